Source: an optimization exercise on an open RTL-to-GDS flow (aim: small area, a short achievable clock period and few clock cycles). Production flows keep margins and buffers that such runs may drop. Where RTL was checked, it was by simulation tests only, not by an equivalence proof against the original. The runs stand in the order in which they began. Some may have run side by side, so a run need not build on the results above it, and the first need not be the original design. The series may have gaps, and a smaller design here may also do less where the tests do not look. Function not checked in runs 13, 16 to 18, 25, 26, 28, 29, 36, 38 and 43: the RTL went through the layout flow alone. Power is estimated from default activity; no workload was simulated.

### config.mk
export PLATFORM = sky130hd
export DESIGN_NAME = PE
export DESIGN_NICKNAME = PE
export VERILOG_FILES = /design/flow/design.v
export SDC_FILE = /design/flow/constraint.sdc
export NUM_CORES = 8
export LEC_CHECK = 0
export CAP_MARGIN = 20
export CORE_MARGIN = 2
export CORE_UTILIZATION = 40
export SLEW_MARGIN = 20
### constraint.sdc
create_clock -name core_clock -period 12.0 [get_ports {clk}]
set_input_delay 2.4000 -clock core_clock [delete_from_list [all_inputs] [get_ports {clk}]]
set_output_delay 2.4000 -clock core_clock [all_outputs]
set_load 0.01 [all_outputs]
### design.v
module PE (
	input clk,
	input rst,
	input PE_en,
	input [13-1:0] i_config,
	input [32-1:0] ifmap,
	input [32-1:0] filter,
	input [32-1:0] ipsum,
	input ifmap_valid,
	input filter_valid,
	input ipsum_valid,
	input opsum_ready,
	output reg [32-1:0] opsum,
	output reg ifmap_ready,
	output reg filter_ready,
	output reg ipsum_ready,
	output reg opsum_valid
);
integer i;
reg [13-1:0] i_config_reg;
reg  U_minus1;
reg  [2:0] p;  
reg  [4:0] F;  
reg  [2:0] q;  
reg  [1:0] filter_rs;
reg depthwise;
always@(*) begin
	depthwise = i_config_reg[12];
	filter_rs = i_config_reg[11:10] + 2'b1;
	U_minus1 = i_config_reg[9];
	p = {1'b0, i_config_reg[8:7]} + 3'b1;
	F = i_config_reg[6:2];
	q = {1'b0, i_config_reg[1:0]} + 3'b1;
end
always @(posedge clk or posedge rst) begin
	if(rst)begin
		i_config_reg <= 13'b0;
	end
	else if (PE_en)begin
		i_config_reg <= i_config;
	end
	else begin
		i_config_reg <= i_config_reg;
	end
end
reg signed [8 - 1:0] ifmap_spad  [0:12 - 1];
reg signed [8 - 1:0]filter_spad [0:48 - 1];
reg signed [32 - 1:0]	 psum_spad [0:4 - 1];
reg [2:0] state;
reg [2:0] next_state;
parameter IDLE          	= 3'd0;
parameter READ_FILTER   	= 3'd1;
parameter READ_IFMAP		= 3'd2;
parameter READ_IPSUM    	= 3'd3;
parameter CONV				= 3'd4;
parameter WRITE_OPSUM   	= 3'd5;
reg [4 - 1:0]  ifmap_spad_cnt;
reg [6 - 1:0] filter_spad_cnt;
reg [2 - 1:0]  psum_spad_cnt;
reg [4 - 1:0]  conv_ifmap_cnt;
reg [6 - 1:0] conv_filter_cnt;
reg [2 - 1:0]  conv_result_cnt;
wire filter_full = ({26'b0, filter_spad_cnt} == (p * q * filter_rs));
wire ifmap_full = ({28'b0, ifmap_spad_cnt} == ({29'b0, q} * filter_rs));
wire filter_fire = filter_valid && !filter_full;
wire ifmap_fire = ifmap_valid && !ifmap_full;
wire [3:0] shift;
assign shift = ({1'b0, q} << U_minus1);
reg [8 - 1:0] split_filter[0:3];
reg [8 - 1:0] split_ifmap[0:3];
always@(*) begin
	{split_filter[3], split_filter[2], split_filter[1], split_filter[0]} = filter;
	{split_ifmap[3], split_ifmap[2], split_ifmap[1], split_ifmap[0]} = ifmap;
end
always @(posedge clk or posedge rst) begin
	if(rst)begin
		ifmap_spad_cnt <= 4'b0;
		filter_spad_cnt <= 6'b0;
		psum_spad_cnt <= 2'b0;
		conv_ifmap_cnt <= 4'b0;
		conv_filter_cnt <= 6'b0;
		conv_result_cnt <= 2'b0;
	end
	else begin
		case (state)
			READ_FILTER:begin
				filter_spad_cnt <= (filter_fire)? 
					filter_spad_cnt + {3'b0, q}:
					filter_spad_cnt;
			end
			READ_IFMAP:begin
				ifmap_spad_cnt <= (ifmap_fire)?
					ifmap_spad_cnt + {1'b0, q}:
					ifmap_spad_cnt;
			end
			READ_IPSUM:begin
				psum_spad_cnt <= (ipsum_valid)?
					psum_spad_cnt + 2'b1:
					psum_spad_cnt;
			end
			CONV:begin
				conv_filter_cnt <= conv_filter_cnt + 6'b1;
				if(depthwise)begin
					conv_ifmap_cnt <= conv_ifmap_cnt + 4'b1;
					if(conv_result_cnt == q[1:0]-2'b1)begin
						conv_result_cnt <= 2'b0;
					end
					else begin
						conv_result_cnt <= conv_result_cnt + 2'b1;
					end
				end
				else begin
					if(conv_ifmap_cnt == ifmap_spad_cnt - 4'b1)begin
						conv_ifmap_cnt <= 4'b0;
						conv_result_cnt <= conv_result_cnt + 2'b1;
					end
					else begin
						conv_ifmap_cnt <= conv_ifmap_cnt + 4'b1;
					end
				end
				if(next_state == WRITE_OPSUM)
					conv_result_cnt <= 2'b0;
			end
			WRITE_OPSUM:begin
				conv_result_cnt <= (opsum_ready)?
					conv_result_cnt + 2'b1:
					conv_result_cnt;
				if(next_state == READ_IFMAP)begin
					conv_result_cnt <= 2'b0;
					conv_ifmap_cnt <= 4'b0;
					conv_filter_cnt <= 6'b0;
					psum_spad_cnt <= 2'b0;
					ifmap_spad_cnt <= ifmap_spad_cnt - ({1'b0, q} << U_minus1);
				end
			end
			default: begin
				ifmap_spad_cnt <= 4'b0;
				filter_spad_cnt <= 6'b0;
				psum_spad_cnt <= 2'b0;
				conv_ifmap_cnt <= 4'b0;
				conv_filter_cnt <= 6'b0;
				conv_result_cnt <= 2'b0;
			end
		endcase
	end
end
always @(posedge clk or posedge rst) begin
	if(rst)begin
		for (i = 0;i <12 ; i = i + 1) begin
			ifmap_spad[i] <= 8'b0;
		end
		for (i = 0;i <48 ; i = i + 1) begin
			filter_spad[i] <= 8'b0;
		end
		for (i = 0;i <4 ; i = i + 1) begin
			psum_spad[i] <= 32'b0;
		end
	end
	else begin
		case (state)
			READ_FILTER:begin
				if(filter_fire)begin
					filter_spad[
						filter_spad_cnt + 6'd0
					] <=  split_filter[0];
					filter_spad[
						filter_spad_cnt + 6'd1
					] <=  split_filter[1];
					filter_spad[
						filter_spad_cnt + 6'd2
					] <=  split_filter[2];
					filter_spad[
						filter_spad_cnt + 6'd3
					] <=  split_filter[3];
				end
			end
			READ_IFMAP:begin
				if(ifmap_fire)begin
					ifmap_spad[
						ifmap_spad_cnt + 4'd0
					] <= split_ifmap[0]  ^ 8'd128;
					ifmap_spad[
						ifmap_spad_cnt + 4'd1
					] <= split_ifmap[1]  ^ 8'd128;
					ifmap_spad[
						ifmap_spad_cnt + 4'd2
					] <= split_ifmap[2]  ^ 8'd128;
					ifmap_spad[
						ifmap_spad_cnt + 4'd3
					] <= split_ifmap[3]  ^ 8'd128;
				end
			end
			READ_IPSUM:begin
				if(ipsum_valid)begin
					psum_spad[psum_spad_cnt] <= ipsum;
				end
			end
			CONV:begin
				psum_spad[conv_result_cnt] <= psum_spad[conv_result_cnt] + (
					filter_spad[conv_filter_cnt] * ifmap_spad[conv_ifmap_cnt]
				);
			end
			WRITE_OPSUM:begin
			if(next_state == READ_IFMAP)begin
				for (i = 0; i < 12; i = i + 1) begin
					ifmap_spad[i] <= (shift + i[3:0] >= 12)?
						8'b0:
						ifmap_spad[shift + i[3:0]];
				end
			end
			end
			default: begin
				for (i = 0;i <12 ; i = i + 1) begin
					ifmap_spad[i] <= 8'b0;
				end
				for (i = 0;i <48 ; i = i + 1) begin
					filter_spad[i] <= 8'b0;
				end
				for (i = 0;i <4 ; i = i + 1) begin
					psum_spad[i] <= 32'b0;
				end
			end
		endcase
	end
end
reg [4:0] output_col_cnt;
always @(posedge clk or posedge rst) begin
	if(rst)begin
		output_col_cnt <= 5'b0;
	end
	else if(state == IDLE)begin
		output_col_cnt <= 5'b0;
	end
	else if(state == WRITE_OPSUM && next_state == READ_IFMAP)begin
		output_col_cnt <= output_col_cnt + 5'b1;
	end
end
always @(posedge clk or posedge rst) begin
	if(rst)begin
		state <= IDLE;
	end
	else begin
		state <= next_state;
	end
end
always @(*) begin
	case (state)
		IDLE: begin
			if(PE_en)begin
				next_state = READ_FILTER;
			end
			else begin
				next_state = IDLE;
			end
		end
		READ_FILTER: begin
			if(filter_full)begin
				next_state = READ_IFMAP;
			end
			else begin
				next_state = READ_FILTER;
			end
		end
		READ_IFMAP: begin
			if(ifmap_full)begin
				next_state = READ_IPSUM;
			end
			else begin
				next_state = READ_IFMAP;
			end
		end
		READ_IPSUM: begin
			if(depthwise)begin
				if(({1'b0, psum_spad_cnt} == (q - 3'b1)) && ipsum_valid)begin
					next_state = CONV;
				end
				else begin
					next_state = READ_IPSUM;
				end
			end
			else begin
				if(({1'b0, psum_spad_cnt} == (p - 3'b1)) && ipsum_valid)begin
					next_state = CONV;
				end
				else begin
					next_state = READ_IPSUM;
				end
			end
		end
		CONV:begin
			if(depthwise)begin
				if(
					{1'b0,conv_result_cnt} == (q-1) && 
					conv_ifmap_cnt == ((filter_rs * q) -1)
				)begin
					next_state = WRITE_OPSUM;
				end
				else begin
					next_state = CONV;
				end
			end
			else begin
				if(conv_filter_cnt == filter_spad_cnt - 6'b1)begin
					next_state = WRITE_OPSUM;
				end
				else begin
					next_state = CONV;
				end
			end
		end
		WRITE_OPSUM:begin
			if(depthwise)begin
				if(({1'b0, conv_result_cnt} == (q - 3'b1)) && opsum_ready)begin
					if (output_col_cnt == F) begin
						next_state = IDLE;
					end
					else begin
						next_state = READ_IFMAP;
					end
				end
				else begin
					next_state = WRITE_OPSUM;
				end
			end
			else begin
				if(({1'b0, conv_result_cnt} == (p - 3'b1)) && opsum_ready)begin
					if (output_col_cnt == F) begin
						next_state = IDLE;
					end
					else begin
						next_state = READ_IFMAP;
					end
				end
				else begin
					next_state = WRITE_OPSUM;
				end
			end
		end
		default: next_state = IDLE;
	endcase
end
always@(*) begin
	opsum = psum_spad[conv_result_cnt];
	filter_ready = (state == READ_FILTER && !filter_full) ? 1'b1 : 1'b0;
	ifmap_ready = (state == READ_IFMAP && !ifmap_full) ? 1'b1 : 1'b0;
	ipsum_ready = (state == READ_IPSUM) ? 1'b1 : 1'b0;
	opsum_valid = (state == WRITE_OPSUM)? 1'b1: 1'b0;
end
endmodule
### run.sh
#!/bin/bash
# synth_recipe.tcl (not shown) runs the flow's synth.tcl, then flattens the netlist and writes it again
# the make line also repeats each setting of config.mk as NAME=value (left out here)
make -C /OpenROAD-flow-scripts/flow DESIGN_CONFIG=/design/flow/config.mk WORK_HOME=/design/flow/orfs CLKGATE_MAP_FILE= SYNTH_SCRIPT=/design/flow/synth_recipe.tcl finish
==> impl_metrics.json, run 1 <==
{
  "status": "timing/DRC/antenna clean",
  "synth_top_cells_by_count": "nand2_1 (911), nor2_1 (881), a21oi_1 (724), dfrtp_1 (653), clkbuf_1 (642)",
  "total_power_w": 0.0167,
  "syn_nets": 8151,
  "post_cts_buffers": 0,
  "yosysMostFrequentCell": "nand2_1",
  "synthDistinctLibCells": 104,
  "clkLatencyLatePin_ns": 0.74,
  "numCtsBuffers": 86,
  "antenna_found_initial": 15,
  "drc": 0,
  "port_buffers": 151,
  "cts_sinks": 653,
  "cts_resized": 0,
  "cp.required_ns": 12.60,
  "cp-start-kind": "register",
  "crit_arrival_ns": 11.04,
  "slowest_delay_ns": 1.08,
  "report.final.hold_viol_count": 0,
  "synthesis.area_um2": 61800,
  "cts_hold_buf": 0,
  "drt_pass1_iterations": 11,
  "core_area_um2": 154000,
  "path_buf_inv": 3,
  "viasPerCell": 6.88,
  "rsz0062_at_grt": "no",
  "htreeDepth": 3,
  "routed_wl_mm": 331,
  "yosysTopAreaCell": "dfrtp_1",
  "gr-total-overflow": 0,
  "detailed_place_hpwl_mm": 219,
  "path_delay_family": "adder cells",
  "die_y_um": 397,
  "grt_pass1_vias": 60558,
  "routabilityCongestion": 1.03,
  "wl_per_cell_um": 34.7,
  "layout-drive-gt1-share_pct": 10.3,
  "rows": 144,
  "synth_top_area_share_pct": 26.5,
  "regMostFlops": "filter_spad",
  "start_util_pct": 40.2,
  "vias": 65590,
  "nNetsFinal": 7821,
  "synthTopCellsByArea": "dfrtp_1 (26%), mux2i_1 (9.8%), a21oi_1 (5.9%)",
  "grtUsageTotal_pct": 40.7,
  "max-vdd-ir-drop_mv": 0.188,
  "synth-main-ff-cell": "dfrtp_1",
  "largest_reg_flops": 384,
  "synth_seq_area_share_pct": 26.5,
  "cpMaxStageDelayCell": "fa_1",
  "path_clk_slew_ns": 0.06,
  "io_pins": 152,
  "hold_path.class": "reg2reg",
  "synth_enable_flop_cells": 0,
  "cts_tree": "done",
  "fp.dieW_um": 397,
  "p_leak_nw": 27.3,
  "synthCells": 7746,
  "syn_avg_cell_area_um2": 7.98,
  "finalMaxSlewViolations": 0,
  "dieArea_um2": 158000,
  "fin_crit_sh_pct": 86.9,
  "ant_nets": 0,
  "power.density_nw_per_um2": 246,
  "tns_ns": 0,
  "crit_fanout": 21,
  "relSlewSlack_pct": 12.7,
  "cts.path.max_buffers": 3,
  "async_reset_ff_share_pct": 100,
  "yosys_warnings": 6,
  "synth_seq_cells": 653,
  "root_buffer": "clkbuf_16",
  "skew_ns": 0.0418,
  "fmax_mhz": 95.8,
  "maxCapViolCount": 0,
  "tightest_slew_ns": 1.31,
  "drt_iter0_drc": 10509,
  "area.growth.synth_to_final_pct": 9.59,
  "grt_max_degree": 158,
  "setup_viol": 0,
  "crit_path_end_kind": "register",
  "fin_crit_ns": 10.43,
  "setup.worst_path.class": "reg2reg",
  "path_common_cell": "fa_1",
  "grt_pass1_wl_mm": 468,
  "top_regs": "filter_spad (384), psum_spad (128), ifmap_spad (96)",
  "reg2reg_slack_ns": 1.57
}
[cells in the final DEF (no fill, tap or decap), types with 87 or more instances in the layout]
cell / instances
a211oi_1: 174
a21oi_1: 715
a221oi_1: 142
a222oi_1: 153
a22o_1: 143
a22oi_1: 140
buf_4: 238
clkbuf_16: 87
clkdlybuf4s50_1: 119
dfrtp_1: 651
fa_1: 144
ha_1: 140
inv_1: 198
mux2_2: 111
mux2i_1: 605
nand2_1: 909
nand3_1: 132
nor2_1: 845
o21ai_0: 477
o31ai_1: 259
[metal layers]
| metal | up-vias | track usage (%) | share of wire [%] |
|---|---|---|---|
| li1 | 27735 | - | - |
| met1 | 31638 | 51.9 | 38 |
| met2 | 4821 | 59.9 | 42 |
| met3 | 1376 | 11.8 | 12 |
| met4 | 20 | 26.8 | 8.3 |
| met5 | - | 0 | 0.038 |
[cell families after synthesis]
group                    after synthesis  synth area share (%)
AO/OA/AOI/OAI                       2643                  29.4
flip-flops                           653                  26.5
buffers and inverters               1004                  6.57
adder cells (fa/ha/maj)              289                  7.60
AND/OR/NAND/NOR                     2320                  16.2
multiplexers                         740                  12.4
XOR/XNOR                              97                  1.38
[metrics by stage]
stage                     setup WS, ns  util, %  instances  area, µm²  hold slack (ns)
after global routing              1.13     44.0       9528      67700            0.505
after global placement            1.79     42.0       9365      64600            0.460
final                             1.57     44.1       9533      67700            0.479
after detailed placement          1.69     42.0       9367      64600            0.468
after CTS                         1.69     43.9       9523      67500            0.482
after floorplan                  0.675        -       7746      61800            0.447
[area by class of cell]
type	instances	area, µm²
fillers	15224	86000
clock buffers	119	2480
diodes	5	12.5
clock inverters	37	468
well taps	2044	2560
inverters	203	766
multi-input cells	6089	41900
flip-flops and latches	653	16300
repair buffers	383	3170
[tightest hold or removal path: cells and delay by family, from the launching register on]
| family | cells | cell delay, ns |
|---|---|---|
| AND/OR/NAND/NOR | 1 | 0.05 |
| flip-flops | 1 | 0.34 |
| AO/OA/AOI/OAI | 1 | 0.06 |
[worst paths after layout]
check / from / to / cells after the start
worst max-delay path: conv_filter_cnt[5] / psum_spad[0][26] / 27
worst max register to register: conv_filter_cnt[5] / psum_spad[0][26] / 27
max in group asynchronous: rst / i_config_reg[9] / 4
min in group asynchronous: rst / ifmap_spad[10][5] / 2
worst min register to register: filter_spad[0][7] / filter_spad[0][7] / 2
worst min-delay path: filter_spad[0][7] / filter_spad[0][7] / 2
[power by group]
group          switching (W)  internal, W
sequential           0.00109      0.00293
clock                0.00115      0.00162
combinational        0.00655      0.00331
total                0.00879      0.00786
Testbench counts, summed over its fixed seeds: cycles 76,993.
==> run 2: too many edits to list; what changed since run 1 <==
design.v: 349 -> 2802 lines; modules unchanged: 0
  PE: edited, 349 -> 2802 lines, shown in part
==> module PE, changes in run 2, first 59 of 3096 lines <==
@@ -17,333 +17,2786 @@
 	output reg opsum_valid
 );
 integer i;
-reg [13-1:0] i_config_reg;
-reg  U_minus1;
-reg  [2:0] p;  
-reg  [4:0] F;  
-reg  [2:0] q;  
-reg  [1:0] filter_rs;
-reg depthwise;
-always@(*) begin
-	depthwise = i_config_reg[12];
-	filter_rs = i_config_reg[11:10] + 2'b1;
-	U_minus1 = i_config_reg[9];
-	p = {1'b0, i_config_reg[8:7]} + 3'b1;
-	F = i_config_reg[6:2];
-	q = {1'b0, i_config_reg[1:0]} + 3'b1;
+reg busy;
+reg cdw;           
+reg [1:0] crs;     
+reg cst;           
+reg [1:0] cp;      
+reg [4:0] ccol;    
+reg [1:0] cq;      
+wire f_fire = filter_valid & filter_ready;
+wire i_fire = ifmap_valid & ifmap_ready;
+wire p_fire = ipsum_valid & ipsum_ready;
+reg vA, lA, vB, lB, olast;
+reg [1:0] np;                       
+wire o_free = !opsum_valid | opsum_ready;
+wire c_go = vB & (np != 2'd0) & o_free;    
+wire adv = !vB | c_go;                     
+wire job_end = opsum_valid & opsum_ready & olast;
+reg [383:0] fmem;
+reg [2:0] kw;      
+reg [1:0] fr;      
+reg fdone;         
+wire [1:0] e_rs = busy ? crs : i_config[11:10];
+wire [1:0] e_p = busy ? cp : i_config[8:7];
+wire f_rowlast = (fr == e_rs);
+wire f_last = f_rowlast & (kw[1:0] == e_p);
+always @(posedge clk) begin
+	for (i = 0; i < 12; i = i + 1)
+		if (f_fire && kw[1:0] == i / 3 && fr == i % 3)
+			fmem[i*32 +: 32] <= filter;
 end
 always @(posedge clk or posedge rst) begin
-	if(rst)begin
-		i_config_reg <= 13'b0;
-	end
-	else if (PE_en)begin
-		i_config_reg <= i_config;
-	end
-	else begin
-		i_config_reg <= i_config_reg;
+	if (rst) begin
+		kw <= 3'd0; fr <= 2'd0; fdone <= 1'b0; filter_ready <= 1'b1;
+	end else if (job_end) begin
==> impl_metrics.json, run 2 <==
{
  "fin_crit_sh_pct": 58.3,
  "io_pins": 152,
  "crit_fanout": 21,
  "synthCells": 4198,
  "met3_usage_pct": 5.61,
  "crit_arrival_ns": 7.42,
  "cp-start-kind": "register",
  "total_power_w": 0.0167,
  "setup_viol": 0,
  "tns_ns": 0,
  "numCtsBuffers": 94,
  "port_buffers": 151,
  "setup.worst_path.class": "reg2reg",
  "grt_pass1_vias": 35107,
  "viasPerCell": 5.41,
  "maxCapViolCount": 0,
  "status": "timing/DRC/antenna clean",
  "max-vdd-ir-drop_mv": 0.201,
  "final_common_cell": "edfxtp_1",
  "layout-drive-gt1-share_pct": 10.4,
  "gr-usage-met1_pct": 34.6,
  "grt_pass1_wl_mm": 249,
  "drt_pass1_iterations": 8,
  "path_delay_family": "adder cells",
  "post_cts_buffers": 0,
  "synth_seq_area_share_pct": 45.1,
  "cts_hold_buf": 0,
  "yosysTopAreaCell": "edfxtp_1",
  "fin_crit_ns": 7.00,
  "yosys_warnings": 1,
  "grtUsageTotal_pct": 24.6,
  "relSlewSlack_pct": 18.6,
  "synthDistinctLibCells": 73,
  "cts_tree": "done",
  "power.density_nw_per_um2": 270,
  "rows": 136,
  "rsz0062_at_grt": "no",
  "async_reset_ff_share_pct": 5.02,
  "gr-total-overflow": 0,
  "syn_avg_cell_area_um2": 13.2,
  "cts_sinks": 836,
  "grt_max_degree": 84,
  "largest_reg_flops": 384,
  "fin_cells": 6235,
  "routed_wl_mm": 172,
  "final_cell_mix": "edfxtp_1 (794), fa_1 (750), inv_1 (689)",
  "tightest_slew_ns": 1.21,
  "clkLatencyLatePin_ns": 0.75,
  "drt_iter0_drc": 3651,
  "dieArea_um2": 141000,
  "antenna_found_initial": 8,
  "dp_cells": 6060,
  "wl_per_cell_um": 27.5,
  "start_util_pct": 40.2,
  "ant_nets": 0,
  "die_y_um": 376,
  "root_buffer": "clkbuf_16",
  "path_common_cell": "fa_1",
  "final_util_pct": 45.2,
  "core_area_um2": 137000,
  "synth_seq_cells": 836,
  "p_leak_nw": 24.4,
  "cp.required_ns": 12.42,
  "skew_ns": 0.0734,
  "yosysMostFrequentCell": "edfxtp_1",
  "synthTopCellsByArea": "edfxtp_1 (43%), fa_1 (27%), inv_1 (4.7%)",
  "slowest_delay_ns": 0.78,
  "syn_nets": 5129,
  "cts.path.max_buffers": 3,
  "place_area_um2": 58900,
  "synth_top_cells_by_count": "edfxtp_1 (794), fa_1 (750), inv_1 (690), nand2_1 (594), and2_1 (298)",
  "regMostFlops": "fmem",
  "crit_path_end_kind": "register",
  "routabilityCongestion": 1.03,
  "hold_path.class": "reg2reg",
  "htreeDepth": 3,
  "synthesis.area_um2": 55300,
  "synth_top_area_share_pct": 43.1,
  "drc": 0,
  "area.growth.synth_to_final_pct": 12.3,
  "cts_resized": 0,
  "vias": 33707,
  "synth_enable_flop_cells": 794,
  "fp.dieW_um": 376,
  "fmax_mhz": 143,
  "synth-main-ff-cell": "edfxtp_1",
  "path_buf_inv": 4,
  "diodes": 0,
  "use_met2_pct": 37.4,
  "finalMaxSlewViolations": 0,
  "cpMaxStageDelayCell": "nor2b_1",
  "fin_area_um2": 62100,
  "grt_busiest_layer": "met2",
  "path_clk_slew_ns": 0.06,
  "report.final.hold_viol_count": 0,
  "detailed_place_hpwl_mm": 136,
  "path_cells": "inv_1 -> ha_1 -> buf_4 -> nor2b_1 -> nor2b_1 -> buf_4 -> nor2b_1 -> a22o_1 -> a221o_1 -> nand2_1 -> fa_1 -> fa_1 -> fa_1 -> fa_1 -> inv_1 -> fa_1",
  "nNetsFinal": 5294
}
## run 2: cell type report
type | count | area (µm²)
fillers | 12366 | 75300
multi-input cells | 2526 | 27200
flip-flops and latches | 836 | 24900
inverters | 694 | 2610
clock buffers | 113 | 2420
well taps | 1794 | 2240
repair buffers | 211 | 1970
clock inverters | 61 | 724
## run 2: per-layer routing
metal	wire length, µm	vias up	share of wire [%]
met3	15300	337	8.9
met4	6460	2	3.8
met2	76100	1703	44
li1	-	14129	-
met1	73700	17536	43
met5	13	-	0.0076
## run 2: worst register-to-register path, delay by kind of cell (launching register included)
| kind | cells | cell delay [ns] |
|---|---|---|
| fa+ha+maj | 6 | 2.80 |
| simple gates | 4 | 1.91 |
| buf+inv | 4 | 0.74 |
| compound gates | 2 | 0.82 |
| flops | 1 | 0.41 |
## run 2: logic make-up (layout without fill, tap and decap cells)
logic type                 after synthesis  count (layout)  share of synthesized area [%]
and+or+nand+nor                       1081            1081                           9.36
DFF                                    836             836                           45.1
AOI/OAI and AO/OA                      308             308                           4.33
muxes                                  278             278                           6.02
xor gates and xnor gates                44              44                          0.725
adders and majority gates              815             815                           28.6
buffers and inverters                  836            1079                           5.87
## run 2: through the flow
| stage | worst slack [ns] | hold WS [ns] |
|---|---|---|
| after floorplan | 1.07 | 0.400 |
| after global placement | 5.24 | 0.402 |
| after detailed placement | 5.18 | 0.415 |
| after CTS | 5.08 | 0.422 |
| after global routing | 4.72 | 0.445 |
| final | 5.00 | 0.428 |
## run 2: final timing paths
| path | from | to | slack, ns | depth (start not counted) |
|---|---|---|---|---|
| max | ki[1] | ca_7_9 | 5.00 | 16 |
| min | ca_0_1 | cb_0_1 | 0.43 | 0 |
| max reg2reg | ki[1] | ca_7_9 | 5.00 | 16 |
| min reg2reg | ca_0_1 | cb_0_1 | 0.43 | 0 |
| max in group asynchronous | rst | cst | 9.40 | 3 |
| min in group asynchronous | rst | cp[1] | 2.14 | 3 |
## run 2: power by group
part / switching, W / total (W) / internal (W) / leakage [nW]
Clock: 0.00126 / 0.00294 / 0.00168 / 1.51
Sequential: 0.000387 / 0.00477 / 0.00439 / 7.98
Combinational: 0.00537 / 0.00902 / 0.00365 / 14.9
Total: 0.00702 / 0.0167 / 0.00971 / 24.4
Testbench counts for the RTL of run 2, summed over its fixed seeds: cycles 9,744.
==> run 3: changes to the inputs <==
--- a/config.mk
+++ b/config.mk
@@ -5,7 +5,10 @@
 export SDC_FILE = /design/flow/constraint.sdc
 export NUM_CORES = 8
 export LEC_CHECK = 0
-export CAP_MARGIN = 20
+export ABC_CLOCK_PERIOD_IN_PS = 3000
+export CAP_MARGIN = 50
 export CORE_MARGIN = 2
 export CORE_UTILIZATION = 40
-export SLEW_MARGIN = 20
+export SETUP_SLACK_MARGIN = 5
+export SLEW_MARGIN = 50
+export TNS_END_PERCENT = 100
==> impl_metrics.json, run 3 <==
{
  "status": "timing/DRC/antenna clean",
  "post_cts_buffers": 0,
  "cp.required_ns": 12.46,
  "viasPerCell": 5.39,
  "path_clk_slew_ns": 0.06,
  "path_delay_family": "adder cells",
  "io_pins": 152,
  "yosysMostFrequentCell": "edfxtp_1",
  "drt_pass1_iterations": 7,
  "synth_top_cells_by_count": "edfxtp_1 (794), fa_1 (750), inv_1 (690), nand2_1 (594), and2_1 (298)",
  "synth_mux_area_share_pct": 6.02,
  "final_common_cell": "edfxtp_1",
  "cp-start-kind": "register",
  "yosys_warnings": 1,
  "synth-main-ff-cell": "edfxtp_1",
  "gr-total-overflow": 0,
  "slowest_delay_ns": 0.63,
  "hold_path.class": "reg2reg",
  "rsz0062_at_grt": "no",
  "layout-drive-gt1-share_pct": 11.9,
  "fin_crit_ns": 6.37,
  "routabilityCongestion": 1.05,
  "holdWs_ns": 0.420,
  "root_buffer": "clkbuf_16",
  "synthAdderAreaFrac_pct": 28.6,
  "largest_reg_flops": 384,
  "yosysTopAreaCell": "edfxtp_1",
  "fin_area_um2": 62300,
  "path_buf_inv": 6,
  "maxCapViolCount": 0,
  "wl_per_cell_um": 27.6,
  "synth_enable_flop_cells": 794,
  "synthDistinctLibCells": 73,
  "synth_seq_area_share_pct": 45.1,
  "numCtsBuffers": 93,
  "cpMaxStageDelayCell": "a221o_1",
  "relSlewSlack_pct": 43.8,
  "tightest_slew_ns": 0.843,
  "cts_hold_buf": 0,
  "finalMaxSlewViolations": 0,
  "report.final.hold_viol_count": 0,
  "fin_cells": 6246,
  "cts_resized": 0,
  "fp.dieW_um": 376,
  "die_y_um": 376,
  "synthTopCellsByArea": "edfxtp_1 (43%), fa_1 (27%), inv_1 (4.7%)",
  "cts_tree": "done",
  "power.density_nw_per_um2": 265,
  "fmax_mhz": 157,
  "routed_wl_mm": 173,
  "place_area_um2": 59300,
  "area.growth.synth_to_final_pct": 12.8,
  "nNetsFinal": 5303,
  "clkLatencyLatePin_ns": 0.74,
  "start_util_pct": 40.2,
  "crit_arrival_ns": 6.82,
  "p_leak_nw": 24.5,
  "syn_nets": 5129,
  "path_cells": "inv_1 -> ha_1 -> buf_4 -> nor2b_2 -> nor2b_1 -> buf_4 -> nor2b_2 -> a22o_1 -> a221o_1 -> nand2_1 -> fa_1 -> fa_1 -> inv_1 -> fa_1 -> inv_1 -> fa_1 -> inv_1 -> fa_1",
  "synthesis.area_um2": 55300,
  "path_common_cell": "fa_1",
  "fin_crit_sh_pct": 53.0,
  "port_buffers": 151,
  "final_cell_mix": "edfxtp_1 (794), fa_1 (750), inv_1 (689)",
  "finalWorstSetupSlack_ns": 5.63,
  "synth_top_area_share_pct": 43.1,
  "antenna_found_initial": 4,
  "dp_slack_ns": 5.53,
  "synth_xor_area_share_pct": 0.725,
  "drc": 0,
  "cts.path.max_buffers": 3,
  "cts_sinks": 836,
  "setup_viol": 0,
  "skew_ns": 0.0731,
  "synth_top_family_by_area": "adder cells",
  "syn_avg_cell_area_um2": 13.2,
  "crit_path_end_kind": "register",
  "async_reset_ff_share_pct": 5.02,
  "setup.worst_path.class": "reg2reg",
  "rows": 136,
  "drt_iter0_drc": 3690,
  "synth_seq_cells": 836,
  "synthCells": 4198,
  "regMostFlops": "fmem",
  "ant_nets": 0,
  "synth_compound_area_share_pct": 4.33,
  "grtUsageTotal_pct": 24.7,
  "core_area_um2": 137000,
  "dp_cells": 6070,
  "max-vdd-ir-drop_mv": 0.156,
  "tns_ns": 0,
  "grt_max_degree": 80,
  "synthSimpleGateAreaFrac_pct": 9.36,
  "grt_pass1_wl_mm": 249,
  "crit_fanout": 21,
  "detailed_place_hpwl_mm": 136,
  "grt_pass1_vias": 35214,
  "vias": 33646,
  "final.fill_count": 12342,
  "dieArea_um2": 141000,
  "htreeDepth": 3
}
-- run 3: cell type report --
cell class / count / area, µm² / share of cell area [%]
Sequential cell: 836 / 24900 / 39.9
Tap cell: 1794 / 2240 / 3.60
Timing Repair Buffer: 221 / 2080 / 3.34
Multi-Input combinational cell: 2526 / 27500 / 44.1
Clock buffer: 110 / 2410 / 3.87
Inverter: 694 / 2610 / 4.18
Antenna cell: 3 / 7.51 / 0.0120
Clock inverter: 62 / 607 / 0.973
-- run 3: final timing paths --
kind | startpoint | to | slack (ns) | cells past startpoint
worst min register to register | ca_2_0 | cb_2_0 | 0.42 | 0
max in group asynchronous | rst | cst | 9.52 | 3
min in group asynchronous | rst | cq[1] | 2.09 | 3
worst min-delay path | ca_2_0 | cb_2_0 | 0.42 | 0
worst max register to register | ki[1] | ca_6_6 | 5.63 | 18
worst max-delay path | ki[1] | ca_6_6 | 5.63 | 18
-- run 3: logic make-up (layout without fill, tap and decap cells) --
| family | Yosys count | in the layout |
|---|---|---|
| AOI/OAI and AO/OA | 308 | 308 |
| xor gates and xnor gates | 44 | 44 |
| adders and majority gates | 815 | 815 |
| buffers and inverters | 836 | 1087 |
| DFF | 836 | 836 |
| muxes | 278 | 278 |
| other | 0 | 3 |
| and+or+nand+nor | 1081 | 1081 |
-- run 3: power breakdown --
group	internal [W]	switching [W]	leakage, nW
Clock	0.00158	0.00122	1.45
Combinational	0.00364	0.00531	15.1
Sequential	0.00439	0.000393	7.98
-- run 3: stage by stage --
stage	utilization (%)	power, W
after floorplan	-	0.0104
after global placement	43.0	0.0136
after detailed placement	43.2	0.0138
after CTS	45.4	0.0167
after global routing	45.4	0.0180
final	45.4	0.0165
-- run 3: routing by layer --
layer | track usage (%) | vias to the layer above | share of wire [%] | wire length, µm
met5 | 0 | - | 0 | 0
met4 | 9.24 | 0 | 4.0 | 6910
met3 | 5.68 | 350 | 8.8 | 15200
met2 | 37.8 | 1623 | 45 | 76900
met1 | 34.4 | 17531 | 43 | 73600
li1 | - | 14142 | - | -
==> run 4: changes to the inputs <==
==> config.mk (replaced) <==
export PLATFORM = sky130hd
export DESIGN_NAME = PE
export DESIGN_NICKNAME = PE
export VERILOG_FILES = /design/flow/design.v
export SDC_FILE = /design/flow/constraint.sdc
export NUM_CORES = 8
export LEC_CHECK = 0
export CAP_MARGIN = 20
export CORE_MARGIN = 2
export CORE_UTILIZATION = 40
export SETUP_SLACK_MARGIN = 5
export SLEW_MARGIN = 20
export TNS_END_PERCENT = 100
==> impl_metrics.json, run 4 <==
{
  "rows": 136,
  "dieArea_um2": 141000,
  "yosys_warnings": 1,
  "finalMaxSlewViolations": 0,
  "place_area_um2": 59100,
  "fin_area_um2": 62300,
  "root_buffer": "clkbuf_16",
  "cts.path.max_buffers": 3,
  "ant_nets": 0,
  "p_seq_share_pct": 28.9,
  "status": "timing/DRC/antenna clean",
  "maxCapViolCount": 0,
  "yosysTopAreaCell": "edfxtp_1",
  "cts_tree": "done",
  "drt_iter0_drc": 3594,
  "power_frac_comb_pct": 53.6,
  "dp_slack_ns": 5.28,
  "crit_fanout": 21,
  "cp.required_ns": 12.45,
  "cpMaxStageDelayCell": "nor2b_1",
  "yosysMostFrequentCell": "edfxtp_1",
  "r2r-start": "ki[1]",
  "drc": 0,
  "cts_hold_buf": 0,
  "pwr-share-clk_pct": 17.6,
  "area.growth.synth_to_final_pct": 12.7,
  "synthDistinctLibCells": 73,
  "power.net_switching_w": 0.00689,
  "tns_ns": 0,
  "setup.worst_path.class": "reg2reg",
  "finalWorstSetupSlack_ns": 5.42,
  "regMostFlops": "fmem",
  "synthesis.area_um2": 55300,
  "layout-drive-gt1-share_pct": 11.0,
  "path_cells": "inv_1 -> ha_1 -> buf_4 -> nor2b_2 -> nor2b_1 -> buf_4 -> nor2b_1 -> a22o_1 -> a221o_1 -> nand2_1 -> fa_1 -> fa_1 -> inv_1 -> fa_1 -> inv_1 -> fa_1 -> inv_1 -> fa_1",
  "fin_crit_ns": 6.58,
  "crit_arrival_ns": 7.03,
  "path_delay_family": "adder cells",
  "largest_reg_flops": 384,
  "numCtsBuffers": 92,
  "fp.dieW_um": 376,
  "switching_share_pct": 41.6,
  "detailed_place_hpwl_mm": 136,
  "synth_seq_cells": 836,
  "p_leak_nw": 24.5,
  "final_common_cell": "edfxtp_1",
  "timing.critical_path.from": "ki[1]",
  "setup_viol": 0,
  "synth_seq_area_share_pct": 45.1,
  "holdCritStartpoint": "ca_2_1",
  "syn_nets": 5129,
  "nNetsFinal": 5299,
  "start_util_pct": 40.2,
  "relSlewSlack_pct": 16.8,
  "core_area_um2": 137000,
  "vias": 33692,
  "hold_path.class": "reg2reg",
  "grt_max_degree": 80,
  "power.density_nw_per_um2": 266,
  "viasPerCell": 5.40,
  "internal-power_w": 0.00969,
  "grt_pass1_vias": 35117,
  "slowest_delay_ns": 0.65,
  "syn_avg_cell_area_um2": 13.2,
  "async_reset_ff_share_pct": 5.02,
  "synthCells": 4198,
  "routabilityCongestion": 1.05,
  "post_cts_buffers": 0,
  "wl_per_cell_um": 27.7,
  "synth_enable_flop_cells": 794,
  "die_y_um": 376,
  "final_cell_mix": "edfxtp_1 (794), fa_1 (750), inv_1 (689)",
  "grtUsageTotal_pct": 24.7,
  "total_power_w": 0.0166,
  "crit_path_end_kind": "register",
  "holdWs_ns": 0.434,
  "synthTopCellsByArea": "edfxtp_1 (43%), fa_1 (27%), inv_1 (4.7%)",
  "fin_crit_sh_pct": 54.8,
  "path_buf_inv": 6,
  "report.final.hold_viol_count": 0,
  "antenna_found_initial": 4,
  "clkLatencyLatePin_ns": 0.74,
  "skew_ns": 0.0809,
  "synth-main-ff-cell": "edfxtp_1",
  "fmax_mhz": 152,
  "rsz0062_at_grt": "no",
  "routed_wl_mm": 173,
  "grt_pass1_wl_mm": 249,
  "path_common_cell": "fa_1",
  "cp-start-kind": "register",
  "port_buffers": 151,
  "cts_sinks": 836,
  "drt_pass1_iterations": 7,
  "max-vdd-ir-drop_mv": 0.160,
  "io_pins": 152,
  "tightest_slew_ns": 1.24,
  "gr-total-overflow": 0,
  "htreeDepth": 3,
  "path_clk_slew_ns": 0.06,
  "synth_top_area_share_pct": 43.1,
  "synth_top_cells_by_count": "edfxtp_1 (794), fa_1 (750), inv_1 (690), nand2_1 (594), and2_1 (298)"
}
[run 4: cell types whose count changed in the layout (fill, tap and decap cells not counted), sizes merged]
cell / change
buf: -2
clkinv: -12
diode: -1
bufinv: +6
clkbuf: -2
clkinvlp: +2
[run 4: routing by layer]
layer	up-vias	wire (µm)	GRT usage [%]
met2	1614	76900	37.9
met4	4	6850	8.80
li1	14121	-	-
met1	17609	73500	34.5
met5	-	33	0
met3	344	15200	5.51
[run 4: final timing paths]
path,to,slack [ns],cells after the start
hold reg to reg,cb_2_1,0.43,0
setup reg to reg,ca_4_3,5.42,18
hold / removal,cb_2_1,0.43,0
min in group asynchronous,cdw,2.17,3
max in group asynchronous,cst,9.34,3
setup / recovery,ca_4_3,5.42,18
[run 4: power groups by stage]
| stage | Clock (W) | Sequential (W) | Combinational, W |
|---|---|---|---|
| 2_1_floorplan | 0 | 0.00459 | 0.00582 |
| 3_3_place_gp | 0 | 0.00483 | 0.00874 |
| 3_5_place_dp | 0 | 0.00484 | 0.00897 |
| 4_1_cts | 0.00299 | 0.00478 | 0.00897 |
| 5_1_grt | 0.00309 | 0.00481 | 0.0101 |
| 6_report | 0.00291 | 0.00478 | 0.00888 |
[run 4: cell type report]
class                   count  area (µm²)
diodes                      2        5.00
clock buffers             109        2370
clock inverters            58         763
fillers                 12306       75100
inverters                 694        2610
multi-input cells        2526       27400
flip-flops and latches    836       24900
well taps                1794        2240
repair buffers            218        2030
[run 4: kinds of logic after synthesis]
logic type / after synthesis / synth area share (%)
XOR/XNOR: 44 / 0.725
multiplexers: 278 / 6.02
buffers and inverters: 836 / 5.87
adder cells (fa/ha/maj): 815 / 28.6
flip-flops: 836 / 45.1
AO/OA/AOI/OAI: 308 / 4.33
AND/OR/NAND/NOR: 1081 / 9.36
[run 4: worst register-to-register path: cells and delay by family, from the launching register on]
family	cells	cell delay, ns
simple gates	4	1.51
fa+ha+maj	6	2.72
buf+inv	6	0.85
compound gates	2	0.82
flops	1	0.41
[run 4: what timing repair did]
item,in CTS,in global routing
resized for setup,0,1
setup endpoints to repair,0,3
endpoints found under the hold margin,0,0
[run 4: through the flow]
stage / util (%) / instances
2_1_floorplan: - / 4198
3_3_place_gp: 43.0 / 6066
3_5_place_dp: 43.0 / 6066
4_1_cts: 45.3 / 6233
5_1_grt: 45.3 / 6235
6_report: 45.3 / 6237
==> run 5: changes to the inputs <==
==> flow/run.sh (new file) <==
#!/bin/bash
# Standard ORFS layout, with repair_timing asked for more setup margin than the clock needs.
set -euo pipefail
bash standard.sh SETUP_SLACK_MARGIN=8 TNS_END_PERCENT=100 finish > standard.log 2>&1
==> standard.sh (new file) <==
#!/bin/bash
# synth_recipe.tcl (not shown) runs the flow's synth.tcl, then flattens the netlist and writes it again
# the make line also repeats each setting of config.mk as NAME=value (left out here)
make -C /OpenROAD-flow-scripts/flow DESIGN_CONFIG=/design/flow/config.mk WORK_HOME=/design/flow/orfs CLKGATE_MAP_FILE= SYNTH_SCRIPT=/design/flow/synth_recipe.tcl "${@:-finish}"
--- a/config.mk
+++ b/config.mk
@@ -8,6 +8,4 @@
 export CAP_MARGIN = 20
 export CORE_MARGIN = 2
 export CORE_UTILIZATION = 40
-export SETUP_SLACK_MARGIN = 5
 export SLEW_MARGIN = 20
-export TNS_END_PERCENT = 100
removed: run.sh
==> impl_metrics.json, run 5 <==
{
  "fp.dieW_um": 376,
  "antenna_found_initial": 7,
  "rsz0062_at_grt": "yes",
  "slowest_delay_ns": 0.57,
  "r2r_cells": 16,
  "clkLatencyLatePin_ns": 0.75,
  "path_common_cell": "fa_2",
  "syn_avg_cell_area_um2": 13.2,
  "cts.path.max_buffers": 3,
  "r2r-start": "ki[1]",
  "power_frac_comb_pct": 57.4,
  "numCtsBuffers": 89,
  "regArea_um2": 24900,
  "yosys_warnings": 1,
  "pwr-share-clk_pct": 16.2,
  "multiInputGateArea_um2": 29700,
  "routed_wl_mm": 180,
  "crit_path_end_kind": "register",
  "crit_arrival_ns": 5.48,
  "grtUsageTotal_pct": 25.5,
  "path_clk_slew_ns": 0.06,
  "largest_reg_flops": 384,
  "die_y_um": 376,
  "holdPathEnd": "cb_0_1",
  "ant_nets": 0,
  "viasPerCell": 5.42,
  "max-vdd-ir-drop_mv": 0.216,
  "syn_nets": 5129,
  "final_cell_mix": "edfxtp_1 (794), nand2_1 (523), inv_1 (514)",
  "cts_sinks": 836,
  "drc": 0,
  "cts_tree": "done",
  "vias": 35317,
  "path_cells": "inv_4 -> ha_4 -> nor2b_4 -> buf_4 -> and2_4 -> a222oi_1 -> o21ai_4 -> buf_4 -> buf_6 -> nand2_2 -> fa_2 -> fa_2 -> fa_2 -> fa_2 -> inv_2 -> fa_2",
  "yosysMostFrequentCell": "edfxtp_1",
  "tightest_slew_ns": 1.04,
  "port_buffers": 151,
  "synth_top_cells_by_count": "edfxtp_1 (794), fa_1 (750), inv_1 (690), nand2_1 (594), and2_1 (298)",
  "synthDistinctLibCells": 73,
  "cp.required_ns": 12.41,
  "synthCells": 4198,
  "nNetsFinal": 5580,
  "setup.worst_path.class": "reg2reg",
  "setup_viol": 0,
  "root_buffer": "clkbuf_16",
  "synth_enable_flop_cells": 794,
  "final_common_cell": "edfxtp_1",
  "synth-main-ff-cell": "edfxtp_1",
  "status": "timing/DRC/antenna clean",
  "skew_ns": 0.0821,
  "power.net_switching_w": 0.00744,
  "io_pins": 152,
  "layout-drive-gt1-share_pct": 33.3,
  "internal-power_w": 0.0106,
  "synthTopCellsByArea": "edfxtp_1 (43%), fa_1 (27%), inv_1 (4.7%)",
  "detailed_place_hpwl_mm": 133,
  "synth_seq_area_share_pct": 45.1,
  "wl_per_cell_um": 27.5,
  "report.final.hold_viol_count": 0,
  "dieArea_um2": 141000,
  "power.density_nw_per_um2": 264,
  "synthesis.area_um2": 55300,
  "fin_crit_ns": 5.07,
  "final_util_pct": 49.8,
  "synth_seq_cells": 836,
  "drt_iter0_drc": 3385,
  "hold_depth": 0,
  "finalMaxSlewViolations": 0,
  "fin_crit_sh_pct": 42.2,
  "path_delay_family": "adder cells",
  "synth_top_area_share_pct": 43.1,
  "grt_max_degree": 158,
  "start_util_pct": 40.2,
  "reg2reg_slack_ns": 6.93,
  "htreeDepth": 3,
  "cp-start-kind": "register",
  "switching_share_pct": 41.2,
  "routabilityCongestion": 1.01,
  "grt_pass1_wl_mm": 258,
  "async_reset_ff_share_pct": 5.02,
  "relSlewSlack_pct": 30.6,
  "gr-total-overflow": 0,
  "drt_pass1_iterations": 7,
  "rows": 136,
  "p_seq_share_pct": 26.5,
  "path_buf_inv": 5,
  "regMostFlops": "fmem",
  "hold_path.class": "reg2reg",
  "p_leak_nw": 26.6,
  "fmax_mhz": 197,
  "area.growth.synth_to_final_pct": 23.8,
  "r2r_end": "ca_5_6",
  "crit_fanout": 8,
  "grt_pass1_vias": 37009,
  "cpMaxStageDelayCell": "fa_2",
  "yosysTopAreaCell": "edfxtp_1",
  "holdCritStartpoint": "ca_0_1",
  "maxCapViolCount": 0,
  "tns_ns": 0,
  "final.fill_count": 11698,
  "core_area_um2": 137000
}
run 5: timing repair:
| item | 4_1_cts | 5_1_grt |
|---|---|---|
| setup buffers | 235 | 49 |
| endpoints found under the setup margin | 527 | 418 |
| gates cloned | 27 | 4 |
| resized for setup | 666 | 138 |
| pin swaps | 306 | 171 |
| hold buffers | 0 | 0 |
run 5: cell families (layout without fill, tap and decap cells):
family | after synthesis | in the layout | share of synthesized area, %
simple gates | 1081 | 1089 | 9.36
flops | 836 | 836 | 45.1
buf+inv | 836 | 1353 | 5.87
fa+ha+maj | 815 | 815 | 28.6
compound gates | 308 | 309 | 4.33
mux | 278 | 278 | 6.02
xor+xnor | 44 | 44 | 0.725
other cells | 0 | 1 | 0
run 5: worst max path at each step:
| stage | from | endpoint | slack (ns) | cells after the start |
|---|---|---|---|---|
| finish | ki[1] | ca_5_6 | 6.93 | 16 |
| global route | ki[0] | ca_6_6 | 6.84 | 17 |
| CTS | ki[0] | ca_6_6 | 6.96 | 17 |
| detailed placement | opsum_ready | p0[13] | 5.62 | 8 |
| global placement | opsum_ready | p0[16] | 5.69 | 8 |
| floorplan | opsum_ready | q3[0] | 4.38 | 7 |
run 5: layout make-up:
cell class / count / area share (%)
inverters: 694 / 3.84
clock inverters: 66 / 1.26
clock buffers: 100 / 3.32
well taps: 1794 / 3.28
diodes: 1 / 0.00366
multi-input cells: 2535 / 43.5
flip-flops and latches: 836 / 36.4
repair buffers: 493 / 8.41
run 5: power by group through the flow:
stage,Combinational (W),Clock (W),Sequential (W)
after CTS,0.0103,0.00298,0.00478
final,0.0104,0.00292,0.00479
after global placement,0.00921,0,0.00483
after detailed placement,0.00948,0,0.00483
after global routing,0.0117,0.00309,0.00481
after floorplan,0.00614,0,0.00459
run 5: stage by stage:
stage | power (W) | cell area, µm² | std cells | setup slack, ns | hold WS, ns
2_1_floorplan | 0.0107 | 56300 | 4198 | 4.38 | 0.400
3_3_place_gp | 0.0140 | 59600 | 6036 | 5.69 | 0.405
3_5_place_dp | 0.0143 | 59600 | 6036 | 5.62 | 0.408
4_1_cts | 0.0181 | 67500 | 6464 | 6.96 | 0.421
5_1_grt | 0.0196 | 68400 | 6519 | 6.84 | 0.441
6_report | 0.0181 | 68400 | 6519 | 6.93 | 0.427
run 5: worst register-to-register path, cell delays in order, from the launching register on:
cell and delay (ns):
dfrtp_2 0.45, inv_4 0.10, ha_4 0.17, nor2b_4 0.18, buf_4 0.12, and2_4 0.21, a222oi_1 0.15, o21ai_4 0.46
buf_4 0.21, buf_6 0.08, nand2_2 0.05, fa_2 0.58, fa_2 0.53, fa_2 0.42, fa_2 0.54, inv_2 0.04
fa_2 0.44
run 5: layer usage:
metal | global-route usage, % | up-vias | wire, µm
met5 | 0 | - | 27
met4 | 10.7 | 4 | 9070
met3 | 6.10 | 460 | 17100
met2 | 40.4 | 1850 | 81800
met1 | 33.8 | 18251 | 71700
li1 | - | 14752 | -
==> run 6: too many edits to list; what changed since run 5 <==
design.v: 2802 -> 2948 lines; modules unchanged: 0
  PE: edited, 2802 -> 2948 lines, shown in part
==> module PE, changes in run 6, first 35 of 1387 lines <==
@@ -30,8 +30,9 @@
 reg vA, lA, vB, lB, olast;
 reg [1:0] np;                       
 wire o_free = !opsum_valid | opsum_ready;
-wire c_go = vB & (np != 2'd0) & o_free;    
-wire adv = !vB | c_go;                     
+wire hasp = (np != 2'd0);
+wire c_go = vB & hasp & o_free;            
+wire adv = !vB | (hasp & !opsum_valid) | (vB & hasp & opsum_ready);    
 wire job_end = opsum_valid & opsum_ready & olast;
 reg [383:0] fmem;
 reg [2:0] kw;      
@@ -48,13 +49,16 @@
 end
 always @(posedge clk or posedge rst) begin
 	if (rst) begin
-		kw <= 3'd0; fr <= 2'd0; fdone <= 1'b0; filter_ready <= 1'b1;
+		kw <= 3'd0; fr <= 2'd0; fdone <= 1'b0; filter_ready <= 1'b0;
 	end else if (job_end) begin
 		kw <= 3'd0; fr <= 2'd0; fdone <= 1'b0; filter_ready <= 1'b1;
 	end else if (f_fire) begin
 		fr <= f_rowlast ? 2'd0 : fr + 2'd1;
 		if (f_rowlast) kw <= kw + 3'd1;
-		if (f_last) begin fdone <= 1'b1; filter_ready <= 1'b0; end
+		if (f_last) fdone <= 1'b1;
+		filter_ready <= !f_last;
+	end else begin
+		filter_ready <= !fdone;
 	end
 end
 reg [31:0] q0, q1, q2, q3, q4;
@@ -62,6 +66,9 @@
 reg [4:0] ci;      
 reg [1:0] ki;      
 reg idone;         
removed: flow/run.sh
removed: standard.sh
==> run.sh (new file) <==
#!/bin/bash
# synth_recipe.tcl (not shown) runs the flow's synth.tcl, then flattens the netlist and writes it again
# the make line also repeats each setting of config.mk as NAME=value (left out here)
make -C /OpenROAD-flow-scripts/flow DESIGN_CONFIG=/design/flow/config.mk WORK_HOME=/design/flow/orfs CLKGATE_MAP_FILE= SYNTH_SCRIPT=/design/flow/synth_recipe.tcl finish
--- a/config.mk
+++ b/config.mk
@@ -8,4 +8,6 @@
 export CAP_MARGIN = 20
 export CORE_MARGIN = 2
 export CORE_UTILIZATION = 40
+export SETUP_SLACK_MARGIN = 5
 export SLEW_MARGIN = 20
+export TNS_END_PERCENT = 100
==> impl_metrics.json, run 6 <==
{
  "status": "timing/DRC/antenna clean",
  "synth_top_area_share_pct": 44.7,
  "nNetsFinal": 5532,
  "synthDistinctLibCells": 65,
  "detailed_place_hpwl_mm": 167,
  "async_reset_ff_share_pct": 6.65,
  "path_cells": "clkdlybuf4s50_1 -> nor2b_4 -> o21ai_4 -> buf_4 -> and3b_1 -> o221a_4 -> and2_4 -> mux2i_4 -> and4_2 -> buf_4 -> or2_4",
  "wl_met3_mm": 15.8,
  "ant_nets": 0,
  "antenna_found_initial": 13,
  "yosysTopAreaCell": "edfxtp_1",
  "viasPerCell": 5.44,
  "path_clk_slew_ns": 0.06,
  "hold_depth": 0,
  "tightest_slew_ns": 1.18,
  "highest_layer": "met5",
  "vias": 35849,
  "htreeDepth": 3,
  "dp_cells": 6404,
  "synth_xor_area_share_pct": 0.746,
  "report.final.hold_viol_count": 0,
  "io_pins": 152,
  "cts_sinks": 917,
  "synth-main-ff-cell": "edfxtp_1",
  "fmax_mhz": 162,
  "crit_fanout": 68,
  "maxCapViolCount": 0,
  "tns_ns": 0,
  "wl_per_cell_um": 30.7,
  "cp.required_ns": 12.34,
  "synth_compound_area_share_pct": 4.59,
  "synth_top_cells_by_count": "edfxtp_1 (856), fa_1 (750), inv_1 (712), nand2_1 (374), nor2_1 (336)",
  "cts_hold_buf": 0,
  "skew_ns": 0.0613,
  "synthAdderAreaFrac_pct": 27.5,
  "clkLatencyLatePin_ns": 0.74,
  "cts_resized": 0,
  "layout-drive-gt1-share_pct": 11.9,
  "fp.dieW_um": 383,
  "rows": 139,
  "drt_pass1_iterations": 6,
  "synth_seq_area_share_pct": 47.3,
  "dieArea_um2": 147000,
  "relSlewSlack_pct": 21.3,
  "synth_seq_cells": 917,
  "syn_nets": 5329,
  "path_common_cell": "buf_4",
  "die_y_um": 383,
  "largest_reg_flops": 384,
  "synthSimpleGateAreaFrac_pct": 8.77,
  "drt_iter0_drc": 3623,
  "r2r_cells": 9,
  "drc": 0,
  "fin_crit_sh_pct": 51.6,
  "grt_pass1_wl_mm": 281,
  "area.growth.synth_to_final_pct": 13.1,
  "grtUsageTotal_pct": 27.7,
  "yosys_warnings": 1,
  "synthCells": 4398,
  "gr-total-overflow": 0,
  "cts.path.max_buffers": 3,
  "finalMaxSlewViolations": 0,
  "synthTopCellsByArea": "edfxtp_1 (45%), fa_1 (26%), inv_1 (4.6%)",
  "rsz0062_at_grt": "no",
  "fin_crit_ns": 6.19,
  "fin_cells": 6588,
  "grt_max_degree": 81,
  "cts_tree": "done",
  "route.met2.wl_mm": 91.5,
  "regMostFlops": "fmem",
  "synth_enable_flop_cells": 856,
  "synth_mux_area_share_pct": 5.48,
  "start_util_pct": 40.2,
  "crit_path_end_kind": "register",
  "yosysMostFrequentCell": "edfxtp_1",
  "final.fill_count": 13008,
  "core_area_um2": 143000,
  "cpMaxStageDelayCell": "buf_4",
  "cp-start-kind": "input pin",
  "crit_arrival_ns": 6.53,
  "final_cell_mix": "edfxtp_1 (856), fa_1 (750), inv_1 (711)",
  "synthesis.area_um2": 57500,
  "port_buffers": 151,
  "post_cts_buffers": 0,
  "setup.worst_path.class": "in2reg",
  "final_util_pct": 45.5,
  "routed_wl_mm": 202,
  "grt_pass1_vias": 36883,
  "routabilityCongestion": 1.08,
  "final_common_cell": "edfxtp_1",
  "syn_avg_cell_area_um2": 13.1,
  "numCtsBuffers": 98,
  "synth_top_family_by_area": "adder cells",
  "wl_met1_mm": 84.2,
  "root_buffer": "clkbuf_16",
  "setup_viol": 0,
  "hold_path.class": "reg2reg",
  "slowest_delay_ns": 0.72
}
-- run 6: cell count changes in the layout (fill, tap and decap cells not counted), moves of 98 or more --
cell	previous run	this run
inv_1	514	711
nor2_1	36	334
inv_2	172	2
fa_2	351	0
fa_1	399	750
nand3_1	19	176
and2_1	200	80
a22oi_1	17	130
and2_4	99	1
nand2_1	523	374
-- run 6: worst paths after layout --
path,slack [ns],startpoint,endpoint
min in group asynchronous,2.27,rst,cp[0]
max in group asynchronous,9.00,rst,sk1
max reg2reg,6.61,sk2,ca_9_16
min,0.42,ca_0_0,cb_0_0
min reg2reg,0.42,ca_0_0,cb_0_0
max,5.81,opsum_ready,q2[18]
-- run 6: metrics by stage --
stage | cell area, µm² | worst slack (ns) | hold WS [ns]
after global placement | 61800 | 5.10 | 0.404
after CTS | 65100 | 5.83 | 0.427
final | 65100 | 5.81 | 0.422
after detailed placement | 61900 | 5.07 | 0.408
after floorplan | 57800 | 3.71 | 0.400
after global routing | 65100 | 5.57 | 0.442
-- run 6: area by class of cell --
type,count,area [µm²],share of cell area [%]
antenna,1,2.50,0.00385
clock buffer,127,2580,3.97
clock inverter,56,628,0.965
inverter,713,2680,4.11
multi-input combinational,2644,27400,42.2
sequential,917,27200,41.9
tap,1903,2380,3.66
timing repair buffer,227,2110,3.25
-- run 6: cells by family after synthesis --
| family | Yosys count |
|---|---|
| multiplexers | 275 |
| buffers and inverters | 837 |
| AO/OA/AOI/OAI | 384 |
| flip-flops | 917 |
| AND/OR/NAND/NOR | 1121 |
| adder cells (fa/ha/maj) | 815 |
| XOR/XNOR | 49 |
-- run 6: layer usage --
metal | vias to the layer above | global-route usage [%]
met1 | 18863 | 37.9
met4 | 4 | 12.7
met5 | - | 0
li1 | 15003 | -
met2 | 1616 | 43.2
met3 | 363 | 4.98
-- run 6: critical path: cells and delay by family --
| kind | cells | cell delay (ns) |
|---|---|---|
| AO/OA/AOI/OAI | 2 | 0.36 |
| buffers and inverters | 3 | 1.78 |
| AND/OR/NAND/NOR | 5 | 1.51 |
| multiplexers | 1 | 0.39 |
Testbench counts for the RTL of run 6, summed over its fixed seeds: cycles 9,744.
Power of run 6 is not shown: default switching activity piles up to over one toggle a cycle in this logic, so the estimate is an artifact.
==> run 7: changes to the inputs <==
==> flow/run.sh (new file) <==
#!/bin/bash
# Standard ORFS layout, with repair_timing asked for more setup margin than the clock needs.
set -euo pipefail
bash standard.sh SETUP_SLACK_MARGIN=8 TNS_END_PERCENT=100 finish > standard.log 2>&1
==> standard.sh (new file) <==
#!/bin/bash
# synth_recipe.tcl (not shown) runs the flow's synth.tcl, then flattens the netlist and writes it again
# the make line also repeats each setting of config.mk as NAME=value (left out here)
make -C /OpenROAD-flow-scripts/flow DESIGN_CONFIG=/design/flow/config.mk WORK_HOME=/design/flow/orfs CLKGATE_MAP_FILE= SYNTH_SCRIPT=/design/flow/synth_recipe.tcl "${@:-finish}"
--- a/config.mk
+++ b/config.mk
@@ -8,6 +8,4 @@
 export CAP_MARGIN = 20
 export CORE_MARGIN = 2
 export CORE_UTILIZATION = 40
-export SETUP_SLACK_MARGIN = 5
 export SLEW_MARGIN = 20
-export TNS_END_PERCENT = 100
removed: run.sh
==> impl_metrics.json, run 7 <==
{
  "status": "timing/DRC/antenna clean",
  "synth_seq_area_share_pct": 47.3,
  "finalMaxSlewViolations": 0,
  "synthTopCellsByArea": "edfxtp_1 (45%), fa_1 (26%), inv_1 (4.6%)",
  "cp.required_ns": 12.49,
  "path_clk_slew_ns": 0.07,
  "yosysMostFrequentCell": "edfxtp_1",
  "slowest_delay_ns": 0.46,
  "r2r-start": "sk1",
  "port_buffers": 151,
  "rsz0062_at_grt": "yes",
  "cts.path.max_buffers": 3,
  "reg2reg_slack_ns": 7.75,
  "crit_path_end_kind": "register",
  "drc": 0,
  "grt_max_degree": 79,
  "tns_ns": 0,
  "core_area_um2": 143000,
  "synth_top_cells_by_count": "edfxtp_1 (856), fa_1 (750), inv_1 (712), nand2_1 (374), nor2_1 (336)",
  "cts_hold_buf": 0,
  "hold_path.class": "reg2reg",
  "ant_nets": 0,
  "r2r_end": "ca_4_5",
  "layout-drive-gt1-share_pct": 32.0,
  "clkLatencyLatePin_ns": 0.76,
  "synth_seq_cells": 917,
  "nNetsFinal": 5850,
  "gr-total-overflow": 0,
  "fmax_mhz": 231,
  "dieArea_um2": 147000,
  "drt_iter0_drc": 4000,
  "path_common_cell": "buf_12",
  "synthCells": 4398,
  "grtUsageTotal_pct": 29.9,
  "synth-main-ff-cell": "edfxtp_1",
  "syn_avg_cell_area_um2": 13.1,
  "final_common_cell": "edfxtp_1",
  "synth_top_area_share_pct": 44.7,
  "synthDistinctLibCells": 65,
  "holdCritStartpoint": "ca_2_3",
  "report.final.hold_viol_count": 0,
  "cp-start-kind": "input pin",
  "detailed_place_hpwl_mm": 169,
  "vias": 38044,
  "hold_depth": 0,
  "holdPathEnd": "cb_2_1",
  "yosysTopAreaCell": "edfxtp_1",
  "rows": 139,
  "synthesis.area_um2": 57500,
  "viasPerCell": 5.51,
  "maxCapViolCount": 0,
  "cts_sinks": 917,
  "regMostFlops": "fmem",
  "area.growth.synth_to_final_pct": 24.4,
  "fin_crit_sh_pct": 36.0,
  "skew_ns": 0.0576,
  "fp.dieW_um": 383,
  "start_util_pct": 40.2,
  "root_buffer": "clkbuf_16",
  "tightest_slew_ns": 1.11,
  "numCtsBuffers": 98,
  "largest_reg_flops": 384,
  "htreeDepth": 3,
  "io_pins": 152,
  "crit_arrival_ns": 4.81,
  "setup.worst_path.class": "in2reg",
  "syn_nets": 5329,
  "relSlewSlack_pct": 25.7,
  "synth_enable_flop_cells": 856,
  "cpMaxStageDelayCell": "or3b_4",
  "fin_crit_ns": 4.33,
  "wl_per_cell_um": 32.0,
  "antenna_found_initial": 13,
  "r2r_cells": 14,
  "die_y_um": 383,
  "grt_pass1_wl_mm": 301,
  "path_cells": "buf_8 -> nor2b_4 -> o21ai_4 -> buf_12 -> and3b_1 -> o221a_4 -> and2_4 -> mux2i_4 -> buf_6 -> or3b_4 -> buf_12 -> clkbuf_16 -> mux2_4",
  "cts_tree": "done",
  "setup_viol": 0,
  "async_reset_ff_share_pct": 6.65,
  "crit_fanout": 5,
  "routed_wl_mm": 221,
  "drt_pass1_iterations": 6,
  "final_cell_mix": "edfxtp_1 (856), inv_1 (558), fa_1 (478)",
  "yosys_warnings": 1,
  "grt_pass1_vias": 38937,
  "routabilityCongestion": 1.03
}
==> run 7: final cells by class <==
cell class,instances,area (µm²)
multi-input cells,2656,29800
clock inverters,59,704
clock buffers,120,2590
repair buffers,533,6170
flip-flops and latches,917,27300
fillers,12437,71600
diodes,3,7.51
well taps,1903,2380
inverters,713,2690
==> run 7: worst max-delay path by stage <==
stage               slack [ns]  cells past startpoint   startpoint     end
floorplan                 3.71                      8  opsum_ready   q4[0]
global placement          5.19                     10  opsum_ready  q2[21]
detailed placement        5.11                     10  opsum_ready  q2[12]
CTS                       7.75                     13  opsum_ready   q1[4]
global route              7.63                     14  opsum_ready  q3[11]
finish                    7.67                     13  opsum_ready  q1[20]
==> run 7: layer usage <==
layer | part of all wire [%] | track usage (%) | vias to the layer above
met3 | 8.8 | 6.83 | 432
met4 | 5.3 | 13.2 | 10
met2 | 45 | 46.5 | 1867
met5 | 0.031 | 0 | -
met1 | 41 | 40.3 | 20040
li1 | - | - | 15695
==> run 7: worst max-delay path: cells and delay by family <==
family	cells	cell delay, ns
buffers and inverters	5	0.70
and+or+nand+nor	4	0.97
muxes	2	0.51
AOI/OAI and AO/OA	2	0.21
==> run 7: logic make-up (layout without fill, tap and decap cells) <==
logic type | Yosys count | in the layout | share of synthesized area (%)
other cells | 0 | 3 | 0
simple gates | 1121 | 1133 | 8.77
mux | 275 | 275 | 5.48
fa+ha+maj | 815 | 815 | 27.5
flops | 917 | 917 | 47.3
buf+inv | 837 | 1425 | 5.56
xor+xnor | 49 | 49 | 0.746
compound gates | 384 | 384 | 4.59
==> run 7: repair_timing <==
| action | in CTS | in global routing |
|---|---|---|
| gates cloned | 33 | 9 |
| pin swaps | 150 | 285 |
| buffers inserted | 182 | 87 |
| gates resized for setup | 582 | 494 |
| endpoints found under the setup margin | 746 | 566 |
==> run 7: per-stage QoR <==
step                hold WS [ns]  worst slack (ns)  util (%)  std cells  area, µm²
CTS                        0.429              7.75      48.4       6805      69300
global placement           0.406              5.19      43.2       6410      61900
global route               0.432              7.63      50.0       6901      71600
detailed placement         0.415              5.11      43.2       6411      61900
finish                     0.425              7.67      50.0       6904      71600
floorplan                  0.400              3.71         -       4398      57800
Power of run 7 is left out for the same reason.
==> run 8: changes to the inputs <==
--- a/config.mk
+++ b/config.mk
@@ -7,5 +7,5 @@
 export LEC_CHECK = 0
 export CAP_MARGIN = 20
 export CORE_MARGIN = 2
-export CORE_UTILIZATION = 40
+export CORE_UTILIZATION = 60
 export SLEW_MARGIN = 20
==> impl_metrics.json, run 8 <==
{
  "routabilityCongestion": 1.12,
  "start_util_pct": 60.5,
  "hold_path.class": "reg2reg",
  "yosys_warnings": 1,
  "yosysTopAreaCell": "edfxtp_1",
  "fin_crit_ns": 4.40,
  "synth_enable_flop_cells": 856,
  "syn_nets": 5329,
  "regArea_um2": 27300,
  "setup.worst_path.class": "reg2reg",
  "path_buf_inv": 4,
  "r2r_cells": 11,
  "relSlewSlack_pct": 21.0,
  "synthCells": 4398,
  "cp.required_ns": 12.41,
  "synth_seq_area_share_pct": 47.3,
  "yosysMostFrequentCell": "edfxtp_1",
  "synthTopCellsByArea": "edfxtp_1 (45%), fa_1 (26%), inv_1 (4.6%)",
  "nNetsFinal": 5797,
  "fmax_mhz": 227,
  "syn_avg_cell_area_um2": 13.1,
  "ant_nets": 0,
  "crit_path_end_kind": "register",
  "r2r-start": "sk1",
  "multiInputGateArea_um2": 29600,
  "grtUsageTotal_pct": 44.9,
  "path_clk_slew_ns": 0.06,
  "drc": 0,
  "synth-main-ff-cell": "edfxtp_1",
  "tightest_slew_ns": 1.19,
  "maxCapViolCount": 0,
  "core_area_um2": 95000,
  "tns_ns": 0,
  "path_delay_family": "adder cells",
  "status": "timing/DRC/antenna clean",
  "cpMaxStageDelayCell": "fa_1",
  "cts_tree": "done",
  "slowest_delay_ns": 0.67,
  "rsz0062_at_grt": "yes",
  "synthesis.area_um2": 57500,
  "synthDistinctLibCells": 65,
  "grt_max_degree": 154,
  "htreeDepth": 3,
  "report.final.hold_viol_count": 0,
  "dieArea_um2": 98400,
  "port_buffers": 151,
  "hold_depth": 0,
  "grt_pass1_wl_mm": 300,
  "r2r_end": "ca_4_6",
  "layout-drive-gt1-share_pct": 29.8,
  "die_y_um": 314,
  "clkLatencyLatePin_ns": 0.74,
  "gr-total-overflow": 0,
  "fin_crit_sh_pct": 36.7,
  "async_reset_ff_share_pct": 6.65,
  "finalMaxSlewViolations": 0,
  "routed_wl_mm": 224,
  "cp-start-kind": "register",
  "path_cells": "buf_12 -> buf_12 -> buf_16 -> a22oi_1 -> nand2_1 -> nand3_1 -> fa_1 -> fa_1 -> inv_1 -> fa_2 -> fa_2",
  "wl_per_cell_um": 36.1,
  "largest_reg_flops": 384,
  "finalWorstSetupSlack_ns": 7.60,
  "rows": 113,
  "root_buffer": "clkbuf_16",
  "drt_pass1_iterations": 8,
  "fp.dieW_um": 314,
  "final_common_cell": "edfxtp_1",
  "holdCritStartpoint": "ca_0_0",
  "cts.path.max_buffers": 3,
  "final_cell_mix": "edfxtp_1 (856), inv_1 (581), fa_1 (471)",
  "crit_arrival_ns": 4.81,
  "grt_pass1_vias": 40716,
  "final.fill_count": 5874,
  "cts_sinks": 917,
  "holdPathEnd": "cb_0_0",
  "synth_top_area_share_pct": 44.7,
  "crit_fanout": 6,
  "regMostFlops": "fmem",
  "viasPerCell": 6.45,
  "synth_seq_cells": 917,
  "vias": 40055,
  "synth_top_cells_by_count": "edfxtp_1 (856), fa_1 (750), inv_1 (712), nand2_1 (374), nor2_1 (336)",
  "skew_ns": 0.0679,
  "reg2reg_slack_ns": 7.60,
  "drt_iter0_drc": 5651,
  "detailed_place_hpwl_mm": 160,
  "numCtsBuffers": 94,
  "area.growth.synth_to_final_pct": 21.7,
  "setup_viol": 0,
  "dp_slack_ns": 5.30,
  "io_pins": 152,
  "antenna_found_initial": 16
}
-- run 8: worst max-delay path by stage --
stage	from	end	slack [ns]	cells after the start
3_3_place_gp	opsum_ready	q2[14]	5.46	9
3_5_place_dp	opsum_ready	q2[12]	5.30	9
4_1_cts	opsum_ready	q1[0]	7.69	13
5_1_grt	opsum_ready	q2[28]	7.58	14
2_1_floorplan	opsum_ready	q4[0]	3.71	8
6_report	sk1	ca_4_6	7.60	11
-- run 8: layer usage --
layer,wire length [µm],vias up,track usage [%]
met3,28900,879,13.3
met2,101000,3199,69.3
met5,143,-,0
li1,-,15580,-
met1,75800,20377,56.6
met4,17900,20,26.8
-- run 8: per-stage QoR --
step	std cells	utilization (%)	instance area (µm²)	hold WS, ns
after floorplan	4398	-	57800	0.400
after global placement	5755	64.2	61000	0.405
after detailed placement	5755	64.2	61000	0.405
after CTS	6133	71.7	68100	0.424
after global routing	6209	73.7	70000	0.445
final	6212	73.7	70000	0.425
-- run 8: cell families after synthesis --
group / Yosys count / synth area share [%]
XOR/XNOR: 49 / 0.746
adder cells (fa/ha/maj): 815 / 27.5
AND/OR/NAND/NOR: 1121 / 8.77
multiplexers: 275 / 5.48
flip-flops: 917 / 47.3
buffers and inverters: 837 / 5.56
AO/OA/AOI/OAI: 384 / 4.59
-- run 8: final cells by class --
type	instances	area share, %
inverters	713	3.83
flip-flops and latches	917	38.9
well taps	1265	2.26
multi-input cells	2657	42.4
clock inverters	56	0.846
diodes	3	0.0107
repair buffers	483	8.17
clock buffers	118	3.58
-- run 8: timing repair --
action,4_1_cts,5_1_grt
setup buffers,167,68
pin swaps,168,206
endpoints found under the setup margin,659,597
resized for setup,567,372
cloned,37,8
hold buffers,0,0
endpoints found under the hold margin,0,0
Power of run 8 is left out for the same reason.
==> run 9: changes to the inputs <==
==> flow/run.sh (replaced) <==
#!/bin/bash
# Standard ORFS layout, with repair_timing asked for more setup margin than the clock needs.
set -euo pipefail
bash standard.sh SETUP_SLACK_MARGIN=7.5 TNS_END_PERCENT=100 finish > standard.log 2>&1
--- a/config.mk
+++ b/config.mk
@@ -7,5 +7,5 @@
 export LEC_CHECK = 0
 export CAP_MARGIN = 20
 export CORE_MARGIN = 2
-export CORE_UTILIZATION = 60
+export CORE_UTILIZATION = 40
 export SLEW_MARGIN = 20
==> impl_metrics.json, run 9 <==
{
  "yosys_warnings": 1,
  "synth-main-ff-cell": "edfxtp_1",
  "tns_ns": 0,
  "synth_seq_cells": 917,
  "cp.required_ns": 12.47,
  "final_common_cell": "edfxtp_1",
  "crit_arrival_ns": 4.98,
  "syn_avg_cell_area_um2": 13.1,
  "synth_seq_area_share_pct": 47.3,
  "syn_nets": 5329,
  "grt_max_degree": 152,
  "routed_wl_mm": 207,
  "largest_reg_flops": 384,
  "start_util_pct": 40.2,
  "tightest_slew_ns": 1.10,
  "viasPerCell": 5.45,
  "skew_ns": 0.0545,
  "crit_fanout": 14,
  "nNetsFinal": 5572,
  "layout-drive-gt1-share_pct": 13.5,
  "synthTopCellsByArea": "edfxtp_1 (45%), fa_1 (26%), inv_1 (4.6%)",
  "fin_crit_ns": 4.51,
  "rows": 139,
  "async_reset_ff_share_pct": 6.65,
  "path_delay_family": "adder cells",
  "cp-start-kind": "register",
  "path_cells": "a22oi_1 -> nand2_1 -> nand3_1 -> fa_1 -> fa_1 -> inv_1 -> fa_1 -> inv_1 -> fa_1",
  "path_buf_inv": 2,
  "crit_path_end_kind": "register",
  "io_pins": 152,
  "ant_nets": 0,
  "regMostFlops": "fmem",
  "timing.critical_path.from": "sk2",
  "grt_pass1_wl_mm": 285,
  "cts.path.max_buffers": 3,
  "synthesis.area_um2": 57500,
  "slowest_delay_ns": 0.82,
  "grtUsageTotal_pct": 28.3,
  "final.fill_count": 12958,
  "fp.dieW_um": 383,
  "synth_top_area_share_pct": 44.7,
  "final_cell_mix": "edfxtp_1 (856), fa_1 (750), inv_1 (711)",
  "path_depth": 9,
  "dieArea_um2": 147000,
  "relSlewSlack_pct": 26.4,
  "vias": 36121,
  "synthDistinctLibCells": 65,
  "die_y_um": 383,
  "status": "timing/DRC/antenna clean",
  "path_clk_slew_ns": 0.06,
  "reg2reg_slack_ns": 7.49,
  "endpoint": "ca_8_16",
  "port_buffers": 151,
  "cts_tree": "done",
  "final_util_pct": 46.1,
  "gr-total-overflow": 0,
  "area.growth.synth_to_final_pct": 14.7,
  "yosysMostFrequentCell": "edfxtp_1",
  "cts_sinks": 917,
  "wl_per_cell_um": 31.2,
  "cpMaxStageDelayCell": "a22oi_1",
  "routabilityCongestion": 1.08,
  "antenna_found_initial": 11,
  "htreeDepth": 3,
  "numCtsBuffers": 98,
  "report.final.hold_viol_count": 0,
  "path_common_cell": "fa_1",
  "synthCells": 4398,
  "drt_iter0_drc": 3694,
  "synth_top_cells_by_count": "edfxtp_1 (856), fa_1 (750), inv_1 (712), nand2_1 (374), nor2_1 (336)",
  "fmax_mhz": 222,
  "maxCapViolCount": 0,
  "yosysTopAreaCell": "edfxtp_1",
  "hold_path.class": "reg2reg",
  "detailed_place_hpwl_mm": 167,
  "finalMaxSlewViolations": 0,
  "r2r_cells": 9,
  "drc": 0,
  "fin_crit_sh_pct": 37.6,
  "clkLatencyLatePin_ns": 0.76,
  "setup_viol": 0,
  "r2r_end": "ca_8_16",
  "r2r-start": "sk2",
  "drt_pass1_iterations": 6,
  "synth_enable_flop_cells": 856,
  "rsz0062_at_grt": "yes",
  "grt_pass1_vias": 37321,
  "setup.worst_path.class": "reg2reg",
  "root_buffer": "clkbuf_16",
  "core_area_um2": 143000
}
==> run 9: cell types whose count changed in the layout (fill, tap and decap cells not counted), moves of 27 or more <==
cell and change:
inv_2 -127, a22oi_2 -53, mux2_4 -27, fa_2 -279
buf_4 -71, nand2_1 +36, buf_12 -37, fa_1 +279
buf_6 -84, inv_1 +130, nor2_1 +37, a22oi_1 +53
==> run 9: kinds of logic (layout without fill, tap and decap cells) <==
logic type / Yosys count / after routing / synth area share, %
other cells: 0 / 3 / 0
buf+inv: 837 / 1151 / 5.56
fa+ha+maj: 815 / 815 / 27.5
mux: 275 / 275 / 5.48
xor+xnor: 49 / 49 / 0.746
flops: 917 / 917 / 47.3
compound gates: 384 / 384 / 4.59
simple gates: 1121 / 1130 / 8.77
==> run 9: worst min path at each step <==
stage / start / to / slack, ns / cells after the start
2_1_floorplan: ca_0_0 / cb_0_0 / 0.40 / 0
3_3_place_gp: ca_2_2 / cb_2_0 / 0.41 / 0
3_5_place_dp: ca_2_2 / cb_2_0 / 0.41 / 0
4_1_cts: ca_2_2 / cb_2_0 / 0.43 / 0
5_1_grt: ca_2_2 / cb_2_0 / 0.43 / 0
6_report: ca_0_1 / cb_0_1 / 0.42 / 0
==> run 9: area by class of cell <==
| class | instances | area [µm²] | area share, % |
|---|---|---|---|
| antenna | 3 | 7.51 | 0.0114 |
| multi-input combinational | 2653 | 27700 | 42.0 |
| inverter | 713 | 2680 | 4.06 |
| clock buffer | 121 | 2580 | 3.91 |
| clock inverter | 59 | 707 | 1.07 |
| tap | 1903 | 2380 | 3.61 |
| timing repair buffer | 258 | 2630 | 3.98 |
| sequential | 917 | 27300 | 41.3 |
==> run 9: routing by layer <==
layer  vias up  wire length (µm)  track usage [%]  share of wire [%]
met2      1631             95600             44.9                 46
li1      15104                 -                -                  -
met5         -                85                0              0.041
met4        12              8920             10.9                4.3
met1     18970             84700             37.8                 41
met3       404             17600             6.50                8.5
==> run 9: repair_timing <==
item                                    CTS  global route
endpoints found under the setup margin  518           117
pin swaps                                 9             2
cloned                                   11             0
hold endpoints to repair                  0             0
resized for setup                        59            22
setup buffers                            21             4
hold buffers                              0             0
==> run 9: stage by stage <==
stage                     hold slack [ns]  cell area [µm²]  instances  worst slack [ns]
after detailed placement            0.412            61900       6408              5.68
final                               0.421            66000       6627              7.49
after global routing                0.432            66000       6624              7.48
after CTS                           0.430            65800       6620              7.49
after floorplan                     0.400            57800       4398              3.71
after global placement              0.408            61800       6407              5.70
==> run 9: worst reg2reg max path, stage by stage (launching register included) <==
cell and delay [ns]:
dfrtp_4 0.62, a22oi_1 0.82, nand2_1 0.39, nand3_1 0.21
fa_1 0.44, fa_1 0.52, inv_1 0.05, fa_1 0.62
inv_1 0.09, fa_1 0.48
Power of run 9 is left out for the same reason.
==> run 10: changes to the inputs <==
==> flow/run.sh (replaced) <==
#!/bin/bash
# Layout flow: the standard synthesis, then a netlist pass (fapol.py) that
# re-polarises full adders to drop the inverters synthesis leaves between them,
# then the standard ORFS layout with repair_timing asked for extra setup margin.
set -euo pipefail
RES=$PWD/orfs/results/sky130hd/PE/base
LIB=$FLOW_HOME/platforms/sky130hd/lib/sky130_fd_sc_hd__tt_025C_1v80.lib
bash standard.sh synth > synth.log 2>&1
cp $RES/1_2_yosys.v $RES/1_2_yosys.orig.v
python3 flow/fapol.py $LIB $RES/1_2_yosys.orig.v $RES/1_2_yosys.v > fapol.log 2>&1
rm -f $RES/1_synth.odb
bash standard.sh SETUP_SLACK_MARGIN=8 TNS_END_PERCENT=100 finish > standard.log 2>&1
==> flow/fapol.py (new file) <==
#!/usr/bin/env python3
"""Re-polarise full adders (and simple gates) in a mapped sky130hd netlist.

A full adder is self-dual: FA(~a, ~b, ~c) = (~cout, ~sum).  Yosys' extract_fa
leaves inverters between chained fa cells.  This pass chooses, for every fa
cell, whether it computes the true or the complemented function, and for some
simple gates whether to use the cell or its complement (nand2 <-> and2, ...),
so that as few inverters as possible are needed.  It then removes every
inverter and adds back one inverter per signal whose complement is still
read.  Flip-flops, ports and all other cells keep their function and names.

usage: fapol.py LIBERTY IN.v OUT.v [report]
"""
import re, sys, random, math
from collections import defaultdict, Counter

lib, fin, fout = sys.argv[1:4]
rng = random.Random(1)

# ---- liberty: pin directions and areas
txt = open(lib).read()
pindir, AREA = {}, {}
for chunk in re.split(r'\n\s*cell\s*\(', txt)[1:]:
    nm = re.match(r'\s*"?(\w+)"?', chunk).group(1)
    am = re.search(r'area\s*:\s*([\d.]+)', chunk)
    if am:
        AREA[nm] = float(am.group(1))
    d = {}
    for pm in re.finditer(r'\bpin\s*\(\s*"?(\w+)"?\s*\)\s*\{[^{}]*?direction\s*:\s*"?(\w+)"?', chunk, re.S):
        d[pm.group(1)] = pm.group(2)
    pindir[nm] = d
INV = AREA["sky130_fd_sc_hd__inv_1"]

# ---- netlist
src = open(fin).read()
inst_re = re.compile(r'^  (sky130_fd_sc_hd__\w+)\s+(\\\S+ |\S+)\s*\((.*?)\);\n', re.M | re.S)
pin_re = re.compile(r'\.(\w+)\(\s*(\\\S+ |[^()]*?)\s*\)')
insts = []
for m in inst_re.finditer(src):
    pins = [(p, n.strip()) for p, n in pin_re.findall(m.group(3))]
    insts.append(dict(typ=m.group(1), name=m.group(2), pins=pins, span=m.span()))
if re.search(r'^\s*assign\s', src, re.M):
    sys.exit("fapol: netlist has assign statements; not handled")
outports = set()
for m in re.finditer(r'^\s*output\s+(\[(\d+):(\d+)\]\s+)?(\w+);', src, re.M):
    if m.group(1):
        hi, lo = int(m.group(2)), int(m.group(3))
        for b in range(min(hi, lo), max(hi, lo) + 1):
            outports.add(f"{m.group(4)}[{b}]")
    else:
        outports.add(m.group(4))

def is_inv(t): return re.fullmatch(r'sky130_fd_sc_hd__(inv|clkinv)_\d+', t) is not None
def is_fa(t): return re.fullmatch(r'sky130_fd_sc_hd__fa_\d+', t) is not None

driver = {}
for i, ins in enumerate(insts):
    for p, n in ins['pins']:
        if pindir[ins['typ']].get(p) == 'output' and n:
            driver[n] = (i, p)

def root(n):
    par = 0
    for _ in range(1000):
        if n in driver and is_inv(insts[driver[n][0]]['typ']):
            n = dict(insts[driver[n][0]]['pins'])['A']
            par ^= 1
        else:
            return n, par
    sys.exit("fapol: inverter loop")

cons = defaultdict(list)          # root -> [(inst or None, pin/port, parity)]
for i, ins in enumerate(insts):
    if is_inv(ins['typ']):
        continue
    for p, n in ins['pins']:
        if pindir[ins['typ']].get(p) == 'input' and n and not n.startswith("1'"):
            r, par = root(n)
            cons[r].append((i, p, par))
for n in outports:
    r, par = root(n)
    cons[r].append((None, n, par))

fas = [i for i, ins in enumerate(insts) if is_fa(ins['typ'])]
s = {i: 0 for i in fas}
fa_of_root = {}
for i in fas:
    for p, n in insts[i]['pins']:
        if p in ('SUM', 'COUT'):
            fa_of_root[n] = i
fa_inroots = defaultdict(set)
for r, lst in cons.items():
    for ci, p, par in lst:
        if ci is not None and ci in s:
            fa_inroots[ci].add(r)

COMP = {}
for a, b in [("nand2_1", "and2_1"), ("nor2_1", "or2_1"), ("xor2_1", "xnor2_1"),
             ("nand3_1", "and3_1"), ("nor3_1", "or3_1"), ("a21oi_1", "a21o_1"),
             ("o21ai_0", "o21a_1"), ("a22oi_1", "a22o_1"), ("o22ai_1", "o22a_1"),
             ("mux2i_1", "mux2_1"), ("a211oi_1", "a211o_1"), ("o211ai_1", "o211a_1"),
             ("nand4_1", "and4_1"), ("nor4_1", "or4_1"), ("a31oi_1", "a31o_1"),
             ("o31ai_1", "o31a_1")]:
    COMP["sky130_fd_sc_hd__" + a] = "sky130_fd_sc_hd__" + b
    COMP["sky130_fd_sc_hd__" + b] = "sky130_fd_sc_hd__" + a
gates = {}
for i, ins in enumerate(insts):
    if ins['typ'] in COMP:
        outs = [n for p, n in ins['pins'] if pindir[ins['typ']].get(p) == 'output']
        if len(outs) == 1 and outs[0] in cons:
            gates[i] = outs[0]
g_of_root = {n: i for i, n in gates.items()}
gs = {i: 0 for i in gates}

def pol(r):
    if r in fa_of_root: return s[fa_of_root[r]]
    if r in g_of_root: return gs[g_of_root[r]]
    return 0
def need_inv(r):
    pi = pol(r)
    for ci, p, par in cons[r]:
        if par ^ (s[ci] if (ci is not None and ci in s) else 0) != pi:
            return 1
    return 0
def affected(i):
    rs = set(fa_inroots[i])
    for p, n in insts[i]['pins']:
        if p in ('SUM', 'COUT') and n in cons:
            rs.add(n)
    return rs
def gdelta(i):
    t0 = insts[i]['typ']
    return AREA[COMP[t0]] - AREA[t0]

ninv_old = sum(1 for ins in insts if is_inv(ins['typ']))
before = sum(need_inv(r) for r in cons)

# ---- simulated annealing over fa polarities and gate types
moves = [("f", i) for i in fas] + [("g", i) for i in gates]
cur = before * INV
best_cost, best = cur, (dict(s), dict(gs))
T0, T1, N = 4.0, 0.02, 400000
for step in range(N):
    T = T0 * (T1 / T0) ** (step / N)
    kind, i = moves[rng.randrange(len(moves))]
    if kind == "f":
        rs = affected(i)
        c0 = sum(need_inv(r) for r in rs) * INV
        s[i] ^= 1
        d = sum(need_inv(r) for r in rs) * INV - c0
        if d <= 0 or rng.random() < math.exp(-d / T):
            cur += d
        else:
            s[i] ^= 1
    else:
        r = gates[i]
        c0 = need_inv(r) * INV
        gs[i] ^= 1
        d = need_inv(r) * INV + (gdelta(i) if gs[i] else -gdelta(i)) - c0
        if d <= 0 or rng.random() < math.exp(-d / T):
            cur += d
        else:
            gs[i] ^= 1
    if cur < best_cost - 1e-9:
        best_cost, best = cur, (dict(s), dict(gs))
s, gs = best
for i in gates:
    if gs[i]:
        old_t = insts[i]['typ']; new_t = COMP[old_t]
        oo = [p for p, dd in pindir[old_t].items() if dd == 'output']
        no = [p for p, dd in pindir[new_t].items() if dd == 'output']
        assert len(oo) == 1 and len(no) == 1
        insts[i]['pins'] = [((no[0] if p == oo[0] else p), n) for p, n in insts[i]['pins']]
        assert set(p for p, n in insts[i]['pins']) <= set(pindir[new_t]), (old_t, new_t)
        insts[i]['typ'] = new_t
after = sum(need_inv(r) for r in cons)

# ---- rebuild
def fmt(n):
    return n.rstrip() + ' ' if n.startswith('\\') else n
newinv, newwires = {}, []
def phys(r, want):
    if want == pol(r):
        return r
    if r not in newinv:
        k = len(newinv)
        newinv[r] = f"fapol_n{k}"
        newwires.append((f"fapol_inv{k}", r, f"fapol_n{k}"))
    return newinv[r]
newpins = {}
for r, lst in cons.items():
    for ci, p, par in lst:
        req = par ^ (s[ci] if (ci is not None and ci in s) else 0)
        newpins[(ci, p)] = phys(r, req)

out, pos = [], 0
for i, ins in enumerate(insts):
    a, b = ins['span']
    out.append(src[pos:a]); pos = b
    if is_inv(ins['typ']):
        continue
    pins = [(p, newpins.get((i, p), n)) for p, n in ins['pins']]
    body = ",\n".join(f"    .{p}({fmt(n)})" for p, n in pins)
    out.append(f"  {ins['typ']} {ins['name']} (\n{body}\n  );\n")
tail = src[pos:]
extra = []
for n in sorted(outports):
    pn = newpins[(None, n)]
    if pn != n:
        extra.append(f"  sky130_fd_sc_hd__buf_1 fapol_obuf{len(extra)} (\n    .A({fmt(pn)}),\n    .X({n})\n  );\n")
decl = "".join(f"  wire {w};\n" for _, _, w in newwires)
invs = "".join(f"  sky130_fd_sc_hd__inv_1 {nm} (\n    .A({fmt(r)}),\n    .Y({w})\n  );\n" for nm, r, w in newwires)
res = "".join(out)
hdr_end = res.index(');\n') + 3
res = res[:hdr_end] + decl + res[hdr_end:]
tail = tail.replace("endmodule", invs + "".join(extra) + "endmodule", 1)
open(fout, "w").write(res + tail)
print(f"fapol: {len(fas)} fa cells, {sum(s.values())} flipped; {sum(gs.values())} gates swapped; "
      f"inverters {ninv_old} -> {len(newwires)}, port buffers {len(extra)}; area change "
      f"{(len(newwires) - ninv_old) * INV + sum(gdelta(i) * 0 for i in gates):.0f} um2 (inverters only)")
if len(sys.argv) > 4:
    c = Counter()
    for nm, r, w in newwires:
        t = (insts[driver[r][0]]['typ'][18:] + "." + driver[r][1]) if r in driver else "port"
        kinds = Counter(insts[ci]['typ'][18:] if ci is not None else 'port' for ci, p, par in cons[r])
        c[(t, tuple(sorted(kinds)))] += 1
    for k, v in c.most_common(15): print(v, k)
==> impl_metrics.json, run 10 <==
{
  "cts_sinks": 917,
  "core_area_um2": 139000,
  "met3_usage_pct": 6.00,
  "regArea_um2": 27300,
  "hold_path.class": "reg2reg",
  "routed_wl_mm": 213,
  "setup_viol": 0,
  "vias": 35419,
  "nNetsFinal": 5223,
  "finalMaxSlewViolations": 0,
  "root_buffer": "clkbuf_16",
  "grt_pass1_vias": 36609,
  "fin_crit_ns": 4.17,
  "final.fill_count": 12083,
  "layout-drive-gt1-share_pct": 27.2,
  "cp.required_ns": 12.51,
  "holdCritStartpoint": "ca_2_2",
  "syn_avg_cell_area_um2": 14.4,
  "use_met2_pct": 46.9,
  "gr-total-overflow": 0,
  "htreeDepth": 3,
  "grt_max_degree": 82,
  "routabilityCongestion": 1.08,
  "report.final.hold_viol_count": 0,
  "cts.path.max_buffers": 3,
  "port_buffers": 151,
  "rows": 137,
  "skew_ns": 0.0578,
  "antenna_found_initial": 13,
  "clkLatencyLatePin_ns": 0.76,
  "drt_iter0_drc": 3891,
  "fmax_mhz": 240,
  "rsz0062_at_grt": "yes",
  "drc": 0,
  "cts_tree": "done",
  "drt_pass1_iterations": 6,
  "cp-start-kind": "input pin",
  "synthCells": 3875,
  "wl_per_cell_um": 34.0,
  "regMostFlops": "fmem",
  "crit_path_end_kind": "register",
  "start_util_pct": 40.2,
  "numCtsBuffers": 100,
  "crit_arrival_ns": 4.68,
  "crit_fanout": 5,
  "tns_ns": 0,
  "dieArea_um2": 143000,
  "multiInputGateArea_um2": 29400,
  "cts_hold_buf": 0,
  "fp.dieW_um": 378,
  "grtUsageTotal_pct": 29.7,
  "final_common_cell": "edfxtp_1",
  "area.growth.synth_to_final_pct": 21.3,
  "ant_nets": 0,
  "gr-usage-met1_pct": 39.9,
  "final_cell_mix": "edfxtp_1 (856), fa_1 (565), nor2_1 (284)",
  "tightest_slew_ns": 1.16,
  "path_clk_slew_ns": 0.06,
  "io_pins": 152,
  "grt_pass1_wl_mm": 288,
  "detailed_place_hpwl_mm": 165,
  "setup.worst_path.class": "in2reg",
  "status": "timing/DRC/antenna clean",
  "die_y_um": 378,
  "relSlewSlack_pct": 22.6,
  "fin_crit_sh_pct": 34.7,
  "yosys_warnings": 1,
  "largest_reg_flops": 384,
  "timing.critical_path.from": "opsum_ready",
  "viasPerCell": 5.67,
  "syn_nets": 4806,
  "synthesis.area_um2": 55900,
  "r2r-start": "sk1",
  "grt_busiest_layer": "met2",
  "maxCapViolCount": 0
}
-- run 10: final cells by class --
class,instances,area share [%]
timing repair buffer,426,7.14
multi-input combinational,2657,43.4
clock inverter,50,0.822
inverter,190,1.05
clock buffer,132,3.96
sequential,917,40.2
tap,1876,3.46
antenna,4,0.0148
-- run 10: metrics by stage --
| stage | hold WS, ns | setup slack [ns] | instance area (µm²) | utilization [%] | std cells |
|---|---|---|---|---|---|
| detailed placement | 0.410 | 5.61 | 60200 | 43.2 | 5854 |
| global placement | 0.407 | 5.64 | 60200 | 43.2 | 5852 |
| global route | 0.438 | 7.83 | 67800 | 48.7 | 6248 |
| CTS | 0.419 | 7.87 | 66400 | 47.7 | 6186 |
| finish | 0.422 | 7.83 | 67900 | 48.7 | 6252 |
| floorplan | 0.400 | 3.71 | 56200 | - | 3875 |
-- run 10: what timing repair did --
item / in CTS / in global routing
cloned: 29 / 16
endpoints found under the setup margin: 749 / 490
setup buffers: 121 / 46
resized for setup: 400 / 216
pin swaps: 143 / 161
-- run 10: per-layer routing --
metal  wire length, µm  share of wire (%)  vias up
li1                  -                  -    14456
met1             86900                 41    18905
met2             98600                 46     1644
met3             16600                7.8      406
met4             10700                5.0        8
met5                95              0.045        -
-- run 10: path summary, 6_finish.rpt --
path	to	slack, ns	cells after the start
setup / recovery	q1[11]	7.83	13
hold / removal	cb_2_0	0.42	0
setup reg to reg	ca_6_11	7.83	12
hold reg to reg	cb_2_0	0.42	0
max in group asynchronous	cst	8.98	3
min in group asynchronous	fr[1]	2.28	3
-- run 10: critical path: stages --
cell	delay (ns)
buf_8	0.08
nor2b_4	0.04
o21ai_4	0.13
buf_12	0.16
and3b_1	0.18
o221a_4	0.19
buf_6	0.11
nand4_1	0.15
o31ai_4	0.10
or3b_4	0.48
buf_8	0.17
clkbuf_16	0.16
mux2_4	0.29
Power of run 10 is left out for the same reason.
--- run 11: outline of the changes from run 10 ---
design.v: 2948 -> 2872 lines; modules unchanged: 0
  PE: edited, 2948 -> 2872 lines, shown in part
==> module PE, changes in run 11, first 37 of 1360 lines <==
@@ -29,10 +29,12 @@
 wire p_fire = ipsum_valid & ipsum_ready;
 reg vA, lA, vB, lB, olast;
 reg [1:0] np;                       
-wire o_free = !opsum_valid | opsum_ready;
+reg sfull, slast;                   
+reg [31:0] sk_o;
+wire o_take = !opsum_valid | opsum_ready;
 wire hasp = (np != 2'd0);
-wire c_go = vB & hasp & o_free;            
-wire adv = !vB | (hasp & !opsum_valid) | (vB & hasp & opsum_ready);    
+wire c_go = vB & hasp & !sfull;            
+wire adv = !vB | c_go;                     
 wire job_end = opsum_valid & opsum_ready & olast;
 reg [383:0] fmem;
 reg [2:0] kw;      
@@ -49,16 +51,18 @@
 end
 always @(posedge clk or posedge rst) begin
 	if (rst) begin
-		kw <= 3'd0; fr <= 2'd0; fdone <= 1'b0; filter_ready <= 1'b0;
+		kw <= 3'd0; fr <= 2'd0; fdone <= 1'b0; filter_ready <= 1'b0; kwd <= 3'd0;
 	end else if (job_end) begin
-		kw <= 3'd0; fr <= 2'd0; fdone <= 1'b0; filter_ready <= 1'b1;
+		kw <= 3'd0; fr <= 2'd0; fdone <= 1'b0; filter_ready <= 1'b1; kwd <= 3'd0;
 	end else if (f_fire) begin
+		kwd <= kw;
 		fr <= f_rowlast ? 2'd0 : fr + 2'd1;
 		if (f_rowlast) kw <= kw + 3'd1;
 		if (f_last) fdone <= 1'b1;
 		filter_ready <= !f_last;
 	end else begin
 		filter_ready <= !fdone;
+		kwd <= kw;
 	end
 end
 reg [31:0] q0, q1, q2, q3, q4;
--- a/flow/run.sh
+++ b/flow/run.sh
@@ -9,4 +9,4 @@
 cp $RES/1_2_yosys.v $RES/1_2_yosys.orig.v
 python3 flow/fapol.py $LIB $RES/1_2_yosys.orig.v $RES/1_2_yosys.v > fapol.log 2>&1
 rm -f $RES/1_synth.odb
-bash standard.sh SETUP_SLACK_MARGIN=8 TNS_END_PERCENT=100 finish > standard.log 2>&1
+bash standard.sh SETUP_SLACK_MARGIN=7.5 TNS_END_PERCENT=100 finish > standard.log 2>&1
==> impl_metrics.json, run 11 <==
{
  "dieArea_um2": 148000,
  "fin_crit_ns": 4.40,
  "largest_reg_flops": 384,
  "hold_depth": 0,
  "core_area_um2": 144000,
  "crit_arrival_ns": 4.80,
  "numCtsBuffers": 105,
  "multiInputGateArea_um2": 28000,
  "clkLatencyLatePin_ns": 0.76,
  "holdCritStartpoint": "ca_0_0",
  "r2r_end": "ca_6_6",
  "synthCells": 4016,
  "gr-total-overflow": 0,
  "drt_pass1_iterations": 5,
  "status": "timing/DRC/antenna clean",
  "fin_cells": 6134,
  "holdPathEnd": "cb_0_0",
  "regArea_um2": 28800,
  "port_buffers": 151,
  "fmax_mhz": 227,
  "finalMaxSlewViolations": 0,
  "tns_ns": 0,
  "fp.dieW_um": 385,
  "die_y_um": 385,
  "tightest_slew_ns": 0.959,
  "r2r-start": "xen[8]",
  "root_buffer": "clkbuf_16",
  "io_pins": 152,
  "drc": 0,
  "cts_tree": "done",
  "grt_max_degree": 80,
  "start_util_pct": 40.3,
  "top_regs": "fmem (384), fsr (96)",
  "cts.path.max_buffers": 3,
  "final.fill_count": 12737,
  "crit_path_end_kind": "register",
  "r2r_cells": 9,
  "rows": 139,
  "viasPerCell": 5.70,
  "routabilityCongestion": 1.09,
  "fin_area_um2": 65400,
  "routed_wl_mm": 175,
  "wl_per_cell_um": 28.6,
  "synthesis.area_um2": 58000,
  "drt_iter0_drc": 3335,
  "setup_viol": 0,
  "ant_nets": 0,
  "regMostFlops": "fmem",
  "fin_crit_sh_pct": 36.7,
  "syn_nets": 4945,
  "crit_fanout": 34,
  "grtUsageTotal_pct": 23.9,
  "final_common_cell": "edfxtp_1",
  "maxCapViolCount": 0,
  "report.final.hold_viol_count": 0,
  "layout-drive-gt1-share_pct": 12.6,
  "nNetsFinal": 5065,
  "path_clk_slew_ns": 0.06,
  "relSlewSlack_pct": 36.1,
  "syn_avg_cell_area_um2": 14.4,
  "yosys_warnings": 1,
  "antenna_found_initial": 11,
  "area.growth.synth_to_final_pct": 12.8,
  "hold_path.class": "reg2reg",
  "rsz0062_at_grt": "no",
  "detailed_place_hpwl_mm": 135,
  "setup.worst_path.class": "in2reg",
  "cp.required_ns": 12.40,
  "cp-start-kind": "input pin",
  "cts_sinks": 1002,
  "reg2reg_slack_ns": 7.62,
  "final_cell_mix": "edfxtp_1 (840), fa_1 (750), nand3_1 (429)",
  "dp_cells": 5925,
  "place_area_um2": 61800,
  "skew_ns": 0.0650,
  "grt_pass1_wl_mm": 252,
  "grt_pass1_vias": 36188,
  "htreeDepth": 3,
  "vias": 34934
}
[run 11: final cells by class]
cell class | count | share of cell area [%]
Antenna cell | 4 | 0.0153
Clock buffer | 144 | 4.48
Clock inverter | 54 | 0.884
Inverter | 191 | 1.10
Multi-Input combinational cell | 2628 | 42.8
Sequential cell | 1002 | 44.0
Tap cell | 1903 | 3.64
Timing Repair Buffer | 208 | 3.02
[run 11: per-layer routing]
layer	share of wire (%)	GRT usage, %
met5	0.050	0
met3	11	7.71
met4	4.5	9.88
met2	44	36.0
met1	41	31.8
[run 11: stage by stage]
stage / util [%] / hold slack, ns / setup WS, ns
after floorplan: - / 0.400 / 6.10
after global placement: 42.9 / 0.404 / 6.13
after detailed placement: 42.9 / 0.409 / 6.65
after CTS: 45.4 / 0.418 / 7.55
after global routing: 45.5 / 0.432 / 7.50
final: 45.5 / 0.421 / 7.60
[run 11: worst max-delay path by stage]
| stage | from | to | slack, ns | cells past startpoint |
|---|---|---|---|---|
| floorplan | sfull | q1[0] | 6.10 | 9 |
| global placement | ifmap_valid | q3[24] | 6.13 | 5 |
| detailed placement | sfull | q1[2] | 6.65 | 8 |
| CTS | sfull | q2[30] | 7.55 | 9 |
| global route | sfull | q3[4] | 7.50 | 9 |
| finish | ifmap_valid | q3[4] | 7.60 | 5 |
[run 11: worst max-delay path, cell delays in order]
cell and delay [ns]:
clkdlybuf4s50_1 0.46, nand2_1 0.40, inv_1 0.31, nand3_4 0.61, nand2b_4 0.58
[run 11: what timing repair did]
action	CTS	global route
pin swaps	2	1
resized for setup	4	8
cloned	3	1
setup endpoints to repair	350	128
hold buffers	0	0
buffers inserted	3	0
Testbench counts for the RTL of run 11, summed over its fixed seeds: cycles 9,840.
Power of run 11 is left out for the same reason.
==> run 12: changes to the inputs <==
--- a/flow/run.sh
+++ b/flow/run.sh
@@ -9,4 +9,4 @@
 cp $RES/1_2_yosys.v $RES/1_2_yosys.orig.v
 python3 flow/fapol.py $LIB $RES/1_2_yosys.orig.v $RES/1_2_yosys.v > fapol.log 2>&1
 rm -f $RES/1_synth.odb
-bash standard.sh SETUP_SLACK_MARGIN=7.5 TNS_END_PERCENT=100 finish > standard.log 2>&1
+bash standard.sh SETUP_SLACK_MARGIN=8 TNS_END_PERCENT=100 finish > standard.log 2>&1
==> impl_metrics.json, run 12 <==
{
  "fp.dieW_um": 385,
  "gr-total-overflow": 0,
  "hold_path.class": "reg2reg",
  "route.met2.wl_mm": 83.0,
  "core_area_um2": 144000,
  "clkLatencyLatePin_ns": 0.77,
  "syn_avg_cell_area_um2": 14.4,
  "root_buffer": "clkbuf_16",
  "yosys_warnings": 1,
  "vias": 36046,
  "dp_cells": 5921,
  "die_y_um": 385,
  "detailed_place_hpwl_mm": 136,
  "fin_cells": 6236,
  "area.growth.synth_to_final_pct": 15.9,
  "viasPerCell": 5.78,
  "regMostFlops": "fmem",
  "relSlewSlack_pct": 30.6,
  "crit_arrival_ns": 4.45,
  "cts.path.max_buffers": 3,
  "rsz0062_at_grt": "yes",
  "grt_max_degree": 169,
  "cp-start-kind": "register",
  "fin_crit_ns": 3.98,
  "crit_fanout": 8,
  "antenna_found_initial": 12,
  "wl_per_cell_um": 29.7,
  "report.final.hold_viol_count": 0,
  "io_pins": 152,
  "fmax_mhz": 251,
  "crit_path_end_kind": "register",
  "ant_nets": 0,
  "routabilityCongestion": 1.04,
  "finalMaxSlewViolations": 0,
  "synthCells": 4016,
  "syn_nets": 4945,
  "drt_pass1_iterations": 6,
  "finalWorstSetupSlack_ns": 8.02,
  "dp_slack_ns": 6.70,
  "path_common_cell": "fa_1",
  "htreeDepth": 3,
  "cpMaxStageDelayCell": "edfxtp_1",
  "highest_layer": "met5",
  "path_cells": "nand3_1 -> fa_1 -> inv_1 -> fa_1 -> fa_1 -> fa_1 -> fa_1",
  "start_util_pct": 40.3,
  "setup_viol": 0,
  "setup.worst_path.class": "reg2reg",
  "final.fill_count": 12613,
  "cts_tree": "done",
  "routed_wl_mm": 185,
  "wl_met1_mm": 73.2,
  "skew_ns": 0.0650,
  "maxCapViolCount": 0,
  "regArea_um2": 28900,
  "grt_pass1_vias": 36529,
  "largest_reg_flops": 384,
  "path_clk_slew_ns": 0.06,
  "synthesis.area_um2": 58000,
  "multiInputGateArea_um2": 28400,
  "rows": 139,
  "fin_crit_sh_pct": 33.2,
  "final_cell_mix": "edfxtp_1 (840), fa_1 (706), nand3_1 (429)",
  "port_buffers": 151,
  "cts_sinks": 1002,
  "layout-drive-gt1-share_pct": 18.0,
  "slowest_delay_ns": 0.84,
  "final_common_cell": "edfxtp_1",
  "tns_ns": 0,
  "cp.required_ns": 12.47,
  "numCtsBuffers": 103,
  "grtUsageTotal_pct": 24.6,
  "grt_pass1_wl_mm": 259,
  "dieArea_um2": 148000,
  "wl_met3_mm": 19.2,
  "tightest_slew_ns": 1.04,
  "drt_iter0_drc": 3693,
  "drc": 0,
  "nNetsFinal": 5174,
  "status": "timing/DRC/antenna clean",
  "top_regs": "fmem (384), fsr (96)"
}
==> run 12: path summary, 6_finish.rpt <==
kind	from	to	slack [ns]	cells after the start
setup / recovery	q0[23]	ca_15_3	8.02	7
hold / removal	ca_4_3	cb_4_0	0.42	0
setup reg to reg	q0[23]	ca_15_3	8.02	7
hold reg to reg	ca_4_3	cb_4_0	0.42	0
max in group asynchronous	rst	cst	9.02	3
min in group asynchronous	rst	olast	2.28	3
==> run 12: cell type report <==
| type | instances | share of cell area [%] |
|---|---|---|
| diodes | 2 | 0.00745 |
| clock buffers | 140 | 4.16 |
| clock inverters | 51 | 0.791 |
| inverters | 191 | 1.07 |
| multi-input cells | 2629 | 42.2 |
| flip-flops and latches | 1002 | 43.0 |
| well taps | 1903 | 3.54 |
| repair buffers | 318 | 5.24 |
==> run 12: routing by layer <==
metal,vias to the layer above,GRT usage [%]
met2,1996,37.4
li1,14767,-
met3,500,6.18
met1,18773,33.5
met4,10,10.8
met5,-,0
==> run 12: critical path, delay by kind of cell, from the launching register on <==
family                   cells  cell delay, ns
adder cells (fa/ha/maj)      5            2.53
buffers and inverters        1            0.06
flip-flops                   1            0.84
AND/OR/NAND/NOR              1            0.22
==> run 12: stage by stage <==
step           util [%]  hold slack (ns)  area, µm²
6_report           46.7            0.419      67200
5_1_grt            46.7            0.429      67200
4_1_cts            46.1            0.423      66300
3_5_place_dp       42.9            0.405      61800
3_3_place_gp       42.9            0.403      61800
2_1_floorplan         -            0.400      58300
==> run 12: timing repair <==
action,in CTS,in global routing
endpoints found under the setup margin,584,335
gates cloned,8,10
pin swaps,13,29
buffers inserted,69,35
resized for setup,172,113
hold buffers,0,0
Power of run 12 is left out for the same reason.
--- run 13: outline of the changes from run 12 ---
design.v: 2872 -> 2028 lines; modules unchanged: 0
  PE: edited, 2872 -> 2028 lines, not shown
==> impl_metrics.json, run 13 <==
{
  "status": "timing/DRC/antenna clean",
  "core_area_um2": 154000,
  "grt_pass1_vias": 43432,
  "io_pins": 152,
  "rsz0062_at_grt": "yes",
  "tightest_slew_ns": 1.07,
  "regArea_um2": 28500,
  "grtUsageTotal_pct": 26.3,
  "cts_hold_buf": 0,
  "grt_busiest_layer": "met2",
  "drc": 0,
  "clkLatencyLatePin_ns": 0.78,
  "setup.worst_path.class": "reg2reg",
  "fin_crit_ns": 4.07,
  "use_met2_pct": 40.2,
  "wl_per_cell_um": 27.1,
  "crit_fanout": 6,
  "nNetsFinal": 6346,
  "multiInputGateArea_um2": 32200,
  "cts_tree": "done",
  "tns_ns": 0,
  "vias": 46215,
  "cp-start-kind": "register",
  "top_regs": "fmem (384), fsr (96)",
  "final_util_pct": 46.9,
  "cts_sinks": 989,
  "dp_slack_ns": 6.85,
  "rows": 144,
  "setup_viol": 0,
  "cpMaxStageDelayCell": "fa_2",
  "fp.dieW_um": 397,
  "htreeDepth": 3,
  "fin_crit_sh_pct": 33.9,
  "crit_arrival_ns": 4.55,
  "hold_path.class": "reg2reg",
  "fmax_mhz": 246,
  "gr-total-overflow": 0,
  "regMostFlops": "fmem",
  "slowest_delay_ns": 0.64,
  "syn_avg_cell_area_um2": 11.0,
  "grt_pass1_wl_mm": 304,
  "routed_wl_mm": 213,
  "dieArea_um2": 158000,
  "place_area_um2": 65200,
  "routabilityCongestion": 0.996,
  "die_y_um": 397,
  "numCtsBuffers": 102,
  "finalWorstSetupSlack_ns": 7.93,
  "path_common_cell": "fa_1",
  "drt_pass1_iterations": 9,
  "largest_reg_flops": 384,
  "skew_ns": 0.107,
  "synthCells": 5630,
  "met3_usage_pct": 4.21,
  "path_clk_slew_ns": 0.06,
  "final_cell_mix": "edfxtp_1 (827), nand2_1 (573), o21ai_0 (467)",
  "grt_max_degree": 88,
  "maxCapViolCount": 0,
  "cp.required_ns": 12.48,
  "finalMaxSlewViolations": 0,
  "detailed_place_hpwl_mm": 153,
  "report.final.hold_viol_count": 0,
  "viasPerCell": 5.87,
  "layout-drive-gt1-share_pct": 17.7,
  "syn_nets": 6234,
  "synthesis.area_um2": 61900,
  "ant_nets": 0,
  "final.fill_count": 13995,
  "reg2reg_slack_ns": 7.93,
  "final_common_cell": "edfxtp_1",
  "area.growth.synth_to_final_pct": 16.5,
  "drt_iter0_drc": 5894,
  "relSlewSlack_pct": 28.6,
  "port_buffers": 151,
  "fin_area_um2": 72100,
  "root_buffer": "clkbuf_16",
  "cts.path.max_buffers": 3,
  "start_util_pct": 40.2,
  "yosys_warnings": 1,
  "crit_path_end_kind": "register",
  "antenna_found_initial": 6,
  "path_cells": "buf_12 -> xor2_4 -> and2_4 -> a222oi_1 -> nor2b_1 -> fa_1 -> fa_1 -> fa_2 -> fa_1",
  "gr-usage-met1_pct": 35.7
}
## run 13: layer usage
layer / share of wire, % / wire [µm] / vias up
met2: 44 / 94500 / 2358
met1: 41 / 86600 / 22919
met4: 6.7 / 14400 / 6
met3: 8.2 / 17500 / 428
met5: 0.019 / 41 / -
li1: - / - / 20504
## run 13: final timing paths
| check | from | to | cells after the start |
|---|---|---|---|
| setup reg to reg | q2[1] | ca_7_7 | 9 |
| hold reg to reg | ca_2_0 | cb_2_0 | 0 |
| setup / recovery | q2[1] | ca_7_7 | 9 |
| hold / removal | ca_2_0 | cb_2_0 | 0 |
| min in group asynchronous | rst | ccol[4] | 3 |
| max in group asynchronous | rst | sfull | 3 |
## run 13: final cells by class
cell class / count / share of cell area (%)
multi-input cells: 3947 / 44.7
flip-flops and latches: 989 / 39.5
repair buffers: 456 / 6.12
clock buffers: 149 / 4.02
well taps: 2044 / 3.55
inverters: 246 / 1.39
clock inverters: 42 / 0.697
diodes: 2 / 0.00694
## run 13: stage by stage
step / hold WS, ns / std cells
floorplan: 0.400 / 5630
global placement: 0.403 / 7453
detailed placement: 0.407 / 7453
CTS: 0.424 / 7787
global route: 0.440 / 7873
finish: 0.421 / 7875
## run 13: worst max-delay path: cells and delay by family, from the launching register on
family | cells | cell delay, ns
xor gates and xnor gates | 1 | 0.19
DFF | 1 | 0.46
adders and majority gates | 4 | 2.09
buffers and inverters | 1 | 0.19
and+or+nand+nor | 2 | 0.33
AOI/OAI and AO/OA | 1 | 0.50
## run 13: repair_timing
item	in CTS	in global routing
pin swaps	29	68
setup endpoints to repair	414	308
buffers inserted	137	81
gates cloned	6	5
resized for setup	259	247
hold endpoints to repair	0	0
Power of run 13 is left out for the same reason.
==> run 14: changes to the inputs <==
==> design.v: back to that of run 11 <==
--- a/flow/run.sh
+++ b/flow/run.sh
@@ -9,4 +9,4 @@
 cp $RES/1_2_yosys.v $RES/1_2_yosys.orig.v
 python3 flow/fapol.py $LIB $RES/1_2_yosys.orig.v $RES/1_2_yosys.v > fapol.log 2>&1
 rm -f $RES/1_synth.odb
-bash standard.sh SETUP_SLACK_MARGIN=8 TNS_END_PERCENT=100 finish > standard.log 2>&1
+bash standard.sh SETUP_SLACK_MARGIN=8.5 TNS_END_PERCENT=100 finish > standard.log 2>&1
==> impl_metrics.json, run 14 <==
{
  "crit_path_end_kind": "register",
  "start_util_pct": 40.3,
  "yosys_warnings": 1,
  "r2r_cells": 8,
  "viasPerCell": 5.88,
  "syn_avg_cell_area_um2": 14.4,
  "report.final.hold_viol_count": 0,
  "cts_hold_buf": 0,
  "status": "timing/DRC/antenna clean",
  "hold_path.class": "reg2reg",
  "rows": 139,
  "slowest_delay_ns": 0.64,
  "cpMaxStageDelayCell": "fa_2",
  "regArea_um2": 28900,
  "fin_crit_ns": 3.96,
  "path_common_cell": "fa_2",
  "holdPathEnd": "cb_4_0",
  "reg2reg_slack_ns": 8.04,
  "hold_depth": 0,
  "htreeDepth": 3,
  "wl_met1_mm": 76.8,
  "place_area_um2": 61900,
  "crit_fanout": 6,
  "path_cells": "buf_12 -> and2_4 -> and2_4 -> fa_2 -> fa_2 -> fa_2 -> fa_2 -> fa_2",
  "fmax_mhz": 252,
  "path_delay_family": "adder cells",
  "largest_reg_flops": 384,
  "skew_ns": 0.0623,
  "top_regs": "fmem (384), fsr (96)",
  "cts_sinks": 1002,
  "cts_tree": "done",
  "maxCapViolCount": 0,
  "setup_viol": 0,
  "path_buf_inv": 1,
  "multiInputGateArea_um2": 31100,
  "port_buffers": 151,
  "io_pins": 152,
  "r2r_end": "ca_6_6",
  "highest_layer": "met5",
  "dieArea_um2": 148000,
  "synthesis.area_um2": 58000,
  "fp.dieW_um": 385,
  "path_clk_slew_ns": 0.06,
  "grtUsageTotal_pct": 27.2,
  "nNetsFinal": 5373,
  "grt_pass1_wl_mm": 283,
  "vias": 37852,
  "route.met2.wl_mm": 92.3,
  "wl_met3_mm": 20.5,
  "cts.path.max_buffers": 3,
  "routed_wl_mm": 205,
  "numCtsBuffers": 102,
  "cp-start-kind": "register",
  "tightest_slew_ns": 1.01,
  "ant_nets": 0,
  "synthCells": 4016,
  "finalMaxSlewViolations": 0,
  "die_y_um": 385,
  "layout-drive-gt1-share_pct": 39.4,
  "final_cell_mix": "edfxtp_1 (840), fa_2 (504), nand3_1 (350)",
  "grt_pass1_vias": 39165,
  "final_common_cell": "edfxtp_1",
  "syn_nets": 4945,
  "r2r-start": "xen[1]",
  "final.fill_count": 11971,
  "drt_iter0_drc": 3879,
  "wl_per_cell_um": 31.9,
  "regMostFlops": "fmem",
  "root_buffer": "clkbuf_16",
  "area.growth.synth_to_final_pct": 26.2,
  "rsz0062_at_grt": "yes",
  "antenna_found_initial": 14,
  "tns_ns": 0,
  "drc": 0,
  "grt_max_degree": 89,
  "gr-total-overflow": 0,
  "relSlewSlack_pct": 32.6,
  "core_area_um2": 144000,
  "setup.worst_path.class": "reg2reg",
  "crit_arrival_ns": 4.44,
  "drt_pass1_iterations": 6,
  "clkLatencyLatePin_ns": 0.76,
  "fin_area_um2": 73200,
  "cp.required_ns": 12.48,
  "holdCritStartpoint": "ca_4_3",
  "fin_crit_sh_pct": 33.0,
  "routabilityCongestion": 0.998,
  "detailed_place_hpwl_mm": 135
}
run 14: cell count changes in the layout (fill, tap and decap cells not counted), sizes merged, moves of 156 or more:
cell	before	now
a22oi	348	192
a21oi	260	52
o21ai	502	34
and3	23	200
nor2	373	45
nand2	584	314
fa	426	750
nand3	52	432
run 14: repair_timing:
item                                    4_1_cts  5_1_grt
gates resized for setup                     959      325
pin swaps                                   370      299
cloned                                       58       18
endpoints found under the setup margin     1106      902
setup buffers                               203       57
run 14: how the worst max path moves through the flow:
stage	startpoint	end	slack (ns)	depth (start not counted)
global placement	PE_en	fsr[89]	6.78	7
finish	xen[1]	ca_6_6	8.04	8
detailed placement	PE_en	fsr[79]	6.69	7
CTS	cb_14_2	opsum[25]	8.04	11
global route	cb_14_0	opsum[25]	7.96	11
floorplan	sfull	q1[0]	6.10	9
run 14: area by class of cell:
class | instances | share of cell area [%]
Multi-Input combinational cell | 2647 | 42.5
Sequential cell | 1002 | 39.5
Timing Repair Buffer | 500 | 9.01
Clock buffer | 130 | 3.79
Tap cell | 1903 | 3.25
Inverter | 191 | 0.985
Clock inverter | 58 | 0.930
Antenna cell | 3 | 0.0103
run 14: per-layer routing:
metal	GRT usage, %	up-vias
met3	7.97	782
met1	34.0	19591
met4	15.8	8
met2	42.1	2261
li1	-	15210
met5	0	-
run 14: through the flow:
| step | worst slack (ns) | hold WS, ns | cells | utilization [%] |
|---|---|---|---|---|
| floorplan | 6.10 | 0.400 | 4016 | - |
| global placement | 6.78 | 0.403 | 5907 | 43.0 |
| detailed placement | 6.69 | 0.405 | 5907 | 43.0 |
| CTS | 8.04 | 0.421 | 6356 | 49.4 |
| global route | 7.96 | 0.428 | 6433 | 50.9 |
| finish | 8.04 | 0.420 | 6434 | 50.9 |
run 14: worst register-to-register path, cell delays in order, from the launching register on:
cell,delay [ns]
dfrtp_2,0.55
buf_12,0.16
and2_4,0.23
and2_4,0.17
fa_2,0.44
fa_2,0.65
fa_2,0.49
fa_2,0.56
fa_2,0.44
Testbench counts for the RTL of run 14, summed over its fixed seeds: cycles 9,840.
Power of run 14 is left out for the same reason.
==> run 15: changes to the inputs <==
--- a/flow/run.sh
+++ b/flow/run.sh
@@ -9,4 +9,4 @@
 cp $RES/1_2_yosys.v $RES/1_2_yosys.orig.v
 python3 flow/fapol.py $LIB $RES/1_2_yosys.orig.v $RES/1_2_yosys.v > fapol.log 2>&1
 rm -f $RES/1_synth.odb
-bash standard.sh SETUP_SLACK_MARGIN=8.5 TNS_END_PERCENT=100 finish > standard.log 2>&1
+bash standard.sh SETUP_SLACK_MARGIN=8 TNS_END_PERCENT=100 finish > standard.log 2>&1
--- a/config.mk
+++ b/config.mk
@@ -5,7 +5,7 @@
 export SDC_FILE = /design/flow/constraint.sdc
 export NUM_CORES = 8
 export LEC_CHECK = 0
-export CAP_MARGIN = 20
+export CAP_MARGIN = 5
 export CORE_MARGIN = 2
 export CORE_UTILIZATION = 40
-export SLEW_MARGIN = 20
+export SLEW_MARGIN = 5
==> impl_metrics.json, run 15 <==
{
  "cts.path.max_buffers": 3,
  "area.growth.synth_to_final_pct": 16.1,
  "final_common_cell": "edfxtp_1",
  "vias": 36104,
  "final_cell_mix": "edfxtp_1 (840), fa_1 (694), nand3_1 (429)",
  "finalMaxSlewViolations": 0,
  "routabilityCongestion": 1.04,
  "drc": 0,
  "r2r_cells": 7,
  "cts_sinks": 1002,
  "antenna_found_initial": 15,
  "timing.critical_path.from": "fsr[9]",
  "reg2reg_slack_ns": 7.98,
  "detailed_place_hpwl_mm": 136,
  "cp.required_ns": 12.46,
  "layout-drive-gt1-share_pct": 18.0,
  "synthesis.area_um2": 58000,
  "hold_depth": 0,
  "tns_ns": 0,
  "die_y_um": 385,
  "maxCapViolCount": 0,
  "syn_avg_cell_area_um2": 14.4,
  "rows": 139,
  "dieArea_um2": 148000,
  "setup.worst_path.class": "reg2reg",
  "relSlewSlack_pct": 34.8,
  "fp.dieW_um": 385,
  "clkLatencyLatePin_ns": 0.76,
  "grt_max_degree": 169,
  "multiInputGateArea_um2": 28400,
  "fin_cells": 6235,
  "routed_wl_mm": 187,
  "tightest_slew_ns": 0.978,
  "largest_reg_flops": 384,
  "htreeDepth": 3,
  "ant_nets": 0,
  "skew_ns": 0.0553,
  "syn_nets": 4945,
  "nNetsFinal": 5168,
  "hold_path.class": "reg2reg",
  "fin_crit_sh_pct": 33.5,
  "drt_pass1_iterations": 6,
  "viasPerCell": 5.79,
  "start_util_pct": 40.3,
  "grt_pass1_wl_mm": 261,
  "status": "timing/DRC/antenna clean",
  "crit_path_end_kind": "register",
  "yosys_warnings": 1,
  "core_area_um2": 144000,
  "drt_iter0_drc": 3887,
  "cp-start-kind": "register",
  "wl_per_cell_um": 30.0,
  "numCtsBuffers": 104,
  "io_pins": 152,
  "gr-total-overflow": 0,
  "port_buffers": 151,
  "holdCritStartpoint": "ca_4_3",
  "regMostFlops": "fmem",
  "dp_cells": 5921,
  "setup_viol": 0,
  "fin_crit_ns": 4.02,
  "grt_pass1_vias": 36577,
  "r2r-start": "fsr[9]",
  "regArea_um2": 28900,
  "crit_arrival_ns": 4.48,
  "rsz0062_at_grt": "yes",
  "root_buffer": "clkbuf_16",
  "top_regs": "fmem (384), fsr (96)",
  "final.fill_count": 12607,
  "synthCells": 4016,
  "cts_tree": "done",
  "fmax_mhz": 249,
  "report.final.hold_viol_count": 0,
  "grtUsageTotal_pct": 24.8,
  "crit_fanout": 8,
  "path_clk_slew_ns": 0.06
}
==> run 15: critical path, cell delays in order (launching register included) <==
cell	delay, ns
dfxtp_1	0.80
nand3_1	0.24
fa_1	0.52
fa_1	0.56
fa_1	0.46
fa_1	0.58
inv_1	0.07
fa_1	0.48
==> run 15: worst paths after layout <==
| path | to |
|---|---|
| worst max-delay path | ca_4_3 |
| worst min-delay path | cb_4_0 |
| worst max register to register | ca_4_3 |
| worst min register to register | cb_4_0 |
| max in group asynchronous | cst |
| min in group asynchronous | olast |
==> run 15: layout make-up <==
cell class	instances	area share [%]
sequential	1002	42.9
multi-input combinational	2629	42.1
timing repair buffer	311	5.38
clock buffer	138	4.13
tap	1903	3.54
inverter	191	1.07
clock inverter	55	0.866
antenna	6	0.0223
==> run 15: repair_timing <==
| item | CTS | global route |
|---|---|---|
| endpoints found under the setup margin | 585 | 321 |
| pin swaps | 19 | 25 |
| buffers inserted | 59 | 35 |
| cloned | 9 | 12 |
| hold buffers | 0 | 0 |
| gates resized for setup | 176 | 109 |
==> run 15: per-stage QoR <==
step | cell area, µm² | utilization (%) | hold WS (ns) | worst slack, ns
floorplan | 58300 | - | 0.400 | 6.10
global placement | 61800 | 42.9 | 0.403 | 6.22
detailed placement | 61800 | 42.9 | 0.405 | 6.18
CTS | 66300 | 46.1 | 0.419 | 7.96
global route | 67300 | 46.8 | 0.426 | 7.89
finish | 67300 | 46.8 | 0.418 | 7.98
==> run 15: routing by layer <==
layer	wire length [µm]	GRT usage, %	vias up
met1	74200	33.7	18850
li1	-	-	14742
met2	82900	38.0	1961
met5	72	0	-
met3	19100	6.20	542
met4	10700	10.7	9
Power of run 15 is left out for the same reason.
==> run 16: changes to the inputs <==
--- a/design.v
+++ b/design.v
@@ -28,11 +28,11 @@
 wire i_fire = ifmap_valid & ifmap_ready;
 wire p_fire = ipsum_valid & ipsum_ready;
 reg vA, lA, vB, lB, olast;
-reg [1:0] np;                       
+reg np;                             
 reg sfull, slast;                   
 reg [31:0] sk_o;
 wire o_take = !opsum_valid | opsum_ready;
-wire hasp = (np != 2'd0);
+wire hasp = np;
 wire c_go = vB & hasp & !sfull;            
 wire adv = !vB | c_go;                     
 wire job_end = opsum_valid & opsum_ready & olast;
@@ -65,7 +65,7 @@
 		kwd <= kw;
 	end
 end
-reg [31:0] q0, q1, q2, q3, q4;
+reg [31:0] q0, q1, q2, q3;
 reg [2:0] nq;
 reg [4:0] ci;      
 reg [1:0] ki;      
@@ -88,11 +88,26 @@
 always @(posedge clk) begin
 	if (i_fire && nq_pop == 3'd0) q0 <= iword; else if (pop) q0 <= cst ? q2 : q1;
 	if (i_fire && nq_pop == 3'd1) q1 <= iword; else if (pop) q1 <= cst ? q3 : q2;
-	if (i_fire && nq_pop == 3'd2) q2 <= iword; else if (pop) q2 <= cst ? q4 : q3;
-	if (i_fire && nq_pop == 3'd3) q3 <= iword; else if (pop) q3 <= q4;
-	if (i_fire && nq_pop == 3'd4) q4 <= iword;
+	if (i_fire && nq_pop == 3'd2) q2 <= iword; else if (pop && !cst) q2 <= q3;
+	if (i_fire && nq_pop == 3'd3) q3 <= iword;
 end
 wire [2:0] nq_next = nq_pop + {2'b0, i_fire};
+reg [31:0] p0;
+wire np_next = (np & !c_go) | p_fire;
+wire vB_next = adv ? vA : vB;
+wire sfull_next = !o_take & (sfull | c_go);
+wire c_go_next = vB_next & np_next & !sfull_next;
+wire adv_n = !vB_next | c_go_next;
+wire [1:0] ki_n = issue ? (last_in_col ? 2'd0 : ki + 2'd1) : ki;
+wire [4:0] ci_n = (issue & last_in_col & !last_col) ? ci + 5'd1 : ci;
+wire idone_n = idone | (issue & last_in_col & last_col);
+wire fdone_n = fdone | (f_fire & f_last);
+wire lic_n = (ki_n == nout_m1);
+wire lc_n = (ci_n == ccol);
+wire win_ok_n = (nq_next > {1'b0, crs}) & (!lic_n | lc_n | !cst | (nq_next >= 3'd2));
+wire filt_ok_n = cdw ? (kw != 3'd0) : (kw > {1'b0, ki_n});
+wire fin_ok_n = !(lic_n & lc_n) | fdone_n;
+wire pop_n = busy & !job_end & !idone_n & win_ok_n & filt_ok_n & fin_ok_n & adv_n & lic_n & !lc_n;
 always @(posedge clk or posedge rst) begin
 	if (rst) begin
 		nq <= 3'd0; ifmap_ready <= 1'b0;
@@ -100,22 +115,18 @@
 		nq <= 3'd0; ifmap_ready <= 1'b1;
 	end else begin
 		nq <= nq_next;
-		ifmap_ready <= (nq_next != 3'd5);
+		ifmap_ready <= (nq_next != 3'd4) | pop_n;
 	end
 end
-reg [31:0] p0, p1;
-wire [1:0] np_go = np - {1'b0, c_go};
-wire [1:0] np_next = np_go + {1'b0, p_fire};
 always @(posedge clk) begin
-	if (p_fire && np_go == 2'd0) p0 <= ipsum; else if (c_go) p0 <= p1;
-	if (p_fire && np_go == 2'd1) p1 <= ipsum;
+	if (p_fire) p0 <= ipsum;
 end
 always @(posedge clk or posedge rst) begin
 	if (rst) begin
-		np <= 2'd0; ipsum_ready <= 1'b0;
+		np <= 1'b0; ipsum_ready <= 1'b0;
 	end else begin
 		np <= np_next;
-		ipsum_ready <= (np_next != 2'd2);
+		ipsum_ready <= !np_next | c_go_next;
 	end
 end
 always @(posedge clk or posedge rst) begin
--- a/config.mk
+++ b/config.mk
@@ -5,7 +5,7 @@
 export SDC_FILE = /design/flow/constraint.sdc
 export NUM_CORES = 8
 export LEC_CHECK = 0
-export CAP_MARGIN = 5
+export CAP_MARGIN = 20
 export CORE_MARGIN = 2
 export CORE_UTILIZATION = 40
-export SLEW_MARGIN = 5
+export SLEW_MARGIN = 20
==> impl_metrics.json, run 16 <==
{
  "wl_per_cell_um": 30.4,
  "syn_avg_cell_area_um2": 14.4,
  "drt_iter0_drc": 4402,
  "relSlewSlack_pct": 23.0,
  "final_util_pct": 46.6,
  "path_cells": "and3_1 -> fa_1 -> fa_1 -> fa_1 -> fa_1 -> fa_1",
  "drt_pass1_iterations": 7,
  "path_delay_family": "adder cells",
  "status": "timing/DRC/antenna clean",
  "reg2reg_slack_ns": 7.98,
  "r2r_end": "ca_6_5",
  "rsz0062_at_grt": "yes",
  "area.growth.synth_to_final_pct": 16.0,
  "dieArea_um2": 141000,
  "cp-start-kind": "register",
  "detailed_place_hpwl_mm": 134,
  "layout-drive-gt1-share_pct": 13.3,
  "path_clk_slew_ns": 0.06,
  "cts_hold_buf": 0,
  "top_regs": "fmem (384), fsr (96)",
  "finalWorstSetupSlack_ns": 7.98,
  "fin_crit_sh_pct": 33.5,
  "slowest_delay_ns": 0.84,
  "core_area_um2": 137000,
  "crit_fanout": 8,
  "crit_path_end_kind": "register",
  "final_common_cell": "edfxtp_1",
  "crit_arrival_ns": 4.44,
  "hold_path.class": "reg2reg",
  "port_buffers": 151,
  "cp.required_ns": 12.43,
  "nNetsFinal": 4978,
  "numCtsBuffers": 97,
  "clkLatencyLatePin_ns": 0.74,
  "die_y_um": 375,
  "path_buf_inv": 0,
  "root_buffer": "clkbuf_16",
  "dp_slack_ns": 6.68,
  "syn_nets": 4769,
  "drc": 0,
  "final_cell_mix": "edfxtp_1 (776), fa_1 (729), and3_1 (431)",
  "grt_max_degree": 77,
  "setup.worst_path.class": "reg2reg",
  "fin_crit_ns": 4.02,
  "gr-total-overflow": 0,
  "fmax_mhz": 249,
  "r2r-start": "fsr[28]",
  "yosys_warnings": 1,
  "skew_ns": 0.0559,
  "report.final.hold_viol_count": 0,
  "cpMaxStageDelayCell": "dfxtp_1",
  "io_pins": 152,
  "viasPerCell": 5.91,
  "htreeDepth": 3,
  "vias": 35014,
  "maxCapViolCount": 0,
  "r2r_cells": 6,
  "synthCells": 3839,
  "fp.dieW_um": 375,
  "cts_sinks": 937,
  "largest_reg_flops": 384,
  "grt_pass1_vias": 35378,
  "antenna_found_initial": 11,
  "tightest_slew_ns": 1.15,
  "synthesis.area_um2": 55100,
  "cts_tree": "done",
  "grtUsageTotal_pct": 25.0,
  "ant_nets": 0,
  "start_util_pct": 40.2,
  "grt_pass1_wl_mm": 251,
  "regMostFlops": "fmem",
  "rows": 136,
  "tns_ns": 0,
  "final.fill_count": 12020,
  "holdCritStartpoint": "ca_2_1",
  "finalMaxSlewViolations": 0,
  "holdWs_ns": 0.419,
  "cts.path.max_buffers": 3,
  "holdPathEnd": "cb_2_1",
  "routed_wl_mm": 180,
  "routabilityCongestion": 1.03,
  "hold_depth": 0,
  "setup_viol": 0,
  "path_common_cell": "fa_1"
}
[run 16: cell type report]
type | count | area [µm²] | share of cell area (%)
clock inverters | 44 | 584 | 0.914
flip-flops and latches | 937 | 26900 | 42.1
repair inverters | 2 | 10.0 | 0.0157
multi-input cells | 2567 | 27400 | 42.9
well taps | 1794 | 2240 | 3.51
repair buffers | 293 | 3480 | 5.44
inverters | 150 | 573 | 0.896
diodes | 3 | 7.51 | 0.0117
clock buffers | 137 | 2700 | 4.22
[run 16: worst register-to-register path: stages (launching register included)]
cell and delay [ns]:
dfxtp_1 0.84, and3_1 0.32, fa_1 0.49, fa_1 0.59, fa_1 0.49, fa_1 0.56, fa_1 0.44
[run 16: what timing repair did]
| item | CTS | global route |
|---|---|---|
| hold endpoints to repair | 0 | 0 |
| cloned | 4 | 13 |
| resized for setup | 89 | 91 |
| buffers inserted | 38 | 48 |
| pin swaps | 6 | 22 |
| endpoints found under the setup margin | 509 | 314 |
[run 16: worst max-delay path by stage]
stage / startpoint / to / cells past startpoint
floorplan: sfull / ifmap_ready / 14
global placement: ifmap_valid / q0[18] / 7
detailed placement: ifmap_valid / q2[26] / 7
CTS: sfull / ifmap_ready / 15
global route: cb_4_2 / opsum[26] / 12
finish: fsr[28] / ca_6_5 / 6
[run 16: layer usage]
metal	wire (µm)	vias up	track usage (%)	share of wire [%]
li1	-	14211	-	-
met1	69700	18266	33.4	39
met2	81300	2034	39.1	45
met3	19900	497	6.67	11
met4	9270	6	9.90	5.1
met5	45	-	0	0.025
[run 16: through the flow]
stage | area, µm² | std cells
after floorplan | 55400 | 3839
after global placement | 58700 | 5638
after detailed placement | 58700 | 5640
after CTS | 62700 | 5863
after global routing | 63900 | 5924
final | 63900 | 5927
Power of run 16 is left out for the same reason.
==> run 17: changes to the inputs <==
--- a/flow/run.sh
+++ b/flow/run.sh
@@ -9,4 +9,4 @@
 cp $RES/1_2_yosys.v $RES/1_2_yosys.orig.v
 python3 flow/fapol.py $LIB $RES/1_2_yosys.orig.v $RES/1_2_yosys.v > fapol.log 2>&1
 rm -f $RES/1_synth.odb
-bash standard.sh SETUP_SLACK_MARGIN=8 TNS_END_PERCENT=100 finish > standard.log 2>&1
+bash standard.sh SETUP_SLACK_MARGIN=7.8 TNS_END_PERCENT=100 finish > standard.log 2>&1
==> impl_metrics.json, run 17 <==
{
  "status": "timing/DRC/antenna clean",
  "synthesis.area_um2": 55100,
  "vias": 34181,
  "io_pins": 152,
  "clkLatencyLatePin_ns": 0.75,
  "crit_arrival_ns": 4.74,
  "drt_pass1_iterations": 9,
  "fin_cells": 5837,
  "skew_ns": 0.0672,
  "die_y_um": 375,
  "drc": 0,
  "relSlewSlack_pct": 27.9,
  "path_clk_slew_ns": 0.06,
  "fin_crit_sh_pct": 35.6,
  "r2r_cells": 7,
  "tns_ns": 0,
  "start_util_pct": 40.2,
  "syn_avg_cell_area_um2": 14.4,
  "port_buffers": 151,
  "hold_depth": 0,
  "cts_sinks": 937,
  "root_buffer": "clkbuf_16",
  "nNetsFinal": 4885,
  "fmax_mhz": 234,
  "tightest_slew_ns": 1.08,
  "fin_area_um2": 62300,
  "grt_max_degree": 79,
  "antenna_found_initial": 16,
  "cp.required_ns": 12.46,
  "dp_cells": 5635,
  "routed_wl_mm": 176,
  "setup_viol": 0,
  "routabilityCongestion": 1.03,
  "htreeDepth": 3,
  "final_cell_mix": "edfxtp_1 (776), fa_1 (749), and3_1 (431)",
  "regMostFlops": "fmem",
  "syn_nets": 4769,
  "grt_pass1_vias": 35321,
  "grtUsageTotal_pct": 25.1,
  "gr-total-overflow": 0,
  "rsz0062_at_grt": "yes",
  "report.final.hold_viol_count": 0,
  "dp_slack_ns": 6.62,
  "crit_fanout": 8,
  "fp.dieW_um": 375,
  "drt_iter0_drc": 4074,
  "grt_pass1_wl_mm": 253,
  "wl_per_cell_um": 30.1,
  "regArea_um2": 26900,
  "numCtsBuffers": 97,
  "cts.path.max_buffers": 3,
  "top_regs": "fmem (384), fsr (96)",
  "core_area_um2": 137000,
  "ant_nets": 0,
  "multiInputGateArea_um2": 27300,
  "cp-start-kind": "register",
  "dieArea_um2": 141000,
  "detailed_place_hpwl_mm": 133,
  "final_common_cell": "edfxtp_1",
  "place_area_um2": 58600,
  "layout-drive-gt1-share_pct": 9.71,
  "final.fill_count": 12212,
  "maxCapViolCount": 0,
  "finalWorstSetupSlack_ns": 7.72,
  "finalMaxSlewViolations": 0,
  "viasPerCell": 5.86,
  "hold_path.class": "reg2reg",
  "area.growth.synth_to_final_pct": 12.9,
  "crit_path_end_kind": "register",
  "rows": 136,
  "fin_crit_ns": 4.28,
  "yosys_warnings": 1,
  "synthCells": 3839,
  "setup.worst_path.class": "reg2reg",
  "cts_tree": "done",
  "largest_reg_flops": 384
}
[run 17: per-layer routing]
metal	vias to the layer above	part of all wire (%)	track usage [%]
met5	-	0.035	0
met4	8	4.7	10.4
met3	484	10	6.43
met2	1868	45	38.5
met1	17789	41	34.0
li1	14032	-	-
[run 17: stage by stage]
stage	hold WS [ns]	util [%]
floorplan	0.400	-
global placement	0.403	42.8
detailed placement	0.410	42.8
CTS	0.414	45.3
global route	0.426	45.4
finish	0.422	45.4
[run 17: layout make-up]
| cell class | count | share of cell area [%] |
|---|---|---|
| Tap cell | 1794 | 3.61 |
| Clock inverter | 48 | 0.920 |
| Timing Repair inverter | 1 | 0.00804 |
| Multi-Input combinational cell | 2569 | 43.9 |
| Sequential cell | 937 | 43.1 |
| Antenna cell | 5 | 0.0201 |
| Inverter | 150 | 0.914 |
| Timing Repair Buffer | 199 | 3.22 |
| Clock buffer | 134 | 4.27 |
[run 17: critical path, stage by stage (launching register included)]
cell     delay [ns]
dfxtp_1        0.98
nand3_1        0.20
fa_1           0.52
fa_1           0.51
inv_1          0.07
fa_1           0.68
fa_1           0.49
fa_1           0.50
[run 17: path summary, 6_finish.rpt]
check	from	end	slack, ns
max	fsr[44]	ca_6_6	7.72
max in group asynchronous	rst	xen[4]	9.01
min	ca_2_1	cb_2_1	0.42
min in group asynchronous	rst	vA	2.24
max reg2reg	fsr[44]	ca_6_6	7.72
min reg2reg	ca_2_1	cb_2_1	0.42
[run 17: what timing repair did]
action | 4_1_cts | 5_1_grt
gates resized for setup | 39 | 40
pin swaps | 3 | 3
gates cloned | 4 | 1
endpoints found under the setup margin | 405 | 227
hold buffers | 0 | 0
buffers inserted | 2 | 7
Power of run 17 is left out for the same reason.
==> run 18: too many edits to list; what changed since run 17 <==
design.v: 2883 -> 2787 lines; modules unchanged: 0
  PE: edited, 2883 -> 2787 lines, not shown
--- a/flow/run.sh
+++ b/flow/run.sh
@@ -9,4 +9,4 @@
 cp $RES/1_2_yosys.v $RES/1_2_yosys.orig.v
 python3 flow/fapol.py $LIB $RES/1_2_yosys.orig.v $RES/1_2_yosys.v > fapol.log 2>&1
 rm -f $RES/1_synth.odb
-bash standard.sh SETUP_SLACK_MARGIN=7.8 TNS_END_PERCENT=100 finish > standard.log 2>&1
+bash standard.sh SETUP_SLACK_MARGIN=8 TNS_END_PERCENT=100 finish > standard.log 2>&1
==> impl_metrics.json, run 18 <==
{
  "cts_tree": "done",
  "cp-start-kind": "register",
  "report.final.hold_viol_count": 0,
  "place_area_um2": 57700,
  "fmax_mhz": 230,
  "cts_sinks": 889,
  "final_common_cell": "edfxtp_1",
  "synthesis.area_um2": 54400,
  "syn_avg_cell_area_um2": 13.9,
  "syn_nets": 4853,
  "detailed_place_hpwl_mm": 133,
  "area.growth.synth_to_final_pct": 21.0,
  "cts_hold_buf": 0,
  "fp.dieW_um": 373,
  "numCtsBuffers": 94,
  "drt_iter0_drc": 4544,
  "path_common_cell": "fa_2",
  "grt_pass1_vias": 36776,
  "die_y_um": 373,
  "htreeDepth": 3,
  "cp.required_ns": 12.42,
  "final_cell_mix": "edfxtp_1 (728), fa_2 (418), nand3_1 (380)",
  "clkLatencyLatePin_ns": 0.74,
  "io_pins": 152,
  "root_buffer": "clkbuf_16",
  "rows": 135,
  "grt_max_degree": 82,
  "final_util_pct": 48.7,
  "largest_reg_flops": 384,
  "path_buf_inv": 1,
  "core_area_um2": 135000,
  "viasPerCell": 5.99,
  "vias": 36432,
  "gr-total-overflow": 0,
  "layout-drive-gt1-share_pct": 28.5,
  "cpMaxStageDelayCell": "edfxtp_1",
  "regMostFlops": "fmem",
  "fin_crit_ns": 4.35,
  "tns_ns": 0,
  "drt_pass1_iterations": 8,
  "synthCells": 3923,
  "grt_pass1_wl_mm": 265,
  "yosys_warnings": 1,
  "tightest_slew_ns": 1.11,
  "wl_per_cell_um": 32.1,
  "skew_ns": 0.0554,
  "relSlewSlack_pct": 26.1,
  "maxCapViolCount": 0,
  "slowest_delay_ns": 0.75,
  "path_cells": "and3_1 -> fa_2 -> fa_2 -> fa_1 -> inv_2 -> fa_2 -> fa_2 -> fa_2",
  "crit_arrival_ns": 4.77,
  "drc": 0,
  "rsz0062_at_grt": "yes",
  "path_clk_slew_ns": 0.06,
  "dieArea_um2": 139000,
  "setup_viol": 0,
  "hold_path.class": "reg2reg",
  "grtUsageTotal_pct": 26.8,
  "routed_wl_mm": 195,
  "top_regs": "fmem (384), fsr (96)",
  "cts.path.max_buffers": 3,
  "start_util_pct": 40.2,
  "crit_fanout": 8,
  "ant_nets": 0,
  "final.fill_count": 11632,
  "port_buffers": 151,
  "fin_crit_sh_pct": 36.2,
  "finalMaxSlewViolations": 0,
  "antenna_found_initial": 14,
  "routabilityCongestion": 1.02,
  "path_delay_family": "adder cells",
  "fin_area_um2": 65800,
  "crit_path_end_kind": "register",
  "status": "timing/DRC/antenna clean",
  "nNetsFinal": 5150,
  "setup.worst_path.class": "reg2reg"
}
[run 18: worst register-to-register path: stages, from the launching register on]
cell,delay [ns]
edfxtp_1,0.75
and3_1,0.30
fa_2,0.48
fa_2,0.38
fa_1,0.60
inv_2,0.06
fa_2,0.47
fa_2,0.59
fa_2,0.43
[run 18: timing repair]
item                                    in CTS  in global routing
pin swaps                                  151                276
cloned                                      22                 32
gates resized for setup                    428                307
endpoints found under the setup margin     409                303
buffers inserted                           117                 43
[run 18: worst paths after layout]
kind,startpoint,slack (ns),depth (start not counted),to
setup / recovery,q0[24],7.65,8,ca_8_6
hold / removal,ca_2_0,0.42,0,cb_2_0
setup reg to reg,q0[24],7.65,8,ca_8_6
hold reg to reg,ca_2_0,0.42,0,cb_2_0
max in group asynchronous,rst,8.93,3,xen[0]
min in group asynchronous,rst,2.29,3,ipsum_ready
[run 18: per-stage QoR]
stage / hold slack [ns] / worst slack (ns) / std cells
global route: 0.427 / 7.63 / 6084
CTS: 0.418 / 7.68 / 6006
global placement: 0.403 / 6.91 / 5691
floorplan: 0.400 / 7.97 / 3923
finish: 0.417 / 7.65 / 6086
detailed placement: 0.405 / 6.86 / 5691
[run 18: layer usage]
metal  track usage (%)  wire length, µm  vias up
li1                  -                -    14567
met1              33.6            70700    18687
met2              41.4            86100     2391
met3              8.63            23600      777
met4              14.2            14600       10
met5                 0               62        -
[run 18: area by class of cell]
cell class | instances | area, µm² | area share, %
multi-input combinational | 2659 | 29200 | 44.4
sequential | 889 | 25500 | 38.8
timing repair buffer | 390 | 5180 | 7.86
clock buffer | 132 | 2620 | 3.98
tap | 1781 | 2230 | 3.38
inverter | 186 | 704 | 1.07
clock inverter | 44 | 382 | 0.580
antenna | 5 | 12.5 | 0.0190
Power of run 18 is left out for the same reason.
--- run 19: outline of the changes from run 18 ---
design.v: 2787 -> 2855 lines; modules unchanged: 0
  PE: edited, 2787 -> 2855 lines, not shown
==> impl_metrics.json, run 19 <==
{
  "hold_depth": 0,
  "r2r_end": "ca_9_10",
  "viasPerCell": 5.88,
  "fin_crit_sh_pct": 33.6,
  "cp.required_ns": 12.46,
  "synthCells": 3682,
  "grt_pass1_wl_mm": 258,
  "setup_viol": 0,
  "cp-start-kind": "register",
  "syn_avg_cell_area_um2": 14.9,
  "antenna_found_initial": 10,
  "endpoint": "ca_9_10",
  "finalMaxSlewViolations": 0,
  "fp.dieW_um": 374,
  "area.growth.synth_to_final_pct": 15.0,
  "ant_nets": 0,
  "routabilityCongestion": 1.01,
  "final_cell_mix": "edfxtp_1 (762), fa_1 (730), and3_1 (465)",
  "cts_hold_buf": 0,
  "dp_cells": 5468,
  "tightest_slew_ns": 1.12,
  "gr-total-overflow": 0,
  "htreeDepth": 3,
  "syn_nets": 4612,
  "dp_slack_ns": 6.70,
  "crit_fanout": 8,
  "fmax_mhz": 248,
  "fin_crit_ns": 4.03,
  "clkLatencyLatePin_ns": 0.76,
  "vias": 33829,
  "yosys_warnings": 1,
  "final_common_cell": "edfxtp_1",
  "io_pins": 152,
  "r2r_cells": 6,
  "drt_pass1_iterations": 7,
  "numCtsBuffers": 96,
  "cts_tree": "done",
  "status": "timing/DRC/antenna clean",
  "dieArea_um2": 140000,
  "die_y_um": 374,
  "final_util_pct": 46.4,
  "root_buffer": "clkbuf_16",
  "crit_path_end_kind": "register",
  "reg2reg_slack_ns": 7.97,
  "top_regs": "fmem (384), fsr (96)",
  "largest_reg_flops": 384,
  "path_clk_slew_ns": 0.06,
  "start_util_pct": 40.3,
  "layout-drive-gt1-share_pct": 13.5,
  "finalWorstSetupSlack_ns": 7.97,
  "setup.worst_path.class": "reg2reg",
  "synthesis.area_um2": 54700,
  "rsz0062_at_grt": "yes",
  "rows": 135,
  "grt_max_degree": 71,
  "drt_iter0_drc": 3781,
  "regMostFlops": "fmem",
  "cts_sinks": 923,
  "cts.path.max_buffers": 3,
  "grtUsageTotal_pct": 26.0,
  "routed_wl_mm": 182,
  "skew_ns": 0.0978,
  "core_area_um2": 136000,
  "hold_path.class": "reg2reg",
  "crit_arrival_ns": 4.49,
  "fin_cells": 5749,
  "timing.critical_path.from": "fsr[13]",
  "r2r-start": "fsr[13]",
  "tns_ns": 0,
  "grt_pass1_vias": 35238,
  "port_buffers": 151,
  "detailed_place_hpwl_mm": 132,
  "wl_per_cell_um": 31.6,
  "relSlewSlack_pct": 25.1,
  "maxCapViolCount": 0,
  "final.fill_count": 11913,
  "nNetsFinal": 4812,
  "drc": 0,
  "report.final.hold_viol_count": 0
}
==> run 19: cell count changes in the layout (fill, tap and decap cells not counted), sizes merged, moves of 73 or more <==
cell / previous run / this run
a221o: 0 / 74
a22o: 1 / 74
a22oi: 121 / 2
and3: 396 / 476
buf: 217 / 119
nand2: 272 / 162
nand3: 401 / 253
o21ai: 113 / 36
==> run 19: area by class of cell <==
type	instances	area, µm²	area share (%)
multi-input cells	2466	27400	43.6
flip-flops and latches	923	26500	42.1
repair buffers	278	3170	5.04
clock buffers	130	2630	4.18
well taps	1781	2230	3.54
clock inverters	48	500	0.796
inverters	117	449	0.714
diodes	6	15.0	0.0239
==> run 19: routing by layer <==
| layer | GRT usage [%] | up-vias | part of all wire, % |
|---|---|---|---|
| met4 | 13.5 | 6 | 6.7 |
| met1 | 33.3 | 17644 | 38 |
| met5 | 0 | - | 0.038 |
| li1 | - | 13825 | - |
| met2 | 40.8 | 1837 | 45 |
| met3 | 6.79 | 517 | 9.7 |
==> run 19: worst max-delay path, stage by stage (launching register included) <==
cell	delay [ns]
dfxtp_1	0.97
and3_1	0.32
fa_1	0.44
fa_1	0.53
fa_1	0.42
fa_1	0.49
fa_1	0.56
==> run 19: through the flow <==
| stage | area [µm²] | hold WS [ns] |
|---|---|---|
| after floorplan | 54800 | 0.400 |
| after global placement | 58100 | 0.409 |
| after detailed placement | 58100 | 0.407 |
| after CTS | 62000 | 0.421 |
| after global routing | 62900 | 0.426 |
| final | 62900 | 0.419 |
==> run 19: how the worst min path moves through the flow <==
stage          slack, ns  endpoint  startpoint
6_report            0.42    cb_0_1      ca_0_1
5_1_grt             0.43    cb_0_0      ca_0_0
4_1_cts             0.42    cb_0_1      ca_0_1
3_5_place_dp        0.41    cb_0_1      ca_0_1
3_3_place_gp        0.41    cb_2_1      ca_2_1
2_1_floorplan       0.40    cb_0_0      ca_0_0
==> run 19: repair_timing <==
item / in CTS / in global routing
gates resized for setup: 127 / 66
pin swaps: 12 / 15
gates cloned: 7 / 7
endpoints found under the setup margin: 442 / 184
setup buffers: 37 / 46
Testbench counts for the RTL of run 19, summed over its fixed seeds: cycles 9,840.
Power of run 19 is left out for the same reason.
==> run 20: changes to the inputs <==
--- a/flow/run.sh
+++ b/flow/run.sh
@@ -9,4 +9,4 @@
 cp $RES/1_2_yosys.v $RES/1_2_yosys.orig.v
 python3 flow/fapol.py $LIB $RES/1_2_yosys.orig.v $RES/1_2_yosys.v > fapol.log 2>&1
 rm -f $RES/1_synth.odb
-bash standard.sh SETUP_SLACK_MARGIN=8 TNS_END_PERCENT=100 finish > standard.log 2>&1
+bash standard.sh SETUP_SLACK_MARGIN=8 TNS_END_PERCENT=100 'BUFFER_PORTS_ARGS=-buffer_cell sky130_fd_sc_hd__buf_2' finish > standard.log 2>&1
==> impl_metrics.json, run 20 <==
{
  "syn_nets": 4612,
  "numCtsBuffers": 96,
  "crit_fanout": 9,
  "hold_path.class": "reg2reg",
  "grt_max_degree": 66,
  "maxCapViolCount": 0,
  "tns_ns": 0,
  "drc": 0,
  "detailed_place_hpwl_mm": 130,
  "crit_path_end_kind": "register",
  "largest_reg_flops": 384,
  "crit_arrival_ns": 4.45,
  "slowest_delay_ns": 0.76,
  "yosys_warnings": 1,
  "cts_tree": "done",
  "dieArea_um2": 140000,
  "fin_area_um2": 61700,
  "fin_crit_sh_pct": 33.5,
  "fin_crit_ns": 4.02,
  "fp.dieW_um": 374,
  "path_common_cell": "fa_1",
  "antenna_found_initial": 20,
  "synthCells": 3682,
  "rows": 135,
  "synthesis.area_um2": 54700,
  "wl_per_cell_um": 30.9,
  "grt_pass1_vias": 34810,
  "htreeDepth": 3,
  "fin_cells": 5717,
  "drt_pass1_iterations": 6,
  "finalMaxSlewViolations": 0,
  "report.final.hold_viol_count": 0,
  "status": "timing/DRC/antenna clean",
  "viasPerCell": 5.94,
  "nNetsFinal": 4777,
  "syn_avg_cell_area_um2": 14.9,
  "top_regs": "fmem (384), fsr (96)",
  "path_clk_slew_ns": 0.06,
  "cts.path.max_buffers": 3,
  "area.growth.synth_to_final_pct": 12.8,
  "relSlewSlack_pct": 25.3,
  "cts_hold_buf": 0,
  "io_pins": 152,
  "grtUsageTotal_pct": 25.1,
  "final.fill_count": 11933,
  "final_util_pct": 45.5,
  "tightest_slew_ns": 1.11,
  "path_cells": "nand3_1 -> fa_1 -> fa_1 -> inv_1 -> fa_1 -> fa_1 -> fa_1",
  "setup_viol": 0,
  "path_delay_family": "adder cells",
  "drt_iter0_drc": 4197,
  "clkLatencyLatePin_ns": 0.76,
  "port_buffers": 151,
  "die_y_um": 374,
  "grt_pass1_wl_mm": 251,
  "cts_sinks": 923,
  "vias": 33979,
  "fmax_mhz": 249,
  "cp.required_ns": 12.43,
  "gr-total-overflow": 0,
  "final_common_cell": "edfxtp_1",
  "routabilityCongestion": 1.02,
  "dp_cells": 5476,
  "setup.worst_path.class": "reg2reg",
  "path_buf_inv": 1,
  "routed_wl_mm": 177,
  "start_util_pct": 40.3,
  "cpMaxStageDelayCell": "edfxtp_1",
  "final_cell_mix": "edfxtp_1 (762), fa_1 (739), and3_1 (464)",
  "core_area_um2": 136000,
  "regMostFlops": "fmem",
  "layout-drive-gt1-share_pct": 16.3,
  "skew_ns": 0.0774,
  "place_area_um2": 57400,
  "cp-start-kind": "register",
  "ant_nets": 0,
  "rsz0062_at_grt": "yes",
  "root_buffer": "clkbuf_16"
}
==> run 20: changes by cell type in the layout (fill, tap and decap cells not counted), sizes merged, moves of 2 or more <==
| cell | delta |
|---|---|
| buf | +119 |
| clkdlybuf4s50 | -119 |
| dlygate4sd2 | -31 |
| clkbuf | -15 |
| clkinv | +10 |
| bufinv | +4 |
| clkinvlp | +2 |
| diode | +2 |
==> run 20: repair_timing <==
item | in CTS | in global routing
resized for setup | 61 | 55
cloned | 5 | 6
endpoints found under the setup margin | 254 | 277
pin swaps | 3 | 11
setup buffers | 20 | 23
==> run 20: per-layer routing <==
| metal | vias up | wire length (µm) | track usage (%) |
|---|---|---|---|
| li1 | 13762 | - | - |
| met1 | 17744 | 69400 | 33.3 |
| met2 | 1999 | 79100 | 38.7 |
| met3 | 460 | 20000 | 7.14 |
| met4 | 14 | 8380 | 10.7 |
| met5 | - | 90 | 0 |
==> run 20: per-stage QoR <==
stage               hold slack [ns]  setup slack, ns
floorplan                     0.400             7.86
global placement              0.408             6.79
detailed placement            0.406             6.72
CTS                           0.416             7.95
global route                  0.435             7.96
finish                        0.420             7.98
==> run 20: layout make-up <==
type / instances / area [µm²] / area share [%]
Inverter: 117 / 449 / 0.728
Timing Repair Buffer: 245 / 1940 / 3.14
Antenna cell: 8 / 20.0 / 0.0324
Clock inverter: 63 / 722 / 1.17
Tap cell: 1781 / 2230 / 3.61
Clock buffer: 116 / 2530 / 4.10
Sequential cell: 923 / 26500 / 42.9
Multi-Input combinational cell: 2464 / 27400 / 44.3
==> run 20: path summary, 6_finish.rpt <==
path | slack (ns) | cells after the start | endpoint | startpoint
setup / recovery | 7.98 | 7 | ca_6_6 | q1[3]
hold / removal | 0.42 | 0 | cb_2_1 | ca_2_1
setup reg to reg | 7.98 | 7 | ca_6_6 | q1[3]
hold reg to reg | 0.42 | 0 | cb_2_1 | ca_2_1
max in group asynchronous | 9.32 | 3 | xen[1] | rst
min in group asynchronous | 1.96 | 3 | opsum_valid | rst
Power of run 20 is left out for the same reason.
==> run 21: changes to the inputs <==
--- a/flow/run.sh
+++ b/flow/run.sh
@@ -9,4 +9,4 @@
 cp $RES/1_2_yosys.v $RES/1_2_yosys.orig.v
 python3 flow/fapol.py $LIB $RES/1_2_yosys.orig.v $RES/1_2_yosys.v > fapol.log 2>&1
 rm -f $RES/1_synth.odb
-bash standard.sh SETUP_SLACK_MARGIN=8 TNS_END_PERCENT=100 'BUFFER_PORTS_ARGS=-buffer_cell sky130_fd_sc_hd__buf_2' finish > standard.log 2>&1
+bash standard.sh SETUP_SLACK_MARGIN=8 TNS_END_PERCENT=100 'BUFFER_PORTS_ARGS=-buffer_cell sky130_fd_sc_hd__buf_1' finish > standard.log 2>&1
==> impl_metrics.json, run 21 <==
{
  "routed_wl_mm": 176,
  "hold_depth": 0,
  "cts.path.max_buffers": 3,
  "finalMaxSlewViolations": 0,
  "final_common_cell": "edfxtp_1",
  "reg2reg_slack_ns": 7.96,
  "cts_sinks": 923,
  "fmax_mhz": 248,
  "grt_pass1_vias": 34796,
  "yosys_warnings": 1,
  "multiInputGateArea_um2": 27300,
  "vias": 34335,
  "drc": 0,
  "io_pins": 152,
  "clkLatencyLatePin_ns": 0.75,
  "tns_ns": 0,
  "synthesis.area_um2": 54700,
  "largest_reg_flops": 384,
  "skew_ns": 0.0657,
  "final.fill_count": 12002,
  "drt_pass1_iterations": 6,
  "fin_crit_sh_pct": 33.6,
  "place_area_um2": 57200,
  "dieArea_um2": 140000,
  "regMostFlops": "fmem",
  "gr-total-overflow": 0,
  "die_y_um": 374,
  "r2r_cells": 7,
  "fp.dieW_um": 374,
  "syn_nets": 4612,
  "nNetsFinal": 4795,
  "grt_max_degree": 73,
  "rsz0062_at_grt": "yes",
  "port_buffers": 151,
  "viasPerCell": 5.99,
  "grt_pass1_wl_mm": 251,
  "r2r_end": "ca_10_10",
  "wl_per_cell_um": 30.7,
  "crit_arrival_ns": 4.50,
  "synthCells": 3682,
  "setup.worst_path.class": "reg2reg",
  "tightest_slew_ns": 1.08,
  "antenna_found_initial": 22,
  "start_util_pct": 40.3,
  "routabilityCongestion": 1.03,
  "setup_viol": 0,
  "grtUsageTotal_pct": 25.0,
  "root_buffer": "clkbuf_16",
  "ant_nets": 0,
  "top_regs": "fmem (384), fsr (96)",
  "status": "timing/DRC/antenna clean",
  "htreeDepth": 3,
  "crit_path_end_kind": "register",
  "detailed_place_hpwl_mm": 129,
  "core_area_um2": 136000,
  "path_clk_slew_ns": 0.06,
  "cp.required_ns": 12.46,
  "crit_fanout": 8,
  "report.final.hold_viol_count": 0,
  "fin_area_um2": 61700,
  "cp-start-kind": "register",
  "fin_crit_ns": 4.04,
  "holdCritStartpoint": "ca_0_1",
  "hold_path.class": "reg2reg",
  "numCtsBuffers": 94,
  "rows": 135,
  "syn_avg_cell_area_um2": 14.9,
  "final_cell_mix": "edfxtp_1 (762), fa_1 (737), and3_1 (464)",
  "area.growth.synth_to_final_pct": 12.8,
  "holdPathEnd": "cb_0_1",
  "layout-drive-gt1-share_pct": 12.8,
  "maxCapViolCount": 0,
  "cts_tree": "done",
  "regArea_um2": 26500,
  "r2r-start": "fsr[90]",
  "relSlewSlack_pct": 28.2,
  "drt_iter0_drc": 4459
}
run 21: worst max-delay path by stage:
stage / startpoint / to / slack, ns / cells past startpoint
floorplan: opsum_ready / slast / 7.86 / 4
global placement: ifmap_valid / q0[24] / 6.88 / 7
detailed placement: ifmap_valid / q2[25] / 7.04 / 7
CTS: xen[4] / ca_6_6 / 8.00 / 9
global route: cst / ifmap_ready / 7.78 / 15
finish: fsr[90] / ca_10_10 / 7.96 / 7
run 21: timing repair:
action | 4_1_cts | 5_1_grt
endpoints found under the setup margin | 370 | 337
setup buffers | 21 | 48
pin swaps | 2 | 6
resized for setup | 54 | 77
hold buffers | 0 | 0
cloned | 4 | 7
run 21: layer usage:
metal,global-route usage (%),share of wire [%],up-vias
met1,32.3,38,17877
met5,0,0.049,-
met3,7.88,11,584
li1,-,-,13782
met4,12.6,5.9,12
met2,38.0,44,2080
run 21: cell type report:
cell class	instances	share of cell area, %
repair buffers	267	3.40
flip-flops and latches	923	42.9
clock buffers	122	4.13
multi-input cells	2462	44.3
diodes	12	0.0487
inverters	117	0.728
well taps	1781	3.61
clock inverters	51	0.868
run 21: stage by stage:
| step | hold WS (ns) | instances | util [%] | setup slack [ns] |
|---|---|---|---|---|
| 2_1_floorplan | 0.400 | 3682 | - | 7.86 |
| 3_3_place_gp | 0.406 | 5468 | 42.1 | 6.88 |
| 3_5_place_dp | 0.405 | 5470 | 42.2 | 7.04 |
| 4_1_cts | 0.420 | 5668 | 44.8 | 8.00 |
| 5_1_grt | 0.440 | 5726 | 45.5 | 7.78 |
| 6_report | 0.416 | 5735 | 45.5 | 7.96 |
run 21: worst max-delay path: stages, from the launching register on:
cell and delay [ns]:
dfxtp_1 0.85, and3_1 0.34, fa_1 0.47, fa_1 0.44, inv_1 0.08, fa_1 0.50
fa_1 0.59, fa_1 0.47
Power of run 21 is left out for the same reason.
==> run 22: changes to the inputs <==
--- a/design.v
+++ b/design.v
@@ -142,10 +142,7 @@
 			cp <= i_config[8:7]; ccol <= i_config[6:2]; cq <= i_config[1:0];
 		end
 		sk0 <= sk0_n; sk1 <= sk1_n; sk2 <= sk2_n; sk3 <= sk3_n;
-		if (PE_en && !busy) begin
-			for (i = 0; i < 12; i = i + 1)
-				xen[i] <= (i / 4 <= i_config[11:10]) & (i_config[12] | (i % 4 <= i_config[1:0]));
-		end
+		xen <= xen_n;
 		if (job_end) begin
 			busy <= 1'b0; ci <= 5'd0; ki <= 2'd0; idone <= 1'b0;
 		end else if (issue) begin
@@ -177,11 +174,15 @@
 		end
 	end
 end
+reg [11:0] xen_n;
 reg [3:0] sk0_n;
 reg sk1_n, sk2_n, sk3_n;
 always @(*) begin
 	sk0_n = sk0; sk1_n = sk1; sk2_n = sk2; sk3_n = sk3;
+	xen_n = xen;
 	if (PE_en && !busy) begin
+		for (i = 0; i < 12; i = i + 1)
+			xen_n[i] = (i / 4 <= i_config[11:10]) & (i_config[12] | (i % 4 <= i_config[1:0]));
 		sk0_n = i_config[12] ? 4'b0001 : 4'b1111; sk1_n = 1'b0; sk2_n = 1'b0; sk3_n = 1'b0;
 	end else if (issue) begin
 		if (cdw) begin
@@ -201,21 +202,18 @@
 always @(posedge clk) begin
 	for (fr_i = 0; fr_i < 3; fr_i = fr_i + 1)
 		for (fc_i = 0; fc_i < 4; fc_i = fc_i + 1)
-			fsr[fr_i*32 + fc_i*8 +: 8] <=
+			fsr[fr_i*32 + fc_i*8 +: 8] <= {8{xen_n[fr_i*4 + fc_i]}} & (
 				  ({8{sk0_n[fc_i]}} & fmem[(0*3 + fr_i)*32 + fc_i*8 +: 8])
 				| ({8{sk1_n}} & fmem[(1*3 + fr_i)*32 + fc_i*8 +: 8])
 				| ({8{sk2_n}} & fmem[(2*3 + fr_i)*32 + fc_i*8 +: 8])
-				| ({8{sk3_n}} & fmem[(3*3 + fr_i)*32 + fc_i*8 +: 8]);
+				| ({8{sk3_n}} & fmem[(3*3 + fr_i)*32 + fc_i*8 +: 8]));
 end
 assign {fs03, fs02, fs01, fs00} = fsr[31:0];
 assign {fs13, fs12, fs11, fs10} = fsr[63:32];
 assign {fs23, fs22, fs21, fs20} = fsr[95:64];
-wire [31:0] xm0 = q0 & {{8{xen[3]}}, {8{xen[2]}}, {8{xen[1]}}, {8{xen[0]}}};
-wire [31:0] xm1 = q1 & {{8{xen[7]}}, {8{xen[6]}}, {8{xen[5]}}, {8{xen[4]}}};
-wire [31:0] xm2 = q2 & {{8{xen[11]}}, {8{xen[10]}}, {8{xen[9]}}, {8{xen[8]}}};
-assign {xs03, xs02, xs01, xs00} = xm0;
-assign {xs13, xs12, xs11, xs10} = xm1;
-assign {xs23, xs22, xs21, xs20} = xm2;
+assign {xs03, xs02, xs01, xs00} = q0;
+assign {xs13, xs12, xs11, xs10} = q1;
+assign {xs23, xs22, xs21, xs20} = q2;
 reg ca_0_0;
 reg ca_0_1;
 reg ca_1_0;
--- a/flow/run.sh
+++ b/flow/run.sh
@@ -9,4 +9,4 @@
 cp $RES/1_2_yosys.v $RES/1_2_yosys.orig.v
 python3 flow/fapol.py $LIB $RES/1_2_yosys.orig.v $RES/1_2_yosys.v > fapol.log 2>&1
 rm -f $RES/1_synth.odb
-bash standard.sh SETUP_SLACK_MARGIN=8 TNS_END_PERCENT=100 'BUFFER_PORTS_ARGS=-buffer_cell sky130_fd_sc_hd__buf_1' finish > standard.log 2>&1
+bash standard.sh SETUP_SLACK_MARGIN=8 TNS_END_PERCENT=100 'BUFFER_PORTS_ARGS=-buffer_cell sky130_fd_sc_hd__buf_2' finish > standard.log 2>&1
==> impl_metrics.json, run 22 <==
{
  "holdPathEnd": "cb_0_0",
  "ant_nets": 0,
  "finalMaxSlewViolations": 0,
  "path_common_cell": "fa_1",
  "cts_sinks": 923,
  "holdWs_ns": 0.415,
  "dieArea_um2": 139000,
  "port_buffers": 151,
  "core_area_um2": 135000,
  "synthesis.area_um2": 54300,
  "io_pins": 152,
  "start_util_pct": 40.2,
  "rsz0062_at_grt": "yes",
  "viasPerCell": 5.59,
  "drt_iter0_drc": 3581,
  "drt_pass1_iterations": 6,
  "vias": 33464,
  "r2r-start": "fsr[28]",
  "layout-drive-gt1-share_pct": 15.0,
  "report.final.hold_viol_count": 0,
  "fin_cells": 5987,
  "routabilityCongestion": 1.02,
  "holdCritStartpoint": "ca_0_0",
  "dp_cells": 5755,
  "grt_max_degree": 83,
  "detailed_place_hpwl_mm": 127,
  "antenna_found_initial": 22,
  "final_common_cell": "edfxtp_1",
  "status": "timing/DRC/antenna clean",
  "routed_wl_mm": 172,
  "r2r_end": "ca_6_6",
  "setup_viol": 0,
  "cts_tree": "done",
  "top_regs": "fmem (384), fsr (96)",
  "gr-total-overflow": 0,
  "syn_avg_cell_area_um2": 13.9,
  "die_y_um": 373,
  "final.fill_count": 12089,
  "path_cells": "nand2_1 -> fa_1 -> fa_1 -> inv_1 -> fa_1 -> fa_1 -> fa_1",
  "path_clk_slew_ns": 0.07,
  "grtUsageTotal_pct": 25.0,
  "multiInputGateArea_um2": 26800,
  "crit_path_end_kind": "register",
  "maxCapViolCount": 0,
  "fin_crit_ns": 3.98,
  "reg2reg_slack_ns": 8.02,
  "r2r_cells": 7,
  "grt_pass1_vias": 34765,
  "htreeDepth": 3,
  "drc": 0,
  "root_buffer": "clkbuf_16",
  "regArea_um2": 26500,
  "cp.required_ns": 12.47,
  "finalWorstSetupSlack_ns": 8.02,
  "area.growth.synth_to_final_pct": 12.7,
  "fin_crit_sh_pct": 33.2,
  "yosys_warnings": 1,
  "wl_per_cell_um": 28.7,
  "clkLatencyLatePin_ns": 0.74,
  "hold_depth": 0,
  "grt_pass1_wl_mm": 245,
  "relSlewSlack_pct": 24.7,
  "crit_fanout": 8,
  "syn_nets": 4825,
  "cp-start-kind": "register",
  "path_buf_inv": 1,
  "path_delay_family": "adder cells",
  "largest_reg_flops": 384,
  "nNetsFinal": 5046,
  "fmax_mhz": 251,
  "setup.worst_path.class": "reg2reg",
  "synthCells": 3895,
  "hold_path.class": "reg2reg",
  "skew_ns": 0.0270,
  "tightest_slew_ns": 1.13,
  "tns_ns": 0,
  "rows": 135,
  "cts.path.max_buffers": 3,
  "fp.dieW_um": 373,
  "cpMaxStageDelayCell": "dfxtp_1",
  "dp_slack_ns": 6.95,
  "final_cell_mix": "edfxtp_1 (762), fa_1 (749), nand2_1 (719)",
  "crit_arrival_ns": 4.45,
  "regMostFlops": "fmem",
  "slowest_delay_ns": 0.91,
  "numCtsBuffers": 97
}
## run 22: metal layers
| layer | routed length (µm) | vias up | track usage [%] |
|---|---|---|---|
| met3 | 18800 | 466 | 7.37 |
| met2 | 76900 | 1814 | 38.3 |
| met1 | 69700 | 17394 | 34.0 |
| li1 | - | 13770 | - |
| met4 | 6620 | 20 | 8.52 |
| met5 | 128 | - | 0 |
## run 22: worst max-delay path by stage
stage	endpoint	cells after the start	from
2_1_floorplan	q2[0]	5	ifmap_valid
5_1_grt	ifmap_ready	15	crs[1]
3_3_place_gp	fsr[50]	7	PE_en
3_5_place_dp	fsr[51]	7	PE_en
4_1_cts	ifmap_ready	14	nq[1]
6_report	ca_6_6	7	fsr[28]
## run 22: final cells by class
type,instances,area share (%)
repair buffers,224,2.36
diodes,6,0.0245
clock inverters,63,1.17
well taps,1781,3.64
clock buffers,120,4.21
flip-flops and latches,923,43.3
inverters,243,1.51
multi-input cells,2627,43.8
## run 22: worst register-to-register path: stages, from the launching register on
cell and delay, ns:
dfxtp_1 0.91, nand2_1 0.20, fa_1 0.54, fa_1 0.55
inv_1 0.05, fa_1 0.53, fa_1 0.46, fa_1 0.48
## run 22: stage by stage
step	cell area [µm²]	utilization (%)
floorplan	54400	-
global route	61200	45.3
CTS	60800	45.0
detailed placement	57300	42.4
global placement	57200	42.4
finish	61200	45.3
## run 22: repair_timing
action                                  4_1_cts  5_1_grt
pin swaps                                     1        2
resized for setup                            34       40
setup buffers                                12       26
hold buffers                                  0        0
endpoints found under the setup margin      278      208
cloned                                        2        2
Testbench counts for the RTL of run 22, summed over its fixed seeds: cycles 9,840.
Power of run 22 is not shown: the default activity estimate is doubtful for this run.
==> run 23: changes to the inputs <==
--- a/config.mk
+++ b/config.mk
@@ -8,4 +8,6 @@
 export CAP_MARGIN = 20
 export CORE_MARGIN = 2
 export CORE_UTILIZATION = 40
+export CTS_CLUSTER_DIAMETER = 80
+export CTS_CLUSTER_SIZE = 30
 export SLEW_MARGIN = 20
==> impl_metrics.json, run 23 <==
{
  "grt_pass1_wl_mm": 242,
  "detailed_place_hpwl_mm": 127,
  "top_regs": "fmem (384), fsr (96)",
  "skew_ns": 0.0768,
  "synthCells": 3895,
  "multiInputGateArea_um2": 26800,
  "dieArea_um2": 139000,
  "status": "timing/DRC/antenna clean",
  "die_y_um": 373,
  "io_pins": 152,
  "holdCritStartpoint": "ca_0_0",
  "grtUsageTotal_pct": 24.6,
  "drc": 0,
  "cts_tree": "done",
  "final_cell_mix": "edfxtp_1 (762), fa_1 (749), nand2_1 (719)",
  "crit_fanout": 10,
  "final_common_cell": "edfxtp_1",
  "drt_iter0_drc": 3602,
  "fin_crit_sh_pct": 33.3,
  "grt_pass1_vias": 34091,
  "holdPathEnd": "cb_0_0",
  "finalMaxSlewViolations": 0,
  "slowest_delay_ns": 0.81,
  "crit_path_end_kind": "register",
  "port_buffers": 151,
  "regMostFlops": "fmem",
  "regArea_um2": 26500,
  "start_util_pct": 40.2,
  "yosys_warnings": 1,
  "maxCapViolCount": 0,
  "grt_max_degree": 83,
  "gr-total-overflow": 0,
  "reg2reg_slack_ns": 8.01,
  "syn_nets": 4825,
  "r2r_cells": 7,
  "tightest_slew_ns": 1.14,
  "setup_viol": 0,
  "root_buffer": "clkbuf_16",
  "numCtsBuffers": 51,
  "relSlewSlack_pct": 24.2,
  "cts_hold_buf": 0,
  "cp.required_ns": 12.42,
  "r2r_end": "ca_10_8",
  "path_cells": "nand2_1 -> fa_1 -> fa_1 -> fa_1 -> fa_1 -> fa_1 -> inv_1",
  "nNetsFinal": 5011,
  "report.final.hold_viol_count": 0,
  "core_area_um2": 135000,
  "fin_crit_ns": 3.99,
  "ant_nets": 0,
  "routabilityCongestion": 1.02,
  "hold_depth": 0,
  "wl_per_cell_um": 28.8,
  "fp.dieW_um": 373,
  "clkLatencyLatePin_ns": 0.72,
  "path_clk_slew_ns": 0.11,
  "hold_path.class": "reg2reg",
  "cts_sinks": 923,
  "syn_avg_cell_area_um2": 13.9,
  "cpMaxStageDelayCell": "edfxtp_1",
  "path_common_cell": "fa_1",
  "cts.path.max_buffers": 3,
  "r2r-start": "q2[11]",
  "antenna_found_initial": 20,
  "routed_wl_mm": 170,
  "layout-drive-gt1-share_pct": 13.9,
  "cp-start-kind": "register",
  "synthesis.area_um2": 54300,
  "drt_pass1_iterations": 5,
  "htreeDepth": 2,
  "viasPerCell": 5.59,
  "setup.worst_path.class": "reg2reg",
  "final.fill_count": 12168,
  "rows": 135,
  "fmax_mhz": 250,
  "tns_ns": 0,
  "crit_arrival_ns": 4.42,
  "largest_reg_flops": 384,
  "area.growth.synth_to_final_pct": 10.3,
  "vias": 33055,
  "rsz0062_at_grt": "yes"
}
[run 23: how the worst max path moves through the flow]
stage	startpoint	to	slack [ns]	cells past startpoint
finish	q2[11]	ca_10_8	8.01	7
global route	cdw	ifmap_ready	7.89	13
CTS	cdw	ifmap_ready	7.89	13
detailed placement	PE_en	fsr[51]	6.95	7
global placement	PE_en	fsr[50]	7.00	7
floorplan	ifmap_valid	q2[0]	8.00	5
[run 23: final cells by class]
class                   instances  share of cell area [%]
diodes                          4                  0.0167
clock inverters                31                   0.792
repair buffers                235                    2.68
flip-flops and latches        923                    44.2
inverters                     243                    1.54
clock buffers                  65                    2.25
multi-input cells            2627                    44.8
well taps                    1781                    3.72
[run 23: worst max-delay path, delay by kind of cell, from the launching register on]
kind                       cells  cell delay [ns]
adders and majority gates      5             2.69
buffers and inverters          1             0.05
DFF                            1             0.81
and+or+nand+nor                1             0.16
[run 23: stage by stage]
stage               hold WS (ns)  worst slack (ns)  instance area [µm²]  std cells  util [%]
floorplan                  0.400              8.00                54400       3895         -
global placement           0.408              7.00                57200       5754      42.4
detailed placement         0.405              6.95                57300       5755      42.4
CTS                        0.433              7.89                59400       5871      44.0
global route               0.447              7.89                59900       5907      44.3
finish                     0.429              8.01                59900       5909      44.3
[run 23: routing by layer]
layer | track usage (%) | vias to the layer above | part of all wire [%]
li1 | - | 13638 | -
met1 | 33.9 | 17282 | 41
met2 | 38.2 | 1693 | 45
met3 | 6.42 | 420 | 10
met4 | 7.73 | 22 | 3.7
met5 | 0 | - | 0.089
[run 23: what timing repair did]
action,in CTS,in global routing
pin swaps,0,4
buffers inserted,18,31
endpoints found under the setup margin,294,214
gates cloned,2,2
gates resized for setup,37,39
Power of run 23 is not shown: the default activity estimate is doubtful for this run.
==> run 24: changes to the inputs <==
--- a/config.mk
+++ b/config.mk
@@ -8,6 +8,6 @@
 export CAP_MARGIN = 20
 export CORE_MARGIN = 2
 export CORE_UTILIZATION = 40
-export CTS_CLUSTER_DIAMETER = 80
-export CTS_CLUSTER_SIZE = 30
+export CTS_CLUSTER_DIAMETER = 70
+export CTS_CLUSTER_SIZE = 25
 export SLEW_MARGIN = 20
==> impl_metrics.json, run 24 <==
{
  "cts.path.max_buffers": 3,
  "drt_iter0_drc": 3546,
  "yosys_warnings": 1,
  "relSlewSlack_pct": 24.0,
  "maxCapViolCount": 0,
  "crit_fanout": 8,
  "final.fill_count": 12125,
  "met3_usage_pct": 6.70,
  "regMostFlops": "fmem",
  "syn_avg_cell_area_um2": 13.9,
  "syn_nets": 4825,
  "fp.dieW_um": 373,
  "final_common_cell": "edfxtp_1",
  "skew_ns": 0.0429,
  "hold_path.class": "reg2reg",
  "grtUsageTotal_pct": 24.8,
  "routabilityCongestion": 1.02,
  "top_regs": "fmem (384), fsr (96)",
  "layout-drive-gt1-share_pct": 14.5,
  "fin_crit_ns": 4.01,
  "status": "timing/DRC/antenna clean",
  "crit_arrival_ns": 4.45,
  "synthesis.area_um2": 54300,
  "fin_crit_sh_pct": 33.4,
  "use_met2_pct": 38.2,
  "gr-usage-met1_pct": 34.1,
  "path_clk_slew_ns": 0.09,
  "detailed_place_hpwl_mm": 127,
  "crit_path_end_kind": "register",
  "core_area_um2": 135000,
  "setup_viol": 0,
  "antenna_found_initial": 22,
  "drc": 0,
  "cp.required_ns": 12.44,
  "dieArea_um2": 139000,
  "numCtsBuffers": 66,
  "rows": 135,
  "synthCells": 3895,
  "grt_pass1_wl_mm": 243,
  "htreeDepth": 3,
  "report.final.hold_viol_count": 0,
  "nNetsFinal": 5028,
  "hold_depth": 0,
  "final_cell_mix": "edfxtp_1 (762), fa_1 (749), nand2_1 (719)",
  "largest_reg_flops": 384,
  "cp-start-kind": "register",
  "port_buffers": 151,
  "ant_nets": 0,
  "grt_max_degree": 83,
  "root_buffer": "clkbuf_16",
  "vias": 33272,
  "tns_ns": 0,
  "cts_tree": "done",
  "clkLatencyLatePin_ns": 0.72,
  "rsz0062_at_grt": "yes",
  "finalMaxSlewViolations": 0,
  "drt_pass1_iterations": 7,
  "grt_pass1_vias": 34392,
  "cts_hold_buf": 0,
  "die_y_um": 373,
  "io_pins": 152,
  "fmax_mhz": 249,
  "cts_sinks": 923,
  "r2r_cells": 7,
  "routed_wl_mm": 171,
  "area.growth.synth_to_final_pct": 11.2,
  "gr-total-overflow": 0,
  "wl_per_cell_um": 28.8,
  "start_util_pct": 40.2,
  "tightest_slew_ns": 1.14,
  "grt_busiest_layer": "met2",
  "setup.worst_path.class": "reg2reg",
  "viasPerCell": 5.61
}
==> run 24: cell types whose count changed in the layout (fill, tap and decap cells not counted), moves of 3 or more <==
| cell | before | now |
|---|---|---|
| dfxtp_2 | 38 | 33 |
| clkbuf_16 | 52 | 67 |
| dfxtp_1 | 58 | 63 |
| clkbuf_1 | 13 | 8 |
| clkinv_8 | 5 | 8 |
| clkinv_16 | 5 | 2 |
| inv_8 | 1 | 7 |
| clkinv_2 | 1 | 4 |
==> run 24: final cells by class <==
class                   instances  area [µm²]  share of cell area, %
repair buffers                237        1630                   2.69
clock inverters                45         607                   1.00
diodes                          5        12.5                 0.0207
multi-input cells            2627       26800                   44.4
inverters                     243         923                   1.53
flip-flops and latches        923       26500                   43.8
well taps                    1781        2230                   3.69
clock buffers                  75        1710                   2.83
==> run 24: through the flow <==
| step | area [µm²] | cells | util (%) | setup WS, ns | hold slack (ns) |
|---|---|---|---|---|---|
| 4_1_cts | 59800 | 5891 | 44.3 | 7.89 | 0.425 |
| 3_3_place_gp | 57200 | 5754 | 42.4 | 7.00 | 0.408 |
| 3_5_place_dp | 57300 | 5755 | 42.4 | 6.95 | 0.405 |
| 6_report | 60400 | 5936 | 44.7 | 7.99 | 0.424 |
| 5_1_grt | 60400 | 5933 | 44.7 | 7.92 | 0.437 |
| 2_1_floorplan | 54400 | 3895 | - | 8.00 | 0.400 |
==> run 24: routing by layer <==
layer | up-vias | share of wire [%]
met5 | - | 0.089
met2 | 1746 | 45
met1 | 17378 | 41
met3 | 434 | 10
met4 | 22 | 3.8
li1 | 13692 | -
==> run 24: worst paths after layout <==
path,slack (ns),end,from
max in group asynchronous,9.36,cdw,rst
setup reg to reg,7.99,ca_6_6,fsr[42]
hold reg to reg,0.42,cb_0_0,ca_0_0
min in group asynchronous,1.97,ipsum_ready,rst
setup / recovery,7.99,ca_6_6,fsr[42]
hold / removal,0.42,cb_0_0,ca_0_0
==> run 24: repair_timing <==
action	in CTS	in global routing
endpoints found under the setup margin	264	203
gates cloned	2	2
pin swaps	0	2
resized for setup	35	42
setup buffers	14	37
==> run 24: critical path, cell delays in order (launching register included) <==
cell	delay (ns)
dfxtp_1	0.84
nand2_1	0.17
fa_1	0.53
fa_1	0.50
inv_1	0.05
fa_1	0.67
fa_1	0.49
fa_1	0.49
Power of run 24 is not shown: the default activity estimate is doubtful for this run.
==> run 25: changes to the inputs <==
--- a/design.v
+++ b/design.v
@@ -44,25 +44,28 @@
 wire [1:0] e_p = busy ? cp : i_config[8:7];
 wire f_rowlast = (fr == e_rs);
 wire f_last = f_rowlast & (kw[1:0] == e_p);
+reg [11:0] fwen;
+always @(*) begin
+	for (i = 0; i < 12; i = i + 1)
+		fwen[i] = f_fire && kw[1:0] == i / 3 && fr == i % 3;
+end
 always @(posedge clk) begin
 	for (i = 0; i < 12; i = i + 1)
-		if (f_fire && kw[1:0] == i / 3 && fr == i % 3)
+		if (fwen[i])
 			fmem[i*32 +: 32] <= filter;
 end
 always @(posedge clk or posedge rst) begin
 	if (rst) begin
-		kw <= 3'd0; fr <= 2'd0; fdone <= 1'b0; filter_ready <= 1'b0; kwd <= 3'd0;
+		kw <= 3'd0; fr <= 2'd0; fdone <= 1'b0; filter_ready <= 1'b0;
 	end else if (job_end) begin
-		kw <= 3'd0; fr <= 2'd0; fdone <= 1'b0; filter_ready <= 1'b1; kwd <= 3'd0;
+		kw <= 3'd0; fr <= 2'd0; fdone <= 1'b0; filter_ready <= 1'b1;
 	end else if (f_fire) begin
-		kwd <= kw;
 		fr <= f_rowlast ? 2'd0 : fr + 2'd1;
 		if (f_rowlast) kw <= kw + 3'd1;
 		if (f_last) fdone <= 1'b1;
 		filter_ready <= !f_last;
 	end else begin
 		filter_ready <= !fdone;
-		kwd <= kw;
 	end
 end
 reg [31:0] q0, q1, q2, q3;
@@ -77,8 +80,7 @@
 wire last_in_col = (ki == nout_m1);
 wire last_col = (ci == ccol);
 wire win_ok = (nq > {1'b0, crs}) & (!last_in_col | last_col | !cst | (nq >= 3'd2));
-reg [2:0] kwd;     
-wire filt_ok = cdw ? (kwd != 3'd0) : (kwd > {1'b0, ki});
+wire filt_ok = cdw ? (kw != 3'd0) : (kw > {1'b0, ki});
 wire fin_ok = !(last_in_col & last_col) | fdone;
 wire can_issue = busy & !idone & win_ok & filt_ok & fin_ok;
 wire issue = can_issue & adv;
@@ -105,7 +107,8 @@
 wire lic_n = (ki_n == nout_m1);
 wire lc_n = (ci_n == ccol);
 wire win_ok_n = (nq_next > {1'b0, crs}) & (!lic_n | lc_n | !cst | (nq_next >= 3'd2));
-wire filt_ok_n = cdw ? (kw != 3'd0) : (kw > {1'b0, ki_n});
+wire [2:0] kw_n = kw + {2'b0, f_fire & f_rowlast};
+wire filt_ok_n = cdw ? (kw_n != 3'd0) : (kw_n > {1'b0, ki_n});
 wire fin_ok_n = !(lic_n & lc_n) | fdone_n;
 wire pop_n = busy & !job_end & !idone_n & win_ok_n & filt_ok_n & fin_ok_n & adv_n & lic_n & !lc_n;
 always @(posedge clk or posedge rst) begin
@@ -203,10 +206,12 @@
 	for (fr_i = 0; fr_i < 3; fr_i = fr_i + 1)
 		for (fc_i = 0; fc_i < 4; fc_i = fc_i + 1)
 			fsr[fr_i*32 + fc_i*8 +: 8] <= {8{xen_n[fr_i*4 + fc_i]}} & (
-				  ({8{sk0_n[fc_i]}} & fmem[(0*3 + fr_i)*32 + fc_i*8 +: 8])
-				| ({8{sk1_n}} & fmem[(1*3 + fr_i)*32 + fc_i*8 +: 8])
-				| ({8{sk2_n}} & fmem[(2*3 + fr_i)*32 + fc_i*8 +: 8])
-				| ({8{sk3_n}} & fmem[(3*3 + fr_i)*32 + fc_i*8 +: 8]));
+				  ({8{sk0_n[fc_i] & !fwen[0*3 + fr_i]}} & fmem[(0*3 + fr_i)*32 + fc_i*8 +: 8])
+				| ({8{sk1_n & !fwen[1*3 + fr_i]}} & fmem[(1*3 + fr_i)*32 + fc_i*8 +: 8])
+				| ({8{sk2_n & !fwen[2*3 + fr_i]}} & fmem[(2*3 + fr_i)*32 + fc_i*8 +: 8])
+				| ({8{sk3_n & !fwen[3*3 + fr_i]}} & fmem[(3*3 + fr_i)*32 + fc_i*8 +: 8])
+				| ({8{(sk0_n[fc_i] & fwen[0*3 + fr_i]) | (sk1_n & fwen[1*3 + fr_i])
+				    | (sk2_n & fwen[2*3 + fr_i]) | (sk3_n & fwen[3*3 + fr_i])}} & filter[fc_i*8 +: 8]));
 end
 assign {fs03, fs02, fs01, fs00} = fsr[31:0];
 assign {fs13, fs12, fs11, fs10} = fsr[63:32];
--- a/flow/run.sh
+++ b/flow/run.sh
@@ -9,4 +9,4 @@
 cp $RES/1_2_yosys.v $RES/1_2_yosys.orig.v
 python3 flow/fapol.py $LIB $RES/1_2_yosys.orig.v $RES/1_2_yosys.v > fapol.log 2>&1
 rm -f $RES/1_synth.odb
-bash standard.sh SETUP_SLACK_MARGIN=8 TNS_END_PERCENT=100 'BUFFER_PORTS_ARGS=-buffer_cell sky130_fd_sc_hd__buf_2' finish > standard.log 2>&1
+bash standard.sh SETUP_SLACK_MARGIN=8.4 TNS_END_PERCENT=100 'BUFFER_PORTS_ARGS=-buffer_cell sky130_fd_sc_hd__buf_2' finish > standard.log 2>&1
--- a/config.mk
+++ b/config.mk
@@ -8,6 +8,6 @@
 export CAP_MARGIN = 20
 export CORE_MARGIN = 2
 export CORE_UTILIZATION = 40
-export CTS_CLUSTER_DIAMETER = 70
-export CTS_CLUSTER_SIZE = 25
+export CTS_CLUSTER_DIAMETER = 80
+export CTS_CLUSTER_SIZE = 30
 export SLEW_MARGIN = 20
==> impl_metrics.json, run 25 <==
{
  "setup_viol": 0,
  "die_y_um": 379,
  "largest_reg_flops": 384,
  "syn_avg_cell_area_um2": 13.8,
  "grt_max_degree": 155,
  "gr-total-overflow": 0,
  "fmax_mhz": 254,
  "hold_path.class": "reg2reg",
  "routabilityCongestion": 1.01,
  "tightest_slew_ns": 1.03,
  "fin_crit_sh_pct": 32.8,
  "vias": 36981,
  "finalMaxSlewViolations": 0,
  "viasPerCell": 5.79,
  "yosys_warnings": 1,
  "synthCells": 4096,
  "layout-drive-gt1-share_pct": 27.7,
  "grtUsageTotal_pct": 26.3,
  "syn_nets": 5028,
  "area.growth.synth_to_final_pct": 17.6,
  "crit_fanout": 2,
  "wl_per_cell_um": 29.6,
  "cts_hold_buf": 0,
  "crit_path_end_kind": "register",
  "cts.path.max_buffers": 3,
  "grt_pass1_wl_mm": 269,
  "path_clk_slew_ns": 0.11,
  "regMostFlops": "fmem",
  "top_regs": "fmem (384), fsr (96)",
  "core_area_um2": 140000,
  "grt_pass1_vias": 37579,
  "rows": 137,
  "fin_area_um2": 66300,
  "drc": 0,
  "start_util_pct": 40.3,
  "report.final.hold_viol_count": 0,
  "reg2reg_slack_ns": 8.30,
  "status": "timing/DRC/antenna clean",
  "final_cell_mix": "edfxtp_1 (762), nand2_1 (701), fa_1 (507)",
  "routed_wl_mm": 189,
  "cp.required_ns": 12.66,
  "cts_tree": "done",
  "dieArea_um2": 144000,
  "final_common_cell": "edfxtp_1",
  "crit_arrival_ns": 4.59,
  "place_area_um2": 59500,
  "tns_ns": 0,
  "synthesis.area_um2": 56400,
  "numCtsBuffers": 52,
  "port_buffers": 151,
  "setup.worst_path.class": "in2reg",
  "fp.dieW_um": 379,
  "fin_crit_ns": 3.94,
  "cp-start-kind": "input pin",
  "detailed_place_hpwl_mm": 140,
  "rsz0062_at_grt": "yes",
  "ant_nets": 0,
  "drt_pass1_iterations": 6,
  "relSlewSlack_pct": 31.1,
  "io_pins": 152,
  "cts_sinks": 920,
  "htreeDepth": 2,
  "clkLatencyLatePin_ns": 0.73,
  "holdWs_ns": 0.435,
  "drt_iter0_drc": 4054,
  "maxCapViolCount": 0,
  "root_buffer": "clkbuf_16",
  "skew_ns": 0.0908,
  "nNetsFinal": 5402,
  "antenna_found_initial": 10
}
## run 25: final timing paths
kind / end / from / cells past startpoint
max: ifmap_ready / i_config[10] / 15
min: cb_0_1 / ca_0_1 / 0
max reg2reg: ca_6_6 / q0[24] / 8
min reg2reg: cb_0_1 / ca_0_1 / 0
max in group asynchronous: cdw / rst / 3
min in group asynchronous: ipsum_ready / rst / 2
## run 25: layout make-up
class                      instances  area, µm²
fill                           12217      73400
multi-input combinational       2786      30100
sequential                       920      26600
timing repair buffer             436       4260
tap                             1876       2350
clock buffer                      59       1360
inverter                         267       1050
clock inverter                    39        584
timing repair inverter             7       50.0
antenna                            1       2.50
## run 25: repair_timing
action | in CTS | in global routing
setup endpoints to repair | 625 | 390
pin swaps | 167 | 204
setup buffers | 215 | 28
resized for setup | 416 | 212
gates cloned | 19 | 7
## run 25: per-layer routing
metal  up-vias  GRT usage, %  share of wire (%)
met4         6          8.73                3.9
met2      2139          40.7                 45
met5         -             0              0.022
met3       408          6.62                 11
met1     19301          36.1                 40
li1      15127             -                  -
## run 25: per-stage QoR
step / util (%) / setup slack (ns) / instances
2_1_floorplan: - / 6.42 / 4096
3_3_place_gp: 42.6 / 6.09 / 6023
6_report: 47.5 / 8.06 / 6391
4_1_cts: 46.8 / 8.03 / 6355
5_1_grt: 47.5 / 7.98 / 6391
3_5_place_dp: 42.6 / 5.98 / 6023
## run 25: critical path: stages
cell       delay (ns)
buf_8            0.10
mux2i_4          0.18
xnor2_2          0.10
nor3_2           0.21
ha_2             0.23
ha_4             0.21
ha_4             0.27
nor2b_4          0.13
o21ai_2          0.06
nand3_2          0.08
nand3b_1         0.07
a21oi_1          0.13
nand2_1          0.07
nand4bb_1        0.21
o21ai_1          0.15
Power of run 25 is left out: the tool's default activity adds up to more than one toggle a clock period on the data nets, which glitch-free logic cannot reach.
==> run 26: changes to the inputs <==
--- a/flow/run.sh
+++ b/flow/run.sh
@@ -9,4 +9,4 @@
 cp $RES/1_2_yosys.v $RES/1_2_yosys.orig.v
 python3 flow/fapol.py $LIB $RES/1_2_yosys.orig.v $RES/1_2_yosys.v > fapol.log 2>&1
 rm -f $RES/1_synth.odb
-bash standard.sh SETUP_SLACK_MARGIN=8.4 TNS_END_PERCENT=100 'BUFFER_PORTS_ARGS=-buffer_cell sky130_fd_sc_hd__buf_2' finish > standard.log 2>&1
+bash standard.sh SETUP_SLACK_MARGIN=8.2 TNS_END_PERCENT=100 'BUFFER_PORTS_ARGS=-buffer_cell sky130_fd_sc_hd__buf_2' finish > standard.log 2>&1
==> impl_metrics.json, run 26 <==
{
  "status": "timing/DRC/antenna clean",
  "viasPerCell": 5.74,
  "route.met2.wl_mm": 83.4,
  "top_regs": "fmem (384), fsr (96)",
  "r2r_end": "ca_6_6",
  "path_buf_inv": 1,
  "detailed_place_hpwl_mm": 141,
  "cp-start-kind": "input pin",
  "wl_met3_mm": 20.4,
  "path_cells": "buf_8 -> mux2i_4 -> xnor2_2 -> nor3_2 -> ha_2 -> ha_4 -> ha_4 -> nor2b_4 -> o21ai_1 -> nand3_1 -> nand3b_1 -> a21oi_2 -> nand2_1 -> nand4bb_1 -> o21ai_1",
  "r2r-start": "q1[1]",
  "io_pins": 152,
  "layout-drive-gt1-share_pct": 20.7,
  "largest_reg_flops": 384,
  "routed_wl_mm": 186,
  "grtUsageTotal_pct": 25.8,
  "hold_depth": 0,
  "fin_crit_ns": 3.99,
  "numCtsBuffers": 50,
  "report.final.hold_viol_count": 0,
  "dieArea_um2": 144000,
  "holdCritStartpoint": "ca_0_1",
  "syn_nets": 5028,
  "wl_per_cell_um": 29.3,
  "fin_crit_sh_pct": 33.2,
  "tightest_slew_ns": 1.26,
  "final_util_pct": 46.3,
  "yosys_warnings": 1,
  "wl_met1_mm": 74.3,
  "relSlewSlack_pct": 15.3,
  "setup.worst_path.class": "in2reg",
  "r2r_cells": 8,
  "start_util_pct": 40.3,
  "maxCapViolCount": 0,
  "gr-total-overflow": 0,
  "htreeDepth": 2,
  "core_area_um2": 140000,
  "hold_path.class": "reg2reg",
  "final_cell_mix": "edfxtp_1 (762), nand2_1 (714), fa_1 (695)",
  "synthesis.area_um2": 56400,
  "highest_layer": "met5",
  "grt_max_degree": 155,
  "cts.path.max_buffers": 3,
  "area.growth.synth_to_final_pct": 14.6,
  "rows": 137,
  "crit_arrival_ns": 4.64,
  "skew_ns": 0.106,
  "nNetsFinal": 5350,
  "cts_sinks": 920,
  "grt_pass1_vias": 37060,
  "finalMaxSlewViolations": 0,
  "setup_viol": 0,
  "cts_tree": "done",
  "rsz0062_at_grt": "yes",
  "vias": 36391,
  "ant_nets": 0,
  "holdWs_ns": 0.418,
  "drt_iter0_drc": 4231,
  "fmax_mhz": 251,
  "routabilityCongestion": 0.999,
  "drc": 0,
  "synthCells": 4096,
  "crit_path_end_kind": "register",
  "path_clk_slew_ns": 0.10,
  "holdPathEnd": "cb_0_1",
  "root_buffer": "clkbuf_16",
  "antenna_found_initial": 14,
  "grt_pass1_wl_mm": 264,
  "syn_avg_cell_area_um2": 13.8,
  "path_delay_family": "simple AND/OR/NAND/NOR gates",
  "cp.required_ns": 12.65,
  "drt_pass1_iterations": 7,
  "clkLatencyLatePin_ns": 0.74,
  "fp.dieW_um": 379,
  "tns_ns": 0,
  "crit_fanout": 2,
  "reg2reg_slack_ns": 8.14,
  "cpMaxStageDelayCell": "ha_4",
  "die_y_um": 379,
  "slowest_delay_ns": 0.27,
  "regMostFlops": "fmem",
  "final_common_cell": "edfxtp_1",
  "port_buffers": 151
}
==> run 26: cell count changes in the layout (fill, tap and decap cells not counted), sizes merged, moves of 2 or more <==
cell,delta
nand3,-2
inv,-9
clkinvlp,-4
clkinv,+8
nand2,-5
buf,-37
clkbuf,-2
bufinv,+2
bufbuf,-2
==> run 26: metal layers <==
layer | vias up | track usage [%]
met5 | - | 0
met4 | 14 | 8.54
met3 | 431 | 7.01
met2 | 2027 | 40.1
met1 | 18919 | 35.1
li1 | 15000 | -
==> run 26: worst reg2reg max path: stages (launching register included) <==
cell,delay [ns]
edfxtp_1,0.59
and2_4,0.23
fa_1,0.49
fa_2,0.67
fa_1,0.44
inv_1,0.08
fa_1,0.46
fa_1,0.56
inv_1,0.04
==> run 26: how the worst max path moves through the flow <==
stage	start	endpoint	slack, ns	depth (start not counted)
detailed placement	filter_valid	fsr[91]	5.98	9
global route	i_config[10]	ifmap_ready	7.97	15
finish	i_config[10]	ifmap_ready	8.01	15
global placement	filter_valid	fsr[94]	6.05	9
CTS	i_config[10]	ifmap_ready	7.99	15
floorplan	np	q3[0]	6.42	8
==> run 26: cell type report <==
cell class,instances,area [µm²]
Antenna cell,2,5.00
Clock buffer,57,1320
Clock inverter,37,621
Fill cell,12436,75100
Inverter,267,1040
Multi-Input combinational cell,2776,29100
Sequential cell,920,26500
Tap cell,1876,2350
Timing Repair Buffer,397,3590
Timing Repair inverter,6,45.0
==> run 26: metrics by stage <==
step,setup WS [ns],instance area (µm²),std cells
finish,8.01,64600,6338
global route,7.97,64600,6337
CTS,7.99,63900,6298
detailed placement,5.98,59400,6030
global placement,6.05,59400,6030
floorplan,6.42,56600,4096
==> run 26: timing repair <==
action,CTS,global route
cloned,10,1
pin swaps,26,39
resized for setup,181,108
hold buffers,0,0
endpoints found under the setup margin,539,270
buffers inserted,164,37
Power of run 26 is left out for the same reason.
==> run 27: changes to the inputs <==
==> design.v: back to that of run 22 <==
==> impl_metrics.json, run 27 <==
{
  "status": "timing/DRC/antenna clean",
  "setup_viol": 0,
  "htreeDepth": 2,
  "relSlewSlack_pct": 26.4,
  "start_util_pct": 40.2,
  "path_delay_family": "adder cells",
  "dp_cells": 5754,
  "synthesis.area_um2": 54300,
  "top_regs": "fmem (384), fsr (96)",
  "antenna_found_initial": 14,
  "path_buf_inv": 1,
  "nNetsFinal": 5112,
  "cp-start-kind": "register",
  "regMostFlops": "fmem",
  "fin_crit_sh_pct": 31.8,
  "cp.required_ns": 12.43,
  "fin_cells": 6010,
  "r2r_cells": 7,
  "area.growth.synth_to_final_pct": 13.2,
  "grt_pass1_wl_mm": 243,
  "final_common_cell": "edfxtp_1",
  "hold_path.class": "reg2reg",
  "path_common_cell": "fa_1",
  "skew_ns": 0.0731,
  "cts_hold_buf": 0,
  "fp.dieW_um": 373,
  "yosys_warnings": 1,
  "routed_wl_mm": 172,
  "finalWorstSetupSlack_ns": 8.18,
  "die_y_um": 373,
  "rsz0062_at_grt": "yes",
  "tns_ns": 0,
  "drt_iter0_drc": 3823,
  "finalMaxSlewViolations": 0,
  "r2r-start": "fsr[10]",
  "r2r_end": "ca_4_2",
  "ant_nets": 0,
  "largest_reg_flops": 384,
  "dieArea_um2": 139000,
  "drc": 0,
  "syn_avg_cell_area_um2": 13.9,
  "wl_per_cell_um": 28.6,
  "syn_nets": 4825,
  "rows": 135,
  "grt_max_degree": 80,
  "clkLatencyLatePin_ns": 0.71,
  "path_depth": 7,
  "root_buffer": "clkbuf_16",
  "detailed_place_hpwl_mm": 128,
  "layout-drive-gt1-share_pct": 17.9,
  "tightest_slew_ns": 1.10,
  "synthCells": 3895,
  "cts_sinks": 923,
  "fin_area_um2": 61500,
  "dp_slack_ns": 7.02,
  "holdPathEnd": "cb_2_0",
  "report.final.hold_viol_count": 0,
  "hold_depth": 0,
  "gr-total-overflow": 0,
  "crit_path_end_kind": "register",
  "drt_pass1_iterations": 5,
  "viasPerCell": 5.60,
  "crit_fanout": 8,
  "setup.worst_path.class": "reg2reg",
  "vias": 33667,
  "crit_arrival_ns": 4.25,
  "final_cell_mix": "edfxtp_1 (762), fa_1 (730), nand2_1 (717)",
  "core_area_um2": 135000,
  "cpMaxStageDelayCell": "dfxtp_1",
  "slowest_delay_ns": 0.78,
  "fin_crit_ns": 3.82,
  "path_clk_slew_ns": 0.09,
  "routabilityCongestion": 1.03,
  "grtUsageTotal_pct": 24.7,
  "grt_pass1_vias": 34423,
  "port_buffers": 151,
  "path_cells": "nand2_1 -> fa_1 -> fa_1 -> fa_1 -> fa_1 -> fa_1 -> inv_1",
  "fmax_mhz": 262,
  "reg2reg_slack_ns": 8.18,
  "numCtsBuffers": 53,
  "cts.path.max_buffers": 3,
  "io_pins": 152,
  "holdCritStartpoint": "ca_2_0",
  "maxCapViolCount": 0,
  "cts_tree": "done",
  "place_area_um2": 57300
}
-- run 27: timing repair --
action	in CTS	in global routing
pin swaps	4	24
resized for setup	117	71
setup buffers	112	36
setup endpoints to repair	399	202
gates cloned	3	2
endpoints found under the hold margin	0	0
-- run 27: cell type report --
cell class / count / area [µm²]
Clock buffer: 67 / 1380
Inverter: 243 / 923
Timing Repair Buffer: 333 / 2900
Sequential cell: 923 / 26600
Antenna cell: 4 / 10.0
Multi-Input combinational cell: 2628 / 26900
Fill cell: 12005 / 73600
Clock inverter: 31 / 541
Tap cell: 1781 / 2230
-- run 27: worst max path at each step --
stage	to	start
floorplan	q2[0]	ifmap_valid
global placement	fsr[88]	PE_en
detailed placement	fsr[17]	PE_en
CTS	ca_10_7	q2[7]
global route	ifmap_ready	nq[1]
finish	ca_4_2	fsr[10]
-- run 27: stage by stage --
| step | utilization [%] | hold WS, ns |
|---|---|---|
| 6_report | 45.5 | 0.430 |
| 5_1_grt | 45.5 | 0.447 |
| 4_1_cts | 45.0 | 0.433 |
| 3_5_place_dp | 42.4 | 0.406 |
| 3_3_place_gp | 42.4 | 0.405 |
| 2_1_floorplan | - | 0.400 |
-- run 27: worst register-to-register path, stage by stage (launching register included) --
cell     delay (ns)
dfxtp_1        0.78
nand2_1        0.16
fa_1           0.48
fa_1           0.53
fa_1           0.54
fa_1           0.48
fa_1           0.56
inv_1          0.04
-- run 27: metal layers --
layer  global-route usage, %  wire [µm]  vias up
met2                    38.6      77900     1794
met1                    34.8      71000    17566
met4                    8.17       6870        8
met5                       0         54        -
met3                    4.63      16200      441
li1                        -          -    13858
Testbench counts for the RTL of run 27, summed over its fixed seeds: cycles 9,840.
Power of run 27 is not shown: the default activity estimate is doubtful for this run.
==> run 28: changes to the inputs <==
--- a/design.v
+++ b/design.v
@@ -44,25 +44,28 @@
 wire [1:0] e_p = busy ? cp : i_config[8:7];
 wire f_rowlast = (fr == e_rs);
 wire f_last = f_rowlast & (kw[1:0] == e_p);
+reg [11:0] fwen;
+always @(*) begin
+	for (i = 0; i < 12; i = i + 1)
+		fwen[i] = f_fire && kw[1:0] == i / 3 && fr == i % 3;
+end
 always @(posedge clk) begin
 	for (i = 0; i < 12; i = i + 1)
-		if (f_fire && kw[1:0] == i / 3 && fr == i % 3)
+		if (fwen[i])
 			fmem[i*32 +: 32] <= filter;
 end
 always @(posedge clk or posedge rst) begin
 	if (rst) begin
-		kw <= 3'd0; fr <= 2'd0; fdone <= 1'b0; filter_ready <= 1'b0; kwd <= 3'd0;
+		kw <= 3'd0; fr <= 2'd0; fdone <= 1'b0; filter_ready <= 1'b0;
 	end else if (job_end) begin
-		kw <= 3'd0; fr <= 2'd0; fdone <= 1'b0; filter_ready <= 1'b1; kwd <= 3'd0;
+		kw <= 3'd0; fr <= 2'd0; fdone <= 1'b0; filter_ready <= 1'b1;
 	end else if (f_fire) begin
-		kwd <= kw;
 		fr <= f_rowlast ? 2'd0 : fr + 2'd1;
 		if (f_rowlast) kw <= kw + 3'd1;
 		if (f_last) fdone <= 1'b1;
 		filter_ready <= !f_last;
 	end else begin
 		filter_ready <= !fdone;
-		kwd <= kw;
 	end
 end
 reg [31:0] q0, q1, q2, q3;
@@ -77,8 +80,7 @@
 wire last_in_col = (ki == nout_m1);
 wire last_col = (ci == ccol);
 wire win_ok = (nq > {1'b0, crs}) & (!last_in_col | last_col | !cst | (nq >= 3'd2));
-reg [2:0] kwd;     
-wire filt_ok = cdw ? (kwd != 3'd0) : (kwd > {1'b0, ki});
+wire filt_ok = cdw ? (kw != 3'd0) : (kw > {1'b0, ki});
 wire fin_ok = !(last_in_col & last_col) | fdone;
 wire can_issue = busy & !idone & win_ok & filt_ok & fin_ok;
 wire issue = can_issue & adv;
@@ -101,13 +103,10 @@
 wire [1:0] ki_n = issue ? (last_in_col ? 2'd0 : ki + 2'd1) : ki;
 wire [4:0] ci_n = (issue & last_in_col & !last_col) ? ci + 5'd1 : ci;
 wire idone_n = idone | (issue & last_in_col & last_col);
-wire fdone_n = fdone | (f_fire & f_last);
 wire lic_n = (ki_n == nout_m1);
 wire lc_n = (ci_n == ccol);
-wire win_ok_n = (nq_next > {1'b0, crs}) & (!lic_n | lc_n | !cst | (nq_next >= 3'd2));
 wire filt_ok_n = cdw ? (kw != 3'd0) : (kw > {1'b0, ki_n});
-wire fin_ok_n = !(lic_n & lc_n) | fdone_n;
-wire pop_n = busy & !job_end & !idone_n & win_ok_n & filt_ok_n & fin_ok_n & adv_n & lic_n & !lc_n;
+wire pop_n = busy & !job_end & !idone_n & filt_ok_n & adv_n & lic_n & !lc_n;
 always @(posedge clk or posedge rst) begin
 	if (rst) begin
 		nq <= 3'd0; ifmap_ready <= 1'b0;
@@ -203,10 +202,12 @@
 	for (fr_i = 0; fr_i < 3; fr_i = fr_i + 1)
 		for (fc_i = 0; fc_i < 4; fc_i = fc_i + 1)
 			fsr[fr_i*32 + fc_i*8 +: 8] <= {8{xen_n[fr_i*4 + fc_i]}} & (
-				  ({8{sk0_n[fc_i]}} & fmem[(0*3 + fr_i)*32 + fc_i*8 +: 8])
-				| ({8{sk1_n}} & fmem[(1*3 + fr_i)*32 + fc_i*8 +: 8])
-				| ({8{sk2_n}} & fmem[(2*3 + fr_i)*32 + fc_i*8 +: 8])
-				| ({8{sk3_n}} & fmem[(3*3 + fr_i)*32 + fc_i*8 +: 8]));
+				  ({8{sk0_n[fc_i] & !fwen[0*3 + fr_i]}} & fmem[(0*3 + fr_i)*32 + fc_i*8 +: 8])
+				| ({8{sk1_n & !fwen[1*3 + fr_i]}} & fmem[(1*3 + fr_i)*32 + fc_i*8 +: 8])
+				| ({8{sk2_n & !fwen[2*3 + fr_i]}} & fmem[(2*3 + fr_i)*32 + fc_i*8 +: 8])
+				| ({8{sk3_n & !fwen[3*3 + fr_i]}} & fmem[(3*3 + fr_i)*32 + fc_i*8 +: 8])
+				| ({8{(sk0_n[fc_i] & fwen[0*3 + fr_i]) | (sk1_n & fwen[1*3 + fr_i])
+				    | (sk2_n & fwen[2*3 + fr_i]) | (sk3_n & fwen[3*3 + fr_i])}} & filter[fc_i*8 +: 8]));
 end
 assign {fs03, fs02, fs01, fs00} = fsr[31:0];
 assign {fs13, fs12, fs11, fs10} = fsr[63:32];
==> impl_metrics.json, run 28 <==
{
  "tightest_slew_ns": 1.04,
  "crit_path_end_kind": "register",
  "report.final.hold_viol_count": 0,
  "path_clk_slew_ns": 0.10,
  "drc": 0,
  "synthCells": 4056,
  "start_util_pct": 40.2,
  "wl_per_cell_um": 29.6,
  "hold_path.class": "reg2reg",
  "cp-start-kind": "input pin",
  "htreeDepth": 2,
  "synthesis.area_um2": 55000,
  "vias": 35950,
  "ant_nets": 0,
  "layout-drive-gt1-share_pct": 18.1,
  "reg2reg_slack_ns": 8.19,
  "fp.dieW_um": 375,
  "grtUsageTotal_pct": 25.9,
  "port_buffers": 151,
  "cp.required_ns": 12.55,
  "drt_iter0_drc": 4537,
  "routed_wl_mm": 184,
  "dieArea_um2": 140000,
  "routabilityCongestion": 1.04,
  "rows": 136,
  "final_common_cell": "edfxtp_1",
  "crit_arrival_ns": 4.38,
  "top_regs": "fmem (384), fsr (96)",
  "nNetsFinal": 5313,
  "fin_crit_ns": 3.83,
  "drt_pass1_iterations": 9,
  "area.growth.synth_to_final_pct": 15.5,
  "cts_tree": "done",
  "finalMaxSlewViolations": 0,
  "viasPerCell": 5.78,
  "grt_max_degree": 82,
  "setup_viol": 0,
  "cts.path.max_buffers": 3,
  "antenna_found_initial": 11,
  "numCtsBuffers": 52,
  "gr-total-overflow": 0,
  "fin_crit_sh_pct": 31.9,
  "clkLatencyLatePin_ns": 0.74,
  "final_cell_mix": "edfxtp_1 (762), fa_1 (719), nand2_1 (675)",
  "cts_sinks": 920,
  "relSlewSlack_pct": 30.0,
  "io_pins": 152,
  "status": "timing/DRC/antenna clean",
  "largest_reg_flops": 384,
  "detailed_place_hpwl_mm": 139,
  "crit_fanout": 8,
  "maxCapViolCount": 0,
  "grt_pass1_wl_mm": 261,
  "setup.worst_path.class": "in2reg",
  "syn_nets": 4986,
  "root_buffer": "clkbuf_16",
  "die_y_um": 375,
  "grt_pass1_vias": 36269,
  "yosys_warnings": 1,
  "tns_ns": 0,
  "cts_hold_buf": 0,
  "core_area_um2": 137000,
  "regMostFlops": "fmem",
  "skew_ns": 0.102,
  "rsz0062_at_grt": "yes",
  "fmax_mhz": 261,
  "syn_avg_cell_area_um2": 13.6
}
## run 28: worst paths after layout
check                                   from          end  depth (start not counted)
worst max-delay path            filter_valid      fsr[25]                         13
worst min-delay path                  ca_2_0       cb_2_0                          0
worst max register to register        q2[10]      ca_8_11                          8
worst min register to register        ca_2_0       cb_2_0                          0
max in group asynchronous                rst          cst                          3
min in group asynchronous                rst  ifmap_ready                          3
## run 28: area by class of cell
cell class / count / area (µm²)
sequential: 920 / 26500
timing repair buffer: 388 / 3450
clock inverter: 35 / 619
fill: 12078 / 73400
timing repair inverter: 9 / 45.0
multi-input combinational: 2750 / 28300
clock buffer: 61 / 1390
inverter: 262 / 1030
antenna: 1 / 2.50
tap: 1794 / 2240
## run 28: per-stage QoR
stage	area (µm²)	util [%]	std cells	worst slack [ns]	hold slack (ns)
global placement	58300	42.6	5907	6.61	0.408
CTS	62600	45.7	6167	8.19	0.446
detailed placement	58300	42.6	5907	6.57	0.421
floorplan	55500	-	4056	7.29	0.400
finish	63500	46.4	6220	8.17	0.437
global route	63500	46.4	6219	8.04	0.453
## run 28: what timing repair did
item,4_1_cts,5_1_grt
pin swaps,14,29
cloned,14,5
setup buffers,150,47
endpoints found under the setup margin,412,284
gates resized for setup,140,121
## run 28: routing by layer
layer	GRT usage [%]	part of all wire, %	up-vias
met5	0	0.018	-
met2	39.9	45	2086
met4	8.57	4.0	4
met1	36.1	40	18785
met3	6.39	11	356
li1	-	-	14719
## run 28: critical path, stage by stage
cell and delay, ns:
buf_8 0.10, and2_4 0.18, buf_12 0.13, nand3_4 0.10, clkinvlp_4 0.13, a22o_1 0.20
nand3_1 0.11, o221ai_2 0.12, a211oi_4 0.21, buf_6 0.17, a21oi_4 0.06, buf_12 0.15
a221o_1 0.28
Power of run 28 is not shown: default switching activity piles up to over one toggle a cycle in this logic, so the estimate is an artifact.
==> run 29: changes to the inputs <==
--- a/design.v
+++ b/design.v
@@ -44,28 +44,25 @@
 wire [1:0] e_p = busy ? cp : i_config[8:7];
 wire f_rowlast = (fr == e_rs);
 wire f_last = f_rowlast & (kw[1:0] == e_p);
-reg [11:0] fwen;
-always @(*) begin
-	for (i = 0; i < 12; i = i + 1)
-		fwen[i] = f_fire && kw[1:0] == i / 3 && fr == i % 3;
-end
 always @(posedge clk) begin
 	for (i = 0; i < 12; i = i + 1)
-		if (fwen[i])
+		if (f_fire && kw[1:0] == i / 3 && fr == i % 3)
 			fmem[i*32 +: 32] <= filter;
 end
 always @(posedge clk or posedge rst) begin
 	if (rst) begin
-		kw <= 3'd0; fr <= 2'd0; fdone <= 1'b0; filter_ready <= 1'b0;
+		kw <= 3'd0; fr <= 2'd0; fdone <= 1'b0; filter_ready <= 1'b0; kwd <= 3'd0;
 	end else if (job_end) begin
-		kw <= 3'd0; fr <= 2'd0; fdone <= 1'b0; filter_ready <= 1'b1;
+		kw <= 3'd0; fr <= 2'd0; fdone <= 1'b0; filter_ready <= 1'b1; kwd <= 3'd0;
 	end else if (f_fire) begin
+		kwd <= kw;
 		fr <= f_rowlast ? 2'd0 : fr + 2'd1;
 		if (f_rowlast) kw <= kw + 3'd1;
 		if (f_last) fdone <= 1'b1;
 		filter_ready <= !f_last;
 	end else begin
 		filter_ready <= !fdone;
+		kwd <= kw;
 	end
 end
 reg [31:0] q0, q1, q2, q3;
@@ -80,7 +77,8 @@
 wire last_in_col = (ki == nout_m1);
 wire last_col = (ci == ccol);
 wire win_ok = (nq > {1'b0, crs}) & (!last_in_col | last_col | !cst | (nq >= 3'd2));
-wire filt_ok = cdw ? (kw != 3'd0) : (kw > {1'b0, ki});
+reg [2:0] kwd;     
+wire filt_ok = cdw ? (kwd != 3'd0) : (kwd > {1'b0, ki});
 wire fin_ok = !(last_in_col & last_col) | fdone;
 wire can_issue = busy & !idone & win_ok & filt_ok & fin_ok;
 wire issue = can_issue & adv;
@@ -202,12 +200,10 @@
 	for (fr_i = 0; fr_i < 3; fr_i = fr_i + 1)
 		for (fc_i = 0; fc_i < 4; fc_i = fc_i + 1)
 			fsr[fr_i*32 + fc_i*8 +: 8] <= {8{xen_n[fr_i*4 + fc_i]}} & (
-				  ({8{sk0_n[fc_i] & !fwen[0*3 + fr_i]}} & fmem[(0*3 + fr_i)*32 + fc_i*8 +: 8])
-				| ({8{sk1_n & !fwen[1*3 + fr_i]}} & fmem[(1*3 + fr_i)*32 + fc_i*8 +: 8])
-				| ({8{sk2_n & !fwen[2*3 + fr_i]}} & fmem[(2*3 + fr_i)*32 + fc_i*8 +: 8])
-				| ({8{sk3_n & !fwen[3*3 + fr_i]}} & fmem[(3*3 + fr_i)*32 + fc_i*8 +: 8])
-				| ({8{(sk0_n[fc_i] & fwen[0*3 + fr_i]) | (sk1_n & fwen[1*3 + fr_i])
-				    | (sk2_n & fwen[2*3 + fr_i]) | (sk3_n & fwen[3*3 + fr_i])}} & filter[fc_i*8 +: 8]));
+				  ({8{sk0_n[fc_i]}} & fmem[(0*3 + fr_i)*32 + fc_i*8 +: 8])
+				| ({8{sk1_n}} & fmem[(1*3 + fr_i)*32 + fc_i*8 +: 8])
+				| ({8{sk2_n}} & fmem[(2*3 + fr_i)*32 + fc_i*8 +: 8])
+				| ({8{sk3_n}} & fmem[(3*3 + fr_i)*32 + fc_i*8 +: 8]));
 end
 assign {fs03, fs02, fs01, fs00} = fsr[31:0];
 assign {fs13, fs12, fs11, fs10} = fsr[63:32];
==> impl_metrics.json, run 29 <==
{
  "cts.path.max_buffers": 3,
  "root_buffer": "clkbuf_16",
  "numCtsBuffers": 50,
  "antenna_found_initial": 10,
  "report.final.hold_viol_count": 0,
  "io_pins": 152,
  "wl_per_cell_um": 28.7,
  "rsz0062_at_grt": "yes",
  "gr-total-overflow": 0,
  "crit_arrival_ns": 4.23,
  "nNetsFinal": 4913,
  "fp.dieW_um": 371,
  "drt_pass1_iterations": 6,
  "relSlewSlack_pct": 33.2,
  "fin_crit_sh_pct": 31.8,
  "finalMaxSlewViolations": 0,
  "final_common_cell": "edfxtp_1",
  "synthesis.area_um2": 53800,
  "crit_fanout": 4,
  "detailed_place_hpwl_mm": 127,
  "viasPerCell": 5.67,
  "cp.required_ns": 12.41,
  "drc": 0,
  "tns_ns": 0,
  "port_buffers": 151,
  "path_clk_slew_ns": 0.10,
  "status": "timing/DRC/antenna clean",
  "grtUsageTotal_pct": 24.4,
  "grt_max_degree": 74,
  "skew_ns": 0.0923,
  "maxCapViolCount": 0,
  "start_util_pct": 40.3,
  "die_y_um": 371,
  "cts_hold_buf": 0,
  "vias": 32845,
  "core_area_um2": 133000,
  "synthCells": 3681,
  "grt_pass1_wl_mm": 239,
  "drt_iter0_drc": 3520,
  "cp-start-kind": "register",
  "routabilityCongestion": 1.04,
  "syn_avg_cell_area_um2": 14.6,
  "setup_viol": 0,
  "routed_wl_mm": 167,
  "setup.worst_path.class": "reg2reg",
  "cts_sinks": 923,
  "area.growth.synth_to_final_pct": 13.5,
  "fmax_mhz": 262,
  "final.fill_count": 11880,
  "final_cell_mix": "edfxtp_1 (762), fa_1 (739), nand2_1 (678)",
  "cts_tree": "done",
  "crit_path_end_kind": "register",
  "clkLatencyLatePin_ns": 0.72,
  "largest_reg_flops": 384,
  "top_regs": "fmem (384), fsr (96)",
  "syn_nets": 4611,
  "layout-drive-gt1-share_pct": 19.2,
  "regMostFlops": "fmem",
  "yosys_warnings": 1,
  "tightest_slew_ns": 1.00,
  "htreeDepth": 2,
  "hold_path.class": "reg2reg",
  "dieArea_um2": 137000,
  "grt_pass1_vias": 34031,
  "fin_crit_ns": 3.82,
  "rows": 134,
  "ant_nets": 0
}
run 29: cell types whose count changed in the layout (fill, tap and decap cells not counted), moves of 24 or more:
| cell | change |
|---|---|
| nor2_1 | -113 |
| mux2_2 | +104 |
| and2_1 | -83 |
| o2bb2ai_1 | +72 |
| a221o_1 | -71 |
| mux2i_1 | -50 |
| buf_4 | -48 |
| inv_1 | -48 |
| nand3_1 | -34 |
| o21ai_0 | -34 |
| dfxtp_4 | +30 |
| a22o_1 | -26 |
| mux2_4 | +24 |
run 29: layout make-up:
| cell class | instances | area [µm²] | share of cell area, % |
|---|---|---|---|
| Multi-Input combinational cell | 2463 | 26500 | 43.3 |
| Clock buffer | 60 | 1290 | 2.11 |
| Timing Repair Buffer | 343 | 3220 | 5.27 |
| Inverter | 202 | 762 | 1.25 |
| Sequential cell | 923 | 26600 | 43.6 |
| Tap cell | 1768 | 2210 | 3.62 |
| Antenna cell | 4 | 10.0 | 0.0164 |
| Clock inverter | 33 | 495 | 0.811 |
run 29: worst max-delay path, stage by stage, from the launching register on:
cell      delay [ns]
edfxtp_1        0.51
buf_4           0.20
nand2_1         0.10
fa_1            0.53
fa_1            0.48
fa_1            0.62
fa_1            0.47
fa_1            0.56
inv_1           0.04
run 29: per-layer routing:
layer | up-vias | share of wire [%] | GRT usage [%]
li1 | 13399 | - | -
met1 | 17096 | 40 | 33.0
met2 | 1856 | 45 | 37.9
met3 | 492 | 9.8 | 6.10
met4 | 2 | 4.9 | 9.57
met5 | - | 0.0078 | 0
run 29: path summary, 6_finish.rpt:
kind	depth (start not counted)	slack, ns	from	end
hold / removal	0	0.42	ca_2_0	cb_2_0
hold reg to reg	0	0.42	ca_2_0	cb_2_0
setup reg to reg	8	8.18	q2[3]	ca_4_3
setup / recovery	8	8.18	q2[3]	ca_4_3
max in group asynchronous	3	9.37	rst	cst
min in group asynchronous	3	1.99	rst	ipsum_ready
run 29: repair_timing:
action | 4_1_cts | 5_1_grt
cloned | 1 | 1
resized for setup | 127 | 60
endpoints found under the setup margin | 406 | 248
buffers inserted | 133 | 25
pin swaps | 5 | 13
run 29: stage by stage:
step	setup slack, ns	instance area [µm²]	utilization, %	hold slack (ns)	std cells
after floorplan	6.46	54000	-	0.400	3681
after global placement	6.54	56700	42.5	0.407	5538
after detailed placement	6.56	56800	42.5	0.412	5539
after CTS	8.20	60600	45.4	0.425	5766
after global routing	8.11	61100	45.8	0.436	5794
final	8.18	61100	45.8	0.419	5796
Power of run 29 is left out for the same reason.
## Run 30: large edit since run 29, in outline
design.v: 2850 -> 2948 lines; modules unchanged: 0
  PE: edited, 2850 -> 2948 lines, not shown
==> impl_metrics.json, run 30 <==
{
  "tightest_slew_ns": 1.11,
  "grtUsageTotal_pct": 23.9,
  "top_regs": "fmem (384), fsr (96)",
  "synthesis.area_um2": 55300,
  "grt_max_degree": 85,
  "status": "timing/DRC/antenna clean",
  "dieArea_um2": 141000,
  "maxCapViolCount": 0,
  "holdPathEnd": "cb_1_0",
  "final.fill_count": 12232,
  "finalMaxSlewViolations": 0,
  "vias": 32909,
  "synthCells": 3848,
  "cts_sinks": 970,
  "crit_path_end_kind": "register",
  "wl_per_cell_um": 28.8,
  "routabilityCongestion": 1.04,
  "cts.path.max_buffers": 3,
  "cts_tree": "done",
  "dp_cells": 5704,
  "fin_crit_sh_pct": 31.1,
  "antenna_found_initial": 14,
  "setup_viol": 0,
  "holdCritStartpoint": "ca_1_0",
  "numCtsBuffers": 52,
  "root_buffer": "clkbuf_16",
  "clkLatencyLatePin_ns": 0.74,
  "relSlewSlack_pct": 26.2,
  "syn_avg_cell_area_um2": 14.4,
  "core_area_um2": 137000,
  "hold_depth": 0,
  "fmax_mhz": 268,
  "r2r_cells": 6,
  "fin_cells": 5833,
  "setup.worst_path.class": "reg2reg",
  "reg2reg_slack_ns": 8.26,
  "fin_crit_ns": 3.74,
  "hold_path.class": "reg2reg",
  "r2r_end": "ca_8_15",
  "holdWs_ns": 0.425,
  "gr-total-overflow": 0,
  "die_y_um": 376,
  "htreeDepth": 2,
  "syn_nets": 4780,
  "fp.dieW_um": 376,
  "path_clk_slew_ns": 0.11,
  "skew_ns": 0.114,
  "rows": 136,
  "start_util_pct": 40.3,
  "area.growth.synth_to_final_pct": 9.82,
  "report.final.hold_viol_count": 0,
  "r2r-start": "fsr[68]",
  "drt_pass1_iterations": 5,
  "grt_pass1_vias": 34373,
  "drt_iter0_drc": 3662,
  "final_common_cell": "edfxtp_1",
  "viasPerCell": 5.64,
  "ant_nets": 0,
  "final_util_pct": 44.2,
  "rsz0062_at_grt": "yes",
  "detailed_place_hpwl_mm": 127,
  "grt_pass1_wl_mm": 240,
  "cp.required_ns": 12.37,
  "crit_arrival_ns": 4.11,
  "drc": 0,
  "nNetsFinal": 4923,
  "port_buffers": 151,
  "crit_fanout": 8,
  "cp-start-kind": "register",
  "cts_hold_buf": 0,
  "layout-drive-gt1-share_pct": 12.2,
  "yosys_warnings": 1,
  "tns_ns": 0,
  "routed_wl_mm": 168,
  "io_pins": 152,
  "final_cell_mix": "edfxtp_1 (809), fa_1 (748), nand2_1 (592)",
  "largest_reg_flops": 384,
  "regMostFlops": "fmem"
}
[run 30: worst max-delay path by stage]
stage                 from           to  slack [ns]  cells after the start
3_3_place_gp   ifmap_valid       q0[16]        6.41                      6
4_1_cts            ca_12_0      cb_13_0        8.20                      6
3_5_place_dp   ifmap_valid       q0[16]        6.37                      6
6_report           fsr[68]      ca_8_15        8.26                      6
5_1_grt              ki[1]  ifmap_ready        8.13                     15
2_1_floorplan        sfull  ifmap_ready        5.49                     13
[run 30: critical path, stage by stage (launching register included)]
cell,delay (ns)
dfxtp_1,0.94
nand2_1,0.18
fa_1,0.57
inv_1,0.06
fa_1,0.51
fa_1,0.64
fa_1,0.46
[run 30: layer usage]
| metal | global-route usage, % | vias to the layer above | part of all wire, % |
|---|---|---|---|
| met5 | 0 | - | 0.067 |
| met4 | 9.47 | 16 | 4.9 |
| met3 | 6.30 | 534 | 10 |
| met2 | 37.2 | 1716 | 45 |
| met1 | 31.9 | 17105 | 40 |
| li1 | - | 13538 | - |
[run 30: timing repair]
action,4_1_cts,5_1_grt
resized for setup,27,19
endpoints found under the setup margin,322,304
cloned,5,0
pin swaps,12,24
setup buffers,12,10
[run 30: per-stage QoR]
| stage | cell area (µm²) | setup slack (ns) |
|---|---|---|
| 5_1_grt | 60700 | 8.13 |
| 4_1_cts | 60500 | 8.20 |
| 3_3_place_gp | 58400 | 6.41 |
| 2_1_floorplan | 55900 | 5.49 |
| 6_report | 60700 | 8.26 |
| 3_5_place_dp | 58400 | 6.37 |
[run 30: cell type report]
| class | instances | area [µm²] | area share (%) |
|---|---|---|---|
| diodes | 4 | 10.0 | 0.0165 |
| clock buffers | 64 | 1370 | 2.25 |
| clock inverters | 34 | 485 | 0.800 |
| inverters | 197 | 739 | 1.22 |
| multi-input cells | 2566 | 26800 | 44.1 |
| flip-flops and latches | 970 | 27900 | 45.9 |
| well taps | 1794 | 2240 | 3.70 |
| repair buffers | 204 | 1260 | 2.07 |
Testbench counts for the RTL of run 30, summed over its fixed seeds: cycles 9,840.
Power of run 30 is left out for the same reason.
==> run 31: changes to the inputs <==
--- a/config.mk
+++ b/config.mk
@@ -8,6 +8,6 @@
 export CAP_MARGIN = 20
 export CORE_MARGIN = 2
 export CORE_UTILIZATION = 40
-export CTS_CLUSTER_DIAMETER = 80
-export CTS_CLUSTER_SIZE = 30
+export CTS_CLUSTER_DIAMETER = 70
+export CTS_CLUSTER_SIZE = 25
 export SLEW_MARGIN = 20
==> impl_metrics.json, run 31 <==
{
  "grtUsageTotal_pct": 24.1,
  "clkLatencyLatePin_ns": 0.72,
  "root_buffer": "clkbuf_16",
  "hold_path.class": "reg2reg",
  "nNetsFinal": 4943,
  "final_common_cell": "edfxtp_1",
  "layout-drive-gt1-share_pct": 13.0,
  "dieArea_um2": 141000,
  "numCtsBuffers": 69,
  "place_area_um2": 58400,
  "maxCapViolCount": 0,
  "tightest_slew_ns": 1.13,
  "fin_crit_ns": 3.73,
  "cts.path.max_buffers": 3,
  "gr-total-overflow": 0,
  "io_pins": 152,
  "synthCells": 3848,
  "syn_avg_cell_area_um2": 14.4,
  "status": "timing/DRC/antenna clean",
  "crit_fanout": 36,
  "crit_path_end_kind": "register",
  "core_area_um2": 137000,
  "cp.required_ns": 12.48,
  "ant_nets": 0,
  "r2r_cells": 6,
  "viasPerCell": 5.64,
  "cts_hold_buf": 0,
  "area.growth.synth_to_final_pct": 10.9,
  "rows": 136,
  "regMostFlops": "fmem",
  "synthesis.area_um2": 55300,
  "finalMaxSlewViolations": 0,
  "syn_nets": 4780,
  "fin_crit_sh_pct": 31.1,
  "cp-start-kind": "input pin",
  "multiInputGateArea_um2": 26800,
  "drc": 0,
  "routed_wl_mm": 169,
  "drt_pass1_iterations": 5,
  "report.final.hold_viol_count": 0,
  "grt_pass1_vias": 34634,
  "htreeDepth": 3,
  "port_buffers": 151,
  "fin_area_um2": 61300,
  "tns_ns": 0,
  "largest_reg_flops": 384,
  "grt_pass1_wl_mm": 241,
  "final.fill_count": 12194,
  "fp.dieW_um": 376,
  "setup.worst_path.class": "in2reg",
  "setup_viol": 0,
  "regArea_um2": 27900,
  "routabilityCongestion": 1.04,
  "final_util_pct": 44.6,
  "finalWorstSetupSlack_ns": 8.27,
  "cts_sinks": 970,
  "vias": 33040,
  "relSlewSlack_pct": 24.9,
  "top_regs": "fmem (384), fsr (96)",
  "fmax_mhz": 268,
  "skew_ns": 0.0389,
  "hold_depth": 0,
  "die_y_um": 376,
  "final_cell_mix": "edfxtp_1 (809), fa_1 (748), nand2_1 (592)",
  "grt_max_degree": 85,
  "rsz0062_at_grt": "yes",
  "wl_per_cell_um": 28.8,
  "crit_arrival_ns": 4.21,
  "antenna_found_initial": 12,
  "yosys_warnings": 1,
  "start_util_pct": 40.3,
  "cts_tree": "done",
  "path_clk_slew_ns": 0.09,
  "detailed_place_hpwl_mm": 127,
  "drt_iter0_drc": 3490,
  "dp_slack_ns": 6.37
}
## run 31: critical path, stage by stage
cell and delay (ns):
buf_2 0.07, and2_1 0.33, a21boi_2 0.25, buf_6 0.30, and2_4 0.45, mux2_4 0.34
## run 31: timing repair
item	in CTS	in global routing
resized for setup	26	21
cloned	4	1
setup buffers	7	18
endpoints found under the setup margin	323	321
pin swaps	12	26
## run 31: worst paths after layout
kind	start	endpoint	slack (ns)
max in group asynchronous	rst	cst	9.34
max	ifmap_valid	q0[9]	8.27
min in group asynchronous	rst	ipsum_ready	1.92
min	ca_1_0	cb_1_0	0.42
max reg2reg	ca_12_0	cb_12_0	8.27
min reg2reg	ca_1_0	cb_1_0	0.42
## run 31: area by class of cell
class                           count  area share [%]
Multi-Input combinational cell   2566            43.7
Timing Repair Buffer              207            2.03
Inverter                          197            1.21
Tap cell                         1794            3.66
Clock inverter                     48           0.992
Clock buffer                       80            3.00
Antenna cell                        1         0.00408
Sequential cell                   970            45.4
## run 31: stage by stage
step | instances | hold WS [ns]
final | 5863 | 0.424
after floorplan | 3848 | 0.400
after CTS | 5843 | 0.424
after global placement | 5704 | 0.408
after global routing | 5863 | 0.436
after detailed placement | 5704 | 0.405
## run 31: per-layer routing
metal | global-route usage, % | up-vias | routed length [µm]
met5 | 0 | - | 99
met1 | 31.7 | 17185 | 66600
met2 | 37.1 | 1706 | 75400
met4 | 10.4 | 14 | 8510
li1 | - | 13594 | -
met3 | 7.15 | 541 | 17900
Power of run 31 is left out for the same reason.
==> run 32: changes to the inputs <==
--- a/flow/run.sh
+++ b/flow/run.sh
@@ -9,4 +9,4 @@
 cp $RES/1_2_yosys.v $RES/1_2_yosys.orig.v
 python3 flow/fapol.py $LIB $RES/1_2_yosys.orig.v $RES/1_2_yosys.v > fapol.log 2>&1
 rm -f $RES/1_synth.odb
-bash standard.sh SETUP_SLACK_MARGIN=8.2 TNS_END_PERCENT=100 'BUFFER_PORTS_ARGS=-buffer_cell sky130_fd_sc_hd__buf_2' finish > standard.log 2>&1
+bash standard.sh SETUP_SLACK_MARGIN=8.4 TNS_END_PERCENT=100 'BUFFER_PORTS_ARGS=-buffer_cell sky130_fd_sc_hd__buf_2' finish > standard.log 2>&1
--- a/config.mk
+++ b/config.mk
@@ -8,6 +8,6 @@
 export CAP_MARGIN = 20
 export CORE_MARGIN = 2
 export CORE_UTILIZATION = 40
-export CTS_CLUSTER_DIAMETER = 70
-export CTS_CLUSTER_SIZE = 25
+export CTS_CLUSTER_DIAMETER = 80
+export CTS_CLUSTER_SIZE = 30
 export SLEW_MARGIN = 20
==> impl_metrics.json, run 32 <==
{
  "dp_cells": 5704,
  "fin_cells": 5863,
  "cts_hold_buf": 0,
  "maxCapViolCount": 0,
  "dieArea_um2": 141000,
  "setup_viol": 0,
  "cp-start-kind": "register",
  "grt_max_degree": 85,
  "drt_iter0_drc": 3766,
  "viasPerCell": 5.67,
  "drt_pass1_iterations": 5,
  "finalMaxSlewViolations": 0,
  "clkLatencyLatePin_ns": 0.74,
  "regMostFlops": "fmem",
  "fin_crit_ns": 3.68,
  "holdWs_ns": 0.425,
  "final_cell_mix": "edfxtp_1 (809), fa_1 (731), nand2_1 (592)",
  "grt_pass1_wl_mm": 241,
  "numCtsBuffers": 52,
  "die_y_um": 376,
  "crit_path_end_kind": "register",
  "fin_crit_sh_pct": 30.7,
  "port_buffers": 151,
  "tightest_slew_ns": 1.12,
  "crit_arrival_ns": 4.08,
  "synthesis.area_um2": 55300,
  "root_buffer": "clkbuf_16",
  "rows": 136,
  "layout-drive-gt1-share_pct": 14.2,
  "nNetsFinal": 4956,
  "gr-total-overflow": 0,
  "grtUsageTotal_pct": 24.0,
  "routabilityCongestion": 1.04,
  "routed_wl_mm": 170,
  "yosys_warnings": 1,
  "status": "timing/DRC/antenna clean",
  "area.growth.synth_to_final_pct": 11.0,
  "report.final.hold_viol_count": 0,
  "synthCells": 3848,
  "rsz0062_at_grt": "yes",
  "skew_ns": 0.110,
  "detailed_place_hpwl_mm": 127,
  "htreeDepth": 2,
  "relSlewSlack_pct": 25.6,
  "top_regs": "fmem (384), fsr (96)",
  "drc": 0,
  "largest_reg_flops": 384,
  "fp.dieW_um": 376,
  "hold_path.class": "reg2reg",
  "vias": 33235,
  "setup.worst_path.class": "reg2reg",
  "ant_nets": 0,
  "path_clk_slew_ns": 0.09,
  "syn_avg_cell_area_um2": 14.4,
  "crit_fanout": 1,
  "start_util_pct": 40.3,
  "final_common_cell": "edfxtp_1",
  "antenna_found_initial": 11,
  "tns_ns": 0,
  "cts_sinks": 970,
  "syn_nets": 4780,
  "cts_tree": "done",
  "wl_per_cell_um": 28.9,
  "grt_pass1_vias": 34523,
  "cp.required_ns": 12.40,
  "cts.path.max_buffers": 3,
  "io_pins": 152,
  "fmax_mhz": 272,
  "core_area_um2": 137000
}
run 32: critical path, cell delays in order, from the launching register on:
cell and delay (ns):
edfxtp_1 0.40, fa_1 0.59, fa_2 0.47, fa_2 0.55, fa_2 0.45, fa_1 0.54, fa_2 0.43
run 32: final timing paths:
kind	start	end	slack (ns)	cells after the start
worst min register to register	ca_1_0	cb_1_0	0.43	0
worst min-delay path	ca_1_0	cb_1_0	0.43	0
worst max-delay path	ca_12_3	cb_12_0	8.32	6
min in group asynchronous	rst	ipsum_ready	1.97	3
worst max register to register	ca_12_3	cb_12_0	8.32	6
max in group asynchronous	rst	cst	9.34	3
run 32: final cells by class:
class                           instances  area (µm²)
Antenna cell                            1        2.50
Clock buffer                           64        1370
Clock inverter                         34         485
Fill cell                           12174       75900
Inverter                              197         739
Multi-Input combinational cell       2567       26900
Sequential cell                       970       27900
Tap cell                             1794        2240
Timing Repair Buffer                  236        1740
run 32: stage by stage:
stage                     instance area [µm²]  util [%]  setup slack, ns
final                                   61400      44.7             8.32
after global routing                    61400      44.7             8.22
after CTS                               60900      44.4             8.29
after detailed placement                58400      42.5             6.37
after global placement                  58400      42.5             6.41
after floorplan                         55900         -             5.49
run 32: repair_timing:
item	in CTS	in global routing
pin swaps	47	20
buffers inserted	30	21
gates resized for setup	65	64
cloned	7	2
setup endpoints to repair	424	375
run 32: routing by layer:
metal	up-vias	part of all wire [%]	GRT usage, %
met5	-	0.065	0
met4	16	5.0	9.78
met3	548	10	6.44
met2	1816	45	37.4
met1	17248	39	31.9
li1	13607	-	-
Power of run 32 is left out for the same reason.
==> run 33: changes to the inputs <==
--- a/design.v
+++ b/design.v
@@ -36,33 +36,57 @@
 wire c_go = vB & hasp & !sfull;            
 wire adv = !vB | c_go;                     
 wire job_end = opsum_valid & opsum_ready & olast;
-reg [383:0] fmem;
+reg [95:0] stg;                   
+reg stg_full;                     
+reg [1:0] stg_k;                  
+reg [95:0] R0, R1, R2, R3;
+reg [2:0] T0, T1, T2, T3;         
 reg [2:0] kw;      
 reg [1:0] fr;      
 reg fdone;         
+wire e_dw = busy ? cdw : i_config[12];
 wire [1:0] e_rs = busy ? crs : i_config[11:10];
 wire [1:0] e_p = busy ? cp : i_config[8:7];
 wire f_rowlast = (fr == e_rs);
 wire f_last = f_rowlast & (kw[1:0] == e_p);
+wire f_store = f_fire & (!e_dw | (kw == 3'd0));
+wire f_done_one = f_store & f_rowlast;
+wire ins_rule = cdw ? !T1[2] : ((stg_k == 2'd0) | (T0[2] & (T0[1:0] == stg_k - 2'd1)));
+wire ins = stg_full & ins_rule;
 always @(posedge clk) begin
-	for (i = 0; i < 12; i = i + 1)
-		if (f_fire && kw[1:0] == i / 3 && fr == i % 3)
-			fmem[i*32 +: 32] <= filter;
-end
+	if (f_store && fr == 2'd0) stg[31:0] <= filter;
+	if (f_store && fr == 2'd1) stg[63:32] <= filter;
+	if (f_store && fr == 2'd2) stg[95:64] <= filter;
+	R0 <= ins ? stg : R1;
+	R1 <= R2;
+	R2 <= R3;
+	R3 <= R0;
+end
+wire stg_full_next = f_done_one | (stg_full & !(ins & !cdw));
+wire [1:0] stg_k_next = f_done_one ? kw[1:0] : stg_k;
+wire [2:0] T0_next = ins ? {1'b1, stg_k} : T1;
+wire ins_next = stg_full_next & (cdw ? !T2[2] :
+	((stg_k_next == 2'd0) | (T0_next[2] & (T0_next[1:0] == stg_k_next - 2'd1))));
+wire fdone_next = fdone | (f_fire & f_last);
 always @(posedge clk or posedge rst) begin
 	if (rst) begin
-		kw <= 3'd0; fr <= 2'd0; fdone <= 1'b0; filter_ready <= 1'b0; kwd <= 3'd0;
+		kw <= 3'd0; fr <= 2'd0; fdone <= 1'b0; filter_ready <= 1'b0;
+		stg_full <= 1'b0; stg_k <= 2'd0;
+		T0 <= 3'd0; T1 <= 3'd0; T2 <= 3'd0; T3 <= 3'd0;
 	end else if (job_end) begin
-		kw <= 3'd0; fr <= 2'd0; fdone <= 1'b0; filter_ready <= 1'b1; kwd <= 3'd0;
-	end else if (f_fire) begin
-		kwd <= kw;
-		fr <= f_rowlast ? 2'd0 : fr + 2'd1;
-		if (f_rowlast) kw <= kw + 3'd1;
-		if (f_last) fdone <= 1'b1;
-		filter_ready <= !f_last;
+		kw <= 3'd0; fr <= 2'd0; fdone <= 1'b0; filter_ready <= 1'b1;
+		stg_full <= 1'b0; stg_k <= 2'd0;
+		T0 <= 3'd0; T1 <= 3'd0; T2 <= 3'd0; T3 <= 3'd0;
 	end else begin
-		filter_ready <= !fdone;
-		kwd <= kw;
+		if (f_fire) begin
+			fr <= f_rowlast ? 2'd0 : fr + 2'd1;
+			if (f_rowlast) kw <= kw + 3'd1;
+		end
+		fdone <= fdone_next;
+		stg_full <= stg_full_next;
+		stg_k <= stg_k_next;
+		T0 <= T0_next; T1 <= T2; T2 <= T3; T3 <= T0;
+		filter_ready <= !fdone_next & !(stg_full_next & !ins_next & !cdw);
 	end
 end
 reg [31:0] q0, q1, q2, q3;
@@ -70,15 +94,14 @@
 reg [4:0] ci;      
 reg [1:0] ki;      
 reg idone;         
-reg [3:0] sk0;     
-reg sk1, sk2, sk3;
 reg [11:0] xen;    
+reg [3:0] dwl;     
+reg [11:0] lm;     
 wire [1:0] nout_m1 = cdw ? cq : cp;
 wire last_in_col = (ki == nout_m1);
 wire last_col = (ci == ccol);
 wire win_ok = (nq > {1'b0, crs}) & (!last_in_col | last_col | !cst | (nq >= 3'd2));
-reg [2:0] kwd;     
-wire filt_ok = cdw ? (kwd != 3'd0) : (kwd > {1'b0, ki});
+wire filt_ok = T0[2] & (cdw | (T0[1:0] == ki));
 wire fin_ok = !(last_in_col & last_col) | fdone;
 wire can_issue = busy & !idone & win_ok & filt_ok & fin_ok;
 wire issue = can_issue & adv;
@@ -103,7 +126,7 @@
 wire idone_n = idone | (issue & last_in_col & last_col);
 wire lic_n = (ki_n == nout_m1);
 wire lc_n = (ci_n == ccol);
-wire filt_ok_n = cdw ? (kw != 3'd0) : (kw > {1'b0, ki_n});
+wire filt_ok_n = T0_next[2] & (cdw | (T0_next[1:0] == ki_n));
 wire pop_n = busy & !job_end & !idone_n & filt_ok_n & adv_n & lic_n & !lc_n;
 always @(posedge clk or posedge rst) begin
 	if (rst) begin
@@ -131,15 +154,14 @@
 		busy <= 1'b0;
 		cdw <= 1'b0; crs <= 2'd0; cst <= 1'b0; cp <= 2'd0; ccol <= 5'd0; cq <= 2'd0;
 		ci <= 5'd0; ki <= 2'd0; idone <= 1'b0;
-		sk0 <= 4'd0; sk1 <= 1'b0; sk2 <= 1'b0; sk3 <= 1'b0; xen <= 12'd0;
+		xen <= 12'd0; dwl <= 4'd0; lm <= 12'd0;
 	end else begin
 		if (PE_en && !busy) begin
 			busy <= 1'b1;
 			cdw <= i_config[12]; crs <= i_config[11:10]; cst <= i_config[9];
 			cp <= i_config[8:7]; ccol <= i_config[6:2]; cq <= i_config[1:0];
 		end
-		sk0 <= sk0_n; sk1 <= sk1_n; sk2 <= sk2_n; sk3 <= sk3_n;
-		xen <= xen_n;
+		xen <= xen_n; dwl <= dwl_n; lm <= xen_n & {3{dwl_n}};
 		if (job_end) begin
 			busy <= 1'b0; ci <= 5'd0; ki <= 2'd0; idone <= 1'b0;
 		end else if (issue) begin
@@ -172,45 +194,26 @@
 	end
 end
 reg [11:0] xen_n;
-reg [3:0] sk0_n;
-reg sk1_n, sk2_n, sk3_n;
+reg [3:0] dwl_n;
 always @(*) begin
-	sk0_n = sk0; sk1_n = sk1; sk2_n = sk2; sk3_n = sk3;
 	xen_n = xen;
+	dwl_n = dwl;
 	if (PE_en && !busy) begin
 		for (i = 0; i < 12; i = i + 1)
 			xen_n[i] = (i / 4 <= i_config[11:10]) & (i_config[12] | (i % 4 <= i_config[1:0]));
-		sk0_n = i_config[12] ? 4'b0001 : 4'b1111; sk1_n = 1'b0; sk2_n = 1'b0; sk3_n = 1'b0;
-	end else if (issue) begin
-		if (cdw) begin
-			sk0_n = last_in_col ? 4'b0001 : {sk0[2:0], 1'b0};
-		end else begin
-			sk0_n = {4{last_in_col}};
-			sk1_n = !last_in_col & (ki == 2'd0);
-			sk2_n = !last_in_col & (ki == 2'd1);
-			sk3_n = !last_in_col & (ki == 2'd2);
-		end
+		dwl_n = i_config[12] ? 4'b0001 : 4'b1111;
+	end else if (issue & cdw) begin
+		dwl_n = last_in_col ? 4'b0001 : {dwl[2:0], 1'b0};
 	end
 end
 wire [7:0] fs00, fs01, fs02, fs03, fs10, fs11, fs12, fs13, fs20, fs21, fs22, fs23;
 wire [7:0] xs00, xs01, xs02, xs03, xs10, xs11, xs12, xs13, xs20, xs21, xs22, xs23;
-reg [95:0] fsr;
-integer fr_i, fc_i;
-always @(posedge clk) begin
-	for (fr_i = 0; fr_i < 3; fr_i = fr_i + 1)
-		for (fc_i = 0; fc_i < 4; fc_i = fc_i + 1)
-			fsr[fr_i*32 + fc_i*8 +: 8] <= {8{xen_n[fr_i*4 + fc_i]}} & (
-				  ({8{sk0_n[fc_i]}} & fmem[(0*3 + fr_i)*32 + fc_i*8 +: 8])
-				| ({8{sk1_n}} & fmem[(1*3 + fr_i)*32 + fc_i*8 +: 8])
-				| ({8{sk2_n}} & fmem[(2*3 + fr_i)*32 + fc_i*8 +: 8])
-				| ({8{sk3_n}} & fmem[(3*3 + fr_i)*32 + fc_i*8 +: 8]));
-end
-assign {fs03, fs02, fs01, fs00} = fsr[31:0];
-assign {fs13, fs12, fs11, fs10} = fsr[63:32];
-assign {fs23, fs22, fs21, fs20} = fsr[95:64];
-assign {xs03, xs02, xs01, xs00} = q0;
-assign {xs13, xs12, xs11, xs10} = q1;
-assign {xs23, xs22, xs21, xs20} = q2;
+assign {fs03, fs02, fs01, fs00} = R0[31:0];
+assign {fs13, fs12, fs11, fs10} = R0[63:32];
+assign {fs23, fs22, fs21, fs20} = R0[95:64];
+assign {xs03, xs02, xs01, xs00} = q0 & {{8{lm[3]}}, {8{lm[2]}}, {8{lm[1]}}, {8{lm[0]}}};
+assign {xs13, xs12, xs11, xs10} = q1 & {{8{lm[7]}}, {8{lm[6]}}, {8{lm[5]}}, {8{lm[4]}}};
+assign {xs23, xs22, xs21, xs20} = q2 & {{8{lm[11]}}, {8{lm[10]}}, {8{lm[9]}}, {8{lm[8]}}};
 reg ca_0_0;
 reg ca_0_1;
 reg ca_1_0;
--- a/flow/run.sh
+++ b/flow/run.sh
@@ -9,4 +9,4 @@
 cp $RES/1_2_yosys.v $RES/1_2_yosys.orig.v
 python3 flow/fapol.py $LIB $RES/1_2_yosys.orig.v $RES/1_2_yosys.v > fapol.log 2>&1
 rm -f $RES/1_synth.odb
-bash standard.sh SETUP_SLACK_MARGIN=8.4 TNS_END_PERCENT=100 'BUFFER_PORTS_ARGS=-buffer_cell sky130_fd_sc_hd__buf_2' finish > standard.log 2>&1
+bash standard.sh SETUP_SLACK_MARGIN=8.2 TNS_END_PERCENT=100 'BUFFER_PORTS_ARGS=-buffer_cell sky130_fd_sc_hd__buf_2' finish > standard.log 2>&1
==> impl_metrics.json, run 33 <==
{
  "status": "timing/DRC/antenna clean",
  "skew_ns": 0.0425,
  "final_common_cell": "fa_1",
  "grt_pass1_vias": 32254,
  "rsz0062_at_grt": "no",
  "r2r-start": "lm[6]",
  "grt_pass1_wl_mm": 231,
  "crit_arrival_ns": 4.13,
  "drt_pass1_iterations": 7,
  "tns_ns": 0,
  "cts_tree": "done",
  "gr-usage-met1_pct": 32.8,
  "maxCapViolCount": 0,
  "numCtsBuffers": 48,
  "final.fill_count": 11957,
  "crit_fanout": 54,
  "syn_avg_cell_area_um2": 14.5,
  "met3_usage_pct": 7.17,
  "yosys_warnings": 1,
  "gr-total-overflow": 0,
  "core_area_um2": 131000,
  "multiInputGateArea_um2": 26800,
  "fp.dieW_um": 368,
  "crit_path_end_kind": "register",
  "hold_path.class": "reg2reg",
  "tightest_slew_ns": 1.00,
  "drt_iter0_drc": 3391,
  "grt_max_degree": 171,
  "cts_sinks": 991,
  "rows": 133,
  "htreeDepth": 2,
  "vias": 31194,
  "cts.path.max_buffers": 3,
  "routabilityCongestion": 1.02,
  "cp-start-kind": "register",
  "drc": 0,
  "relSlewSlack_pct": 33.2,
  "fin_crit_ns": 3.72,
  "finalMaxSlewViolations": 0,
  "antenna_found_initial": 20,
  "grt_busiest_layer": "met2",
  "layout-drive-gt1-share_pct": 15.3,
  "use_met2_pct": 35.8,
  "clkLatencyLatePin_ns": 0.68,
  "area.growth.synth_to_final_pct": 9.03,
  "io_pins": 152,
  "wl_per_cell_um": 29.2,
  "fin_crit_sh_pct": 31.0,
  "path_clk_slew_ns": 0.11,
  "cp.required_ns": 12.41,
  "detailed_place_hpwl_mm": 127,
  "dieArea_um2": 135000,
  "die_y_um": 368,
  "report.final.hold_viol_count": 0,
  "port_buffers": 151,
  "final_cell_mix": "fa_1 (750), edfxtp_1 (521), and3_1 (506)",
  "regArea_um2": 25500,
  "cts_hold_buf": 0,
  "root_buffer": "clkbuf_16",
  "holdCritStartpoint": "R3[29]",
  "fmax_mhz": 269,
  "routed_wl_mm": 162,
  "syn_nets": 4567,
  "timing.critical_path.from": "lm[6]",
  "setup.worst_path.class": "reg2reg",
  "setup_viol": 0,
  "reg2reg_slack_ns": 8.28,
  "synthesis.area_um2": 53000,
  "start_util_pct": 40.3,
  "ant_nets": 0,
  "viasPerCell": 5.64,
  "grtUsageTotal_pct": 23.8,
  "nNetsFinal": 4655,
  "synthCells": 3642
}
run 33: stage by stage:
| step | instance area, µm² | std cells | util (%) | setup slack, ns | hold WS (ns) |
|---|---|---|---|---|---|
| 2_1_floorplan | 53100 | 3642 | - | 7.80 | 0.310 |
| 3_3_place_gp | 55700 | 5419 | 42.4 | 7.15 | 0.310 |
| 3_5_place_dp | 55700 | 5419 | 42.4 | 7.03 | 0.312 |
| 4_1_cts | 57600 | 5519 | 43.8 | 8.17 | 0.322 |
| 5_1_grt | 57700 | 5525 | 43.9 | 8.20 | 0.319 |
| 6_report | 57800 | 5533 | 43.9 | 8.28 | 0.323 |
run 33: final timing paths:
| path | to | cells past startpoint |
|---|---|---|
| setup / recovery | ca_8_14 | 7 |
| hold / removal | R2[29] | 0 |
| setup reg to reg | ca_8_14 | 7 |
| hold reg to reg | R2[29] | 0 |
| max in group asynchronous | cst | 3 |
| min in group asynchronous | kw[0] | 2 |
run 33: layout make-up:
class / count / share of cell area [%]
clock inverters: 25 / 0.672
repair buffers: 195 / 2.05
well taps: 1755 / 3.80
multi-input cells: 2408 / 46.4
flip-flops and latches: 991 / 44.1
clock buffers: 63 / 2.29
inverters: 86 / 0.578
diodes: 10 / 0.0433
run 33: what timing repair did:
action | 4_1_cts | 5_1_grt
gates cloned | 2 | 0
buffers inserted | 10 | 4
endpoints found under the setup margin | 241 | 169
pin swaps | 4 | 16
resized for setup | 15 | 20
run 33: metal layers:
metal  vias to the layer above  share of wire, %  wire [µm]
met4                         4               3.8       6160
met5                         -             0.017         27
li1                      12862                 -          -
met2                      1530                44      70800
met1                     16457                42      67500
met3                       341                11      17000
run 33: worst max-delay path, stage by stage, from the launching register on:
cell	delay [ns]
dfrtp_1	0.35
buf_6	0.32
and2_1	0.42
and2_1	0.21
fa_1	0.45
fa_1	0.59
fa_1	0.54
fa_1	0.53
Testbench counts for the RTL of run 33, summed over its fixed seeds: cycles 10,032.
Power of run 33 is not shown: the default activity estimate is doubtful for this run.
==> run 34: changes to the inputs <==
--- a/flow/run.sh
+++ b/flow/run.sh
@@ -9,4 +9,4 @@
 cp $RES/1_2_yosys.v $RES/1_2_yosys.orig.v
 python3 flow/fapol.py $LIB $RES/1_2_yosys.orig.v $RES/1_2_yosys.v > fapol.log 2>&1
 rm -f $RES/1_synth.odb
-bash standard.sh SETUP_SLACK_MARGIN=8.2 TNS_END_PERCENT=100 'BUFFER_PORTS_ARGS=-buffer_cell sky130_fd_sc_hd__buf_2' finish > standard.log 2>&1
+bash standard.sh SETUP_SLACK_MARGIN=8.4 TNS_END_PERCENT=100 'BUFFER_PORTS_ARGS=-buffer_cell sky130_fd_sc_hd__buf_2' finish > standard.log 2>&1
==> impl_metrics.json, run 34 <==
{
  "status": "timing/DRC/antenna clean",
  "crit_fanout": 1,
  "setup.worst_path.class": "reg2reg",
  "multiInputGateArea_um2": 27200,
  "die_y_um": 368,
  "crit_path_end_kind": "register",
  "detailed_place_hpwl_mm": 126,
  "skew_ns": 0.0764,
  "hold_path.class": "reg2reg",
  "relSlewSlack_pct": 35.8,
  "start_util_pct": 40.3,
  "crit_arrival_ns": 4.13,
  "grtUsageTotal_pct": 23.2,
  "vias": 30833,
  "antenna_found_initial": 8,
  "setup_viol": 0,
  "drt_iter0_drc": 3073,
  "cts.path.max_buffers": 3,
  "io_pins": 152,
  "fin_crit_sh_pct": 30.9,
  "htreeDepth": 2,
  "rows": 133,
  "fin_crit_ns": 3.71,
  "report.final.hold_viol_count": 0,
  "synthCells": 3642,
  "core_area_um2": 131000,
  "yosys_warnings": 1,
  "viasPerCell": 5.55,
  "cp.required_ns": 12.42,
  "finalMaxSlewViolations": 0,
  "fp.dieW_um": 368,
  "grt_pass1_vias": 31926,
  "regArea_um2": 25500,
  "tns_ns": 0,
  "clkLatencyLatePin_ns": 0.70,
  "root_buffer": "clkbuf_16",
  "maxCapViolCount": 0,
  "rsz0062_at_grt": "yes",
  "final_common_cell": "fa_1",
  "gr-total-overflow": 0,
  "dieArea_um2": 135000,
  "port_buffers": 151,
  "syn_avg_cell_area_um2": 14.5,
  "syn_nets": 4567,
  "grt_pass1_wl_mm": 226,
  "numCtsBuffers": 52,
  "drc": 0,
  "drt_pass1_iterations": 5,
  "cp-start-kind": "register",
  "routed_wl_mm": 158,
  "wl_per_cell_um": 28.4,
  "cts_sinks": 991,
  "path_clk_slew_ns": 0.10,
  "cts_tree": "done",
  "final_cell_mix": "fa_1 (722), edfxtp_1 (521), and3_1 (506)",
  "fmax_mhz": 270,
  "synthesis.area_um2": 53000,
  "routabilityCongestion": 0.976,
  "final.fill_count": 11731,
  "nNetsFinal": 4680,
  "area.growth.synth_to_final_pct": 10.7,
  "grt_max_degree": 163,
  "tightest_slew_ns": 0.963,
  "layout-drive-gt1-share_pct": 17.7,
  "ant_nets": 0
}
run 34: repair_timing:
action | CTS | global route
setup buffers | 20 | 14
endpoints found under the setup margin | 538 | 347
hold buffers | 0 | 0
cloned | 5 | 1
pin swaps | 37 | 30
gates resized for setup | 68 | 79
run 34: layer usage:
| layer | share of wire, % | GRT usage, % | up-vias |
|---|---|---|---|
| met4 | 2.9 | 5.97 | 6 |
| li1 | - | - | 12910 |
| met5 | 0.023 | 0 | - |
| met1 | 43 | 33.3 | 16279 |
| met3 | 9.6 | 5.40 | 271 |
| met2 | 45 | 35.5 | 1367 |
run 34: final timing paths:
path	cells after the start	to	from	slack, ns
min in group asynchronous	2	lm[0]	rst	1.68
min reg2reg	0	R1[45]	R2[45]	0.32
max reg2reg	6	cb_12_0	ca_12_2	8.29
max	6	cb_12_0	ca_12_2	8.29
max in group asynchronous	3	lm[1]	rst	9.01
min	0	R1[45]	R2[45]	0.32
run 34: area by class of cell:
class | instances | area share [%]
well taps | 1755 | 3.75
inverters | 86 | 0.583
diodes | 1 | 0.00427
multi-input cells | 2411 | 46.3
clock buffers | 64 | 2.35
repair buffers | 213 | 2.56
clock inverters | 33 | 0.958
flip-flops and latches | 991 | 43.5
run 34: stage by stage:
| stage | hold WS (ns) | cell area (µm²) | instances | setup WS (ns) | util (%) |
|---|---|---|---|---|---|
| 2_1_floorplan | 0.310 | 53200 | 3642 | 7.80 | - |
| 3_3_place_gp | 0.309 | 55800 | 5416 | 6.74 | 42.4 |
| 3_5_place_dp | 0.312 | 55800 | 5416 | 6.64 | 42.4 |
| 4_1_cts | 0.318 | 58200 | 5538 | 8.24 | 44.3 |
| 5_1_grt | 0.310 | 58600 | 5553 | 8.21 | 44.6 |
| 6_report | 0.316 | 58600 | 5554 | 8.29 | 44.6 |
run 34: worst max-delay path: stages, from the launching register on:
cell and delay [ns]:
edfxtp_1 0.41, fa_2 0.59, fa_2 0.45, fa_2 0.55, fa_2 0.45, fa_2 0.57
fa_2 0.43
Power of run 34 is not shown: default switching activity piles up to over one toggle a cycle in this logic, so the estimate is an artifact.
==> run 35: changes to the inputs <==
--- a/config.mk
+++ b/config.mk
@@ -5,6 +5,7 @@
 export SDC_FILE = /design/flow/constraint.sdc
 export NUM_CORES = 8
 export LEC_CHECK = 0
+export ABC_AREA = 1
 export CAP_MARGIN = 20
 export CORE_MARGIN = 2
 export CORE_UTILIZATION = 40
==> impl_metrics.json, run 35 <==
{
  "syn_nets": 5332,
  "grt_pass1_wl_mm": 240,
  "area.growth.synth_to_final_pct": 11.1,
  "fin_crit_ns": 3.76,
  "port_buffers": 151,
  "clkLatencyLatePin_ns": 0.69,
  "dieArea_um2": 134000,
  "rsz0062_at_grt": "yes",
  "drt_iter0_drc": 3174,
  "timing.critical_path.from": "ca_10_10",
  "routed_wl_mm": 170,
  "final.fill_count": 12031,
  "cp.required_ns": 12.44,
  "setup_viol": 0,
  "tns_ns": 0,
  "final_util_pct": 44.9,
  "antenna_found_initial": 9,
  "hold_path.class": "reg2reg",
  "grt_busiest_layer": "met2",
  "rows": 132,
  "cts_sinks": 991,
  "crit_fanout": 1,
  "path_cells": "fa_1 -> fa_2 -> fa_2 -> fa_2 -> fa_2 -> fa_1",
  "path_delay_family": "adder cells",
  "io_pins": 152,
  "htreeDepth": 2,
  "die_y_um": 366,
  "drc": 0,
  "synthesis.area_um2": 52500,
  "use_met2_pct": 39.1,
  "nNetsFinal": 5541,
  "path_depth": 6,
  "syn_avg_cell_area_um2": 11.9,
  "core_area_um2": 130000,
  "cp-start-kind": "register",
  "met3_usage_pct": 4.77,
  "detailed_place_hpwl_mm": 138,
  "wl_per_cell_um": 26.5,
  "relSlewSlack_pct": 24.3,
  "fin_crit_sh_pct": 31.3,
  "r2r-start": "ca_10_10",
  "layout-drive-gt1-share_pct": 10.6,
  "cpMaxStageDelayCell": "fa_2",
  "slowest_delay_ns": 0.63,
  "gr-usage-met1_pct": 35.1,
  "start_util_pct": 40.4,
  "cts_tree": "done",
  "hold_depth": 0,
  "cts.path.max_buffers": 3,
  "grtUsageTotal_pct": 25.2,
  "vias": 32870,
  "status": "timing/DRC/antenna clean",
  "final_common_cell": "nand2_1",
  "grt_max_degree": 188,
  "numCtsBuffers": 54,
  "r2r_cells": 6,
  "skew_ns": 0.0382,
  "root_buffer": "clkbuf_16",
  "yosys_warnings": 1,
  "routabilityCongestion": 1.07,
  "finalMaxSlewViolations": 0,
  "report.final.hold_viol_count": 0,
  "synthCells": 4407,
  "viasPerCell": 5.13,
  "tightest_slew_ns": 1.14,
  "grt_pass1_vias": 33597,
  "final_cell_mix": "nand2_1 (920), fa_1 (719), nor2_1 (522)",
  "gr-total-overflow": 0,
  "setup.worst_path.class": "reg2reg",
  "path_clk_slew_ns": 0.11,
  "path_buf_inv": 0,
  "holdCritStartpoint": "R3[73]",
  "fmax_mhz": 266,
  "crit_path_end_kind": "register",
  "drt_pass1_iterations": 7,
  "maxCapViolCount": 0,
  "ant_nets": 0,
  "path_common_cell": "fa_2",
  "crit_arrival_ns": 4.20,
  "fp.dieW_um": 366
}
## run 35: timing repair
item	in CTS	in global routing
gates cloned	12	2
gates resized for setup	87	63
buffers inserted	17	36
hold buffers	0	0
pin swaps	39	30
setup endpoints to repair	313	281
## run 35: worst register-to-register path, delay by kind of cell, from the launching register on
family / cells / cell delay (ns)
fa+ha+maj: 6 / 3.08
flops: 1 / 0.44
## run 35: area by class of cell
class / count / area [µm²] / area share [%]
well taps: 1742 / 2180 / 3.74
diodes: 2 / 5.00 / 0.00859
clock inverters: 33 / 558 / 0.957
repair buffers: 218 / 1400 / 2.40
inverters: 438 / 1680 / 2.87
multi-input cells: 2911 / 25500 / 43.7
repair inverters: 2 / 10.0 / 0.0172
flip-flops and latches: 991 / 25500 / 43.8
clock buffers: 69 / 1450 / 2.49
## run 35: per-layer routing
layer | part of all wire (%) | up-vias
li1 | - | 14289
met1 | 43 | 16859
met2 | 45 | 1395
met3 | 7.8 | 317
met4 | 4.4 | 10
met5 | 0.044 | -
## run 35: worst paths after layout
path / endpoint / slack, ns
setup / recovery: cb_10_0 / 8.24
hold / removal: R2[73] / 0.30
setup reg to reg: cb_10_0 / 8.24
hold reg to reg: R2[73] / 0.30
max in group asynchronous: cst / 9.02
min in group asynchronous: ki[1] / 1.70
## run 35: metrics by stage
stage / worst slack [ns] / cells / cell area (µm²) / hold slack (ns)
after global routing: 8.15 / 6404 / 58300 / 0.305
after floorplan: 7.87 / 4407 / 52600 / 0.310
after global placement: 7.70 / 6235 / 55300 / 0.310
final: 8.24 / 6406 / 58300 / 0.301
after CTS: 8.23 / 6366 / 57800 / 0.309
after detailed placement: 7.64 / 6235 / 55300 / 0.312
Power of run 35 is not shown: the default activity estimate is doubtful for this run.
==> run 36: too many edits to list; what changed since run 35 <==
design.v: 2951 -> 2981 lines; modules unchanged: 0
  PE: edited, 2951 -> 2981 lines, not shown
--- a/config.mk
+++ b/config.mk
@@ -5,7 +5,6 @@
 export SDC_FILE = /design/flow/constraint.sdc
 export NUM_CORES = 8
 export LEC_CHECK = 0
-export ABC_AREA = 1
 export CAP_MARGIN = 20
 export CORE_MARGIN = 2
 export CORE_UTILIZATION = 40
==> impl_metrics.json, run 36 <==
{
  "setup.worst_path.class": "in2reg",
  "cp.required_ns": 12.62,
  "hold_path.class": "reg2reg",
  "fin_crit_sh_pct": 30.8,
  "crit_path_end_kind": "register",
  "grt_pass1_wl_mm": 228,
  "final_common_cell": "fa_1",
  "relSlewSlack_pct": 33.6,
  "tns_ns": 0,
  "fmax_mhz": 271,
  "port_buffers": 151,
  "syn_avg_cell_area_um2": 14.6,
  "io_pins": 152,
  "synthesis.area_um2": 53500,
  "cts_sinks": 1006,
  "die_y_um": 370,
  "routabilityCongestion": 0.999,
  "status": "timing/DRC/antenna clean",
  "drt_pass1_iterations": 6,
  "numCtsBuffers": 51,
  "area.growth.synth_to_final_pct": 10.5,
  "drt_iter0_drc": 3421,
  "syn_nets": 4579,
  "rows": 134,
  "finalWorstSetupSlack_ns": 8.31,
  "root_buffer": "clkbuf_16",
  "yosys_warnings": 1,
  "cp-start-kind": "input pin",
  "antenna_found_initial": 23,
  "dp_slack_ns": 7.37,
  "viasPerCell": 5.58,
  "fp.dieW_um": 370,
  "setup_viol": 0,
  "start_util_pct": 40.2,
  "fin_crit_ns": 3.69,
  "grt_pass1_vias": 32171,
  "dieArea_um2": 137000,
  "tightest_slew_ns": 0.995,
  "clkLatencyLatePin_ns": 0.70,
  "grtUsageTotal_pct": 23.3,
  "drc": 0,
  "cts.path.max_buffers": 3,
  "crit_arrival_ns": 4.31,
  "wl_per_cell_um": 28.6,
  "synthCells": 3654,
  "path_clk_slew_ns": 0.11,
  "cts_hold_buf": 0,
  "final.fill_count": 12011,
  "gr-total-overflow": 0,
  "vias": 31196,
  "htreeDepth": 2,
  "rsz0062_at_grt": "yes",
  "finalMaxSlewViolations": 0,
  "report.final.hold_viol_count": 0,
  "detailed_place_hpwl_mm": 125,
  "layout-drive-gt1-share_pct": 17.9,
  "skew_ns": 0.0334,
  "routed_wl_mm": 160,
  "cts_tree": "done",
  "ant_nets": 0,
  "core_area_um2": 133000,
  "nNetsFinal": 4703,
  "holdWs_ns": 0.311,
  "final_cell_mix": "fa_1 (745), edfxtp_1 (536), and3_1 (509)",
  "maxCapViolCount": 0,
  "grt_max_degree": 96,
  "crit_fanout": 4
}
-- run 36: layer usage --
metal	routed length [µm]	up-vias	global-route usage (%)
met2	71400	1483	36.0
met4	5400	6	6.96
li1	-	12992	-
met1	68000	16381	33.0
met5	39	-	0
met3	15000	334	5.27
-- run 36: metrics by stage --
step	cell area [µm²]	util, %	instances
after floorplan	53600	-	3654
after global placement	56200	42.2	5444
after detailed placement	56200	42.2	5444
after CTS	58600	44.1	5571
after global routing	59100	44.4	5590
final	59100	44.4	5592
-- run 36: worst paths after layout --
check                               endpoint  slack, ns  cells after the start          from
worst min-delay path                  R1[65]       0.31                      0        R2[65]
min in group asynchronous            ccol[3]       1.95                      3           rst
max in group asynchronous              lm[4]       9.43                      3           rst
worst max-delay path            filter_ready       8.31                     11  i_config[11]
worst max register to register     opsum[20]       8.32                     11        cb_4_2
worst min register to register        R1[65]       0.31                      0        R2[65]
-- run 36: area by class of cell --
class | instances | area, µm² | share of cell area, %
Timing Repair Buffer | 228 | 1520 | 2.57
Clock inverter | 32 | 467 | 0.789
Inverter | 95 | 363 | 0.614
Clock buffer | 63 | 1350 | 2.29
Antenna cell | 4 | 10.0 | 0.0169
Tap cell | 1768 | 2210 | 3.74
Sequential cell | 1006 | 26000 | 43.9
Multi-Input combinational cell | 2396 | 27200 | 46.1
-- run 36: repair_timing --
action	CTS	global route
resized for setup	72	94
cloned	3	0
setup buffers	29	17
setup endpoints to repair	369	336
pin swaps	23	37
-- run 36: critical path: stages --
cell and delay (ns):
buf_2 0.14, mux2i_4 0.20, xnor2_2 0.10, nor2_2 0.15
nand2_2 0.10, inv_4 0.10, mux2i_2 0.23, ha_1 0.27
xor2_1 0.15, or3_1 0.31, a31oi_1 0.17
Power of run 36 is not shown: the default activity estimate is doubtful for this run.
==> run 37: changes to the inputs <==
==> design.v: back to that of run 33 <==
--- a/config.mk
+++ b/config.mk
@@ -8,6 +8,6 @@
 export CAP_MARGIN = 20
 export CORE_MARGIN = 2
 export CORE_UTILIZATION = 40
-export CTS_CLUSTER_DIAMETER = 80
-export CTS_CLUSTER_SIZE = 30
+export CTS_CLUSTER_DIAMETER = 60
+export CTS_CLUSTER_SIZE = 20
 export SLEW_MARGIN = 20
==> impl_metrics.json, run 37 <==
{
  "synthesis.area_um2": 53000,
  "fin_crit_sh_pct": 30.9,
  "crit_fanout": 1,
  "crit_path_end_kind": "register",
  "layout-drive-gt1-share_pct": 18.7,
  "status": "timing/DRC/antenna clean",
  "drc": 0,
  "syn_nets": 4567,
  "final.fill_count": 11653,
  "vias": 31038,
  "numCtsBuffers": 85,
  "final_cell_mix": "fa_1 (719), edfxtp_1 (521), and3_1 (506)",
  "finalMaxSlewViolations": 0,
  "cts_sinks": 991,
  "crit_arrival_ns": 4.19,
  "drt_pass1_iterations": 6,
  "grt_pass1_vias": 32287,
  "antenna_found_initial": 13,
  "cts_hold_buf": 0,
  "cts.path.max_buffers": 3,
  "cp-start-kind": "register",
  "viasPerCell": 5.53,
  "fmax_mhz": 269,
  "setup.worst_path.class": "reg2reg",
  "drt_iter0_drc": 3031,
  "core_area_um2": 131000,
  "grt_pass1_wl_mm": 228,
  "synthCells": 3642,
  "yosys_warnings": 1,
  "gr-total-overflow": 0,
  "tightest_slew_ns": 0.965,
  "grtUsageTotal_pct": 23.5,
  "clkLatencyLatePin_ns": 0.74,
  "hold_path.class": "reg2reg",
  "syn_avg_cell_area_um2": 14.5,
  "final_common_cell": "fa_1",
  "rows": 133,
  "routabilityCongestion": 0.976,
  "root_buffer": "clkbuf_16",
  "port_buffers": 151,
  "skew_ns": 0.0484,
  "dieArea_um2": 135000,
  "nNetsFinal": 4708,
  "detailed_place_hpwl_mm": 126,
  "relSlewSlack_pct": 35.7,
  "wl_per_cell_um": 28.2,
  "setup_viol": 0,
  "cp.required_ns": 12.47,
  "area.growth.synth_to_final_pct": 12.4,
  "maxCapViolCount": 0,
  "io_pins": 152,
  "start_util_pct": 40.3,
  "fp.dieW_um": 368,
  "rsz0062_at_grt": "yes",
  "die_y_um": 368,
  "tns_ns": 0,
  "fin_crit_ns": 3.71,
  "ant_nets": 0,
  "report.final.hold_viol_count": 0,
  "grt_max_degree": 163,
  "path_clk_slew_ns": 0.08,
  "routed_wl_mm": 158,
  "htreeDepth": 3,
  "cts_tree": "done"
}
## run 37: cell count changes in the layout (fill, tap and decap cells not counted), moves of 15 or more
cell / change
nor2_1: +15
edfxtp_1: -15
clkbuf_16: +34
mux2_4: +24
mux2_1: -23
fa_1: -26
buf_4: -17
o21ai_0: +15
fa_2: +26
## run 37: area by class of cell
type	instances	area (µm²)	area share (%)
Inverter	86	342	0.574
Antenna cell	2	5.00	0.00841
Clock buffer	104	2250	3.78
Multi-Input combinational cell	2411	27100	45.6
Sequential cell	991	25500	42.8
Timing Repair Buffer	208	1410	2.37
Clock inverter	56	706	1.19
Tap cell	1755	2200	3.69
## run 37: routing by layer
| layer | global-route usage (%) | routed length [µm] | part of all wire, % |
|---|---|---|---|
| met3 | 5.96 | 15400 | 9.7 |
| met5 | 0 | 37 | 0.023 |
| met2 | 35.5 | 70300 | 44 |
| met1 | 33.3 | 67700 | 43 |
| met4 | 7.33 | 4840 | 3.1 |
## run 37: critical path, stage by stage (launching register included)
cell,delay [ns]
edfxtp_1,0.40
fa_2,0.59
fa_1,0.45
fa_2,0.57
fa_2,0.46
fa_2,0.58
fa_2,0.44
## run 37: worst paths after layout
| path | start | endpoint | slack (ns) | depth (start not counted) |
|---|---|---|---|---|
| max in group asynchronous | rst | cst | 9.02 | 3 |
| setup / recovery | ca_12_2 | cb_12_0 | 8.29 | 6 |
| min in group asynchronous | rst | lm[0] | 1.66 | 2 |
| setup reg to reg | ca_12_2 | cb_12_0 | 8.29 | 6 |
| hold / removal | R2[75] | R1[75] | 0.31 | 0 |
| hold reg to reg | R2[75] | R1[75] | 0.31 | 0 |
## run 37: timing repair
item / CTS / global route
gates cloned: 5 / 0
buffers inserted: 17 / 13
endpoints found under the setup margin: 533 / 350
gates resized for setup: 60 / 78
pin swaps: 39 / 31
## run 37: stage by stage
stage / hold WS, ns / util [%] / instance area (µm²) / setup WS [ns] / std cells
2_1_floorplan: 0.310 / - / 53200 / 7.80 / 3642
3_3_place_gp: 0.309 / 42.4 / 55800 / 6.74 / 5416
3_5_place_dp: 0.312 / 42.4 / 55800 / 6.64 / 5416
4_1_cts: 0.319 / 45.0 / 59200 / 8.22 / 5598
5_1_grt: 0.318 / 45.3 / 59500 / 8.21 / 5611
6_report: 0.314 / 45.3 / 59500 / 8.29 / 5613
Testbench counts for the RTL of run 37, summed over its fixed seeds: cycles 10,032.
Power of run 37 is not shown: the default activity estimate is doubtful for this run.
==> run 38: changes to the inputs <==
--- a/design.v
+++ b/design.v
@@ -149,19 +149,19 @@
 		ipsum_ready <= !np_next | c_go_next;
 	end
 end
+always @(posedge clk) begin
+	if (PE_en && !busy) begin
+		cdw <= i_config[12]; crs <= i_config[11:10]; cst <= i_config[9];
+		cp <= i_config[8:7]; ccol <= i_config[6:2]; cq <= i_config[1:0];
+	end
+	xen <= xen_n; dwl <= dwl_n; lm <= xen_n & {3{dwl_n}};
+end
 always @(posedge clk or posedge rst) begin
 	if (rst) begin
 		busy <= 1'b0;
-		cdw <= 1'b0; crs <= 2'd0; cst <= 1'b0; cp <= 2'd0; ccol <= 5'd0; cq <= 2'd0;
 		ci <= 5'd0; ki <= 2'd0; idone <= 1'b0;
-		xen <= 12'd0; dwl <= 4'd0; lm <= 12'd0;
 	end else begin
-		if (PE_en && !busy) begin
-			busy <= 1'b1;
-			cdw <= i_config[12]; crs <= i_config[11:10]; cst <= i_config[9];
-			cp <= i_config[8:7]; ccol <= i_config[6:2]; cq <= i_config[1:0];
-		end
-		xen <= xen_n; dwl <= dwl_n; lm <= xen_n & {3{dwl_n}};
+		if (PE_en && !busy) busy <= 1'b1;
 		if (job_end) begin
 			busy <= 1'b0; ci <= 5'd0; ki <= 2'd0; idone <= 1'b0;
 		end else if (issue) begin
--- a/config.mk
+++ b/config.mk
@@ -8,6 +8,6 @@
 export CAP_MARGIN = 20
 export CORE_MARGIN = 2
 export CORE_UTILIZATION = 40
-export CTS_CLUSTER_DIAMETER = 60
-export CTS_CLUSTER_SIZE = 20
+export CTS_CLUSTER_DIAMETER = 80
+export CTS_CLUSTER_SIZE = 30
 export SLEW_MARGIN = 20
==> impl_metrics.json, run 38 <==
{
  "status": "timing/DRC/antenna clean",
  "holdCritStartpoint": "R2[81]",
  "fp.dieW_um": 367,
  "crit_arrival_ns": 4.39,
  "r2r-start": "ca_10_8",
  "syn_avg_cell_area_um2": 14.7,
  "cts_sinks": 991,
  "cts_hold_buf": 0,
  "wl_met3_mm": 16.1,
  "wl_met1_mm": 67.4,
  "synthCells": 3585,
  "fin_cells": 5519,
  "crit_fanout": 3,
  "area.growth.synth_to_final_pct": 10.9,
  "cpMaxStageDelayCell": "or3_1",
  "r2r_cells": 6,
  "ant_nets": 0,
  "grt_pass1_wl_mm": 227,
  "highest_layer": "met5",
  "cp.required_ns": 12.63,
  "drc": 0,
  "port_buffers": 151,
  "path_cells": "buf_2 -> mux2i_1 -> xnor2_1 -> nor2_1 -> nand2_2 -> inv_4 -> mux2i_4 -> ha_1 -> xor2_1 -> or3_1 -> a31oi_1",
  "gr-total-overflow": 0,
  "wl_per_cell_um": 28.5,
  "rsz0062_at_grt": "yes",
  "synthesis.area_um2": 52700,
  "rows": 133,
  "grt_max_degree": 87,
  "syn_nets": 4510,
  "tns_ns": 0,
  "report.final.hold_viol_count": 0,
  "routabilityCongestion": 0.995,
  "hold_path.class": "reg2reg",
  "dieArea_um2": 135000,
  "dp_cells": 5358,
  "path_clk_slew_ns": 0.12,
  "die_y_um": 367,
  "root_buffer": "clkbuf_16",
  "crit_path_end_kind": "register",
  "cp-start-kind": "input pin",
  "numCtsBuffers": 55,
  "grt_pass1_vias": 31960,
  "nNetsFinal": 4641,
  "skew_ns": 0.0398,
  "drt_iter0_drc": 3198,
  "finalMaxSlewViolations": 0,
  "vias": 30300,
  "slowest_delay_ns": 0.34,
  "htreeDepth": 2,
  "core_area_um2": 131000,
  "tightest_slew_ns": 1.03,
  "io_pins": 152,
  "fmax_mhz": 266,
  "yosys_warnings": 1,
  "final_cell_mix": "fa_1 (725), and3_1 (545), edfxtp_1 (534)",
  "relSlewSlack_pct": 31.0,
  "setup.worst_path.class": "in2reg",
  "hold_depth": 0,
  "maxCapViolCount": 0,
  "fin_crit_sh_pct": 31.4,
  "routed_wl_mm": 157,
  "drt_pass1_iterations": 7,
  "viasPerCell": 5.49,
  "final_common_cell": "fa_1",
  "layout-drive-gt1-share_pct": 17.2,
  "antenna_found_initial": 15,
  "detailed_place_hpwl_mm": 125,
  "route.met2.wl_mm": 68.5,
  "clkLatencyLatePin_ns": 0.70,
  "cts_tree": "done",
  "grtUsageTotal_pct": 23.4,
  "r2r_end": "cb_10_0",
  "fin_crit_ns": 3.76,
  "holdPathEnd": "R1[81]",
  "final_util_pct": 44.6,
  "start_util_pct": 40.2,
  "setup_viol": 0,
  "cts.path.max_buffers": 3,
  "reg2reg_slack_ns": 8.30
}
==> run 38: per-stage QoR <==
stage / setup WS [ns] / hold slack [ns] / instance area, µm²
finish: 8.24 / 0.302 / 58400
global route: 8.17 / 0.307 / 58400
CTS: 8.26 / 0.305 / 58100
detailed placement: 7.39 / 0.312 / 55400
global placement: 7.45 / 0.310 / 55400
floorplan: 7.82 / 0.310 / 52900
==> run 38: layer usage <==
layer / global-route usage [%] / up-vias
met4: 7.01 / 8
met2: 35.0 / 1342
met3: 6.56 / 282
li1: - / 12787
met1: 33.1 / 15881
met5: 0 / -
==> run 38: area by class of cell <==
class                   instances  area (µm²)
diodes                          3        7.51
clock buffers                  69        1460
clock inverters                33         656
fillers                     11794       72700
inverters                      77         299
multi-input cells            2361       26800
flip-flops and latches        991       25400
well taps                    1755        2200
repair buffers                230        1630
==> run 38: how the worst max path moves through the flow <==
stage                            start            to  slack (ns)  cells after the start
after floorplan           i_config[10]  filter_ready        7.82                     10
after global placement    i_config[12]  filter_ready        7.45                     11
after detailed placement  i_config[12]  filter_ready        7.39                     11
after CTS                      ca_11_6       cb_11_0        8.26                      6
after global routing      i_config[10]  filter_ready        8.17                     11
final                     i_config[10]  filter_ready        8.24                     11
==> run 38: critical path: cells and delay by family <==
family          cells  cell delay [ns]
fa+ha+maj           1             0.26
buf+inv             2             0.21
simple gates        3             0.67
compound gates      1             0.18
mux                 2             0.39
xor+xnor            2             0.28
==> run 38: what timing repair did <==
| item | CTS | global route |
|---|---|---|
| endpoints found under the setup margin | 355 | 277 |
| cloned | 4 | 0 |
| pin swaps | 38 | 34 |
| buffers inserted | 36 | 16 |
| gates resized for setup | 43 | 60 |
| endpoints found under the hold margin | 0 | 0 |
Power of run 38 is not shown: the default activity estimate is doubtful for this run.
==> run 39: changes to the inputs <==
--- a/design.v
+++ b/design.v
@@ -62,11 +62,14 @@
 	R2 <= R3;
 	R3 <= R0;
 end
-wire stg_full_next = f_done_one | (stg_full & !(ins & !cdw));
+wire stg_keep = stg_full & !(ins & !cdw);
+wire stg_full_next = f_done_one | stg_keep;
 wire [1:0] stg_k_next = f_done_one ? kw[1:0] : stg_k;
 wire [2:0] T0_next = ins ? {1'b1, stg_k} : T1;
-wire ins_next = stg_full_next & (cdw ? !T2[2] :
-	((stg_k_next == 2'd0) | (T0_next[2] & (T0_next[1:0] == stg_k_next - 2'd1))));
+wire rule0_next = cdw ? !T2[2] : ((stg_k == 2'd0) | (T0_next[2] & (T0_next[1:0] == stg_k - 2'd1)));
+wire rule1_next = cdw ? !T2[2] : ((kw[1:0] == 2'd0) | (T0_next[2] & (T0_next[1:0] == kw[1:0] - 2'd1)));
+wire block0 = stg_keep & !rule0_next & !cdw;    
+wire block1 = !rule1_next & !cdw;               
 wire fdone_next = fdone | (f_fire & f_last);
 always @(posedge clk or posedge rst) begin
 	if (rst) begin
@@ -86,7 +89,7 @@
 		stg_full <= stg_full_next;
 		stg_k <= stg_k_next;
 		T0 <= T0_next; T1 <= T2; T2 <= T3; T3 <= T0;
-		filter_ready <= !fdone_next & !(stg_full_next & !ins_next & !cdw);
+		filter_ready <= !fdone_next & !(f_done_one ? block1 : block0);
 	end
 end
 reg [31:0] q0, q1, q2, q3;
==> impl_metrics.json, run 39 <==
{
  "status": "timing/DRC/antenna clean",
  "cts_sinks": 991,
  "clkLatencyLatePin_ns": 0.72,
  "routabilityCongestion": 1.01,
  "hold_depth": 0,
  "cp-start-kind": "register",
  "root_buffer": "clkbuf_16",
  "htreeDepth": 2,
  "viasPerCell": 5.60,
  "final_common_cell": "fa_1",
  "path_depth": 1,
  "cts_hold_buf": 0,
  "core_area_um2": 131000,
  "setup.worst_path.class": "reg2out",
  "crit_arrival_ns": 1.28,
  "crit_fanout": 2,
  "slowest_delay_ns": 0.43,
  "cp.required_ns": 9.60,
  "dieArea_um2": 135000,
  "hold_path.class": "reg2reg",
  "path_delay_family": "flip-flops",
  "nNetsFinal": 4683,
  "path_buf_inv": 1,
  "antenna_found_initial": 11,
  "skew_ns": 0.0482,
  "report.final.hold_viol_count": 0,
  "layout-drive-gt1-share_pct": 16.1,
  "die_y_um": 368,
  "grt_pass1_vias": 32141,
  "drc": 0,
  "tns_ns": 0,
  "fin_cells": 5566,
  "syn_avg_cell_area_um2": 14.5,
  "syn_nets": 4562,
  "synthesis.area_um2": 52900,
  "wl_per_cell_um": 29.2,
  "io_pins": 152,
  "cpMaxStageDelayCell": "dfrtp_1",
  "path_clk_slew_ns": 0.10,
  "grt_max_degree": 84,
  "setup_viol": 0,
  "fp.dieW_um": 368,
  "synthCells": 3638,
  "holdWs_ns": 0.301,
  "drt_iter0_drc": 3115,
  "gr-total-overflow": 0,
  "crit_path_end_kind": "output pin",
  "port_buffers": 151,
  "path_cells": "buf_2",
  "cts.path.max_buffers": 3,
  "start_util_pct": 40.3,
  "fin_crit_sh_pct": 30.7,
  "tightest_slew_ns": 1.00,
  "rows": 133,
  "finalMaxSlewViolations": 0,
  "maxCapViolCount": 0,
  "area.growth.synth_to_final_pct": 10.7,
  "routed_wl_mm": 163,
  "grt_pass1_wl_mm": 230,
  "dp_cells": 5406,
  "r2r_cells": 6,
  "vias": 31191,
  "fmax_mhz": 271,
  "yosys_warnings": 1,
  "grtUsageTotal_pct": 23.8,
  "ant_nets": 0,
  "numCtsBuffers": 56,
  "relSlewSlack_pct": 33.0,
  "rsz0062_at_grt": "yes",
  "detailed_place_hpwl_mm": 126,
  "final_cell_mix": "fa_1 (728), edfxtp_1 (534), and3_1 (485)",
  "cts_tree": "done",
  "fin_crit_ns": 3.68,
  "drt_pass1_iterations": 6
}
run 39: routing by layer:
layer,vias up,wire length (µm),track usage (%)
li1,12963,-,-
met1,16345,68500,32.9
met2,1567,71600,35.9
met3,312,17000,7.06
met4,4,5470,7.65
met5,-,21,0
run 39: layout make-up:
| type | count | area, µm² |
|---|---|---|
| sequential | 991 | 25400 |
| multi-input combinational | 2395 | 26900 |
| fill | 11670 | 72800 |
| tap | 1755 | 2200 |
| antenna | 4 | 10.0 |
| timing repair buffer | 218 | 1530 |
| inverter | 97 | 370 |
| clock inverter | 37 | 588 |
| clock buffer | 69 | 1470 |
run 39: timing repair:
action,in CTS,in global routing
gates cloned,9,5
setup endpoints to repair,386,203
endpoints found under the hold margin,0,0
pin swaps,39,29
setup buffers,27,9
resized for setup,75,68
run 39: path summary, 6_finish.rpt:
kind                              startpoint            to  slack, ns
worst max-delay path            filter_ready  filter_ready       8.32
worst min-delay path                  R3[24]        R2[24]       0.30
worst max register to register        ca_9_0        cb_9_0       8.32
worst min register to register        R3[24]        R2[24]       0.30
max in group asynchronous                rst   opsum_valid       9.68
min in group asynchronous                rst         fr[1]       1.85
run 39: stage by stage:
step	worst slack (ns)	utilization, %	instance area [µm²]
after floorplan	7.87	-	53000
after global placement	6.98	42.2	55400
after detailed placement	6.88	42.2	55400
after CTS	8.26	44.2	58100
after global routing	8.22	44.6	58500
final	8.32	44.6	58500
Testbench counts for the RTL of run 39, summed over its fixed seeds: cycles 10,032.
Power of run 39 is not shown: the default activity estimate is doubtful for this run.
==> run 40: changes to the inputs <==
--- a/config.mk
+++ b/config.mk
@@ -10,4 +10,5 @@
 export CORE_UTILIZATION = 40
 export CTS_CLUSTER_DIAMETER = 80
 export CTS_CLUSTER_SIZE = 30
+export PLACE_DENSITY = 0.75
 export SLEW_MARGIN = 20
==> impl_metrics.json, run 40 <==
{
  "status": "timing/DRC/antenna clean",
  "r2r_end": "cb_12_0",
  "rows": 133,
  "cts.path.max_buffers": 3,
  "drt_pass1_iterations": 6,
  "syn_avg_cell_area_um2": 14.5,
  "antenna_found_initial": 11,
  "finalMaxSlewViolations": 0,
  "clkLatencyLatePin_ns": 0.69,
  "tns_ns": 0,
  "path_cells": "fa_2 -> fa_2 -> fa_1 -> fa_2 -> fa_2 -> fa_2",
  "cpMaxStageDelayCell": "fa_2",
  "layout-drive-gt1-share_pct": 15.8,
  "maxCapViolCount": 0,
  "io_pins": 152,
  "cts_hold_buf": 0,
  "setup.worst_path.class": "reg2reg",
  "die_y_um": 368,
  "detailed_place_hpwl_mm": 125,
  "viasPerCell": 5.59,
  "core_area_um2": 131000,
  "port_buffers": 151,
  "grt_max_degree": 96,
  "crit_path_end_kind": "register",
  "syn_nets": 4562,
  "nNetsFinal": 4685,
  "cp-start-kind": "register",
  "final_common_cell": "fa_1",
  "tightest_slew_ns": 0.859,
  "gr-total-overflow": 0,
  "fp.dieW_um": 368,
  "numCtsBuffers": 49,
  "synthCells": 3638,
  "fin_crit_sh_pct": 30.9,
  "synthesis.area_um2": 52900,
  "start_util_pct": 40.3,
  "cts_tree": "done",
  "setup_viol": 0,
  "cts_sinks": 991,
  "fin_cells": 5559,
  "ant_nets": 0,
  "crit_arrival_ns": 4.14,
  "holdWs_ns": 0.295,
  "drt_iter0_drc": 3462,
  "report.final.hold_viol_count": 0,
  "fin_crit_ns": 3.71,
  "yosys_warnings": 1,
  "path_clk_slew_ns": 0.11,
  "skew_ns": 0.0446,
  "hold_depth": 0,
  "routed_wl_mm": 159,
  "vias": 31060,
  "dp_cells": 5404,
  "grt_pass1_vias": 32217,
  "crit_fanout": 1,
  "drc": 0,
  "grt_pass1_wl_mm": 227,
  "routabilityCongestion": 1.02,
  "hold_path.class": "reg2reg",
  "slowest_delay_ns": 0.60,
  "reg2reg_slack_ns": 8.29,
  "rsz0062_at_grt": "yes",
  "path_common_cell": "fa_2",
  "root_buffer": "clkbuf_16",
  "holdPathEnd": "R1[4]",
  "holdCritStartpoint": "R2[4]",
  "r2r_cells": 6,
  "fmax_mhz": 270,
  "r2r-start": "ca_12_1",
  "final_cell_mix": "fa_1 (727), edfxtp_1 (534), and3_1 (485)",
  "htreeDepth": 2,
  "relSlewSlack_pct": 42.7,
  "dieArea_um2": 135000,
  "cp.required_ns": 12.43,
  "area.growth.synth_to_final_pct": 10.3,
  "grtUsageTotal_pct": 23.3,
  "wl_per_cell_um": 28.6
}
run 40: cell types whose count changed in the layout (fill, tap and decap cells not counted), moves of 3 or more:
cell	previous run	this run
a31oi_2	0	3
clkbuf_16	57	53
inv_16	6	2
ha_1	52	57
dfxtp_2	5	2
buf_6	9	13
dfxtp_1	407	410
clkbuf_1	11	14
buf_4	42	47
inv_12	12	5
ha_4	5	0
run 40: routing by layer:
| metal | vias to the layer above | track usage, % | share of wire [%] |
|---|---|---|---|
| met2 | 1648 | 35.2 | 44 |
| met5 | - | 0 | 0.031 |
| met3 | 348 | 7.36 | 12 |
| met1 | 16104 | 31.7 | 40 |
| met4 | 8 | 8.21 | 4.0 |
| li1 | 12952 | - | - |
run 40: cell type report:
| type | count | area, µm² |
|---|---|---|
| fill | 11515 | 73000 |
| multi-input combinational | 2391 | 26900 |
| sequential | 991 | 25400 |
| tap | 1755 | 2200 |
| timing repair buffer | 230 | 1650 |
| clock buffer | 65 | 1330 |
| clock inverter | 27 | 453 |
| inverter | 97 | 382 |
| timing repair inverter | 1 | 8.76 |
| antenna | 2 | 5.00 |
run 40: repair_timing:
| item | in CTS | in global routing |
|---|---|---|
| cloned | 8 | 4 |
| resized for setup | 89 | 49 |
| setup endpoints to repair | 466 | 199 |
| setup buffers | 24 | 24 |
| pin swaps | 42 | 21 |
run 40: through the flow:
stage          setup slack [ns]  cell area (µm²)  utilization, %
2_1_floorplan              7.87            53000               -
3_3_place_gp               6.91            55400            42.2
3_5_place_dp               6.83            55400            42.2
4_1_cts                    8.27            57800            44.0
5_1_grt                    8.23            58300            44.4
6_report                   8.29            58300            44.4
run 40: worst max-delay path by stage:
stage,cells past startpoint,from,to,slack [ns]
finish,6,ca_12_1,cb_12_0,8.29
global route,6,ca_12_1,cb_12_0,8.23
CTS,6,ca_12_2,cb_12_0,8.27
detailed placement,9,sfull,q1[0],6.83
global placement,9,sfull,q1[1],6.91
floorplan,3,sfull,ca_0_0,7.87
run 40: worst max-delay path: cells and delay by family, from the launching register on:
family,cells,cell delay [ns]
adders and majority gates,6,3.04
DFF,1,0.42
Power of run 40 is not shown: the default activity estimate is doubtful for this run.
==> run 41: changes to the inputs <==
--- a/config.mk
+++ b/config.mk
@@ -7,8 +7,7 @@
 export LEC_CHECK = 0
 export CAP_MARGIN = 20
 export CORE_MARGIN = 2
-export CORE_UTILIZATION = 40
+export CORE_UTILIZATION = 55
 export CTS_CLUSTER_DIAMETER = 80
 export CTS_CLUSTER_SIZE = 30
-export PLACE_DENSITY = 0.75
 export SLEW_MARGIN = 20
==> impl_metrics.json, run 41 <==
{
  "detailed_place_hpwl_mm": 126,
  "viasPerCell": 6.29,
  "cp-start-kind": "register",
  "reg2reg_slack_ns": 8.27,
  "finalMaxSlewViolations": 0,
  "rows": 113,
  "yosys_warnings": 1,
  "syn_avg_cell_area_um2": 14.5,
  "report.final.hold_viol_count": 0,
  "crit_fanout": 1,
  "fin_crit_ns": 3.73,
  "cts.path.max_buffers": 3,
  "synthesis.area_um2": 52900,
  "vias": 31845,
  "hold_depth": 0,
  "final_cell_mix": "fa_1 (735), edfxtp_1 (534), and3_1 (485)",
  "port_buffers": 151,
  "skew_ns": 0.0479,
  "multiInputGateArea_um2": 26900,
  "drt_pass1_iterations": 8,
  "dieArea_um2": 98600,
  "ant_nets": 0,
  "maxCapViolCount": 0,
  "routabilityCongestion": 0.999,
  "tns_ns": 0,
  "grt_max_degree": 178,
  "grt_pass1_wl_mm": 231,
  "setup_viol": 0,
  "fp.dieW_um": 314,
  "cts_hold_buf": 0,
  "holdCritStartpoint": "R3[12]",
  "status": "timing/DRC/antenna clean",
  "layout-drive-gt1-share_pct": 15.5,
  "tightest_slew_ns": 1.03,
  "rsz0062_at_grt": "yes",
  "fin_area_um2": 57500,
  "setup.worst_path.class": "reg2reg",
  "syn_nets": 4562,
  "grt_pass1_vias": 33159,
  "r2r_cells": 6,
  "numCtsBuffers": 46,
  "crit_arrival_ns": 4.14,
  "crit_path_end_kind": "register",
  "dp_slack_ns": 6.45,
  "area.growth.synth_to_final_pct": 8.69,
  "path_clk_slew_ns": 0.10,
  "finalWorstSetupSlack_ns": 8.27,
  "gr-total-overflow": 0,
  "final.fill_count": 7319,
  "root_buffer": "clkbuf_16",
  "nNetsFinal": 4680,
  "place_area_um2": 54800,
  "cts_sinks": 991,
  "start_util_pct": 55.6,
  "final_common_cell": "fa_1",
  "htreeDepth": 2,
  "io_pins": 152,
  "core_area_um2": 95200,
  "regArea_um2": 25400,
  "cts_tree": "done",
  "holdWs_ns": 0.321,
  "fmax_mhz": 268,
  "hold_path.class": "reg2reg",
  "drt_iter0_drc": 3777,
  "routed_wl_mm": 160,
  "r2r_end": "cb_9_0",
  "die_y_um": 314,
  "grtUsageTotal_pct": 33.0,
  "r2r-start": "ca_9_2",
  "antenna_found_initial": 17,
  "drc": 0,
  "synthCells": 3638,
  "holdPathEnd": "R2[12]",
  "fin_crit_sh_pct": 31.1,
  "cp.required_ns": 12.41,
  "clkLatencyLatePin_ns": 0.69,
  "wl_per_cell_um": 31.6,
  "relSlewSlack_pct": 31.1
}
[run 41: layer usage]
layer	up-vias	GRT usage [%]	routed length [µm]
met2	1912	48.2	69400
met1	16586	46.7	64800
met3	391	10.4	19000
met5	-	0	53
li1	12948	-	-
met4	8	12.0	6690
[run 41: how the worst max path moves through the flow]
stage / start / to / slack [ns] / depth (start not counted)
3_3_place_gp: sfull / q1[1] / 6.70 / 9
3_5_place_dp: sfull / q1[18] / 6.45 / 9
5_1_grt: ca_12_0 / cb_12_0 / 8.21 / 6
2_1_floorplan: sfull / ca_0_0 / 7.87 / 3
6_report: ca_9_2 / cb_9_0 / 8.27 / 6
4_1_cts: ca_12_0 / cb_12_0 / 8.26 / 6
[run 41: repair_timing]
item                                    4_1_cts  5_1_grt
pin swaps                                    33       28
gates resized for setup                      74       60
endpoints found under the setup margin      402      291
cloned                                        8        5
buffers inserted                             26       25
[run 41: area by class of cell]
class,instances,share of cell area [%]
tap,1265,2.75
multi-input combinational,2395,46.8
timing repair inverter,1,0.0131
antenna,5,0.0218
timing repair buffer,224,2.71
clock inverter,26,0.577
sequential,991,44.2
clock buffer,60,2.19
inverter,97,0.669
[run 41: through the flow]
step | util (%) | instances
detailed placement | 57.6 | 4909
global route | 60.4 | 5059
finish | 60.4 | 5064
CTS | 59.8 | 5029
floorplan | - | 3638
global placement | 57.6 | 4909
[run 41: critical path, stage by stage (launching register included)]
cell and delay, ns:
edfxtp_1 0.41, fa_1 0.52, fa_1 0.59, fa_2 0.45, fa_1 0.52, fa_1 0.56
fa_2 0.43
Power of run 41 is not shown: the default activity estimate is doubtful for this run.
==> run 42: changes to the inputs <==
--- a/design.v
+++ b/design.v
@@ -36,11 +36,9 @@
 wire c_go = vB & hasp & !sfull;            
 wire adv = !vB | c_go;                     
 wire job_end = opsum_valid & opsum_ready & olast;
-reg [95:0] stg;                   
-reg stg_full;                     
-reg [1:0] stg_k;                  
 reg [95:0] R0, R1, R2, R3;
 reg [2:0] T0, T1, T2, T3;         
+reg [3:0] M;                      
 reg [2:0] kw;      
 reg [1:0] fr;      
 reg fdone;         
@@ -49,47 +47,52 @@
 wire [1:0] e_p = busy ? cp : i_config[8:7];
 wire f_rowlast = (fr == e_rs);
 wire f_last = f_rowlast & (kw[1:0] == e_p);
-wire f_store = f_fire & (!e_dw | (kw == 3'd0));
+wire f_keep = !e_dw | (kw == 3'd0);         
+wire f_store = f_fire & f_keep;
 wire f_done_one = f_store & f_rowlast;
-wire ins_rule = cdw ? !T1[2] : ((stg_k == 2'd0) | (T0[2] & (T0[1:0] == stg_k - 2'd1)));
-wire ins = stg_full & ins_rule;
+wire hold = cdw & T0[2];
+wire [2:0] tagc = {1'b1, kw[1:0]};
 always @(posedge clk) begin
-	if (f_store && fr == 2'd0) stg[31:0] <= filter;
-	if (f_store && fr == 2'd1) stg[63:32] <= filter;
-	if (f_store && fr == 2'd2) stg[95:64] <= filter;
-	R0 <= ins ? stg : R1;
+	R0[31:0] <= (f_store && fr == 2'd0) ? filter : (hold ? R0[31:0] : R1[31:0]);
+	R0[95:32] <= hold ? R0[95:32] : R1[95:32];
 	R1 <= R2;
-	R2 <= R3;
-	R3 <= R0;
+	R2[63:0] <= R3[63:0];
+	R2[95:64] <= (f_store && fr == 2'd2) ? filter : R3[95:64];
+	R3[31:0] <= R0[31:0];
+	R3[63:32] <= (f_store && fr == 2'd1) ? filter : R0[63:32];
+	R3[95:64] <= R0[95:64];
 end
-wire stg_keep = stg_full & !(ins & !cdw);
-wire stg_full_next = f_done_one | stg_keep;
-wire [1:0] stg_k_next = f_done_one ? kw[1:0] : stg_k;
-wire [2:0] T0_next = ins ? {1'b1, stg_k} : T1;
-wire rule0_next = cdw ? !T2[2] : ((stg_k == 2'd0) | (T0_next[2] & (T0_next[1:0] == stg_k - 2'd1)));
-wire rule1_next = cdw ? !T2[2] : ((kw[1:0] == 2'd0) | (T0_next[2] & (T0_next[1:0] == kw[1:0] - 2'd1)));
-wire block0 = stg_keep & !rule0_next & !cdw;    
-wire block1 = !rule1_next & !cdw;               
+wire idle_n = (!busy & !PE_en) | job_end;
+wire [3:0] rotM = {M[0], M[3], M[2], M[1]};
+wire [3:0] M_n0 = idle_n ? 4'b0010 : rotM;
+wire [3:0] M_n1 = (f_keep & f_rowlast) ? M : rotM;
+wire [1:0] fr_n1 = f_rowlast ? 2'd0 : fr + 2'd1;
+wire [2:0] kw_n1 = kw + {2'b0, f_rowlast};
+wire pos_n0 = (fr == 2'd0 & M_n0[1]) | (fr == 2'd1 & M_n0[0]) | (fr == 2'd2 & M_n0[3]);
+wire pos_n1 = (fr_n1 == 2'd0 & M_n1[1]) | (fr_n1 == 2'd1 & M_n1[0]) | (fr_n1 == 2'd2 & M_n1[3]);
+wire rdy_n0 = !fdone & ((e_dw & (kw != 3'd0)) | pos_n0);
+wire rdy_n1 = !(fdone | f_last) & ((e_dw & (kw_n1 != 3'd0)) | pos_n1);
 wire fdone_next = fdone | (f_fire & f_last);
+wire [2:0] T0_next = hold ? T0 : T1;       
 always @(posedge clk or posedge rst) begin
 	if (rst) begin
-		kw <= 3'd0; fr <= 2'd0; fdone <= 1'b0; filter_ready <= 1'b0;
-		stg_full <= 1'b0; stg_k <= 2'd0;
+		kw <= 3'd0; fr <= 2'd0; fdone <= 1'b0; filter_ready <= 1'b0; M <= 4'b0010;
 		T0 <= 3'd0; T1 <= 3'd0; T2 <= 3'd0; T3 <= 3'd0;
 	end else if (job_end) begin
-		kw <= 3'd0; fr <= 2'd0; fdone <= 1'b0; filter_ready <= 1'b1;
-		stg_full <= 1'b0; stg_k <= 2'd0;
+		kw <= 3'd0; fr <= 2'd0; fdone <= 1'b0; filter_ready <= 1'b1; M <= 4'b0010;
 		T0 <= 3'd0; T1 <= 3'd0; T2 <= 3'd0; T3 <= 3'd0;
 	end else begin
 		if (f_fire) begin
-			fr <= f_rowlast ? 2'd0 : fr + 2'd1;
-			if (f_rowlast) kw <= kw + 3'd1;
+			fr <= fr_n1;
+			kw <= kw_n1;
 		end
 		fdone <= fdone_next;
-		stg_full <= stg_full_next;
-		stg_k <= stg_k_next;
-		T0 <= T0_next; T1 <= T2; T2 <= T3; T3 <= T0;
-		filter_ready <= !fdone_next & !(f_done_one ? block1 : block0);
+		M <= f_fire ? M_n1 : M_n0;
+		T0 <= (f_done_one && e_rs == 2'd0) ? tagc : T0_next;
+		T1 <= T2;
+		T2 <= (f_done_one && e_rs == 2'd2) ? tagc : T3;
+		T3 <= (f_done_one && e_rs == 2'd1) ? tagc : T0;
+		filter_ready <= f_fire ? rdy_n1 : rdy_n0;
 	end
 end
 reg [31:0] q0, q1, q2, q3;
--- a/config.mk
+++ b/config.mk
@@ -7,7 +7,7 @@
 export LEC_CHECK = 0
 export CAP_MARGIN = 20
 export CORE_MARGIN = 2
-export CORE_UTILIZATION = 55
+export CORE_UTILIZATION = 40
 export CTS_CLUSTER_DIAMETER = 80
 export CTS_CLUSTER_SIZE = 30
 export SLEW_MARGIN = 20
==> impl_metrics.json, run 42 <==
{
  "r2r-start": "ca_12_1",
  "r2r_end": "cb_12_0",
  "clkLatencyLatePin_ns": 0.68,
  "final.fill_count": 11372,
  "grt_pass1_vias": 31387,
  "finalMaxSlewViolations": 0,
  "cp-start-kind": "register",
  "drt_iter0_drc": 3408,
  "grtUsageTotal_pct": 24.3,
  "setup.worst_path.class": "reg2reg",
  "final_common_cell": "fa_1",
  "numCtsBuffers": 48,
  "wl_per_cell_um": 29.5,
  "tightest_slew_ns": 1.13,
  "crit_arrival_ns": 4.12,
  "fin_crit_ns": 3.69,
  "cts_tree": "done",
  "dp_cells": 5225,
  "fin_area_um2": 56100,
  "holdPathEnd": "R2[19]",
  "viasPerCell": 5.70,
  "grt_busiest_layer": "met2",
  "cp.required_ns": 12.43,
  "cts_sinks": 896,
  "routed_wl_mm": 158,
  "gr-usage-met1_pct": 34.4,
  "routabilityCongestion": 0.999,
  "tns_ns": 0,
  "report.final.hold_viol_count": 0,
  "drt_pass1_iterations": 6,
  "relSlewSlack_pct": 24.8,
  "use_met2_pct": 35.5,
  "crit_path_end_kind": "register",
  "drc": 0,
  "io_pins": 152,
  "finalWorstSetupSlack_ns": 8.31,
  "rows": 130,
  "r2r_cells": 6,
  "yosys_warnings": 1,
  "holdCritStartpoint": "R3[19]",
  "die_y_um": 361,
  "maxCapViolCount": 0,
  "cts_hold_buf": 0,
  "hold_path.class": "reg2reg",
  "grt_max_degree": 198,
  "synthesis.area_um2": 50900,
  "root_buffer": "clkbuf_16",
  "port_buffers": 151,
  "dp_slack_ns": 7.39,
  "fin_crit_sh_pct": 30.7,
  "crit_fanout": 1,
  "syn_nets": 4483,
  "hold_depth": 0,
  "fin_cells": 5354,
  "ant_nets": 0,
  "layout-drive-gt1-share_pct": 17.0,
  "dieArea_um2": 130000,
  "antenna_found_initial": 20,
  "vias": 30513,
  "area.growth.synth_to_final_pct": 10.1,
  "status": "timing/DRC/antenna clean",
  "detailed_place_hpwl_mm": 125,
  "path_clk_slew_ns": 0.11,
  "rsz0062_at_grt": "yes",
  "htreeDepth": 2,
  "met3_usage_pct": 8.03,
  "place_area_um2": 53600,
  "setup_viol": 0,
  "grt_pass1_wl_mm": 226,
  "gr-total-overflow": 0,
  "nNetsFinal": 4585,
  "reg2reg_slack_ns": 8.31,
  "core_area_um2": 126000,
  "fp.dieW_um": 361,
  "final_cell_mix": "fa_1 (729), edfxtp_1 (534), and3_1 (424)",
  "synthCells": 3560,
  "syn_avg_cell_area_um2": 14.3,
  "start_util_pct": 40.4,
  "cts.path.max_buffers": 3,
  "skew_ns": 0.0472,
  "fmax_mhz": 271
}
-- run 42: worst max-delay path by stage --
stage,slack (ns),endpoint,cells past startpoint,startpoint
after floorplan,7.84,ca_0_0,3,sfull
after global placement,7.42,R0[1],6,i_config[12]
after detailed placement,7.39,R0[4],6,i_config[12]
after CTS,8.27,cb_12_0,6,ca_12_2
after global routing,8.24,cb_12_0,6,ca_12_1
final,8.31,cb_12_0,6,ca_12_1
-- run 42: final cells by class --
type / instances / area [µm²] / share of cell area [%]
clock inverter: 31 / 479 / 0.854
inverter: 121 / 462 / 0.823
tap: 1650 / 2060 / 3.68
sequential: 896 / 23500 / 41.9
antenna: 3 / 7.51 / 0.0134
clock buffer: 58 / 1280 / 2.28
multi-input combinational: 2389 / 26800 / 47.8
timing repair buffer: 206 / 1450 / 2.58
-- run 42: repair_timing --
item	CTS	global route
resized for setup	55	56
pin swaps	30	23
buffers inserted	20	12
cloned	5	0
endpoints found under the setup margin	404	108
-- run 42: critical path, cell delays in order (launching register included) --
cell	delay, ns
edfxtp_1	0.42
fa_2	0.60
fa_2	0.45
fa_2	0.55
fa_2	0.45
fa_2	0.56
fa_1	0.41
-- run 42: through the flow --
step                hold slack [ns]  util [%]
floorplan                     0.310         -
global placement              0.310      42.5
detailed placement            0.312      42.5
CTS                           0.316      44.2
global route                  0.316      44.5
finish                        0.319      44.5
-- run 42: metal layers --
layer,part of all wire [%],wire [µm]
met1,42,67100
met3,12,19000
met2,42,67100
met5,0.017,27
met4,3.1,4940
Testbench counts for the RTL of run 42, summed over its fixed seeds: cycles 10,064.
Power of run 42 is not shown: the default activity estimate is doubtful for this run.
==> run 43: changes to the inputs <==
--- a/design.v
+++ b/design.v
@@ -389,38 +389,53 @@
 reg cb_1_0;
 reg cb_2_0;
 reg cb_2_1;
+reg cb_2_2;
 reg cb_3_0;
 reg cb_3_1;
+reg cb_3_2;
 reg cb_4_0;
 reg cb_4_1;
+reg cb_4_2;
 reg cb_5_0;
 reg cb_5_1;
+reg cb_5_2;
 reg cb_6_0;
 reg cb_6_1;
+reg cb_6_2;
 reg cb_7_0;
 reg cb_7_1;
+reg cb_7_2;
 reg cb_8_0;
 reg cb_8_1;
+reg cb_8_2;
 reg cb_9_0;
 reg cb_9_1;
+reg cb_9_2;
 reg cb_10_0;
 reg cb_10_1;
+reg cb_10_2;
 reg cb_11_0;
 reg cb_11_1;
+reg cb_11_2;
 reg cb_12_0;
 reg cb_12_1;
+reg cb_12_2;
 reg cb_13_0;
 reg cb_13_1;
+reg cb_13_2;
 reg cb_14_0;
 reg cb_14_1;
+reg cb_14_2;
 reg cb_15_0;
 reg cb_15_1;
+reg cb_15_2;
 reg cb_16_0;
 reg cb_16_1;
+reg cb_16_2;
 reg cb_17_0;
 reg cb_17_1;
+reg cb_17_2;
 reg cb_18_0;
-reg cb_18_1;
 wire t_1 = fs00[0] & xs00[0];
 wire t_2 = fs00[0] & xs00[1];
 wire t_3 = fs00[0] & xs00[2];
@@ -2647,77 +2662,77 @@
 wire t_2224 = (t_2142 & t_2193) | (t_2142 & t_2190) | (t_2193 & t_2190);
 wire t_2225 = ca_17_0 ^ 1'b1;
 wire t_2226 = ca_17_0 & 1'b1;
-wire t_2227 = ca_2_2 ^ ca_2_3;
-wire t_2228 = ca_2_2 & ca_2_3;
-wire t_2229 = t_2143 ^ t_2197 ^ t_2196;
-wire t_2230 = (t_2143 & t_2197) | (t_2143 & t_2196) | (t_2197 & t_2196);
-wire t_2231 = t_2144 ^ t_2199 ^ t_2198;
-wire t_2232 = (t_2144 & t_2199) | (t_2144 & t_2198) | (t_2199 & t_2198);
-wire t_2233 = t_2148 ^ t_2201 ^ t_2200;
-wire t_2234 = (t_2148 & t_2201) | (t_2148 & t_2200) | (t_2201 & t_2200);
-wire t_2235 = t_2152 ^ t_2203 ^ t_2202;
-wire t_2236 = (t_2152 & t_2203) | (t_2152 & t_2202) | (t_2203 & t_2202);
-wire t_2237 = t_2156 ^ t_2205 ^ t_2204;
-wire t_2238 = (t_2156 & t_2205) | (t_2156 & t_2204) | (t_2205 & t_2204);
-wire t_2239 = t_2160 ^ t_2207 ^ t_2206;
-wire t_2240 = (t_2160 & t_2207) | (t_2160 & t_2206) | (t_2207 & t_2206);
-wire t_2241 = t_2164 ^ t_2209 ^ t_2208;
-wire t_2242 = (t_2164 & t_2209) | (t_2164 & t_2208) | (t_2209 & t_2208);
-wire t_2243 = t_2168 ^ t_2211 ^ t_2210;
-wire t_2244 = (t_2168 & t_2211) | (t_2168 & t_2210) | (t_2211 & t_2210);
-wire t_2245 = t_2172 ^ t_2213 ^ t_2212;
-wire t_2246 = (t_2172 & t_2213) | (t_2172 & t_2212) | (t_2213 & t_2212);
-wire t_2247 = t_2176 ^ t_2215 ^ t_2214;
-wire t_2248 = (t_2176 & t_2215) | (t_2176 & t_2214) | (t_2215 & t_2214);
-wire t_2249 = t_2180 ^ t_2217 ^ t_2216;
-wire t_2250 = (t_2180 & t_2217) | (t_2180 & t_2216) | (t_2217 & t_2216);
-wire t_2251 = t_2184 ^ t_2219 ^ t_2218;
-wire t_2252 = (t_2184 & t_2219) | (t_2184 & t_2218) | (t_2219 & t_2218);
-wire t_2253 = t_2188 ^ t_2221 ^ t_2220;
-wire t_2254 = (t_2188 & t_2221) | (t_2188 & t_2220) | (t_2221 & t_2220);
-wire t_2255 = t_2192 ^ t_2223 ^ t_2222;
-wire t_2256 = (t_2192 & t_2223) | (t_2192 & t_2222) | (t_2223 & t_2222);
-wire t_2257 = t_2194 ^ t_2225 ^ t_2224;
-wire t_2258 = (t_2194 & t_2225) | (t_2194 & t_2224) | (t_2225 & t_2224);
 wire [31:0] sum_a, sum_b;
+wire t_2227 = cb_2_0 ^ cb_2_1;
+wire t_2228 = cb_2_0 & cb_2_1;
+wire t_2229 = cb_3_0 ^ cb_3_1 ^ cb_3_2;
+wire t_2230 = (cb_3_0 & cb_3_1) | (cb_3_0 & cb_3_2) | (cb_3_1 & cb_3_2);
+wire t_2231 = cb_4_0 ^ cb_4_1 ^ cb_4_2;
+wire t_2232 = (cb_4_0 & cb_4_1) | (cb_4_0 & cb_4_2) | (cb_4_1 & cb_4_2);
+wire t_2233 = cb_5_0 ^ cb_5_1 ^ cb_5_2;
+wire t_2234 = (cb_5_0 & cb_5_1) | (cb_5_0 & cb_5_2) | (cb_5_1 & cb_5_2);
+wire t_2235 = cb_6_0 ^ cb_6_1 ^ cb_6_2;
+wire t_2236 = (cb_6_0 & cb_6_1) | (cb_6_0 & cb_6_2) | (cb_6_1 & cb_6_2);
+wire t_2237 = cb_7_0 ^ cb_7_1 ^ cb_7_2;
+wire t_2238 = (cb_7_0 & cb_7_1) | (cb_7_0 & cb_7_2) | (cb_7_1 & cb_7_2);
+wire t_2239 = cb_8_0 ^ cb_8_1 ^ cb_8_2;
+wire t_2240 = (cb_8_0 & cb_8_1) | (cb_8_0 & cb_8_2) | (cb_8_1 & cb_8_2);
+wire t_2241 = cb_9_0 ^ cb_9_1 ^ cb_9_2;
+wire t_2242 = (cb_9_0 & cb_9_1) | (cb_9_0 & cb_9_2) | (cb_9_1 & cb_9_2);
+wire t_2243 = cb_10_0 ^ cb_10_1 ^ cb_10_2;
+wire t_2244 = (cb_10_0 & cb_10_1) | (cb_10_0 & cb_10_2) | (cb_10_1 & cb_10_2);
+wire t_2245 = cb_11_0 ^ cb_11_1 ^ cb_11_2;
+wire t_2246 = (cb_11_0 & cb_11_1) | (cb_11_0 & cb_11_2) | (cb_11_1 & cb_11_2);
+wire t_2247 = cb_12_0 ^ cb_12_1 ^ cb_12_2;
+wire t_2248 = (cb_12_0 & cb_12_1) | (cb_12_0 & cb_12_2) | (cb_12_1 & cb_12_2);
+wire t_2249 = cb_13_0 ^ cb_13_1 ^ cb_13_2;
+wire t_2250 = (cb_13_0 & cb_13_1) | (cb_13_0 & cb_13_2) | (cb_13_1 & cb_13_2);
+wire t_2251 = cb_14_0 ^ cb_14_1 ^ cb_14_2;
+wire t_2252 = (cb_14_0 & cb_14_1) | (cb_14_0 & cb_14_2) | (cb_14_1 & cb_14_2);
+wire t_2253 = cb_15_0 ^ cb_15_1 ^ cb_15_2;
+wire t_2254 = (cb_15_0 & cb_15_1) | (cb_15_0 & cb_15_2) | (cb_15_1 & cb_15_2);
+wire t_2255 = cb_16_0 ^ cb_16_1 ^ cb_16_2;
+wire t_2256 = (cb_16_0 & cb_16_1) | (cb_16_0 & cb_16_2) | (cb_16_1 & cb_16_2);
+wire t_2257 = cb_17_0 ^ cb_17_1 ^ cb_17_2;
+wire t_2258 = (cb_17_0 & cb_17_1) | (cb_17_0 & cb_17_2) | (cb_17_1 & cb_17_2);
 wire t_2259 = cb_0_0 ^ cb_0_1;
 wire t_2260 = cb_0_0 & cb_0_1;
 wire t_2261 = cb_1_0 ^ p0[1];
 wire t_2262 = cb_1_0 & p0[1];
-wire t_2263 = cb_2_0 ^ cb_2_1 ^ p0[2];
-wire t_2264 = (cb_2_0 & cb_2_1) | (cb_2_0 & p0[2]) | (cb_2_1 & p0[2]);
-wire t_2265 = cb_3_0 ^ cb_3_1 ^ p0[3];
-wire t_2266 = (cb_3_0 & cb_3_1) | (cb_3_0 & p0[3]) | (cb_3_1 & p0[3]);
-wire t_2267 = cb_4_0 ^ cb_4_1 ^ p0[4];
-wire t_2268 = (cb_4_0 & cb_4_1) | (cb_4_0 & p0[4]) | (cb_4_1 & p0[4]);
-wire t_2269 = cb_5_0 ^ cb_5_1 ^ p0[5];
-wire t_2270 = (cb_5_0 & cb_5_1) | (cb_5_0 & p0[5]) | (cb_5_1 & p0[5]);
-wire t_2271 = cb_6_0 ^ cb_6_1 ^ p0[6];
-wire t_2272 = (cb_6_0 & cb_6_1) | (cb_6_0 & p0[6]) | (cb_6_1 & p0[6]);
-wire t_2273 = cb_7_0 ^ cb_7_1 ^ p0[7];
-wire t_2274 = (cb_7_0 & cb_7_1) | (cb_7_0 & p0[7]) | (cb_7_1 & p0[7]);
-wire t_2275 = cb_8_0 ^ cb_8_1 ^ p0[8];
-wire t_2276 = (cb_8_0 & cb_8_1) | (cb_8_0 & p0[8]) | (cb_8_1 & p0[8]);
-wire t_2277 = cb_9_0 ^ cb_9_1 ^ p0[9];
-wire t_2278 = (cb_9_0 & cb_9_1) | (cb_9_0 & p0[9]) | (cb_9_1 & p0[9]);
-wire t_2279 = cb_10_0 ^ cb_10_1 ^ p0[10];
-wire t_2280 = (cb_10_0 & cb_10_1) | (cb_10_0 & p0[10]) | (cb_10_1 & p0[10]);
-wire t_2281 = cb_11_0 ^ cb_11_1 ^ p0[11];
-wire t_2282 = (cb_11_0 & cb_11_1) | (cb_11_0 & p0[11]) | (cb_11_1 & p0[11]);
-wire t_2283 = cb_12_0 ^ cb_12_1 ^ p0[12];
-wire t_2284 = (cb_12_0 & cb_12_1) | (cb_12_0 & p0[12]) | (cb_12_1 & p0[12]);
-wire t_2285 = cb_13_0 ^ cb_13_1 ^ p0[13];
-wire t_2286 = (cb_13_0 & cb_13_1) | (cb_13_0 & p0[13]) | (cb_13_1 & p0[13]);
-wire t_2287 = cb_14_0 ^ cb_14_1 ^ p0[14];
-wire t_2288 = (cb_14_0 & cb_14_1) | (cb_14_0 & p0[14]) | (cb_14_1 & p0[14]);
-wire t_2289 = cb_15_0 ^ cb_15_1 ^ p0[15];
-wire t_2290 = (cb_15_0 & cb_15_1) | (cb_15_0 & p0[15]) | (cb_15_1 & p0[15]);
-wire t_2291 = cb_16_0 ^ cb_16_1 ^ p0[16];
-wire t_2292 = (cb_16_0 & cb_16_1) | (cb_16_0 & p0[16]) | (cb_16_1 & p0[16]);
-wire t_2293 = cb_17_0 ^ cb_17_1 ^ p0[17];
-wire t_2294 = (cb_17_0 & cb_17_1) | (cb_17_0 & p0[17]) | (cb_17_1 & p0[17]);
-wire t_2295 = cb_18_0 ^ cb_18_1 ^ p0[18];
-wire t_2296 = (cb_18_0 & cb_18_1) | (cb_18_0 & p0[18]) | (cb_18_1 & p0[18]);
+wire t_2263 = cb_2_2 ^ p0[2] ^ t_2227;
+wire t_2264 = (cb_2_2 & p0[2]) | (cb_2_2 & t_2227) | (p0[2] & t_2227);
+wire t_2265 = p0[3] ^ t_2229 ^ t_2228;
+wire t_2266 = (p0[3] & t_2229) | (p0[3] & t_2228) | (t_2229 & t_2228);
+wire t_2267 = p0[4] ^ t_2231 ^ t_2230;
+wire t_2268 = (p0[4] & t_2231) | (p0[4] & t_2230) | (t_2231 & t_2230);
+wire t_2269 = p0[5] ^ t_2233 ^ t_2232;
+wire t_2270 = (p0[5] & t_2233) | (p0[5] & t_2232) | (t_2233 & t_2232);
+wire t_2271 = p0[6] ^ t_2235 ^ t_2234;
+wire t_2272 = (p0[6] & t_2235) | (p0[6] & t_2234) | (t_2235 & t_2234);
+wire t_2273 = p0[7] ^ t_2237 ^ t_2236;
+wire t_2274 = (p0[7] & t_2237) | (p0[7] & t_2236) | (t_2237 & t_2236);
+wire t_2275 = p0[8] ^ t_2239 ^ t_2238;
+wire t_2276 = (p0[8] & t_2239) | (p0[8] & t_2238) | (t_2239 & t_2238);
+wire t_2277 = p0[9] ^ t_2241 ^ t_2240;
+wire t_2278 = (p0[9] & t_2241) | (p0[9] & t_2240) | (t_2241 & t_2240);
+wire t_2279 = p0[10] ^ t_2243 ^ t_2242;
+wire t_2280 = (p0[10] & t_2243) | (p0[10] & t_2242) | (t_2243 & t_2242);
+wire t_2281 = p0[11] ^ t_2245 ^ t_2244;
+wire t_2282 = (p0[11] & t_2245) | (p0[11] & t_2244) | (t_2245 & t_2244);
+wire t_2283 = p0[12] ^ t_2247 ^ t_2246;
+wire t_2284 = (p0[12] & t_2247) | (p0[12] & t_2246) | (t_2247 & t_2246);
+wire t_2285 = p0[13] ^ t_2249 ^ t_2248;
+wire t_2286 = (p0[13] & t_2249) | (p0[13] & t_2248) | (t_2249 & t_2248);
+wire t_2287 = p0[14] ^ t_2251 ^ t_2250;
+wire t_2288 = (p0[14] & t_2251) | (p0[14] & t_2250) | (t_2251 & t_2250);
+wire t_2289 = p0[15] ^ t_2253 ^ t_2252;
+wire t_2290 = (p0[15] & t_2253) | (p0[15] & t_2252) | (t_2253 & t_2252);
+wire t_2291 = p0[16] ^ t_2255 ^ t_2254;
+wire t_2292 = (p0[16] & t_2255) | (p0[16] & t_2254) | (t_2255 & t_2254);
+wire t_2293 = p0[17] ^ t_2257 ^ t_2256;
+wire t_2294 = (p0[17] & t_2257) | (p0[17] & t_2256) | (t_2257 & t_2256);
+wire t_2295 = cb_18_0 ^ p0[18] ^ t_2258;
+wire t_2296 = (cb_18_0 & p0[18]) | (cb_18_0 & t_2258) | (p0[18] & t_2258);
 wire t_2297 = p0[19] ^ 1'b1;
 wire t_2298 = p0[19] & 1'b1;
 wire t_2299 = p0[20] ^ 1'b1;
@@ -2916,40 +2931,55 @@
 		cb_0_0 <= ca_0_0;
 		cb_0_1 <= ca_0_1;
 		cb_1_0 <= ca_1_0;
-		cb_2_0 <= t_2195;
-		cb_2_1 <= t_2227;
-		cb_3_0 <= t_2229;
-		cb_3_1 <= t_2228;
-		cb_4_0 <= t_2231;
-		cb_4_1 <= t_2230;
-		cb_5_0 <= t_2233;
-		cb_5_1 <= t_2232;
-		cb_6_0 <= t_2235;
-		cb_6_1 <= t_2234;
-		cb_7_0 <= t_2237;
-		cb_7_1 <= t_2236;
-		cb_8_0 <= t_2239;
-		cb_8_1 <= t_2238;
-		cb_9_0 <= t_2241;
-		cb_9_1 <= t_2240;
-		cb_10_0 <= t_2243;
-		cb_10_1 <= t_2242;
-		cb_11_0 <= t_2245;
-		cb_11_1 <= t_2244;
-		cb_12_0 <= t_2247;
-		cb_12_1 <= t_2246;
-		cb_13_0 <= t_2249;
-		cb_13_1 <= t_2248;
-		cb_14_0 <= t_2251;
-		cb_14_1 <= t_2250;
-		cb_15_0 <= t_2253;
-		cb_15_1 <= t_2252;
-		cb_16_0 <= t_2255;
-		cb_16_1 <= t_2254;
-		cb_17_0 <= t_2257;
-		cb_17_1 <= t_2256;
+		cb_2_0 <= ca_2_2;
+		cb_2_1 <= ca_2_3;
+		cb_2_2 <= t_2195;
+		cb_3_0 <= t_2143;
+		cb_3_1 <= t_2197;
+		cb_3_2 <= t_2196;
+		cb_4_0 <= t_2144;
+		cb_4_1 <= t_2199;
+		cb_4_2 <= t_2198;
+		cb_5_0 <= t_2148;
+		cb_5_1 <= t_2201;
+		cb_5_2 <= t_2200;
+		cb_6_0 <= t_2152;
+		cb_6_1 <= t_2203;
+		cb_6_2 <= t_2202;
+		cb_7_0 <= t_2156;
+		cb_7_1 <= t_2205;
+		cb_7_2 <= t_2204;
+		cb_8_0 <= t_2160;
+		cb_8_1 <= t_2207;
+		cb_8_2 <= t_2206;
+		cb_9_0 <= t_2164;
+		cb_9_1 <= t_2209;
+		cb_9_2 <= t_2208;
+		cb_10_0 <= t_2168;
+		cb_10_1 <= t_2211;
+		cb_10_2 <= t_2210;
+		cb_11_0 <= t_2172;
+		cb_11_1 <= t_2213;
+		cb_11_2 <= t_2212;
+		cb_12_0 <= t_2176;
+		cb_12_1 <= t_2215;
+		cb_12_2 <= t_2214;
+		cb_13_0 <= t_2180;
+		cb_13_1 <= t_2217;
+		cb_13_2 <= t_2216;
+		cb_14_0 <= t_2184;
+		cb_14_1 <= t_2219;
+		cb_14_2 <= t_2218;
+		cb_15_0 <= t_2188;
+		cb_15_1 <= t_2221;
+		cb_15_2 <= t_2220;
+		cb_16_0 <= t_2192;
+		cb_16_1 <= t_2223;
+		cb_16_2 <= t_2222;
+		cb_17_0 <= t_2194;
+		cb_17_1 <= t_2225;
+		cb_17_2 <= t_2224;
 		cb_18_0 <= t_2226;
-		cb_18_1 <= t_2258;
 	end
 	if (o_take) opsum <= sfull ? sk_o : result;
 	if (!o_take && c_go) sk_o <= result;
==> impl_metrics.json, run 43 <==
{
  "viasPerCell": 5.64,
  "crit_arrival_ns": 4.19,
  "layout-drive-gt1-share_pct": 15.9,
  "rsz0062_at_grt": "yes",
  "cts_tree": "done",
  "rows": 131,
  "routed_wl_mm": 160,
  "vias": 30847,
  "grt_max_degree": 194,
  "drc": 0,
  "antenna_found_initial": 22,
  "hold_path.class": "reg2reg",
  "ant_nets": 0,
  "wl_per_cell_um": 29.3,
  "finalMaxSlewViolations": 0,
  "synthCells": 3628,
  "synthesis.area_um2": 51400,
  "dieArea_um2": 131000,
  "grt_pass1_vias": 31457,
  "numCtsBuffers": 50,
  "final_common_cell": "fa_1",
  "fp.dieW_um": 362,
  "fmax_mhz": 266,
  "grtUsageTotal_pct": 24.2,
  "cts_sinks": 911,
  "setup_viol": 0,
  "status": "timing/DRC/antenna clean",
  "yosys_warnings": 1,
  "syn_avg_cell_area_um2": 14.2,
  "final_cell_mix": "fa_1 (746), edfxtp_1 (549), and3_1 (519)",
  "skew_ns": 0.0455,
  "cts.path.max_buffers": 3,
  "final.fill_count": 11371,
  "grt_pass1_wl_mm": 226,
  "cp.required_ns": 12.43,
  "path_clk_slew_ns": 0.11,
  "drt_iter0_drc": 3266,
  "port_buffers": 151,
  "routabilityCongestion": 1.00,
  "htreeDepth": 2,
  "drt_pass1_iterations": 5,
  "setup.worst_path.class": "reg2reg",
  "tightest_slew_ns": 1.09,
  "maxCapViolCount": 0,
  "gr-total-overflow": 0,
  "start_util_pct": 40.3,
  "crit_path_end_kind": "register",
  "nNetsFinal": 4681,
  "crit_fanout": 3,
  "fin_crit_sh_pct": 31.3,
  "core_area_um2": 128000,
  "relSlewSlack_pct": 27.3,
  "detailed_place_hpwl_mm": 126,
  "area.growth.synth_to_final_pct": 11.5,
  "io_pins": 152,
  "fin_crit_ns": 3.76,
  "clkLatencyLatePin_ns": 0.69,
  "die_y_um": 362,
  "syn_nets": 4551,
  "tns_ns": 0,
  "cp-start-kind": "register",
  "report.final.hold_viol_count": 0,
  "root_buffer": "clkbuf_16"
}
run 43: routing by layer:
layer	share of wire, %	routed length [µm]	GRT usage, %
met2	44	69900	36.2
met4	3.2	5050	6.86
met3	11	17000	7.05
met5	0.039	63	0
met1	43	68100	34.3
run 43: path summary, 6_finish.rpt:
| path | startpoint | end | slack (ns) | cells after the start |
|---|---|---|---|---|
| max reg2reg | cb_9_0 | opsum[25] | 8.24 | 12 |
| min reg2reg | R3[21] | R2[21] | 0.31 | 0 |
| max in group asynchronous | rst | ipsum_ready | 9.57 | 2 |
| max | cb_9_0 | opsum[25] | 8.24 | 12 |
| min | R3[21] | R2[21] | 0.31 | 0 |
| min in group asynchronous | rst | idone | 1.85 | 2 |
run 43: through the flow:
stage	worst slack (ns)	utilization, %	hold slack, ns	area [µm²]	std cells
floorplan	7.64	-	0.310	51500	3628
global placement	7.46	42.2	0.310	53800	5291
detailed placement	7.39	42.2	0.312	53800	5291
CTS	8.18	44.3	0.309	56500	5427
global route	8.14	44.9	0.306	57300	5463
finish	8.24	44.9	0.313	57300	5465
run 43: area by class of cell:
| class | count | area [µm²] | share of cell area [%] |
|---|---|---|---|
| multi-input cells | 2463 | 27200 | 47.4 |
| inverters | 93 | 387 | 0.675 |
| clock buffers | 62 | 1370 | 2.39 |
| clock inverters | 32 | 548 | 0.957 |
| diodes | 3 | 7.51 | 0.0131 |
| flip-flops and latches | 911 | 24000 | 41.8 |
| repair buffers | 239 | 1760 | 3.07 |
| well taps | 1662 | 2080 | 3.63 |
run 43: repair_timing:
action	CTS	global route
resized for setup	83	111
hold buffers	0	0
pin swaps	37	50
endpoints found under the setup margin	421	258
buffers inserted	37	31
cloned	5	4
run 43: critical path: stages (launching register included):
cell      delay (ns)
edfxtp_1        0.41
fa_1            0.57
fa_1            0.45
ha_4            0.23
or3_1           0.34
o211ai_1        0.22
nand3_2         0.16
a221oi_4        0.34
buf_4           0.19
o21ai_4         0.05
a31oi_1         0.17
xnor2_1         0.13
mux2_4          0.26
Power of run 43 is not shown: the default activity estimate is doubtful for this run.
==> run 44: changes to the inputs <==
==> design.v: back to that of run 42 <==
--- a/flow/run.sh
+++ b/flow/run.sh
@@ -9,4 +9,4 @@
 cp $RES/1_2_yosys.v $RES/1_2_yosys.orig.v
 python3 flow/fapol.py $LIB $RES/1_2_yosys.orig.v $RES/1_2_yosys.v > fapol.log 2>&1
 rm -f $RES/1_synth.odb
-bash standard.sh SETUP_SLACK_MARGIN=8.4 TNS_END_PERCENT=100 'BUFFER_PORTS_ARGS=-buffer_cell sky130_fd_sc_hd__buf_2' finish > standard.log 2>&1
+bash standard.sh SETUP_SLACK_MARGIN=8.6 TNS_END_PERCENT=100 'BUFFER_PORTS_ARGS=-buffer_cell sky130_fd_sc_hd__buf_2' finish > standard.log 2>&1
==> impl_metrics.json, run 44 <==
{
  "reg2reg_slack_ns": 8.29,
  "setup_viol": 0,
  "endpoint": "cb_10_0",
  "hold_path.class": "reg2reg",
  "fmax_mhz": 270,
  "skew_ns": 0.0391,
  "final_common_cell": "fa_1",
  "layout-drive-gt1-share_pct": 24.1,
  "r2r_cells": 6,
  "cts_tree": "done",
  "syn_avg_cell_area_um2": 14.3,
  "crit_fanout": 1,
  "grt_max_degree": 201,
  "port_buffers": 151,
  "drt_iter0_drc": 3715,
  "cp-start-kind": "register",
  "vias": 31740,
  "area.growth.synth_to_final_pct": 16.9,
  "drc": 0,
  "routed_wl_mm": 167,
  "dieArea_um2": 130000,
  "io_pins": 152,
  "path_clk_slew_ns": 0.11,
  "rows": 130,
  "drt_pass1_iterations": 6,
  "ant_nets": 0,
  "finalMaxSlewViolations": 0,
  "viasPerCell": 5.71,
  "wl_per_cell_um": 30.0,
  "fin_crit_sh_pct": 30.9,
  "maxCapViolCount": 0,
  "nNetsFinal": 4790,
  "gr-total-overflow": 0,
  "relSlewSlack_pct": 28.6,
  "grtUsageTotal_pct": 24.4,
  "cp.required_ns": 12.39,
  "setup.worst_path.class": "reg2reg",
  "yosys_warnings": 1,
  "final_cell_mix": "fa_1 (686), edfxtp_1 (534), and3_1 (422)",
  "r2r_end": "cb_10_0",
  "clkLatencyLatePin_ns": 0.67,
  "fp.dieW_um": 361,
  "numCtsBuffers": 46,
  "synthesis.area_um2": 50900,
  "fin_crit_ns": 3.71,
  "detailed_place_hpwl_mm": 125,
  "synthCells": 3560,
  "r2r-start": "ca_10_11",
  "root_buffer": "clkbuf_16",
  "antenna_found_initial": 10,
  "grt_pass1_vias": 31273,
  "routabilityCongestion": 0.990,
  "core_area_um2": 126000,
  "crit_arrival_ns": 4.10,
  "rsz0062_at_grt": "yes",
  "die_y_um": 361,
  "syn_nets": 4483,
  "final.fill_count": 10944,
  "tightest_slew_ns": 1.07,
  "timing.critical_path.from": "ca_10_11",
  "grt_pass1_wl_mm": 227,
  "report.final.hold_viol_count": 0,
  "htreeDepth": 2,
  "status": "timing/DRC/antenna clean",
  "cts_sinks": 896,
  "crit_path_end_kind": "register",
  "start_util_pct": 40.4,
  "tns_ns": 0,
  "cts.path.max_buffers": 3
}
[run 44: stage by stage]
step                hold WS (ns)  std cells  util (%)  cell area, µm²  setup slack, ns
CTS                        0.299       5392      45.4           57200             8.25
finish                     0.295       5560      47.2           59500             8.29
global route               0.292       5555      47.2           59500             8.22
detailed placement         0.312       5225      42.8           53900             7.49
floorplan                  0.310       3560         -           51700             7.84
global placement           0.310       5225      42.8           53900             7.50
[run 44: cell type report]
class / instances / area, µm² / share of cell area [%]
inverter: 121 / 473 / 0.795
antenna: 5 / 12.5 / 0.0210
multi-input combinational: 2393 / 27600 / 46.3
sequential: 896 / 23600 / 39.6
clock buffer: 58 / 1310 / 2.21
clock inverter: 28 / 407 / 0.683
tap: 1650 / 2060 / 3.47
timing repair buffer: 409 / 4130 / 6.94
[run 44: metal layers]
metal / wire (µm) / up-vias / global-route usage (%)
met5: 13 / - / 0
met4: 7470 / 2 / 6.37
met3: 20000 / 403 / 7.75
met2: 71800 / 1754 / 36.5
met1: 67400 / 16534 / 34.4
li1: - / 13047 / -
[run 44: critical path, stage by stage (launching register included)]
cell and delay [ns]:
edfxtp_1 0.44, fa_1 0.58, fa_1 0.45, fa_2 0.57
fa_2 0.45, fa_2 0.54, fa_2 0.42
[run 44: how the worst min path moves through the flow]
| stage | end | slack (ns) | cells past startpoint | start |
|---|---|---|---|---|
| after global placement | R1[15] | 0.31 | 0 | R2[15] |
| after CTS | R1[50] | 0.30 | 0 | R2[50] |
| after detailed placement | R1[69] | 0.31 | 0 | R2[69] |
| after global routing | R1[50] | 0.29 | 0 | R2[50] |
| after floorplan | R1[0] | 0.31 | 0 | R2[0] |
| final | R1[50] | 0.29 | 0 | R2[50] |
[run 44: what timing repair did]
action                                  CTS  global route
buffers inserted                         69           148
resized for setup                       142           104
endpoints found under the setup margin  491           437
hold buffers                              0             0
cloned                                   12            15
pin swaps                                26            40
Testbench counts for the RTL of run 44, summed over its fixed seeds: cycles 10,064.
Power of run 44 is not shown: the default activity estimate is doubtful for this run.
==> run 45: changes to the inputs <==
--- a/flow/run.sh
+++ b/flow/run.sh
@@ -9,4 +9,4 @@
 cp $RES/1_2_yosys.v $RES/1_2_yosys.orig.v
 python3 flow/fapol.py $LIB $RES/1_2_yosys.orig.v $RES/1_2_yosys.v > fapol.log 2>&1
 rm -f $RES/1_synth.odb
-bash standard.sh SETUP_SLACK_MARGIN=8.6 TNS_END_PERCENT=100 'BUFFER_PORTS_ARGS=-buffer_cell sky130_fd_sc_hd__buf_2' finish > standard.log 2>&1
+bash standard.sh SETUP_SLACK_MARGIN=8.5 TNS_END_PERCENT=100 'BUFFER_PORTS_ARGS=-buffer_cell sky130_fd_sc_hd__buf_2' finish > standard.log 2>&1
==> impl_metrics.json, run 45 <==
{
  "htreeDepth": 2,
  "tightest_slew_ns": 1.04,
  "wl_per_cell_um": 29.5,
  "report.final.hold_viol_count": 0,
  "rows": 130,
  "cp-start-kind": "register",
  "gr-total-overflow": 0,
  "detailed_place_hpwl_mm": 124,
  "setup_viol": 0,
  "crit_fanout": 1,
  "clkLatencyLatePin_ns": 0.68,
  "r2r-start": "ca_10_11",
  "fin_crit_sh_pct": 30.8,
  "antenna_found_initial": 11,
  "fmax_mhz": 271,
  "hold_path.class": "reg2reg",
  "port_buffers": 151,
  "grt_pass1_vias": 30935,
  "grt_max_degree": 179,
  "finalMaxSlewViolations": 0,
  "drt_iter0_drc": 3634,
  "numCtsBuffers": 47,
  "fin_crit_ns": 3.69,
  "dieArea_um2": 130000,
  "start_util_pct": 40.4,
  "grtUsageTotal_pct": 24.0,
  "yosys_warnings": 1,
  "wl_met1_mm": 66.2,
  "ant_nets": 0,
  "final_common_cell": "fa_1",
  "cts_sinks": 896,
  "nNetsFinal": 4631,
  "path_clk_slew_ns": 0.11,
  "cts.path.max_buffers": 3,
  "root_buffer": "clkbuf_16",
  "timing.critical_path.from": "ca_10_11",
  "cts_tree": "done",
  "tns_ns": 0,
  "core_area_um2": 126000,
  "grt_pass1_wl_mm": 223,
  "io_pins": 152,
  "die_y_um": 361,
  "synthesis.area_um2": 50900,
  "skew_ns": 0.0563,
  "wl_met3_mm": 19.0,
  "holdCritStartpoint": "R3[44]",
  "relSlewSlack_pct": 30.3,
  "syn_avg_cell_area_um2": 14.3,
  "maxCapViolCount": 0,
  "rsz0062_at_grt": "yes",
  "status": "timing/DRC/antenna clean",
  "crit_path_end_kind": "register",
  "highest_layer": "met5",
  "cts_hold_buf": 0,
  "routabilityCongestion": 0.972,
  "setup.worst_path.class": "reg2reg",
  "drc": 0,
  "fp.dieW_um": 361,
  "cp.required_ns": 12.40,
  "final_cell_mix": "fa_1 (713), edfxtp_1 (534), and3_1 (422)",
  "crit_arrival_ns": 4.09,
  "area.growth.synth_to_final_pct": 12.5,
  "routed_wl_mm": 159,
  "viasPerCell": 5.67,
  "vias": 30625,
  "syn_nets": 4483,
  "layout-drive-gt1-share_pct": 19.9,
  "synthCells": 3560,
  "route.met2.wl_mm": 69.5,
  "drt_pass1_iterations": 7
}
-- run 45: final timing paths --
check	end	slack (ns)	depth (start not counted)
max in group asynchronous	ifmap_ready	9.61	3
hold / removal	R2[44]	0.33	0
hold reg to reg	R2[44]	0.33	0
setup reg to reg	cb_10_0	8.31	6
setup / recovery	cb_10_0	8.31	6
min in group asynchronous	ipsum_ready	1.86	3
-- run 45: metrics by stage --
stage	cell area, µm²	setup slack [ns]	utilization, %	hold slack [ns]	instances
5_1_grt	57300	8.22	45.4	0.335	5397
2_1_floorplan	51500	7.84	-	0.310	3560
3_5_place_dp	53700	7.48	42.6	0.312	5224
4_1_cts	56100	8.26	44.5	0.332	5339
6_report	57300	8.31	45.4	0.328	5399
3_3_place_gp	53700	7.49	42.6	0.310	5224
-- run 45: layout make-up --
type	instances	area [µm²]
sequential	896	23500
inverter	121	463
timing repair buffer	250	2150
clock inverter	31	546
multi-input combinational	2392	27300
tap	1650	2060
clock buffer	57	1210
antenna	2	5.00
fill	11130	68800
-- run 45: repair_timing --
item	in CTS	in global routing
setup endpoints to repair	510	262
buffers inserted	21	50
gates resized for setup	102	95
pin swaps	27	38
cloned	6	8
-- run 45: per-layer routing --
metal	global-route usage [%]	vias up
li1	-	12718
met1	33.8	16003
met2	35.8	1616
met3	7.80	280
met4	5.87	8
met5	0	-
-- run 45: critical path, cell delays in order, from the launching register on --
cell and delay, ns:
edfxtp_1 0.43, fa_1 0.58, fa_2 0.45, fa_2 0.55, fa_2 0.44, fa_1 0.52, fa_2 0.43
Power of run 45 is not shown: the default activity estimate is doubtful for this run.
==> run 46: changes to the inputs <==
--- a/flow/run.sh
+++ b/flow/run.sh
@@ -9,4 +9,4 @@
 cp $RES/1_2_yosys.v $RES/1_2_yosys.orig.v
 python3 flow/fapol.py $LIB $RES/1_2_yosys.orig.v $RES/1_2_yosys.v > fapol.log 2>&1
 rm -f $RES/1_synth.odb
-bash standard.sh SETUP_SLACK_MARGIN=8.5 TNS_END_PERCENT=100 'BUFFER_PORTS_ARGS=-buffer_cell sky130_fd_sc_hd__buf_2' finish > standard.log 2>&1
+bash standard.sh SETUP_SLACK_MARGIN=8.3 TNS_END_PERCENT=100 'BUFFER_PORTS_ARGS=-buffer_cell sky130_fd_sc_hd__buf_2' finish > standard.log 2>&1
==> impl_metrics.json, run 46 <==
{
  "synthCells": 3560,
  "numCtsBuffers": 49,
  "port_buffers": 151,
  "drt_pass1_iterations": 6,
  "hold_depth": 0,
  "cp.required_ns": 12.55,
  "cts.path.max_buffers": 3,
  "ant_nets": 0,
  "routabilityCongestion": 0.975,
  "maxCapViolCount": 0,
  "die_y_um": 361,
  "r2r_cells": 6,
  "drt_iter0_drc": 3480,
  "layout-drive-gt1-share_pct": 15.7,
  "crit_fanout": 32,
  "slowest_delay_ns": 0.62,
  "grt_pass1_vias": 31004,
  "htreeDepth": 2,
  "yosys_warnings": 1,
  "fin_crit_sh_pct": 31.8,
  "fin_crit_ns": 3.81,
  "synthesis.area_um2": 50900,
  "grt_pass1_wl_mm": 220,
  "status": "timing/DRC/antenna clean",
  "area.growth.synth_to_final_pct": 9.54,
  "detailed_place_hpwl_mm": 122,
  "hold_path.class": "reg2reg",
  "rows": 130,
  "io_pins": 152,
  "syn_nets": 4483,
  "path_buf_inv": 1,
  "drc": 0,
  "path_depth": 6,
  "crit_arrival_ns": 4.36,
  "syn_avg_cell_area_um2": 14.3,
  "tns_ns": 0,
  "path_cells": "buf_2 -> mux2i_2 -> nor2_2 -> nor2_2 -> nand2_2 -> mux2_2",
  "gr-total-overflow": 0,
  "reg2reg_slack_ns": 8.32,
  "rsz0062_at_grt": "yes",
  "path_clk_slew_ns": 0.10,
  "root_buffer": "clkbuf_16",
  "dieArea_um2": 130000,
  "start_util_pct": 40.4,
  "grtUsageTotal_pct": 23.5,
  "skew_ns": 0.0507,
  "setup.worst_path.class": "in2reg",
  "path_delay_family": "simple AND/OR/NAND/NOR gates",
  "fp.dieW_um": 361,
  "cpMaxStageDelayCell": "nand2_2",
  "path_common_cell": "nor2_2",
  "core_area_um2": 126000,
  "report.final.hold_viol_count": 0,
  "cts_tree": "done",
  "finalMaxSlewViolations": 0,
  "final_common_cell": "fa_1",
  "antenna_found_initial": 19,
  "relSlewSlack_pct": 28.7,
  "viasPerCell": 5.67,
  "grt_max_degree": 86,
  "crit_path_end_kind": "register",
  "routed_wl_mm": 154,
  "setup_viol": 0,
  "fmax_mhz": 262,
  "wl_per_cell_um": 28.8,
  "cts_sinks": 896,
  "final_cell_mix": "fa_1 (744), edfxtp_1 (534), and3_1 (424)",
  "cp-start-kind": "input pin",
  "holdWs_ns": 0.302,
  "clkLatencyLatePin_ns": 0.70,
  "tightest_slew_ns": 1.07,
  "nNetsFinal": 4579,
  "vias": 30347
}
[run 46: cell count changes in the layout (fill, tap and decap cells not counted), moves of 23 or more]
cell,before,now
buf_12,40,7
mux2_2,209,232
mux2_1,0,26
fa_2,37,6
fa_1,713,744
mux2_4,50,1
buf_4,51,24
[run 46: through the flow]
step	utilization [%]	std cells	area [µm²]	worst slack, ns
final	44.3	5349	55800	8.19
after global routing	44.2	5347	55800	8.10
after CTS	44.1	5337	55500	8.22
after detailed placement	42.4	5225	53400	7.10
after global placement	42.4	5225	53400	7.14
after floorplan	-	3560	51100	7.84
[run 46: worst paths after layout]
path                         startpoint      end
max                        i_config[12]   R3[47]
min                              R3[47]   R2[47]
max reg2reg                     ca_12_0  cb_12_0
min in group asynchronous           rst    T2[2]
min reg2reg                      R3[47]   R2[47]
max in group asynchronous           rst    ci[1]
[run 46: routing by layer]
| metal | GRT usage (%) | vias to the layer above | wire length, µm |
|---|---|---|---|
| met3 | 7.78 | 284 | 17900 |
| met5 | 0 | - | 104 |
| met2 | 34.4 | 1527 | 65400 |
| li1 | - | 12624 | - |
| met1 | 33.5 | 15898 | 65900 |
| met4 | 6.19 | 14 | 4750 |
[run 46: final cells by class]
class                           instances  area [µm²]
Tap cell                             1650        2060
Timing Repair Buffer                  195        1240
Inverter                              121         458
Clock inverter                         34         567
Clock buffer                           58        1270
Multi-Input combinational cell       2392       26700
Timing Repair inverter                  1        7.51
Fill cell                           11196       70300
Sequential cell                       896       23500
Antenna cell                            2        5.00
[run 46: repair_timing]
action,in CTS,in global routing
endpoints found under the setup margin,417,238
pin swaps,24,20
gates resized for setup,21,35
setup buffers,14,7
cloned,6,3
hold buffers,0,0
Power of run 46 is not shown: the default activity estimate is doubtful for this run.

-- port drivers added, routing unchanged --
Ports are ideal in the flow. The routed layouts listed here were re-timed in OpenROAD.
Step 1 assumes that a clkbuf_16 drives the clock port and a buf_2 every other input.
Step 2, shift: input delay + t, output delay - t, t = (earliest + latest rising clock arrival at the registers) / 2. This alone moves slack from input paths to output paths.
a / b / c = ideal ports / drivers / drivers and shift; a / b = the first two.
| run | t (ns) | slack for setup (ns) | slew at the worst register clock pin (ns) | cell pins on the clock port's net |
|---|---|---|---|---|
| run 1 | 0.804 | 1.567 / 1.567 / 1.567 | 0.06 / 0.06 | 1 |
| run 2 | 0.789 | 5.002 / 5.002 / 5.002 | 0.07 / 0.07 | 1 |
| run 3 | 0.781 | 5.635 / 5.635 / 5.635 | 0.07 / 0.07 | 1 |
| run 4 | 0.777 | 5.422 / 5.422 / 5.422 | 0.07 / 0.07 | 1 |
| run 5 | 0.794 | 6.931 / 6.931 / 6.912 | 0.08 / 0.08 | 1 |
| run 6 | 0.791 | 5.812 / 5.853 / 5.061 | 0.09 / 0.09 | 1 |
| run 7 | 0.812 | 7.675 / 7.715 / 6.902 | 0.07 / 0.07 | 1 |
| run 8 | 0.780 | 7.602 / 7.602 / 6.859 | 0.07 / 0.07 | 1 |
| run 9 | 0.816 | 7.488 / 7.488 / 6.746 | 0.08 / 0.08 | 1 |
| run 10 | 0.821 | 7.830 / 7.831 / 7.027 | 0.07 / 0.07 | 1 |
| run 11 | 0.815 | 7.599 / 7.621 / 6.841 | 0.08 / 0.08 | 1 |
| run 12 | 0.816 | 8.015 / 8.015 / 7.277 | 0.07 / 0.07 | 1 |
| run 13 | 0.810 | 7.932 / 7.932 / 7.307 | 0.07 / 0.07 | 1 |
| run 14 | 0.812 | 8.037 / 8.037 / 7.742 | 0.08 / 0.08 | 1 |
| run 15 | 0.821 | 7.983 / 7.983 / 7.278 | 0.07 / 0.07 | 1 |
| run 16 | 0.796 | 7.982 / 7.982 / 7.287 | 0.07 / 0.07 | 1 |
| run 17 | 0.795 | 7.725 / 7.725 / 7.168 | 0.07 / 0.07 | 1 |
| run 18 | 0.785 | 7.651 / 7.651 / 7.104 | 0.07 / 0.07 | 1 |
| run 19 | 0.788 | 7.966 / 7.966 / 7.322 | 0.07 / 0.07 | 1 |
| run 20 | 0.804 | 7.984 / 7.984 / 7.487 | 0.07 / 0.07 | 1 |
| run 21 | 0.793 | 7.962 / 7.962 / 7.219 | 0.07 / 0.07 | 1 |
| run 22 | 0.801 | 8.017 / 8.017 / 7.377 | 0.07 / 0.07 | 1 |
| run 23 | 0.762 | 8.006 / 8.006 / 7.401 | 0.11 / 0.11 | 1 |
| run 24 | 0.772 | 7.991 / 7.991 / 7.411 | 0.10 / 0.10 | 1 |
| run 25 | 0.764 | 8.064 / 8.099 / 7.336 | 0.12 / 0.12 | 1 |
| run 26 | 0.766 | 8.013 / 8.044 / 7.278 | 0.12 / 0.12 | 1 |
| run 27 | 0.750 | 8.184 / 8.184 / 7.562 | 0.12 / 0.12 | 1 |
| run 28 | 0.771 | 8.168 / 8.168 / 7.437 | 0.12 / 0.12 | 1 |
| run 29 | 0.754 | 8.184 / 8.184 / 7.592 | 0.11 / 0.11 | 1 |
| run 30 | 0.757 | 8.264 / 8.254 / 7.598 | 0.12 / 0.12 | 1 |
| run 31 | 0.780 | 8.270 / 8.271 / 7.548 | 0.09 / 0.09 | 1 |
| run 32 | 0.758 | 8.320 / 8.267 / 7.684 | 0.12 / 0.12 | 1 |
| run 33 | 0.736 | 8.277 / 8.223 / 7.665 | 0.11 / 0.11 | 1 |
| run 34 | 0.742 | 8.291 / 8.252 / 7.729 | 0.11 / 0.11 | 1 |
| run 35 | 0.756 | 8.239 / 8.228 / 7.727 | 0.11 / 0.11 | 1 |
| run 36 | 0.764 | 8.305 / 8.227 / 7.602 | 0.11 / 0.11 | 1 |
| run 37 | 0.788 | 8.287 / 8.244 / 7.694 | 0.09 / 0.09 | 1 |
| run 38 | 0.748 | 8.235 / 8.241 / 7.541 | 0.12 / 0.12 | 1 |
| run 39 | 0.773 | 8.316 / 8.241 / 7.775 | 0.11 / 0.11 | 1 |
| run 40 | 0.738 | 8.293 / 8.267 / 7.790 | 0.11 / 0.11 | 1 |
| run 41 | 0.740 | 8.272 / 8.246 / 7.720 | 0.11 / 0.11 | 1 |
| run 42 | 0.738 | 8.314 / 8.285 / 7.760 | 0.11 / 0.11 | 1 |
| run 43 | 0.736 | 8.239 / 8.239 / 7.829 | 0.11 / 0.11 | 1 |
| run 44 | 0.726 | 8.294 / 8.285 / 7.879 | 0.12 / 0.12 | 1 |
| run 45 | 0.729 | 8.306 / 8.252 / 7.856 | 0.11 / 0.11 | 1 |
| run 46 | 0.746 | 8.186 / 8.193 / 7.488 | 0.11 / 0.11 | 1 |
After both steps every run listed still meets setup and hold. For run 10, which loses most, drivers alone change the setup slack by +0.001 ns; drivers and shift together by -0.803 ns.
